Context: an optimization exercise on an open-source flow, tuned for small area. The choices shown serve that exercise and are no tape-out recipe.
At most, simulation tests tie the RTL to the original design; equivalence was not proved.
The runs stand in the order in which they began. Some may have run side by side, so a run need not build on the results above it, and the first need not be the original design.
Not every run is shown, and edits may drop behaviour that the tests do not exercise.
Only the layout flow was run in runs 5, 6, 15, 20, 21 and 24; the RTL was not checked for function there.
No driver is modelled on the clock port, so clocking that relies on it looks cheaper here than on a real chip.
Power figures rest on the tool's default switching activity, not on a simulated workload.

<file path="flow/run.sh">
#!/bin/bash
# synth_recipe.tcl (not shown) runs the flow's synth.tcl, then flattens the netlist and writes it again
# the make line also repeats each setting of config.mk as NAME=value (left out here)
make -C /OpenROAD-flow-scripts/flow DESIGN_CONFIG=/design/flow/config.mk WORK_HOME=/design/flow/orfs CLKGATE_MAP_FILE= SYNTH_SCRIPT=/design/flow/synth_recipe.tcl finish
</file>
<file path="flow/config.mk">
export PLATFORM = sky130hd
export DESIGN_NAME = ekf_est
export DESIGN_NICKNAME = ekf_est
export VERILOG_FILES = /design/flow/design.v
export SDC_FILE = /design/flow/constraint.sdc
export NUM_CORES = 8
export LEC_CHECK = 0
export CAP_MARGIN = 20
export CORE_MARGIN = 2
export CORE_UTILIZATION = 30
export PLACE_DENSITY = 0.45
export SLEW_MARGIN = 20
</file>
<file path="flow/constraint.sdc">
create_clock -name core_clock -period 20.0 [get_ports {clk}]
set_input_delay 4.0000 -clock core_clock [delete_from_list [all_inputs] [get_ports {clk}]]
set_output_delay 4.0000 -clock core_clock [all_outputs]
set_load 0.01 [all_outputs]
</file>
<file path="flow/design.v">
`timescale 1ps/1ps
module add #(
    parameter SIGN_BIT,
    parameter INT_BIT,
    parameter FLT_BIT
)
(
    din_a,
    din_b,
    dout
);
localparam DW = SIGN_BIT+INT_BIT+FLT_BIT;
input [DW-1:0] din_a;
input [DW-1:0] din_b;
output [DW:0] dout;
wire [DW:0] din_a_ext;
wire din_a_sign;
wire [DW:0] din_b_ext;
wire din_b_sign;
assign din_a_sign = din_a[DW-1];
assign din_b_sign = din_b[DW-1];
assign din_a_ext = {din_a_sign,din_a};
assign din_b_ext = {din_b_sign,din_b};
assign dout = din_a_ext+din_b_ext;
endmodule
`timescale 1ps/1ps
module mul #(
    parameter D_WIDTH1,
    parameter D_WIDTH2
)
(
    clk,
    n_rst,
    mul_a,
    mul_b,
    mul_out
);
    input clk;
    input n_rst;
    input [D_WIDTH1-1:0] mul_a;
    input [D_WIDTH2-1:0] mul_b;
    output [D_WIDTH1+D_WIDTH2-1-1:0] mul_out;
    wire [D_WIDTH1+D_WIDTH2-1-1:0] mul_zero;
    wire a_sign, b_sign;
    assign a_sign = mul_a[D_WIDTH1-1];  
    assign b_sign = mul_b[D_WIDTH2-1];  
    wire [D_WIDTH1-2:0] a_abs;          
    wire [D_WIDTH2-2:0] b_abs;          
    assign a_abs = (a_sign == 1'b1) ? ~mul_a[D_WIDTH1-2:0] + {{D_WIDTH1-2{1'b0}},1'b1} : mul_a[D_WIDTH1-2:0];
    assign b_abs = (b_sign == 1'b1) ? ~mul_b[D_WIDTH2-2:0] + {{D_WIDTH2-2{1'b0}},1'b1} : mul_b[D_WIDTH2-2:0];
    reg [D_WIDTH1+D_WIDTH2-2-1:0] mul_abs;                     
    always @(posedge clk or negedge n_rst) begin
        if (!n_rst) begin
            mul_abs <= {D_WIDTH1+D_WIDTH2-2{1'b0}};
        end
        else begin
            mul_abs <= a_abs * b_abs; 
        end
    end
    reg a_sign_d, b_sign_d;
    always @(posedge clk or negedge n_rst) begin
        if (!n_rst) begin
            a_sign_d <= 1'b0;
            b_sign_d <= 1'b0;
        end
        else begin
            a_sign_d <= a_sign;
            b_sign_d <= b_sign;
        end
    end
    wire [D_WIDTH1+D_WIDTH2-2-1:0] mul_abs_2s;
    assign mul_abs_2s = ~mul_abs + {{D_WIDTH1+D_WIDTH2-2-1{1'b0}},1'b1};
    assign mul_zero = (a_sign_d == b_sign_d) ? {1'b0,mul_abs} : {1'b1,mul_abs_2s};
    assign mul_out = (mul_zero[D_WIDTH1+D_WIDTH2-1-2:0] == {D_WIDTH1+D_WIDTH2-1-1{1'b0}}) ? {D_WIDTH1+D_WIDTH2-1{1'b0}} : mul_zero;
endmodule
`timescale 1ps/1ps
module alu_2 #(
    parameter DW_A = 24,
    parameter INT_A = 0,
    parameter DW_B = 24,
    parameter INT_B = 0,
    parameter DW_C = 24,
    parameter INT_C = 0
)
(
    clk,
    n_rst,
    din_a,
    din_b,
    din_c,
    dout
);
    parameter SIGN = 1;
    parameter D_WIDTH = 24;
    parameter FLT_A = DW_A - INT_A - SIGN;
    parameter FLT_B = DW_B - INT_B - SIGN;
    parameter FLT_C = DW_C - INT_C - SIGN;
    parameter EXT = INT_C - (INT_A + INT_B);
    input clk, n_rst;
    input [DW_A-1:0] din_a;
    input [DW_B-1:0] din_b;
    input [DW_C-1:0] din_c;
    output [DW_A+DW_B-1-1+EXT+1:0] dout;
    wire [DW_A+DW_B-1-1:0] mul_ab;  
mul #(
    .D_WIDTH1(DW_A),
    .D_WIDTH2(DW_B)
) u_multiple1
(
    .clk(clk),
    .n_rst(n_rst),
    .mul_a(din_a),  
    .mul_b(din_b),  
    .mul_out(mul_ab)  
);
wire [DW_A+DW_B-1-1:0] mul_ab_zero;
assign mul_ab_zero = (mul_ab[DW_A+DW_B-1-2:0] == {DW_A+DW_B-1-1{1'b0}}) ? {DW_A+DW_B-1{1'b0}} : mul_ab;
add #(
    .SIGN_BIT(SIGN),
    .INT_BIT(INT_C),
    .FLT_BIT(FLT_A+FLT_B)
) u_adder_c
(
    .din_a({din_c,{FLT_A+FLT_B-FLT_C{1'b0}}}), 
    .din_b({mul_ab_zero[DW_A+DW_B-1-1],{EXT{mul_ab_zero[DW_A+DW_B-1-1]}},mul_ab_zero[DW_A+DW_B-1-2:0]}), 
    .dout(dout) 
);
endmodule
`timescale 1ps/1ps
module alu_3 #(
    parameter DW_A = 24,
    parameter INT_A = 0,
    parameter DW_B = 24,
    parameter INT_B = 0,
    parameter DW_C = 24,
    parameter INT_C = 0
)
(
    clk,
    n_rst,
    din_a,
    din_b,
    din_c,
    dout
);
    parameter SIGN = 1;
    parameter D_WIDTH = 24;
    parameter FLT_A = DW_A - INT_A - SIGN;
    parameter FLT_B = DW_B - INT_B - SIGN;
    parameter FLT_C = DW_C - INT_C - SIGN;
    parameter EXT = INT_C - (INT_A + INT_B);
    input clk, n_rst;
    input [DW_A-1:0] din_a;
    input [DW_B-1:0] din_b;
    input [DW_C-1:0] din_c;
    output [DW_A+DW_B-1-1+EXT+1:0] dout;
    wire [DW_A+DW_B-1-1:0] mul_ab;  
mul #(
    .D_WIDTH1(DW_A),
    .D_WIDTH2(DW_B)
) u_multiple1
(
    .clk(clk),
    .n_rst(n_rst),
    .mul_a(din_a),  
    .mul_b(din_b),  
    .mul_out(mul_ab)  
);
wire [DW_A+DW_B-1-1:0] mul_ab_zero;
assign mul_ab_zero = (mul_ab[DW_A+DW_B-1-2:0] == {DW_A+DW_B-1-1{1'b0}}) ? {DW_A+DW_B-1{1'b0}} : mul_ab;
add #(
    .SIGN_BIT(SIGN),
    .INT_BIT(INT_C),
    .FLT_BIT(FLT_A+FLT_B)
) u_adder_c
(
    .din_a({din_c,{FLT_A+FLT_B-FLT_C{1'b0}}}), 
    .din_b(mul_ab_zero), 
    .dout(dout) 
);
endmodule
module div_d(
    clk,
    rst_n,
    M,
    Q,
    start,
    done,
    result_r,
    result_p
);
input clk,rst_n,start;
input signed [47:0] M,Q;
wire signed [47:0] si_M,si_Q;
output signed[47:0] result_r,result_p;
wire valid;
reg signed[97:0] total_Q;
reg [7:0] count;
output reg done;
wire r_done;
assign si_M=(valid==1'b1)?0:(M[47]==1)?~M+1:M;
assign si_Q=(valid==1'b1)?0:(Q[47]==1)?~Q+1:Q;
always @ (posedge clk or negedge rst_n)
begin
    if(!rst_n)
    begin   
        count <= 49;
    end
    else
    begin
        if (start ==1)
            count <= 49;
        else if(count<50 && count>0)
            count <= count-1'b1; 
    end
end
wire signed[97:0] a,sh_l;
always @ (posedge clk or negedge rst_n)
begin
    if(!rst_n)
    begin
        total_Q<=0;
    end
    else
        begin
        if(start==1)
        begin
            total_Q<={50'b0,si_Q};
        end
        else if (count<50 && count>0)
        begin
            if(a[97]==1'b1)
            begin
                total_Q<={sh_l[97:1],1'b0};
            end
            else
                total_Q<={a[97:1],1'b1};
        end
    end
end
assign sh_l={total_Q[96:0],1'b0};
assign a={sh_l[97:49]+(~si_M+1),sh_l[48:0]};
assign result_r=(count!=0)?0:
                ((Q[47]==0 && M[47]==0)||(Q[47]==0 && M[47]==1))?total_Q[96:49]:
                ((Q[47]==1 && M[47]==1)||(Q[47]==1 && M[47]==0))?~(total_Q[96:49])+1:0;
assign result_p=(count!=0)?0:
                ((Q[47]==1 && M[47]==1)||(Q[47]==0 && M[47]==0))?total_Q[47:0]:
                ((Q[47]==1 && M[47]==0)||(Q[47]==0 && M[47]==1))?~(total_Q[47:0])+1:0;
assign valid=(count!=0||start==1'b1)?1'b0:1'b1;
assign r_done = (count == 1) ? 1'b1 :1'b0;
always @ (posedge clk or negedge rst_n) begin
	if (!rst_n)
		done <= 1'b0;
	else
		done <= r_done;
end
endmodule 
`timescale 1ps/1ps
module K_alu #(
	parameter DW_1 = 48,
	parameter INT_1 = 0,
	parameter DW_2 = 48,
	parameter INT_2 = 0,
	parameter DW_B = 24,
	parameter INT_B = 0
)
(
	clk,
	n_rst,
	start,
	k1_up,
	k2_up,
	k_bottom,
	k_1,
	k_2,
	div_done
);
	parameter SIGN = 1;
	parameter D_WIDTH = 24;
	parameter FLT_1 = DW_1 - INT_1 - SIGN;  
	parameter FLT_2 = DW_2 - INT_2 - SIGN;  
	parameter FLT_B = DW_B - INT_B - SIGN;  
	input				clk, n_rst, start;
	input [DW_1-1:0]	k1_up;		 
	input [DW_2-1:0]	k2_up;		 
	input [DW_B-1:0]	k_bottom;	 
	output [D_WIDTH-1:0] k_1;		 
	output [D_WIDTH-1:0] k_2;		 
	output div_done;
	wire [47:0] t_k_bottom;		 
	wire [47:0] t_k_1;			 
	wire [47:0] t_k_2;			 
assign t_k_bottom = {k_bottom[23],{24{k_bottom[23]}},k_bottom[22:0]};
wire done_k1, done_k2;
div_d u_div_k_1(
    .clk(clk),
    .rst_n(n_rst),
    .M(t_k_bottom),
    .Q(k1_up),
    .start(start),
    .done(done_k1),
    .result_r(),
    .result_p(t_k_1)
);
div_d u_div_k_2(
    .clk(clk),
    .rst_n(n_rst),
    .M(t_k_bottom),
    .Q(k2_up),
    .start(start),
    .done(done_k2),
    .result_r(),
    .result_p(t_k_2)
);
wire [D_WIDTH-1:0] k_1_data;
assign k_1_data = {t_k_1[47],t_k_1[26:4]};
wire [D_WIDTH-1:0] k_2_data;
assign k_2_data = {t_k_2[47],t_k_2[23:1]};
assign k_1 = k_1_data;
assign k_2 = k_2_data;
assign div_done = ((done_k1 == 1'b1) && (done_k2 == 1'b1)) ? 1'b1 : 1'b0;
endmodule
`timescale 1ps/1ps
module K_bottom #(
    parameter DW_A = 24,
    parameter INT_A = 0,
    parameter DW_B = 24,
    parameter INT_B = 0,
    parameter DW_C = 24,
    parameter INT_C = 0,
    parameter DW_D = 24,
    parameter INT_D = 0,
    parameter DW_E = 24,
    parameter INT_E = 0,
    parameter INT_F = 0,
    parameter DW_F = 24
)
(
    clk,
    n_rst,
    h_1,
    p1_p,
    p2_p,
    p3_p,
    p4_p,
    r,
    k_bottom
);
    parameter SIGN = 1;
    parameter D_WIDTH = 24;
    parameter FLT_A = DW_A - INT_A - SIGN;
    parameter FLT_B = DW_B - INT_B - SIGN;
    parameter FLT_C = DW_C - INT_C - SIGN;
    parameter FLT_D = DW_D - INT_D - SIGN;
    parameter FLT_E = DW_E - INT_E - SIGN;
    parameter FLT_F = DW_F - INT_F - SIGN;
    input clk, n_rst;
    input [DW_A-1:0] h_1;
    input [DW_B-1:0] p1_p;
    input [DW_C-1:0] p2_p;
    input [DW_D-1:0] p3_p;
    input [DW_E-1:0] p4_p;
    input [DW_F-1:0] r;
    output [D_WIDTH-1:0] k_bottom;
    wire [DW_A+DW_B-2:0]mul_h1_p1_p;
    wire [DW_A+DW_D-1:0] add_mul_p3_p;  
    wire [70:0] mul_add_p3_p_h_1;   
mul #(
    .D_WIDTH1(DW_A),
    .D_WIDTH2(DW_B)
) u_multiple1
(
    .clk(clk),
    .n_rst(n_rst),
    .mul_a(h_1),  
    .mul_b(p1_p),  
    .mul_out(mul_h1_p1_p)  
);
add #(
    .SIGN_BIT(SIGN),
    .INT_BIT(0),
    .FLT_BIT(46)
) u_adder_h1_p1_p_p3_p
(
    .din_a(mul_h1_p1_p),  
    .din_b(~{p3_p,{23{1'b0}}}+1'b1),  
    .dout(add_mul_p3_p)  
);
mul #(
    .D_WIDTH1(48),
    .D_WIDTH2(DW_B)
) u_multiple2
(
    .clk(clk),
    .n_rst(n_rst),
    .mul_a(add_mul_p3_p),  
    .mul_b(h_1),  
    .mul_out(mul_add_p3_p_h_1)  
);
    wire [DW_A+DW_C-2:0]mul_h1_p2_p;
    wire [DW_A+DW_E-1:0] add_mul_p4_p;  
mul #(
    .D_WIDTH1(DW_A),
    .D_WIDTH2(DW_C)
) u_multiple3
(
    .clk(clk),
    .n_rst(n_rst),
    .mul_a(h_1),  
    .mul_b(p2_p),  
    .mul_out(mul_h1_p2_p)  
);
add #(
    .SIGN_BIT(SIGN),
    .INT_BIT(0),
    .FLT_BIT(46)
) u_adder_h1_p2_p_p4_p
(
    .din_a(mul_h1_p2_p),  
    .din_b(~{p4_p,{23{1'b0}}}+1'b1),  
    .dout(add_mul_p4_p)  
);
wire[71:0]alu_kb_1;
add #(
    .SIGN_BIT(SIGN),
    .INT_BIT(1),
    .FLT_BIT(69)
) u_adder_alu_kb_1
(
    .din_a(mul_add_p3_p_h_1),  
    .din_b(~{add_mul_p4_p,{23{1'b0}}}+1'b1),  
    .dout(alu_kb_1)  
);
wire [72:0]k_bot;
add #(
    .SIGN_BIT(SIGN),
    .INT_BIT(2),
    .FLT_BIT(69)
) u_adder_alu_kb_last
(
    .din_a(alu_kb_1),  
    .din_b({r[23],{2{r[23]}},r[22:0],{46{1'b0}}}),  
    .dout(k_bot)  
);
assign k_bottom = {k_bot[72],k_bot[68:46]};
endmodule
`timescale 1ps/1ps
module alu_x_vt_hat #(
    parameter DW_A = 24,
    parameter INT_A = 0,
    parameter DW_B = 24,
    parameter INT_B = 7,
    parameter DW_C = 24,
    parameter INT_C = 2,
    parameter DW_D = 24,
    parameter INT_D = 0,
    parameter DW_E = 24,
    parameter INT_E = 0,
    parameter DW_F = 24,
    parameter INT_F = 0,
    parameter DW_G = 5,
    parameter INT_G = 4    
)
(
    clk,
    n_rst,
    theta4,
    i_b,
    x_soc,
    theta5,
    a_4,
    x_rc,
    dt_cd_ri,
    x_vt_hat
);
    parameter SIGN = 1;
    parameter D_WIDTH = 24;
    parameter FLT_A = DW_A - INT_A - SIGN;
    parameter FLT_B = DW_B - INT_B - SIGN;
    parameter FLT_C = DW_C - INT_C - SIGN;
    parameter FLT_D = DW_D - INT_D - SIGN;
    parameter FLT_E = DW_E - INT_E - SIGN;
    parameter FLT_F = DW_F - INT_F - SIGN;
    parameter FLT_G = DW_G - INT_G - SIGN;
    input clk, n_rst;
    input [DW_A-1:0] theta4;
    input [DW_B-1:0] x_soc;
    input [DW_C-1:0] theta5;
    input [DW_D-1:0] a_4;
    input [DW_E-1:0] x_rc;
    input [DW_F-1:0] dt_cd_ri;
    input [DW_G-1:0] i_b;
    output [D_WIDTH-1:0] x_vt_hat;
    wire [DW_A + DW_B-2:0]mul_theta4_x_soc;
    wire [DW_A+DW_C-1:0] add_theta5;  
    wire [DW_D+DW_E-1-1:0] mul_a4_x_rc;   
    wire [27:0] mul_b2_ri_ib;
    wire [51:0] add_xrc_ib;  
    wire [55:0] r_x_vt_hat; 
mul #(
    .D_WIDTH1(DW_A),
    .D_WIDTH2(DW_B)
) u_multiple1
(
    .clk(clk),
    .n_rst(n_rst),
    .mul_a(theta4),  
    .mul_b(x_soc),  
    .mul_out(mul_theta4_x_soc)  
);
add #(
    .SIGN_BIT(SIGN),
    .INT_BIT(7),
    .FLT_BIT(FLT_A + FLT_B)
) u_adder_add_theta
(
    .din_a(mul_theta4_x_soc),  
    .din_b({theta5[DW_C-1],{5{theta5[DW_C-1]}},theta5[DW_C-2:0],{18{1'b0}}}),  
    .dout(add_theta5)  
);
mul #(
    .D_WIDTH1(DW_D),
    .D_WIDTH2(DW_E)
) u_multiple2
(
    .clk(clk),
    .n_rst(n_rst),
    .mul_a(a_4),  
    .mul_b(x_rc),  
    .mul_out(mul_a4_x_rc)  
);
mul #(
    .D_WIDTH1(DW_F),
    .D_WIDTH2(DW_G)
) u_multiple3
(
    .clk(clk),
    .n_rst(n_rst),
    .mul_a(dt_cd_ri),  
    .mul_b(i_b),  
    .mul_out(mul_b2_ri_ib)  
);
wire [51:0]sub_add_xrc_ib;
add #(
    .SIGN_BIT(SIGN),
    .INT_BIT(4),
    .FLT_BIT(46)
) u_adder_2
(
    .din_a({mul_b2_ri_ib,{23{1'b0}}}),  
    .din_b({mul_a4_x_rc[DW_D+DW_E-1-1],{4{mul_a4_x_rc[DW_D+DW_E-1-1]}},mul_a4_x_rc[DW_D+DW_E-1-2:0]}),  
    .dout(sub_add_xrc_ib)  
);
assign add_xrc_ib = ~(sub_add_xrc_ib) +1'b1;
add #(
    .SIGN_BIT(SIGN),
    .INT_BIT(8),
    .FLT_BIT(46)
) u_adder_x_vt_hat
(
    .din_a({add_theta5,{7{1'b0}}}),  
    .din_b({add_xrc_ib[51],{3{add_xrc_ib[51]}},{add_xrc_ib[50:0]}}),  
    .dout(r_x_vt_hat)  
);
assign x_vt_hat = {r_x_vt_hat[55],r_x_vt_hat[48:26]};
endmodule
`timescale 1ps/1ps
module alu_p_1to4 #(
    parameter DW_A = 24,
    parameter INT_A = 0,
    parameter DW_B = 24,
    parameter INT_B = 3,
    parameter DW_C = 24,
    parameter INT_C = 0,
    parameter DW_D = 24,
    parameter INT_D = 0,
    parameter DW_E = 24,
    parameter INT_E = 0,
    parameter DW_F = 24,
    parameter INT_F = 0,
    parameter DW_G = 24,
    parameter INT_G = 0
)
(
    clk,
    n_rst,
    p1_p,
    p3_p,
    p2_p,
    p4_p,
    k_1,
    k_2,
    h_1,
    p_1,
    p_2,
    p_3,
    p_4
);
    parameter SIGN = 1;
    parameter D_WIDTH = 24;
    parameter FLT_A = DW_A - INT_A - SIGN;
    parameter FLT_B = DW_B - INT_B - SIGN;
    parameter FLT_C = DW_C - INT_C - SIGN;
    parameter FLT_D = DW_D - INT_D - SIGN;
    parameter FLT_E = DW_E - INT_E - SIGN;
    parameter FLT_F = DW_F - INT_F - SIGN;
    parameter FLT_G = DW_G - INT_G - SIGN;
    input clk, n_rst;
    input [DW_A-1:0] p1_p;
    input [DW_B-1:0] k_1;
    input [DW_C-1:0] h_1;
    input [DW_D-1:0] p3_p;
    input [DW_E-1:0] p2_p;
    input [DW_F-1:0] p4_p;
    input [DW_G-1:0] k_2;
    output [D_WIDTH-1:0] p_1;
    output [D_WIDTH-1:0] p_2;
    output [D_WIDTH-1:0] p_3;
    output [D_WIDTH-1:0] p_4;
    wire [DW_C+DW_B-2:0]mul_kh1;
    wire [DW_C+DW_B+DW_A-3:0] mul_p1_p_kh1;  
    wire [DW_D+DW_B-1-1:0] mul_kh2_p3_p;   
mul #(
    .D_WIDTH1(DW_B),
    .D_WIDTH2(DW_C)
) u_multiple1
(
    .clk(clk),
    .n_rst(n_rst),
    .mul_a(k_1),  
    .mul_b(h_1),  
    .mul_out(mul_kh1)  
);
mul #(
    .D_WIDTH1(47),
    .D_WIDTH2(DW_A)
) u_multiple2
(
    .clk(clk),
    .n_rst(n_rst),
    .mul_a(mul_kh1),  
    .mul_b(p1_p),  
    .mul_out(mul_p1_p_kh1)  
);
mul #(
    .D_WIDTH1(DW_B),
    .D_WIDTH2(DW_A)
) u_multiple3
(
    .clk(clk),
    .n_rst(n_rst),
    .mul_a(~(k_1)+1'b1),  
    .mul_b(p3_p),  
    .mul_out(mul_kh2_p3_p)  
);
wire [70:0]add_kh1_kh2_p;
add #(
    .SIGN_BIT(SIGN),
    .INT_BIT(3),
    .FLT_BIT(66)
) u_adder_kh1_p1_p_p3_p
(
    .din_a(mul_p1_p_kh1),  
    .din_b({mul_kh2_p3_p[DW_B+DW_D-2],mul_kh2_p3_p[45:0],{23{1'b0}}}),  
    .dout(add_kh1_kh2_p)  
);
wire [71:0]r_p_1;
add #(
    .SIGN_BIT(SIGN),
    .INT_BIT(4),
    .FLT_BIT(66)
) u_adder_p1_p
(
    .din_a(~(add_kh1_kh2_p)+1'b1),  
    .din_b({p1_p[DW_A-1],{4{p1_p[DW_A-1]}},p1_p[22:0],{43{1'b0}}}),  
    .dout(r_p_1)  
);
assign p_1 = {r_p_1[71],r_p_1[65:43]};
    wire [DW_C+DW_B+DW_A-3:0] mul_kh1_p2_p;  
    wire [DW_D+DW_B-1-1:0] mul_kh2_p4_p;   
mul #(
    .D_WIDTH1(47),
    .D_WIDTH2(DW_A)
) u_multiple5
(
    .clk(clk),
    .n_rst(n_rst),
    .mul_a(mul_kh1),  
    .mul_b(p2_p),  
    .mul_out(mul_kh1_p2_p)  
);
mul #(
    .D_WIDTH1(DW_B),
    .D_WIDTH2(DW_A)
) u_multiple6
(
    .clk(clk),
    .n_rst(n_rst),
    .mul_a(~(k_1)+1'b1),  
    .mul_b(p4_p),  
    .mul_out(mul_kh2_p4_p)  
);
wire [70:0]add_p2_p_kh1_kh2_p;
add #(
    .SIGN_BIT(SIGN),
    .INT_BIT(3),
    .FLT_BIT(66)
) u_adder_kh1_p2_p_p4_p_p2
(
    .din_a(mul_kh1_p2_p),  
    .din_b({mul_kh2_p4_p[DW_B+DW_D-2],mul_kh2_p4_p[45:0],{23{1'b0}}}),  
    .dout(add_p2_p_kh1_kh2_p)  
);
wire [71:0]r_p_2;
add #(
    .SIGN_BIT(SIGN),
    .INT_BIT(4),
    .FLT_BIT(66)
) u_adder_p22222
(
    .din_a(~(add_p2_p_kh1_kh2_p)+1'b1),  
    .din_b({p2_p[DW_E-1],{4{p2_p[DW_E-1]}},p2_p[22:0],{43{1'b0}}}),  
    .dout(r_p_2)  
);
assign p_2 = {r_p_2[71],r_p_2[65:43]};
    wire [DW_C+DW_G-2:0]mul_kh3;
    wire [DW_C+DW_G+DW_A-3:0] mul_p1_p_kh3;  
    wire [DW_D+DW_G-1-1:0] mul_kh4_p3_p;   
mul #(
    .D_WIDTH1(DW_G),
    .D_WIDTH2(DW_C)
) u_multiple7
(
    .clk(clk),
    .n_rst(n_rst),
    .mul_a(k_2),  
    .mul_b(h_1),  
    .mul_out(mul_kh3)  
);
mul #(
    .D_WIDTH1(47),
    .D_WIDTH2(DW_A)
) u_multiple8
(
    .clk(clk),
    .n_rst(n_rst),
    .mul_a(mul_kh3),  
    .mul_b(p1_p),  
    .mul_out(mul_p1_p_kh3)  
);
mul #(
    .D_WIDTH1(DW_G),
    .D_WIDTH2(DW_A)
) u_multiple9
(
    .clk(clk),
    .n_rst(n_rst),
    .mul_a(~(k_2)+1'b1),  
    .mul_b(p3_p),  
    .mul_out(mul_kh4_p3_p)  
);
wire [70:0]add_kh3_kh4_p;
add #(
    .SIGN_BIT(SIGN),
    .INT_BIT(0),
    .FLT_BIT(69)
) u_adder_kh3_p1_p_p3_p
(
    .din_a(mul_p1_p_kh3),  
    .din_b({mul_kh4_p3_p[DW_G+DW_D-2],mul_kh4_p3_p[45:0],{23{1'b0}}}),  
    .dout(add_kh3_kh4_p)  
);
wire [71:0]r_p_3;
add #(
    .SIGN_BIT(SIGN),
    .INT_BIT(1),
    .FLT_BIT(69)
) u_adder_p3_p3
(
    .din_a(~(add_kh3_kh4_p)+1'b1),  
    .din_b({p3_p[DW_D-1],{1{p3_p[DW_D-1]}},p3_p[22:0],{46{1'b0}}}),  
    .dout(r_p_3)  
);
assign p_3 = {r_p_3[71],r_p_3[68:46]};
    wire [DW_C+DW_G+DW_E-3:0] mul_p2_p_kh3;  
    wire [DW_F+DW_G-1-1:0] mul_kh4_p4_p;   
mul #(
    .D_WIDTH1(47),
    .D_WIDTH2(DW_E)
) u_multiple11
(
    .clk(clk),
    .n_rst(n_rst),
    .mul_a(mul_kh3),  
    .mul_b(p2_p),  
    .mul_out(mul_p2_p_kh3)  
);
mul #(
    .D_WIDTH1(DW_G),
    .D_WIDTH2(DW_C)
) u_multiple12
(
    .clk(clk),
    .n_rst(n_rst),
    .mul_a(~(k_2)+1'b1),  
    .mul_b(p4_p),  
    .mul_out(mul_kh4_p4_p)  
);
wire [70:0]add_p4_kh3_kh4_p;
add #(
    .SIGN_BIT(SIGN),
    .INT_BIT(0),
    .FLT_BIT(69)
) u_adder_kh4_p1_p_p3_p
(
    .din_a(mul_p2_p_kh3),  
    .din_b({mul_kh4_p4_p[DW_G+DW_F-2],mul_kh4_p4_p[45:0],{23{1'b0}}}),  
    .dout(add_p4_kh3_kh4_p)  
);
wire [71:0]r_p_4;
add #(
    .SIGN_BIT(SIGN),
    .INT_BIT(1),
    .FLT_BIT(69)
) u_adder_p4_p_p
(
    .din_a(~(add_p4_kh3_kh4_p)+1'b1),  
    .din_b({p4_p[DW_F-1],{1{p4_p[DW_F-1]}},p4_p[22:0],{46{1'b0}}}),  
    .dout(r_p_4)  
);
assign p_4 = {r_p_4[71],r_p_4[68:46]};
endmodule
`timescale 1ps/1ps
module alu_xrc_p #(
    parameter DW_A = 24,
    parameter INT_A = 0,
    parameter DW_B = 24,
    parameter INT_B = 0,
    parameter DW_C = 24,
    parameter INT_C = 0,
    parameter DW_D = 5,
    parameter INT_D = 4,
    parameter DW_E = 24,
    parameter INT_E = 0
)
(
    clk,
    n_rst,
    bef_x_rc,
    i_b,
    a_4,
    b_2,
    x_rc_p
);
    parameter SIGN = 1;
    parameter D_WIDTH = 24;
    parameter FLT_A = DW_A - INT_A - SIGN;
    parameter FLT_B = DW_B - INT_B - SIGN;
    parameter FLT_C = DW_C - INT_C - SIGN;
    parameter FLT_D = DW_D - INT_D - SIGN;
    input clk, n_rst;
    input [DW_A-1:0] a_4;
    input [DW_B-1:0] bef_x_rc;
    input [DW_C-1:0] b_2;
    input [DW_D-1:0] i_b;
    output [D_WIDTH-1:0] x_rc_p;
    wire [DW_A+DW_B-1+4:0]add_x_rc_p;
    wire [DW_A+DW_B-1-1:0] mul_x_rc_a4;  
    wire [DW_C+DW_D-1-1:0] mul_b2_ib;   
mul #(
    .D_WIDTH1(DW_A),
    .D_WIDTH2(DW_B)
) u_multiple1
(
    .clk(clk),
    .n_rst(n_rst),
    .mul_a(bef_x_rc),  
    .mul_b(a_4),  
    .mul_out(mul_x_rc_a4)  
);
mul #(
    .D_WIDTH1(DW_C),
    .D_WIDTH2(DW_D)
) u_multiple2
(
    .clk(clk),
    .n_rst(n_rst),
    .mul_a(b_2),  
    .mul_b(i_b),  
    .mul_out(mul_b2_ib)  
);
add #(
    .SIGN_BIT(SIGN),
    .INT_BIT(4),
    .FLT_BIT(FLT_A + FLT_B)
) u_adder_x_rc_p
(
    .din_a({mul_b2_ib,{23{1'b0}}}),  
    .din_b({mul_x_rc_a4[DW_A+DW_B-1-1],{INT_D{mul_x_rc_a4[DW_A+DW_B-1-1]}},mul_x_rc_a4[DW_A+DW_B-1-2:DW_A+DW_B-1-2-(FLT_A+FLT_B-1)]}),  
    .dout(add_x_rc_p)  
);
assign x_rc_p = {add_x_rc_p[51],add_x_rc_p[45:23]};
endmodule
`timescale 1ps/1ps
module ekf_est (
    clk,
    n_rst,
    start,
    init,
    mode,    
    i_b,
    v_t,
    ready,
    ekf_vrc,
    ekf_soc,
    ekf_done
);
parameter SIGN = 1;
parameter INT_CASE1 = 0;
parameter FR_CASE1 = 23;
parameter INT_CASE2 = 2;
parameter FR_CASE2 = 21;
parameter INT_CASE3 = 7;
parameter FR_CASE3 = 16;
parameter D_WIDTH = 24;
parameter STATE_CNT = 4;
parameter IDLE      = 4'h0;
parameter LATENCY_1 = 4'h1; 
parameter LATENCY_2 = 4'h2;
parameter LATENCY_3 = 4'h3;
parameter LATENCY_4 = 4'h4;
parameter LATENCY_5 = 4'h5;
parameter DONE      = 4'h6;
parameter SOC_DONE  = 4'h7;
parameter INIT      = 4'h8;
parameter RI = 24'b0__0000_0110_0110_0110_0110_011;  
parameter RD = 24'b0__0000_1000_1011_0100_0011_100;  
parameter CD = 24'b0__0111_0101_0011_1111_1110_001;
parameter CB = 24'b0__0111_0111_0000_1000_1100_101;
parameter Q_1 = 24'b0__0000_0000_0000_0_1101_0001_10;  
parameter Q_4 = 24'b0__0000_0000_0000_0_1101_0001_10;
parameter R = 24'b0__0000_0000_0000_0_1101_0001_10;
parameter b_1_1000 = 24'b1__1111_0001_0111_1100_1100_111;
parameter b_2_1000 = 24'b0__0000_1110_0100_1111_0100_011;
parameter a_4_1000 = 24'b1__0101_1011_1110_1110_1111_110;  
parameter a_4_1000_2 = 24'b0__0110_1001_0001_1001_1011_000;  
parameter b_1_100 = 24'b1__1111_1110_1000_1100_0111_110;
parameter b_2_100 = 24'b0__0000_0001_0110_1110_0101_001;
parameter a_4_100 = 24'b0__1101_0101_1111_1110_0100_110;
parameter a_4_100_2 = 24'b0__1011_0010_1111_0111_0010_001;
parameter theta4_1 = 24'b0__0000_0110_1100_1000_1011_010;  
parameter theta4_2 = 24'b0__0000_0010_0011_1010_0010_100;  
parameter theta4_3 = 24'b0__0000_0011_1111_0111_1100_111;  
parameter theta5_1 = 24'b0_10_1110_1001_0010_0011_1010_0;  
parameter theta5_2 = 24'b0_11_0100_0100_0011_0010_1100_1;  
parameter theta5_3 = 24'b0_10_1001_1110_1001_1110_0001_1;  
parameter dt_cd_ri_1000 = 24'b0__0001_0100_1010_1110_1010_011;  
parameter dt_cd_ri_100 = 24'b0__0000_0111_1101_0100_0000_011;
input clk, n_rst;
input start;
input init;
input mode;
input [4:0] i_b;  
input [D_WIDTH-1:0] v_t;
output ready;
output [D_WIDTH-1:0] ekf_vrc;
output [D_WIDTH-1:0] ekf_soc;
output ekf_done;
wire [D_WIDTH-1:0] first_soc;
wire [D_WIDTH-1:0] first_vrc;
wire [D_WIDTH-1:0] first_soc_ch;
wire [D_WIDTH-1:0] first_soc_dis;
assign first_soc_ch = 24'b0_000_0001_0000_0000_0000_0000;  
assign first_soc_dis = {1'b0,7'h64,{16{1'b0}}};  
assign first_vrc = {D_WIDTH{1'b0}};  
parameter first_p1 = 24'b0__0000_0000_0000_0_1101_0001_10;  
parameter first_p2 = {D_WIDTH{1'b0}};  
parameter first_p3 = {D_WIDTH{1'b0}};  
parameter first_p4 = 24'b0__0000_0000_0000_0_1101_0001_10;  
reg [STATE_CNT-1:0] state, n_state;
always @(posedge clk or negedge n_rst) begin
    if (!n_rst) begin
        state <= IDLE;
    end
    else begin
        state <= n_state;
    end
end
reg [4:0] cnt_1, cnt_2;
reg [7:0] cnt_4;
reg [5:0] cnt_3;
wire div_done;
wire la1_done;
reg la2_done;
reg la3_done;
reg la4_done;
reg [4:0] i_b_r;
reg [D_WIDTH-1:0] v_t_r;
reg mode_r;
always @(posedge clk or negedge n_rst) begin
    if (!n_rst) begin
        i_b_r <= 5'h00;
        v_t_r <= {D_WIDTH{1'b0}};
        mode_r <= 1'b0;
    end
    else begin
        if ((state == IDLE) && (start == 1'b1)) begin
            i_b_r <= i_b;
            v_t_r <= v_t;
            mode_r <= mode;
        end
    end
end
assign first_soc = (mode_r == 1'b1) ? first_soc_ch : first_soc_dis;
always @(*)
    case(state)
        IDLE : n_state = (start == 1'b1) ? ((init == 1'b1) ? INIT : LATENCY_1) : state;
        INIT : n_state = SOC_DONE;
        LATENCY_1 : n_state = (la1_done == 1'b1) ? LATENCY_2 : state;
        LATENCY_2 : n_state = (la2_done == 1'b1) ? LATENCY_3 : state;
        LATENCY_3 : n_state = (la3_done == 1'b1) ? LATENCY_4 : state;  
        LATENCY_4 : n_state = (la4_done == 1'b1) ? SOC_DONE : state;
        SOC_DONE : n_state = DONE;
        DONE : n_state = IDLE;
        default : n_state = IDLE;
    endcase
    reg [D_WIDTH-1:0] x_soc_p_reg;
    reg [D_WIDTH-1:0] x_rc_p_reg;
    reg [D_WIDTH-1:0] p1_p_reg;
    reg [D_WIDTH-1:0] p2_p_reg;
    reg [D_WIDTH-1:0] p3_p_reg;
    reg [D_WIDTH-1:0] p4_p_reg;
    reg [D_WIDTH-1:0] x_vt_hat_reg;
    reg [47:0] k1_up_reg;
    reg [47:0] k2_up_reg;
    reg [D_WIDTH-1:0] k_bottom_reg;
    reg [D_WIDTH-1:0] k_1_reg;
    reg [D_WIDTH-1:0] k_2_reg;
    reg [D_WIDTH-1:0] x_soc_reg;
    reg [D_WIDTH-1:0] x_rc_reg;
    reg [D_WIDTH-1:0] p1_reg;
    reg [D_WIDTH-1:0] p2_reg;
    reg [D_WIDTH-1:0] p3_reg;
    reg [D_WIDTH-1:0] p4_reg;
    wire [D_WIDTH-1:0] p1_wire;
    wire [D_WIDTH-1:0] p2_wire;
    wire [D_WIDTH-1:0] p3_wire;
    wire [D_WIDTH-1:0] p4_wire;
    wire [D_WIDTH-1:0] x_rc_p_wire;
    wire [D_WIDTH-1:0] k_bottom_wire;
    wire [D_WIDTH-1:0] k_1_wire;
    wire [D_WIDTH-1:0] k_2_wire;
    wire [D_WIDTH-1:0] x_vt_hat_wire;
wire fast;
assign fast = (mode_r == 1'b1) ? (x_soc_reg[22:16] > 7'd70) : (x_soc_reg[D_WIDTH-2:D_WIDTH-3] == 2'b00);
wire [D_WIDTH-1:0] a_4;
assign a_4 = fast ? a_4_100 : a_4_1000;
wire [D_WIDTH-1:0] a_4_2;
assign a_4_2 = fast ? a_4_100_2 : a_4_1000_2;
wire [D_WIDTH-1:0] b_1;
assign b_1 = fast ? b_1_100 : b_1_1000;
wire [D_WIDTH-1:0] b_2;
assign b_2 = fast ? b_2_100 : b_2_1000;
wire [D_WIDTH-1:0] dt_cd_ri;
assign dt_cd_ri = fast ? dt_cd_ri_100 : dt_cd_ri_1000;
wire [D_WIDTH-1:0] theta4;
assign theta4 = (x_soc_reg[22:16] < 7'h14) ? theta4_1 : ((x_soc_reg[22:16] >= 7'h14) && (x_soc_reg[22:16] <= 7'h5f)) ? theta4_2 : theta4_3;
wire [D_WIDTH-1:0] theta5;
assign theta5 = (x_soc_reg[22:16] < 7'h14) ? theta5_1 : ((x_soc_reg[22:16] >= 7'h14) && (x_soc_reg[22:16] <= 7'h5f)) ? theta5_2 : theta5_3;
wire [D_WIDTH-1:0] h_1;
assign h_1 = theta4;
    wire [D_WIDTH:0] p1_p_wire_ext;              
    wire [D_WIDTH+D_WIDTH-1-1:0] p2_p_wire_ext;  
    wire [D_WIDTH+D_WIDTH-1-1:0] p3_p_wire_ext;  
    wire [47:0] p4_p_wire_ext;                  
    wire [31:0] x_soc_p_wire_ext;
    wire [47:0] k1_up_wire_ext;
    wire [47:0] k2_up_wire_ext;
    wire [47:0] x_soc_ext_1;
    wire [48:0] x_soc_ext_2;  
    wire [47:0] x_rc_ext_1;
    wire [48:0] x_rc_ext_2;
    wire [D_WIDTH-1:0] p1_p_wire;
    assign p1_p_wire = {p1_p_wire_ext[D_WIDTH],p1_p_wire_ext[D_WIDTH-2:0]};
    wire [D_WIDTH-1:0] p2_p_wire;
    assign p2_p_wire = p2_p_wire_ext[46:23];
    wire [D_WIDTH-1:0] p3_p_wire;
    assign p3_p_wire = p3_p_wire_ext[46:23];
    wire [D_WIDTH-1:0] p4_p_wire;
    assign p4_p_wire = {p4_p_wire_ext[47],p4_p_wire_ext[45:23]};
    wire [D_WIDTH-1:0] x_soc_p_wire;
    assign x_soc_p_wire = {x_soc_p_wire_ext[31],x_soc_p_wire_ext[29:7]};
    wire [47:0] k1_up_wire;
    assign k1_up_wire = {k1_up_wire_ext[47],k1_up_wire_ext[45:0],1'b0};
    wire [47:0] k2_up_wire;
    assign k2_up_wire = {k2_up_wire_ext[47],k2_up_wire_ext[45:0],1'b0};
    wire [D_WIDTH-1:0] x_soc_wire;
    assign x_soc_wire = {x_soc_ext_2[48],x_soc_ext_2[46:24]};
    wire [D_WIDTH-1:0] x_rc_wire;
    assign x_rc_wire = {x_rc_ext_2[48],x_rc_ext_2[42:20]};
always @(posedge clk or negedge n_rst) begin
    if (!n_rst) begin
        cnt_1 <= 5'h0;
    end
    else begin
        if (state == LATENCY_1) begin
            if (cnt_1 < 5'h0b)
                cnt_1 <= cnt_1 + 5'h1;
            else
                cnt_1 <= 5'h0;
        end
        else begin
            cnt_1 <= 5'h0;
        end
    end
end
assign la1_done = (cnt_1 == 5'h0a) ? 1'b1 : 1'b0;
always @(posedge clk or negedge n_rst) begin
    if (!n_rst) begin
        cnt_2 <= 5'h0;
        la2_done <= 1'b0;
    end
    else begin
        if (state == LATENCY_2) begin
            cnt_2 <= cnt_2 + 5'h1;
            if (cnt_2 == 5'h0a) 
                la2_done <= 1'b1;
            else
                la2_done <= 1'b0;
        end
        else begin
            cnt_2 <= 5'h0;
            la2_done <= 1'b0;
        end
    end
end
always @(posedge clk or negedge n_rst) begin
    if (!n_rst) begin
        cnt_3 <= 6'h00;
        la3_done <= 1'b0;
    end
    else begin
        if (state == LATENCY_3) begin
            cnt_3 <= cnt_3 + 6'h01;
            if (cnt_3 == 6'd50)
                la3_done <= 1'b1;
            else
                la3_done <= 1'b0;
        end
        else begin
            cnt_3 <= 6'h00;
            la3_done <= 1'b0;
        end
    end
end
always @(posedge clk or negedge n_rst) begin
    if (!n_rst) begin
        cnt_4 <= 8'h0;
        la4_done <= 1'b0;
    end
    else begin
        if (state == LATENCY_4) begin
            cnt_4 <= cnt_4 + 5'h1;
            if (cnt_4 == 8'h1f)
                la4_done <= 1'b1;
            else
                la4_done <= 1'b0;
        end
        else begin
            cnt_4 <= 5'h0;
            la4_done <= 1'b0;
        end
    end
end
always @(posedge clk or negedge n_rst) begin
    if (!n_rst) begin
        p1_p_reg <= {D_WIDTH{1'b0}};
        p2_p_reg <= {D_WIDTH{1'b0}};
        p3_p_reg <= {D_WIDTH{1'b0}};
        p4_p_reg <= {D_WIDTH{1'b0}};
    end
    else begin
        if (state == LATENCY_1) begin
            p1_p_reg <= p1_p_wire;
            p2_p_reg <= p2_p_wire;
            p3_p_reg <= p3_p_wire;
            p4_p_reg <= p4_p_wire;
        end
        else begin
            p1_p_reg <= p1_p_reg;
            p2_p_reg <= p2_p_reg;
            p3_p_reg <= p3_p_reg;
            p4_p_reg <= p4_p_reg;
        end
    end
end
always @(posedge clk or negedge n_rst) begin
    if (!n_rst) begin
        x_soc_p_reg <= {D_WIDTH{1'b0}};
    end
    else begin
        if (state == LATENCY_1) begin
            x_soc_p_reg <= x_soc_p_wire;
        end
        else begin
            x_soc_p_reg <= x_soc_p_reg;
        end
    end
end
always @(posedge clk or negedge n_rst) begin
    if (!n_rst) begin
        x_rc_p_reg <= {D_WIDTH{1'b0}};
    end
    else begin
        if (state == LATENCY_1) begin
            x_rc_p_reg <= x_rc_p_wire;
        end
        else begin
            x_rc_p_reg <= x_rc_p_reg;
        end
    end
end
always @(posedge clk or negedge n_rst) begin
    if (!n_rst) begin
        x_vt_hat_reg <= {D_WIDTH{1'b0}};
    end
    else begin
        if (state == LATENCY_1) begin
            x_vt_hat_reg <= x_vt_hat_wire;
        end
        else begin
            x_vt_hat_reg <= x_vt_hat_reg;
        end
    end
end
always @(posedge clk or negedge n_rst) begin
    if (!n_rst) begin
        k1_up_reg <= {D_WIDTH{1'b0}};
    end
    else begin
        if (state == LATENCY_2) begin
            k1_up_reg <= k1_up_wire;
        end
        else begin
            k1_up_reg <= k1_up_reg;
        end
    end
end
always @(posedge clk or negedge n_rst) begin
    if (!n_rst) begin
        k2_up_reg <= {D_WIDTH{1'b0}};
    end
    else begin
        if (state == LATENCY_2) begin
            k2_up_reg <= k2_up_wire;
        end
        else begin
            k2_up_reg <= k2_up_reg;
        end
    end
end
always @(posedge clk or negedge n_rst) begin
    if (!n_rst) begin
        k_bottom_reg <= {D_WIDTH{1'b0}};
    end
    else begin
        if (state == LATENCY_2) begin
            k_bottom_reg <= k_bottom_wire;
        end
        else begin
            k_bottom_reg <= k_bottom_reg;
        end
    end
end
always @(posedge clk or negedge n_rst) begin
    if (!n_rst) begin
        k_1_reg <= {D_WIDTH{1'b0}};
    end
    else begin
        if (state == LATENCY_3) begin
            k_1_reg <= (div_done == 1'b1) ? k_1_wire : k_1_reg;
        end
        else begin
            k_1_reg <= k_1_reg;
        end
    end
end
always @(posedge clk or negedge n_rst) begin
    if (!n_rst) begin
        k_2_reg <= {D_WIDTH{1'b0}};
    end
    else begin
        if (state == LATENCY_3) begin
            k_2_reg <= (div_done == 1'b1) ? k_2_wire : k_2_reg;
        end
        else begin
            k_2_reg <= k_2_reg;
        end
    end
end
always @(posedge clk or negedge n_rst) begin
    if (!n_rst) begin
        x_soc_reg <= {D_WIDTH{1'b0}};
    end
    else begin
        if (state == INIT) begin
            x_soc_reg <= first_soc;
        end
        else if (state == LATENCY_4) begin
            x_soc_reg <= x_soc_wire; 
        end
        else begin
            x_soc_reg <= x_soc_reg;
        end
    end
end
always @(posedge clk or negedge n_rst) begin
    if (!n_rst) begin
        x_rc_reg <= {D_WIDTH{1'b0}};
    end
    else begin
        if (state == INIT) begin
            x_rc_reg <= first_vrc;
        end
        else if (state == LATENCY_4) begin
            x_rc_reg <= x_rc_wire;
        end
        else begin
            x_rc_reg <= x_rc_reg;
        end
    end
end
always @(posedge clk or negedge n_rst) begin
    if (!n_rst) begin
        p1_reg <= {D_WIDTH{1'b0}};
        p2_reg <= {D_WIDTH{1'b0}};
        p3_reg <= {D_WIDTH{1'b0}};
        p4_reg <= {D_WIDTH{1'b0}};
    end
    else begin
        if (state == INIT) begin
            p1_reg <= first_p1;
            p2_reg <= first_p2;
            p3_reg <= first_p3;
            p4_reg <= first_p4;
        end
        else if (state == LATENCY_4) begin
            p1_reg <= p1_wire;
            p2_reg <= p2_wire;
            p3_reg <= p3_wire;
            p4_reg <= p4_wire;
        end
        else begin
            p1_reg <= p1_reg;
            p2_reg <= p2_reg;
            p3_reg <= p3_reg;
            p4_reg <= p4_reg;
        end
    end
end
alu_2 #(
        .DW_A(24),
        .INT_A(0),
        .DW_B(5),
        .INT_B(4),
        .DW_C(24),
        .INT_C(7)
    ) u_alu_2_x_soc_p (
        .clk(clk),
        .n_rst(n_rst),
        .din_a(b_1),
        .din_b(i_b_r),
        .din_c(x_soc_reg),
        .dout(x_soc_p_wire_ext)
    );
alu_xrc_p #(
    . DW_A(24),
    . INT_A(0),
    . DW_B(24),
    . INT_B(0),
    . DW_C(24),
    . INT_C(0),
    . DW_D(5),
    . INT_D(4),
    . DW_E(24),
    . INT_E(0)
) u_alu_xrc_p (
    .clk(clk),
    .n_rst(n_rst),
    .bef_x_rc(x_rc_reg),
    .i_b(i_b_r),
    .a_4(a_4),
    .b_2(b_2),
    .x_rc_p(x_rc_p_wire)
);
alu_3 #(
        .DW_A(24),
        .INT_A(0),
        .DW_B(24),
        .INT_B(0),
        .DW_C(24),
        .INT_C(0)
    ) u_alu_2_p4_p (
        .clk(clk),
        .n_rst(n_rst),
        .din_a(a_4_2),
        .din_b(p4_reg),
        .din_c(Q_4),
        .dout(p4_p_wire_ext)
);
add #(
    .SIGN_BIT(SIGN),
    .INT_BIT(INT_CASE1),  
    .FLT_BIT(FR_CASE1)    
) u_adder_p1_p (
    .din_a(p1_reg),
    .din_b(Q_1),
    .dout(p1_p_wire_ext)  
);
mul #(
    .D_WIDTH1(D_WIDTH),
    .D_WIDTH2(D_WIDTH)
) u_multiple_p2_p
(
    .clk(clk),
    .n_rst(n_rst),
    .mul_a(p2_reg),
    .mul_b(a_4), 
    .mul_out(p2_p_wire_ext)  
);
mul #(
    .D_WIDTH1(D_WIDTH),
    .D_WIDTH2(D_WIDTH)
) u_multiple_p3_p
(
    .clk(clk),
    .n_rst(n_rst),
    .mul_a(p3_reg),
    .mul_b(a_4), 
    .mul_out(p3_p_wire_ext)  
);
alu_x_vt_hat #(
    . DW_A (24),
    . INT_A(0),
    . DW_B(24),
    . INT_B(7),
    . DW_C(24),
    . INT_C(2),
    . DW_D(24),
    . INT_D(0),
    . DW_E(24),
    . INT_E(0),
    . DW_F(24),
    . INT_F(0),
    . DW_G(5),
    . INT_G(4)    
) u_alu_x_vt_hat (
    .clk(clk),
    .n_rst(n_rst),
    .theta4(theta4),
    .i_b(i_b_r),
    .x_soc(x_soc_reg),
    .theta5(theta5),
    .a_4(a_4),
    .x_rc(x_rc_reg),
    .dt_cd_ri(dt_cd_ri),
    .x_vt_hat(x_vt_hat_wire)
);
alu_3 #(
        .DW_A(24),
        .INT_A(0),
        .DW_B(24),
        .INT_B(0),
        .DW_C(24),
        .INT_C(0)
    ) u_alu_2_k1_up (
        .clk(clk),
        .n_rst(n_rst),
        .din_a(p1_p_reg),
        .din_b(h_1),
        .din_c(~p2_p_reg + 1'b1),
        .dout(k1_up_wire_ext)
    );
alu_3 #(
        .DW_A(24),
        .INT_A(0),
        .DW_B(24),
        .INT_B(0),
        .DW_C(24),
        .INT_C(0)
    ) u_alu_2_k2_up (
        .clk(clk),
        .n_rst(n_rst),
        .din_a(p3_p_reg),
        .din_b(h_1),
        .din_c(~p4_p_reg + 1'b1),
        .dout(k2_up_wire_ext)
    );
K_bottom #(
    .DW_A(24),
    .INT_A(0),
    .DW_B(24),
    .INT_B(0),
    .DW_C(24),
    .INT_C(0),
    .DW_D(24),
    .INT_D(0),
    .DW_E(24),
    .INT_E(0),
    .INT_F(0),
    .DW_F(24)
) u_k_bottom (
    .clk(clk),
    .n_rst(n_rst),
    .h_1(h_1),
    .p1_p(p1_p_reg),
    .p2_p(p2_p_reg),
    .p3_p(p3_p_reg),
    .p4_p(p4_p_reg),
    .r(R),
    .k_bottom(k_bottom_wire)
);
wire div_start;
assign div_start = ((state == LATENCY_3) && (cnt_3 == 6'h00)) ? 1'b1 : 1'b0;
K_alu #(
	.DW_1(48),
	.INT_1(0),
	.DW_2(48),
	.INT_2(0),
	.DW_B(24),
	.INT_B(0)
) u_K_alu (
	.clk(clk),
	.n_rst(n_rst),
	.start(div_start),
	.k1_up(k1_up_reg),
	.k2_up(k2_up_reg),
	.k_bottom(k_bottom_reg),
	.k_1(k_1_wire),
	.k_2(k_2_wire),
    .div_done(div_done)
);
wire [24:0] sub_hat;
add #(
    .SIGN_BIT(SIGN),
    .INT_BIT(3),
    .FLT_BIT(20)
) u_adder_sub_hat
(
    .din_a(v_t_r),  
    .din_b(~(x_vt_hat_reg) + 1'b1),  
    .dout(sub_hat)  
);
mul #(
    .D_WIDTH1(D_WIDTH),
    .D_WIDTH2(25)
) u_multiple_k_1_sub_hat
(
    .clk(clk),
    .n_rst(n_rst),
    .mul_a(k_1_reg),      
    .mul_b(sub_hat),      
    .mul_out(x_soc_ext_1)  
);
add #(
    .SIGN_BIT(SIGN),
    .INT_BIT(7),
    .FLT_BIT(40)
) u_adder_x_soc
(
    .din_a(x_soc_ext_1),  
    .din_b({x_soc_p_reg,{24{1'b0}}}),  
    .dout(x_soc_ext_2)  
);
mul #(
    .D_WIDTH1(D_WIDTH),
    .D_WIDTH2(25)
) u_multiple_k_2_sub_hat
(
    .clk(clk),
    .n_rst(n_rst),
    .mul_a(k_2_reg),      
    .mul_b(sub_hat),      
    .mul_out(x_rc_ext_1)  
);
add #(
    .SIGN_BIT(SIGN),
    .INT_BIT(4),
    .FLT_BIT(43)
) u_adder_x_rc
(
    .din_a(x_rc_ext_1),  
    .din_b({x_rc_p_reg[D_WIDTH-1],{4{x_rc_p_reg[D_WIDTH-1]}},x_rc_p_reg[D_WIDTH-2:0],{20{1'b0}}}),  
    .dout(x_rc_ext_2)  
);
alu_p_1to4 #(
    .DW_A(24),
    .INT_A(0),
    .DW_B(24),
    .INT_B(3),
    .DW_C(24),
    .INT_C(0),
    .DW_D(24),
    .INT_D(0),
    .DW_E(24),
    .INT_E(0),
    .DW_F(24),
    .INT_F(0),
    .DW_G(24),
    .INT_G(0)
) u_alu_p_1to4 (
    .clk(clk),
    .n_rst(n_rst),
    .p1_p(p1_p_reg),
    .p3_p(p3_p_reg),
    .p2_p(p2_p_reg),
    .p4_p(p4_p_reg),
    .k_1(k_1_reg),
    .k_2(k_2_reg),
    .h_1(h_1),
    .p_1(p1_wire),
    .p_2(p2_wire),
    .p_3(p3_wire),
    .p_4(p4_wire)
);
reg [D_WIDTH-1:0] ekf_soc_d;
reg [D_WIDTH-1:0] ekf_vrc_d;
always @(posedge clk or negedge n_rst) begin
    if (!n_rst) begin
        ekf_soc_d <= {D_WIDTH{1'b0}};
        ekf_vrc_d <= {D_WIDTH{1'b0}};
    end
    else begin
        if (state == SOC_DONE) begin
            ekf_soc_d <= x_soc_reg;
            ekf_vrc_d <= x_rc_reg;
        end
        else begin
            ekf_soc_d <= ekf_soc_d;
            ekf_vrc_d <= ekf_vrc_d;
        end
    end
end
assign ekf_soc = ekf_soc_d;
assign ekf_vrc = ekf_vrc_d;
assign ekf_done = (state == DONE) ? 1'b1 : 1'b0;
assign ready = (state == IDLE) ? 1'b1 : 1'b0;
endmodule
</file>
==> metrics list, run 1 <==
* Data arrival time at the worst-slack endpoint: 17.07 ns
- Residual overflow from global routing: 0
* Cell class contributing the biggest share of worst-path delay: compound AO/OA/AOI/OAI gates
- Setup violations remaining at the end of the flow were counted as 0.
* Total detailed-routing wirelength: 2030000 µm
* Hold depth: 1
* Result of the run: no timing/DRC/antenna violations
- In this run, synthesis inferred 0 flip-flops with an integrated enable.
- The floorplan step set the die height to 1320 µm.
- Number of distinct standard cells referenced by the synthesized netlist: 119
- Residual DRC: 0
- Summing over every cut layer, the via total after detailed routing is 403000.
- Post-synthesis instance total: 58800
- Derived from the worst setup path, the maximum achievable clock frequency is 0.0620 GHz.
- At the pin with the least slew margin, the transition time is 1.42 ns.
* Final sum of negative setup slack: 0 ns
* Largest stage delay on the critical path: 0.67 ns
- Number of endpoints with negative hold slack in the final report: 0
- Subtracting the final worst setup slack from the clock period gives 16.13 ns.
* Capture point of the worst reg-to-reg path: u_alu_p_1to4.u_multiple5.mul_abs[68]
* Post-synth ARST share: 1.00
* Min-delay src: cnt_1[4]
- First-pass detailed-route iteration total: 10
* Clock latency on the worst-skew pair: 1.14 ns
- HPWL Detailed: 1670000 µm
- The worst register-to-register path begins at u_alu_p_1to4.u_multiple1.mul_abs[0].
- Category of the worst setup path launch point: flip-flop
- In this run the count of I/O pins placed on the die edge is 84.
- R2R setup slack: 3.87 ns
- Post-synthesis average cell area: 8.85 µm²
* Quantity of gates resized following cts: 0
* Cell with the biggest individual delay on the critical path: o21ai_1
* Util after Layout: 0.328
- In the final layout, the registers with the most flip-flops are u_K_alu.u_div_k_1.total_Q: 97 flops, u_K_alu.u_div_k_2.total_Q: 97 flops.
* Final Skew: 0.121 ns
* Combined global-route utilization of all metal layers: 0.233
- Top area cells in the synthesized netlist: fa_1, ha_1, dfrtp_1
- Number of storage elements in the synthesis netlist: 1953
- Using the TritonRoute via totals, the vias-per-cell ratio works out to 4.93.
- Post-CTS setup buffers: 0
- Fill cell total of the finished layout: 183000
- The number of antenna violations at the first check in global routing was 206.
* Count of buffers inserted at the top-level ports: 83
- Final Instance Area: 567000 µm²
- Number of buffers on the longest clock path: 5
- The first global-routing pass estimated 2980000 µm of wire.
- Die width: 1320 µm
- In this run, post-CTS hold repair placed 0 buffers.
- Std-Cell Rows: 483
* Placed inst area: 556000 µm²
- Fraction of final layout cells with drive strength greater than 1: 0.0446
- Setup repair after global routing left no endpoint under its margin.
- End of the worst hold path: cnt_1[3]
- Core Region: 1730000 µm²
* Clock transition at the registers of the reported paths: 0.09 ns
- In the final routed layout, each cell accounts on average for 24.8 µm.
* Setup slack at placement: 3.96 ns
- Syn Std Cell Area: 520000 µm²
- For the worst setup path, the data required time is 20.94 ns.
* Total of warnings raised by yosys: 7
- Via count of the first global-routing pass: 423000
- The final count of pins violating max slew was 0.
- The worst setup path is captured at a flip-flop.
- Layout net count: 73600
* Max-Cap Viols: 0
* Remaining antenna violation count after routing: 0
* Share of the cycle needed by the critical path after routing: 0.807
- Class of the most critical setup path: flip-flop to flip-flop
- DRC violation total after the first TritonRoute iteration: 29100
- Number of buffer and inverter instances along the worst setup path: 12
- TritonCTS created 294 clock buffers.
* Leading area contributor after synthesis: fa_1
- The H-tree was split into 5 levels.
- Area growth syn-to-layout: 8.92%
* Clock root buffer: clkbuf_16
* Hold crit path type: flip-flop to flip-flop
- Of the post-synthesis cell area, the dominant cell type holds 0.395.
* Crit-path max FO: 34
- Gpl congestion: 0.930
* CTS tree: built
* Least setup slack across all paths after layout: 3.87 ns
- In this design, the critical path's most frequently occurring cell is inv_1.
- Prevailing post-synth register cell: dfrtp_1
* Largest net degree at the start of global routing: 192
- In this run the tightest slew margin relative to its limit is 0.0492.
- Measured in cells, the most critical reg-to-reg path has a length of 51.
- The initial utilization of the core area, before any placement, comes to 0.301.
- For this run, the register share of the synthesized area comes to 0.0939.
- Number of clock sinks: 1953
- Die ar.: 1750000 µm²
-- layout make-up --
class / instances / area, µm² / area share
multi-input cells: 42100 / 420000 / 0.742
flip-flops and latches: 1953 / 48900 / 0.0863
inverters: 12700 / 47900 / 0.0845
well taps: 23000 / 28800 / 0.0509
repair buffers: 1204 / 9850 / 0.0174
clock buffers: 374 / 8100 / 0.0143
clock inverters: 152 / 2110 / 0.00372
diodes: 258 / 646 / 0.00114
-- cell usage after synthesis, types with 210 or more instances --
master    count
and3_1      210
o21bai_1    266
nand3_1     543
nor4_1      333
nor2_1     3626
inv_1     12700
xnor2_1    2144
o21a_1      255
nor3_1      730
nor2b_1     264
nand2b_1    363
nand2_1    8416
a31oi_1     336
a21oi_1    1746
xor2_1     1302
clkbuf_1   2020
a21o_1      595
and2_1      623
dfrtp_1    1947
or3_1       387
o31ai_1     332
o21ai_0    1549
or4_1       246
fa_1      10300
ha_1       5057
-- logic make-up (layout without fill, tap and decap cells) --
kind of cell,Yosys count,count (layout),share of synthesized area
simple gates,16500,16500,0.140
fa+ha+maj,15300,15300,0.517
buf+inv,14900,14500,0.108
compound gates,6412,6412,0.0785
xor+xnor,3448,3448,0.0581
flops,1953,1953,0.0939
mux,229,229,0.00466
other cells,2,412,0.0000144
-- layout by cell type (no fill, tap or decap), types with 363 or more instances in the layout --
cell type,netlist,final
xor2_1,1302,1139
nand3_1,543,538
buf_4,4,1073
nand2_1,8416,8410
inv_1,12700,12700
xnor2_1,2144,1893
o21ai_0,1549,1543
nand2b_1,363,363
a21oi_1,1746,1746
ha_1,5057,5057
or3_1,387,386
nor3_1,730,724
fa_1,10300,10300
a21o_1,595,595
and2_1,623,622
dfrtp_1,1947,1934
nor2_1,3626,3621
-- through the flow --
stage               instances  hold slack [ns]
floorplan               58900            0.411
global placement        81000            0.433
detailed placement      81000            0.450
CTS                     81500            0.458
global route            81700            0.468
finish                  81800            0.450
-- worst max-delay path by stage --
stage                                                    from                                    to  depth (start not counted)
final                     u_alu_p_1to4.u_multiple1.mul_abs[0]  u_alu_p_1to4.u_multiple5.mul_abs[68]                         51
after global routing        u_k_bottom.u_multiple1.mul_abs[0]    u_k_bottom.u_multiple2.mul_abs[66]                         50
after CTS                   u_k_bottom.u_multiple1.mul_abs[0]    u_k_bottom.u_multiple2.mul_abs[66]                         50
after detailed placement    u_k_bottom.u_multiple1.mul_abs[0]    u_k_bottom.u_multiple2.mul_abs[66]                         50
after global placement      u_k_bottom.u_multiple1.mul_abs[0]    u_k_bottom.u_multiple2.mul_abs[66]                         50
after floorplan                                   p3_p_reg[0]    u_k_bottom.u_multiple2.mul_abs[65]                         52
-- per-layer routing --
metal  part of all wire  vias to the layer above  global-route usage
met5            0.00046                        -                   0
met4              0.051                       76              0.0992
met3              0.063                     2351              0.0393
met2               0.45                    11600               0.371
met1               0.43                   209000               0.312
li1                   -                   180000                   -
Power of run 1 is not shown: default switching activity piles up to over one toggle a cycle in this logic, so the estimate is an artifact.
==> run 2: changes to the inputs <==
==> flow/design.v (replaced) <==
`timescale 1ps/1ps
module ekf_est (
    clk,
    n_rst,
    start,
    init,
    mode,
    i_b,
    v_t,
    ready,
    ekf_vrc,
    ekf_soc,
    ekf_done
);
input clk, n_rst;
input start;
input init;
input mode;
input [4:0] i_b;
input [23:0] v_t;
output ready;
output [23:0] ekf_vrc;
output [23:0] ekf_soc;
output ekf_done;
localparam [23:0] TH4_1 = 24'h03645a, TH4_2 = 24'h011d14, TH4_3 = 24'h01fbe7;
localparam [23:0] TH5_1 = 24'h5d2474, TH5_2 = 24'h688659, TH5_3 = 24'h53d3c3;
localparam [23:0] A4_F = 24'h6aff26, A4_S = 24'hadf77e;
localparam [23:0] A42_F = 24'h597b91, A42_S = 24'h348cd8;
localparam [23:0] B1_F = 24'hff463e, B1_S = 24'hf8be67;
localparam [23:0] B2_F = 24'h00b729, B2_S = 24'h0727a3;
localparam [23:0] DT_F = 24'h03ea03, DT_S = 24'h0a5753;
localparam [23:0] QC = 24'h000346;       
localparam [23:0] SOC_CH = 24'h010000, SOC_DIS = 24'h640000;
localparam [4:0] S_IDLE = 5'd0, S_A = 5'd1, S_B = 5'd2, S_C = 5'd3, S_D = 5'd4,
                 S_E = 5'd5, S_F = 5'd6, S_G = 5'd7, S_H = 5'd8, S_I = 5'd9,
                 S_J = 5'd10, S_K = 5'd11, S_L = 5'd12, S_M = 5'd13, S_N = 5'd14,
                 S_O = 5'd15, S_P = 5'd16, S_INIT = 5'd17, S_DONE = 5'd18;
reg [4:0] st;
reg [6:0] c;
reg [6:0] lastc;
always @(*) begin
    case (st)
        S_A: lastc = 7'd56;
        S_B: lastc = 7'd51;
        S_C, S_G, S_J, S_K: lastc = 7'd47;
        S_D: lastc = 7'd73;
        S_E, S_F, S_H, S_I, S_L, S_M, S_O: lastc = 7'd48;
        S_N, S_P: lastc = 7'd71;
        S_INIT: lastc = 7'd23;
        default: lastc = 7'd0;
    endcase
end
wire last = (c == lastc);
wire accept = (st == S_IDLE) && start;
always @(posedge clk or negedge n_rst) begin
    if (!n_rst) begin
        st <= S_IDLE;
        c <= 7'd0;
    end else if (st == S_IDLE) begin
        c <= 7'd0;
        if (start) st <= init ? S_INIT : S_A;
    end else if (last) begin
        c <= 7'd0;
        if (st == S_P || st == S_INIT) st <= S_DONE;
        else if (st == S_DONE) st <= S_IDLE;
        else st <= st + 5'd1;
    end else begin
        c <= c + 7'd1;
    end
end
assign ready = (st == S_IDLE);
assign ekf_done = (st == S_DONE);
reg [23:0] XS, XR, P1, P2, P3, P4;
reg [24:0] VT;
reg [4:0] IBS;
reg FAST;
reg [1:0] BAND;
reg [48:0] D;
reg [23:0] K1, K2;
reg [23:0] ACCA, ACCB;
reg [4:0] MSACC;
reg NEGF;
assign ekf_soc = XS;
assign ekf_vrc = XR;
wire [6:0] xsi = XS[22:16];
wire [1:0] band_x = (xsi < 7'h14) ? 2'd0 : ((xsi <= 7'h5f) ? 2'd1 : 2'd2);
wire fast_x = mode ? (xsi > 7'd70) : (XS[22:21] == 2'b00);
wire [1:0] hb = (st >= S_M) ? band_x : BAND;
wire [23:0] TH4 = (hb == 2'd0) ? TH4_1 : ((hb == 2'd1) ? TH4_2 : TH4_3);
wire [23:0] TH5 = (BAND == 2'd0) ? TH5_1 : ((BAND == 2'd1) ? TH5_2 : TH5_3);
wire [23:0] A4 = FAST ? A4_F : A4_S;
wire [23:0] A42 = FAST ? A42_F : A42_S;
always @(posedge clk) begin
    if (accept) begin
        FAST <= init ? mode : fast_x;
        BAND <= band_x;
        IBS <= (i_b == 5'b10000) ? 5'd0 : i_b;
    end
end
reg [23:0] ca;
reg a_neg, sa_raw;
reg [6:0] da, ea;
always @(*) begin
    ca = TH4; a_neg = 1'b0; sa_raw = 1'b0; da = 7'd0; ea = 7'd23;
    case (st)
        S_A: begin sa_raw = XS[0]; da = 7'd7; ea = 7'd30; end
        S_B: begin ca = A4; sa_raw = P2[0]; end
        S_C: begin ca = A4; sa_raw = P3[0]; end
        S_D, S_E, S_M: begin sa_raw = P1[0]; end
        S_H: begin sa_raw = P3[0]; end
        S_O: begin sa_raw = P2[0]; end
        S_L: begin ca = (K1 == 24'h800000) ? 24'd0 : K1; sa_raw = VT[0]; ea = 7'd24; end
        S_N, S_P: begin ca = (K1 == 24'h800000) ? 24'd0 : K1; a_neg = 1'b1; sa_raw = D[0]; ea = 7'd48; end
        default: ;
    endcase
end
reg seen_a;
wire a_on = (c >= da) && (c <= ea);
wire a_msb = (c == ea);
wire sa = a_on & sa_raw & (~a_msb | seen_a);
wire suba = a_msb ^ a_neg;
wire [24:0] adda = ({25{sa}} & {ca[23], ca}) ^ {25{suba}};
wire [24:0] suma = {ACCA[23], ACCA} + adda + {24'd0, suba};
wire pa = suma[0];
always @(posedge clk) begin
    ACCA <= last ? 24'd0 : suma[24:1];
    seen_a <= last ? 1'b0 : (seen_a | (a_on & sa_raw & ~a_msb));
end
reg [23:0] cb;
reg b_neg, sb_raw;
reg [6:0] db, eb;
reg WREG;
wire divm = (st == S_G) || (st == S_J);
always @(*) begin
    cb = A4; b_neg = 1'b0; sb_raw = 1'b0; db = 7'd0; eb = 7'd23;
    case (st)
        S_A, S_B: begin sb_raw = XR[0]; end
        S_C: begin cb = A42; sb_raw = P4[0]; end
        S_D: begin cb = TH4; sb_raw = WREG; db = 7'd1; eb = 7'd49; end
        S_L: begin cb = (K2 == 24'h800000) ? 24'd0 : K2; sb_raw = VT[0]; eb = 7'd24; end
        S_N, S_P: begin cb = (K2 == 24'h800000) ? 24'd0 : K2; b_neg = 1'b1; sb_raw = D[0]; eb = 7'd48; end
        S_G, S_J: begin cb = K2; end
        default: ;
    endcase
end
reg seen_b;
wire b_on = (c >= db) && (c <= eb);
wire b_msb = (c == eb);
wire sb = divm | (b_on & sb_raw & (~b_msb | seen_b));
wire subb = divm ? ~(ACCB[23] ^ K2[23]) : (b_msb ^ b_neg);
wire [24:0] addb = ({25{sb}} & {cb[23], cb}) ^ {25{subb}};
wire [24:0] ainb = divm ? {ACCB, D[47]} : {ACCB[23], ACCB};
wire [24:0] sumb = ainb + addb + {24'd0, subb};
wire pb = sumb[0];
wire kbzero = (K2 == 24'd0);
wire qbit = ~sumb[24] | kbzero;
always @(posedge clk) begin
    ACCB <= last ? 24'd0 : (divm ? sumb[23:0] : sumb[24:1]);
    seen_b <= last ? 1'b0 : (seen_b | (b_on & sb_raw & ~b_msb));
end
reg ms_on;
reg [6:0] kms;
reg [23:0] msc;
always @(*) begin
    ms_on = 1'b0; kms = c - 7'd23; msc = B1_F;
    case (st)
        S_A: begin ms_on = (c >= 7'd23) && (c <= 7'd46); msc = FAST ? DT_F : DT_S; end
        S_B: begin ms_on = (c >= 7'd23) && (c <= 7'd46); msc = FAST ? B2_F : B2_S; end
        S_C: begin ms_on = (c <= 7'd23); kms = c; msc = FAST ? B1_F : B1_S; end
        default: ;
    endcase
end
wire ms_bit = ms_on & msc[kms[4:0]];
wire subs = ms_on & (kms[4:0] == 5'd23);
wire [5:0] adds = ({6{ms_bit}} & {IBS[4], IBS}) ^ {6{subs}};
wire [5:0] sums = {MSACC[4], MSACC} + adds + {5'd0, subs};
wire ps = sums[0];
always @(posedge clk) MSACC <= last ? 5'd0 : sums[5:1];
function cbit;
    input [23:0] k;
    input [6:0] cc;
    input [6:0] off;
    reg [6:0] t;
    begin
        t = cc - off;
        cbit = (cc >= off) && (t <= 7'd23) && k[t[4:0]];
    end
endfunction
reg f1_x, f1_sm, f2_x, f3_x;
always @(*) begin
    f1_x = 1'b0; f1_sm = 1'b0;
    case (st)
        S_D: f1_x = P3[0];
        S_E: f1_x = P2[0];
        S_H: f1_x = P4[0];
        S_M: begin f1_x = P3[0]; f1_sm = 1'b1; end
        S_O: begin f1_x = P4[0]; f1_sm = 1'b1; end
        default: ;
    endcase
    f2_x = P2[0];
    f3_x = P4[0];
end
reg f1_seen, f1_hold, f2_seen, f2_hold, f3_seen, f3_hold;
wire f1_out = (c < 7'd23) ? 1'b0 : (c < 7'd46) ? (f1_x ^ f1_seen) :
              (c == 7'd46) ? (((f1_sm ? (f1_x & f1_seen) : f1_x)) ^ f1_seen) : f1_hold;
wire f2_out = (c < 7'd23) ? 1'b0 : (c < 7'd46) ? (f2_x ^ f2_seen) :
              (c == 7'd46) ? ((f2_x & f2_seen) ^ f2_seen) : f2_hold;
wire f3_out = (c < 7'd47) ? 1'b0 : (c < 7'd70) ? (f3_x ^ f3_seen) :
              (c == 7'd70) ? (f3_x ^ f3_seen) : f3_hold;
always @(posedge clk) begin
    f1_seen <= last ? 1'b0 : (f1_seen | ((c >= 7'd23) && (c < 7'd46) && f1_x));
    f2_seen <= last ? 1'b0 : (f2_seen | ((c >= 7'd23) && (c < 7'd46) && f2_x));
    f3_seen <= last ? 1'b0 : (f3_seen | ((c >= 7'd47) && (c < 7'd70) && f3_x));
    if (c == 7'd46) f1_hold <= f1_out;
    if (c == 7'd46) f2_hold <= f2_out;
    if (c == 7'd70) f3_hold <= f3_out;
end
reg x1, y1, i1, x2, y2, i2, x3, y3, i3, x4, y4, i4, act4;
reg cy1, cy2, cy3, cy4;
wire s1, s2, s3, s4;
reg nseen;
wire vn_act = (c >= 7'd26) && (c <= 7'd48);
wire vn_out = s3 ^ nseen;
wire dn_out = D[0] ^ (NEGF & nseen);
always @(*) begin
    x1 = 1'b0; y1 = 1'b0; i1 = 1'b0;
    x2 = 1'b0; y2 = 1'b0; i2 = 1'b0;
    x3 = 1'b0; y3 = 1'b0; i3 = 1'b0;
    x4 = 1'b0; y4 = 1'b0; i4 = 1'b0; act4 = 1'b1;
    case (st)
        S_A: begin
            x1 = pa; y1 = cbit(TH5, c, 7'd25);
            x2 = s1; y2 = pb; i2 = 1'b1;
            x3 = s2; y3 = ps; i3 = 1'b1;
            x4 = VT[0]; y4 = vn_out; act4 = vn_act || (c == 7'd55) || (c == 7'd56);
        end
        S_B: begin x1 = pb; y1 = ps; end
        S_C: begin
            x1 = pb; y1 = cbit(QC, c, 7'd23);
            x2 = (c >= 7'd7) & XS[0]; y2 = ps;
            x3 = P1[0]; y3 = cbit(QC, c, 7'd0);
        end
        S_D: begin
            x1 = pa; y1 = f1_out;
            x2 = s1; y2 = f2_out;
            x3 = pb; y3 = cbit(QC, c, 7'd47);
            x4 = s3; y4 = f3_out; i4 = 1'b1;
        end
        S_E, S_H, S_M, S_O: begin x1 = pa; y1 = f1_out; end
        S_L: begin
            x1 = pa; y1 = (c >= 7'd24) & XS[0];
            x2 = pb; y2 = (c >= 7'd20) & XR[0];
        end
        S_N: begin
            x1 = pa; y1 = (c >= 7'd43) & P1[0];
            x2 = pb; y2 = (c >= 7'd46) & P3[0];
        end
        S_P: begin
            x1 = pa; y1 = (c >= 7'd43) & P2[0];
            x2 = pb; y2 = (c >= 7'd46) & P4[0];
        end
        default: ;
    endcase
end
wire c1 = (c == 7'd0) ? i1 : cy1;
wire c2 = (c == 7'd0) ? i2 : cy2;
wire c3 = (c == 7'd0) ? i3 : cy3;
wire c4 = (c == 7'd0) ? i4 : cy4;
wire y1e = y1 ^ i1, y2e = y2 ^ i2, y3e = y3 ^ i3, y4e = y4 ^ i4;
assign s1 = x1 ^ y1e ^ c1;
assign s2 = x2 ^ y2e ^ c2;
assign s3 = x3 ^ y3e ^ c3;
assign s4 = x4 ^ y4e ^ c4;
reg sdel;
always @(posedge clk) begin
    cy1 <= (x1 & y1e) | (x1 & c1) | (y1e & c1);
    cy2 <= (x2 & y2e) | (x2 & c2) | (y2e & c2);
    cy3 <= (x3 & y3e) | (x3 & c3) | (y3e & c3);
    cy4 <= act4 ? ((x4 & y4e) | (x4 & c4) | (y4e & c4)) : c4;
    sdel <= s1;
    WREG <= s2;
    if (last) nseen <= 1'b0;
    else if (st == S_A) begin
        if (vn_act) nseen <= nseen | s3;
    end else if (c <= 7'd47) nseen <= nseen | D[0];
end
function win;
    input [6:0] cc;
    input [6:0] lo;
    input [6:0] hi;
    begin
        win = (cc >= lo) && (cc <= hi);
    end
endfunction
reg shXS, shXR, shP1, shP2, shP3, shP4, shVT, shK1, shK2;
reg inXS, inXR, inP1, inP2, inP3, inP4, inVT, inK1, inK2, inD;
always @(*) begin
    shXS = 1'b0; shXR = 1'b0; shP1 = 1'b0; shP2 = 1'b0; shP3 = 1'b0; shP4 = 1'b0;
    shVT = 1'b0; shK1 = 1'b0; shK2 = 1'b0;
    inXS = XS[0]; inXR = XR[0]; inP1 = P1[0]; inP2 = P2[0]; inP3 = P3[0]; inP4 = P4[0];
    inVT = s4; inK1 = dn_out; inK2 = dn_out; inD = D[0];
    case (st)
        S_INIT: begin
            shXS = 1'b1; shXR = 1'b1; shP1 = 1'b1; shP2 = 1'b1; shP3 = 1'b1; shP4 = 1'b1;
            inXS = cbit(FAST ? SOC_CH : SOC_DIS, c, 7'd0);
            inXR = 1'b0; inP2 = 1'b0; inP3 = 1'b0;
            inP1 = cbit(QC, c, 7'd0); inP4 = cbit(QC, c, 7'd0);
        end
        S_A: begin
            shXS = win(c, 7'd7, 7'd30);
            shXR = win(c, 7'd0, 7'd23);
            shVT = act4;
        end
        S_B: begin
            shXR = win(c, 7'd0, 7'd45) || (c == 7'd51); inXR = s1;
            shP2 = win(c, 7'd0, 7'd46); inP2 = pa;
        end
        S_C: begin
            shP3 = win(c, 7'd0, 7'd46); inP3 = pa;
            shP4 = win(c, 7'd0, 7'd45) || (c == 7'd47); inP4 = s1;
            shXS = win(c, 7'd7, 7'd29) || (c == 7'd31); inXS = s2;
            shP1 = win(c, 7'd0, 7'd22) || (c == 7'd24); inP1 = s3;
        end
        S_D: begin
            shP1 = win(c, 7'd0, 7'd23);
            shP3 = win(c, 7'd23, 7'd46);
            shP2 = win(c, 7'd23, 7'd46);
            shP4 = win(c, 7'd47, 7'd70);
            shK2 = win(c, 7'd47, 7'd69) || (c == 7'd73); inK2 = s4;
        end
        S_E: begin
            shP1 = win(c, 7'd0, 7'd23);
            shP2 = win(c, 7'd23, 7'd46);
            inD = (c == 7'd0) ? 1'b0 : (c == 7'd47) ? s1 : sdel;
        end
        S_F, S_I: inD = dn_out;
        S_H: begin
            shP3 = win(c, 7'd0, 7'd23);
            shP4 = win(c, 7'd23, 7'd46);
            inD = (c == 7'd0) ? 1'b0 : (c == 7'd47) ? s1 : sdel;
            shK1 = win(c, 7'd4, 7'd26) || (c == 7'd47);
        end
        S_K: shK2 = win(c, 7'd1, 7'd23) || (c == 7'd47);
        S_L: begin
            shVT = win(c, 7'd0, 7'd24);
            shXS = win(c, 7'd24, 7'd46) || (c == 7'd48); inXS = s1;
            shXR = win(c, 7'd20, 7'd42) || (c == 7'd48); inXR = s2;
        end
        S_M: begin
            shP1 = win(c, 7'd0, 7'd23);
            shP3 = win(c, 7'd23, 7'd46);
            inD = s1;
        end
        S_N: begin
            shP1 = win(c, 7'd43, 7'd65) || (c == 7'd71); inP1 = s1;
            shP3 = win(c, 7'd46, 7'd68) || (c == 7'd71); inP3 = s2;
        end
        S_O: begin
            shP2 = win(c, 7'd0, 7'd23);
            shP4 = win(c, 7'd23, 7'd46);
            inD = s1;
        end
        S_P: begin
            shP2 = win(c, 7'd43, 7'd65) || (c == 7'd71); inP2 = s1;
            shP4 = win(c, 7'd46, 7'd68) || (c == 7'd71); inP4 = s2;
        end
        default: ;
    endcase
end
always @(posedge clk) begin
    if (shXS) XS <= {inXS, XS[23:1]};
    if (shXR) XR <= {inXR, XR[23:1]};
    if (shP1) P1 <= {inP1, P1[23:1]};
    if (shP2) P2 <= {inP2, P2[23:1]};
    if (shP3) P3 <= {inP3, P3[23:1]};
    if (shP4) P4 <= {inP4, P4[23:1]};
    if (shK1) K1 <= {inK1, K1[23:1]};
    if (shK2) K2 <= {inK2, K2[23:1]};
    if (accept) VT <= {v_t[23], v_t};
    else if (shVT) VT <= {inVT, VT[24:1]};
    if (divm) D <= {D[47:0], qbit};
    else D <= {inD, D[48:1]};
    if ((st == S_E || st == S_H) && (c == 7'd47)) NEGF <= s1;
    else if (divm && last) NEGF <= NEGF ^ K2[23];
end
endmodule
==> run 2 against run 1 <==
Against the previous run: still clean on timing, DRC and antenna; clock skew decreased by 0.10 ns; global-route usage decreased by 7.1 points; register-to-register slack improved by 7.9 ns; clock-buffer cell count decreased by 318; synthesized cell count decreased by 97%; wire length decreased by 97%; critical path depth decreased by 28; fmax increased by 97%; synthesized area decreased by 96%; hold slack got worse by 0.036 ns; die area decreased by 96%; flip-flop and latch count decreased by 1598; critical path type unchanged.
==> metrics list, run 2 <==
- Wires add up to 52300 µm.
- Class of the most critical setup path: flip-flop to flip-flop
- Row generation in the floorplan step produced 92 rows.
- The worst register-to-register path ends at VT[24].
* Total of warnings raised by yosys: 1
- First-pass detailed-route iteration total: 7
- No sink is reached through more buffers than the 3 on the longest clock path.
* Via total after detailed routing: 14900
- Detailed-route wire length per cell: 17.9 µm
* Min cycle time layout: 8.20 ns
* Number of antenna violations at the first check in global routing: 0
* Layout net count: 2161
- In this run the post-CTS setup repair buffer count came out at 0.
* End of the worst hold path: P4[11]
- Result of the run: no timing/DRC/antenna violations
* I/O pin count: 84
- Vert. Die Dim: 255 µm
* Regs by FF count: D: 49 flops, VT: 25 flops
* Max frequency: 0.122 GHz
- Leading area contributor after synthesis: edfxtp_1
- Of the cells placed in the final design, the portion with a size suffix greater than 1 is 0.0694.
* RSZ-0062 raised after global routing: false
- By area the synthesized netlist is led by edfxtp_1, dfxtp_1, nand2_1.
- Among all flip-flop cells after synthesis, the most frequent one is edfxtp_1.
- Die ar.: 65000 µm²
* Data required time at the worst endpoint: 20.32 ns
- Crit-path max FO: 11
- Of the available clock period, the critical path in the final layout requires 0.410.
* Die width: 255 µm
- The hold violation total from the final report is 0.
* Number of storage elements in the synthesis netlist: 355
- Yosys mapped the design onto 90 distinct sky130hd cell types.
* Number of flip-flops in the largest register: 49
* Final sum of negative setup slack: 0 ns
- Clock-pin slew was measured on the worst setup and hold paths at 0.07 ns.
- Clock tree synthesis selected as its root buffer the cell clkbuf_16.
* Syn Std Cell Area: 18900 µm²
* Initial standard-cell utilization of the core: 0.302
* Combined global-route utilization of all metal layers: 0.161
* Number of clock sinks: 355
- For this run the aggregate overflow at the end of global routing stands at 0.
* Post-synthesis instance total: 1985
- During placement, the flow inserted port buffers numbering 83.
- Number of clock buffers inserted by TritonCTS: 44
- Counting instances, the worst hold path has a depth of 0.
- Crit Reg-Reg Startpoint: st[1]
- Headroom to the max-slew limit came out at 0.418.
* Most common cell after layout, fill and taps aside: nand2_1
- In the routed layout, each cell is associated on average with a via count of 5.09.
- Share of the synthesized area in the top cell type: 0.364
* Final max-slew violation count: 0
* Cells on worst reg2reg path: 23
* Clock latency on the worst-skew pair: 0.58 ns
- Area growth syn-to-layout: 17.2%
* HPWL Detailed: 36300 µm
* Transition time at the pin with the least slew margin: 0.869 ns
- Entering global routing, the biggest net connects 83 pins.
- The repair_antennas step left the layout with diodes totalling 0.
- Post-synth ARST share: 0.0338
- On the final layout, the worst clock skew is 0.0200 ns.
- H-tree levels: 2
- Gpl congestion: 0.903
- Data arrival time at the worst-slack endpoint: 8.52 ns
* Hold crit path type: flip-flop to flip-flop
- DRC violation total after the first TritonRoute iteration: 1024
* Number of endpoints failing setup at the final stage: 0
- Post-synthesis average cell area: 9.52 µm²
- Residual DRC: 0
- In this run, synthesis inferred 229 flip-flops with an integrated enable.
- The number of global-route vias before repair is 14300.
- The register with the most flip-flops in the final layout is D.
- Sort of element at the end of the critical path: flip-flop
* Core Region: 62600 µm²
* Remaining antenna violation count after routing: 0
- Quantity of gates resized following cts: 0
- TritonCTS built the clock tree.
* R2R setup slack: 11.80 ns
- Category of the worst setup path launch point: flip-flop
* Wire length of the first global-routing pass: 82500 µm
- The top cell types in the final layout, fill and taps aside, are nand2_1, edfxtp_1, nor2_1.
- Most numerous cell types in the synthesized netlist: nand2_1, edfxtp_1, nor2_1, a21oi_1, dfxtp_1
* Min-delay src: P4[12]
* Post-CTS Hold Fix Bufs: 0
* Top-count cell post-synth: nand2_1
- Sequential element share of the synthesized area: 0.501
* Max-Cap Viols: 0
==> run 2: cell count changes after synthesis, sizes merged, moves of 1945 or more <==
cell	previous run	this run
clkbuf	2020	75
nor2	3627	154
ha	5057	79
xnor2	2146	82
fa	10278	7
inv	12707	40
nand2	8418	446
==> run 2: area by class of cell <==
cell class	count	area (µm²)
Clock buffer	56	1160
Fill cell	6375	40500
Inverter	43	161
Sequential cell	355	9460
Multi-Input combinational cell	1478	8900
Clock inverter	25	309
Timing Repair Buffer	119	1100
Tap cell	846	1060
==> run 2: per-stage QoR <==
step | instances | hold slack (ns) | setup WS, ns | utilization | area [µm²]
4_1_cts | 2922 | 0.417 | 11.92 | 0.354 | 22100
6_report | 2922 | 0.414 | 11.80 | 0.354 | 22100
5_1_grt | 2922 | 0.420 | 11.32 | 0.354 | 22100
3_3_place_gp | 2841 | 0.402 | 12.24 | 0.330 | 20700
3_5_place_dp | 2841 | 0.405 | 11.95 | 0.330 | 20700
2_1_floorplan | 1985 | 0.399 | 12.90 | - | 18900
==> run 2: worst max-delay path, stage by stage, from the launching register on <==
cell       delay (ns)
dfrtp_1          0.49
inv_1            0.15
ha_1             0.44
nand4bb_1        0.62
nand2_1          0.47
inv_1            0.10
ha_1             0.30
and4b_1          0.24
a21boi_0         0.13
a32oi_1          0.23
o211ai_2         0.17
a211o_1          0.41
xnor2_1          0.42
o21ai_0          0.22
fa_1             0.81
a221oi_1         0.17
fa_1             0.65
nor2_1           0.07
a221o_1          0.29
fa_1             0.63
xor2_1           0.16
a21oi_1          0.11
fa_1             0.55
o21ai_0          0.10
==> run 2: logic make-up (layout without fill, tap and decap cells) <==
group | after synthesis | in the layout | share of synthesized area
AND/OR/NAND/NOR | 816 | 816 | 0.192
adder cells (fa/ha/maj) | 86 | 86 | 0.0597
AO/OA/AOI/OAI | 436 | 436 | 0.150
multiplexers | 18 | 18 | 0.00980
flip-flops | 355 | 355 | 0.501
XOR/XNOR | 122 | 122 | 0.0565
buffers and inverters | 152 | 243 | 0.0316
==> run 2: metal layers <==
metal  routed length, µm  up-vias  global-route usage
met5                   0        -                   0
met4                1490        0              0.0563
met3                2450       93              0.0238
met2               23400      364               0.254
met1               25000     7170               0.226
li1                    -     7245                   -
==> run 2: how the worst max path moves through the flow <==
stage	start	endpoint	cells after the start
3_3_place_gp	st[0]	VT[24]	23
6_report	st[1]	VT[24]	23
3_5_place_dp	st[1]	VT[24]	23
4_1_cts	st[1]	VT[24]	23
5_1_grt	st[1]	VT[24]	23
2_1_floorplan	st[1]	VT[24]	26
Power of run 2 is not shown: the default activity estimate is doubtful for this run.
==> run 3: changes to the inputs <==
--- a/flow/design.v
+++ b/flow/design.v
@@ -44,7 +44,8 @@
         S_B: lastc = 7'd51;
         S_C, S_G, S_J, S_K: lastc = 7'd47;
         S_D: lastc = 7'd73;
-        S_E, S_F, S_H, S_I, S_L, S_M, S_O: lastc = 7'd48;
+        S_E, S_F, S_H, S_I, S_M, S_O: lastc = 7'd47;
+        S_L: lastc = 7'd48;
         S_N, S_P: lastc = 7'd71;
         S_INIT: lastc = 7'd23;
         default: lastc = 7'd0;
@@ -75,19 +76,20 @@
 reg [4:0] IBS;
 reg FAST;
 reg [1:0] BAND;
-reg [48:0] D;
+reg [47:0] D;
 reg [23:0] K1, K2;
 reg [23:0] ACCA, ACCB;
 reg [4:0] MSACC;
 reg NEGF;
 assign ekf_soc = XS;
+wire K1Z = (K1 == 24'h800000);
+wire K2Z = (K2 == 24'h800000);
 assign ekf_vrc = XR;
 wire [6:0] xsi = XS[22:16];
 wire [1:0] band_x = (xsi < 7'h14) ? 2'd0 : ((xsi <= 7'h5f) ? 2'd1 : 2'd2);
 wire fast_x = mode ? (xsi > 7'd70) : (XS[22:21] == 2'b00);
 wire [1:0] hb = (st >= S_M) ? band_x : BAND;
 wire [23:0] TH4 = (hb == 2'd0) ? TH4_1 : ((hb == 2'd1) ? TH4_2 : TH4_3);
-wire [23:0] TH5 = (BAND == 2'd0) ? TH5_1 : ((BAND == 2'd1) ? TH5_2 : TH5_3);
 wire [23:0] A4 = FAST ? A4_F : A4_S;
 wire [23:0] A42 = FAST ? A42_F : A42_S;
 always @(posedge clk) begin
@@ -98,59 +100,74 @@
     end
 end
 reg [23:0] ca;
-reg a_neg, sa_raw;
-reg [6:0] da, ea;
+reg a_neg, sa_raw, a_on, a_msb;
 always @(*) begin
-    ca = TH4; a_neg = 1'b0; sa_raw = 1'b0; da = 7'd0; ea = 7'd23;
+    ca = TH4; a_neg = 1'b0; sa_raw = 1'b0;
+    a_on = (c <= 7'd23); a_msb = (c == 7'd23);
     case (st)
-        S_A: begin sa_raw = XS[0]; da = 7'd7; ea = 7'd30; end
+        S_A: begin sa_raw = XS[0]; a_on = (c >= 7'd7) && (c <= 7'd30); a_msb = (c == 7'd30); end
         S_B: begin ca = A4; sa_raw = P2[0]; end
         S_C: begin ca = A4; sa_raw = P3[0]; end
         S_D, S_E, S_M: begin sa_raw = P1[0]; end
         S_H: begin sa_raw = P3[0]; end
         S_O: begin sa_raw = P2[0]; end
-        S_L: begin ca = (K1 == 24'h800000) ? 24'd0 : K1; sa_raw = VT[0]; ea = 7'd24; end
-        S_N, S_P: begin ca = (K1 == 24'h800000) ? 24'd0 : K1; a_neg = 1'b1; sa_raw = D[0]; ea = 7'd48; end
+        S_L: begin ca = K1Z ? 24'd0 : K1; sa_raw = VT[0]; a_on = (c <= 7'd24); a_msb = (c == 7'd24); end
+        S_N, S_P: begin ca = K1Z ? 24'd0 : K1; a_neg = 1'b1; sa_raw = D[0]; a_on = (c <= 7'd47); a_msb = (c == 7'd47); end
         default: ;
     endcase
 end
 reg seen_a;
-wire a_on = (c >= da) && (c <= ea);
-wire a_msb = (c == ea);
 wire sa = a_on & sa_raw & (~a_msb | seen_a);
 wire suba = a_msb ^ a_neg;
 wire [24:0] adda = ({25{sa}} & {ca[23], ca}) ^ {25{suba}};
-wire [24:0] suma = {ACCA[23], ACCA} + adda + {24'd0, suba};
+wire [24:0] aina = {ACCA[23], ACCA};
+reg [24:0] suma;
+reg cya;
+integer ia;
+always @(*) begin
+    cya = suba;
+    for (ia = 0; ia < 25; ia = ia + 1) begin
+        suma[ia] = aina[ia] ^ adda[ia] ^ cya;
+        cya = (aina[ia] & adda[ia]) | (aina[ia] & cya) | (adda[ia] & cya);
+    end
+end
 wire pa = suma[0];
 always @(posedge clk) begin
     ACCA <= last ? 24'd0 : suma[24:1];
     seen_a <= last ? 1'b0 : (seen_a | (a_on & sa_raw & ~a_msb));
 end
 reg [23:0] cb;
-reg b_neg, sb_raw;
-reg [6:0] db, eb;
+reg b_neg, sb_raw, b_on, b_msb;
 reg WREG;
 wire divm = (st == S_G) || (st == S_J);
 always @(*) begin
-    cb = A4; b_neg = 1'b0; sb_raw = 1'b0; db = 7'd0; eb = 7'd23;
+    cb = A4; b_neg = 1'b0; sb_raw = 1'b0;
+    b_on = (c <= 7'd23); b_msb = (c == 7'd23);
     case (st)
         S_A, S_B: begin sb_raw = XR[0]; end
         S_C: begin cb = A42; sb_raw = P4[0]; end
-        S_D: begin cb = TH4; sb_raw = WREG; db = 7'd1; eb = 7'd49; end
-        S_L: begin cb = (K2 == 24'h800000) ? 24'd0 : K2; sb_raw = VT[0]; eb = 7'd24; end
-        S_N, S_P: begin cb = (K2 == 24'h800000) ? 24'd0 : K2; b_neg = 1'b1; sb_raw = D[0]; eb = 7'd48; end
+        S_D: begin cb = TH4; sb_raw = WREG; b_on = (c >= 7'd1) && (c <= 7'd49); b_msb = (c == 7'd49); end
+        S_L: begin cb = K2Z ? 24'd0 : K2; sb_raw = VT[0]; b_on = (c <= 7'd24); b_msb = (c == 7'd24); end
+        S_N, S_P: begin cb = K2Z ? 24'd0 : K2; b_neg = 1'b1; sb_raw = D[0]; b_on = (c <= 7'd47); b_msb = (c == 7'd47); end
         S_G, S_J: begin cb = K2; end
         default: ;
     endcase
 end
 reg seen_b;
-wire b_on = (c >= db) && (c <= eb);
-wire b_msb = (c == eb);
 wire sb = divm | (b_on & sb_raw & (~b_msb | seen_b));
 wire subb = divm ? ~(ACCB[23] ^ K2[23]) : (b_msb ^ b_neg);
 wire [24:0] addb = ({25{sb}} & {cb[23], cb}) ^ {25{subb}};
 wire [24:0] ainb = divm ? {ACCB, D[47]} : {ACCB[23], ACCB};
-wire [24:0] sumb = ainb + addb + {24'd0, subb};
+reg [24:0] sumb;
+reg cyb;
+integer ib;
+always @(*) begin
+    cyb = subb;
+    for (ib = 0; ib < 25; ib = ib + 1) begin
+        sumb[ib] = ainb[ib] ^ addb[ib] ^ cyb;
+        cyb = (ainb[ib] & addb[ib]) | (ainb[ib] & cyb) | (addb[ib] & cyb);
+    end
+end
 wire pb = sumb[0];
 wire kbzero = (K2 == 24'd0);
 wire qbit = ~sumb[24] | kbzero;
@@ -158,34 +175,43 @@
     ACCB <= last ? 24'd0 : (divm ? sumb[23:0] : sumb[24:1]);
     seen_b <= last ? 1'b0 : (seen_b | (b_on & sb_raw & ~b_msb));
 end
-reg ms_on;
-reg [6:0] kms;
-reg [23:0] msc;
+function cbit;
+    input [23:0] k;
+    input [6:0] cc;
+    input [6:0] off;
+    integer i;
+    reg r;
+    begin
+        r = 1'b0;
+        for (i = 0; i < 24; i = i + 1)
+            if (k[i]) r = r | (cc == off + i);
+        cbit = r;
+    end
+endfunction
+reg ms_bit, subs;
 always @(*) begin
-    ms_on = 1'b0; kms = c - 7'd23; msc = B1_F;
+    ms_bit = 1'b0; subs = 1'b0;
     case (st)
-        S_A: begin ms_on = (c >= 7'd23) && (c <= 7'd46); msc = FAST ? DT_F : DT_S; end
-        S_B: begin ms_on = (c >= 7'd23) && (c <= 7'd46); msc = FAST ? B2_F : B2_S; end
-        S_C: begin ms_on = (c <= 7'd23); kms = c; msc = FAST ? B1_F : B1_S; end
+        S_A: begin ms_bit = FAST ? cbit(DT_F, c, 7'd23) : cbit(DT_S, c, 7'd23); end
+        S_B: begin ms_bit = FAST ? cbit(B2_F, c, 7'd23) : cbit(B2_S, c, 7'd23); end
+        S_C: begin ms_bit = FAST ? cbit(B1_F, c, 7'd0) : cbit(B1_S, c, 7'd0); subs = (c == 7'd23); end
         default: ;
     endcase
 end
-wire ms_bit = ms_on & msc[kms[4:0]];
-wire subs = ms_on & (kms[4:0] == 5'd23);
 wire [5:0] adds = ({6{ms_bit}} & {IBS[4], IBS}) ^ {6{subs}};
-wire [5:0] sums = {MSACC[4], MSACC} + adds + {5'd0, subs};
+wire [5:0] ains = {MSACC[4], MSACC};
+reg [5:0] sums;
+reg cys;
+integer is;
+always @(*) begin
+    cys = subs;
+    for (is = 0; is < 6; is = is + 1) begin
+        sums[is] = ains[is] ^ adds[is] ^ cys;
+        cys = (ains[is] & adds[is]) | (ains[is] & cys) | (adds[is] & cys);
+    end
+end
 wire ps = sums[0];
 always @(posedge clk) MSACC <= last ? 5'd0 : sums[5:1];
-function cbit;
-    input [23:0] k;
-    input [6:0] cc;
-    input [6:0] off;
-    reg [6:0] t;
-    begin
-        t = cc - off;
-        cbit = (cc >= off) && (t <= 7'd23) && k[t[4:0]];
-    end
-endfunction
 reg f1_x, f1_sm, f2_x, f3_x;
 always @(*) begin
     f1_x = 1'b0; f1_sm = 1'b0;
@@ -229,7 +255,7 @@
     x4 = 1'b0; y4 = 1'b0; i4 = 1'b0; act4 = 1'b1;
     case (st)
         S_A: begin
-            x1 = pa; y1 = cbit(TH5, c, 7'd25);
+            x1 = pa; y1 = (BAND == 2'd0) ? cbit(TH5_1, c, 7'd25) : (BAND == 2'd1) ? cbit(TH5_2, c, 7'd25) : cbit(TH5_3, c, 7'd25);
             x2 = s1; y2 = pb; i2 = 1'b1;
             x3 = s2; y3 = ps; i3 = 1'b1;
             x4 = VT[0]; y4 = vn_out; act4 = vn_act || (c == 7'd55) || (c == 7'd56);
@@ -302,7 +328,7 @@
     case (st)
         S_INIT: begin
             shXS = 1'b1; shXR = 1'b1; shP1 = 1'b1; shP2 = 1'b1; shP3 = 1'b1; shP4 = 1'b1;
-            inXS = cbit(FAST ? SOC_CH : SOC_DIS, c, 7'd0);
+            inXS = FAST ? cbit(SOC_CH, c, 7'd0) : cbit(SOC_DIS, c, 7'd0);
             inXR = 1'b0; inP2 = 1'b0; inP3 = 1'b0;
             inP1 = cbit(QC, c, 7'd0); inP4 = cbit(QC, c, 7'd0);
         end
@@ -378,8 +404,8 @@
     if (shK2) K2 <= {inK2, K2[23:1]};
     if (accept) VT <= {v_t[23], v_t};
     else if (shVT) VT <= {inVT, VT[24:1]};
-    if (divm) D <= {D[47:0], qbit};
-    else D <= {inD, D[48:1]};
+    if (divm) D <= {D[46:0], qbit};
+    else D <= {inD, D[47:1]};
     if ((st == S_E || st == S_H) && (c == 7'd47)) NEGF <= s1;
     else if (divm && last) NEGF <= NEGF ^ K2[23];
 end
--- a/flow/config.mk
+++ b/flow/config.mk
@@ -5,8 +5,10 @@
 export SDC_FILE = /design/flow/constraint.sdc
 export NUM_CORES = 8
 export LEC_CHECK = 0
+export ABC_AREA = 1
 export CAP_MARGIN = 20
 export CORE_MARGIN = 2
 export CORE_UTILIZATION = 30
+export CTS_BUF_LIST = sky130_fd_sc_hd__clkbuf_4
 export PLACE_DENSITY = 0.45
 export SLEW_MARGIN = 20
==> run 3 against run 2 <==
Against the previous run: setup slack lost 4.7 ns; cell area shrank 8.9%; wire length shrank 13%; utilization grew 0.35 points; flip-flop and latch count shrank 1; clock-buffer cell count grew 103; die area shrank 9.1%; non-clock buffer count shrank 24; sequential share of layout area grew 4.1 points; global-route usage shrank 0.50 points; critical path type unchanged; highest routed layer unchanged.
==> metrics list, run 3 <==
- The flow ran to the end and the layout has no timing, DRC or antenna violations.
* Hold crit path type: flip-flop to flip-flop
- D holds more flip-flops than any other register.
* Via count of the first global-routing pass: 13100
- Top area cells in the synthesized netlist: edfxtp_1, dfxtp_1, nand2_1
* Data required time at the worst endpoint: 20.75 ns
* Most numerous cell types in the synthesized netlist: nand2_1, edfxtp_1, nor2_1, inv_1, o21ai_0
- Dividing the synthesized area by the synthesized cell count gives 9.45 µm².
- Clock latency on the worst-skew pair: 0.86 ns
- Remaining antenna violation count after routing: 0
- 84 I/O pins were placed.
* R2R setup slack: 7.06 ns
* H-tree levels: 3
* DRC violation total after the first TritonRoute iteration: 998
* Number of buffers on the longest clock path: 3
- Prevailing post-synth register cell: edfxtp_1
* Gpl congestion: 0.944
- CTS tree: built
- For the worst setup path, the data arrival time is 13.70 ns.
- For the worst flop-to-flop path, the logic depth is 43.
- Crit-path max FO: 12
* Residual overflow from global routing: 0
- Share of the synthesized area in the top cell type: 0.401
- Vias per cell: 4.63
* Max frequency: 0.0773 GHz
- HPWL Detailed: 32800 µm
- Across the routed clock network, the largest skew measured is 0.0805 ns.
- Post-synthesis instance total: 1815
* Regs by FF count: D: 48 flops, VT: 25 flops
* Sort of element at the end of the critical path: flip-flop
- Count of buffers inserted at the top-level ports: 83
- TritonCTS created 101 clock buffers.
- The library cell used most frequently in the layout, excluding fill and tap cells, is nand2_1.
- Clock root buffer: clkbuf_4
- Min-delay src: P1[17]
- Rel. slew slack: 0.398
- In this run the critical register-to-register path is launched from c[5].
* First-pass detailed-route iteration total: 6
- Among the stages of the critical path, the cell type that occurs most often is fa_1.
* Commonest cells after routing, fill and taps aside: nand2_1, edfxtp_1, nor2_1
* Capture point of the worst reg-to-reg path: ACCB[23]
- After floorplanning, the core was divided into 87 placement rows.
- Cell with the biggest individual delay on the critical path: nor2_1
- Clock tree synthesis found a total of 354 sinks.
* End of the worst hold path: P1[16]
- The die is 243 µm wide.
- The largest total area in the synthesized netlist belongs to edfxtp_1.
- Fraction of final layout cells with drive strength greater than 1: 0.113
* Combined global-route utilization of all metal layers: 0.156
* Largest net degree at the start of global routing: 100
* Core Region: 56500 µm²
- Number of flip-flops in the largest register: 48
- Summing every instance area after synthesis gives 17100 µm².
- Fill cell total of the finished layout: 5853
- Min cycle time layout: 12.94 ns
- Setup violations remaining at the end of the flow were counted as 0.
* Final max-slew violation count: 0
- The share of the Yosys chip area taken by registers is 0.551.
- The tool flagged a number of max-cap violations equal to 0.
* Class of the most critical setup path: flip-flop to flip-flop
* Wire length of the first global-routing pass: 72300 µm
* Layout net count: 2054
- Final sum of negative setup slack: 0 ns
* Transition time at the pin with the least slew margin: 0.903 ns
- Post-CTS setup buffers: 0
- Post-synth ARST share: 0.0339
* Post-CTS Hold Fix Bufs: 0
- In this run, synthesis inferred 229 flip-flops with an integrated enable.
- Number of antenna violations at the first check in global routing: 2
* Number of distinct standard cells referenced by the synthesized netlist: 56
- STA classifies the critical path startpoint as a flip-flop.
* Hold depth: 0
- Wires add up to 45600 µm.
* Vert. Die Dim: 243 µm
- After clock tree synthesis, the clock-pin slew on the worst setup and hold paths is 0.08 ns.
- Final hold slack: 0.397 ns
* Detailed-route wire length per cell: 16.3 µm
- Quantity of gates resized following cts: 0
- Area growth syn-to-layout: 17.7%
- The final route contains 13000 vias.
* Share of the cycle needed by the critical path after routing: 0.647
- Top-count cell post-synth: nand2_1
- In this design, the stage delay of the slowest critical-path cell is 0.60 ns.
- Residual DRC: 0
* Number of endpoints with negative hold slack in the final report: 0
- The die covers 59100 µm².
- Setup repair after global routing left no endpoint under its margin.
- The initial utilization of the core area, before any placement, comes to 0.303.
- Counting flops and latches in the post-synthesis netlist gives 354.
- Total of warnings raised by yosys: 1
==> run 3: layout make-up <==
cell class,instances,area [µm²],area share
diodes,5,12.5,0.000620
clock buffers,159,1190,0.0592
clock inverters,31,215,0.0107
inverters,201,761,0.0377
multi-input cells,1199,6670,0.331
flip-flops and latches,354,9440,0.468
well taps,756,946,0.0469
repair buffers,95,938,0.0465
==> run 3: cell families (layout without fill, tap and decap cells) <==
group | count (synthesis) | after routing | synth area share
multiplexers | 2 | 2 | 0.00117
buffers and inverters | 262 | 486 | 0.0621
flip-flops | 354 | 354 | 0.551
XOR/XNOR | 62 | 62 | 0.0328
other | 0 | 5 | 0
AND/OR/NAND/NOR | 834 | 834 | 0.199
adder cells (fa/ha/maj) | 68 | 68 | 0.0741
AO/OA/AOI/OAI | 233 | 233 | 0.0798
==> run 3: metal layers <==
metal / routed length [µm] / global-route usage
met1: 21400 / 0.214
met2: 19700 / 0.231
met3: 3010 / 0.0458
met4: 1500 / 0.0632
met5: 0 / 0
==> run 3: worst max path at each step <==
stage                      from        to  cells after the start
after floorplan           st[0]  ACCB[23]                     46
after global placement     c[6]  ACCB[23]                     43
after detailed placement   c[6]  ACCB[23]                     43
after CTS                  c[5]  ACCB[23]                     43
after global routing       c[5]  ACCB[23]                     43
final                      c[5]  ACCB[23]                     43
==> run 3: stage by stage <==
step                      utilization  setup slack [ns]  cells  area (µm²)
after global routing            0.357              6.26   2800       20200
after floorplan                     -              8.70   1815       17100
after CTS                       0.356              7.09   2794       20100
after global placement          0.331              7.24   2604       18700
final                           0.357              7.06   2800       20200
after detailed placement        0.331              7.14   2604       18700
==> run 3: worst max-delay path: cells and delay by family (launching register included) <==
family          cells  cell delay, ns
compound gates      1            0.24
buf+inv             6            0.67
flops               1            0.48
xor+xnor            2            0.36
fa+ha+maj          23            8.77
simple gates       11            2.31
Power of run 3 is not shown: the default activity estimate is doubtful for this run.
==> run 4: changes to the inputs <==
--- a/flow/config.mk
+++ b/flow/config.mk
@@ -8,7 +8,7 @@
 export ABC_AREA = 1
 export CAP_MARGIN = 20
 export CORE_MARGIN = 2
-export CORE_UTILIZATION = 30
-export CTS_BUF_LIST = sky130_fd_sc_hd__clkbuf_4
-export PLACE_DENSITY = 0.45
+export CORE_UTILIZATION = 60
+export CTS_BUF_LIST = sky130_fd_sc_hd__clkbuf_2 sky130_fd_sc_hd__clkbuf_4 sky130_fd_sc_hd__clkbuf_8
+export PLACE_DENSITY = 0.7
 export SLEW_MARGIN = 20
==> run 4 against run 3 <==
Against the previous run: utilization grew 34 points; via count is the same; first-iteration DRC count grew 46%; setup slack lost 0.35 ns; sequential share of layout area grew 1.9 points; wire length shrank 4.6%; clock skew shrank 0.049 ns; synthesized cell count is the same; clock-buffer cell count shrank 69; synthesized area is the same; critical endpoint unchanged.
==> metrics list, run 4 <==
- The worst path in the final design needs a cycle of 13.29 ns, including I/O delays and setup.
- Measured on the finished design, the core utilization comes to 0.694.
- Leaving out fill and tap cells, the most frequent cell in the layout is nand2_1.
- Final sum of negative setup slack: 0 ns
- Hold crit path type: flip-flop to flip-flop
* Via total after detailed routing: 13000
- Sort of element at the end of the critical path: flip-flop
- HPWL Detailed: 31400 µm
- The die covers 29900 µm².
- Dividing the detail-routed wire length by the instance count gives 18.7 µm.
- From left edge to right edge, the die measures 173 µm.
- Clock transition at the registers of the reported paths: 0.06 ns
- Top area cells in the synthesized netlist: edfxtp_1, dfxtp_1, nand2_1
- Using the TritonRoute via totals, the vias-per-cell ratio works out to 5.58.
- Post-synthesis instance total: 1815
- Layout net count: 2004
* Clock latency on the worst-skew pair: 0.61 ns
- Max-Cap Viols: 0
* Core Region: 27900 µm²
- Along the worst path, the maximum fanout reaches 104.
- CTS tree: built
* Number of buffers on the longest clock path: 3
- Among all cell types in the netlist, the one instantiated most often is nand2_1.
- Max frequency: 0.0752 GHz
* Largest stage delay on the critical path: 0.65 ns
* I/O pin count: 84
- The hold violation total from the final report was 0.
- From bottom edge to top edge, the die measures 173 µm.
- The final count of pins violating max slew came to 0.
- Number of distinct standard cells referenced by the synthesized netlist: 56
* Clock root buffer: clkbuf_8
* Gpl congestion: 1.02
* Syn Std Cell Area: 17100 µm²
- Post-CTS setup buffers: 0
- Std-Cell Rows: 61
- In this run the tightest slew margin relative to its limit is 0.265.
- Residual overflow from global routing: 0
- Via count of the first global-routing pass: 13100
- The repair_antennas step left the layout with diodes totalling 0.
* Data required time at the worst endpoint: 20.50 ns
- Yosys mapped a number of flops with a built-in enable equal to 229.
* Data arrival time at the worst-slack endpoint: 13.79 ns
* First-pass detailed-route iteration total: 6
- Number of antenna violations at the first check in global routing: 0
- In this run, the number of DRC markers left after iteration 0 of detailed routing was 1459.
* Area growth syn-to-layout: 13.1%
* Most numerous cell types in the synthesized netlist: nand2_1, edfxtp_1, nor2_1, inv_1, o21ai_0
* Regs by FF count: D: 48 flops, VT: 25 flops
- Of the synthesized area, sequential elements account for 0.551.
* Count of buffers inserted at the top-level ports: 83
- Leaving out fill and tap cells, the most frequent cells in the layout are nand2_1, edfxtp_1, nor2_1.
- Largest net degree at the start of global routing: 105
- Final standard cell count with taps included and fillers excluded: 2323
- Quantity of gates resized following cts: 0
- Setup repair after global routing left no endpoint under its margin.
* Post-CTS Hold Fix Bufs: 0
- The H-tree generated during clock tree synthesis spans 2 levels.
- The share of synthesized area in the top cell type comes to 0.401.
- In this design, the critical path's most frequently occurring cell is fa_1.
- Post-synthesis average cell area: 9.45 µm²
- Number of clock sinks: 354
- Result of the run: no timing/DRC/antenna violations
* Post-synth ARST share: 0.0339
* Total of warnings raised by yosys: 1
- Number of storage elements in the synthesis netlist: 354
- The most used flip-flop cell after synthesis is edfxtp_1.
- Number of clock buffers inserted by TritonCTS: 54
- After detailed placement, the design holds a cell count of 2224.
- Initial standard-cell utilization of the core: 0.614
- The register with the most flip-flops in the layout has 48 of them.
- Combined global-route utilization of all metal layers: 0.295
* Class of the most critical setup path: flip-flop to flip-flop
- Share of the cycle needed by the critical path after routing: 0.665
- Number of endpoints failing setup at the final stage: 0
- The first global-routing pass estimated 69400 µm of wire.
* Remaining antenna violation count after routing: 0
* Transition time at the pin with the least slew margin: 1.10 ns
* Residual DRC: 0
* Fraction of final layout cells with drive strength greater than 1: 0.0797
- The routed design has 43500 µm of wire.
- Register ranked first by flip-flop count: D
* Cell with the biggest individual delay on the critical path: buf_4
* Leading area contributor after synthesis: edfxtp_1
* Final Skew: 0.0313 ns
- STA classifies the critical path startpoint as a flip-flop.
-- run 4: cells by family after synthesis --
| group | share of synthesized area |
|---|---|
| and+or+nand+nor | 0.199 |
| DFF | 0.551 |
| buffers and inverters | 0.0621 |
| AOI/OAI and AO/OA | 0.0798 |
| adders and majority gates | 0.0741 |
| xor gates and xnor gates | 0.0328 |
| muxes | 0.00117 |
-- run 4: final timing paths --
check | from | to | slack (ns) | depth (start not counted)
max | st[0] | ACCB[23] | 6.71 | 42
min | P3[23] | P3[22] | 0.42 | 0
max reg2reg | st[0] | ACCB[23] | 6.71 | 42
min reg2reg | P3[23] | P3[22] | 0.42 | 0
max in group asynchronous | n_rst | c[6] | 15.68 | 1
min in group asynchronous | n_rst | c[0] | 3.83 | 1
-- run 4: layer usage --
layer,up-vias,GRT usage,share of wire
met1,6178,0.411,0.43
met2,588,0.467,0.46
li1,6101,-,-
met5,-,0.0160,0.0014
met3,88,0.0611,0.086
met4,2,0.0897,0.026
-- run 4: per-stage QoR --
stage	hold WS [ns]	area [µm²]	setup slack (ns)
3_5_place_dp	0.405	18200	6.84
4_1_cts	0.411	19400	6.82
3_3_place_gp	0.404	18200	7.18
2_1_floorplan	0.400	17100	8.70
5_1_grt	0.422	19400	5.99
6_report	0.417	19400	6.71
-- run 4: final cells by class --
cell class                      instances  area, µm²
Clock inverter                          9       95.1
Timing Repair Buffer                   92        898
Inverter                              201        761
Clock buffer                           90       1050
Multi-Input combinational cell       1199       6670
Tap cell                              378        473
Fill cell                            2174       8550
Sequential cell                       354       9440
-- run 4: critical path, delay by kind of cell, from the launching register on --
kind / cells / cell delay, ns
flip-flops: 1 / 0.41
buffers and inverters: 9 / 2.08
AO/OA/AOI/OAI: 1 / 0.23
adder cells (fa/ha/maj): 24 / 9.11
AND/OR/NAND/NOR: 6 / 0.87
XOR/XNOR: 2 / 0.36
Power of run 4 is not shown: the default activity estimate is doubtful for this run.
==> run 5: changes to the inputs <==
--- a/flow/design.v
+++ b/flow/design.v
@@ -42,7 +42,8 @@
     case (st)
         S_A: lastc = 7'd56;
         S_B: lastc = 7'd51;
-        S_C, S_G, S_J, S_K: lastc = 7'd47;
+        S_C, S_K: lastc = 7'd47;
+        S_G, S_J: lastc = 7'd48;
         S_D: lastc = 7'd73;
         S_E, S_F, S_H, S_I, S_M, S_O: lastc = 7'd47;
         S_L: lastc = 7'd48;
@@ -78,7 +79,8 @@
 reg [1:0] BAND;
 reg [47:0] D;
 reg [23:0] K1, K2;
-reg [23:0] ACCA, ACCB;
+reg [23:0] ACCA;
+reg [24:0] ACCB;
 reg [4:0] MSACC;
 reg NEGF;
 assign ekf_soc = XS;
@@ -155,9 +157,9 @@
 end
 reg seen_b;
 wire sb = divm | (b_on & sb_raw & (~b_msb | seen_b));
-wire subb = divm ? ~(ACCB[23] ^ K2[23]) : (b_msb ^ b_neg);
+wire subb = divm ? ~(ACCB[24] ^ K2[23]) : (b_msb ^ b_neg);
 wire [24:0] addb = ({25{sb}} & {cb[23], cb}) ^ {25{subb}};
-wire [24:0] ainb = divm ? {ACCB, D[47]} : {ACCB[23], ACCB};
+wire [24:0] ainb = ACCB;
 reg [24:0] sumb;
 reg cyb;
 integer ib;
@@ -172,7 +174,7 @@
 wire kbzero = (K2 == 24'd0);
 wire qbit = ~sumb[24] | kbzero;
 always @(posedge clk) begin
-    ACCB <= last ? 24'd0 : (divm ? sumb[23:0] : sumb[24:1]);
+    ACCB <= last ? 25'd0 : (divm ? {sumb[23:0], D[47]} : {sumb[24], sumb[24:1]});
     seen_b <= last ? 1'b0 : (seen_b | (b_on & sb_raw & ~b_msb));
 end
 function cbit;
==> run 5 against run 4 <==
Against the previous run: global-route usage shrank 2.8 points; critical path depth shrank 3; non-clock buffer count grew 4; cell area grew 0.13%; wire length shrank 9.2%; hold slack lost 0.0062 ns; clock-buffer cell count shrank 5; flip-flop and latch count grew 1; cell count grew 0.17%; first-iteration DRC count grew 0.55%; critical endpoint is now ACCA[22]; highest routed layer is now met4.
==> metrics list, run 5 <==
- Post-CTS setup buffers: 0
- Die ar.: 29800 µm²
- Total of warnings raised by yosys: 1
- Crit-path max FO: 23
- Residual DRC: 0
* Sort of element at the end of the critical path: flip-flop
- The number of antenna violations at the first check in global routing was 0.
* Data required time at the worst endpoint: 20.45 ns
* Final Skew: 0.0489 ns
- For the pin with the worst max-slew slack, the measured transition is 0.977 ns.
* HPWL Detailed: 28100 µm
- Gates resized during post-CTS repair numbered 0.
* Least setup slack across all paths after layout: 7.22 ns
* Crit Reg-Reg Startpoint: st[0]
* Max frequency: 0.0782 GHz
- The flow ran to the end and the layout has no timing, DRC or antenna violations.
- Number of endpoints with negative hold slack in the final report: 0
- Wire length of the first global-routing pass: 64400 µm
- For the finished layout, the period the worst path requires is 12.78 ns.
- Post-CTS Hold Fix Bufs: 0
* Residual overflow from global routing: 0
- The routed design has 39500 µm of wire.
- Number of clock buffers inserted by TritonCTS: 56
- Synthesis produced 1805 cells.
* Gpl congestion: 1.06
- CP Launch Point: st[0]
- Final sum of negative setup slack: 0 ns
* Clock transition at the registers of the reported paths: 0.06 ns
- After detailed placement, the total cell area comes to 18200 µm².
* Clock latency on the worst-skew pair: 0.61 ns
- Data arrives at the worst endpoint at 13.23 ns.
* Combined global-route utilization of all metal layers: 0.267
- Final Instance Area: 19400 µm²
- Layout net count: 2005
- The worst setup path is launched from a flip-flop.
- Via total after detailed routing: 12700
- The die is 173 µm tall.
- After the first detailed-routing iteration, the DRC count stood at 1467.
* Rel. slew slack: 0.344
* Post-synth ARST share: 0.0338
- After detailed routing, the number of vias per cell comes to 5.46.
- The most common cell in the synthesized netlist is nand2_1.
- The pre-antenna-repair detailed-routing pass consisted of 9 iterations.
* Top area cells in the synthesized netlist: edfxtp_1, dfxtp_1, nand2_1
- In this run the register-to-register setup slack is 7.22 ns.
* Number of distinct standard cells referenced by the synthesized netlist: 61
* Fill cell total of the finished layout: 2210
- The clock drives 355 sinks.
- Setup violations remaining at the end of the flow were counted as 0.
- The critical path in this run is classified as flip-flop to flip-flop.
- The library cell used most frequently in the layout, excluding fill and tap cells, is nand2_1.
- In this run the count of I/O pins placed on the die edge is 84.
- Largest net degree at the start of global routing: 79
- 0 antenna diodes ended up in the layout.
- Number of flip-flops in the largest register: 48
* Setup slack at placement: 7.30 ns
- Initial standard-cell utilization of the core: 0.611
* Core Region: 27900 µm²
* Sequential element share of the synthesized area: 0.554
- Regs by FF count: D: 48 flops, ACCB: 25 flops, VT: 25 flops
- Cell with the biggest individual delay on the critical path: inv_1
* CTS tree: built
- Max-Cap Viols: 0
* Number of buffers on the longest clock path: 3
- After detailed routing, the average wire length per cell comes to 17.0 µm.
* Post-synthesis average cell area: 9.46 µm²
- The share of synthesized area in the top cell type comes to 0.403.
- Largest stage delay on the critical path: 0.59 ns
* Via count of the first global-routing pass: 12400
- The floorplan step set the die width to 173 µm.
- Capture point of the worst reg-to-reg path: ACCA[22]
- Count of flip-flops with a built-in enable after synthesis: 229
* Commonest cells after routing, fill and taps aside: nand2_1, edfxtp_1, inv_1
- Final hold slack: 0.411 ns
- Syn Std Cell Area: 17100 µm²
- In this run the worst hold path is classified as flip-flop to flip-flop.
- Ranked by flip-flop count, first place goes to D.
- Once detail routing completed, the nets flagged for antenna violations numbered 0.
- Std-Cell Rows: 61
* Leading area contributor after synthesis: edfxtp_1
- Crit path top cell by count: fa_1
* Worst Setup EP: ACCA[22]
* Fraction of final layout cells with drive strength greater than 1: 0.0836
* Count of buffers inserted at the top-level ports: 83
- From synthesis to final layout, the design area changed by 13.7%.
- Cells on worst reg2reg path: 39
- H-tree levels: 2
* Clock root buffer: clkbuf_8
* Most numerous cell types in the synthesized netlist: nand2_1, edfxtp_1, inv_1, nor2_1, dfxtp_1
- Prevailing post-synth register cell: edfxtp_1
* Final max-slew violation count: 0
- In the finished design, the share of the clock period the worst path needs comes to 0.639.
- Synthesis inferred 355 register bits.
- RSZ-0062 raised after global routing: false
## run 5: changes by cell type in the layout (fill, tap and decap cells not counted), moves of 7 or more
| cell | previous run | this run |
|---|---|---|
| nand2_1 | 480 | 503 |
| clkinv_1 | 5 | 14 |
| nor2_1 | 207 | 158 |
| o21a_1 | 24 | 2 |
| o21ai_1 | 0 | 7 |
| a21oi_1 | 40 | 59 |
| inv_1 | 187 | 212 |
| o21ai_0 | 116 | 92 |
| a31oi_1 | 15 | 8 |
## run 5: metal layers
layer,track usage,up-vias,routed length [µm]
met2,0.401,567,17200
li1,-,6066,-
met3,0.0543,110,3380
met4,0.103,0,1390
met1,0.385,5971,17600
met5,0,-,0
## run 5: cell type report
type / count / area [µm²] / share of cell area
Sequential cell: 355 / 9460 / 0.487
Inverter: 226 / 852 / 0.0439
Multi-Input combinational cell: 1166 / 6490 / 0.334
Clock buffer: 85 / 1010 / 0.0519
Clock inverter: 21 / 189 / 0.00973
Tap cell: 378 / 473 / 0.0244
Timing Repair Buffer: 96 / 943 / 0.0486
## run 5: cell families after synthesis
group | share of synthesized area
and+or+nand+nor | 0.200
buffers and inverters | 0.0674
DFF | 0.554
xor gates and xnor gates | 0.0318
muxes | 0.000586
AOI/OAI and AO/OA | 0.0704
adders and majority gates | 0.0759
## run 5: per-stage QoR
stage	utilization	instances
5_1_grt	0.695	2327
3_5_place_dp	0.651	2219
4_1_cts	0.694	2325
2_1_floorplan	-	1805
6_report	0.695	2327
3_3_place_gp	0.651	2218
## run 5: worst min-delay path by stage
stage,startpoint,endpoint,slack (ns),cells after the start
6_report,P3[21],P3[20],0.41,0
5_1_grt,P4[18],P4[17],0.41,0
4_1_cts,P4[18],P4[17],0.41,0
3_5_place_dp,P1[18],P1[17],0.40,0
3_3_place_gp,P3[23],P3[22],0.40,0
2_1_floorplan,P1[1],P1[0],0.40,0
## run 5: worst max-delay path: cells and delay by family, from the launching register on
family | cells | cell delay (ns)
compound gates | 1 | 0.14
flops | 1 | 0.47
buf+inv | 5 | 1.32
xor+xnor | 1 | 0.17
fa+ha+maj | 24 | 9.52
simple gates | 8 | 0.99
Power of run 5 is not shown: the default activity estimate is doubtful for this run.
==> run 6: changes to the inputs <==
==> flow/flow/run.sh (new file) <==
#!/bin/bash
set -euo pipefail
export CTS_ARGS="-sink_clustering_enable -repair_clock_nets -dont_use_dummy_load -buf_list {sky130_fd_sc_hd__clkbuf_2 sky130_fd_sc_hd__clkbuf_4 sky130_fd_sc_hd__clkbuf_8}"
bash standard.sh > standard_flow.log 2>&1
==> flow/standard.sh (new file) <==
#!/bin/bash
# synth_recipe.tcl (not shown) runs the flow's synth.tcl, then flattens the netlist and writes it again
# the make line also repeats each setting of config.mk as NAME=value (left out here)
make -C /OpenROAD-flow-scripts/flow DESIGN_CONFIG=/design/flow/config.mk WORK_HOME=/design/flow/orfs CLKGATE_MAP_FILE= SYNTH_SCRIPT=/design/flow/synth_recipe.tcl "${@:-finish}"
removed: flow/run.sh
==> run 6 against run 5 <==
Against the previous run: still clean; flip-flop and latch count did not move; critical path depth did not move; first-iteration DRC count rose by 2.9%; cell count fell by 2.2%; clock skew rose by 0.028 ns; non-clock buffer count fell by 1; utilization fell by 1.6 points; sequential share of layout area rose by 1.1 points; cell area fell by 2.3%; critical path type unchanged; largest cell class unchanged.
==> metrics list, run 6 <==
- Once detail routing completed, the nets flagged for antenna violations numbered 0.
- The path class of the tightest hold or removal check is flip-flop to flip-flop.
* Final Skew: 0.0770 ns
* Number of clock sinks: 355
- The floorplan has 61 rows.
- Number of buffer and inverter instances along the worst setup path: 5
- After synthesis, the most frequently instantiated cells are nand2_1, edfxtp_1, inv_1, nor2_1, dfxtp_1.
- 84 I/O pins were placed.
- Once placement finished, the instance area stood at 18200 µm².
- After synthesis the cells add up to 17100 µm².
- Total of warnings raised by yosys: 1
- Number of flip-flops in the largest register: 48
- Commonest cells after routing, fill and taps aside: nand2_1, edfxtp_1, inv_1
* Top area cells in the synthesized netlist: edfxtp_1, dfxtp_1, nand2_1
* Regs by FF count: D: 48 flops, ACCB: 25 flops, VT: 25 flops
- Number of clock buffers inserted by TritonCTS: 56
- Entering global routing, the biggest net connects 79 pins.
- The later pin in the worst-skew pair is clocked with a latency of 0.59 ns.
- Post-synth ARST share: 0.0338
- The most numerous cell type found on the critical path is fa_1.
- For this configuration, the core starts out at a cell density of 0.611.
- Of the cells placed in the final design, the portion with a size suffix greater than 1 is 0.0643.
- Data arrival time at the worst-slack endpoint: 13.19 ns
- In this run the tool buffered the top-level ports with 83 buffer cells.
* Most common cell after layout, fill and taps aside: nand2_1
* Max-Cap Viols: 0
- Share of the synthesized area in the top cell type: 0.403
* # diodes: 0
- Largest stage delay on the critical path: 0.57 ns
* RSZ-0062 raised after global routing: false
- Counting every instance in the synthesized netlist gives 1805.
- Counting flops and latches in the post-synthesis netlist gives 355.
* Die ar.: 29800 µm²
- Top-count cell post-synth: nand2_1
- Final max-slew violation count: 0
- The most used flip-flop cell after synthesis is edfxtp_1.
- Class of the most critical setup path: flip-flop to flip-flop
* Number of antenna violations at the first check in global routing: 0
- In this design, the largest share of critical-path delay is due to adder cells.
- Number of distinct standard cells referenced by the synthesized netlist: 61
- Number of endpoints failing setup at the final stage: 0
- Sequential element share of the synthesized area: 0.554
- In this run the vertical extent of the chip is 173 µm.
- Number of buffers on the longest clock path: 3
- TritonCTS built the clock tree.
* Combined global-route utilization of all metal layers: 0.266
- In this run the clock root is driven by a clkbuf_8.
* First-pass detailed-route iteration total: 8
* Max frequency: 0.0785 GHz
- The flow ran to the end and the layout has no timing, DRC or antenna violations.
- Layout net count: 2004
- Rel. slew slack: 0.322
- After routing, the total negative slack on setup checks comes to 0 ns.
* Register ranked first by flip-flop count: D
* Core Region: 27900 µm²
- The congestion estimate from routability-driven global placement came to 1.06.
* Count of flip-flops with a built-in enable after synthesis: 229
- Of the available clock period, the critical path in the final layout requires 0.637.
- The number of global-route vias before repair came to 12400.
- The clock period could shrink to 12.74 ns.
* Wire length of the first global-routing pass: 64100 µm
- Cell with the biggest individual delay on the critical path: inv_1
- Summed over all nets, the half-perimeter wirelength after detailed placement is 28100 µm.
* Post-CTS Hold Fix Bufs: 0
* Vias per cell: 5.58
- H-tree levels: 2
- DRC violation total after the first TritonRoute iteration: 1509
* Sort of element at the end of the critical path: flip-flop
* Crit-path max FO: 23
- Detailed-route wire length per cell: 17.2 µm
- For this block, the via count after detailed routing is 12700.
- Data on the critical path is required at its endpoint by 20.45 ns.
* Category of the worst setup path launch point: flip-flop
- Post-synthesis average cell area: 9.46 µm²
- Of all cell types, the one taking the most synthesized area is edfxtp_1.
- In this run the post-CTS setup repair buffer count came out at 0.
- Transition time at the pin with the least slew margin: 1.01 ns
* Number of endpoints with negative hold slack in the final report: 0
- Residual DRC: 0
* Clock transition at the registers of the reported paths: 0.06 ns
* Area growth syn-to-layout: 11.2%
- Total detailed-routing wirelength: 39200 µm
* Die width: 173 µm
- In this run, post-CTS repair resized a total of 0 instances.
* Residual overflow from global routing: 0
- Final Instance Area: 19000 µm²
[run 6: cell counts after synthesis]
Identical to the previous run, type by type.
[run 6: cells by family after synthesis]
kind of cell | synth area share
xor+xnor | 0.0318
fa+ha+maj | 0.0759
compound gates | 0.0704
flops | 0.554
simple gates | 0.200
buf+inv | 0.0674
mux | 0.000586
[run 6: worst paths after layout]
check	startpoint	to	slack, ns	cells after the start
worst max register to register	st[0]	ACCA[22]	7.26	39
worst max-delay path	st[0]	ACCA[22]	7.26	39
max in group asynchronous	n_rst	c[5]	15.81	1
worst min-delay path	P3[21]	P3[20]	0.39	0
min in group asynchronous	n_rst	c[4]	3.81	1
worst min register to register	P3[21]	P3[20]	0.39	0
[run 6: worst reg2reg max path: cells and delay by family (launching register included)]
family	cells	cell delay, ns
AO/OA/AOI/OAI	1	0.14
XOR/XNOR	1	0.18
adder cells (fa/ha/maj)	24	9.54
buffers and inverters	5	1.31
flip-flops	1	0.47
AND/OR/NAND/NOR	8	0.97
[run 6: through the flow]
step                      std cells   util  setup slack, ns  hold WS (ns)
after floorplan                1805      -             8.73         0.400
after global placement         2218  0.651             7.63         0.401
after detailed placement       2219  0.651             7.30         0.405
after CTS                      2275  0.679             7.31         0.399
after global routing           2276  0.679             6.56         0.404
final                          2276  0.679             7.26         0.395
[run 6: metal layers]
metal  vias up  global-route usage  share of wire
met5         -                   0              0
met1      5968               0.384           0.44
li1       6015                   -              -
met4         0              0.0992          0.036
met3       118              0.0556          0.088
met2       602               0.400           0.43
[run 6: cell type report]
| cell class | instances | area [µm²] |
|---|---|---|
| fill | 2258 | 8960 |
| multi-input combinational | 1166 | 6490 |
| sequential | 355 | 9460 |
| tap | 378 | 473 |
| inverter | 226 | 852 |
| clock buffer | 56 | 771 |
| timing repair buffer | 95 | 928 |
Power of run 6 is not shown: the default activity estimate is doubtful for this run.
==> run 7: changes to the inputs <==
==> flow/design.v (replaced) <==
`timescale 1ps/1ps
module ekf_est (
    clk,
    n_rst,
    start,
    init,
    mode,
    i_b,
    v_t,
    ready,
    ekf_vrc,
    ekf_soc,
    ekf_done
);
input clk, n_rst;
input start;
input init;
input mode;
input [4:0] i_b;
input [23:0] v_t;
output ready;
output [23:0] ekf_vrc;
output [23:0] ekf_soc;
output ekf_done;
localparam [23:0] TH4_1 = 24'h03645a, TH4_2 = 24'h011d14, TH4_3 = 24'h01fbe7;
localparam [23:0] TH5_1 = 24'h5d2474, TH5_2 = 24'h688659, TH5_3 = 24'h53d3c3;
localparam [23:0] A4_F = 24'h6aff26, A4_S = 24'hadf77e;
localparam [23:0] A42_F = 24'h597b91, A42_S = 24'h348cd8;
localparam [23:0] B1_F = 24'hff463e, B1_S = 24'hf8be67;
localparam [23:0] B2_F = 24'h00b729, B2_S = 24'h0727a3;
localparam [23:0] DT_F = 24'h03ea03, DT_S = 24'h0a5753;
localparam [23:0] QC = 24'h000346;       
localparam [23:0] SOC_CH = 24'h010000, SOC_DIS = 24'h640000;
reg [4:0] ph;
always @(posedge clk or negedge n_rst) begin
    if (!n_rst) ph <= 5'd0;
    else ph <= (ph == 5'd23) ? 5'd0 : ph + 5'd1;
end
localparam [1:0] M_IDLE = 2'd0, M_WAIT = 2'd1, M_RUN = 2'd2, M_DONE = 2'd3;
reg [1:0] md;
reg [5:0] fr;
reg INITF, MODE;
wire accept = (md == M_IDLE) && start;
always @(posedge clk or negedge n_rst) begin
    if (!n_rst) begin
        md <= M_IDLE;
        fr <= 6'd0;
    end else begin
        case (md)
            M_IDLE: begin
                fr <= 6'd0;
                if (start) md <= (ph == 5'd23) ? M_RUN : M_WAIT;
            end
            M_WAIT: begin
                fr <= 6'd0;
                if (ph == 5'd23) md <= M_RUN;
            end
            M_RUN: begin
                if (ph == 5'd23) begin
                    fr <= fr + 6'd1;
                    if (INITF || (fr == 6'd37)) md <= M_DONE;
                end
            end
            default: md <= M_IDLE;
        endcase
    end
end
always @(posedge clk) begin
    if (accept) begin
        INITF <= init;
        MODE <= mode;
    end
end
assign ready = (md == M_IDLE);
assign ekf_done = (md == M_DONE);
wire run = (md == M_RUN);
wire filt = run & ~INITF;
wire ini = run & INITF;
wire [10:0] tt = {fr, ph};
wire [10:0] tf = {filt ? fr : 6'h3f, ph};
function [10:0] T;
    input integer x;
    begin
        T = ((x / 24) << 5) + (x % 24);
    end
endfunction
function tin;
    input [10:0] tv;
    input integer a;
    input integer b;
    integer fa, pa, fb, pb;
    begin
        fa = a / 24; pa = a % 24; fb = b / 24; pb = b % 24;
        if (fa == fb)
            tin = (tv[10:5] == fa) && (tv[4:0] >= pa) && (tv[4:0] <= pb);
        else
            tin = ((tv[10:5] == fa) && (tv[4:0] >= pa)) || ((tv[10:5] > fa) && (tv[10:5] < fb)) ||
                  ((tv[10:5] == fb) && (tv[4:0] <= pb));
    end
endfunction
function tat;
    input [10:0] tv;
    input integer a;
    begin
        tat = (tv[10:5] == a / 24) && (tv[4:0] == a % 24);
    end
endfunction
function cbit;
    input [10:0] tv;
    input [23:0] k;
    input integer off;
    integer i;
    reg r;
    begin
        r = 1'b0;
        for (i = 0; i < 24; i = i + 1)
            if (k[i]) r = r | tat(tv, off + i);
        cbit = r;
    end
endfunction
reg [23:0] XS, XR, P1, P2, P3, P4;      
reg [24:0] VT;
reg [4:0] IBS;
reg FAST;
reg [1:0] BAND;
reg [47:0] D;
reg [23:0] K1, K2;
reg [23:0] ACCA;
reg [24:0] ACCB;
reg [4:0] MSACC;
reg NEGF;
assign ekf_soc = XS;
assign ekf_vrc = XR;
always @(posedge clk) begin
    if (accept) IBS <= (i_b == 5'b10000) ? 5'd0 : i_b;
end
wire [6:0] xsi = XS[22:16];
wire [1:0] band_x = (xsi < 7'h14) ? 2'd0 : ((xsi <= 7'h5f) ? 2'd1 : 2'd2);
wire fast_x = MODE ? (xsi > 7'd70) : (XS[22:21] == 2'b00);
wire t0 = tat(tf, 0);
wire t624 = tat(tf, 624);
wire [1:0] hb = (t0 | t624) ? band_x : BAND;
wire fe = t0 ? fast_x : FAST;
wire [23:0] TH4 = (hb == 2'd0) ? TH4_1 : ((hb == 2'd1) ? TH4_2 : TH4_3);
wire [23:0] A4 = fe ? A4_F : A4_S;
wire [23:0] A42 = FAST ? A42_F : A42_S;
always @(posedge clk) begin
    if (t0) FAST <= fast_x;
    if (t0 | t624) BAND <= band_x;
end
wire K1Z = (K1 == 24'h800000);
wire K2Z = (K2 == 24'h800000);
wire a_k = tin(tf, 576, 600) | tin(tf, 677, 724) | tin(tf, 821, 868);
wire a_neg = tin(tf, 677, 724) | tin(tf, 821, 868);
wire a_a4 = tin(tf, 48, 71);
wire a_a42 = tin(tf, 96, 119);
wire [23:0] ca = a_k ? (K1Z ? 24'd0 : K1) : (a_a4 ? A4 : (a_a42 ? A42 : TH4));
wire a_on = tin(tf, 0, 23) | tin(tf, 48, 71) | tin(tf, 96, 119) | tin(tf, 144, 167) | tin(tf, 192, 215) |
            tin(tf, 360, 383) | tin(tf, 576, 600) | tin(tf, 624, 647) | tin(tf, 677, 724) |
            tin(tf, 768, 791) | tin(tf, 821, 868);
wire a_msb = tat(tf, 23) | tat(tf, 71) | tat(tf, 119) | tat(tf, 167) | tat(tf, 215) | tat(tf, 383) | tat(tf, 600) |
             tat(tf, 647) | tat(tf, 724) | tat(tf, 791) | tat(tf, 868);
wire clra = ~filt | tat(tf, 47) | tat(tf, 95) | tat(tf, 143) | tat(tf, 191) | tat(tf, 359) | tat(tf, 575) |
            tat(tf, 623) | tat(tf, 676) | tat(tf, 767) | tat(tf, 820);
reg sa_raw;
always @(*) begin
    sa_raw = P1[0];
    if (tin(tf, 0, 23)) sa_raw = XS[0];
    else if (tin(tf, 48, 71) | tin(tf, 360, 383)) sa_raw = P3[0];
    else if (tin(tf, 96, 119)) sa_raw = P4[0];
    else if (tin(tf, 576, 600)) sa_raw = VT[0];
    else if (tin(tf, 677, 724) | tin(tf, 821, 868)) sa_raw = D[44];
    else if (tin(tf, 768, 791)) sa_raw = P2[0];
end
reg seen_a;
wire sa = a_on & sa_raw & (~a_msb | seen_a);
wire suba = a_msb ^ a_neg;
wire [24:0] adda = ({25{sa}} & {ca[23], ca}) ^ {25{suba}};
wire [24:0] aina = {ACCA[23], ACCA};
reg [24:0] suma;
reg cya;
integer ia;
always @(*) begin
    cya = suba;
    for (ia = 0; ia < 25; ia = ia + 1) begin
        suma[ia] = aina[ia] ^ adda[ia] ^ cya;
        cya = (aina[ia] & adda[ia]) | (aina[ia] & cya) | (adda[ia] & cya);
    end
end
wire pa = suma[0];
reg par;
always @(posedge clk) begin
    ACCA <= clra ? 24'd0 : suma[24:1];
    seen_a <= clra ? 1'b0 : (seen_a | (a_on & sa_raw & ~a_msb));
    par <= pa;
end
wire divm = tin(tf, 289, 337) | tin(tf, 457, 505);
wire b_k = tin(tf, 580, 604) | tin(tf, 674, 721) | tin(tf, 818, 865);
wire b_neg = tin(tf, 674, 721) | tin(tf, 818, 865);
wire b_th = tin(tf, 146, 194);
wire [23:0] cb = divm ? K2 : (b_k ? (K2Z ? 24'd0 : K2) : (b_th ? TH4 : A4));
wire b_on = tin(tf, 0, 23) | tin(tf, 48, 71) | tin(tf, 146, 194) | tin(tf, 580, 604) | tin(tf, 674, 721) |
            tin(tf, 818, 865);
wire b_msb = tat(tf, 23) | tat(tf, 71) | tat(tf, 194) | tat(tf, 604) | tat(tf, 721) | tat(tf, 865);
wire clrb = ~filt | tat(tf, 47) | tat(tf, 144) | tat(tf, 288) | tat(tf, 456) | tat(tf, 579) | tat(tf, 673) |
            tat(tf, 817);
reg s2, WREG;
reg sb_raw;
always @(*) begin
    sb_raw = D[47];
    if (tin(tf, 0, 23)) sb_raw = P2[0];
    else if (tin(tf, 48, 71)) sb_raw = XR[0];
    else if (tin(tf, 146, 194)) sb_raw = WREG;
    else if (tin(tf, 580, 604)) sb_raw = VT[21];
end
reg seen_b;
wire sb = divm | (b_on & sb_raw & (~b_msb | seen_b));
wire subb = divm ? ~(ACCB[24] ^ K2[23]) : (b_msb ^ b_neg);
wire [24:0] addb = ({25{sb}} & {cb[23], cb}) ^ {25{subb}};
reg [24:0] sumb;
reg cyb;
integer ib;
always @(*) begin
    cyb = subb;
    for (ib = 0; ib < 25; ib = ib + 1) begin
        sumb[ib] = ACCB[ib] ^ addb[ib] ^ cyb;
        cyb = (ACCB[ib] & addb[ib]) | (ACCB[ib] & cyb) | (addb[ib] & cyb);
    end
end
wire pb = sumb[0];
wire kbzero = (K2 == 24'd0);
wire qbit = ~sumb[24] | kbzero;
reg pbr, pbsign;
always @(posedge clk) begin
    ACCB <= clrb ? 25'd0 : (divm ? {sumb[23:0], D[47]} : {sumb[24], sumb[24:1]});
    seen_b <= clrb ? 1'b0 : (seen_b | (b_on & sb_raw & ~b_msb));
    pbr <= pb;
    if (tat(tf, 95)) pbsign <= pb;
end
wire ms_bit = FAST ? (cbit(tf, DT_F, 16) | cbit(tf, B2_F, 72) | cbit(tf, B1_F, 113))
                   : (cbit(tf, DT_S, 16) | cbit(tf, B2_S, 72) | cbit(tf, B1_S, 113));
wire subs = tat(tf, 136);
wire clrs = ~filt | tat(tf, 47) | tat(tf, 95) | tat(tf, 143);
wire [5:0] adds = ({6{ms_bit}} & {IBS[4], IBS}) ^ {6{subs}};
wire [5:0] ains = {MSACC[4], MSACC};
reg [5:0] sums;
reg cys;
integer is;
always @(*) begin
    cys = subs;
    for (is = 0; is < 6; is = is + 1) begin
        sums[is] = ains[is] ^ adds[is] ^ cys;
        cys = (ains[is] & adds[is]) | (ains[is] & cys) | (adds[is] & cys);
    end
end
wire ps = sums[0];
always @(posedge clk) MSACC <= clrs ? 5'd0 : sums[5:1];
wire f1_act = filt & ((fr == 6'd7) | (fr == 6'd9) | (fr == 6'd16) | (fr == 6'd27) | (fr == 6'd33));
wire f1_sm = (fr == 6'd27) | (fr == 6'd33);
reg f1_x;
always @(*) begin
    f1_x = P4[0];
    if ((fr == 6'd7) | (fr == 6'd27)) f1_x = P3[0];
    else if (fr == 6'd9) f1_x = P2[0];
end
wire f2_act = filt & (fr == 6'd7);
wire f3_act = filt & (fr == 6'd8);
wire phl = (ph == 5'd23);
reg f1_seen, f1_hold, f2_seen, f2_hold, f3_seen, f3_hold;
wire f1_y = (phl & f1_sm) ? (f1_x & f1_seen) : f1_x;
wire f1_out = f1_act ? (f1_y ^ f1_seen) : f1_hold;
wire f2_y = phl ? (P2[0] & f2_seen) : P2[0];
wire f2_out = f2_act ? (f2_y ^ f2_seen) : f2_hold;
wire f3_out = f3_act ? (P4[0] ^ f3_seen) : f3_hold;
always @(posedge clk) begin
    f1_seen <= f1_act & (f1_seen | f1_x);
    f2_seen <= f2_act & (f2_seen | P2[0]);
    f3_seen <= f3_act & (f3_seen | P4[0]);
    if (f1_act & phl) f1_hold <= f1_out;
    if (f2_act & phl) f2_hold <= f2_out;
    if (f3_act & phl) f3_hold <= f3_out;
end
reg x1, y1, i1, x2, y2, i2, x3, y3, i3, x4, y4, i4;
reg cy1, cy2, cy3, cy4;
wire s1, s3, s4;
reg nseen;
reg parS, yh1, yh2, hold1, hold2;
wire sk = (tin(tf, 216, 240) | tin(tf, 384, 408) | tin(tf, 648, 672) | tin(tf, 792, 816)) ? s1 : par;
reg sdel;
wire vn_upd = tin(tf, 74, 96);
wire vn_act = vn_upd | tat(tf, 103) | tat(tf, 104);
wire vn_keep = tin(tf, 74, 104);
wire vn_out = s2 ^ nseen;
wire dn_act = tin(tf, 241, 288) | tin(tf, 338, 385) | tin(tf, 409, 456) | tin(tf, 506, 553);
wire dn_out = D[0] ^ (NEGF & nseen);
wire etap = tin(tf, 55, 102) ? D[41] : (tat(tf, 103) ? D[40] : (tat(tf, 104) ? D[39] : 1'b0));
wire pbv = tin(tf, 96, 104) ? pbsign : pb;
always @(*) begin
    x1 = 1'b0; y1 = 1'b0;
    x2 = 1'b0; y2 = 1'b0; i2 = 1'b0;
    x3 = 1'b0; y3 = 1'b0;
    x4 = 1'b0; y4 = 1'b0; i4 = 1'b0;
    if (tin(tf, 0, 47)) begin x1 = pa; y1 = cbit(tf, BAND == 2'd0 ? TH5_1 : (BAND == 2'd1 ? TH5_2 : TH5_3), 18); end
    else if (tin(tf, 72, 95)) begin x1 = pbr; y1 = ps; end
    else if (tin(tf, 120, 143)) begin x1 = par; y1 = cbit(tf, QC, 120); end
    else if (tin(tf, 145, 193)) begin x1 = tat(tf, 193) ? parS : par; y1 = tin(tf, 168, 193) & f1_out; end
    else if (tin(tf, 216, 240) | tin(tf, 384, 408) | tin(tf, 648, 672) | tin(tf, 792, 816)) begin x1 = par; y1 = f1_out; end
    else if (tin(tf, 600, 623)) begin x1 = pa; y1 = XS[0]; end
    else if (tin(tf, 720, 748)) begin x1 = pa; y1 = tin(tf, 720, 743) ? P1[0] : yh1; end
    else if (tin(tf, 864, 892)) begin x1 = pa; y1 = tin(tf, 864, 887) ? P2[0] : yh1; end
    if (tin(tf, 0, 47)) begin x2 = s1; y2 = ps; i2 = 1'b1; end
    else if (tin(tf, 48, 104)) begin x2 = etap; y2 = pbv; i2 = 1'b1; end
    else if (tin(tf, 120, 143)) begin x2 = XS[0]; y2 = ps; end
    else if (tin(tf, 145, 193)) begin x2 = s1; y2 = tin(tf, 168, 193) & f2_out; end
    else if (tin(tf, 600, 628)) begin x2 = pb; y2 = tin(tf, 600, 623) ? XR[0] : yh2; end
    else if (tin(tf, 720, 745)) begin x2 = pb; y2 = tin(tf, 720, 743) ? P3[0] : yh2; end
    else if (tin(tf, 864, 889)) begin x2 = pb; y2 = tin(tf, 864, 887) ? P4[0] : yh2; end
    if (tin(tf, 0, 23)) begin x3 = P1[0]; y3 = cbit(tf, QC, 0); end
    else if (tin(tf, 146, 218)) begin x3 = pb; y3 = cbit(tf, QC, 192); end
    if (tin(tf, 74, 104)) begin x4 = VT[0]; y4 = vn_out; end
    else if (tin(tf, 146, 218)) begin x4 = s3; y4 = tin(tf, 192, 218) & f3_out; i4 = 1'b1; end
end
wire st1 = tat(tf, 0) | tat(tf, 72) | tat(tf, 120) | tat(tf, 145) | tat(tf, 216) | tat(tf, 384) | tat(tf, 600) |
           tat(tf, 648) | tat(tf, 720) | tat(tf, 792) | tat(tf, 864);
wire st2 = tat(tf, 0) | tat(tf, 48) | tat(tf, 120) | tat(tf, 145) | tat(tf, 600) | tat(tf, 720) | tat(tf, 864);
wire st3 = tat(tf, 0) | tat(tf, 146);
wire st4 = tat(tf, 74) | tat(tf, 146);
wire c1 = st1 ? 1'b0 : cy1;
wire c2 = st2 ? i2 : cy2;
wire c3 = st3 ? 1'b0 : cy3;
wire c4 = st4 ? i4 : cy4;
wire y1e = y1, y2e = y2 ^ i2, y3e = y3, y4e = y4 ^ i4;
assign s1 = x1 ^ y1e ^ c1;
always @(*) s2 = x2 ^ y2e ^ c2;
assign s3 = x3 ^ y3e ^ c3;
assign s4 = x4 ^ y4e ^ c4;
wire m1 = (x1 & y1e) | (x1 & c1) | (y1e & c1);
wire m2 = (x2 & y2e) | (x2 & c2) | (y2e & c2);
wire m3 = (x3 & y3e) | (x3 & c3) | (y3e & c3);
wire m4 = (x4 & y4e) | (x4 & c4) | (y4e & c4);
wire act4 = ~tin(tf, 74, 104) | vn_act;
wire xrp_sg = pb ^ ps ^ m1;                  
wire xsp_sg = XS[0] ^ ps ^ m2;               
wire p1p_sg = P1[0] & ~c3;                   
wire xsn_sg = suma[1] ^ XS[0] ^ m1;          
always @(posedge clk) begin
    cy1 <= m1;
    cy2 <= m2;
    cy3 <= m3;
    cy4 <= act4 ? m4 : c4;
    sdel <= sk;
    WREG <= s2;
    if (tat(tf, 192)) parS <= par;
    if (tat(tf, 743)) yh1 <= P1[0];
    if (tat(tf, 887)) yh1 <= P2[0];
    if (tat(tf, 623) | tat(tf, 743) | tat(tf, 887)) yh2 <= y2;
    if (tat(tf, 748) | tat(tf, 892)) hold1 <= s1;
    if (tat(tf, 628) | tat(tf, 745) | tat(tf, 889)) hold2 <= s2;
    if (vn_keep) begin
        if (vn_upd) nseen <= nseen | s2;
    end else if (dn_act) nseen <= nseen | D[0];
    else nseen <= 1'b0;
end
reg wXS, wXR, wP1, wP2, wP3, wP4;
reg dXS, dXR, dP1, dP2, dP3, dP4;
always @(*) begin
    wXS = 1'b0; wXR = 1'b0; wP1 = 1'b0; wP2 = 1'b0; wP3 = 1'b0; wP4 = 1'b0;
    dXS = s2; dXR = s1; dP1 = s1; dP2 = s1; dP3 = s2; dP4 = s2;
    if (ini) begin
        wXS = 1'b1; wXR = 1'b1; wP1 = 1'b1; wP2 = 1'b1; wP3 = 1'b1; wP4 = 1'b1;
        dXS = MODE ? SOC_CH[ph] : SOC_DIS[ph];
        dXR = 1'b0; dP2 = 1'b0; dP3 = 1'b0;
        dP1 = QC[ph]; dP4 = QC[ph];
    end
    if (tin(tf, 120, 143)) begin wXS = 1'b1; dXS = tat(tf, 143) ? xsp_sg : s2; end
    if (tin(tf, 600, 623)) begin wXS = 1'b1; dXS = tat(tf, 623) ? xsn_sg : s1; end
    if (tin(tf, 72, 95)) begin wXR = 1'b1; dXR = tat(tf, 95) ? xrp_sg : s1; end
    if (tin(tf, 600, 622)) begin wXR = 1'b1; dXR = s2; end
    if (tat(tf, 647)) begin wXR = 1'b1; dXR = hold2; end
    if (tin(tf, 0, 23)) begin wP1 = 1'b1; dP1 = tat(tf, 23) ? p1p_sg : s3; end
    if (tin(tf, 720, 742)) begin wP1 = 1'b1; dP1 = s1; end
    if (tat(tf, 767)) begin wP1 = 1'b1; dP1 = hold1; end
    if (tin(tf, 24, 47)) begin wP2 = 1'b1; dP2 = pbr; end
    if (tin(tf, 864, 886)) begin wP2 = 1'b1; dP2 = s1; end
    if (tat(tf, 911)) begin wP2 = 1'b1; dP2 = hold1; end
    if (tin(tf, 72, 95)) begin wP3 = 1'b1; dP3 = par; end
    if (tin(tf, 720, 742)) begin wP3 = 1'b1; dP3 = s2; end
    if (tat(tf, 767)) begin wP3 = 1'b1; dP3 = hold2; end
    if (tin(tf, 120, 143)) begin wP4 = 1'b1; dP4 = s1; end
    if (tin(tf, 864, 886)) begin wP4 = 1'b1; dP4 = s2; end
    if (tat(tf, 911)) begin wP4 = 1'b1; dP4 = hold2; end
end
wire shVT = vn_act | tin(tf, 576, 604);
wire inVT = tin(tf, 576, 604) ? VT[0] : s4;
wire shK1 = tin(tf, 342, 364) | tat(tf, 385);
wire shK2 = tin(tf, 192, 214) | tat(tf, 218) | tin(tf, 507, 529) | tat(tf, 553);
wire inK2 = tin(tf, 192, 218) ? s4 : dn_out;
reg inD;
always @(*) begin
    inD = D[0];
    if (tin(tf, 0, 47)) inD = s2;
    else if (tin(tf, 193, 240) | tin(tf, 361, 408)) inD = (tat(tf, 193) | tat(tf, 361)) ? 1'b0 : ((tat(tf, 240) | tat(tf, 408)) ? sk : sdel);
    else if (tin(tf, 241, 288) | tin(tf, 409, 456)) inD = dn_out;
    else if (tin(tf, 625, 672) | tin(tf, 769, 816)) inD = sk;
end
always @(posedge clk) begin
    XS <= {wXS ? dXS : XS[0], XS[23:1]};
    XR <= {wXR ? dXR : XR[0], XR[23:1]};
    P1 <= {wP1 ? dP1 : P1[0], P1[23:1]};
    P2 <= {wP2 ? dP2 : P2[0], P2[23:1]};
    P3 <= {wP3 ? dP3 : P3[0], P3[23:1]};
    P4 <= {wP4 ? dP4 : P4[0], P4[23:1]};
    if (shK1) K1 <= {dn_out, K1[23:1]};
    if (shK2) K2 <= {inK2, K2[23:1]};
    if (accept) VT <= {v_t[23], v_t};
    else if (shVT) VT <= {inVT, VT[24:1]};
    if (divm) D <= {D[46:0], qbit};
    else D <= {inD, D[47:1]};
    if (tat(tf, 240) | tat(tf, 408)) NEGF <= sk;
    else if (tat(tf, 337) | tat(tf, 505)) NEGF <= NEGF ^ K2[23];
end
endmodule
==> flow/run.sh (new file) <==
#!/bin/bash
# synth_recipe.tcl (not shown) runs the flow's synth.tcl, then flattens the netlist and writes it again
# the make line also repeats each setting of config.mk as NAME=value (left out here)
make -C /OpenROAD-flow-scripts/flow DESIGN_CONFIG=/design/flow/config.mk WORK_HOME=/design/flow/orfs CLKGATE_MAP_FILE= SYNTH_SCRIPT=/design/flow/synth_recipe.tcl finish
removed: flow/flow/run.sh
removed: flow/standard.sh
==> run 7 against run 6 <==
Against the previous run: clock-buffer cell count rose by 25; setup slack got worse by 1.0 ns; first-iteration DRC count decreased by 5.0%; critical path type unchanged; largest cell class unchanged.
==> metrics list, run 7 <==
- Result of the run: no timing/DRC/antenna violations
* Crit-path max FO: 82
- Residual overflow from global routing: 0
* Net load switching power: 0.586 mW
- Crit path top cell by count: fa_1
- From bottom edge to top edge, the die measures 170 µm.
- Rel. slew slack: 0.339
- Of the total power, the share spent switching nets is 0.286.
- For this run, the share of the core covered by cells in the final layout is 0.701.
- Post-synth ARST share: 0.0355
* Post-synthesis instance total: 1868
- Global-route met2 utilization: 0.499
- Die ar.: 28900 µm²
* CTS tree: built
- Most common cell after layout, fill and taps aside: nand2_1
- Number of storage elements in the synthesis netlist: 366
- Share of the cycle needed by the critical path after routing: 0.687
- Averaged over all synthesized cells, the footprint is 8.85 µm².
- The first global-routing pass estimated 68200 µm of wire.
- For this run, global-route usage on met3 was measured as 0.0607.
- Post-CTS setup buffers: 0
- Count of flip-flops with a built-in enable after synthesis: 91
* Clock network power share: 0.345
- For the worst flop-to-flop path, the logic depth is 45.
- After detailed routing, the number of vias per cell comes to 5.58.
- For this run, the number of Yosys warnings is 1.
- Most numerous cell types in the synthesized netlist: nand2_1, dfxtp_1, inv_1, nor2_1, o21ai_0
* Fraction of power consumed by combinational cells: 0.183
- Part of the power in registers: 0.472
- Regs by FF count: D: 48 flops, ACCB: 25 flops, VT: 25 flops
* Leakage power figure: 7.85 nW
- The final count of pins violating max slew was 0.
- The H-tree generated during clock tree synthesis spans 2 levels.
* Transition time at the pin with the least slew margin: 0.983 ns
- For the finished layout, the period the worst path requires is 13.74 ns.
- Clock latency on the worst-skew pair, taken at its later pin, is 0.61 ns.
* Sort of element at the end of the critical path: flip-flop
- On the critical path, the stage with the largest delay is an instance of buf_4.
* Number of clock sinks: 366
- Sequential element share of the synthesized area: 0.502
- For this run, the post-layout net count is 2075.
* Number of endpoints with negative hold slack in the final report: 0
* Combined global-route utilization of all metal layers: 0.304
- In this design, the stage delay of the slowest critical-path cell is 0.62 ns.
* Remaining antenna violation count after routing: 0
- The detailed router finished its first iteration with 1434 violations.
- Setup slack at placement: 6.50 ns
* Residual DRC: 0
* Total internal power: 1.46 mW
- STA puts the critical path data required time at 20.49 ns.
* Final sum of negative setup slack: 0 ns
- RSZ-0062 raised after global routing: false
- The number of hold buffers added after CTS was 0.
- HPWL Detailed: 31600 µm
* First-pass detailed-route iteration total: 6
- dfxtp_1 takes more of the synthesized area than any other cell.
- Max rail drop VDD: 0.0000970 V
- Share of the synthesized area in the top cell type: 0.317
* Prevailing post-synth register cell: dfxtp_1
* Gpl congestion: 1.01
- Quantity of gates resized following cts: 0
- Of the cells placed in the final design, the portion with a size suffix greater than 1 is 0.105.
- Fill cells in the final layout number 2138.
- The tree is rooted in a clkbuf_8.
* Number of buffers on the longest clock path: 3
- Clock-pin slew was measured on the worst setup and hold paths at 0.07 ns.
- For met1 alone, demand over resource in global routing was 0.398.
* Register ranked first by flip-flop count: D
- Least setup slack across all paths after layout: 6.26 ns
- Final Skew: 0.0265 ns
* Detailed-route wire length per cell: 18.4 µm
* Commonest cells after routing, fill and taps aside: nand2_1, dfxtp_1, inv_1
* Class of the most critical setup path: flip-flop to flip-flop
* I/O pin count: 84
* Number of clock buffers inserted by TritonCTS: 56
- Largest net degree at the start of global routing: 83
- Setup violations remaining at the end of the flow were counted as 0.
- The min-delay analysis places its worst path in the category flip-flop to flip-flop.
- Top-count cell post-synth: nand2_1
* Cell Pwr Density: 108 nW/µm²
- Total detailed-routing wirelength: 43300 µm
* Area growth syn-to-layout: 14.6%
* Max-Cap Viols: 0
- Hold depth: 0
* Via total after detailed routing: 13200
- After floorplanning, the core was divided into 60 placement rows.
* Syn Std Cell Area: 16500 µm²
- Number of distinct standard cells referenced by the synthesized netlist: 70
* Core Region: 27000 µm²
* Top area cells in the synthesized netlist: dfxtp_1, edfxtp_1, nand2_1
- For this run, the top clock speed supported by timing is 0.0728 GHz.
- In this run the horizontal extent of the chip is 170 µm.
- The register with the most flip-flops in the layout has 48 of them.
- The number of antenna violations at the first check in global routing came to 1.
- Port buffering added 83 buffers.
* Via count of the first global-routing pass: 12900
- The worst setup path is launched from a flip-flop.
- For this configuration, the core starts out at a cell density of 0.611.
* Data arrival time at the worst-slack endpoint: 14.23 ns
- In this run the most used layer during global routing was met2.
==> run 7: final timing paths <==
path	to	start	slack, ns
setup / recovery	D[0]	md[0]	6.26
hold / removal	P1[14]	P1[15]	0.32
setup reg to reg	D[0]	md[0]	6.26
hold reg to reg	P1[14]	P1[15]	0.32
max in group asynchronous	ph[1]	n_rst	15.84
min in group asynchronous	fr[3]	n_rst	3.76
==> run 7: final cells by class <==
cell class | count | area [µm²] | share of cell area
clock buffer | 81 | 1030 | 0.0542
sequential | 366 | 8300 | 0.438
antenna | 1 | 2.50 | 0.000132
tap | 341 | 427 | 0.0225
clock inverter | 22 | 278 | 0.0147
inverter | 251 | 946 | 0.0499
multi-input combinational | 1202 | 7050 | 0.372
timing repair buffer | 94 | 913 | 0.0482
==> run 7: power by group through the flow <==
stage / clock network (mW) / registers (mW) / logic (mW)
floorplan: 0 / 0.977 / 0.186
global placement: 0 / 0.973 / 0.366
detailed placement: 0 / 0.979 / 0.370
CTS: 0.720 / 0.968 / 0.374
global route: 0.747 / 0.979 / 0.408
finish: 0.707 / 0.965 / 0.375
==> run 7: layer usage <==
layer | vias up | wire [µm]
met4 | 0 | 1600
met2 | 602 | 20000
met5 | - | 0
li1 | 6254 | -
met1 | 6171 | 17900
met3 | 130 | 3770
==> run 7: cells by family after synthesis <==
kind of cell    after synthesis  share of synthesized area
compound gates              274                      0.104
xor+xnor                     60                     0.0327
fa+ha+maj                    70                     0.0784
buf+inv                     300                     0.0714
flops                       366                      0.502
mux                           3                    0.00197
simple gates                795                      0.209
==> run 7: critical path: cells and delay by family, from the launching register on <==
kind	cells	cell delay, ns
DFF	1	0.42
AOI/OAI and AO/OA	3	0.41
xor gates and xnor gates	2	0.41
adders and majority gates	24	9.51
buffers and inverters	7	1.49
and+or+nand+nor	9	1.29
==> run 7: stage by stage <==
stage	instances	instance area, µm²	power (mW)	hold WS (ns)
3_5_place_dp	2254	17600	1.35	0.312
6_report	2358	18900	2.05	0.318
5_1_grt	2357	18900	2.13	0.317
2_1_floorplan	1868	16500	1.16	0.310
3_3_place_gp	2254	17600	1.34	0.310
4_1_cts	2357	18900	2.06	0.320
==> run 8: changes to the inputs <==
==> flow/flow/run.sh (new file) <==
#!/bin/bash
# The standard layout, with two changes: the port buffers are the smallest
# buffer cell, and clock tree synthesis adds no dummy loads.
set -euo pipefail
export BUFFER_PORTS_ARGS="-buffer_cell sky130_fd_sc_hd__buf_1"
export CTS_ARGS="-sink_clustering_enable -repair_clock_nets -dont_use_dummy_load -buf_list {sky130_fd_sc_hd__clkbuf_2 sky130_fd_sc_hd__clkbuf_4 sky130_fd_sc_hd__clkbuf_8}"
bash standard.sh > standard_flow.log 2>&1
==> flow/standard.sh (new file) <==
#!/bin/bash
# synth_recipe.tcl (not shown) runs the flow's synth.tcl, then flattens the netlist and writes it again
# the make line also repeats each setting of config.mk as NAME=value (left out here)
make -C /OpenROAD-flow-scripts/flow DESIGN_CONFIG=/design/flow/config.mk WORK_HOME=/design/flow/orfs CLKGATE_MAP_FILE= SYNTH_SCRIPT=/design/flow/synth_recipe.tcl "${@:-finish}"
removed: flow/run.sh
==> run 8 against run 7 <==
Against the previous run: still clean; first-iteration DRC count is 27% lower; clock-buffer cell count shrank 25; cell count decreased by 2.0%; critical path depth is 3 lower; fmax increased by 4.1%; power decreased by 13%; clock skew increased by 0.0061 ns; setup slack better by 0.54 ns; wire length shrank 3.2%; via count down 2.0%; flip-flop and latch count stayed put; largest cell class unchanged.
==> metrics list, run 8 <==
- Number of endpoints failing setup at the final stage: 0
* Die ar.: 28900 µm²
- Number of antenna violations at the first check in global routing: 1
- Syn Std Cell Area: 16500 µm²
- At the end of the flow, the number of nets in the layout was 2075.
- Detailed-route wire length per cell: 18.2 µm
- Cell Pwr Density: 99.0 nW/µm²
* Final Skew: 0.0326 ns
- Area growth syn-to-layout: 8.27%
* Core Region: 27000 µm²
- Post-CTS Hold Fix Bufs: 0
- DRC violation total after the first TritonRoute iteration: 1045
* Number of buffers on the longest clock path: 3
- The critical path is of the flip-flop to flip-flop type.
* Category of the worst setup path launch point: flip-flop
- Prevailing post-synth register cell: dfxtp_1
- Clock root buffer: clkbuf_8
- I/O pin count: 84
- Leaving out fill and tap cells, the most frequent cell in the layout is nand2_1.
- Cell class contributing the biggest share of worst-path delay: adder cells
- Largest net degree at the start of global routing: 83
* Post-synth ARST share: 0.0355
* Regs by FF count: D: 48 flops, ACCB: 25 flops, VT: 25 flops
- At the pin with the least slew margin, the transition time is 1.01 ns.
- Count of flip-flops with a built-in enable after synthesis: 91
* CTS tree: built
* Top-count cell post-synth: nand2_1
* Vert. Die Dim: 170 µm
- For this run, the top clock speed supported by timing is 0.0758 GHz.
* Number of endpoints with negative hold slack in the final report: 0
* Count of buffers inserted at the top-level ports: 83
- Routability-driven placement finished with a final weighted congestion of 1.01.
- Share of the synthesized area in the top cell type: 0.317
* Quantity of gates resized following cts: 0
- Register ranked first by flip-flop count: D
- For this configuration, the core starts out at a cell density of 0.611.
- Along the worst path, the maximum fanout reaches 82.
* Number of clock buffers inserted by TritonCTS: 56
* Number of buffer and inverter instances along the worst setup path: 5
- In the routed layout, each cell is associated on average with a via count of 5.58.
- Sorting the synthesized cells by how often they occur yields nand2_1, dfxtp_1, inv_1, nor2_1, o21ai_0.
* Post-synthesis average cell area: 8.85 µm²
- Data on the critical path arrives at its endpoint at 13.69 ns.
- From left edge to right edge, the die measures 170 µm.
- Share of the cycle needed by the critical path after routing: 0.660
* Std-Cell Rows: 60
* Residual overflow from global routing: 0
- Summed over all nets, the half-perimeter wirelength after detailed placement is 31700 µm.
- The final count of pins violating max slew came to 0.
- The tightest hold path in the finished design has a slack of 0.319 ns.
- The routed design has 42000 µm of wire.
* Number of clock sinks: 366
- The number of setup buffers added after CTS is 0.
* Remaining antenna violation count after routing: 0
- Cell with the biggest individual delay on the critical path: nor2_8
* Clock latency on the worst-skew pair: 0.60 ns
- Top area cells in the synthesized netlist: dfxtp_1, edfxtp_1, nand2_1
- Max rail drop VDD: 0.000102 V
- Fill cells in the final layout number 2236.
* Final standard cell count with taps included and fillers excluded: 2311
* Number of flip-flops in the largest register: 48
* Post-synthesis instance total: 1868
* Sequential element share of the synthesized area: 0.502
- Largest stage delay on the critical path: 0.74 ns
- RSZ-0062 raised after global routing: false
- At the worst endpoint, the required time is 20.49 ns.
- The synthesized netlist contains 70 unique library cells.
- In the final layout, the share of cells above drive strength 1 is 0.0843.
* First-pass detailed-route iteration total: 8
- For this design the static power due to leakage is 7.33 nW.
* Max-Cap Viols: 0
- The routed design could run at a clock period as short as 13.20 ns.
* Number of storage elements in the synthesis netlist: 366
- Across every metal layer, demand over resource in global routing totals 0.299.
* Rel. slew slack: 0.323
* Final Instance Area: 17900 µm²
- Via total after detailed routing: 12900
* Total of warnings raised by yosys: 1
- Once placement completed, the tool counted placed cells totaling 2254.
- H-tree levels: 2
* Final sum of negative setup slack: 0 ns
- The library cells used most frequently in the layout, excluding fill and tap cells, are nand2_1, dfxtp_1, inv_1.
- Crit path top cell by count: fa_1
* Clock transition at the registers of the reported paths: 0.06 ns
* Placed inst area: 17100 µm²
- Residual DRC: 0
- Hold crit path type: flip-flop to flip-flop
- Leading area contributor after synthesis: dfxtp_1
* Total power: 1.77 mW
- Result of the run: no timing/DRC/antenna violations
- The first global-routing pass estimated 67200 µm of wire.
- STA classifies the critical path endpoint as a flip-flop.
* Via count of the first global-routing pass: 12900
[run 8: area by class of cell]
class                   instances  area (µm²)  area share
flip-flops and latches        366        8300       0.464
multi-input cells            1202        7050       0.394
inverters                     251         946      0.0529
clock buffers                  56         771      0.0431
well taps                     341         427      0.0238
repair buffers                 94         394      0.0220
diodes                          1        2.50    0.000140
[run 8: layer usage]
metal	global-route usage	wire length, µm	share of wire	vias to the layer above
met3	0.0565	3170	0.076	141
met5	0	0	0	-
met1	0.404	18100	0.43	6031
met4	0.125	1840	0.044	0
met2	0.474	18900	0.45	512
li1	-	-	-	6215
[run 8: kinds of logic after synthesis]
group | count (synthesis) | synth area share
flip-flops | 366 | 0.502
adder cells (fa/ha/maj) | 70 | 0.0784
AO/OA/AOI/OAI | 274 | 0.104
AND/OR/NAND/NOR | 795 | 0.209
multiplexers | 3 | 0.00197
XOR/XNOR | 60 | 0.0327
buffers and inverters | 300 | 0.0714
[run 8: worst paths after layout]
path	slack [ns]	cells past startpoint	from	end
max in group asynchronous	16.07	1	n_rst	md[0]
max reg2reg	6.80	42	md[0]	ACCB[23]
min	0.32	0	P4[13]	P4[12]
max	6.80	42	md[0]	ACCB[23]
min reg2reg	0.32	0	P4[13]	P4[12]
min in group asynchronous	3.45	1	n_rst	ph[4]
[run 8: worst reg2reg max path, delay by kind of cell, from the launching register on]
| family | cells | cell delay (ns) |
|---|---|---|
| AOI/OAI and AO/OA | 3 | 0.54 |
| xor gates and xnor gates | 2 | 0.30 |
| adders and majority gates | 24 | 9.43 |
| buffers and inverters | 5 | 0.80 |
| DFF | 1 | 0.41 |
| and+or+nand+nor | 8 | 1.66 |
[run 8: where the power goes]
| part | total, mW | switching [mW] | internal (mW) |
|---|---|---|---|
| clock network | 0.495 | 0.250 | 0.245 |
| registers | 0.965 | 0.0622 | 0.903 |
| logic | 0.312 | 0.221 | 0.0909 |
| total | 1.77 | 0.533 | 1.24 |
[run 8: metrics by stage]
stage	worst slack [ns]	util
after detailed placement	6.85	0.633
after global routing	6.05	0.662
after floorplan	8.21	-
after global placement	7.16	0.633
final	6.80	0.662
after CTS	6.84	0.662
==> run 9: changes to the inputs <==
==> flow/flow/run.sh (replaced) <==
#!/bin/bash
# The standard layout, with two changes: the port buffers are the smallest
# buffer cell, and clock tree synthesis adds no dummy loads and uses larger clusters.
set -euo pipefail
export BUFFER_PORTS_ARGS="-buffer_cell sky130_fd_sc_hd__buf_1"
export CTS_ARGS="-sink_clustering_enable -repair_clock_nets -dont_use_dummy_load -sink_clustering_size 30 -sink_clustering_max_diameter 150 -buf_list {sky130_fd_sc_hd__clkbuf_4 sky130_fd_sc_hd__clkbuf_8 sky130_fd_sc_hd__clkbuf_16}"
bash standard.sh > standard_flow.log 2>&1
==> run 9 against run 8 <==
Against the previous run: largest power group unchanged; wire length shrank 1.1%; cell count shrank 1.8%; non-clock buffer count is the same; clock power shrank 28%; still clean on timing, DRC and antenna; highest routed layer is now met5; critical path depth grew 1; critical endpoint unchanged; clock skew grew 0.049 ns; combinational power is essentially flat; fmax is essentially flat; hold slack lost 0.0057 ns; setup slack gained 0.0056 ns; synthesized cell count is the same; die area is the same.
==> metrics list, run 9 <==
* HPWL Detailed: 31700 µm
* Sequential element share of the synthesized area: 0.502
* Post-synthesis instance total: 1868
* # diodes: 0
- STA classifies the critical path startpoint as a flip-flop.
- Entering global routing, the biggest net connects 83 pins.
* Number of endpoints failing setup at the final stage: 0
* Rel. slew slack: 0.333
* Syn Std Cell Area: 16500 µm²
* Commonest cells after routing, fill and taps aside: nand2_1, dfxtp_1, inv_1
- Leakage power figure: 7.13 nW
- From synthesis to final layout, the design area changed by 6.01%.
* Count of flip-flops with a built-in enable after synthesis: 91
- Placed inst area: 17100 µm²
- After clock tree synthesis, the flow added hold-fix buffers numbering 0.
- Number of endpoints with negative hold slack in the final report: 0
- Final hold slack: 0.314 ns
* Cell with the biggest individual delay on the critical path: nor2_8
- Number of clock sinks: 366
* Leading area contributor after synthesis: dfxtp_1
- In this run, synthesis produced a sequential element count of 366.
* I/O pin count: 84
- Data arrival time at the worst-slack endpoint: 13.62 ns
- Combined global-route utilization of all metal layers: 0.294
* Cells on worst reg2reg path: 43
- Crit path top cell by count: fa_1
- TritonCTS built the clock tree.
- Most numerous cell types in the synthesized netlist: nand2_1, dfxtp_1, inv_1, nor2_1, o21ai_0
* Most common cell after layout, fill and taps aside: nand2_1
* Layout net count: 2035
- Gpl congestion: 1.01
- Largest stage delay on the critical path: 0.73 ns
- Total power: 1.63 mW
- Counting both buffers and inverters, the worst setup path holds a total of 7.
- Ranked by total cell area, the synthesized netlist is headed by dfxtp_1, edfxtp_1, nand2_1.
- Count of buffers inserted at the top-level ports: 83
* DRC violation total after the first TritonRoute iteration: 1128
- Across all setup checks in the final design, the least slack found is 6.81 ns.
- In this run, CTS created clock tree buffers numbering 16.
* Core Region: 27000 µm²
- After synthesis, the share of flip-flops with an asynchronous set or reset is 0.0355.
- The largest registers in the layout are D: 48 flops, ACCB: 25 flops, VT: 25 flops.
* Min-delay src: P4[13]
* Total of warnings raised by yosys: 1
- Counting instances, the worst hold path has a depth of 0.
- The die covers 28900 µm².
* Result of the run: no timing/DRC/antenna violations
- The first detailed-routing pass ran for 7 iterations.
* Remaining antenna violation count after routing: 0
* Clock latency on the worst-skew pair: 0.53 ns
* Via total after detailed routing: 12800
- The clock passes through at most 3 buffers.
- Vert. Die Dim: 170 µm
- Util after Layout: 0.648
- Max rail drop VDD: 0.000113 V
- Max-cap violations in this run came to 0.
- Max frequency: 0.0758 GHz
- Capture point of the worst reg-to-reg path: ACCB[23]
- Cell class contributing the biggest share of worst-path delay: adder cells
* Fraction of final layout cells with drive strength greater than 1: 0.0653
- The initialized floorplan defines 60 standard-cell rows.
- Clock tree synthesis selected as its root buffer the cell clkbuf_16.
- Via count of the first global-routing pass: 12600
- Vias per cell: 5.62
* Post-synthesis average cell area: 8.85 µm²
* H-tree levels: 1
- End of the worst hold path: P4[12]
- The synthesized netlist contains 70 unique library cells.
- Final Instance Area: 17500 µm²
* Post-CTS setup buffers: 0
- Total detailed-routing wirelength: 41500 µm
- Data required time at the worst endpoint: 20.43 ns
- Final Skew: 0.0814 ns
- For this run the aggregate overflow at the end of global routing stands at 0.
* Number of antenna violations at the first check in global routing: 1
* Min cycle time layout: 13.19 ns
- In this run the worst hold path is classified as flip-flop to flip-flop.
- From left edge to right edge, the die measures 170 µm.
* Setup slack at placement: 6.85 ns
* Crit-path max FO: 82
- Number of placed instances with taps included: 2254
* Initial standard-cell utilization of the core: 0.611
- Detailed-route wire length per cell: 18.3 µm
* Final standard cell count with taps included and fillers excluded: 2270
* Transition time at the pin with the least slew margin: 1.00 ns
- The final count of pins violating max slew was 0.
- Cell Pwr Density: 93.3 nW/µm²
- By instance count, the leading cell after synthesis is nand2_1.
- Quantity of gates resized following cts: 0
- By startpoint and endpoint, the worst setup path is classified as flip-flop to flip-flop.
- Number of flip-flops in the largest register: 48
- Register ranked first by flip-flop count: D
- Of the available clock period, the critical path in the final layout requires 0.660.
* Share of the synthesized area in the top cell type: 0.317
- RSZ-0062 raised after global routing: false
* R2R setup slack: 6.81 ns
- For the final routed database, the setup TNS stands at 0 ns.
* Residual DRC: 0
- Fill cell total of the finished layout: 2317
- Clock transition at the registers of the reported paths: 0.11 ns
- For this run, the leading register cell type out of synthesis is dfxtp_1.
- The startpoint identified for the worst register-to-register timing path is ph[1].
- Wire length of the first global-routing pass: 66600 µm
- STA classifies the critical path endpoint as a flip-flop.
run 9: cell counts after synthesis:
No cell type changed its count.
run 9: where the power goes:
part           switching (mW)  internal (mW)  leakage [nW]
logic                   0.222         0.0911          3.78
registers              0.0635          0.900          3.15
clock network           0.212          0.145         0.197
run 9: worst max path at each step:
stage	slack, ns	start	cells past startpoint	end
finish	6.81	ph[1]	43	ACCB[23]
global route	6.03	ph[1]	43	ACCB[23]
CTS	6.85	ph[1]	43	ACCB[23]
detailed placement	6.85	md[0]	42	ACCB[23]
global placement	7.16	md[0]	42	ACCB[23]
floorplan	8.21	md[0]	48	D[0]
run 9: per-layer routing:
layer	track usage	wire, µm	vias up
met4	0.0951	1450	2
met2	0.478	19100	500
li1	-	-	6140
met5	0	13	-
met1	0.412	18200	6004
met3	0.0386	2750	105
run 9: cell type report:
class | instances | area (µm²) | area share
multi-input cells | 1202 | 7050 | 0.402
repair buffers | 94 | 394 | 0.0225
inverters | 251 | 946 | 0.0540
flip-flops and latches | 366 | 8300 | 0.474
clock buffers | 16 | 400 | 0.0229
well taps | 341 | 427 | 0.0244
run 9: logic make-up (layout without fill, tap and decap cells):
group                    count (synthesis)  after routing  synth area share
AO/OA/AOI/OAI                          274            274             0.104
XOR/XNOR                                60             60            0.0327
adder cells (fa/ha/maj)                 70             70            0.0784
buffers and inverters                  300            361            0.0714
flip-flops                             366            366             0.502
multiplexers                             3              3           0.00197
AND/OR/NAND/NOR                        795            795             0.209
run 9: worst reg2reg max path: cells and delay by family, from the launching register on:
family / cells / cell delay (ns)
buffers and inverters: 7 / 1.09
adder cells (fa/ha/maj): 24 / 9.32
AND/OR/NAND/NOR: 8 / 1.48
AO/OA/AOI/OAI: 2 / 0.45
XOR/XNOR: 2 / 0.30
flip-flops: 1 / 0.50
==> run 10: changes to the inputs <==
==> flow/flow/run.sh (replaced) <==
#!/bin/bash
# The standard layout, with two changes: the port buffers are the smallest
# buffer cell, and clock tree synthesis adds no dummy loads and uses larger clusters.
set -euo pipefail
export BUFFER_PORTS_ARGS="-buffer_cell sky130_fd_sc_hd__buf_1"
export CTS_ARGS="-sink_clustering_enable -repair_clock_nets -dont_use_dummy_load -sink_clustering_size 20 -sink_clustering_max_diameter 100 -buf_list {sky130_fd_sc_hd__clkbuf_8 sky130_fd_sc_hd__clkbuf_16}"
bash standard.sh > standard_flow.log 2>&1
==> run 10 against run 9 <==
Against the previous run: sequential share of layout area shrank 0.41 points; cell count is 0.31% higher; critical path type unchanged; non-clock buffer count unchanged; largest power group unchanged; still clean.
==> metrics list, run 10 <==
- Result of the run: no timing/DRC/antenna violations
- Total of warnings raised by yosys: 1
- Across the run, the number of max-cap violations was 0.
- H-tree levels: 1
- Yosys attributes the largest share of cell area to dfxtp_1, edfxtp_1, nand2_1.
- Final max-slew violation count: 0
- The worst register-to-register path begins at md[0].
* Die ar.: 28900 µm²
- Gpl congestion: 1.01
* Clock latency on the worst-skew pair: 0.53 ns
- The number of global-route vias before repair is 12600.
- Hold crit path type: flip-flop to flip-flop
- For this run, the register share of the synthesized area comes to 0.502.
* Class of the most critical setup path: flip-flop to flip-flop
* Post-synth ARST share: 0.0355
- Vias per cell: 5.59
- Remaining antenna violation count after routing: 0
- CTS tree: built
* Total detailed-routing wirelength: 41800 µm
- The initial utilization of the core area, before any placement, comes to 0.611.
- After floorplanning, the core was sized to cover 27000 µm².
- Number of buffers on the longest clock path: 3
- Combined global-route utilization of all metal layers: 0.297
* Commonest cells after routing, fill and taps aside: nand2_1, dfxtp_1, inv_1
- RSZ-0062 raised after global routing: false
- Including well taps, the total number of placed cells is 2254.
- Of the available clock period, the critical path in the final layout requires 0.661.
* Transition time at the pin with the least slew margin: 1.02 ns
- Vert. Die Dim: 170 µm
* Std-Cell Rows: 60
- Clock transition at the registers of the reported paths: 0.09 ns
* Number of clock sinks: 366
- Layout net count: 2041
* Cell class contributing the biggest share of worst-path delay: adder cells
- After routing the design area is 17700 µm².
- Synthesis produced a netlist whose cell count is 1868.
* Area growth syn-to-layout: 6.93%
- HPWL Detailed: 31700 µm
- Regs by FF count: D: 48 flops, ACCB: 25 flops, VT: 25 flops
* Via total after detailed routing: 12700
* Number of flip-flops in the largest register: 48
- The number of antenna violations at the first check in global routing came to 1.
* Final sum of negative setup slack: 0 ns
- The number of clock buffers added by TritonCTS is 22.
* Prevailing post-synth register cell: dfxtp_1
- For this run, the slowest stage of the critical path takes 0.75 ns.
- In this run the most critical hold path is launched from P4[13].
* Number of endpoints with negative hold slack in the final report: 0
* Fraction of final layout cells with drive strength greater than 1: 0.0682
- Buffers inserted to repair hold after CTS numbered 0.
- Number of endpoints failing setup at the final stage: 0
* Crit-path max FO: 82
- For this run, design rule violations remaining after detail routing come to 0.
- Yosys mapped the design onto 70 distinct sky130hd cell types.
- The worst setup path is captured at a flip-flop.
- Residual overflow from global routing: 0
- First-pass detailed-route iteration total: 6
- Post-synthesis average cell area: 8.85 µm²
- Number of storage elements in the synthesis netlist: 366
- Max frequency: 0.0757 GHz
- Of the post-synthesis cell area, the dominant cell type holds 0.317.
- Largest net degree at the start of global routing: 83
- The library cell used most frequently in the layout, excluding fill and tap cells, is nand2_1.
- Syn Std Cell Area: 16500 µm²
* Max rail drop VDD: 0.000107 V
* Clock root buffer: clkbuf_16
- Cell with the biggest individual delay on the critical path: nor2_8
- Leakage power figure: 7.20 nW
- Rel. slew slack: 0.316
* Post-CTS setup buffers: 0
- Power spread over the standard cell area amounts to 96.1 nW/µm².
* Top-count cell post-synth: nand2_1
* Wire length of the first global-routing pass: 66900 µm
* Count of flip-flops with a built-in enable after synthesis: 91
- Data arrival time at the worst-slack endpoint: 13.65 ns
- For this block, the initial DRC count from the detailed router was 1265.
- The clock period could shrink to 13.22 ns.
- Final standard cell count with taps included and fillers excluded: 2277
* Most numerous cell types in the synthesized netlist: nand2_1, dfxtp_1, inv_1, nor2_1, o21ai_0
- Final Skew: 0.0242 ns
* Die width: 170 µm
- In this run, post-CTS repair resized a total of 0 instances.
- After detailed routing, the average wire length per cell comes to 18.3 µm.
- Category of the worst setup path launch point: flip-flop
- Leading area contributor after synthesis: dfxtp_1
- After detailed placement, the total cell area comes to 17100 µm².
- 84 I/O pins were placed.
- Tracing the worst setup path back leads to its startpoint at md[0].
- Crit path top cell by count: fa_1
- Number of buffer and inverter instances along the worst setup path: 5
- Data on the critical path is required at its endpoint by 20.43 ns.
* Register ranked first by flip-flop count: D
- Count of buffers inserted at the top-level ports: 83
## run 10: area by class of cell
cell class / instances / area [µm²]
Multi-Input combinational cell: 1202 / 7050
Antenna cell: 1 / 2.50
Clock buffer: 22 / 551
Inverter: 251 / 946
Sequential cell: 366 / 8300
Tap cell: 341 / 427
Fill cell: 2269 / 9350
Timing Repair Buffer: 94 / 394
## run 10: cells by family after synthesis
| kind of cell | share of synthesized area |
|---|---|
| mux | 0.00197 |
| fa+ha+maj | 0.0784 |
| compound gates | 0.104 |
| flops | 0.502 |
| simple gates | 0.209 |
| buf+inv | 0.0714 |
| xor+xnor | 0.0327 |
## run 10: power breakdown
part           internal [mW]  switching [mW]
Sequential             0.900          0.0633
Clock                  0.195           0.225
Combinational         0.0910           0.222
Total                   1.19           0.511
## run 10: layer usage
metal	global-route usage	vias up	routed length (µm)
met1	0.405	5987	17900
met4	0.100	0	1540
met2	0.485	486	19200
met3	0.0493	92	3070
met5	0	-	0
li1	-	6158	-
## run 10: worst paths after layout
check	slack [ns]	cells past startpoint	end
setup reg to reg	6.78	42	ACCB[23]
hold reg to reg	0.31	0	P4[12]
setup / recovery	6.78	42	ACCB[23]
hold / removal	0.31	0	P4[12]
min in group asynchronous	3.50	1	fr[2]
max in group asynchronous	16.02	1	ph[4]
## run 10: through the flow
stage	setup slack (ns)	utilization	power, mW	hold WS, ns
global placement	7.16	0.633	1.28	0.310
floorplan	8.21	-	1.16	0.310
detailed placement	6.85	0.633	1.29	0.312
finish	6.78	0.654	1.70	0.313
CTS	6.81	0.654	1.71	0.316
global route	6.03	0.654	1.78	0.321
==> run 11: changes to the inputs <==
==> flow/flow/run.sh (replaced) <==
#!/bin/bash
# The standard layout, with two changes: the port buffers are the smallest
# buffer cell, and clock tree synthesis adds no dummy loads and uses larger clusters.
set -euo pipefail
export BUFFER_PORTS_ARGS="-buffer_cell sky130_fd_sc_hd__buf_1"
export CTS_ARGS="-sink_clustering_enable -repair_clock_nets -dont_use_dummy_load -sink_clustering_size 15 -sink_clustering_max_diameter 80 -buf_list {sky130_fd_sc_hd__clkbuf_8}"
bash standard.sh > standard_flow.log 2>&1
==> run 11 against run 10 <==
Against the previous run: register-to-register slack got worse by 0.02 ns; clock-buffer cell count grew 6; clock skew increased by 0.038 ns; synthesized cell count unchanged; fmax fell by 0.13%; sequential power hardly changed; utilization is 0.61 points lower; combinational power about the same; wire length decreased by 1.0%; clock power down 19%; critical path depth is the same; critical path type unchanged; critical endpoint unchanged.
==> metrics list, run 11 <==
- For this run, the number of Yosys warnings is 1.
- Std-Cell Rows: 60
- Area growth syn-to-layout: 5.94%
* Final hold slack: 0.285 ns
* Cell with the biggest individual delay on the critical path: nor2_8
- Quantity of gates resized following cts: 0
- Top area cells in the synthesized netlist: dfxtp_1, edfxtp_1, nand2_1
- Leading area contributor after synthesis: dfxtp_1
* Vias per cell: 5.57
* Min-delay src: P4[13]
- Final Instance Area: 17500 µm²
- Gpl congestion: 1.01
- In the final routed layout, each cell accounts on average for 18.1 µm.
- In this run the horizontal extent of the chip is 170 µm.
- In this run the critical register-to-register path is captured at ACCB[23].
* Cell Pwr Density: 92.4 nW/µm²
- HPWL Detailed: 31700 µm
- Wire length of the first global-routing pass: 66300 µm
- The worst register-to-register path begins at md[0].
- Hold repair after CTS inserted 0 buffers.
* Fraction of final layout cells with drive strength greater than 1: 0.0711
- Setup violations remaining at the end of the flow were counted as 0.
* Layout net count: 2047
* Share of synthesized cell area in and, or, nand and nor gates: 0.209
- Fraction of power consumed by combinational cells: 0.193
- The filler cells instantiated in the layout total 2314.
* Util after Layout: 0.648
- Of the total power, the share spent switching nets is 0.310.
- For this block, the via count after detailed routing is 12700.
* Post-CTS setup buffers: 0
- The path class of the tightest hold or removal check is flip-flop to flip-flop.
* Share of the cycle needed by the critical path after routing: 0.662
- nand2_1 is the most common cell in the netlist.
- The final count of pins violating max slew is 0.
- For this block, the routed nets add up to 41400 µm of wire.
* Clock network power share: 0.212
- Post-synthesis average cell area: 8.85 µm²
* Vert. Die Dim: 170 µm
- The top cell types in the final layout, fill and taps aside, are nand2_1, dfxtp_1, inv_1.
- Mux contribution to synthesized area: 0.00197
- The number of antenna violations at the first check in global routing came to 1.
- Synth Area in Compound Gates: 0.104
- Count of buffers inserted at the top-level ports: 83
* Count of flip-flops with a built-in enable after synthesis: 91
- The register with the most flip-flops in the layout has 48 of them.
* RSZ-0062 raised after global routing: false
- In this run the worst path has a maximum fanout of 82.
* Clock root buffer: clkbuf_8
- Crit path top cell by count: fa_1
* Number of clock buffers inserted by TritonCTS: 28
- TritonCTS built the clock tree.
- Of the post-synthesis cell area, the dominant cell type holds 0.317.
* Final standard cell count with taps included and fillers excluded: 2283
- Hold depth: 0
- For hold timing, the worst endpoint is P4[12].
* Residual DRC: 0
* Clock transition at the registers of the reported paths: 0.09 ns
- Max frequency: 0.0756 GHz
- The synthesized netlist occupies a cell area of 16500 µm².
- Core Region: 27000 µm²
* Data arrival time at the worst-slack endpoint: 13.71 ns
- Die ar.: 28900 µm²
* Largest net degree at the start of global routing: 83
- Max-cap violations in this run came to 0.
- Final sum of negative setup slack: 0 ns
- Min cycle time layout: 13.23 ns
- The share of total power dissipated in sequential elements is 0.595.
* Prevailing post-synth register cell: dfxtp_1
* Placed inst area: 17100 µm²
- In this run the remaining antenna-violating nets after routing total 0.
- The number of different library cells used by synthesis comes to 70.
* Cells on worst reg2reg path: 42
- Across every metal layer, demand over resource in global routing totals 0.294.
- At the pin with the least slew margin, the transition time is 1.02 ns.
- Result of the run: no timing/DRC/antenna violations
* Number of storage elements in the synthesis netlist: 366
* Xor and xnor fraction of the mapped netlist area: 0.0327
- In this design, the stage delay of the slowest critical-path cell is 0.75 ns.
* Net load switching power: 0.501 mW
- Post-synthesis instance total: 1868
- First-pass detailed-route iteration total: 7
- R2R setup slack: 6.77 ns
- In this run the deepest clock path goes through 3 buffers.
- 84 I/O pins were placed.
* Adder and majority cell fraction of the synthesized area: 0.0784
* Most numerous cell types in the synthesized netlist: nand2_1, dfxtp_1, inv_1, nor2_1, o21ai_0
- The worst-case IR drop observed on VDD is 0.000104 V.
- Most common cell after layout, fill and taps aside: nand2_1
* Combinational family with the most area after synthesis: simple AND/OR/NAND/NOR gates
- In this run the static leakage power is 7.13 nW.
- Final Skew: 0.0620 ns
* Post-synth ARST share: 0.0355
- The number of global-route vias before repair is 12600.
- Regs by FF count: D: 48 flops, ACCB: 25 flops, VT: 25 flops
* Category of the worst setup path launch point: flip-flop
- Initial standard-cell utilization of the core: 0.611
- CTS built an H-tree with a depth of 1.
- By startpoint and endpoint, the worst setup path is classified as flip-flop to flip-flop.
* Data required time at the worst endpoint: 20.47 ns
* Sequential element share of the synthesized area: 0.502
* Sort of element at the end of the critical path: flip-flop
- DRC violation total after the first TritonRoute iteration: 1143
- Ranked by flip-flop count, first place goes to D.
- Number of clock sinks: 366
* Residual overflow from global routing: 0
- Rel. slew slack: 0.313
- In this run, placement finished with an instance count of 2254.
* Clock latency on the worst-skew pair: 0.61 ns
- Total internal power: 1.12 mW
- The hold violation total from the final report was 0.
-- run 11: cell counts after synthesis --
No cell type changed its count.
-- run 11: how the worst max path moves through the flow --
stage,startpoint,endpoint,cells after the start
6_report,md[0],ACCB[23],42
3_5_place_dp,md[0],ACCB[23],42
5_1_grt,md[0],ACCB[23],42
3_3_place_gp,md[0],ACCB[23],42
4_1_cts,md[0],ACCB[23],42
2_1_floorplan,md[0],D[0],48
-- run 11: area by class of cell --
class | instances | area [µm²] | share of cell area
sequential | 366 | 8300 | 0.474
multi-input combinational | 1202 | 7050 | 0.403
inverter | 251 | 946 | 0.0540
tap | 341 | 427 | 0.0244
timing repair buffer | 94 | 394 | 0.0225
clock buffer | 28 | 385 | 0.0220
antenna | 1 | 2.50 | 0.000143
-- run 11: cell families after synthesis --
logic type	after synthesis
flops	366
buf+inv	300
fa+ha+maj	70
simple gates	795
mux	3
compound gates	274
xor+xnor	60
-- run 11: worst max-delay path: cells and delay by family (launching register included) --
family / cells / cell delay (ns)
AO/OA/AOI/OAI: 3 / 0.53
XOR/XNOR: 2 / 0.30
adder cells (fa/ha/maj): 24 / 9.42
buffers and inverters: 5 / 0.78
flip-flops: 1 / 0.42
AND/OR/NAND/NOR: 8 / 1.68
-- run 11: through the flow --
stage	total power, mW	setup slack (ns)
5_1_grt	1.70	6.00
6_report	1.62	6.77
3_5_place_dp	1.29	6.85
2_1_floorplan	1.16	8.21
4_1_cts	1.63	6.80
3_3_place_gp	1.28	7.16
-- run 11: power groups by stage --
stage	sequential, mW	combinational, mW	clock (mW)
after floorplan	0.977	0.186	0
after CTS	0.965	0.311	0.352
after detailed placement	0.980	0.309	0
after global placement	0.972	0.306	0
final	0.963	0.312	0.343
after global routing	0.975	0.348	0.374
-- run 11: layer usage --
metal  global-route usage  wire length (µm)  up-vias
met2                0.471             18600      477
met1                0.402             18200     5972
li1                     -                 -     6163
met3               0.0528              2830      110
met4                0.107              1680        0
met5                    0                 0        -
==> run 12: changes to the inputs <==
--- a/flow/config.mk
+++ b/flow/config.mk
@@ -8,7 +8,7 @@
 export ABC_AREA = 1
 export CAP_MARGIN = 20
 export CORE_MARGIN = 2
-export CORE_UTILIZATION = 60
+export CORE_UTILIZATION = 75
 export CTS_BUF_LIST = sky130_fd_sc_hd__clkbuf_2 sky130_fd_sc_hd__clkbuf_4 sky130_fd_sc_hd__clkbuf_8
-export PLACE_DENSITY = 0.7
+export PLACE_DENSITY = 0.85
 export SLEW_MARGIN = 20
==> run 12 against run 11 <==
Against the previous run: still clean on timing, DRC and antenna; first-iteration DRC count rose by 47%; power rose by 2.1%; hold slack improved by 0.035 ns.
==> metrics list, run 12 <==
- STA classifies the critical path startpoint as a flip-flop.
* Gpl congestion: 1.08
* Post-synthesis instance total: 1868
- Top area cells in the synthesized netlist: dfxtp_1, edfxtp_1, nand2_1
- Cell Pwr Density: 94.7 nW/µm²
* Prevailing post-synth register cell: dfxtp_1
- The largest registers in the layout are D: 48 flops, ACCB: 25 flops, VT: 25 flops.
- Detailed-route wire length per cell: 21.3 µm
- Vert. Die Dim: 152 µm
- Once the clock tree was built, the setup fixing pass inserted 0 buffers.
- I/O pin count: 84
- At the pin with the least slew margin, the transition time is 1.00 ns.
- The run finished with no timing, DRC or antenna violations.
- Core Region: 21800 µm²
* CTS tree: built
- HPWL Detailed: 34400 µm
* Share of the cycle needed by the critical path after routing: 0.693
* Min-delay src: P3[20]
* Number of antenna violations at the first check in global routing: 1
* Number of endpoints failing setup at the final stage: 0
- The biggest area contributor in the post-synthesis netlist is dfxtp_1.
- Total of warnings raised by yosys: 1
- Entering global routing, the biggest net connects 83 pins.
- Std-Cell Rows: 54
- Final standard cell count with taps included and fillers excluded: 2222
* Crit-path max FO: 82
* Total detailed-routing wirelength: 47300 µm
- Number of buffers on the longest clock path: 3
* Util after Layout: 0.801
- The die covers 23200 µm².
- First-pass detailed-route iteration total: 8
* Cell with the biggest individual delay on the critical path: a21oi_4
* Fraction of final layout cells with drive strength greater than 1: 0.0711
- Hold crit path type: flip-flop to flip-flop
- The worst hold path passes through 0 cells.
- The startpoint identified for the worst register-to-register timing path is md[0].
- The most numerous cell type found on the critical path is fa_1.
* Number of clock buffers inserted by TritonCTS: 28
- In this run the remaining antenna-violating nets after routing total 0.
- Via total after detailed routing: 13800
* Via count of the first global-routing pass: 13800
- Share of the synthesized area in the top cell type: 0.317
- Data on the critical path arrives at its endpoint at 14.35 ns.
* Count of buffers inserted at the top-level ports: 83
- Most common cell after layout, fill and taps aside: nand2_1
- Wire length of the first global-routing pass: 74900 µm
- Final max-slew violation count: 0
* Max frequency: 0.0721 GHz
* Leakage power figure: 7.13 nW
- Combined global-route utilization of all metal layers: 0.409
- The net count of the finished layout is 2047.
- Residual DRC: 0
* Data required time at the worst endpoint: 20.49 ns
* Post-synth ARST share: 0.0355
* Min cycle time layout: 13.86 ns
- The worst pin sits at a relative slew slack of 0.329.
- Syn Std Cell Area: 16500 µm²
- Initial standard-cell utilization of the core: 0.760
* Commonest cells after routing, fill and taps aside: nand2_1, dfxtp_1, inv_1
- DRC violation total after the first TritonRoute iteration: 1675
- For this run the aggregate overflow at the end of global routing stands at 0.
- Die width: 152 µm
- Area growth syn-to-layout: 5.47%
* Fill cell total of the finished layout: 1313
- Vias per cell: 6.22
- Number of distinct standard cells referenced by the synthesized netlist: 70
- The register with the most flip-flops in the layout has 48 of them.
* Top-count cell post-synth: nand2_1
- Clock-pin slew was measured on the worst setup and hold paths at 0.11 ns.
- Sorting the synthesized cells by how often they occur yields nand2_1, dfxtp_1, inv_1, nor2_1, o21ai_0.
- A synthesized cell averages 8.85 µm².
- CP Launch Point: md[0]
- Quantity of gates resized following cts: 0
* Count of flip-flops with a built-in enable after synthesis: 91
- Counting flops per register, the top entry is D.
* Clock root buffer: clkbuf_8
* Max-Cap Viols: 0
- Number of endpoints with negative hold slack in the final report: 0
- RSZ-0062 raised after global routing: false
- Sequential element share of the synthesized area: 0.502
- STA classifies the critical path endpoint as a flip-flop.
- The synthesized design contains 366 register bits.
- Final Skew: 0.0341 ns
* H-tree levels: 1
* Number of clock sinks: 366
- Max rail drop VDD: 0.000110 V
- Post-CTS Hold Fix Bufs: 0
- Largest stage delay on the critical path: 0.82 ns
- Final sum of negative setup slack: 0 ns
- Clock latency on the worst-skew pair: 0.61 ns
- Cells on worst reg2reg path: 42
* Number of placed instances with taps included: 2193
- The critical path is of the flip-flop to flip-flop type.
* Final hold slack: 0.320 ns
[run 12: cell counts after synthesis]
No cell type changed its count.
[run 12: worst max-delay path, delay by kind of cell (launching register included)]
family / cells / cell delay [ns]
buffers and inverters: 5 / 1.02
XOR/XNOR: 2 / 0.45
flip-flops: 1 / 0.43
AND/OR/NAND/NOR: 8 / 1.11
adder cells (fa/ha/maj): 24 / 9.57
AO/OA/AOI/OAI: 3 / 1.10
[run 12: per-layer routing]
layer / routed length, µm / share of wire / GRT usage
met1: 17100 / 0.36 / 0.514
met5: 12 / 0.00025 / 0
met3: 4820 / 0.10 / 0.0904
met2: 22000 / 0.47 / 0.667
met4: 3320 / 0.070 / 0.220
[run 12: cells by family after synthesis]
logic type	share of synthesized area
adders and majority gates	0.0784
DFF	0.502
buffers and inverters	0.0714
AOI/OAI and AO/OA	0.104
and+or+nand+nor	0.209
xor gates and xnor gates	0.0327
muxes	0.00197
[run 12: power by group]
part	total [mW]	internal, mW	switching, mW	leakage [nW]
sequential	0.969	0.901	0.0684	3.15
clock	0.355	0.125	0.230	0.201
combinational	0.327	0.0916	0.235	3.78
[run 12: worst paths after layout]
path | to | slack, ns
setup / recovery | ACCB[24] | 6.14
setup reg to reg | ACCB[24] | 6.14
hold / removal | P3[19] | 0.32
hold reg to reg | P3[19] | 0.32
max in group asynchronous | ph[1] | 16.14
min in group asynchronous | fr[2] | 3.40
[run 12: cell type report]
| cell class | count | area [µm²] | area share |
|---|---|---|---|
| Inverter | 251 | 946 | 0.0543 |
| Multi-Input combinational cell | 1202 | 7050 | 0.404 |
| Tap cell | 280 | 350 | 0.0201 |
| Antenna cell | 1 | 2.50 | 0.000144 |
| Timing Repair Buffer | 94 | 394 | 0.0226 |
| Clock buffer | 28 | 385 | 0.0221 |
| Sequential cell | 366 | 8300 | 0.476 |
[run 12: through the flow]
stage / total power, mW / area [µm²] / setup slack (ns)
5_1_grt: 1.70 / 17400 / 5.67
4_1_cts: 1.64 / 17400 / 6.37
3_3_place_gp: 1.27 / 17000 / 7.09
6_report: 1.65 / 17400 / 6.14
3_5_place_dp: 1.29 / 17000 / 6.42
2_1_floorplan: 1.16 / 16500 / 8.21
==> run 13: changes to the inputs <==
==> flow/flow/run.sh (replaced) <==
#!/bin/bash
# The standard layout, with two changes: the port buffers are the smallest
# buffer cell, and clock tree synthesis adds no dummy loads and uses larger clusters.
set -euo pipefail
export BUFFER_PORTS_ARGS="-buffer_cell sky130_fd_sc_hd__buf_1"
export CTS_ARGS="-sink_clustering_enable -repair_clock_nets -dont_use_dummy_load -sink_clustering_size 12 -sink_clustering_max_diameter 70 -buf_list {sky130_fd_sc_hd__clkbuf_4 sky130_fd_sc_hd__clkbuf_8}"
bash standard.sh > standard_flow.log 2>&1
--- a/flow/config.mk
+++ b/flow/config.mk
@@ -8,7 +8,7 @@
 export ABC_AREA = 1
 export CAP_MARGIN = 20
 export CORE_MARGIN = 2
-export CORE_UTILIZATION = 75
+export CORE_UTILIZATION = 60
 export CTS_BUF_LIST = sky130_fd_sc_hd__clkbuf_2 sky130_fd_sc_hd__clkbuf_4 sky130_fd_sc_hd__clkbuf_8
-export PLACE_DENSITY = 0.85
+export PLACE_DENSITY = 0.7
 export SLEW_MARGIN = 20
==> run 13 against run 12 <==
Against the previous run: still clean; first-iteration DRC count shrank 32%; sequential power is 0.6% lower; critical path depth is the same; clock-buffer cell count rose by 10; synthesized cell count unchanged; synthesized area unchanged; clock skew rose by 0.0045 ns; cell area up 1.2%; power increased by 1.6%; combinational power is 4% lower; utilization down 15 points; critical path type unchanged; critical endpoint is now ACCB[23].
==> metrics list, run 13 <==
- The run finished with no timing, DRC or antenna violations.
- Summed over all nets, the half-perimeter wirelength after detailed placement is 31700 µm.
* Std-Cell Rows: 60
* First-pass detailed-route iteration total: 6
- The tree is rooted in a clkbuf_8.
- H-tree levels: 2
- Final Skew: 0.0385 ns
* Largest stage delay on the critical path: 0.76 ns
* Fraction of final layout cells with drive strength greater than 1: 0.0759
- Top-count cell post-synth: nand2_1
- Wire length of the first global-routing pass: 66600 µm
- Cells on worst reg2reg path: 42
- Leading area contributor after synthesis: dfxtp_1
* Post-CTS Hold Fix Bufs: 0
- Prevailing post-synth register cell: dfxtp_1
- The number of global-route vias before repair was 12800.
- Via total after detailed routing: 12700
- Area growth syn-to-layout: 6.77%
* Layout net count: 2057
- The die is 170 µm tall.
- The worst hold path passes through 0 cells.
- The detail route stage leaves a number of antenna-violating nets equal to 0.
- Port buffering added 83 buffers.
* Number of clock sinks: 366
* Number of endpoints with negative hold slack in the final report: 0
* Max-Cap Viols: 0
- Measured against its own limit, the worst slew margin works out to 0.285.
* Most common cell after layout, fill and taps aside: nand2_1
- The number of clock buffers added by TritonCTS is 38.
- Number of distinct standard cells referenced by the synthesized netlist: 70
- 84 I/O pins were placed.
- For this run, the number of Yosys warnings is 1.
* Class of the most critical setup path: flip-flop to flip-flop
- The average instance in the mapped netlist occupies 8.85 µm².
* Data arrival time at the worst-slack endpoint: 13.68 ns
- At the placement stage, the worst setup path has a slack of 6.85 ns.
- Data on the critical path is required at its endpoint by 20.46 ns.
- DRC violation total after the first TritonRoute iteration: 1141
- Register ranked first by flip-flop count: D
- The die covers 28900 µm².
- Along the worst path, the maximum fanout reaches 82.
- The worst setup path is launched from a flip-flop.
* Residual overflow from global routing: 0
* Count of flip-flops with a built-in enable after synthesis: 91
- STA classifies the critical path endpoint as a flip-flop.
* Number of storage elements in the synthesis netlist: 366
- Clock-pin slew was measured on the worst setup and hold paths at 0.07 ns.
- In the post-route analysis, the smallest setup slack over all paths is 6.78 ns.
- Total detailed-routing wirelength: 41600 µm
- Regs by FF count: D: 48 flops, ACCB: 25 flops, VT: 25 flops
* Residual DRC: 0
- Post-CTS setup buffers: 0
- For the final routed database, the setup TNS stands at 0 ns.
- At the later pin of the worst-skew pair, clock insertion delay measures 0.56 ns.
- Share of the cycle needed by the critical path after routing: 0.661
- The congestion estimate from routability-driven global placement came to 1.01.
- Number of endpoints failing setup at the final stage: 0
* Cell with the biggest individual delay on the critical path: nor2_8
- For this configuration, the core starts out at a cell density of 0.611.
- TritonCTS built the clock tree.
- After synthesis the cells add up to 16500 µm².
- Post-synthesis instance total: 1868
- Transition time at the pin with the least slew margin: 1.06 ns
- Derived from the worst setup path, the maximum achievable clock frequency is 0.0756 GHz.
- Commonest cells after routing, fill and taps aside: nand2_1, dfxtp_1, inv_1
* Post-synth ARST share: 0.0355
* Crit path top cell by count: fa_1
* Hold crit path type: flip-flop to flip-flop
* Leakage power figure: 7.20 nW
- Sequential element share of the synthesized area: 0.502
- Final max-slew violation count: 0
* Number of buffers on the longest clock path: 3
- After detailed routing, the average wire length per cell comes to 18.2 µm.
- Entering global routing, the biggest net connects 83 pins.
- The total area inside the core boundary comes to 27000 µm².
- Dividing the detail-routed via count by the number of cells gives 5.55.
- Setup repair after global routing left no endpoint under its margin.
* Cell Pwr Density: 95.0 nW/µm²
- The register with the most flip-flops in the layout has 48 of them.
- Die width: 170 µm
- Quantity of gates resized following cts: 0
- For this run, the total global-route usage over all layers was measured as 0.297.
- VDD sags by at most 0.000110 V.
* Share of the synthesized area in the top cell type: 0.317
- Min cycle time layout: 13.22 ns
- Most numerous cell types in the synthesized netlist: nand2_1, dfxtp_1, inv_1, nor2_1, o21ai_0
- Top area cells in the synthesized netlist: dfxtp_1, edfxtp_1, nand2_1
* Number of antenna violations at the first check in global routing: 1
- Overall power consumption after layout is estimated at 1.68 mW.
[run 13: cell types whose count changed in the layout (fill, tap and decap cells not counted), sizes merged]
cell,delta
clkbuf,+10
[run 13: kinds of logic (layout without fill, tap and decap cells)]
group / count (synthesis) / after routing / share of synthesized area
muxes: 3 / 3 / 0.00197
buffers and inverters: 300 / 383 / 0.0714
xor gates and xnor gates: 60 / 60 / 0.0327
and+or+nand+nor: 795 / 795 / 0.209
other: 0 / 1 / 0
AOI/OAI and AO/OA: 274 / 274 / 0.104
DFF: 366 / 366 / 0.502
adders and majority gates: 70 / 70 / 0.0784
[run 13: layout make-up]
type	instances	area, µm²
Timing Repair Buffer	94	394
Inverter	251	946
Tap cell	341	427
Sequential cell	366	8300
Clock buffer	38	523
Multi-Input combinational cell	1202	7050
Antenna cell	1	2.50
Fill cell	2302	9380
[run 13: through the flow]
step                instance area [µm²]  std cells   util  hold slack, ns
finish                            17600       2293  0.653           0.315
global route                      17600       2292  0.653           0.324
CTS                               17600       2292  0.653           0.316
detailed placement                17100       2254  0.633           0.312
global placement                  17100       2254  0.633           0.310
floorplan                         16500       1868      -           0.310
[run 13: path summary, 6_finish.rpt]
kind	from	end	slack [ns]
max reg2reg	md[0]	ACCB[23]	6.78
max	md[0]	ACCB[23]	6.78
min in group asynchronous	n_rst	ph[4]	3.49
max in group asynchronous	n_rst	md[0]	16.03
min	P4[13]	P4[12]	0.32
min reg2reg	P4[13]	P4[12]	0.32
[run 13: report_power, final]
group / internal, mW / switching (mW)
clock: 0.170 / 0.231
combinational: 0.0910 / 0.222
sequential: 0.901 / 0.0623
total: 1.16 / 0.515
[run 13: metal layers]
metal	vias up	GRT usage	share of wire
met5	-	0	0
li1	6182	-	-
met1	5962	0.401	0.43
met4	0	0.123	0.044
met3	123	0.0577	0.074
met2	465	0.472	0.45
[run 13: critical path: cells and delay by family, from the launching register on]
kind	cells	cell delay, ns
XOR/XNOR	2	0.30
AND/OR/NAND/NOR	8	1.69
AO/OA/AOI/OAI	3	0.53
adder cells (fa/ha/maj)	24	9.39
buffers and inverters	5	0.78
flip-flops	1	0.41
==> run 14: changes to the inputs <==
==> flow/flow/run.sh (replaced) <==
#!/bin/bash
# The standard layout, with two changes: the port buffers are the smallest
# buffer cell, and clock tree synthesis adds no dummy loads and uses larger clusters.
set -euo pipefail
export BUFFER_PORTS_ARGS="-buffer_cell sky130_fd_sc_hd__buf_1"
export CTS_ARGS="-sink_clustering_enable -repair_clock_nets -dont_use_dummy_load -sink_clustering_size 10 -sink_clustering_max_diameter 60 -buf_list {sky130_fd_sc_hd__clkbuf_4}"
bash standard.sh > standard_flow.log 2>&1
==> run 14 against run 13 <==
Against the previous run: fmax decreased by 0.32%; critical path depth stayed put; clock-buffer cell count increased by 6; sequential share of layout area up 0.51 points; setup slack lost 0.042 ns; clock power decreased by 19%; power shrank 4.6%; critical endpoint unchanged.
==> metrics list, run 14 <==
* Number of buffers on the longest clock path: 3
- In the global route stage, met3 resource usage came out at 0.0556.
- Min-delay src: P1[11]
- Std-Cell Rows: 60
- In this run the register-to-register setup slack is 6.73 ns.
- Commonest cells after routing, fill and taps aside: nand2_1, dfxtp_1, inv_1
- DRC violation total after the first TritonRoute iteration: 1081
- Combined global-route utilization of all metal layers: 0.297
- Count of flip-flops with a built-in enable after synthesis: 91
* Count of buffers inserted at the top-level ports: 83
- TritonCTS built the clock tree.
* Number of antenna violations at the first check in global routing: 2
- For this run, the slowest stage of the critical path takes 0.75 ns.
* Max frequency: 0.0754 GHz
- Post-synth ARST share: 0.0355
- Result of the run: no timing/DRC/antenna violations
- The cell family contributing the most delay on the critical path is adder cells.
* Largest net degree at the start of global routing: 83
* Quantity of gates resized following cts: 0
* Via total after detailed routing: 12900
- The H-tree was split into 2 levels.
- Via count of the first global-routing pass: 12800
* Clock network power share: 0.203
* Transition time at the pin with the least slew margin: 1.07 ns
- Number of endpoints failing setup at the final stage: 0
* Clock transition at the registers of the reported paths: 0.10 ns
* Top area cells in the synthesized netlist: dfxtp_1, edfxtp_1, nand2_1
- Sequential element share of the synthesized area: 0.502
- After detailed routing, the number of vias per cell comes to 5.59.
* Number of distinct standard cells referenced by the synthesized netlist: 70
* Clock latency on the worst-skew pair: 0.74 ns
- RSZ-0062 raised after global routing: false
- Post-synthesis average cell area: 8.85 µm²
- Global-route met2 utilization: 0.471
* Hold depth: 0
- Counting stages on the worst path, the most repeated cell is fa_1.
- Once the clock tree was built, the setup fixing pass inserted 0 buffers.
- Along the worst path, the maximum fanout reaches 82.
- In the synthesized netlist, the number of instances is 1868.
* Gpl congestion: 1.01
- Total detailed-routing wirelength: 41700 µm
* First-pass detailed-route iteration total: 8
- Register ranked first by flip-flop count: D
* Cell with the biggest individual delay on the critical path: nor2_8
- Number of clock buffers inserted by TritonCTS: 44
- Among all cell types in the netlist, the one instantiated most often is nand2_1.
- After synthesis, the largest family of logic cells by area is simple AND/OR/NAND/NOR gates.
- Across the run, the number of max-cap violations was 0.
* End of the worst hold path: P1[10]
- Share of synthesized cell area in and, or, nand and nor gates: 0.209
- Final Skew: 0.0820 ns
- The compound-cell area share of the yosys netlist was 0.104.
- Wire length of the first global-routing pass: 66700 µm
- The worst register-to-register path has a depth of 42.
- Of the total power, the share spent switching nets is 0.317.
* Fraction of power consumed by combinational cells: 0.196
- Clock root buffer: clkbuf_4
- Sort of element at the end of the critical path: flip-flop
- For met1 alone, demand over resource in global routing was 0.405.
- The share of synthesized area in the top cell type comes to 0.317.
- Area growth syn-to-layout: 5.62%
* Data arrival time at the worst-slack endpoint: 13.85 ns
- Category of the worst setup path launch point: flip-flop
- Xor and xnor fraction of the mapped netlist area: 0.0327
- Mux contribution to synthesized area: 0.00197
- Capture point of the worst reg-to-reg path: ACCB[23]
- For this run, design rule violations remaining after detail routing come to 0.
- Final max-slew violation count: 0
* Leakage power figure: 7.13 nW
- The worst path needs 13.27 ns of the cycle, external delays included.
* Total internal power: 1.09 mW
- Of the total synthesized cell area, the portion taken by full adders, half adders and majority gates is 0.0784.
* Post-CTS Hold Fix Bufs: 0
- In this run the power spent charging and discharging nets is 0.507 mW.
- Measured against its own limit, the worst slew margin works out to 0.281.
* Max rail drop VDD: 0.0000944 V
- Remaining antenna violation count after routing: 0
- Counting instances in the post-synthesis netlist gives the leading cell types as nand2_1, dfxtp_1, inv_1, nor2_1, o21ai_0.
* Leading area contributor after synthesis: dfxtp_1
- For this configuration, the core starts out at a cell density of 0.611.
- In the final routed layout, each cell accounts on average for 18.1 µm.
- For this run the aggregate overflow at the end of global routing stands at 0.
- Of the cells placed in the final design, the portion with a size suffix greater than 1 is 0.0787.
- Regs by FF count: D: 48 flops, ACCB: 25 flops, VT: 25 flops
- The wire-length estimate of the detail-placed layout is 31700 µm.
- Share of the cycle needed by the critical path after routing: 0.663
- The library cell used most frequently in the layout, excluding fill and tap cells, is nand2_1.
- Total power: 1.60 mW
- Total of warnings raised by yosys: 1
- The register with the most flip-flops in the layout has 48 of them.
- Final sum of negative setup slack: 0 ns
- In this run the most used layer during global routing was met2.
- After floorplanning, the core was sized to cover 27000 µm².
- Number of endpoints with negative hold slack in the final report: 0
- Syn Std Cell Area: 16500 µm²
- Crit Reg-Reg Startpoint: md[0]
- Prevailing post-synth register cell: dfxtp_1
- For the worst setup path, the data required time is 20.58 ns.
- Die width: 170 µm
- The share of total power dissipated in sequential elements is 0.602.
* Number of clock sinks: 366
- The number of buffers and inverters on the critical path is 5.
* Die ar.: 28900 µm²
- Number of storage elements in the synthesis netlist: 366
- In this run the power density over the cells is 91.6 nW/µm².
- 84 I/O pins were placed.
- Hold crit path type: flip-flop to flip-flop
* Vert. Die Dim: 170 µm
* Class of the most critical setup path: flip-flop to flip-flop
* Layout net count: 2063
run 14: cell counts after synthesis:
No cell type changed its count.
run 14: area by class of cell:
type                            count  area [µm²]
Inverter                          251         946
Timing Repair Buffer               94         394
Multi-Input combinational cell   1202        7050
Tap cell                          341         427
Sequential cell                   366        8300
Clock buffer                       44         330
Antenna cell                        2        5.00
Fill cell                        2326        9570
run 14: worst max-delay path by stage:
| stage | start | end | cells past startpoint |
|---|---|---|---|
| after floorplan | md[0] | D[0] | 48 |
| after global placement | md[0] | ACCB[23] | 42 |
| after detailed placement | md[0] | ACCB[23] | 42 |
| after CTS | md[0] | ACCB[23] | 42 |
| after global routing | md[0] | ACCB[24] | 42 |
| final | md[0] | ACCB[23] | 42 |
run 14: power by group through the flow:
stage | Sequential [mW] | Clock [mW] | Combinational (mW)
CTS | 0.964 | 0.337 | 0.311
global placement | 0.972 | 0 | 0.306
floorplan | 0.977 | 0 | 0.186
finish | 0.962 | 0.324 | 0.313
detailed placement | 0.980 | 0 | 0.309
global route | 0.975 | 0.362 | 0.348
run 14: cells by family after synthesis:
group,after synthesis
adders and majority gates,70
DFF,366
buffers and inverters,300
AOI/OAI and AO/OA,274
muxes,3
xor gates and xnor gates,60
and+or+nand+nor,795
run 14: worst register-to-register path, delay by kind of cell (launching register included):
kind / cells / cell delay, ns
fa+ha+maj: 24 / 9.41
simple gates: 8 / 1.68
buf+inv: 5 / 0.79
compound gates: 3 / 0.54
flops: 1 / 0.42
xor+xnor: 2 / 0.30
run 14: metal layers:
layer | vias up | routed length [µm]
met4 | 0 | 1810
met2 | 492 | 18600
met3 | 118 | 3120
met1 | 6035 | 18100
met5 | - | 0
li1 | 6213 | -
run 14: stage by stage:
stage | area [µm²] | hold WS (ns) | util | setup WS (ns) | cells
4_1_cts | 17400 | 0.303 | 0.646 | 6.75 | 2298
2_1_floorplan | 16500 | 0.310 | - | 8.21 | 1868
3_3_place_gp | 17100 | 0.310 | 0.633 | 7.16 | 2254
6_report | 17500 | 0.296 | 0.646 | 6.73 | 2300
3_5_place_dp | 17100 | 0.312 | 0.633 | 6.85 | 2254
5_1_grt | 17500 | 0.333 | 0.646 | 5.99 | 2299
==> run 15: changes to the inputs <==
--- a/flow/design.v
+++ b/flow/design.v
@@ -230,12 +230,11 @@
 wire pb = sumb[0];
 wire kbzero = (K2 == 24'd0);
 wire qbit = ~sumb[24] | kbzero;
-reg pbr, pbsign;
+reg pbr;
 always @(posedge clk) begin
     ACCB <= clrb ? 25'd0 : (divm ? {sumb[23:0], D[47]} : {sumb[24], sumb[24:1]});
     seen_b <= clrb ? 1'b0 : (seen_b | (b_on & sb_raw & ~b_msb));
     pbr <= pb;
-    if (tat(tf, 95)) pbsign <= pb;
 end
 wire ms_bit = FAST ? (cbit(tf, DT_F, 16) | cbit(tf, B2_F, 72) | cbit(tf, B1_F, 113))
                    : (cbit(tf, DT_S, 16) | cbit(tf, B2_S, 72) | cbit(tf, B1_S, 113));
@@ -284,7 +283,7 @@
 reg cy1, cy2, cy3, cy4;
 wire s1, s3, s4;
 reg nseen;
-reg parS, yh1, yh2, hold1, hold2;
+reg parS, hold1, hold2;
 wire sk = (tin(tf, 216, 240) | tin(tf, 384, 408) | tin(tf, 648, 672) | tin(tf, 792, 816)) ? s1 : par;
 reg sdel;
 wire vn_upd = tin(tf, 74, 96);
@@ -294,7 +293,6 @@
 wire dn_act = tin(tf, 241, 288) | tin(tf, 338, 385) | tin(tf, 409, 456) | tin(tf, 506, 553);
 wire dn_out = D[0] ^ (NEGF & nseen);
 wire etap = tin(tf, 55, 102) ? D[41] : (tat(tf, 103) ? D[40] : (tat(tf, 104) ? D[39] : 1'b0));
-wire pbv = tin(tf, 96, 104) ? pbsign : pb;
 always @(*) begin
     x1 = 1'b0; y1 = 1'b0;
     x2 = 1'b0; y2 = 1'b0; i2 = 1'b0;
@@ -306,15 +304,15 @@
     else if (tin(tf, 145, 193)) begin x1 = tat(tf, 193) ? parS : par; y1 = tin(tf, 168, 193) & f1_out; end
     else if (tin(tf, 216, 240) | tin(tf, 384, 408) | tin(tf, 648, 672) | tin(tf, 792, 816)) begin x1 = par; y1 = f1_out; end
     else if (tin(tf, 600, 623)) begin x1 = pa; y1 = XS[0]; end
-    else if (tin(tf, 720, 748)) begin x1 = pa; y1 = tin(tf, 720, 743) ? P1[0] : yh1; end
-    else if (tin(tf, 864, 892)) begin x1 = pa; y1 = tin(tf, 864, 887) ? P2[0] : yh1; end
+    else if (tin(tf, 720, 748)) begin x1 = pa; y1 = tin(tf, 720, 743) ? P1[0] : hold1; end
+    else if (tin(tf, 864, 892)) begin x1 = pa; y1 = tin(tf, 864, 887) ? P2[0] : hold1; end
     if (tin(tf, 0, 47)) begin x2 = s1; y2 = ps; i2 = 1'b1; end
-    else if (tin(tf, 48, 104)) begin x2 = etap; y2 = pbv; i2 = 1'b1; end
+    else if (tin(tf, 48, 104)) begin x2 = etap; y2 = pb; i2 = 1'b1; end
     else if (tin(tf, 120, 143)) begin x2 = XS[0]; y2 = ps; end
     else if (tin(tf, 145, 193)) begin x2 = s1; y2 = tin(tf, 168, 193) & f2_out; end
-    else if (tin(tf, 600, 628)) begin x2 = pb; y2 = tin(tf, 600, 623) ? XR[0] : yh2; end
-    else if (tin(tf, 720, 745)) begin x2 = pb; y2 = tin(tf, 720, 743) ? P3[0] : yh2; end
-    else if (tin(tf, 864, 889)) begin x2 = pb; y2 = tin(tf, 864, 887) ? P4[0] : yh2; end
+    else if (tin(tf, 600, 628)) begin x2 = pb; y2 = tin(tf, 600, 623) ? XR[0] : hold2; end
+    else if (tin(tf, 720, 745)) begin x2 = pb; y2 = tin(tf, 720, 743) ? P3[0] : hold2; end
+    else if (tin(tf, 864, 889)) begin x2 = pb; y2 = tin(tf, 864, 887) ? P4[0] : hold2; end
     if (tin(tf, 0, 23)) begin x3 = P1[0]; y3 = cbit(tf, QC, 0); end
     else if (tin(tf, 146, 218)) begin x3 = pb; y3 = cbit(tf, QC, 192); end
     if (tin(tf, 74, 104)) begin x4 = VT[0]; y4 = vn_out; end
@@ -351,11 +349,10 @@
     sdel <= sk;
     WREG <= s2;
     if (tat(tf, 192)) parS <= par;
-    if (tat(tf, 743)) yh1 <= P1[0];
-    if (tat(tf, 887)) yh1 <= P2[0];
-    if (tat(tf, 623) | tat(tf, 743) | tat(tf, 887)) yh2 <= y2;
-    if (tat(tf, 748) | tat(tf, 892)) hold1 <= s1;
-    if (tat(tf, 628) | tat(tf, 745) | tat(tf, 889)) hold2 <= s2;
+    if (tat(tf, 743) | tat(tf, 887)) hold1 <= y1;
+    else if (tat(tf, 748) | tat(tf, 892)) hold1 <= s1;
+    if (tat(tf, 623) | tat(tf, 743) | tat(tf, 887)) hold2 <= y2;
+    else if (tat(tf, 628) | tat(tf, 745) | tat(tf, 889)) hold2 <= s2;
     if (vn_keep) begin
         if (vn_upd) nseen <= nseen | s2;
     end else if (dn_act) nseen <= nseen | D[0];
==> flow/flow/run.sh (replaced) <==
#!/bin/bash
# The standard layout, with two changes: the port buffers are the smallest
# buffer cell, and clock tree synthesis adds no dummy loads and uses larger clusters.
set -euo pipefail
export BUFFER_PORTS_ARGS="-buffer_cell sky130_fd_sc_hd__buf_1"
export CTS_ARGS="-sink_clustering_enable -repair_clock_nets -dont_use_dummy_load -sink_clustering_size 15 -sink_clustering_max_diameter 80 -buf_list {sky130_fd_sc_hd__clkbuf_8}"
bash standard.sh > standard_flow.log 2>&1
==> run 15 against run 14 <==
Against the previous run: still clean; setup slack got worse by 0.24 ns; non-clock buffer count fell by 3; clock-buffer cell count fell by 16; register-to-register slack got worse by 0.24 ns; critical path depth rose by 2; utilization rose by 0.23 points; wire length rose by 5.3%; via count rose by 0.79%; synthesized cell count rose by 0.80%; critical endpoint unchanged.
==> metrics list, run 15 <==
* Quantity of gates resized following cts: 0
- The setup check on the worst reg-to-reg path leaves a slack of 6.50 ns.
- Crit path top cell by count: fa_1
- Vias per cell: 5.65
- In this run the critical register-to-register path is captured at ACCB[23].
- RSZ-0062 raised after global routing: false
* Cell with the biggest individual delay on the critical path: dfrtp_1
* Syn Std Cell Area: 16600 µm²
- The library cell used most frequently in the layout, excluding fill and tap cells, is nand2_1.
- Of all cell types, the one taking the most synthesized area is dfxtp_1.
- Final max-slew violation count: 0
- Die ar.: 29000 µm²
- Number of endpoints with negative hold slack in the final report: 0
- Clock transition at the registers of the reported paths: 0.10 ns
- Crit Reg-Reg Startpoint: md[0]
* CTS tree: built
* Worst path depth: 44
- Vert. Die Dim: 170 µm
- Residual DRC: 0
- The synthesized design contains 363 register bits.
- Before antenna repair, the detailed router went through 6 iterations.
* Class of the most critical setup path: flip-flop to flip-flop
- Among all flip-flop cells after synthesis, the most frequent one is dfxtp_1.
* Register ranked first by flip-flop count: D
- The register with the most flip-flops in the layout has 48 of them.
* Number of buffer and inverter instances along the worst setup path: 5
- Top-count cell post-synth: nand2_1
- The most critical setup path has its endpoint at ACCB[23].
- On the final layout, the worst clock skew is 0.0845 ns.
- Initial standard-cell utilization of the core: 0.613
- The initialized floorplan defines 60 standard-cell rows.
- Crit-path max FO: 87
- Regs by FF count: D: 48 flops, ACCB: 25 flops, VT: 25 flops
* Data arrival time at the worst-slack endpoint: 14.04 ns
- Min cycle time layout: 13.50 ns
* Max frequency: 0.0741 GHz
- Via total after detailed routing: 13000
* Count of buffers inserted at the top-level ports: 83
- Combined global-route utilization of all metal layers: 0.306
- Routability-driven placement finished with a final weighted congestion of 1.06.
* Sort of element at the end of the critical path: flip-flop
- Share of the cycle needed by the critical path after routing: 0.675
- In this run the clock root is driven by a clkbuf_8.
* Post-synthesis instance total: 1883
* Largest net degree at the start of global routing: 88
- Area growth syn-to-layout: 5.71%
- Result of the run: no timing/DRC/antenna violations
- Summed over all layers, the routed wires come to 43900 µm.
- Among cell families on the critical path, the largest total delay comes from adder cells.
* Share of the synthesized area in the top cell type: 0.317
- The share of the Yosys chip area taken by registers is 0.496.
* Category of the worst setup path launch point: flip-flop
- After routing the design area is 17500 µm².
- Final sum of negative setup slack: 0 ns
* Rel. slew slack: 0.331
- At the later pin of the worst-skew pair, clock insertion delay measures 0.62 ns.
- Counting instances, the worst hold path has a depth of 0.
* Remaining antenna violation count after routing: 0
* HPWL Detailed: 33700 µm
- Fraction of final layout cells with drive strength greater than 1: 0.0897
- Detailed-route wire length per cell: 19.1 µm
- Area of the multi-input gates: 7190 µm²
- Post-CTS setup buffers: 0
- Min-delay src: P4[2]
- Die width: 170 µm
- Summing all flip-flop and latch instances after layout gives 8210 µm².
- Number of antenna violations at the first check in global routing: 0
* Max-Cap Viols: 0
- Largest stage delay on the critical path: 0.43 ns
* Number of distinct standard cells referenced by the synthesized netlist: 70
- Wire length of the first global-routing pass: 68600 µm
- After synthesis, the most frequently instantiated cells are nand2_1, dfxtp_1, inv_1, nor2_1, o21ai_0.
- By area the synthesized netlist is led by dfxtp_1, edfxtp_1, nand2_1.
* I/O pin count: 84
- In this run, synthesis inferred 88 flip-flops with an integrated enable.
* Post-synthesis average cell area: 8.80 µm²
* H-tree levels: 1
- For the pin with the worst max-slew slack, the measured transition is 1.00 ns.
- In the layout the commonest cells are nand2_1, dfxtp_1, inv_1.
- The critical path starts at md[0].
- Data required time at the worst endpoint: 20.53 ns
* Fill cell total of the finished layout: 2282
* Total of warnings raised by yosys: 1
- In this run the deepest clock path goes through 3 buffers.
- DRC violation total after the first TritonRoute iteration: 1489
* Number of endpoints failing setup at the final stage: 0
- At the end of the flow, the number of nets in the layout was 2059.
* Hold crit path type: flip-flop to flip-flop
* Post-CTS Hold Fix Bufs: 0
- Post-synth ARST share: 0.0358
* Cells on worst reg2reg path: 44
- Residual overflow from global routing: 0
* Number of clock sinks: 363
- Core Region: 27000 µm²
- # diodes: 0
- Via count of the first global-routing pass: 12500
- Number of clock buffers inserted by TritonCTS: 28
- Placed inst area: 17100 µm²
run 15: changes by cell type after synthesis, sizes merged, moves of 4 or more:
cell and change:
or2 +4, a211oi -18, nand3 -4, o21ai +17
inv -9, nor3 +8, nand2 +12, xor2 +37
xnor2 -40, nor2 -20, a21oi +23, o211ai -6
clkinv +4
run 15: cell type report:
type	instances	area share
Multi-Input combinational cell	1224	0.410
Timing Repair Buffer	91	0.0212
Inverter	246	0.0533
Sequential cell	363	0.469
Clock buffer	28	0.0220
Tap cell	341	0.0244
run 15: cell families (layout without fill, tap and decap cells):
logic type,count (synthesis),in the layout,synth area share
and+or+nand+nor,796,796,0.213
AOI/OAI and AO/OA,295,295,0.106
muxes,5,5,0.00317
buffers and inverters,296,365,0.0715
DFF,363,363,0.496
xor gates and xnor gates,57,57,0.0317
adders and majority gates,71,71,0.0790
run 15: worst min-delay path by stage:
stage,endpoint,slack (ns)
after floorplan,P1[0],0.31
after global placement,P2[14],0.31
after detailed placement,P3[6],0.31
after CTS,P4[1],0.29
after global routing,P1[0],0.30
final,P4[1],0.29
run 15: worst register-to-register path: cells and delay by family, from the launching register on:
| kind | cells | cell delay [ns] |
|---|---|---|
| XOR/XNOR | 2 | 0.42 |
| flip-flops | 1 | 0.43 |
| AND/OR/NAND/NOR | 12 | 1.96 |
| adder cells (fa/ha/maj) | 24 | 9.43 |
| AO/OA/AOI/OAI | 1 | 0.15 |
| buffers and inverters | 5 | 1.06 |
run 15: through the flow:
stage           util  hold WS, ns  setup slack [ns]  cells
2_1_floorplan      -        0.310              8.05   1883
3_5_place_dp   0.634        0.312              6.60   2265
4_1_cts        0.648        0.291              6.54   2293
6_report       0.648        0.291              6.50   2293
3_3_place_gp   0.634        0.310              6.94   2265
5_1_grt        0.648        0.304              5.92   2293
run 15: layer usage:
metal  wire, µm  vias up  track usage
li1           -     6205            -
met1      18700     6114        0.416
met2      20100      505        0.491
met3       2970      135       0.0474
met4       2030        0        0.128
met5          0        -            0
Power of run 15 is not shown: the default activity estimate is doubtful for this run.
==> run 16: changes to the inputs <==
==> flow/design.v: back to that of run 7 <==
--- a/flow/config.mk
+++ b/flow/config.mk
@@ -6,9 +6,9 @@
 export NUM_CORES = 8
 export LEC_CHECK = 0
 export ABC_AREA = 1
-export CAP_MARGIN = 20
+export CAP_MARGIN = 0
 export CORE_MARGIN = 2
 export CORE_UTILIZATION = 60
 export CTS_BUF_LIST = sky130_fd_sc_hd__clkbuf_2 sky130_fd_sc_hd__clkbuf_4 sky130_fd_sc_hd__clkbuf_8
 export PLACE_DENSITY = 0.7
-export SLEW_MARGIN = 20
+export SLEW_MARGIN = 0
==> run 16 against run 15 <==
Against the previous run: synthesized area is 0.26% lower; first-iteration DRC count shrank 23%; sequential share of layout area up 0.54 points; hold slack got worse by 0.0057 ns; non-clock buffer count increased by 3; critical path depth down 2; die area shrank 0.26%; global-route usage decreased by 1.2 points; via count shrank 1.8%; fmax rose by 2.0%; register-to-register slack improved by 0.27 ns; clock-buffer cell count unchanged; critical endpoint unchanged.
==> metrics list, run 16 <==
- Result of the run: no timing/DRC/antenna violations
* Layout net count: 2047
- Subtracting the final worst setup slack from the clock period gives 13.23 ns.
- Data required time at the worst endpoint: 20.47 ns
- Cell Pwr Density: 92.4 nW/µm²
- Largest net degree at the start of global routing: 83
- Core Region: 27000 µm²
- RSZ-0062 raised after global routing: false
* Number of flip-flops in the largest register: 48
- The first global-routing pass estimated 66300 µm of wire.
* Number of endpoints failing setup at the final stage: 0
* Post-CTS Hold Fix Bufs: 0
- Std-Cell Rows: 60
* Max frequency: 0.0756 GHz
- Remaining antenna violation count after routing: 0
* Final max-slew violation count: 0
- The worst-case IR drop observed on VDD is 0.000104 V.
* Count of buffers inserted at the top-level ports: 83
- DRC violation total after the first TritonRoute iteration: 1143
* Vias per cell: 5.57
* Number of endpoints with negative hold slack in the final report: 0
* Final standard cell count with taps included and fillers excluded: 2283
* Number of clock sinks: 366
- Number of buffers on the longest clock path: 3
* Via count of the first global-routing pass: 12600
- For this block, the via count after detailed routing is 12700.
- Share of the cycle needed by the critical path after routing: 0.662
- Number of distinct standard cells referenced by the synthesized netlist: 70
- Detailed-route wire length per cell: 18.1 µm
* Number of placed instances with taps included: 2254
- Of all flip-flops after synthesis, the portion carrying an async set or reset was 0.0355.
* Post-synthesis instance total: 1868
* CTS tree: built
- In this run the static leakage power is 7.13 nW.
* Final sum of negative setup slack: 0 ns
- Clock latency on the worst-skew pair: 0.61 ns
- The die is 170 µm wide.
- Residual overflow from global routing: 0
- The die is 170 µm tall.
- Top-count cell post-synth: nand2_1
* Number of antenna violations at the first check in global routing: 1
* Number of clock buffers inserted by TritonCTS: 28
- Combined global-route utilization of all metal layers: 0.294
* Largest stage delay on the critical path: 0.75 ns
- Max-Cap Viols: 0
- Sort of element at the end of the critical path: flip-flop
- Leading area contributor after synthesis: dfxtp_1
- Transition time at the pin with the least slew margin: 1.02 ns
- Initial standard-cell utilization of the core: 0.611
- Rel. slew slack: 0.313
* Clock transition at the registers of the reported paths: 0.09 ns
- Count of flip-flops with a built-in enable after synthesis: 91
- Area growth syn-to-layout: 5.94%
- For this run, the number of Yosys warnings is 1.
- Cell with the biggest individual delay on the critical path: nor2_8
* Number of storage elements in the synthesis netlist: 366
- The top cell types in the final layout, fill and taps aside, are nand2_1, dfxtp_1, inv_1.
- Most numerous cell types in the synthesized netlist: nand2_1, dfxtp_1, inv_1, nor2_1, o21ai_0
- CTS built an H-tree with a depth of 1.
* Die ar.: 28900 µm²
- Among the stages of the critical path, the cell type that occurs most often is fa_1.
* Top area cells in the synthesized netlist: dfxtp_1, edfxtp_1, nand2_1
- I/O pin count: 84
- Post-CTS timing repair inserted 0 buffers for setup.
- Of the post-synthesis cell area, the dominant cell type holds 0.317.
- Detailed placement finished with a half-perimeter wire length of 31700 µm.
* Gpl congestion: 1.01
- Fill cell total of the finished layout: 2314
- In the synthesized netlist the dominant register cell turns out to be dfxtp_1.
- Dividing the synthesized area by the synthesized cell count gives 8.85 µm².
* Regs by FF count: D: 48 flops, ACCB: 25 flops, VT: 25 flops
- For this run, the register share of the synthesized area comes to 0.502.
* Hold depth: 0
- The routed design has 41400 µm of wire.
- Once the clock tree was built, the resizer swapped 0 gates to a different size.
* Cells on worst reg2reg path: 42
- More flip-flops sit in one register than any other, and that register is D.
* Syn Std Cell Area: 16500 µm²
* Final Skew: 0.0620 ns
- Clock root buffer: clkbuf_8
- The setup path with the least slack is of type flip-flop to flip-flop.
- Most common cell after layout, fill and taps aside: nand2_1
- First-pass detailed-route iteration total: 7
- Hold crit path type: flip-flop to flip-flop
- Of all nets on the critical path, the largest fanout is 82.
- Data arrives at the worst endpoint at 13.71 ns.
- Residual DRC: 0
- The worst setup path is launched from a flip-flop.
* Fraction of final layout cells with drive strength greater than 1: 0.0711
run 16: area by class of cell:
class / count / area [µm²] / share of cell area
clock buffers: 28 / 385 / 0.0220
well taps: 341 / 427 / 0.0244
multi-input cells: 1202 / 7050 / 0.403
repair buffers: 94 / 394 / 0.0225
flip-flops and latches: 366 / 8300 / 0.474
diodes: 1 / 2.50 / 0.000143
inverters: 251 / 946 / 0.0540
run 16: power by group:
group	internal [mW]	switching (mW)
combinational	0.0909	0.221
clock	0.125	0.218
sequential	0.900	0.0623
run 16: final timing paths:
check                      startpoint  endpoint  slack [ns]
setup / recovery                md[0]  ACCB[23]        6.77
hold / removal                 P4[13]    P4[12]        0.29
hold reg to reg                P4[13]    P4[12]        0.29
max in group asynchronous       n_rst     ph[0]       16.08
setup reg to reg                md[0]  ACCB[23]        6.77
min in group asynchronous       n_rst     fr[2]        3.45
run 16: per-layer routing:
layer / vias to the layer above / GRT usage / part of all wire
met2: 477 / 0.471 / 0.45
met3: 110 / 0.0528 / 0.068
li1: 6163 / - / -
met1: 5972 / 0.402 / 0.44
met4: 0 / 0.107 / 0.041
met5: - / 0 / 0
run 16: stage by stage:
stage                     utilization  cell area [µm²]  hold WS (ns)  setup WS, ns  power [mW]
after floorplan                     -            16500         0.310          8.21        1.16
after global placement          0.633            17100         0.310          7.16        1.28
after detailed placement        0.633            17100         0.312          6.85        1.29
after CTS                       0.648            17500         0.277          6.80        1.63
after global routing            0.648            17500         0.299          6.00        1.70
final                           0.648            17500         0.285          6.77        1.62
run 16: cells by family after synthesis:
| kind of cell | count (synthesis) | synth area share |
|---|---|---|
| DFF | 366 | 0.502 |
| buffers and inverters | 300 | 0.0714 |
| AOI/OAI and AO/OA | 274 | 0.104 |
| xor gates and xnor gates | 60 | 0.0327 |
| muxes | 3 | 0.00197 |
| and+or+nand+nor | 795 | 0.209 |
| adders and majority gates | 70 | 0.0784 |
run 16: critical path: cells and delay by family, from the launching register on:
family,cells,cell delay [ns]
AOI/OAI and AO/OA,3,0.53
xor gates and xnor gates,2,0.30
adders and majority gates,24,9.42
buffers and inverters,5,0.78
DFF,1,0.42
and+or+nand+nor,8,1.68
==> run 17: changes to the inputs <==
==> flow/flow/run.sh (replaced) <==
#!/bin/bash
# The standard layout, with three changes: the port buffers are the smallest
# buffer cell, clock tree synthesis adds no dummy loads and uses larger clusters,
# and after placement sizing the resizer recovers area on paths with slack.
set -euo pipefail
export BUFFER_PORTS_ARGS="-buffer_cell sky130_fd_sc_hd__buf_1"
export CTS_ARGS="-sink_clustering_enable -repair_clock_nets -dont_use_dummy_load -sink_clustering_size 15 -sink_clustering_max_diameter 80 -buf_list {sky130_fd_sc_hd__clkbuf_8}"
export POST_RESIZE_TCL="$PWD/flow/recover.tcl"
bash standard.sh > standard_flow.log 2>&1
==> flow/flow/recover.tcl (new file) <==
# After placement sizing: with the large setup slack, let the resizer shrink
# cells on paths that have slack to spare (area recovery).
estimate_parasitics -placement
repair_timing -recover_power 100 -verbose
--- a/flow/config.mk
+++ b/flow/config.mk
@@ -6,9 +6,10 @@
 export NUM_CORES = 8
 export LEC_CHECK = 0
 export ABC_AREA = 1
-export CAP_MARGIN = 0
+export CAP_MARGIN = 20
 export CORE_MARGIN = 2
 export CORE_UTILIZATION = 60
 export CTS_BUF_LIST = sky130_fd_sc_hd__clkbuf_2 sky130_fd_sc_hd__clkbuf_4 sky130_fd_sc_hd__clkbuf_8
+export GPL_TIMING_DRIVEN = 0
 export PLACE_DENSITY = 0.7
-export SLEW_MARGIN = 0
+export SLEW_MARGIN = 20
==> run 17 against run 16 <==
Against the previous run: cell count increased by 1.8%; clock-buffer cell count stayed put; flip-flop and latch count stayed put; first-iteration DRC count is 12% higher; power up 0.17%.
==> metrics list, run 17 <==
- Setup violations remaining at the end of the flow were counted as 0.
- Cell with the biggest individual delay on the critical path: nor3_1
* Commonest cells after routing, fill and taps aside: nand2_1, dfxtp_1, inv_1
- Total internal power: 1.12 mW
- Cells on worst reg2reg path: 47
- Remaining antenna violation count after routing: 0
* Syn Std Cell Area: 16500 µm²
- In the synthesized netlist the async set-or-reset flop fraction comes to 0.0355.
* Number of distinct standard cells referenced by the synthesized netlist: 70
- In this run, post-CTS hold repair placed 0 buffers.
* Sequential element share of the synthesized area: 0.502
* Via total after detailed routing: 13000
* Gpl congestion: 1.04
- Largest net degree at the start of global routing: 26
- Clock transition at the registers of the reported paths: 0.09 ns
- Post-CTS setup buffers: 0
- Subtracting the final worst setup slack from the clock period gives 14.85 ns.
- For this configuration, the core starts out at a cell density of 0.611.
- The placed instances occupy a cell area of 17200 µm².
* Area growth syn-to-layout: 6.22%
* Data arrival time at the worst-slack endpoint: 15.35 ns
- Gates resized during post-CTS repair numbered 0.
- Util after Layout: 0.649
- In this run the worst hold path is classified as flip-flop to flip-flop.
* Crit path top cell by count: fa_1
* Register ranked first by flip-flop count: D
* Data required time at the worst endpoint: 20.50 ns
- Along the worst hold path, the cell count comes to 0.
* Category of the worst setup path launch point: flip-flop
- By count the netlist is led by nand2_1, dfxtp_1, inv_1, nor2_1, o21ai_0.
- The largest registers in the layout are D: 48 flops, ACCB: 25 flops, VT: 25 flops.
- On the worst path, the slowest cell contributes a delay of 0.56 ns.
- Area of the multi-input gates: 6950 µm²
* Max rail drop VDD: 0.0000832 V
- Clock root buffer: clkbuf_8
- First-pass detailed-route iteration total: 6
- The startpoint identified for the worst register-to-register timing path is md[0].
- The register with the most flip-flops in the layout has 48 of them.
- In the synthesized netlist the dominant register cell turns out to be dfxtp_1.
- Number of buffers on the longest clock path: 3
* Transition time at the pin with the least slew margin: 1.17 ns
- In this run the worst path has a maximum fanout of 10.
* End of the worst hold path: P1[12]
- Post-synthesis instance total: 1868
- Residual overflow from global routing: 0
- In this run the power spent charging and discharging nets is 0.504 mW.
* R2R setup slack: 5.15 ns
- Leakage power figure: 7.15 nW
- The number of global-route vias before repair is 12700.
- The average instance in the mapped netlist occupies 8.85 µm².
- Of the available clock period, the critical path in the final layout requires 0.742.
- Total of warnings raised by yosys: 1
- The endpoint identified for the worst register-to-register timing path is ACCB[23].
- I/O pin count: 84
- Clock network power share: 0.216
* Fill cell total of the finished layout: 2292
- Core Region: 27000 µm²
- Max frequency: 0.0673 GHz
* Detailed-route wire length per cell: 18.6 µm
- Combined global-route utilization of all metal layers: 0.304
- Min-delay src: P1[13]
* Number of endpoints with negative hold slack in the final report: 0
* Top area cells in the synthesized netlist: dfxtp_1, edfxtp_1, nand2_1
* Most common cell after layout, fill and taps aside: nand2_1
- Leading area contributor after synthesis: dfxtp_1
* Count of buffers inserted at the top-level ports: 83
- Layout net count: 2089
* Total detailed-routing wirelength: 43100 µm
* Fraction of power consumed by combinational cells: 0.192
* Final sum of negative setup slack: 0 ns
- CTS tree: built
- Vias per cell: 5.61
- Between clock sinks in the finished design, the worst skew comes to 0.0711 ns.
- The die is 170 µm tall.
- Area taken by flip-flops and latches: 8300 µm²
- Of the total power, the share spent switching nets is 0.311.
- Fraction of final layout cells with drive strength greater than 1: 0.0560
- Buffers inserted during clock tree synthesis total 28.
* Residual DRC: 0
- Class of the most critical setup path: flip-flop to flip-flop
- Std-Cell Rows: 60
- Number of antenna violations at the first check in global routing: 0
- Yosys mapped a number of flops with a built-in enable equal to 91.
* Number of storage elements in the synthesis netlist: 366
- Die width: 170 µm
- Share of the synthesized area in the top cell type: 0.317
* Final Instance Area: 17600 µm²
- The first routing iteration left 1278 violations.
* Die ar.: 28900 µm²
* Wire length of the first global-routing pass: 68500 µm
- Number of clock sinks: 366
* Rel. slew slack: 0.214
- Setup repair after global routing left no endpoint under its margin.
* Part of the power in registers: 0.592
- HPWL Detailed: 32900 µm
* Clock latency on the worst-skew pair: 0.63 ns
- Final max-slew violation count: 0
- Cell Pwr Density: 92.3 nW/µm²
- Sort of element at the end of the critical path: flip-flop
- Max-cap violations in this run came to 0.
- By instance count, the leading cell after synthesis is nand2_1.
- The number of antenna diodes in the final layout is 0.
- The run finished with no timing, DRC or antenna violations.
- In this run the number of H-tree levels came out at 1.
==> run 17: changes by cell type in the layout (fill, tap and decap cells not counted), moves of 3 or more <==
cell / delta
buf_1: +3
buf_2: +6
buf_4: -7
clkbuf_1: +38
clkinv_1: +5
inv_2: -7
nand2_1: +7
nand2_2: -6
nor2_1: +7
nor2_2: -3
nor2_4: -3
o21ai_0: +3
==> run 17: worst max path at each step <==
stage	endpoint	start	slack (ns)	depth (start not counted)
after CTS	ACCB[24]	md[0]	5.21	47
final	ACCB[23]	md[0]	5.15	47
after floorplan	D[0]	md[0]	8.21	48
after detailed placement	ACCB[24]	md[0]	5.28	47
after global placement	ACCB[24]	md[0]	7.23	47
after global routing	ACCB[23]	md[0]	4.48	47
==> run 17: metrics by stage <==
stage	setup WS (ns)	std cells	hold WS, ns	power, mW
2_1_floorplan	8.21	1868	0.310	1.16
3_3_place_gp	7.23	2292	0.312	1.28
3_5_place_dp	5.28	2296	0.312	1.29
4_1_cts	5.21	2324	0.330	1.63
5_1_grt	4.48	2324	0.338	1.70
6_report	5.15	2324	0.327	1.62
==> run 17: power groups by stage <==
| stage | registers, mW | clock network [mW] | logic, mW |
|---|---|---|---|
| CTS | 0.962 | 0.357 | 0.310 |
| global placement | 0.972 | 0 | 0.311 |
| finish | 0.960 | 0.349 | 0.311 |
| floorplan | 0.977 | 0 | 0.186 |
| global route | 0.974 | 0.382 | 0.345 |
| detailed placement | 0.977 | 0 | 0.308 |
==> run 17: routing by layer <==
metal | wire length (µm) | global-route usage | up-vias | share of wire
li1 | - | - | 6238 | -
met1 | 18900 | 0.433 | 6143 | 0.44
met2 | 19400 | 0.485 | 547 | 0.45
met3 | 3250 | 0.0360 | 117 | 0.075
met4 | 1610 | 0.0988 | 0 | 0.037
met5 | 0 | 0 | - | 0
==> run 17: critical path: cells and delay by family (launching register included) <==
family,cells,cell delay (ns)
xor+xnor,2,0.28
fa+ha+maj,24,9.31
compound gates,4,0.99
simple gates,9,1.85
buf+inv,8,1.92
flops,1,0.42
==> run 17: logic make-up after synthesis <==
family,after synthesis,share of synthesized area
compound gates,274,0.104
xor+xnor,60,0.0327
fa+ha+maj,70,0.0784
buf+inv,300,0.0714
flops,366,0.502
mux,3,0.00197
simple gates,795,0.209
==> run 17: area by class of cell <==
class	instances	share of cell area
Multi-Input combinational cell	1202	0.396
Inverter	251	0.0539
Clock buffer	28	0.0220
Buffer	49	0.0122
Tap cell	341	0.0243
Sequential cell	366	0.473
Timing Repair Buffer	87	0.0187
==> run 18: changes to the inputs <==
--- a/flow/config.mk
+++ b/flow/config.mk
@@ -10,6 +10,5 @@
 export CORE_MARGIN = 2
 export CORE_UTILIZATION = 60
 export CTS_BUF_LIST = sky130_fd_sc_hd__clkbuf_2 sky130_fd_sc_hd__clkbuf_4 sky130_fd_sc_hd__clkbuf_8
-export GPL_TIMING_DRIVEN = 0
 export PLACE_DENSITY = 0.7
 export SLEW_MARGIN = 20
==> run 18 against run 17 <==
Against the previous run: critical path type unchanged; power is 0.60% lower; via count shrank 2.1%; clock-buffer cell count stayed put; die area is the same; setup slack gained 0.51 ns.
==> metrics list, run 18 <==
- Vias per cell: 5.59
- Dividing the synthesized area by the synthesized cell count gives 8.85 µm².
- Counting I/O delays and the setup requirement, the final critical path takes 14.34 ns.
- After the last flow step, the layout net total stands at 2049.
- The largest registers in the layout are D: 48 flops, ACCB: 25 flops, VT: 25 flops.
- Crit path top cell by count: fa_1
- Number of buffers on the longest clock path: 3
- I/O pin count: 84
- Detailed-route wire length per cell: 18.3 µm
- Dividing total power by cell area gives a power density of 92.3 nW/µm².
* Number of endpoints with negative hold slack in the final report: 0
- At the pin with the least slew margin, the transition time is 1.05 ns.
* Commonest cells after routing, fill and taps aside: nand2_1, dfxtp_1, inv_1
- CTS tree: built
* Result of the run: no timing/DRC/antenna violations
- The core region is 27000 µm².
* Fill cell total of the finished layout: 2346
- Data arrives at the worst endpoint at 14.82 ns.
- By count the netlist is led by nand2_1, dfxtp_1, inv_1, nor2_1, o21ai_0.
* Layer with the highest usage after global routing: met2
* Die ar.: 28900 µm²
- STA classifies the critical path endpoint as a flip-flop.
* H-tree levels: 1
- Measured along the y axis, the die boundary spans 170 µm.
- In this run the core area contains 60 standard-cell rows.
- Summed over all failing endpoints, the final setup total negative slack is 0 ns.
- Category of the worst setup path launch point: flip-flop
* Number of storage elements in the synthesis netlist: 366
- In this run, CTS created clock tree buffers numbering 28.
* Max rail drop VDD: 0.000103 V
- In this run the remaining antenna-violating nets after routing total 0.
- RSZ-0062 raised after global routing: false
* First-pass detailed-route iteration total: 8
- Count of buffers inserted at the top-level ports: 83
- Largest stage delay on the critical path: 0.75 ns
- The number of global-route vias before repair came to 12600.
- Sorting the synthesized cells by area gives the leading types as dfxtp_1, edfxtp_1, nand2_1.
- Leading area contributor after synthesis: dfxtp_1
- Post-synthesis instance total: 1868
- Die width: 170 µm
- Number of endpoints failing setup at the final stage: 0
- Post-CTS setup buffers: 0
* Largest net degree at the start of global routing: 83
* Class of the most critical setup path: flip-flop to flip-flop
- Of all flip-flops after synthesis, the portion carrying an async set or reset was 0.0355.
* Final Skew: 0.0659 ns
- The number of antenna violations at the first check in global routing was 1.
* Final max-slew violation count: 0
- In this run, the number of DRC markers left after iteration 0 of detailed routing was 1390.
- The mapped netlist covers 16500 µm².
* Util after Layout: 0.645
* Number of clock sinks: 366
- Total detailed-routing wirelength: 41800 µm
- Data on the critical path is required at its endpoint by 20.48 ns.
- Met3 demand-to-capacity share in global routing: 0.0316
- Sequential element share of the synthesized area: 0.502
* Number of flip-flops in the largest register: 48
- Compared with the post-synthesis result, the final layout area differs by 5.50%.
- Global-route met2 utilization: 0.487
- Share of the cycle needed by the critical path after routing: 0.717
- The worst pin sits at a relative slew slack of 0.298.
- Counting distinct cell types in the post-synthesis netlist gives 70.
- In the global route stage, overall resource usage came out at 0.296.
- Post-CTS Hold Fix Bufs: 0
* Clock transition at the registers of the reported paths: 0.09 ns
* Max-Cap Viols: 0
- Most common cell after layout, fill and taps aside: nand2_1
- Prevailing post-synth register cell: dfxtp_1
- Among all stages on the critical path, the largest delay is contributed by nor2_1.
- Met1 GRT Util: 0.414
- Register ranked first by flip-flop count: D
- Total of warnings raised by yosys: 1
- In the final layout, the share of cells above drive strength 1 is 0.0582.
* Via total after detailed routing: 12800
* Clock latency on the worst-skew pair: 0.62 ns
* Total power: 1.61 mW
- HPWL Detailed: 31700 µm
- 0 antenna diodes ended up in the layout.
- Share of the synthesized area in the top cell type: 0.317
* Crit-path max FO: 19
- Hold crit path type: flip-flop to flip-flop
- The analysis attributes to cell leakage a power of 7.12 nW.
- Derived from the worst setup path, the maximum achievable clock frequency is 0.0697 GHz.
- Clock root buffer: clkbuf_8
* Count of flip-flops with a built-in enable after synthesis: 91
- Residual DRC: 0
- At the end of routability-driven placement, the weighted congestion stood at 1.01.
- Residual overflow from global routing: 0
- Post-CTS repair changed the size of 0 cells.
* Top-count cell post-synth: nand2_1
* Wire length of the first global-routing pass: 66900 µm
* Initial standard-cell utilization of the core: 0.611
-- run 18: cell types whose count changed in the layout (fill, tap and decap cells not counted), moves of 2 or more --
cell	delta
o21ai_1	-2
clkbuf_2	+4
clkbuf_1	-36
nand2_2	+2
clkinv_1	-2
o21ai_0	+2
buf_2	-6
buf_1	-4
-- run 18: critical path, delay by kind of cell, from the launching register on --
kind            cells  cell delay, ns
compound gates      2            0.57
xor+xnor            1            0.22
fa+ha+maj          24            9.49
buf+inv             5            1.16
flops               1            0.42
simple gates        8            2.38
-- run 18: report_power, final --
part           internal [mW]  switching, mW
combinational         0.0882          0.218
clock                  0.125          0.217
sequential             0.901         0.0613
total                   1.11          0.496
-- run 18: area by class of cell --
| type | count | area, µm² | area share |
|---|---|---|---|
| Multi-Input combinational cell | 1202 | 6950 | 0.399 |
| Sequential cell | 366 | 8300 | 0.476 |
| Tap cell | 341 | 427 | 0.0245 |
| Clock buffer | 28 | 385 | 0.0221 |
| Inverter | 251 | 945 | 0.0542 |
| Timing Repair Buffer | 96 | 425 | 0.0244 |
-- run 18: kinds of logic (layout without fill, tap and decap cells) --
logic type,after synthesis,after routing,share of synthesized area
AO/OA/AOI/OAI,274,274,0.104
multiplexers,3,3,0.00197
flip-flops,366,366,0.502
XOR/XNOR,60,60,0.0327
adder cells (fa/ha/maj),70,70,0.0784
AND/OR/NAND/NOR,795,795,0.209
buffers and inverters,300,375,0.0714
-- run 18: worst paths after layout --
check | startpoint | endpoint | slack (ns) | depth (start not counted)
hold / removal | P4[13] | P4[12] | 0.28 | 0
max in group asynchronous | n_rst | ph[0] | 16.08 | 1
hold reg to reg | P4[13] | P4[12] | 0.28 | 0
min in group asynchronous | n_rst | fr[2] | 3.45 | 1
setup reg to reg | md[0] | ACCA[22] | 5.66 | 40
setup / recovery | md[0] | ACCA[22] | 5.66 | 40
-- run 18: per-layer routing --
metal	vias up	wire length, µm
li1	6163	-
met1	6046	18500
met2	472	19300
met3	92	2630
met4	0	1430
met5	-	0
-- run 18: metrics by stage --
| stage | hold WS, ns | instances | area (µm²) | worst slack (ns) |
|---|---|---|---|---|
| 2_1_floorplan | 0.310 | 1868 | 16500 | 8.21 |
| 3_3_place_gp | 0.310 | 2254 | 17100 | 7.16 |
| 3_5_place_dp | 0.312 | 2254 | 17000 | 3.14 |
| 4_1_cts | 0.281 | 2282 | 17400 | 3.09 |
| 5_1_grt | 0.291 | 2284 | 17400 | 4.85 |
| 6_report | 0.282 | 2284 | 17400 | 5.66 |
==> run 19: changes to the inputs <==
--- a/flow/flow/run.sh
+++ b/flow/flow/run.sh
@@ -6,4 +6,5 @@
 export BUFFER_PORTS_ARGS="-buffer_cell sky130_fd_sc_hd__buf_1"
 export CTS_ARGS="-sink_clustering_enable -repair_clock_nets -dont_use_dummy_load -sink_clustering_size 15 -sink_clustering_max_diameter 80 -buf_list {sky130_fd_sc_hd__clkbuf_8}"
 export POST_RESIZE_TCL="$PWD/flow/recover.tcl"
+export POST_CTS_TCL="$PWD/flow/recover_cts.tcl"
 bash standard.sh > standard_flow.log 2>&1
==> flow/flow/recover_cts.tcl (new file) <==
# After clock tree synthesis: recover area again on paths with slack.
estimate_parasitics -placement
repair_timing -recover_power 100 -verbose
==> run 19 against run 18 <==
Against the previous run: clock-buffer cell count unchanged; setup slack got worse by 0.14 ns; hold slack improved by 0.0029 ns; via count increased by 0.72%; global-route usage unchanged; sequential power about the same; register-to-register slack got worse by 0.14 ns; utilization about the same; wire length decreased by 0.12%; non-clock buffer count unchanged; critical path type unchanged; critical endpoint is now ACCB[23]; largest cell class unchanged; largest power group unchanged; highest routed layer unchanged.
==> metrics list, run 19 <==
- Leakage power figure: 7.11 nW
* Commonest cells after routing, fill and taps aside: nand2_1, dfxtp_1, inv_1
- Dividing total power by cell area gives a power density of 92.4 nW/µm².
- RSZ-0062 raised after global routing: false
- The die is 170 µm tall.
- Layout net count: 2049
- In the global route stage, overall resource usage came out at 0.296.
- Wire segments on met2 add up to 19100 µm in the final route.
- Max frequency: 0.0691 GHz
* Number of clock sinks: 366
* Leading area contributor after synthesis: dfxtp_1
* Fill cell total of the finished layout: 2349
* Residual overflow from global routing: 0
* Number of endpoints with negative hold slack in the final report: 0
* Largest stage delay on the critical path: 0.74 ns
- Regs by FF count: D: 48 flops, ACCB: 25 flops, VT: 25 flops
- Clock-pin slew was measured on the worst setup and hold paths at 0.09 ns.
- Number of storage elements in the synthesis netlist: 366
- Initial standard-cell utilization of the core: 0.611
- Prevailing post-synth register cell: dfxtp_1
- Category of the worst setup path launch point: flip-flop
* Via total after detailed routing: 12900
- For flop-to-flop paths, the worst setup slack is 5.52 ns.
* Class of the most critical setup path: flip-flop to flip-flop
- Counting flops per register, the top entry is D.
- STA puts the critical path data required time at 20.49 ns.
* Max-Cap Viols: 0
- Share of the synthesized area in the top cell type: 0.317
- Top sig layer: met4
* Crit path top cell by count: fa_1
* Adder and majority cell fraction of the synthesized area: 0.0784
* Wire length of the first global-routing pass: 66900 µm
- The final count of pins violating max slew was 0.
- Share of synthesized cell area in and, or, nand and nor gates: 0.209
- The library cell used most frequently in the layout, excluding fill and tap cells, is nand2_1.
- Setup violations remaining at the end of the flow were counted as 0.
- Of the total power, combinational logic draws 0.190.
* Count of flip-flops with a built-in enable after synthesis: 91
- Timing analysis after detailed placement gives a worst setup slack of 3.14 ns.
* Die ar.: 28900 µm²
- Metal-1 WL: 18300 µm
- The analysis attributes to net switching a power of 0.497 mW.
- Among cell families on the critical path, the largest total delay comes from adder cells.
- HPWL Detailed: 31700 µm
- Synth Area in Compound Gates: 0.104
* Area of the multi-input gates: 6940 µm²
- Pin placement for this block handled 84 I/O pins.
- Sequential element share of the synthesized area: 0.502
- Rel. slew slack: 0.295
* Top area cells in the synthesized netlist: dfxtp_1, edfxtp_1, nand2_1
* CTS tree: built
* Core Region: 27000 µm²
* Part of the power in registers: 0.597
- The internal power of the cells totals 1.11 mW.
* Clock latency on the worst-skew pair: 0.63 ns
- Wire segments on met3 add up to 2730 µm in the final route.
* Final hold slack: 0.284 ns
- Data arrival time at the worst-slack endpoint: 14.97 ns
- Of the total power, the clock network draws 0.213.
- Using the TritonRoute via totals, the vias-per-cell ratio works out to 5.63.
- IR analysis of the VDD net gives a maximum drop of 0.000103 V.
* DRC violation total after the first TritonRoute iteration: 1425
* Detailed-route wire length per cell: 18.3 µm
- Min cycle time layout: 14.48 ns
- Mux contribution to synthesized area: 0.00197
- Measured along the x axis, the die boundary spans 170 µm.
- Area growth syn-to-layout: 5.44%
* Hold crit path type: flip-flop to flip-flop
- For the final routed database, the setup TNS stands at 0 ns.
* First-pass detailed-route iteration total: 6
* Number of flip-flops in the largest register: 48
- The congestion estimate from routability-driven global placement came to 1.01.
* Count of buffers inserted at the top-level ports: 83
* Final standard cell count with taps included and fillers excluded: 2284
- Total of warnings raised by yosys: 1
- Area taken by flip-flops and latches: 8300 µm²
* Final Skew: 0.0661 ns
* Residual DRC: 0
- Syn Std Cell Area: 16500 µm²
- The worst setup path is captured at a flip-flop.
- Number of antenna violations at the first check in global routing: 1
* Post-synth ARST share: 0.0355
- Number of distinct standard cells referenced by the synthesized netlist: 70
* Sw Share: 0.309
- Fraction of final layout cells with drive strength greater than 1: 0.0561
- Post-synthesis average cell area: 8.85 µm²
- Most numerous cell types in the synthesized netlist: nand2_1, dfxtp_1, inv_1, nor2_1, o21ai_0
* Combinational family with the most area after synthesis: simple AND/OR/NAND/NOR gates
- Crit-path max FO: 12
* Post-synthesis instance total: 1868
- Via count of the first global-routing pass: 12600
* Largest net degree at the start of global routing: 83
- The slowest stage of the critical path belongs to the cell nor2_1.
- In this run the remaining antenna-violating nets after routing total 0.
- The initialized floorplan defines 60 standard-cell rows.
- Share of the cycle needed by the critical path after routing: 0.724
- Result of the run: no timing/DRC/antenna violations
- Xor and xnor fraction of the mapped netlist area: 0.0327
- Least setup slack across all paths after layout: 5.52 ns
* # diodes: 0
- Top-count cell post-synth: nand2_1
* Transition time at the pin with the least slew margin: 1.06 ns
- Number of placed instances with taps included: 2254
- After detailed routing, the total wire length is 41800 µm.
* Number of buffer and inverter instances along the worst setup path: 6
[run 19: cell counts after synthesis]
No cell type changed its count.
[run 19: worst paths after layout]
| path | start | to | cells past startpoint |
|---|---|---|---|
| max | md[0] | ACCB[23] | 45 |
| min | P4[13] | P4[12] | 0 |
| max reg2reg | md[0] | ACCB[23] | 45 |
| min reg2reg | P4[13] | P4[12] | 0 |
| max in group asynchronous | n_rst | ph[0] | 1 |
| min in group asynchronous | n_rst | fr[2] | 1 |
[run 19: routing by layer]
metal  up-vias  global-route usage
met4         0              0.0903
met1      6040               0.414
met2       543               0.487
li1       6166                   -
met3       116              0.0316
met5         -                   0
[run 19: final cells by class]
type                       instances  area share
multi-input combinational       1202       0.398
sequential                       366       0.476
tap                              341      0.0245
clock buffer                      28      0.0221
timing repair buffer              96      0.0244
inverter                         251      0.0542
[run 19: through the flow]
stage	total power, mW	cell area (µm²)	util
final	1.61	17400	0.645
after global routing	1.69	17400	0.645
after detailed placement	1.28	17000	0.629
after global placement	1.28	17100	0.633
after floorplan	1.16	16500	-
[run 19: worst register-to-register path: cells and delay by family (launching register included)]
kind,cells,cell delay (ns)
XOR/XNOR,2,0.31
flip-flops,1,0.42
AO/OA/AOI/OAI,4,0.97
adder cells (fa/ha/maj),24,9.38
buffers and inverters,6,0.97
AND/OR/NAND/NOR,9,2.32
[run 19: cell families after synthesis]
kind of cell / Yosys count
adder cells (fa/ha/maj): 70
AO/OA/AOI/OAI: 274
multiplexers: 3
buffers and inverters: 300
flip-flops: 366
AND/OR/NAND/NOR: 795
XOR/XNOR: 60
[run 19: power by group through the flow]
| stage | clock network, mW | logic [mW] | registers [mW] |
|---|---|---|---|
| after floorplan | 0 | 0.186 | 0.977 |
| after global placement | 0 | 0.306 | 0.972 |
| after detailed placement | 0 | 0.304 | 0.979 |
| after global routing | 0.375 | 0.342 | 0.975 |
| final | 0.343 | 0.306 | 0.962 |
==> run 20: changes to the inputs <==
--- a/flow/design.v
+++ b/flow/design.v
@@ -44,21 +44,27 @@
 always @(posedge clk or negedge n_rst) begin
     if (!n_rst) begin
         md <= M_IDLE;
-        fr <= 6'd0;
+        fr <= 6'd63;
     end else begin
         case (md)
             M_IDLE: begin
-                fr <= 6'd0;
-                if (start) md <= (ph == 5'd23) ? M_RUN : M_WAIT;
+                if (start) begin
+                    md <= (ph == 5'd23) ? M_RUN : M_WAIT;
+                    if (ph == 5'd23) fr <= init ? 6'd62 : 6'd0;
+                end
             end
             M_WAIT: begin
-                fr <= 6'd0;
-                if (ph == 5'd23) md <= M_RUN;
+                if (ph == 5'd23) begin
+                    md <= M_RUN;
+                    fr <= INITF ? 6'd62 : 6'd0;
+                end
             end
             M_RUN: begin
                 if (ph == 5'd23) begin
-                    fr <= fr + 6'd1;
-                    if (INITF || (fr == 6'd37)) md <= M_DONE;
+                    if ((fr == 6'd62) || (fr == 6'd37)) begin
+                        md <= M_DONE;
+                        fr <= 6'd63;
+                    end else fr <= fr + 6'd1;
                 end
             end
             default: md <= M_IDLE;
@@ -73,11 +79,9 @@
 end
 assign ready = (md == M_IDLE);
 assign ekf_done = (md == M_DONE);
-wire run = (md == M_RUN);
-wire filt = run & ~INITF;
-wire ini = run & INITF;
-wire [10:0] tt = {fr, ph};
-wire [10:0] tf = {filt ? fr : 6'h3f, ph};
+wire ini = (fr == 6'd62);
+wire filt = ~fr[5] | ~fr[4] | ~fr[3] | ~fr[2] | ~fr[1];
+wire [10:0] tf = {fr, ph};
 function [10:0] T;
     input integer x;
     begin
@@ -230,12 +234,11 @@
 wire pb = sumb[0];
 wire kbzero = (K2 == 24'd0);
 wire qbit = ~sumb[24] | kbzero;
-reg pbr, pbsign;
+reg pbr;
 always @(posedge clk) begin
     ACCB <= clrb ? 25'd0 : (divm ? {sumb[23:0], D[47]} : {sumb[24], sumb[24:1]});
     seen_b <= clrb ? 1'b0 : (seen_b | (b_on & sb_raw & ~b_msb));
     pbr <= pb;
-    if (tat(tf, 95)) pbsign <= pb;
 end
 wire ms_bit = FAST ? (cbit(tf, DT_F, 16) | cbit(tf, B2_F, 72) | cbit(tf, B1_F, 113))
                    : (cbit(tf, DT_S, 16) | cbit(tf, B2_S, 72) | cbit(tf, B1_S, 113));
@@ -284,7 +287,7 @@
 reg cy1, cy2, cy3, cy4;
 wire s1, s3, s4;
 reg nseen;
-reg parS, yh1, yh2, hold1, hold2;
+reg parS, hold1, hold2;
 wire sk = (tin(tf, 216, 240) | tin(tf, 384, 408) | tin(tf, 648, 672) | tin(tf, 792, 816)) ? s1 : par;
 reg sdel;
 wire vn_upd = tin(tf, 74, 96);
@@ -294,7 +297,6 @@
 wire dn_act = tin(tf, 241, 288) | tin(tf, 338, 385) | tin(tf, 409, 456) | tin(tf, 506, 553);
 wire dn_out = D[0] ^ (NEGF & nseen);
 wire etap = tin(tf, 55, 102) ? D[41] : (tat(tf, 103) ? D[40] : (tat(tf, 104) ? D[39] : 1'b0));
-wire pbv = tin(tf, 96, 104) ? pbsign : pb;
 always @(*) begin
     x1 = 1'b0; y1 = 1'b0;
     x2 = 1'b0; y2 = 1'b0; i2 = 1'b0;
@@ -306,15 +308,15 @@
     else if (tin(tf, 145, 193)) begin x1 = tat(tf, 193) ? parS : par; y1 = tin(tf, 168, 193) & f1_out; end
     else if (tin(tf, 216, 240) | tin(tf, 384, 408) | tin(tf, 648, 672) | tin(tf, 792, 816)) begin x1 = par; y1 = f1_out; end
     else if (tin(tf, 600, 623)) begin x1 = pa; y1 = XS[0]; end
-    else if (tin(tf, 720, 748)) begin x1 = pa; y1 = tin(tf, 720, 743) ? P1[0] : yh1; end
-    else if (tin(tf, 864, 892)) begin x1 = pa; y1 = tin(tf, 864, 887) ? P2[0] : yh1; end
+    else if (tin(tf, 720, 748)) begin x1 = pa; y1 = tin(tf, 720, 743) ? P1[0] : hold1; end
+    else if (tin(tf, 864, 892)) begin x1 = pa; y1 = tin(tf, 864, 887) ? P2[0] : hold1; end
     if (tin(tf, 0, 47)) begin x2 = s1; y2 = ps; i2 = 1'b1; end
-    else if (tin(tf, 48, 104)) begin x2 = etap; y2 = pbv; i2 = 1'b1; end
+    else if (tin(tf, 48, 104)) begin x2 = etap; y2 = pb; i2 = 1'b1; end
     else if (tin(tf, 120, 143)) begin x2 = XS[0]; y2 = ps; end
     else if (tin(tf, 145, 193)) begin x2 = s1; y2 = tin(tf, 168, 193) & f2_out; end
-    else if (tin(tf, 600, 628)) begin x2 = pb; y2 = tin(tf, 600, 623) ? XR[0] : yh2; end
-    else if (tin(tf, 720, 745)) begin x2 = pb; y2 = tin(tf, 720, 743) ? P3[0] : yh2; end
-    else if (tin(tf, 864, 889)) begin x2 = pb; y2 = tin(tf, 864, 887) ? P4[0] : yh2; end
+    else if (tin(tf, 600, 628)) begin x2 = pb; y2 = tin(tf, 600, 623) ? XR[0] : hold2; end
+    else if (tin(tf, 720, 745)) begin x2 = pb; y2 = tin(tf, 720, 743) ? P3[0] : hold2; end
+    else if (tin(tf, 864, 889)) begin x2 = pb; y2 = tin(tf, 864, 887) ? P4[0] : hold2; end
     if (tin(tf, 0, 23)) begin x3 = P1[0]; y3 = cbit(tf, QC, 0); end
     else if (tin(tf, 146, 218)) begin x3 = pb; y3 = cbit(tf, QC, 192); end
     if (tin(tf, 74, 104)) begin x4 = VT[0]; y4 = vn_out; end
@@ -351,11 +353,10 @@
     sdel <= sk;
     WREG <= s2;
     if (tat(tf, 192)) parS <= par;
-    if (tat(tf, 743)) yh1 <= P1[0];
-    if (tat(tf, 887)) yh1 <= P2[0];
-    if (tat(tf, 623) | tat(tf, 743) | tat(tf, 887)) yh2 <= y2;
-    if (tat(tf, 748) | tat(tf, 892)) hold1 <= s1;
-    if (tat(tf, 628) | tat(tf, 745) | tat(tf, 889)) hold2 <= s2;
+    if (tat(tf, 743) | tat(tf, 887)) hold1 <= y1;
+    else if (tat(tf, 748) | tat(tf, 892)) hold1 <= s1;
+    if (tat(tf, 623) | tat(tf, 743) | tat(tf, 887)) hold2 <= y2;
+    else if (tat(tf, 628) | tat(tf, 745) | tat(tf, 889)) hold2 <= s2;
     if (vn_keep) begin
         if (vn_upd) nseen <= nseen | s2;
     end else if (dn_act) nseen <= nseen | D[0];
--- a/flow/flow/run.sh
+++ b/flow/flow/run.sh
@@ -6,5 +6,4 @@
 export BUFFER_PORTS_ARGS="-buffer_cell sky130_fd_sc_hd__buf_1"
 export CTS_ARGS="-sink_clustering_enable -repair_clock_nets -dont_use_dummy_load -sink_clustering_size 15 -sink_clustering_max_diameter 80 -buf_list {sky130_fd_sc_hd__clkbuf_8}"
 export POST_RESIZE_TCL="$PWD/flow/recover.tcl"
-export POST_CTS_TCL="$PWD/flow/recover_cts.tcl"
 bash standard.sh > standard_flow.log 2>&1
removed: flow/flow/recover_cts.tcl
==> run 20 against run 19 <==
Against the previous run: cell area rose by 0.12%; hold slack lost 0.0043 ns; setup slack improved by 0.51 ns; via count up 1.8%; still clean on timing, DRC and antenna; clock skew is 0.017 ns higher; synthesized cell count grew 1.2%; synthesized area shrank 0.23%; flip-flop and latch count shrank 3.
==> metrics list, run 20 <==
- Result of the run: no timing/DRC/antenna violations
- Least setup slack across all paths after layout: 6.02 ns
* Post-synth ARST share: 0.0358
* Quantity of gates resized following cts: 0
* Via total after detailed routing: 13100
* HPWL Detailed: 32300 µm
* Vert. Die Dim: 170 µm
- Leading area contributor after synthesis: dfxtp_1
- Max frequency: 0.0716 GHz
* Final sum of negative setup slack: 0 ns
- The library cells used most frequently in the layout, excluding fill and tap cells, are nand2_1, dfxtp_1, inv_1.
- Clock transition at the registers of the reported paths: 0.10 ns
- Category of the worst setup path launch point: flip-flop
- The final count of pins violating max slew was 0.
* Most numerous cell types in the synthesized netlist: nand2_1, dfxtp_1, inv_1, nor2_1, o21ai_0
- The library cell used most frequently in the layout, excluding fill and tap cells, is nand2_1.
* Syn Std Cell Area: 16500 µm²
- Max-Cap Viols: 0
- Number of endpoints failing setup at the final stage: 0
- Regs by FF count: D: 48 flops, ACCB: 25 flops, VT: 25 flops
* Std-Cell Rows: 60
- The number of antenna diodes in the final layout is 0.
* Share of the cycle needed by the critical path after routing: 0.699
- Crit-path max FO: 18
- Post-CTS Hold Fix Bufs: 0
* Count of buffers inserted at the top-level ports: 83
- H-tree levels: 1
- Post-synthesis average cell area: 8.72 µm²
- RSZ-0062 raised after global routing: false
- Global-route met2 utilization: 0.485
* Die ar.: 28800 µm²
- The first routing iteration left 1429 violations.
- Ranked by flip-flop count, first place goes to D.
* Number of buffers on the longest clock path: 3
* Layout net count: 2070
- Entering global routing, the biggest net connects 82 pins.
- Among all stages on the critical path, the largest delay is contributed by nor2_1.
* Final Skew: 0.0834 ns
- Before antenna repair, the detailed router went through 6 iterations.
- Data required time at the worst endpoint: 20.49 ns
* Residual overflow from global routing: 0
- Min cycle time layout: 13.98 ns
- Layer with the highest usage after global routing: met2
- Number of endpoints with negative hold slack in the final report: 0
* Gpl congestion: 0.989
* Number of flip-flops in the largest register: 48
* I/O pin count: 84
- Top-count cell post-synth: nand2_1
- End of the worst hold path: XS[13]
- After detailed routing, the number of remaining DRC violations is 0.
- Hold depth: 0
- Number of clock buffers inserted by TritonCTS: 28
* Number of clock sinks: 363
* Total detailed-routing wirelength: 42900 µm
- CTS tree: built
- In this run the critical register-to-register path is captured at ACCA[22].
- Fraction of final layout cells with drive strength greater than 1: 0.0601
- The setup path with the least slack is of type flip-flop to flip-flop.
- Measured in cells, the most critical reg-to-reg path has a length of 39.
- Met3 demand-to-capacity share in global routing: 0.0448
* Transition time at the pin with the least slew margin: 1.06 ns
- For this run, the number of Yosys warnings is 1.
- In this run the critical register-to-register path is launched from ph[1].
- Worst path depth: 39
- Wire length of the first global-routing pass: 68400 µm
- Combined global-route utilization of all metal layers: 0.302
- Synthesis produced 1891 cells.
* Number of distinct standard cells referenced by the synthesized netlist: 71
- The startpoint identified for the worst hold timing path is XS[14].
* Post-CTS setup buffers: 0
- Vias per cell: 5.68
- Fill cell total of the finished layout: 2290
- Remaining antenna violation count after routing: 0
- The number of antenna violations at the first check in global routing came to 0.
* Via count of the first global-routing pass: 12800
* Met1 GRT Util: 0.419
* Hold crit path type: flip-flop to flip-flop
* Area growth syn-to-layout: 5.82%
- Measured against its own limit, the worst slew margin works out to 0.288.
* Die width: 170 µm
* Sort of element at the end of the critical path: flip-flop
- Number of buffer and inverter instances along the worst setup path: 4
* Initial standard-cell utilization of the core: 0.612
- Among all flip-flop cells after synthesis, the most frequent one is dfxtp_1.
- Synthesis inferred 363 register bits.
* Top area cells in the synthesized netlist: dfxtp_1, edfxtp_1, nand2_1
- Setup slack at placement: 3.57 ns
* Detailed-route wire length per cell: 18.6 µm
- The share of the Yosys chip area taken by registers is 0.499.
* Cell class contributing the biggest share of worst-path delay: adder cells
* Share of the synthesized area in the top cell type: 0.318
- Counting flops with a built-in enable in the synthesized netlist gives 88.
* Largest stage delay on the critical path: 0.83 ns
* R2R setup slack: 6.02 ns
- Crit path top cell by count: fa_1
- In this run the clock root is driven by a clkbuf_8.
- Core Region: 27000 µm²
- Data arrives at the worst endpoint at 14.46 ns.
- Clock latency on the worst-skew pair: 0.63 ns
run 20: cell types whose count changed after synthesis, moves of 7 or more:
cell,delta
nor2_1,-38
xnor2_1,-24
o211ai_2,-7
xor2_1,+23
nand2_1,+25
nor3_1,-8
inv_1,+7
o21ai_1,+8
a21oi_1,+19
a211oi_1,-21
o21ai_0,+23
run 20: cells by family after synthesis:
group / Yosys count / synth area share
AO/OA/AOI/OAI: 311 / 0.114
XOR/XNOR: 59 / 0.0323
adder cells (fa/ha/maj): 72 / 0.0801
buffers and inverters: 311 / 0.0746
flip-flops: 363 / 0.499
multiplexers: 2 / 0.00121
AND/OR/NAND/NOR: 773 / 0.200
run 20: metal layers:
metal / vias up / routed length, µm
met4: 0 / 1690
met5: - / 0
li1: 6219 / -
met1: 6180 / 18400
met3: 103 / 3470
met2: 590 / 19300
run 20: worst max path at each step:
| stage | from | end | slack [ns] |
|---|---|---|---|
| 2_1_floorplan | fr[1] | ACCB[23] | 7.89 |
| 5_1_grt | ph[1] | ACCA[22] | 5.39 |
| 6_report | ph[1] | ACCA[22] | 6.02 |
| 3_5_place_dp | fr[0] | D[0] | 3.57 |
| 4_1_cts | fr[0] | D[0] | 3.50 |
| 3_3_place_gp | fr[1] | ACCB[23] | 7.17 |
run 20: layout make-up:
class / instances / area, µm² / area share
Sequential cell: 363 / 8220 / 0.471
Inverter: 260 / 977 / 0.0560
Tap cell: 341 / 427 / 0.0245
Timing Repair Buffer: 94 / 427 / 0.0245
Clock buffer: 28 / 385 / 0.0221
Multi-Input combinational cell: 1217 / 7010 / 0.402
run 20: metrics by stage:
stage / utilization / std cells / hold slack (ns) / instance area [µm²]
6_report: 0.647 / 2303 / 0.280 / 17400
5_1_grt: 0.647 / 2303 / 0.292 / 17400
3_3_place_gp: 0.633 / 2273 / 0.311 / 17100
2_1_floorplan: - / 1891 / 0.310 / 16500
3_5_place_dp: 0.631 / 2273 / 0.312 / 17000
4_1_cts: 0.645 / 2301 / 0.276 / 17400
run 20: worst register-to-register path: cells and delay by family (launching register included):
| family | cells | cell delay, ns |
|---|---|---|
| compound gates | 2 | 0.41 |
| simple gates | 8 | 1.94 |
| xor+xnor | 1 | 0.22 |
| buf+inv | 4 | 1.43 |
| fa+ha+maj | 24 | 9.36 |
| flops | 1 | 0.50 |
Power of run 20 is not shown: the default activity estimate is doubtful for this run.
==> run 21: changes to the inputs <==
--- a/flow/design.v
+++ b/flow/design.v
@@ -159,43 +159,47 @@
 wire a_a4 = tin(tf, 48, 71);
 wire a_a42 = tin(tf, 96, 119);
 wire [23:0] ca = a_k ? (K1Z ? 24'd0 : K1) : (a_a4 ? A4 : (a_a42 ? A42 : TH4));
-wire a_on = tin(tf, 0, 23) | tin(tf, 48, 71) | tin(tf, 96, 119) | tin(tf, 144, 167) | tin(tf, 192, 215) |
-            tin(tf, 360, 383) | tin(tf, 576, 600) | tin(tf, 624, 647) | tin(tf, 677, 724) |
-            tin(tf, 768, 791) | tin(tf, 821, 868);
-wire a_msb = tat(tf, 23) | tat(tf, 71) | tat(tf, 119) | tat(tf, 167) | tat(tf, 215) | tat(tf, 383) | tat(tf, 600) |
-             tat(tf, 647) | tat(tf, 724) | tat(tf, 791) | tat(tf, 868);
+wire a_on = tin(tf, 0, 22) | tin(tf, 48, 70) | tin(tf, 96, 118) | tin(tf, 144, 166) | tin(tf, 192, 214) |
+            tin(tf, 360, 382) | tin(tf, 576, 599) | tin(tf, 624, 646) | tin(tf, 677, 723) |
+            tin(tf, 768, 790) | tin(tf, 821, 867);
+wire a_first = tat(tf, 0) | tat(tf, 48) | tat(tf, 96) | tat(tf, 144) | tat(tf, 192) | tat(tf, 360) |
+               tat(tf, 576) | tat(tf, 624) | tat(tf, 677) | tat(tf, 768) | tat(tf, 821);
 wire clra = ~filt | tat(tf, 47) | tat(tf, 95) | tat(tf, 143) | tat(tf, 191) | tat(tf, 359) | tat(tf, 575) |
             tat(tf, 623) | tat(tf, 676) | tat(tf, 767) | tat(tf, 820);
-reg sa_raw;
+reg sa_raw, sa_sg;
 always @(*) begin
-    sa_raw = P1[0];
-    if (tin(tf, 0, 23)) sa_raw = XS[0];
-    else if (tin(tf, 48, 71) | tin(tf, 360, 383)) sa_raw = P3[0];
-    else if (tin(tf, 96, 119)) sa_raw = P4[0];
-    else if (tin(tf, 576, 600)) sa_raw = VT[0];
-    else if (tin(tf, 677, 724) | tin(tf, 821, 868)) sa_raw = D[44];
-    else if (tin(tf, 768, 791)) sa_raw = P2[0];
-end
-reg seen_a;
-wire sa = a_on & sa_raw & (~a_msb | seen_a);
-wire suba = a_msb ^ a_neg;
-wire [24:0] adda = ({25{sa}} & {ca[23], ca}) ^ {25{suba}};
+    sa_raw = P1[0]; sa_sg = P1[23];
+    if (tin(tf, 0, 23)) begin sa_raw = XS[0]; sa_sg = XS[23]; end
+    else if (tin(tf, 48, 71) | tin(tf, 360, 383)) begin sa_raw = P3[0]; sa_sg = P3[23]; end
+    else if (tin(tf, 96, 119)) begin sa_raw = P4[0]; sa_sg = P4[23]; end
+    else if (tin(tf, 576, 600)) begin sa_raw = VT[0]; sa_sg = VT[24]; end
+    else if (tin(tf, 677, 724) | tin(tf, 821, 868)) begin sa_raw = D[44]; sa_sg = D[43]; end
+    else if (tin(tf, 768, 791)) begin sa_raw = P2[0]; sa_sg = P2[23]; end
+end
+reg seen_a, sgn_a, neg_a, pseen_a;
+wire sa = a_on & (sa_raw ^ (sgn_a & seen_a & ~a_first));
+wire [24:0] adda = {25{sa}} & {ca[23], ca};
 wire [24:0] aina = {ACCA[23], ACCA};
 reg [24:0] suma;
 reg cya;
 integer ia;
 always @(*) begin
-    cya = suba;
+    cya = 1'b0;
     for (ia = 0; ia < 25; ia = ia + 1) begin
         suma[ia] = aina[ia] ^ adda[ia] ^ cya;
         cya = (aina[ia] & adda[ia]) | (aina[ia] & cya) | (adda[ia] & cya);
     end
 end
-wire pa = suma[0];
+wire psg_a = sgn_a ^ neg_a;
+wire pseen = pseen_a & ~a_first;
+wire pa = suma[0] ^ (psg_a & pseen);
+wire pa48 = suma[1] ^ (psg_a & (pseen | suma[0]));    
 reg par;
 always @(posedge clk) begin
     ACCA <= clra ? 24'd0 : suma[24:1];
-    seen_a <= clra ? 1'b0 : (seen_a | (a_on & sa_raw & ~a_msb));
+    seen_a <= (seen_a & ~a_first) | (a_on & sa_raw);
+    pseen_a <= pseen | suma[0];
+    if (a_first) begin sgn_a <= sa_sg; neg_a <= a_neg; end
     par <= pa;
 end
 wire divm = tin(tf, 289, 337) | tin(tf, 457, 505);
@@ -344,7 +348,7 @@
 wire xrp_sg = pb ^ ps ^ m1;                  
 wire xsp_sg = XS[0] ^ ps ^ m2;               
 wire p1p_sg = P1[0] & ~c3;                   
-wire xsn_sg = suma[1] ^ XS[0] ^ m1;          
+wire xsn_sg = pa48 ^ XS[0] ^ m1;          
 always @(posedge clk) begin
     cy1 <= m1;
     cy2 <= m2;
==> run 21 against run 20 <==
Against the previous run: still clean on timing, DRC and antenna; non-clock buffer count down 3; utilization down 0.21 points; clock skew up 0.010 ns; cell area down 0.33%; clock-buffer cell count up 1; first-iteration DRC count down 6.2%; flip-flop and latch count up 3; synthesized area about the same; highest routed layer unchanged.
==> metrics list, run 21 <==
- Crit-path max FO: 23
- Most numerous cell types in the synthesized netlist: nand2_1, dfxtp_1, inv_1, nor2_1, o21ai_0
* Detailed-route wire length per cell: 19.1 µm
- Entering global routing, the biggest net connects 80 pins.
* Residual overflow from global routing: 0
- By area the synthesized netlist is led by dfxtp_1, edfxtp_1, nand2_1.
- The die covers 28800 µm².
* Number of storage elements in the synthesis netlist: 366
- For this run, the top clock speed supported by timing is 0.0676 GHz.
- Area growth syn-to-layout: 5.46%
- Final standard cell count with taps included and fillers excluded: 2318
- Total of warnings raised by yosys: 1
- Number of clock sinks: 366
* Hold depth: 0
* Top-count cell post-synth: nand2_1
- More flip-flops sit in one register than any other, and that register is D.
- Clock root buffer: clkbuf_8
- Area of the multi-input gates: 6940 µm²
- The number of global-route vias before repair is 12800.
* Number of endpoints failing setup at the final stage: 0
- Vert. Die Dim: 170 µm
- The number of cells on the worst reg-to-reg path is 43.
* Post-CTS Hold Fix Bufs: 0
- Residual DRC: 0
* Crit Reg-Reg Startpoint: ph[2]
* Leading area contributor after synthesis: dfxtp_1
* Largest stage delay on the critical path: 0.97 ns
* Core Region: 27000 µm²
- Among cell families on the critical path, the largest total delay comes from adder cells.
- Fill cells in the final layout number 2325.
* Count of buffers inserted at the top-level ports: 83
- Registers take 8300 µm².
- At the pin with the least slew margin, the transition time is 1.09 ns.
- Hold crit path type: flip-flop to flip-flop
- Wire length of the first global-routing pass: 69700 µm
- Data on the critical path arrives at its endpoint at 15.28 ns.
* Via total after detailed routing: 13300
- Post-CTS setup buffers: 0
* Number of antenna violations at the first check in global routing: 0
- Clock latency on the worst-skew pair, taken at its later pin, is 0.63 ns.
- Of all flip-flops after synthesis, the portion carrying an async set or reset was 0.0355.
- The first routing iteration left 1341 violations.
- 84 I/O pins were placed.
* Clock transition at the registers of the reported paths: 0.11 ns
- Most common cell after layout, fill and taps aside: nand2_1
- Number of clock buffers inserted by TritonCTS: 29
- The hold violation total from the final report was 0.
* Die width: 170 µm
- Of the cells placed in the final design, the portion with a size suffix greater than 1 is 0.0521.
- The synthesized design contains 90 enable-type register cells.
- The initial utilization of the core area, before any placement, comes to 0.612.
- Setup slack on the worst reg-to-reg path comes out at 5.21 ns.
- CTS tree: built
- Counting both buffers and inverters, the worst setup path holds a total of 5.
* Final hold slack: 0.281 ns
- In this design, the critical path's most frequently occurring cell is fa_1.
- Post-synthesis average cell area: 8.64 µm²
* Regs by FF count: D: 48 flops, ACCB: 25 flops, VT: 25 flops
- For the final database, setup skew stands at 0.0939 ns.
- Min cycle time layout: 14.79 ns
* Number of distinct standard cells referenced by the synthesized netlist: 62
* Gpl congestion: 1.07
- The final count of pins violating max slew was 0.
- Vias per cell: 5.72
- Remaining antenna violation count after routing: 0
- Share of the synthesized area in the top cell type: 0.319
- Share of the cycle needed by the critical path after routing: 0.739
* Final sum of negative setup slack: 0 ns
* Result of the run: no timing/DRC/antenna violations
- Once placement completed, the tool counted placed cells totaling 2288.
* Sequential element share of the synthesized area: 0.503
- Post-synthesis instance total: 1909
* Util after Layout: 0.645
* Min-delay src: P2[4]
- H-tree levels: 1
- The wire-length estimate of the detail-placed layout is 33800 µm.
- Layout net count: 2085
- The worst setup path is launched from a flip-flop.
- Capture point of the worst reg-to-reg path: D[0]
- Syn Std Cell Area: 16500 µm²
* Number of flip-flops in the largest register: 48
* First-pass detailed-route iteration total: 8
* Combined global-route utilization of all metal layers: 0.311
- Total detailed-routing wirelength: 44300 µm
* Number of buffers on the longest clock path: 3
- Setup repair after global routing left no endpoint under its margin.
- Std-Cell Rows: 60
* End of the worst hold path: P2[3]
* Sort of element at the end of the critical path: flip-flop
* Quantity of gates resized following cts: 0
- Cell with the biggest individual delay on the critical path: nand3_1
- Prevailing post-synth register cell: dfxtp_1
- Measured against its own limit, the worst slew margin works out to 0.270.
- Max-Cap Viols: 0
* Class of the most critical setup path: flip-flop to flip-flop
* Commonest cells after routing, fill and taps aside: nand2_1, dfxtp_1, inv_1
* Data required time at the worst endpoint: 20.49 ns
-- run 21: cell types whose count changed after synthesis, moves of 7 or more --
cell,delta
nor2_1,+55
nand2_1,-30
inv_2,-7
xnor2_1,-18
o21ai_0,+14
a21oi_1,+15
o21ai_1,-8
-- run 21: routing by layer --
| layer | GRT usage | part of all wire | up-vias |
|---|---|---|---|
| li1 | - | - | 6264 |
| met1 | 0.422 | 0.42 | 6268 |
| met2 | 0.516 | 0.47 | 621 |
| met3 | 0.0333 | 0.071 | 113 |
| met4 | 0.120 | 0.044 | 0 |
| met5 | 0 | 0 | - |
-- run 21: area by class of cell --
class | count | area share
Sequential cell | 366 | 0.477
Tap cell | 341 | 0.0245
Multi-Input combinational cell | 1239 | 0.399
Clock buffer | 29 | 0.0230
Antenna cell | 1 | 0.000144
Inverter | 251 | 0.0548
Timing Repair Buffer | 91 | 0.0209
-- run 21: logic make-up after synthesis --
group,synth area share
XOR/XNOR,0.0212
AO/OA/AOI/OAI,0.114
adder cells (fa/ha/maj),0.0809
flip-flops,0.503
buffers and inverters,0.0748
AND/OR/NAND/NOR,0.205
multiplexers,0.000607
-- run 21: how the worst max path moves through the flow --
stage,start,to,slack [ns],cells after the start
detailed placement,ph[4],D[0],4.25,41
finish,ph[2],D[0],5.21,43
global route,ph[2],D[0],4.50,43
floorplan,fr[0],D[0],8.13,42
global placement,ph[4],D[0],6.90,40
CTS,ph[4],D[0],4.19,41
-- run 21: through the flow --
stage,setup slack [ns],instance area (µm²)
final,5.21,17400
after global routing,4.50,17400
after CTS,4.19,17400
after detailed placement,4.25,17000
after global placement,6.90,17000
after floorplan,8.13,16500
Power of run 21 is not shown: the default activity estimate is doubtful for this run.
==> run 22: changes to the inputs <==
--- a/flow/design.v
+++ b/flow/design.v
@@ -44,27 +44,21 @@
 always @(posedge clk or negedge n_rst) begin
     if (!n_rst) begin
         md <= M_IDLE;
-        fr <= 6'd63;
+        fr <= 6'd0;
     end else begin
         case (md)
             M_IDLE: begin
-                if (start) begin
-                    md <= (ph == 5'd23) ? M_RUN : M_WAIT;
-                    if (ph == 5'd23) fr <= init ? 6'd62 : 6'd0;
-                end
+                fr <= 6'd0;
+                if (start) md <= (ph == 5'd23) ? M_RUN : M_WAIT;
             end
             M_WAIT: begin
-                if (ph == 5'd23) begin
-                    md <= M_RUN;
-                    fr <= INITF ? 6'd62 : 6'd0;
-                end
+                fr <= 6'd0;
+                if (ph == 5'd23) md <= M_RUN;
             end
             M_RUN: begin
                 if (ph == 5'd23) begin
-                    if ((fr == 6'd62) || (fr == 6'd37)) begin
-                        md <= M_DONE;
-                        fr <= 6'd63;
-                    end else fr <= fr + 6'd1;
+                    fr <= fr + 6'd1;
+                    if (INITF || (fr == 6'd37)) md <= M_DONE;
                 end
             end
             default: md <= M_IDLE;
@@ -79,9 +73,11 @@
 end
 assign ready = (md == M_IDLE);
 assign ekf_done = (md == M_DONE);
-wire ini = (fr == 6'd62);
-wire filt = ~fr[5] | ~fr[4] | ~fr[3] | ~fr[2] | ~fr[1];
-wire [10:0] tf = {fr, ph};
+wire run = (md == M_RUN);
+wire filt = run & ~INITF;
+wire ini = run & INITF;
+wire [10:0] tt = {fr, ph};
+wire [10:0] tf = {filt ? fr : 6'h3f, ph};
 function [10:0] T;
     input integer x;
     begin
@@ -238,11 +234,12 @@
 wire pb = sumb[0];
 wire kbzero = (K2 == 24'd0);
 wire qbit = ~sumb[24] | kbzero;
-reg pbr;
+reg pbr, pbsign;
 always @(posedge clk) begin
     ACCB <= clrb ? 25'd0 : (divm ? {sumb[23:0], D[47]} : {sumb[24], sumb[24:1]});
     seen_b <= clrb ? 1'b0 : (seen_b | (b_on & sb_raw & ~b_msb));
     pbr <= pb;
+    if (tat(tf, 95)) pbsign <= pb;
 end
 wire ms_bit = FAST ? (cbit(tf, DT_F, 16) | cbit(tf, B2_F, 72) | cbit(tf, B1_F, 113))
                    : (cbit(tf, DT_S, 16) | cbit(tf, B2_S, 72) | cbit(tf, B1_S, 113));
@@ -291,7 +288,7 @@
 reg cy1, cy2, cy3, cy4;
 wire s1, s3, s4;
 reg nseen;
-reg parS, hold1, hold2;
+reg parS, yh1, yh2, hold1, hold2;
 wire sk = (tin(tf, 216, 240) | tin(tf, 384, 408) | tin(tf, 648, 672) | tin(tf, 792, 816)) ? s1 : par;
 reg sdel;
 wire vn_upd = tin(tf, 74, 96);
@@ -301,6 +298,7 @@
 wire dn_act = tin(tf, 241, 288) | tin(tf, 338, 385) | tin(tf, 409, 456) | tin(tf, 506, 553);
 wire dn_out = D[0] ^ (NEGF & nseen);
 wire etap = tin(tf, 55, 102) ? D[41] : (tat(tf, 103) ? D[40] : (tat(tf, 104) ? D[39] : 1'b0));
+wire pbv = tin(tf, 96, 104) ? pbsign : pb;
 always @(*) begin
     x1 = 1'b0; y1 = 1'b0;
     x2 = 1'b0; y2 = 1'b0; i2 = 1'b0;
@@ -312,15 +310,15 @@
     else if (tin(tf, 145, 193)) begin x1 = tat(tf, 193) ? parS : par; y1 = tin(tf, 168, 193) & f1_out; end
     else if (tin(tf, 216, 240) | tin(tf, 384, 408) | tin(tf, 648, 672) | tin(tf, 792, 816)) begin x1 = par; y1 = f1_out; end
     else if (tin(tf, 600, 623)) begin x1 = pa; y1 = XS[0]; end
-    else if (tin(tf, 720, 748)) begin x1 = pa; y1 = tin(tf, 720, 743) ? P1[0] : hold1; end
-    else if (tin(tf, 864, 892)) begin x1 = pa; y1 = tin(tf, 864, 887) ? P2[0] : hold1; end
+    else if (tin(tf, 720, 748)) begin x1 = pa; y1 = tin(tf, 720, 743) ? P1[0] : yh1; end
+    else if (tin(tf, 864, 892)) begin x1 = pa; y1 = tin(tf, 864, 887) ? P2[0] : yh1; end
     if (tin(tf, 0, 47)) begin x2 = s1; y2 = ps; i2 = 1'b1; end
-    else if (tin(tf, 48, 104)) begin x2 = etap; y2 = pb; i2 = 1'b1; end
+    else if (tin(tf, 48, 104)) begin x2 = etap; y2 = pbv; i2 = 1'b1; end
     else if (tin(tf, 120, 143)) begin x2 = XS[0]; y2 = ps; end
     else if (tin(tf, 145, 193)) begin x2 = s1; y2 = tin(tf, 168, 193) & f2_out; end
-    else if (tin(tf, 600, 628)) begin x2 = pb; y2 = tin(tf, 600, 623) ? XR[0] : hold2; end
-    else if (tin(tf, 720, 745)) begin x2 = pb; y2 = tin(tf, 720, 743) ? P3[0] : hold2; end
-    else if (tin(tf, 864, 889)) begin x2 = pb; y2 = tin(tf, 864, 887) ? P4[0] : hold2; end
+    else if (tin(tf, 600, 628)) begin x2 = pb; y2 = tin(tf, 600, 623) ? XR[0] : yh2; end
+    else if (tin(tf, 720, 745)) begin x2 = pb; y2 = tin(tf, 720, 743) ? P3[0] : yh2; end
+    else if (tin(tf, 864, 889)) begin x2 = pb; y2 = tin(tf, 864, 887) ? P4[0] : yh2; end
     if (tin(tf, 0, 23)) begin x3 = P1[0]; y3 = cbit(tf, QC, 0); end
     else if (tin(tf, 146, 218)) begin x3 = pb; y3 = cbit(tf, QC, 192); end
     if (tin(tf, 74, 104)) begin x4 = VT[0]; y4 = vn_out; end
@@ -357,10 +355,11 @@
     sdel <= sk;
     WREG <= s2;
     if (tat(tf, 192)) parS <= par;
-    if (tat(tf, 743) | tat(tf, 887)) hold1 <= y1;
-    else if (tat(tf, 748) | tat(tf, 892)) hold1 <= s1;
-    if (tat(tf, 623) | tat(tf, 743) | tat(tf, 887)) hold2 <= y2;
-    else if (tat(tf, 628) | tat(tf, 745) | tat(tf, 889)) hold2 <= s2;
+    if (tat(tf, 743)) yh1 <= P1[0];
+    if (tat(tf, 887)) yh1 <= P2[0];
+    if (tat(tf, 623) | tat(tf, 743) | tat(tf, 887)) yh2 <= y2;
+    if (tat(tf, 748) | tat(tf, 892)) hold1 <= s1;
+    if (tat(tf, 628) | tat(tf, 745) | tat(tf, 889)) hold2 <= s2;
     if (vn_keep) begin
         if (vn_upd) nseen <= nseen | s2;
     end else if (dn_act) nseen <= nseen | D[0];
==> run 22 against run 21 <==
Against the previous run: critical path type unchanged; first-iteration DRC count up 13%; register-to-register slack got worse by 0.49 ns; still clean; critical path depth up 2; fmax fell by 3.2%.
==> metrics list, run 22 <==
* Result of the run: no timing/DRC/antenna violations
* Clock transition at the registers of the reported paths: 0.10 ns
* Leading area contributor after synthesis: dfxtp_1
- Setup repair after global routing left no endpoint under its margin.
- TritonCTS built the clock tree.
* Final hold slack: 0.295 ns
* Vias per cell: 5.74
- In the layout the commonest cells are nand2_1, dfxtp_1, inv_1.
- In this run the cell area measured after placement is 16900 µm².
- In this run the deepest clock path goes through 3 buffers.
* Count of flip-flops with a built-in enable after synthesis: 93
* Share of the cycle needed by the critical path after routing: 0.764
- Prevailing post-synth register cell: dfxtp_1
- Sorting the synthesized cells by area gives the leading types as dfxtp_1, edfxtp_1, nand2_1.
- Data arrival time at the worst-slack endpoint: 15.76 ns
- IR analysis of the VDD net gives a maximum drop of 0.0000773 V.
- Share of the synthesized area in the top cell type: 0.320
* Via total after detailed routing: 13000
- Fraction of final layout cells with drive strength greater than 1: 0.0606
- Total power: 1.92 mW
- Derived from the worst setup path, the maximum achievable clock frequency is 0.0654 GHz.
- Number of flip-flops in the largest register: 48
* Max-Cap Viols: 0
* Clock root buffer: clkbuf_8
- H-tree levels: 1
- Post-synthesis instance total: 1855
* Number of endpoints failing setup at the final stage: 0
- Among all stages on the critical path, the largest delay is contributed by nor2_1.
- Leakage power figure: 7.09 nW
- Most numerous cell types in the synthesized netlist: nand2_1, dfxtp_1, inv_1, nor2_1, o21ai_0
- Remaining antenna violation count after routing: 0
- The congestion estimate from routability-driven global placement came to 1.03.
* Min cycle time layout: 15.28 ns
- The number of antenna violations at the first check in global routing is 1.
- Clock tree synthesis inserted a total of 28 buffers.
- Number of storage elements in the synthesis netlist: 369
- The cell that appears most often on the critical path is fa_1.
* Crit-path max FO: 11
- Top-count cell post-synth: nand2_1
- Number of placed instances with taps included: 2239
- The die is 170 µm tall.
- The pre-antenna-repair detailed-routing pass consisted of 8 iterations.
* Largest net degree at the start of global routing: 73
- For this design the ratio of total power to cell area is 111 nW/µm².
- The mapped netlist covers 16400 µm².
* Total detailed-routing wirelength: 45600 µm
- Leaving out fill and tap cells, the most frequent cell in the layout is nand2_1.
* Combined global-route utilization of all metal layers: 0.319
- Final Instance Area: 17400 µm²
- Core Region: 27000 µm²
* Post-CTS setup buffers: 0
- For the worst setup path, the data required time is 20.48 ns.
- Clock latency on the worst-skew pair, taken at its later pin, is 0.63 ns.
- Residual DRC: 0
* Count of buffers inserted at the top-level ports: 83
* Quantity of gates resized following cts: 0
- Wire length of the first global-routing pass: 70200 µm
- D holds more flip-flops than any other register.
- I/O pin count: 84
- Final Skew: 0.0870 ns
- The path class of the tightest hold or removal check is flip-flop to flip-flop.
* Final standard cell count with taps included and fillers excluded: 2272
* Category of the worst setup path launch point: flip-flop
- Total of warnings raised by yosys: 1
- Post-synthesis average cell area: 8.87 µm²
- The number of global-route vias before repair is 12600.
- Detailed-route wire length per cell: 20.1 µm
- Sort of element at the end of the critical path: flip-flop
* Number of distinct standard cells referenced by the synthesized netlist: 72
- Initial standard-cell utilization of the core: 0.610
- In this run the core area contains 60 standard-cell rows.
* DRC violation total after the first TritonRoute iteration: 1514
- The critical path is of the flip-flop to flip-flop type.
- Measured against its own limit, the worst slew margin works out to 0.378.
- Number of clock sinks: 369
* Transition time at the pin with the least slew margin: 0.933 ns
- Post-CTS Hold Fix Bufs: 0
- The final count of pins violating max slew was 0.
- The hold violation total from the final report was 0.
- The die covers 28800 µm².
- Layout net count: 2037
* Final sum of negative setup slack: 0 ns
- Die width: 170 µm
* Post-synth ARST share: 0.0352
- After global routing the overflow that remains totals 0.
* Area growth syn-to-layout: 5.64%
- The HPWL after detailed placement is 34700 µm.
- The largest registers in the layout are D: 48 flops, ACCB: 25 flops, VT: 25 flops.
- Largest stage delay on the critical path: 0.78 ns
- Of the synthesized area, sequential elements account for 0.510.
run 22: per-stage QoR:
step           utilization  worst slack (ns)
2_1_floorplan            -              8.01
3_3_place_gp         0.632              6.36
3_5_place_dp         0.627              3.45
4_1_cts              0.642              3.44
5_1_grt              0.645              4.12
6_report             0.645              4.72
run 22: power by group:
| part | internal (mW) | leakage (nW) | total (mW) | switching (mW) |
|---|---|---|---|---|
| logic | 0.150 | 3.70 | 0.494 | 0.344 |
| registers | 0.980 | 3.19 | 1.08 | 0.101 |
| clock network | 0.125 | 0.201 | 0.346 | 0.221 |
| total | 1.26 | 7.09 | 1.92 | 0.665 |
run 22: area by class of cell:
class                      count  area (µm²)
clock buffer                  28         385
inverter                     235         887
timing repair buffer          94         403
tap                          341         427
antenna                        1        2.50
fill                        2199        9570
multi-input combinational   1204        6890
sequential                   369        8380
run 22: path summary, 6_finish.rpt:
check,cells past startpoint,slack (ns),from,end
min in group asynchronous,1,3.46,n_rst,ph[2]
worst min-delay path,0,0.30,XR[7],XR[6]
worst min register to register,0,0.30,XR[7],XR[6]
max in group asynchronous,1,15.97,n_rst,fr[0]
worst max-delay path,45,4.72,md[0],ACCB[23]
worst max register to register,45,4.72,md[0],ACCB[23]
run 22: per-layer routing:
| metal | track usage | up-vias | routed length [µm] |
|---|---|---|---|
| met3 | 0.0634 | 151 | 3980 |
| met2 | 0.504 | 660 | 20100 |
| met5 | 0 | - | 0 |
| li1 | - | 6159 | - |
| met1 | 0.424 | 6077 | 18900 |
| met4 | 0.153 | 0 | 2540 |
run 22: cell families after synthesis:
kind of cell / after synthesis / share of synthesized area
flip-flops: 369 / 0.510
adder cells (fa/ha/maj): 71 / 0.0796
multiplexers: 2 / 0.00129
buffers and inverters: 282 / 0.0671
AO/OA/AOI/OAI: 309 / 0.112
AND/OR/NAND/NOR: 784 / 0.208
XOR/XNOR: 38 / 0.0218
run 22: worst max-delay path, delay by kind of cell (launching register included):
| family | cells | cell delay (ns) |
|---|---|---|
| flops | 1 | 0.42 |
| fa+ha+maj | 24 | 9.41 |
| buf+inv | 4 | 0.93 |
| simple gates | 11 | 3.11 |
| compound gates | 3 | 0.75 |
| xor+xnor | 3 | 0.57 |
==> run 23: changes to the inputs <==
--- a/flow/design.v
+++ b/flow/design.v
@@ -44,28 +44,20 @@
 always @(posedge clk or negedge n_rst) begin
     if (!n_rst) begin
         md <= M_IDLE;
-        fr <= 6'd0;
     end else begin
         case (md)
-            M_IDLE: begin
-                fr <= 6'd0;
-                if (start) md <= (ph == 5'd23) ? M_RUN : M_WAIT;
-            end
-            M_WAIT: begin
-                fr <= 6'd0;
-                if (ph == 5'd23) md <= M_RUN;
-            end
-            M_RUN: begin
-                if (ph == 5'd23) begin
-                    fr <= fr + 6'd1;
-                    if (INITF || (fr == 6'd37)) md <= M_DONE;
-                end
-            end
+            M_IDLE: if (start) md <= (ph == 5'd23) ? M_RUN : M_WAIT;
+            M_WAIT: if (ph == 5'd23) md <= M_RUN;
+            M_RUN: if ((ph == 5'd23) && (INITF || (fr == 6'd37))) md <= M_DONE;
             default: md <= M_IDLE;
         endcase
     end
 end
 always @(posedge clk) begin
+    if (md != M_RUN) fr <= 6'd0;
+    else if (ph == 5'd23) fr <= fr + 6'd1;
+end
+always @(posedge clk) begin
     if (accept) begin
         INITF <= init;
         MODE <= mode;
@@ -234,12 +226,11 @@
 wire pb = sumb[0];
 wire kbzero = (K2 == 24'd0);
 wire qbit = ~sumb[24] | kbzero;
-reg pbr, pbsign;
+reg pbr;
 always @(posedge clk) begin
     ACCB <= clrb ? 25'd0 : (divm ? {sumb[23:0], D[47]} : {sumb[24], sumb[24:1]});
     seen_b <= clrb ? 1'b0 : (seen_b | (b_on & sb_raw & ~b_msb));
     pbr <= pb;
-    if (tat(tf, 95)) pbsign <= pb;
 end
 wire ms_bit = FAST ? (cbit(tf, DT_F, 16) | cbit(tf, B2_F, 72) | cbit(tf, B1_F, 113))
                    : (cbit(tf, DT_S, 16) | cbit(tf, B2_S, 72) | cbit(tf, B1_S, 113));
@@ -288,7 +279,7 @@
 reg cy1, cy2, cy3, cy4;
 wire s1, s3, s4;
 reg nseen;
-reg parS, yh1, yh2, hold1, hold2;
+reg parS, hold1, hold2;
 wire sk = (tin(tf, 216, 240) | tin(tf, 384, 408) | tin(tf, 648, 672) | tin(tf, 792, 816)) ? s1 : par;
 reg sdel;
 wire vn_upd = tin(tf, 74, 96);
@@ -298,7 +289,6 @@
 wire dn_act = tin(tf, 241, 288) | tin(tf, 338, 385) | tin(tf, 409, 456) | tin(tf, 506, 553);
 wire dn_out = D[0] ^ (NEGF & nseen);
 wire etap = tin(tf, 55, 102) ? D[41] : (tat(tf, 103) ? D[40] : (tat(tf, 104) ? D[39] : 1'b0));
-wire pbv = tin(tf, 96, 104) ? pbsign : pb;
 always @(*) begin
     x1 = 1'b0; y1 = 1'b0;
     x2 = 1'b0; y2 = 1'b0; i2 = 1'b0;
@@ -310,15 +300,15 @@
     else if (tin(tf, 145, 193)) begin x1 = tat(tf, 193) ? parS : par; y1 = tin(tf, 168, 193) & f1_out; end
     else if (tin(tf, 216, 240) | tin(tf, 384, 408) | tin(tf, 648, 672) | tin(tf, 792, 816)) begin x1 = par; y1 = f1_out; end
     else if (tin(tf, 600, 623)) begin x1 = pa; y1 = XS[0]; end
-    else if (tin(tf, 720, 748)) begin x1 = pa; y1 = tin(tf, 720, 743) ? P1[0] : yh1; end
-    else if (tin(tf, 864, 892)) begin x1 = pa; y1 = tin(tf, 864, 887) ? P2[0] : yh1; end
+    else if (tin(tf, 720, 748)) begin x1 = pa; y1 = tin(tf, 720, 743) ? P1[0] : hold1; end
+    else if (tin(tf, 864, 892)) begin x1 = pa; y1 = tin(tf, 864, 887) ? P2[0] : hold1; end
     if (tin(tf, 0, 47)) begin x2 = s1; y2 = ps; i2 = 1'b1; end
-    else if (tin(tf, 48, 104)) begin x2 = etap; y2 = pbv; i2 = 1'b1; end
+    else if (tin(tf, 48, 104)) begin x2 = etap; y2 = pb; i2 = 1'b1; end
     else if (tin(tf, 120, 143)) begin x2 = XS[0]; y2 = ps; end
     else if (tin(tf, 145, 193)) begin x2 = s1; y2 = tin(tf, 168, 193) & f2_out; end
-    else if (tin(tf, 600, 628)) begin x2 = pb; y2 = tin(tf, 600, 623) ? XR[0] : yh2; end
-    else if (tin(tf, 720, 745)) begin x2 = pb; y2 = tin(tf, 720, 743) ? P3[0] : yh2; end
-    else if (tin(tf, 864, 889)) begin x2 = pb; y2 = tin(tf, 864, 887) ? P4[0] : yh2; end
+    else if (tin(tf, 600, 628)) begin x2 = pb; y2 = tin(tf, 600, 623) ? XR[0] : hold2; end
+    else if (tin(tf, 720, 745)) begin x2 = pb; y2 = tin(tf, 720, 743) ? P3[0] : hold2; end
+    else if (tin(tf, 864, 889)) begin x2 = pb; y2 = tin(tf, 864, 887) ? P4[0] : hold2; end
     if (tin(tf, 0, 23)) begin x3 = P1[0]; y3 = cbit(tf, QC, 0); end
     else if (tin(tf, 146, 218)) begin x3 = pb; y3 = cbit(tf, QC, 192); end
     if (tin(tf, 74, 104)) begin x4 = VT[0]; y4 = vn_out; end
@@ -355,11 +345,10 @@
     sdel <= sk;
     WREG <= s2;
     if (tat(tf, 192)) parS <= par;
-    if (tat(tf, 743)) yh1 <= P1[0];
-    if (tat(tf, 887)) yh1 <= P2[0];
-    if (tat(tf, 623) | tat(tf, 743) | tat(tf, 887)) yh2 <= y2;
-    if (tat(tf, 748) | tat(tf, 892)) hold1 <= s1;
-    if (tat(tf, 628) | tat(tf, 745) | tat(tf, 889)) hold2 <= s2;
+    if (tat(tf, 743) | tat(tf, 887)) hold1 <= y1;
+    else if (tat(tf, 748) | tat(tf, 892)) hold1 <= s1;
+    if (tat(tf, 623) | tat(tf, 743) | tat(tf, 887)) hold2 <= y2;
+    else if (tat(tf, 628) | tat(tf, 745) | tat(tf, 889)) hold2 <= s2;
     if (vn_keep) begin
         if (vn_upd) nseen <= nseen | s2;
     end else if (dn_act) nseen <= nseen | D[0];
==> run 23 against run 22 <==
Against the previous run: still clean on timing, DRC and antenna; setup slack better by 0.72 ns; wire length down 4.3%; clock-buffer cell count unchanged; non-clock buffer count unchanged; largest cell class unchanged.
==> metrics list, run 23 <==
- The flow ran to the end and the layout has no timing, DRC or antenna violations.
- Wire length of the first global-routing pass: 68200 µm
- For this run, the number of Yosys warnings is 1.
- Remaining antenna violation count after routing: 0
- Core Region: 27000 µm²
- Area growth syn-to-layout: 5.19%
- Number of distinct standard cells referenced by the synthesized netlist: 72
* Data arrival time at the worst-slack endpoint: 15.02 ns
- Sequential element share of the synthesized area: 0.503
- Clock-pin slew was measured on the worst setup and hold paths at 0.09 ns.
- By instance count, the cell type seen most on the critical path is fa_1.
- H-tree levels: 1
* Number of antenna violations at the first check in global routing: 3
- The worst hold path belongs to the class flip-flop to flip-flop.
- Counting flops per register, the top entry is D.
* CTS tree: built
- Leaving out fill and tap cells, the most frequent cells in the layout are nand2_1, dfxtp_1, inv_1.
- STA classifies the critical path endpoint as a flip-flop.
* Transition time at the pin with the least slew margin: 1.10 ns
- First-pass detailed-route iteration total: 6
- The worst setup path is launched from a flip-flop.
- The hold violation total from the final report came to 0.
* Data required time at the worst endpoint: 20.46 ns
* Share of the synthesized area in the top cell type: 0.328
* Fill cell total of the finished layout: 2349
* Largest stage delay on the critical path: 0.73 ns
- The most used flip-flop cell after synthesis is dfxtp_1.
- Number of storage elements in the synthesis netlist: 366
* Number of buffers on the longest clock path: 3
* Worst Setup EP: ACCB[23]
- Util after Layout: 0.641
- For this configuration, the core starts out at a cell density of 0.610.
- Cells on worst reg2reg path: 42
* Residual overflow from global routing: 0
- After clock tree synthesis, the repair step resized 0 gates.
* Largest net degree at the start of global routing: 82
- Max frequency: 0.0687 GHz
- Combined global-route utilization of all metal layers: 0.305
* Final hold slack: 0.318 ns
* DRC violation total after the first TritonRoute iteration: 1265
- Rel. slew slack: 0.269
- Of all cell types, the one taking the most synthesized area is dfxtp_1.
- Detailed-route wire length per cell: 19.1 µm
- Counting flops with a built-in enable in the synthesized netlist gives 90.
- Synthesis produced 1871 cells.
* Number of endpoints failing setup at the final stage: 0
- Regs by FF count: D: 48 flops, ACCB: 25 flops, VT: 25 flops
* Fraction of final layout cells with drive strength greater than 1: 0.0593
- Final max-slew violation count: 0
- Across the run, the number of max-cap violations was 0.
- The largest individual stage delay along the critical path comes from the cell nor2_1.
- Via count of the first global-routing pass: 12500
- For this run, design rule violations remaining after detail routing come to 0.
- Final Skew: 0.0675 ns
* Most numerous cell types in the synthesized netlist: nand2_1, dfxtp_1, inv_1, nor2_1, o21ai_0
- Setup repair after global routing left no endpoint under its margin.
- After synthesis the cells add up to 16400 µm².
- Adding up every negative setup slack in the final design gives 0 ns.
- Post-CTS timing repair inserted 0 buffers for setup.
- Leaving out fill and tap cells, the most frequent cell in the layout is nand2_1.
* CP Launch Point: md[0]
- The most common cell in the synthesized netlist is nand2_1.
* Count of buffers inserted at the top-level ports: 83
- Summing over every cut layer, the via total after detailed routing is 12900.
- Top area cells in the synthesized netlist: dfxtp_1, edfxtp_1, nand2_1
- Summed over all nets, the half-perimeter wirelength after detailed placement is 33200 µm.
- After detailed routing, the number of vias per cell comes to 5.67.
- Die width: 169 µm
- Number of clock sinks: 366
- Summed over all layers, the routed wires come to 43600 µm.
- Share of the cycle needed by the critical path after routing: 0.728
* Capture point of the worst reg-to-reg path: ACCB[23]
- Layout net count: 2046
- The die covers 28700 µm².
- 84 I/O pins were placed.
* Clock latency on the worst-skew pair: 0.63 ns
- The cell sitting at the root of the clock tree is a clkbuf_8.
- Post-CTS Hold Fix Bufs: 0
* Crit Reg-Reg Startpoint: md[0]
* R2R setup slack: 5.44 ns
- The floorplan step set the die height to 169 µm.
- Crit-path max FO: 22
- The floorplan has 60 rows.
- Class of the most critical setup path: flip-flop to flip-flop
- Number of flip-flops in the largest register: 48
- The worst hold path begins at P2[7].
* Number of clock buffers inserted by TritonCTS: 28
- Post-synth ARST share: 0.0191
- A synthesized cell averages 8.78 µm².
- Gpl congestion: 1.07
- Min cycle time layout: 14.56 ns
[run 23: changes by cell type in the layout (fill, tap and decap cells not counted), moves of 7 or more]
cell,previous run,this run
o21ai_0,111,142
nand3_1,74,81
a21boi_0,20,2
inv_1,205,224
o211ai_1,18,27
nand2_1,422,381
[run 23: cell type report]
| type | instances | area (µm²) | area share |
|---|---|---|---|
| inverters | 251 | 950 | 0.0549 |
| repair buffers | 94 | 388 | 0.0224 |
| diodes | 1 | 2.50 | 0.000145 |
| multi-input cells | 1200 | 6870 | 0.397 |
| clock buffers | 28 | 385 | 0.0223 |
| well taps | 341 | 427 | 0.0247 |
| flip-flops and latches | 366 | 8260 | 0.478 |
[run 23: worst max-delay path: cells and delay by family (launching register included)]
| kind | cells | cell delay (ns) |
|---|---|---|
| fa+ha+maj | 24 | 9.47 |
| simple gates | 12 | 3.69 |
| buf+inv | 3 | 0.42 |
| flops | 1 | 0.40 |
| compound gates | 2 | 0.26 |
| xor+xnor | 1 | 0.18 |
[run 23: how the worst min path moves through the flow]
stage / endpoint / slack, ns / cells after the start
finish: P2[6] / 0.32 / 0
global route: XS[0] / 0.32 / 0
CTS: P2[18] / 0.32 / 0
detailed placement: P2[18] / 0.31 / 0
global placement: P2[2] / 0.31 / 0
floorplan: P1[0] / 0.31 / 0
[run 23: routing by layer]
metal	part of all wire	global-route usage	wire length, µm
met1	0.43	0.421	18800
met4	0.042	0.120	1830
met3	0.079	0.0644	3460
met2	0.45	0.475	19500
met5	0	0	0
[run 23: metrics by stage]
step                setup slack, ns  instances  area, µm²
global route                   4.65       2280      17300
global placement               7.06       2250      17000
finish                         5.44       2281      17300
detailed placement             3.65       2252      16900
CTS                            3.64       2280      17300
floorplan                      8.30       1871      16400
[run 23: kinds of logic (layout without fill, tap and decap cells)]
logic type      Yosys count  after routing  synth area share
other cells               0              1                 0
compound gates          330            330             0.117
mux                       3              3           0.00198
flops                   366            366             0.503
xor+xnor                 37             37            0.0197
simple gates            759            759             0.205
buf+inv                 305            373            0.0739
fa+ha+maj                71             71            0.0796
Power of run 23 is not shown: the default activity estimate is doubtful for this run.
==> run 24: changes to the inputs <==
--- a/flow/design.v
+++ b/flow/design.v
@@ -140,13 +140,11 @@
     if (t0) FAST <= fast_x;
     if (t0 | t624) BAND <= band_x;
 end
-wire K1Z = (K1 == 24'h800000);
-wire K2Z = (K2 == 24'h800000);
 wire a_k = tin(tf, 576, 600) | tin(tf, 677, 724) | tin(tf, 821, 868);
 wire a_neg = tin(tf, 677, 724) | tin(tf, 821, 868);
 wire a_a4 = tin(tf, 48, 71);
 wire a_a42 = tin(tf, 96, 119);
-wire [23:0] ca = a_k ? (K1Z ? 24'd0 : K1) : (a_a4 ? A4 : (a_a42 ? A42 : TH4));
+wire [23:0] ca = a_k ? K1 : (a_a4 ? A4 : (a_a42 ? A42 : TH4));
 wire a_on = tin(tf, 0, 22) | tin(tf, 48, 70) | tin(tf, 96, 118) | tin(tf, 144, 166) | tin(tf, 192, 214) |
             tin(tf, 360, 382) | tin(tf, 576, 599) | tin(tf, 624, 646) | tin(tf, 677, 723) |
             tin(tf, 768, 790) | tin(tf, 821, 867);
@@ -194,7 +192,7 @@
 wire b_k = tin(tf, 580, 604) | tin(tf, 674, 721) | tin(tf, 818, 865);
 wire b_neg = tin(tf, 674, 721) | tin(tf, 818, 865);
 wire b_th = tin(tf, 146, 194);
-wire [23:0] cb = divm ? K2 : (b_k ? (K2Z ? 24'd0 : K2) : (b_th ? TH4 : A4));
+wire [23:0] cb = (divm | b_k) ? K2 : (b_th ? TH4 : A4);
 wire b_on = tin(tf, 0, 23) | tin(tf, 48, 71) | tin(tf, 146, 194) | tin(tf, 580, 604) | tin(tf, 674, 721) |
             tin(tf, 818, 865);
 wire b_msb = tat(tf, 23) | tat(tf, 71) | tat(tf, 194) | tat(tf, 604) | tat(tf, 721) | tat(tf, 865);
@@ -385,9 +383,13 @@
 end
 wire shVT = vn_act | tin(tf, 576, 604);
 wire inVT = tin(tf, 576, 604) ? VT[0] : s4;
+reg kseen;
+wire kcap = tin(tf, 342, 364) | tin(tf, 507, 529);
+wire ksign = tat(tf, 385) | tat(tf, 553);
+wire kin = ksign ? (dn_out & kseen) : dn_out;
 wire shK1 = tin(tf, 342, 364) | tat(tf, 385);
 wire shK2 = tin(tf, 192, 214) | tat(tf, 218) | tin(tf, 507, 529) | tat(tf, 553);
-wire inK2 = tin(tf, 192, 218) ? s4 : dn_out;
+wire inK2 = tin(tf, 192, 218) ? s4 : kin;
 reg inD;
 always @(*) begin
     inD = D[0];
@@ -403,7 +405,8 @@
     P2 <= {wP2 ? dP2 : P2[0], P2[23:1]};
     P3 <= {wP3 ? dP3 : P3[0], P3[23:1]};
     P4 <= {wP4 ? dP4 : P4[0], P4[23:1]};
-    if (shK1) K1 <= {dn_out, K1[23:1]};
+    if (shK1) K1 <= {kin, K1[23:1]};
+    kseen <= kcap ? (kseen | dn_out) : (ksign ? 1'b0 : (kseen & (tin(tf, 365, 384) | tin(tf, 530, 552))));
     if (shK2) K2 <= {inK2, K2[23:1]};
     if (accept) VT <= {v_t[23], v_t};
     else if (shVT) VT <= {inVT, VT[24:1]};
==> run 24 against run 23 <==
Against the previous run: still clean; die area is 0.47% higher; cell area is 0.64% higher; register-to-register slack better by 0.03 ns; fmax is 0.23% higher; wire length is 4.7% higher; critical path type unchanged.
==> metrics list, run 24 <==
- Min-delay src: P3[8]
* Crit Reg-Reg Startpoint: md[0]
- Clock transition at the registers of the reported paths: 0.10 ns
- The number of clock buffers added by TritonCTS is 28.
* Fraction of final layout cells with drive strength greater than 1: 0.0608
- Post-CTS setup buffers: 0
- At the worst endpoint, the required time is 20.55 ns.
* Initial standard-cell utilization of the core: 0.613
- After synthesis the netlist holds a flip-flop and latch count of 367.
- The clock reaches the later pin of the worst-skew pair after 0.63 ns.
- Total detailed-routing wirelength: 45600 µm
- Of all nets on the critical path, the largest fanout is 22.
- The worst pin sits at a relative slew slack of 0.237.
- Share of the cycle needed by the critical path after routing: 0.726
- 84 I/O pins were placed.
* Via count of the first global-routing pass: 12800
* Cell with the biggest individual delay on the critical path: nand3_1
* Remaining antenna violation count after routing: 0
- The longest clock path from root to sink contains 3 buffers.
* Layout net count: 2065
- Share of the synthesized area in the top cell type: 0.327
- The tightest min-delay check is of the flip-flop to flip-flop type.
- The final count of pins violating max slew was 0.
* First-pass detailed-route iteration total: 6
* Most numerous cell types in the synthesized netlist: nand2_1, dfxtp_1, inv_1, nor2_1, o21ai_0
- # diodes: 0
* Syn Std Cell Area: 16500 µm²
- After global routing the overflow that remains totals 0.
* Prevailing post-synth register cell: dfxtp_1
- Row generation in the floorplan step produced 60 rows.
* Total of warnings raised by yosys: 1
* Data arrival time at the worst-slack endpoint: 15.08 ns
- Synthesis produced 1886 cells.
* Area growth syn-to-layout: 5.35%
- Category of the worst setup path launch point: flip-flop
- The hold violation total from the final report is 0.
* Detailed-route wire length per cell: 19.8 µm
- In the routed design, unresolved DRC markers number 0.
* Most common cell after layout, fill and taps aside: nand2_1
- For the pin with the worst max-slew slack, the measured transition is 1.14 ns.
- The floorplan step defined a core boundary enclosing 27000 µm².
- Max frequency: 0.0688 GHz
- Count of buffers inserted at the top-level ports: 83
- Top area cells in the synthesized netlist: dfxtp_1, edfxtp_1, nand2_1
* Max-Cap Viols: 0
- H-tree levels: 1
- Via total after detailed routing: 13200
- Number of flip-flops in the largest register: 48
- The number of cells on the worst reg-to-reg path is 45.
- Post-synthesis average cell area: 8.76 µm²
* Top-count cell post-synth: nand2_1
* RSZ-0062 raised after global routing: false
* Regs by FF count: D: 48 flops, ACCB: 25 flops, VT: 25 flops
* Largest net degree at the start of global routing: 82
- STA classifies the critical path endpoint as a flip-flop.
- Result of the run: no timing/DRC/antenna violations
- Measured along the y axis, the die boundary spans 170 µm.
- In the layout the commonest cells are nand2_1, dfxtp_1, inv_1.
* Combined global-route utilization of all metal layers: 0.319
* Sequential element share of the synthesized area: 0.502
- Vias per cell: 5.74
- Number of clock sinks: 367
* Number of endpoints failing setup at the final stage: 0
- DRC violation total after the first TritonRoute iteration: 1305
- Synthesis instantiated 66 different standard cells from the library.
- Post-CTS Hold Fix Bufs: 0
* Count of flip-flops with a built-in enable after synthesis: 90
* Register ranked first by flip-flop count: D
- The worst hold path was traced through 0 stages.
- In this run the clock root is driven by a clkbuf_8.
* Quantity of gates resized following cts: 0
* CP Launch Point: md[0]
- HPWL Detailed: 35000 µm
- Number of antenna violations at the first check in global routing: 1
* Post-synth ARST share: 0.0191
* Die ar.: 28900 µm²
- From left edge to right edge, the die measures 170 µm.
* Leading area contributor after synthesis: dfxtp_1
* Final Skew: 0.100 ns
- Gpl congestion: 1.02
- Adding up every negative setup slack in the final design gives 0 ns.
- Wire length of the first global-routing pass: 70400 µm
- The cell that appears most often on the critical path is fa_1.
- By startpoint and endpoint, the worst setup path is classified as flip-flop to flip-flop.
* Min cycle time layout: 14.53 ns
- Largest stage delay on the critical path: 0.73 ns
- TritonCTS built the clock tree.
-- run 24: per-stage QoR --
step	std cells	setup WS [ns]	hold slack, ns	util	area, µm²
after floorplan	1886	8.16	0.310	-	16500
after global placement	2269	6.72	0.311	0.634	17100
after detailed placement	2269	3.10	0.312	0.629	17000
after CTS	2297	3.05	0.330	0.643	17300
after global routing	2299	4.79	0.331	0.645	17400
final	2299	5.47	0.330	0.645	17400
-- run 24: kinds of logic (layout without fill, tap and decap cells) --
logic type | after synthesis | after routing | share of synthesized area
AND/OR/NAND/NOR | 802 | 802 | 0.213
flip-flops | 367 | 367 | 0.502
AO/OA/AOI/OAI | 311 | 311 | 0.113
buffers and inverters | 294 | 366 | 0.0711
adder cells (fa/ha/maj) | 71 | 71 | 0.0793
XOR/XNOR | 35 | 35 | 0.0186
multiplexers | 6 | 6 | 0.00386
-- run 24: area by class of cell --
| type | count | area (µm²) |
|---|---|---|
| multi-input combinational | 1225 | 6970 |
| inverter | 243 | 917 |
| sequential | 367 | 8280 |
| fill | 2329 | 9560 |
| timing repair buffer | 95 | 410 |
| tap | 341 | 427 |
| clock buffer | 28 | 385 |
-- run 24: critical path, delay by kind of cell, from the launching register on --
family,cells,cell delay [ns]
flops,1,0.41
fa+ha+maj,25,9.62
simple gates,10,2.60
buf+inv,6,0.63
compound gates,4,1.24
-- run 24: routing by layer --
metal  vias to the layer above  share of wire  global-route usage
met2                       600           0.45               0.509
li1                       6233              -                   -
met3                       142          0.085              0.0651
met5                         -              0                   0
met1                      6224           0.42               0.429
met4                         0          0.046               0.128
-- run 24: final timing paths --
path,slack [ns],end
worst min register to register,0.33,P3[7]
worst max-delay path,5.47,ACCA[22]
worst min-delay path,0.33,P3[7]
max in group asynchronous,16.28,ph[2]
worst max register to register,5.47,ACCA[22]
min in group asynchronous,3.32,ph[4]
Power of run 24 is not shown: the default activity estimate is doubtful for this run.
==> run 25: changes to the inputs <==
--- a/flow/design.v
+++ b/flow/design.v
@@ -140,11 +140,13 @@
     if (t0) FAST <= fast_x;
     if (t0 | t624) BAND <= band_x;
 end
+wire K1Z = (K1 == 24'h800000);
+wire K2Z = (K2 == 24'h800000);
 wire a_k = tin(tf, 576, 600) | tin(tf, 677, 724) | tin(tf, 821, 868);
 wire a_neg = tin(tf, 677, 724) | tin(tf, 821, 868);
 wire a_a4 = tin(tf, 48, 71);
 wire a_a42 = tin(tf, 96, 119);
-wire [23:0] ca = a_k ? K1 : (a_a4 ? A4 : (a_a42 ? A42 : TH4));
+wire [23:0] ca = a_k ? (K1Z ? 24'd0 : K1) : (a_a4 ? A4 : (a_a42 ? A42 : TH4));
 wire a_on = tin(tf, 0, 22) | tin(tf, 48, 70) | tin(tf, 96, 118) | tin(tf, 144, 166) | tin(tf, 192, 214) |
             tin(tf, 360, 382) | tin(tf, 576, 599) | tin(tf, 624, 646) | tin(tf, 677, 723) |
             tin(tf, 768, 790) | tin(tf, 821, 867);
@@ -192,7 +194,7 @@
 wire b_k = tin(tf, 580, 604) | tin(tf, 674, 721) | tin(tf, 818, 865);
 wire b_neg = tin(tf, 674, 721) | tin(tf, 818, 865);
 wire b_th = tin(tf, 146, 194);
-wire [23:0] cb = (divm | b_k) ? K2 : (b_th ? TH4 : A4);
+wire [23:0] cb = divm ? K2 : (b_k ? (K2Z ? 24'd0 : K2) : (b_th ? TH4 : A4));
 wire b_on = tin(tf, 0, 23) | tin(tf, 48, 71) | tin(tf, 146, 194) | tin(tf, 580, 604) | tin(tf, 674, 721) |
             tin(tf, 818, 865);
 wire b_msb = tat(tf, 23) | tat(tf, 71) | tat(tf, 194) | tat(tf, 604) | tat(tf, 721) | tat(tf, 865);
@@ -383,13 +385,9 @@
 end
 wire shVT = vn_act | tin(tf, 576, 604);
 wire inVT = tin(tf, 576, 604) ? VT[0] : s4;
-reg kseen;
-wire kcap = tin(tf, 342, 364) | tin(tf, 507, 529);
-wire ksign = tat(tf, 385) | tat(tf, 553);
-wire kin = ksign ? (dn_out & kseen) : dn_out;
 wire shK1 = tin(tf, 342, 364) | tat(tf, 385);
 wire shK2 = tin(tf, 192, 214) | tat(tf, 218) | tin(tf, 507, 529) | tat(tf, 553);
-wire inK2 = tin(tf, 192, 218) ? s4 : kin;
+wire inK2 = tin(tf, 192, 218) ? s4 : dn_out;
 reg inD;
 always @(*) begin
     inD = D[0];
@@ -405,8 +403,7 @@
     P2 <= {wP2 ? dP2 : P2[0], P2[23:1]};
     P3 <= {wP3 ? dP3 : P3[0], P3[23:1]};
     P4 <= {wP4 ? dP4 : P4[0], P4[23:1]};
-    if (shK1) K1 <= {kin, K1[23:1]};
-    kseen <= kcap ? (kseen | dn_out) : (ksign ? 1'b0 : (kseen & (tin(tf, 365, 384) | tin(tf, 530, 552))));
+    if (shK1) K1 <= {dn_out, K1[23:1]};
     if (shK2) K2 <= {inK2, K2[23:1]};
     if (accept) VT <= {v_t[23], v_t};
     else if (shVT) VT <= {inVT, VT[24:1]};
--- a/flow/config.mk
+++ b/flow/config.mk
@@ -10,5 +10,6 @@
 export CORE_MARGIN = 2
 export CORE_UTILIZATION = 60
 export CTS_BUF_LIST = sky130_fd_sc_hd__clkbuf_2 sky130_fd_sc_hd__clkbuf_4 sky130_fd_sc_hd__clkbuf_8
+export GPL_ROUTABILITY_DRIVEN = 0
 export PLACE_DENSITY = 0.7
 export SLEW_MARGIN = 20
==> run 25 against run 24 <==
Against the previous run: non-clock buffer count decreased by 2; register-to-register slack got worse by 0.24 ns; flip-flop and latch count is 1 lower; fmax fell by 1.6%; synthesized cell count fell by 0.80%; utilization fell by 0.41 points; sequential share of layout area grew 0.19 points; cell count down 0.83%; cell area fell by 0.63%; clock-buffer cell count did not move; critical path type unchanged; highest routed layer is now met5.
==> metrics list, run 25 <==
- The run finished with no timing, DRC or antenna violations.
- Clock-pin slew was measured on the worst setup and hold paths at 0.09 ns.
- End of the worst hold path: P1[8]
* Xor and xnor fraction of the mapped netlist area: 0.0197
* Die ar.: 28700 µm²
- After routing the design area is 17300 µm².
* Fill cell total of the finished layout: 2348
- After floorplanning, the core was divided into 60 placement rows.
- Yosys instantiated no cell more often than nand2_1.
- Final Skew: 0.0410 ns
* Number of flip-flops in the largest register: 48
- Largest stage delay on the critical path: 0.74 ns
- Syn Std Cell Area: 16400 µm²
- Final sum of negative setup slack: 0 ns
- The biggest area contributor in the post-synthesis netlist is dfxtp_1.
- Crit Reg-Reg Startpoint: md[0]
* Total of warnings raised by yosys: 1
- Residual DRC: 0
* Post-synthesis instance total: 1871
* Post-synthesis average cell area: 8.78 µm²
- The worst setup path is of the flip-flop to flip-flop kind.
* Share of the synthesized area in the top cell type: 0.328
* Capture point of the worst reg-to-reg path: ACCB[24]
* Register ranked first by flip-flop count: D
- Summing all multi-input logic gate instances after layout gives 6880 µm².
- Setup repair after global routing left no endpoint under its margin.
* Count of buffers inserted at the top-level ports: 83
* Crit-path max FO: 15
* Data arrival time at the worst-slack endpoint: 15.20 ns
- Yosys mapped a number of flops with a built-in enable equal to 90.
* Cells on worst reg2reg path: 41
- For this block, the via count after detailed routing is 12900.
* Post-CTS setup buffers: 0
- No sink is reached through more buffers than the 3 on the longest clock path.
- Adder and majority cell fraction of the synthesized area: 0.0796
- The cell family contributing the most delay on the critical path is adder cells.
- Prevailing post-synth register cell: dfxtp_1
* I/O pin count: 84
- Top area cells in the synthesized netlist: dfxtp_1, edfxtp_1, nand2_1
- The share of the Yosys chip area taken by registers is 0.503.
- The hold violation total from the final report came to 0.
- DRC violation total after the first TritonRoute iteration: 1504
- Transition time at the pin with the least slew margin: 1.05 ns
* Number of endpoints failing setup at the final stage: 0
- For flop-to-flop paths, the worst setup slack is 5.23 ns.
* Core Region: 27000 µm²
- First-pass detailed-route iteration total: 7
- Leaving out fill and tap cells, the most frequent cell in the layout is nand2_1.
* Hold depth: 0
- Number of distinct standard cells referenced by the synthesized netlist: 72
- Fraction of final layout cells with drive strength greater than 1: 0.0609
- Vert. Die Dim: 169 µm
- Min cycle time layout: 14.77 ns
- Sort of element at the end of the critical path: flip-flop
- Commonest cells after routing, fill and taps aside: nand2_1, dfxtp_1, inv_1
- Via count of the first global-routing pass: 12300
* Regs by FF count: D: 48 flops, ACCB: 25 flops, VT: 25 flops
- Die width: 169 µm
- Counting flops and latches in the post-synthesis netlist gives 366.
- Rel. slew slack: 0.298
* Share of synthesized cell area in and, or, nand and nor gates: 0.205
* Post-synth ARST share: 0.0191
* Combinational family with the most area after synthesis: simple AND/OR/NAND/NOR gates
- Number of buffer and inverter instances along the worst setup path: 2
- Relative to the synthesized area, the layout overhead comes to 5.19%.
- Min-delay src: P1[9]
- Number of antenna violations at the first check in global routing: 0
* Mux contribution to synthesized area: 0.00198
* Clock latency on the worst-skew pair: 0.58 ns
* Vias per cell: 5.65
* Final max-slew violation count: 0
- Detailed-route wire length per cell: 17.4 µm
- Placed inst area: 16900 µm²
- Synth Area in Compound Gates: 0.117
- Hold crit path type: flip-flop to flip-flop
- Registers take 8260 µm².
- The worst setup path is launched from a flip-flop.
- HPWL Detailed: 29500 µm
* Number of clock buffers inserted by TritonCTS: 28
- Across every metal layer, demand over resource in global routing totals 0.278.
* H-tree levels: 1
- CTS tree: built
* Max-Cap Viols: 0
- Most numerous cell types in the synthesized netlist: nand2_1, dfxtp_1, inv_1, nor2_1, o21ai_0
- Layout net count: 2045
* Data required time at the worst endpoint: 20.43 ns
- Cell with the biggest individual delay on the critical path: nor2_1
* Post-CTS Hold Fix Bufs: 0
- Remaining antenna violation count after routing: 0
* Largest net degree at the start of global routing: 83
- The tree is rooted in a clkbuf_8.
* Number of clock sinks: 366
- Residual overflow from global routing: 0
- Share of the cycle needed by the critical path after routing: 0.738
- In this run, post-CTS repair resized a total of 0 instances.
- Max frequency: 0.0677 GHz
* Wire length of the first global-routing pass: 63800 µm
- Initial standard-cell utilization of the core: 0.610
- Crit path top cell by count: fa_1
- Total detailed-routing wirelength: 39600 µm
-- run 25: changes by cell type in the layout (fill, tap and decap cells not counted), moves of 4 or more --
cell and delta:
o21ai_0 +31, nand2_1 -40, o22ai_1 +7, a211oi_1 -4
a21oi_2 -5, nor2_1 -11, inv_1 +6, o211ai_1 +7
xor2_1 +5, nor3_1 +7, a21boi_0 -17, nand3_1 -5
-- run 25: cell families after synthesis --
family,count (synthesis)
xor+xnor,37
compound gates,330
mux,3
simple gates,759
flops,366
buf+inv,305
fa+ha+maj,71
-- run 25: worst max path at each step --
stage	start	to	slack, ns	cells after the start
after CTS	md[0]	D[0]	3.09	45
after floorplan	md[0]	D[0]	8.30	46
after detailed placement	md[0]	D[0]	3.10	45
after global routing	md[0]	ACCB[24]	4.53	42
after global placement	ph[4]	D[0]	7.06	42
final	md[0]	ACCB[24]	5.23	41
-- run 25: metrics by stage --
stage | setup WS, ns | hold WS [ns] | instances | utilization
after floorplan | 8.30 | 0.310 | 1871 | -
final | 5.23 | 0.288 | 2280 | 0.641
after global routing | 4.53 | 0.290 | 2279 | 0.641
after global placement | 7.06 | 0.310 | 2251 | 0.630
after CTS | 3.09 | 0.291 | 2279 | 0.641
after detailed placement | 3.10 | 0.312 | 2251 | 0.626
-- run 25: worst reg2reg max path: cells and delay by family (launching register included) --
kind	cells	cell delay (ns)
fa+ha+maj	24	9.55
simple gates	8	2.96
compound gates	5	1.09
flops	1	0.41
xor+xnor	2	0.37
buf+inv	2	0.22
-- run 25: final cells by class --
| class | instances | area share |
|---|---|---|
| multi-input combinational | 1200 | 0.398 |
| timing repair buffer | 93 | 0.0221 |
| tap | 341 | 0.0247 |
| clock buffer | 28 | 0.0223 |
| antenna | 1 | 0.000145 |
| sequential | 366 | 0.478 |
| inverter | 251 | 0.0549 |
-- run 25: routing by layer --
layer	global-route usage	share of wire	vias up
li1	-	-	6204
met5	0.0296	0.0026	-
met2	0.412	0.43	580
met1	0.393	0.43	5958
met4	0.112	0.049	4
met3	0.0660	0.089	146
Power of run 25 is not shown: the default activity estimate is doubtful for this run.

separate check: timing with driven ports:
How much do the figures lean on ideal ports? The routed layouts below were timed once more, with nothing changed but the port constraints.
Step 1 assumes that a clkbuf_16 drives the clock port and a buf_2 every other input.
Step 2 adds t to the input delays and takes it off the output delays; t is the mean of the earliest and latest rising clock arrival at the registers after step 1. Input paths then give back, and output paths get back, about the clock's delay inside the block.
Three values: ideal ports, drivers, drivers and shift; two values: the first two.
run | shift t [ns] | setup WS [ns] | hold slack, ns | slew at the worst register clock pin (ns) | pins driven straight from the clock port
run 1 | 1.300 | 3.868 / 3.868 / 3.868 | 0.450 / 0.450 / 0.450 | 0.09 / 0.09 | 1
run 2 | 0.633 | 11.801 / 11.801 / 11.801 | 0.414 / 0.414 / 0.414 | 0.07 / 0.07 | 1
run 3 | 0.871 | 7.056 / 7.056 / 7.056 | 0.397 / 0.397 / 0.397 | 0.08 / 0.08 | 1
run 4 | 0.639 | 6.706 / 6.706 / 6.706 | 0.417 / 0.417 / 0.417 | 0.07 / 0.07 | 1
run 5 | 0.631 | 7.220 / 7.220 / 7.220 | 0.411 / 0.411 / 0.411 | 0.07 / 0.07 | 1
run 6 | 0.599 | 7.260 / 7.260 / 7.260 | 0.395 / 0.395 / 0.395 | 0.06 / 0.06 | 1
run 7 | 0.641 | 6.260 / 6.260 / 6.260 | 0.318 / 0.318 / 0.318 | 0.07 / 0.07 | 1
run 8 | 0.627 | 6.802 / 6.802 / 6.802 | 0.319 / 0.319 / 0.319 | 0.06 / 0.06 | 1
run 9 | 0.543 | 6.808 / 6.808 / 6.808 | 0.314 / 0.314 / 0.314 | 0.12 / 0.12 | 1
run 10 | 0.571 | 6.784 / 6.784 / 6.784 | 0.313 / 0.313 / 0.313 | 0.09 / 0.09 | 1
run 11 | 0.625 | 6.767 / 6.767 / 6.767 | 0.285 / 0.285 / 0.285 | 0.11 / 0.11 | 1
run 12 | 0.639 | 6.138 / 6.138 / 6.138 | 0.320 / 0.320 / 0.320 | 0.11 / 0.11 | 1
run 13 | 0.589 | 6.776 / 6.776 / 6.776 | 0.315 / 0.315 / 0.315 | 0.08 / 0.08 | 1
run 14 | 0.745 | 6.733 / 6.733 / 6.733 | 0.296 / 0.296 / 0.296 | 0.12 / 0.12 | 1
run 15 | 0.627 | 6.497 / 6.497 / 6.497 | 0.291 / 0.291 / 0.291 | 0.12 / 0.12 | 1
run 16 | 0.625 | 6.767 / 6.767 / 6.767 | 0.285 / 0.285 / 0.285 | 0.11 / 0.11 | 1
run 17 | 0.643 | 5.151 / 5.151 / 5.151 | 0.327 / 0.327 / 0.327 | 0.11 / 0.11 | 1
run 18 | 0.633 | 5.656 / 5.656 / 5.656 | 0.282 / 0.282 / 0.282 | 0.11 / 0.11 | 1
run 19 | 0.640 | 5.518 / 5.518 / 5.518 | 0.284 / 0.284 / 0.284 | 0.11 / 0.11 | 1
run 20 | 0.635 | 6.025 / 6.025 / 6.025 | 0.280 / 0.280 / 0.280 | 0.11 / 0.11 | 1
run 21 | 0.632 | 5.210 / 5.210 / 5.210 | 0.281 / 0.281 / 0.281 | 0.11 / 0.11 | 1
run 22 | 0.635 | 4.718 / 4.718 / 4.718 | 0.295 / 0.295 / 0.295 | 0.11 / 0.11 | 1
run 23 | 0.643 | 5.438 / 5.438 / 5.438 | 0.318 / 0.318 / 0.318 | 0.11 / 0.11 | 1
run 24 | 0.622 | 5.472 / 5.472 / 5.472 | 0.330 / 0.330 / 0.330 | 0.11 / 0.11 | 1
run 25 | 0.617 | 5.231 / 5.231 / 5.231 | 0.288 / 0.288 / 0.288 | 0.10 / 0.10 | 1
After both steps setup and hold are still met in every run listed.
